This is an optimization exercise on Yosys and OpenROAD, whose aim is small area, not a production implementation. Where RTL was checked, it was by simulation tests only, not by an equivalence proof against the original. Order is by start time. A run may have started before the one above it ended, and the first run may already hold edits. Not every run is shown, and edits may drop behaviour that the tests do not exercise. For runs 1 to 3, 6, 8 to 10 and 12, only the layout was checked, not whether the RTL still works.

==> flow/design.v <==
`timescale 1 ns / 1 ps
module axis_fraction_divider (
    input  wire        aclk,
    input  wire        aclken,
    input  wire        aresetn,
    input  wire        s_axis_divisor_tvalid,
    input  wire [31:0] s_axis_divisor_tdata,
    input  wire [0:0]  s_axis_divisor_tuser,
    input  wire        s_axis_dividend_tvalid,
    input  wire [31:0] s_axis_dividend_tdata,
    input  wire [0:0]  s_axis_dividend_tuser,
    output wire        m_axis_dout_tvalid,
    output wire [47:0] m_axis_dout_tdata,
    output wire [0:0]  m_axis_dout_tuser
);
wire [31:0] d_in = s_axis_divisor_tdata;
wire [31:0] a_in = s_axis_dividend_tdata;
wire v_in = s_axis_divisor_tvalid & s_axis_dividend_tvalid;
wire [0:0] t0 = a_in[31];
wire [1:0] x0 = {1'b0, t0} - {1'b0, d_in[0:0]};
wire g0 = ~x0[1] & ~|d_in[31:1];
wire [0:0] r0 = g0 ? x0[0:0] : t0[0:0];
wire [0:0] q0 = g0;
wire [1:0] t1 = {r0, a_in[30]};
wire [2:0] x1 = {1'b0, t1} - {1'b0, d_in[1:0]};
wire g1 = ~x1[2] & ~|d_in[31:2];
wire [1:0] r1 = g1 ? x1[1:0] : t1[1:0];
wire [1:0] q1 = {q0, g1};
wire [2:0] t2 = {r1, a_in[29]};
wire [3:0] x2 = {1'b0, t2} - {1'b0, d_in[2:0]};
wire g2 = ~x2[3] & ~|d_in[31:3];
wire [2:0] r2 = g2 ? x2[2:0] : t2[2:0];
wire [2:0] q2 = {q1, g2};
wire [3:0] t3 = {r2, a_in[28]};
wire [4:0] x3 = {1'b0, t3} - {1'b0, d_in[3:0]};
wire g3 = ~x3[4] & ~|d_in[31:4];
wire [3:0] r3 = g3 ? x3[3:0] : t3[3:0];
wire [3:0] q3 = {q2, g3};
wire [4:0] t4 = {r3, a_in[27]};
wire [5:0] x4 = {1'b0, t4} - {1'b0, d_in[4:0]};
wire g4 = ~x4[5] & ~|d_in[31:5];
wire [4:0] r4 = g4 ? x4[4:0] : t4[4:0];
wire [4:0] q4 = {q3, g4};
wire [5:0] t5 = {r4, a_in[26]};
wire [6:0] x5 = {1'b0, t5} - {1'b0, d_in[5:0]};
wire g5 = ~x5[6] & ~|d_in[31:6];
wire [5:0] r5 = g5 ? x5[5:0] : t5[5:0];
wire [5:0] q5 = {q4, g5};
reg [5:0] R_r5;
reg [31:0] R_d5;
reg [5:0] R_q5;
reg R_v5;
reg [25:0] R_a5;
always @(posedge aclk) begin
    if (~aresetn) R_v5 <= 1'b0;
    else if (aclken) R_v5 <= v_in;
end
always @(posedge aclk) begin
    if (aclken) begin
        R_r5 <= r5;
        R_d5 <= d_in;
        R_q5 <= q5;
        R_a5 <= a_in[25:0];
    end
end
wire [31:0] A5 = {6'b0, R_a5};
wire [6:0] t6 = {R_r5, A5[25]};
wire [7:0] x6 = {1'b0, t6} - {1'b0, R_d5[6:0]};
wire g6 = ~x6[7] & ~|R_d5[31:7];
wire [6:0] r6 = g6 ? x6[6:0] : t6[6:0];
wire [6:0] q6 = {R_q5, g6};
wire [7:0] t7 = {r6, A5[24]};
wire [8:0] x7 = {1'b0, t7} - {1'b0, R_d5[7:0]};
wire g7 = ~x7[8] & ~|R_d5[31:8];
wire [7:0] r7 = g7 ? x7[7:0] : t7[7:0];
wire [7:0] q7 = {q6, g7};
wire [8:0] t8 = {r7, A5[23]};
wire [9:0] x8 = {1'b0, t8} - {1'b0, R_d5[8:0]};
wire g8 = ~x8[9] & ~|R_d5[31:9];
wire [8:0] r8 = g8 ? x8[8:0] : t8[8:0];
wire [8:0] q8 = {q7, g8};
wire [9:0] t9 = {r8, A5[22]};
wire [10:0] x9 = {1'b0, t9} - {1'b0, R_d5[9:0]};
wire g9 = ~x9[10] & ~|R_d5[31:10];
wire [9:0] r9 = g9 ? x9[9:0] : t9[9:0];
wire [9:0] q9 = {q8, g9};
reg [9:0] R_r9;
reg [31:0] R_d9;
reg [9:0] R_q9;
reg R_v9;
reg [21:0] R_a9;
always @(posedge aclk) begin
    if (~aresetn) R_v9 <= 1'b0;
    else if (aclken) R_v9 <= R_v5;
end
always @(posedge aclk) begin
    if (aclken) begin
        R_r9 <= r9;
        R_d9 <= R_d5;
        R_q9 <= q9;
        R_a9 <= A5[21:0];
    end
end
wire [31:0] A9 = {10'b0, R_a9};
wire [10:0] t10 = {R_r9, A9[21]};
wire [11:0] x10 = {1'b0, t10} - {1'b0, R_d9[10:0]};
wire g10 = ~x10[11] & ~|R_d9[31:11];
wire [10:0] r10 = g10 ? x10[10:0] : t10[10:0];
wire [10:0] q10 = {R_q9, g10};
wire [11:0] t11 = {r10, A9[20]};
wire [12:0] x11 = {1'b0, t11} - {1'b0, R_d9[11:0]};
wire g11 = ~x11[12] & ~|R_d9[31:12];
wire [11:0] r11 = g11 ? x11[11:0] : t11[11:0];
wire [11:0] q11 = {q10, g11};
wire [12:0] t12 = {r11, A9[19]};
wire [13:0] x12 = {1'b0, t12} - {1'b0, R_d9[12:0]};
wire g12 = ~x12[13] & ~|R_d9[31:13];
wire [12:0] r12 = g12 ? x12[12:0] : t12[12:0];
wire [12:0] q12 = {q11, g12};
wire [13:0] t13 = {r12, A9[18]};
wire [14:0] x13 = {1'b0, t13} - {1'b0, R_d9[13:0]};
wire g13 = ~x13[14] & ~|R_d9[31:14];
wire [13:0] r13 = g13 ? x13[13:0] : t13[13:0];
wire [13:0] q13 = {q12, g13};
reg [13:0] R_r13;
reg [31:0] R_d13;
reg [13:0] R_q13;
reg R_v13;
reg [17:0] R_a13;
always @(posedge aclk) begin
    if (~aresetn) R_v13 <= 1'b0;
    else if (aclken) R_v13 <= R_v9;
end
always @(posedge aclk) begin
    if (aclken) begin
        R_r13 <= r13;
        R_d13 <= R_d9;
        R_q13 <= q13;
        R_a13 <= A9[17:0];
    end
end
wire [31:0] A13 = {14'b0, R_a13};
wire [14:0] t14 = {R_r13, A13[17]};
wire [15:0] x14 = {1'b0, t14} - {1'b0, R_d13[14:0]};
wire g14 = ~x14[15] & ~|R_d13[31:15];
wire [14:0] r14 = g14 ? x14[14:0] : t14[14:0];
wire [14:0] q14 = {R_q13, g14};
wire [15:0] t15 = {r14, A13[16]};
wire [16:0] x15 = {1'b0, t15} - {1'b0, R_d13[15:0]};
wire g15 = ~x15[16] & ~|R_d13[31:16];
wire [15:0] r15 = g15 ? x15[15:0] : t15[15:0];
wire [15:0] q15 = {q14, g15};
wire [16:0] t16 = {r15, A13[15]};
wire [17:0] x16 = {1'b0, t16} - {1'b0, R_d13[16:0]};
wire g16 = ~x16[17] & ~|R_d13[31:17];
wire [16:0] r16 = g16 ? x16[16:0] : t16[16:0];
wire [16:0] q16 = {q15, g16};
wire [17:0] t17 = {r16, A13[14]};
wire [18:0] x17 = {1'b0, t17} - {1'b0, R_d13[17:0]};
wire g17 = ~x17[18] & ~|R_d13[31:18];
wire [17:0] r17 = g17 ? x17[17:0] : t17[17:0];
wire [17:0] q17 = {q16, g17};
reg [17:0] R_r17;
reg [31:0] R_d17;
reg [17:0] R_q17;
reg R_v17;
reg [13:0] R_a17;
always @(posedge aclk) begin
    if (~aresetn) R_v17 <= 1'b0;
    else if (aclken) R_v17 <= R_v13;
end
always @(posedge aclk) begin
    if (aclken) begin
        R_r17 <= r17;
        R_d17 <= R_d13;
        R_q17 <= q17;
        R_a17 <= A13[13:0];
    end
end
wire [31:0] A17 = {18'b0, R_a17};
wire [18:0] t18 = {R_r17, A17[13]};
wire [19:0] x18 = {1'b0, t18} - {1'b0, R_d17[18:0]};
wire g18 = ~x18[19] & ~|R_d17[31:19];
wire [18:0] r18 = g18 ? x18[18:0] : t18[18:0];
wire [18:0] q18 = {R_q17, g18};
wire [19:0] t19 = {r18, A17[12]};
wire [20:0] x19 = {1'b0, t19} - {1'b0, R_d17[19:0]};
wire g19 = ~x19[20] & ~|R_d17[31:20];
wire [19:0] r19 = g19 ? x19[19:0] : t19[19:0];
wire [19:0] q19 = {q18, g19};
wire [20:0] t20 = {r19, A17[11]};
wire [21:0] x20 = {1'b0, t20} - {1'b0, R_d17[20:0]};
wire g20 = ~x20[21] & ~|R_d17[31:21];
wire [20:0] r20 = g20 ? x20[20:0] : t20[20:0];
wire [20:0] q20 = {q19, g20};
wire [21:0] t21 = {r20, A17[10]};
wire [22:0] x21 = {1'b0, t21} - {1'b0, R_d17[21:0]};
wire g21 = ~x21[22] & ~|R_d17[31:22];
wire [21:0] r21 = g21 ? x21[21:0] : t21[21:0];
wire [21:0] q21 = {q20, g21};
reg [21:0] R_r21;
reg [31:0] R_d21;
reg [21:0] R_q21;
reg R_v21;
reg [9:0] R_a21;
always @(posedge aclk) begin
    if (~aresetn) R_v21 <= 1'b0;
    else if (aclken) R_v21 <= R_v17;
end
always @(posedge aclk) begin
    if (aclken) begin
        R_r21 <= r21;
        R_d21 <= R_d17;
        R_q21 <= q21;
        R_a21 <= A17[9:0];
    end
end
wire [31:0] A21 = {22'b0, R_a21};
wire [22:0] t22 = {R_r21, A21[9]};
wire [23:0] x22 = {1'b0, t22} - {1'b0, R_d21[22:0]};
wire g22 = ~x22[23] & ~|R_d21[31:23];
wire [22:0] r22 = g22 ? x22[22:0] : t22[22:0];
wire [22:0] q22 = {R_q21, g22};
wire [23:0] t23 = {r22, A21[8]};
wire [24:0] x23 = {1'b0, t23} - {1'b0, R_d21[23:0]};
wire g23 = ~x23[24] & ~|R_d21[31:24];
wire [23:0] r23 = g23 ? x23[23:0] : t23[23:0];
wire [23:0] q23 = {q22, g23};
wire [24:0] t24 = {r23, A21[7]};
wire [25:0] x24 = {1'b0, t24} - {1'b0, R_d21[24:0]};
wire g24 = ~x24[25] & ~|R_d21[31:25];
wire [24:0] r24 = g24 ? x24[24:0] : t24[24:0];
wire [24:0] q24 = {q23, g24};
wire [25:0] t25 = {r24, A21[6]};
wire [26:0] x25 = {1'b0, t25} - {1'b0, R_d21[25:0]};
wire g25 = ~x25[26] & ~|R_d21[31:26];
wire [25:0] r25 = g25 ? x25[25:0] : t25[25:0];
wire [25:0] q25 = {q24, g25};
reg [25:0] R_r25;
reg [31:0] R_d25;
reg [25:0] R_q25;
reg R_v25;
reg [5:0] R_a25;
always @(posedge aclk) begin
    if (~aresetn) R_v25 <= 1'b0;
    else if (aclken) R_v25 <= R_v21;
end
always @(posedge aclk) begin
    if (aclken) begin
        R_r25 <= r25;
        R_d25 <= R_d21;
        R_q25 <= q25;
        R_a25 <= A21[5:0];
    end
end
wire [31:0] A25 = {26'b0, R_a25};
wire [26:0] t26 = {R_r25, A25[5]};
wire [27:0] x26 = {1'b0, t26} - {1'b0, R_d25[26:0]};
wire g26 = ~x26[27] & ~|R_d25[31:27];
wire [26:0] r26 = g26 ? x26[26:0] : t26[26:0];
wire [26:0] q26 = {R_q25, g26};
wire [27:0] t27 = {r26, A25[4]};
wire [28:0] x27 = {1'b0, t27} - {1'b0, R_d25[27:0]};
wire g27 = ~x27[28] & ~|R_d25[31:28];
wire [27:0] r27 = g27 ? x27[27:0] : t27[27:0];
wire [27:0] q27 = {q26, g27};
wire [28:0] t28 = {r27, A25[3]};
wire [29:0] x28 = {1'b0, t28} - {1'b0, R_d25[28:0]};
wire g28 = ~x28[29] & ~|R_d25[31:29];
wire [28:0] r28 = g28 ? x28[28:0] : t28[28:0];
wire [28:0] q28 = {q27, g28};
reg [28:0] R_r28;
reg [31:0] R_d28;
reg [28:0] R_q28;
reg R_v28;
reg [2:0] R_a28;
always @(posedge aclk) begin
    if (~aresetn) R_v28 <= 1'b0;
    else if (aclken) R_v28 <= R_v25;
end
always @(posedge aclk) begin
    if (aclken) begin
        R_r28 <= r28;
        R_d28 <= R_d25;
        R_q28 <= q28;
        R_a28 <= A25[2:0];
    end
end
wire [31:0] A28 = {29'b0, R_a28};
wire [29:0] t29 = {R_r28, A28[2]};
wire [30:0] x29 = {1'b0, t29} - {1'b0, R_d28[29:0]};
wire g29 = ~x29[30] & ~|R_d28[31:30];
wire [29:0] r29 = g29 ? x29[29:0] : t29[29:0];
wire [29:0] q29 = {R_q28, g29};
wire [30:0] t30 = {r29, A28[1]};
wire [31:0] x30 = {1'b0, t30} - {1'b0, R_d28[30:0]};
wire g30 = ~x30[31] & ~|R_d28[31:31];
wire [30:0] r30 = g30 ? x30[30:0] : t30[30:0];
wire [30:0] q30 = {q29, g30};
wire [31:0] t31 = {r30, A28[0]};
wire [32:0] x31 = {1'b0, t31} - {1'b0, R_d28[31:0]};
wire g31 = ~x31[32] & 1'b1;
wire [31:0] r31 = g31 ? x31[31:0] : t31[31:0];
wire [31:0] q31 = {q30, g31};
reg [31:0] R_r31;
reg [31:0] R_d31;
reg [31:0] R_q31;
reg R_v31;
always @(posedge aclk) begin
    if (~aresetn) R_v31 <= 1'b0;
    else if (aclken) R_v31 <= R_v28;
end
always @(posedge aclk) begin
    if (aclken) begin
        R_r31 <= r31;
        R_d31 <= R_d28;
        R_q31 <= q31;
    end
end
wire [32:0] t32 = {R_r31, 1'b0};
wire [33:0] x32 = {1'b0, t32} - {1'b0, {1'b0, R_d31}};
wire g32 = ~x32[33] & 1'b1;
wire [31:0] r32 = g32 ? x32[31:0] : t32[31:0];
wire [32:0] q32 = {R_q31, g32};
wire [32:0] t33 = {r32, 1'b0};
wire [33:0] x33 = {1'b0, t33} - {1'b0, {1'b0, R_d31}};
wire g33 = ~x33[33] & 1'b1;
wire [31:0] r33 = g33 ? x33[31:0] : t33[31:0];
wire [33:0] q33 = {q32, g33};
wire [32:0] t34 = {r33, 1'b0};
wire [33:0] x34 = {1'b0, t34} - {1'b0, {1'b0, R_d31}};
wire g34 = ~x34[33] & 1'b1;
wire [31:0] r34 = g34 ? x34[31:0] : t34[31:0];
wire [34:0] q34 = {q33, g34};
reg [31:0] R_r34;
reg [31:0] R_d34;
reg [34:0] R_q34;
reg R_v34;
always @(posedge aclk) begin
    if (~aresetn) R_v34 <= 1'b0;
    else if (aclken) R_v34 <= R_v31;
end
always @(posedge aclk) begin
    if (aclken) begin
        R_r34 <= r34;
        R_d34 <= R_d31;
        R_q34 <= q34;
    end
end
wire [32:0] t35 = {R_r34, 1'b0};
wire [33:0] x35 = {1'b0, t35} - {1'b0, {1'b0, R_d34}};
wire g35 = ~x35[33] & 1'b1;
wire [31:0] r35 = g35 ? x35[31:0] : t35[31:0];
wire [35:0] q35 = {R_q34, g35};
wire [32:0] t36 = {r35, 1'b0};
wire [33:0] x36 = {1'b0, t36} - {1'b0, {1'b0, R_d34}};
wire g36 = ~x36[33] & 1'b1;
wire [31:0] r36 = g36 ? x36[31:0] : t36[31:0];
wire [36:0] q36 = {q35, g36};
wire [32:0] t37 = {r36, 1'b0};
wire [33:0] x37 = {1'b0, t37} - {1'b0, {1'b0, R_d34}};
wire g37 = ~x37[33] & 1'b1;
wire [31:0] r37 = g37 ? x37[31:0] : t37[31:0];
wire [37:0] q37 = {q36, g37};
reg [31:0] R_r37;
reg [31:0] R_d37;
reg [37:0] R_q37;
reg R_v37;
always @(posedge aclk) begin
    if (~aresetn) R_v37 <= 1'b0;
    else if (aclken) R_v37 <= R_v34;
end
always @(posedge aclk) begin
    if (aclken) begin
        R_r37 <= r37;
        R_d37 <= R_d34;
        R_q37 <= q37;
    end
end
wire [32:0] t38 = {R_r37, 1'b0};
wire [33:0] x38 = {1'b0, t38} - {1'b0, {1'b0, R_d37}};
wire g38 = ~x38[33] & 1'b1;
wire [31:0] r38 = g38 ? x38[31:0] : t38[31:0];
wire [38:0] q38 = {R_q37, g38};
wire [32:0] t39 = {r38, 1'b0};
wire [33:0] x39 = {1'b0, t39} - {1'b0, {1'b0, R_d37}};
wire g39 = ~x39[33] & 1'b1;
wire [31:0] r39 = g39 ? x39[31:0] : t39[31:0];
wire [39:0] q39 = {q38, g39};
wire [32:0] t40 = {r39, 1'b0};
wire [33:0] x40 = {1'b0, t40} - {1'b0, {1'b0, R_d37}};
wire g40 = ~x40[33] & 1'b1;
wire [31:0] r40 = g40 ? x40[31:0] : t40[31:0];
wire [40:0] q40 = {q39, g40};
reg [31:0] R_r40;
reg [31:0] R_d40;
reg [40:0] R_q40;
reg R_v40;
always @(posedge aclk) begin
    if (~aresetn) R_v40 <= 1'b0;
    else if (aclken) R_v40 <= R_v37;
end
always @(posedge aclk) begin
    if (aclken) begin
        R_r40 <= r40;
        R_d40 <= R_d37;
        R_q40 <= q40;
    end
end
wire [32:0] t41 = {R_r40, 1'b0};
wire [33:0] x41 = {1'b0, t41} - {1'b0, {1'b0, R_d40}};
wire g41 = ~x41[33] & 1'b1;
wire [31:0] r41 = g41 ? x41[31:0] : t41[31:0];
wire [41:0] q41 = {R_q40, g41};
wire [32:0] t42 = {r41, 1'b0};
wire [33:0] x42 = {1'b0, t42} - {1'b0, {1'b0, R_d40}};
wire g42 = ~x42[33] & 1'b1;
wire [31:0] r42 = g42 ? x42[31:0] : t42[31:0];
wire [42:0] q42 = {q41, g42};
wire [32:0] t43 = {r42, 1'b0};
wire [33:0] x43 = {1'b0, t43} - {1'b0, {1'b0, R_d40}};
wire g43 = ~x43[33] & 1'b1;
wire [31:0] r43 = g43 ? x43[31:0] : t43[31:0];
wire [43:0] q43 = {q42, g43};
reg [31:0] R_r43;
reg [31:0] R_d43;
reg [43:0] R_q43;
reg R_v43;
always @(posedge aclk) begin
    if (~aresetn) R_v43 <= 1'b0;
    else if (aclken) R_v43 <= R_v40;
end
always @(posedge aclk) begin
    if (aclken) begin
        R_r43 <= r43;
        R_d43 <= R_d40;
        R_q43 <= q43;
    end
end
wire [32:0] t44 = {R_r43, 1'b0};
wire [33:0] x44 = {1'b0, t44} - {1'b0, {1'b0, R_d43}};
wire g44 = ~x44[33] & 1'b1;
wire [31:0] r44 = g44 ? x44[31:0] : t44[31:0];
wire [44:0] q44 = {R_q43, g44};
wire [32:0] t45 = {r44, 1'b0};
wire [33:0] x45 = {1'b0, t45} - {1'b0, {1'b0, R_d43}};
wire g45 = ~x45[33] & 1'b1;
wire [31:0] r45 = g45 ? x45[31:0] : t45[31:0];
wire [45:0] q45 = {q44, g45};
wire [32:0] t46 = {r45, 1'b0};
wire [33:0] x46 = {1'b0, t46} - {1'b0, {1'b0, R_d43}};
wire g46 = ~x46[33] & 1'b1;
wire [31:0] r46 = g46 ? x46[31:0] : t46[31:0];
wire [46:0] q46 = {q45, g46};
wire [32:0] t47 = {r46, 1'b0};
wire [33:0] x47 = {1'b0, t47} - {1'b0, {1'b0, R_d43}};
wire g47 = ~x47[33] & 1'b1;
wire [31:0] r47 = g47 ? x47[31:0] : t47[31:0];
wire [47:0] q47 = {q46, g47};
assign m_axis_dout_tvalid = R_v43;
assign m_axis_dout_tdata = q47;
assign m_axis_dout_tuser = ~|R_d43;
endmodule
==> flow/run.sh <==
#!/bin/bash
# synth_recipe.tcl (not shown) runs the flow's synth.tcl, then flattens the netlist and writes it again
# the make line also repeats each setting of config.mk as NAME=value (left out here)
make -C /OpenROAD-flow-scripts/flow DESIGN_CONFIG=/design/flow/config.mk WORK_HOME=/design/flow/orfs CLKGATE_MAP_FILE= SYNTH_SCRIPT=/design/flow/synth_recipe.tcl finish
==> flow/config.mk <==
export PLATFORM = sky130hd
export DESIGN_NAME = axis_fraction_divider
export DESIGN_NICKNAME = axis_fraction_divider
export VERILOG_FILES = /design/flow/design.v
export SDC_FILE = /design/flow/constraint.sdc
export NUM_CORES = 4
export LEC_CHECK = 0
export CAP_MARGIN = 20
export CORE_MARGIN = 2
export CORE_UTILIZATION = 45
export PLACE_DENSITY = 0.6
export SLEW_MARGIN = 20
==> flow/constraint.sdc <==
create_clock -name core_clock -period 7.5 [get_ports {aclk}]
set_input_delay 1.5000 -clock core_clock [delete_from_list [all_inputs] [get_ports {aclk}]]
set_output_delay 1.5000 -clock core_clock [all_outputs]
set_load 0.01 [all_outputs]
==> results of run 1 <==
-- synth_stat cells (275+ instances only) --
master,number
xnor2_1,509
mux2_2,395
nor2_1,690
nand2_1,745
xor2_1,275
o21ai_0,711
a21oi_1,855
a21o_1,350
edfxtp_1,1083
ha_1,1023
inv_1,608
-- layout by cell type, fill, tap and decap left out, types with 116 or more instances in the layout --
master	instances
nand3_1	124
a21oi_2	135
o21ai_0	507
ha_1	880
a21o_1	350
o21ai_2	116
clkbuf_16	154
nand2b_1	168
mux2_4	152
mux2_2	301
edfxtp_1	1083
o21a_1	169
buf_4	3931
xor2_1	274
ha_4	123
a21oi_1	701
xnor2_1	508
nand2_1	698
inv_1	540
nor2_1	655
-- area by class of cell --
class	instances	area [um2]
timing repair buffer	4217	33500
multi-input combinational	7627	61800
timing repair inverter	1	5.00
fill	15700	63800
inverter	620	2390
clock buffer	149	3370
clock inverter	92	1190
sequential	1095	32800
antenna	2	5.00
tap	2672	3340
-- final timing paths --
kind                   from              endpoint  slack [ps]  cells after the start
hold / removal      R_q5[0]               R_q9[4]         410                      0
setup / recovery   R_r43[1]  m_axis_dout_tdata[0]       -4370                     47
hold reg to reg     R_q5[0]               R_q9[4]         410                      0
setup reg to reg  R_d21[12]              R_r25[9]       -3310                     45
-- worst max-delay path, delay by kind of cell (launching register included) --
family / cells / cell delay [ps]
AO/OA/AOI/OAI: 24 / 4830
XOR/XNOR: 1 / 130
adder cells (fa/ha/maj): 4 / 1050
buffers and inverters: 7 / 1090
flip-flops: 1 / 440
multiplexers: 1 / 270
AND/OR/NAND/NOR: 10 / 1710
-- flip-flops by register name, indices dropped and copies added (netlist names), 35 cells and up --
| register | count |
|---|---|
| R_q34 | 35 |
| R_q43 | 44 |
| R_q37 | 38 |
| R_q40 | 41 |
-- what timing repair did --
action,CTS,global route
endpoints found under the setup margin,304,304
hold buffers,0,0
pin swaps,60,417
gates resized for setup,166,929
setup buffers,55,259
gates cloned,3,27
-- metal layers --
metal  GRT usage (%)  share of wire (%)  up-vias
met1            36.1                 46    41900
met4            7.41                2.9        0
met3            2.83                3.6      428
met5               0                  0        -
li1                -                  -    43700
met2            45.8                 48     1686
-- cell families after synthesis --
| kind of cell | after synthesis | share of synthesized area (%) |
|---|---|---|
| multiplexers | 519 | 6.46 |
| adder cells (fa/ha/maj) | 1059 | 14.8 |
| AND/OR/NAND/NOR | 2403 | 12.3 |
| AO/OA/AOI/OAI | 2861 | 19.7 |
| XOR/XNOR | 784 | 7.51 |
| flip-flops | 1095 | 35.8 |
| buffers and inverters | 792 | 3.41 |
-- through the flow --
step           instance area (um2)  utilization, %  hold slack [ps]  setup slack (ps)  cells
2_1_floorplan                94400               -              400             -2790   9513
3_3_place_gp                126000            62.5              401             -3980  15900
3_5_place_dp                126000            62.5              405             -4260  15900
4_1_cts                     132000            65.4              407             -4310  16200
5_1_grt                     138000            68.4              414             -4860  16500
6_report                    138000            68.4              408             -4370  16500
==> impl_metrics.yaml, run 1 <==
run_status:
  outcome: "failed layout checks"
  violations: "negative setup slack"
detailed_routing:
  num_vias: 87700
  drt_iter0_drc: 5399
  drc: 0
  routed_wl_mm: 296
  final_antenna_net_count: 0
  dr.pass1.iters: 9
  wl_per_cell_um: 18.0
  viasPerCell: 5.33
sta:
  setup_violations: 285
  drv_slew: 0
  finalClockSkew_ps: 56.5
  finalCriticalPeriod_ps: 11870
  tightest_slew_ps: 1070
  fin_crit_sh_pct: 158
  rsz0062_at_grt: "yes"
  finalWorstSetupSlack_ps: -4370
  slew_headroom_pct: 28.0
  tns_ps: -408500
  max_freq_mhz: 84.3
  hold_viol: 0
yosys:
  seq_area_frac_synth_pct: 35.8
  synthTopCellsByArea: "edfxtp_1 36%, ha_1 14%, xnor2_1 4.9%"
  synth_top_area_share_pct: 35.5
  yosysWarnings: 1
  synth_top_area_cell: "edfxtp_1"
  syn_inst: 9513
  avgSynthCellArea_um2: 9.62
  synth_area_mm2: 0.0915
  synth-edff-count: 1083
  synth-seq-cells: 1095
  ys.flop_type: "edfxtp_1"
  async_reset_ff_share_pct: 0
  synth_cell_types: 114
  syn_nets: 10600
setup_path:
  path_class: "reg -> out"
  critical-path-slowest-cell: "or4_4"
  max_stage_delay_ps: 450
  cp.arrival_ps: 10370
  critPathLaunchType: "register"
  required_ps: 6000
  critPathMaxFanout: 10
  cp-end-kind: "output pin"
floorplanning:
  die_y_um: 455
  fp.dieW_um: 455
  row_count: 165
  die-area_mm2: 0.207
  core_area_mm2: 0.202
  start_util_pct: 45.3
  ios: 121
final_layout:
  layout-drive-gt1-share_pct: 41.7
  syn_to_final_growth_pct: 51.2
  nets: 14800
clocking:
  cts_tree: "built"
  htreeDepth: 4
  cts_sinks: 1095
  clockBufferDepth: 3
  cts_root_buf: "clkbuf_16"
  cts_buffers: 132
  path_clk_slew_ps: 60
  clk_latency_ps: 830
global_route:
  track_usage_pct: 26.9
  grt_pass1_vias: 86100
  antenna_found_initial: 0
  grt_max_degree: 158
  grt_pass1_wl_mm: 450
  grt-ovfl-total: 0
min_path:
  hold_class: "reg -> reg"
placement:
  place_congestion: 0.953
  io_buffers: 118
  dpl.hpwl_mm: 233
job:
  maxCapViolations: 0
Power of run 1 is not shown: default switching activity piles up to over one toggle a cycle in this logic, so the estimate is an artifact.
--- run 2: outline of the changes from run 1 ---
flow/design.v: 463 -> 4080 lines; modules unchanged: 0
  axis_fraction_divider: edited, 462 -> 4079 lines, shown in part
==> module axis_fraction_divider, changes in run 2, first 47 of 4190 lines <==
@@ -14,3 +14,3 @@
 );
-wire [31:0] d_in = s_axis_divisor_tdata;
+wire [31:0] d_in = ~s_axis_divisor_tdata;
 wire [31:0] a_in = s_axis_dividend_tdata;
@@ -18,30 +18,80 @@
 wire [0:0] t0 = a_in[31];
-wire [1:0] x0 = {1'b0, t0} - {1'b0, d_in[0:0]};
-wire g0 = ~x0[1] & ~|d_in[31:1];
-wire [0:0] r0 = g0 ? x0[0:0] : t0[0:0];
+wire [0:0] e0 = d_in[0:0];
+wire [0:0] ci0 = {1'b1};
+wire g0 = (t0[0] | e0[0]) & &d_in[31:1];
+wire [0:0] u0 = {1{g0}} & (e0 ^ ci0);
+wire [0:0] r0 = t0[0:0] ^ u0[0:0];
 wire [0:0] q0 = g0;
 wire [1:0] t1 = {r0, a_in[30]};
-wire [2:0] x1 = {1'b0, t1} - {1'b0, d_in[1:0]};
-wire g1 = ~x1[2] & ~|d_in[31:2];
-wire [1:0] r1 = g1 ? x1[1:0] : t1[1:0];
+wire [1:0] e1 = d_in[1:0];
+wire c1_g0 = (t1[1] & e1[1]) | ((t1[1] | e1[1]) & (t1[0] | e1[0]));
+wire c1_p0 = (t1[1] | e1[1]) & 1'b0;
+wire [1:0] ci1 = {(t1[0] | e1[0]), 1'b1};
+wire g1 = c1_g0 & &d_in[31:2];
+wire [1:0] u1 = {2{g1}} & (e1 ^ ci1);
+wire [1:0] r1 = t1[1:0] ^ u1[1:0];
 wire [1:0] q1 = {q0, g1};
 wire [2:0] t2 = {r1, a_in[29]};
-wire [3:0] x2 = {1'b0, t2} - {1'b0, d_in[2:0]};
-wire g2 = ~x2[3] & ~|d_in[31:3];
-wire [2:0] r2 = g2 ? x2[2:0] : t2[2:0];
+wire [2:0] e2 = d_in[2:0];
+wire c2_g0 = (t2[1] & e2[1]) | ((t2[1] | e2[1]) & (t2[0] | e2[0]));
+wire c2_p0 = (t2[1] | e2[1]) & 1'b0;
+wire c2_g1 = (t2[2] & e2[2]) | ((t2[2] | e2[2]) & c2_g0);
+wire c2_p1 = (t2[2] | e2[2]) & c2_p0;
+wire [2:0] ci2 = {c2_g0, (t2[0] | e2[0]), 1'b1};
+wire g2 = c2_g1 & &d_in[31:3];
+wire [2:0] u2 = {3{g2}} & (e2 ^ ci2);
+wire [2:0] r2 = t2[2:0] ^ u2[2:0];
 wire [2:0] q2 = {q1, g2};
 wire [3:0] t3 = {r2, a_in[28]};
-wire [4:0] x3 = {1'b0, t3} - {1'b0, d_in[3:0]};
-wire g3 = ~x3[4] & ~|d_in[31:4];
-wire [3:0] r3 = g3 ? x3[3:0] : t3[3:0];
+wire [3:0] e3 = d_in[3:0];
--- a/flow/config.mk
+++ b/flow/config.mk
@@ -7,2 +7,3 @@
 export LEC_CHECK = 0
+export ABC_AREA = 1
 export CAP_MARGIN = 20
@@ -10,2 +11,3 @@
 export CORE_UTILIZATION = 45
+export GPL_TIMING_DRIVEN = 0
 export PLACE_DENSITY = 0.6
==> run 2 against run 1 <==
Effect of this change: still fails the layout checks on negative setup slack; utilization decreased by 11 points; synthesized cell count increased by 46%; non-clock buffer count decreased by 3090; sequential cell count decreased by 94; critical path depth decreased by 4; design area decreased by 19%; cell count increased by 6.4%; register-to-register slack improved by 3400 ps; largest cell class unchanged; clock skew increased by 36 ps; first-iteration DRC count increased by 6.1%; area after synthesis decreased by 2.1%; critical path type unchanged.
==> impl_metrics.yaml, run 2 <==
clocking:
  cts_root_buf: "clkbuf_16"
  htreeDepth: 3
  cts_sinks: 1001
  hold_buffers: 0
  clk_latency_ps: 840
  cts_tree: "built"
  path_clk_slew_ps: 60
  cts_buffers: 116
  clockBufferDepth: 3
setup_path:
  cp.arrival_ps: 6220
  critPathLaunchType: "register"
  required_ps: 6000
  critical-path-slowest-cell: "edfxtp_1"
  max_stage_delay_ps: 420
  cp-end-kind: "output pin"
  cpMostUsedCell: "buf_4"
  critPathMaxFanout: 3
  path_class: "reg -> out"
global_route:
  track_usage_pct: 26.5
  grt_max_degree: 147
  grt_pass1_wl_mm: 437
  grt-ovfl-total: 0
  antenna_found_initial: 2
  grt_pass1_vias: 86200
yosys:
  synth_area_mm2: 0.0895
  synth_cell_types: 79
  yosysWarnings: 1
  synth-seq-cells: 1001
  synthTopCellsByArea: "edfxtp_1 33%, nand2_1 22%, nand3_1 9.7%"
  syn_nets: 13900
  yosys-top-cells-count: "5,365 x nand2_1, 1,744 x nand3_1, 1,646 x inv_1"
  avgSynthCellArea_um2: 6.46
  synth.most_common_cell: "nand2_1"
  synth_top_area_cell: "edfxtp_1"
  ys.flop_type: "edfxtp_1"
  synth_top_area_share_pct: 33.2
  synth-edff-count: 990
  syn_inst: 13900
  seq_area_frac_synth_pct: 33.4
  async_reset_ff_share_pct: 0
final_layout:
  num-fill-cells: 18400
  layout_common_cells: "4,712 x nand2_1, 1,584 x inv_1, 1,517 x nand3_1"
  layout-drive-gt1-share_pct: 19.4
  nets: 14900
  reg_top3: "R_q45 x46, R_q41 x42, R_q37 x38"
  mostFrequentLayoutCell: "nand2_1"
  syn_to_final_growth_pct: 25.8
  design_area_mm2: 0.113
  regMostFlops: "R_q45"
  largest_reg_flops: 46
floorplanning:
  die_y_um: 450
  die-area_mm2: 0.203
  fp.dieW_um: 450
  start_util_pct: 45.3
  ios: 121
  core_area_mm2: 0.198
  row_count: 163
placement:
  dpl.hpwl_mm: 216
  place_congestion: 0.954
  io_buffers: 115
  dpl-instance-area_mm2: 0.0943
sta:
  slew_headroom_pct: 12.6
  finalCriticalPeriod_ps: 7720
  setup_violations: 1
  max_freq_mhz: 130
  rsz0062_at_grt: "yes"
  tightest_slew_ps: 1300
  drv_slew: 0
  finalClockSkew_ps: 92.8
  finalWorstSetupSlack_ps: -217
  hold_viol: 0
  fin_crit_sh_pct: 103
detailed_routing:
  drc: 0
  final_antenna_net_count: 0
  wl_per_cell_um: 16.7
  num_vias: 93000
  viasPerCell: 5.31
  dr.pass1.iters: 9
  routed_wl_mm: 292
  drt_iter0_drc: 5727
run_status:
  outcome: "failed layout checks"
  violations: "negative setup slack"
job:
  maxCapViolations: 0
min_path:
  hold_class: "reg -> reg"
## run 2: changes by cell type in the layout (fill, tap and decap cells not counted), moves of 301 or more
cell,change
inv_1,+1044
xnor2_1,-457
nand3_1,+1393
a21oi_1,-505
nand2_1,+4014
nand4_1,+368
buf_4,-3343
xor2_1,+360
ha_1,-875
mux2_2,-301
a21o_1,-348
nand2_2,+581
## run 2: metal layers
| layer | wire length (um) | up-vias | share of wire, % | GRT usage [%] |
|---|---|---|---|---|
| li1 | - | 46800 | - | - |
| met1 | 104000 | 43100 | 36 | 26.8 |
| met2 | 154000 | 2174 | 53 | 51.2 |
| met3 | 9600 | 887 | 3.3 | 2.49 |
| met4 | 24200 | 0 | 8.3 | 17.7 |
| met5 | 0 | - | 0 | 0 |
## run 2: kinds of logic after synthesis
group	count (synthesis)	share of synthesized area (%)
flops	1001	33.4
xor+xnor	736	7.23
buf+inv	2136	10.0
fa+ha+maj	8	0.103
compound gates	961	6.05
simple gates	9029	43.1
## run 2: final timing paths
check,start,end,slack (ps),cells past startpoint
setup / recovery,R_d45[1],m_axis_dout_tdata[0],-220,43
hold / removal,R_q33[28],R_q37[32],350,0
hold reg to reg,R_q33[28],R_q37[32],350,0
setup reg to reg,R_d37[17],R_r41[15],60,59
## run 2: area by class of cell
type	count	area (um2)	area share, %
tap	2640	3300	2.93
inverter	1794	6930	6.15
timing repair buffer	795	7830	6.95
buffer	332	3490	3.10
multi-input combinational	10700	57300	50.8
clock inverter	77	903	0.802
sequential	1001	29900	26.6
antenna	3	7.51	0.00666
clock buffer	139	3000	2.66
## run 2: stage by stage
stage          setup TNS, ps  std cells  hold WS [ps]  setup WS (ps)  util (%)
2_1_floorplan              0      13900           400            811         -
3_3_place_gp               -      16600           400         -29120      47.6
3_5_place_dp         -330920      16600           405          -2430      47.7
4_1_cts                 -127      17200           341           -127      52.5
5_1_grt               -17860      17500           359           -488      57.0
6_report                -217      17500           351           -217      57.0
## run 2: timing repair
| action | 4_1_cts | 5_1_grt |
|---|---|---|
| buffers inserted | 293 | 322 |
| pin swaps | 188 | 609 |
| setup endpoints to repair | 228 | 266 |
| gates cloned | 17 | 48 |
| hold endpoints to repair | 0 | 0 |
| gates resized for setup | 759 | 1650 |
## run 2: worst max-delay path: cells and delay by family (launching register included)
kind,cells,cell delay (ps)
xor gates and xnor gates,1,170
AOI/OAI and AO/OA,9,1130
DFF,1,420
and+or+nand+nor,8,720
buffers and inverters,25,3030
Power of run 2 is left out for the same reason.
==> run 3, diff against run 2 <==
--- a/flow/design.v
+++ b/flow/design.v
@@ -98,22 +98,4 @@
 wire [5:0] q5 = {q4, g5};
-reg [5:0] R_r5;
-reg [31:0] R_d5;
-reg [5:0] R_q5;
-reg R_v5;
-reg [25:0] R_a5;
-always @(posedge aclk) begin
-    if (~aresetn) R_v5 <= 1'b0;
-    else if (aclken) R_v5 <= v_in;
-end
-always @(posedge aclk) begin
-    if (aclken) begin
-        R_r5 <= r5;
-        R_d5 <= d_in;
-        R_q5 <= q5;
-        R_a5 <= a_in[25:0];
-    end
-end
-wire [31:0] A5 = {6'b0, R_a5};
-wire [6:0] t6 = {R_r5, A5[25]};
-wire [6:0] e6 = R_d5[6:0];
+wire [6:0] t6 = {r5, a_in[25]};
+wire [6:0] e6 = d_in[6:0];
 wire c6_g0 = (t6[1] & e6[1]) | ((t6[1] | e6[1]) & (t6[0] | e6[0]));
@@ -135,8 +117,26 @@
 wire [6:0] ci6 = {c6_g4, c6_g6, c6_g3, c6_g5, c6_g0, (t6[0] | e6[0]), 1'b1};
-wire g6 = c6_g7 & &R_d5[31:7];
+wire g6 = c6_g7 & &d_in[31:7];
 wire [6:0] u6 = {7{g6}} & (e6 ^ ci6);
 wire [6:0] r6 = t6[6:0] ^ u6[6:0];
-wire [6:0] q6 = {R_q5, g6};
-wire [7:0] t7 = {r6, A5[24]};
-wire [7:0] e7 = R_d5[7:0];
+wire [6:0] q6 = {q5, g6};
+reg [6:0] R_r6;
+reg [31:0] R_d6;
+reg [6:0] R_q6;
+reg R_v6;
+reg [24:0] R_a6;
+always @(posedge aclk) begin
+    if (~aresetn) R_v6 <= 1'b0;
+    else if (aclken) R_v6 <= v_in;
+end
+always @(posedge aclk) begin
+    if (aclken) begin
+        R_r6 <= r6;
+        R_d6 <= d_in;
+        R_q6 <= q6;
+        R_a6 <= a_in[24:0];
+    end
+end
+wire [31:0] A6 = {7'b0, R_a6};
+wire [7:0] t7 = {R_r6, A6[24]};
+wire [7:0] e7 = R_d6[7:0];
 wire c7_g0 = (t7[1] & e7[1]) | ((t7[1] | e7[1]) & (t7[0] | e7[0]));
@@ -164,8 +164,8 @@
 wire [7:0] ci7 = {c7_g10, c7_g7, c7_g9, c7_g4, c7_g8, c7_g0, (t7[0] | e7[0]), 1'b1};
-wire g7 = c7_g6 & &R_d5[31:8];
+wire g7 = c7_g6 & &R_d6[31:8];
 wire [7:0] u7 = {8{g7}} & (e7 ^ ci7);
 wire [7:0] r7 = t7[7:0] ^ u7[7:0];
-wire [7:0] q7 = {q6, g7};
-wire [8:0] t8 = {r7, A5[23]};
-wire [8:0] e8 = R_d5[8:0];
+wire [7:0] q7 = {R_q6, g7};
+wire [8:0] t8 = {r7, A6[23]};
+wire [8:0] e8 = R_d6[8:0];
 wire c8_g0 = (t8[1] & e8[1]) | ((t8[1] | e8[1]) & (t8[0] | e8[0]));
@@ -195,3 +195,3 @@
 wire [8:0] ci8 = {c8_g6, c8_g10, c8_g7, c8_g9, c8_g4, c8_g8, c8_g0, (t8[0] | e8[0]), 1'b1};
-wire g8 = c8_g11 & &R_d5[31:9];
+wire g8 = c8_g11 & &R_d6[31:9];
 wire [8:0] u8 = {9{g8}} & (e8 ^ ci8);
@@ -199,4 +199,4 @@
 wire [8:0] q8 = {q7, g8};
-wire [9:0] t9 = {r8, A5[22]};
-wire [9:0] e9 = R_d5[9:0];
+wire [9:0] t9 = {r8, A6[22]};
+wire [9:0] e9 = R_d6[9:0];
 wire c9_g0 = (t9[1] & e9[1]) | ((t9[1] | e9[1]) & (t9[0] | e9[0]));
@@ -230,3 +230,3 @@
 wire [9:0] ci9 = {c9_g13, c9_g7, c9_g12, c9_g8, c9_g11, c9_g5, c9_g10, c9_g0, (t9[0] | e9[0]), 1'b1};
-wire g9 = c9_g9 & &R_d5[31:10];
+wire g9 = c9_g9 & &R_d6[31:10];
 wire [9:0] u9 = {10{g9}} & (e9 ^ ci9);
@@ -234,22 +234,4 @@
 wire [9:0] q9 = {q8, g9};
-reg [9:0] R_r9;
-reg [31:0] R_d9;
-reg [9:0] R_q9;
-reg R_v9;
-reg [21:0] R_a9;
-always @(posedge aclk) begin
-    if (~aresetn) R_v9 <= 1'b0;
-    else if (aclken) R_v9 <= R_v5;
-end
-always @(posedge aclk) begin
-    if (aclken) begin
-        R_r9 <= r9;
-        R_d9 <= R_d5;
-        R_q9 <= q9;
-        R_a9 <= A5[21:0];
-    end
-end
-wire [31:0] A9 = {10'b0, R_a9};
-wire [10:0] t10 = {R_r9, A9[21]};
-wire [10:0] e10 = R_d9[10:0];
+wire [10:0] t10 = {r9, A6[21]};
+wire [10:0] e10 = R_d6[10:0];
 wire c10_g0 = (t10[1] & e10[1]) | ((t10[1] | e10[1]) & (t10[0] | e10[0]));
@@ -285,8 +267,8 @@
 wire [10:0] ci10 = {c10_g9, c10_g13, c10_g7, c10_g12, c10_g8, c10_g11, c10_g5, c10_g10, c10_g0, (t10[0] | e10[0]), 1'b1};
-wire g10 = c10_g14 & &R_d9[31:11];
+wire g10 = c10_g14 & &R_d6[31:11];
 wire [10:0] u10 = {11{g10}} & (e10 ^ ci10);
 wire [10:0] r10 = t10[10:0] ^ u10[10:0];
-wire [10:0] q10 = {R_q9, g10};
-wire [11:0] t11 = {r10, A9[20]};
-wire [11:0] e11 = R_d9[11:0];
+wire [10:0] q10 = {q9, g10};
+wire [11:0] t11 = {r10, A6[20]};
+wire [11:0] e11 = R_d6[11:0];
 wire c11_g0 = (t11[1] & e11[1]) | ((t11[1] | e11[1]) & (t11[0] | e11[0]));
@@ -328,3 +310,3 @@
 wire [11:0] ci11 = {c11_g17, c11_g12, c11_g16, c11_g9, c11_g15, c11_g11, c11_g14, c11_g6, c11_g13, c11_g0, (t11[0] | e11[0]), 1'b1};
-wire g11 = c11_g10 & &R_d9[31:12];
+wire g11 = c11_g10 & &R_d6[31:12];
 wire [11:0] u11 = {12{g11}} & (e11 ^ ci11);
@@ -332,4 +314,22 @@
 wire [11:0] q11 = {q10, g11};
-wire [12:0] t12 = {r11, A9[19]};
-wire [12:0] e12 = R_d9[12:0];
+reg [11:0] R_r11;
+reg [31:0] R_d11;
+reg [11:0] R_q11;
+reg R_v11;
+reg [19:0] R_a11;
+always @(posedge aclk) begin
+    if (~aresetn) R_v11 <= 1'b0;
+    else if (aclken) R_v11 <= R_v6;
+end
+always @(posedge aclk) begin
+    if (aclken) begin
+        R_r11 <= r11;
+        R_d11 <= R_d6;
+        R_q11 <= q11;
+        R_a11 <= A6[19:0];
+    end
+end
+wire [31:0] A11 = {12'b0, R_a11};
+wire [12:0] t12 = {R_r11, A11[19]};
+wire [12:0] e12 = R_d11[12:0];
 wire c12_g0 = (t12[1] & e12[1]) | ((t12[1] | e12[1]) & (t12[0] | e12[0]));
@@ -373,8 +373,8 @@
 wire [12:0] ci12 = {c12_g10, c12_g17, c12_g12, c12_g16, c12_g9, c12_g15, c12_g11, c12_g14, c12_g6, c12_g13, c12_g0, (t12[0] | e12[0]), 1'b1};
-wire g12 = c12_g18 & &R_d9[31:13];
+wire g12 = c12_g18 & &R_d11[31:13];
 wire [12:0] u12 = {13{g12}} & (e12 ^ ci12);
 wire [12:0] r12 = t12[12:0] ^ u12[12:0];
-wire [12:0] q12 = {q11, g12};
-wire [13:0] t13 = {r12, A9[18]};
-wire [13:0] e13 = R_d9[13:0];
+wire [12:0] q12 = {R_q11, g12};
+wire [13:0] t13 = {r12, A11[18]};
+wire [13:0] e13 = R_d11[13:0];
 wire c13_g0 = (t13[1] & e13[1]) | ((t13[1] | e13[1]) & (t13[0] | e13[0]));
@@ -422,3 +422,3 @@
 wire [13:0] ci13 = {c13_g20, c13_g11, c13_g19, c13_g13, c13_g18, c13_g10, c13_g17, c13_g12, c13_g16, c13_g7, c13_g15, c13_g0, (t13[0] | e13[0]), 1'b1};
-wire g13 = c13_g14 & &R_d9[31:14];
+wire g13 = c13_g14 & &R_d11[31:14];
 wire [13:0] u13 = {14{g13}} & (e13 ^ ci13);
@@ -426,22 +426,4 @@
 wire [13:0] q13 = {q12, g13};
-reg [13:0] R_r13;
-reg [31:0] R_d13;
-reg [13:0] R_q13;
-reg R_v13;
-reg [17:0] R_a13;
-always @(posedge aclk) begin
-    if (~aresetn) R_v13 <= 1'b0;
-    else if (aclken) R_v13 <= R_v9;
-end
-always @(posedge aclk) begin
-    if (aclken) begin
-        R_r13 <= r13;
-        R_d13 <= R_d9;
-        R_q13 <= q13;
-        R_a13 <= A9[17:0];
-    end
-end
-wire [31:0] A13 = {14'b0, R_a13};
-wire [14:0] t14 = {R_r13, A13[17]};
-wire [14:0] e14 = R_d13[14:0];
+wire [14:0] t14 = {r13, A11[17]};
+wire [14:0] e14 = R_d11[14:0];
 wire c14_g0 = (t14[1] & e14[1]) | ((t14[1] | e14[1]) & (t14[0] | e14[0]));
@@ -491,8 +473,8 @@
 wire [14:0] ci14 = {c14_g14, c14_g20, c14_g11, c14_g19, c14_g13, c14_g18, c14_g10, c14_g17, c14_g12, c14_g16, c14_g7, c14_g15, c14_g0, (t14[0] | e14[0]), 1'b1};
-wire g14 = c14_g21 & &R_d13[31:15];
+wire g14 = c14_g21 & &R_d11[31:15];
 wire [14:0] u14 = {15{g14}} & (e14 ^ ci14);
 wire [14:0] r14 = t14[14:0] ^ u14[14:0];
-wire [14:0] q14 = {R_q13, g14};
-wire [15:0] t15 = {r14, A13[16]};
-wire [15:0] e15 = R_d13[15:0];
+wire [14:0] q14 = {q13, g14};
+wire [15:0] t15 = {r14, A11[16]};
+wire [15:0] e15 = R_d11[15:0];
 wire c15_g0 = (t15[1] & e15[1]) | ((t15[1] | e15[1]) & (t15[0] | e15[0]));
@@ -550,3 +532,3 @@
 wire [15:0] ci15 = {c15_g25, c15_g18, c15_g24, c15_g15, c15_g23, c15_g17, c15_g22, c15_g12, c15_g21, c15_g16, c15_g20, c15_g8, c15_g19, c15_g0, (t15[0] | e15[0]), 1'b1};
-wire g15 = c15_g14 & &R_d13[31:16];
+wire g15 = c15_g14 & &R_d11[31:16];
 wire [15:0] u15 = {16{g15}} & (e15 ^ ci15);
@@ -554,4 +536,4 @@
 wire [15:0] q15 = {q14, g15};
-wire [16:0] t16 = {r15, A13[15]};
-wire [16:0] e16 = R_d13[16:0];
+wire [16:0] t16 = {r15, A11[15]};
+wire [16:0] e16 = R_d11[16:0];
 wire c16_g0 = (t16[1] & e16[1]) | ((t16[1] | e16[1]) & (t16[0] | e16[0]));
@@ -611,3 +593,3 @@
 wire [16:0] ci16 = {c16_g14, c16_g25, c16_g18, c16_g24, c16_g15, c16_g23, c16_g17, c16_g22, c16_g12, c16_g21, c16_g16, c16_g20, c16_g8, c16_g19, c16_g0, (t16[0] | e16[0]), 1'b1};
-wire g16 = c16_g26 & &R_d13[31:17];
+wire g16 = c16_g26 & &R_d11[31:17];
 wire [16:0] u16 = {17{g16}} & (e16 ^ ci16);
@@ -615,4 +597,22 @@
 wire [16:0] q16 = {q15, g16};
-wire [17:0] t17 = {r16, A13[14]};
-wire [17:0] e17 = R_d13[17:0];
+reg [16:0] R_r16;
+reg [31:0] R_d16;
+reg [16:0] R_q16;
+reg R_v16;
+reg [14:0] R_a16;
+always @(posedge aclk) begin
+    if (~aresetn) R_v16 <= 1'b0;
+    else if (aclken) R_v16 <= R_v11;
+end
+always @(posedge aclk) begin
+    if (aclken) begin
+        R_r16 <= r16;
+        R_d16 <= R_d11;
+        R_q16 <= q16;
+        R_a16 <= A11[14:0];
+    end
+end
+wire [31:0] A16 = {17'b0, R_a16};
+wire [17:0] t17 = {R_r16, A16[14]};
+wire [17:0] e17 = R_d16[17:0];
 wire c17_g0 = (t17[1] & e17[1]) | ((t17[1] | e17[1]) & (t17[0] | e17[0]));
@@ -676,26 +676,8 @@
 wire [17:0] ci17 = {c17_g28, c17_g15, c17_g27, c17_g19, c17_g26, c17_g16, c17_g25, c17_g18, c17_g24, c17_g13, c17_g23, c17_g17, c17_g22, c17_g9, c17_g21, c17_g0, (t17[0] | e17[0]), 1'b1};
-wire g17 = c17_g20 & &R_d13[31:18];
+wire g17 = c17_g20 & &R_d16[31:18];
 wire [17:0] u17 = {18{g17}} & (e17 ^ ci17);
 wire [17:0] r17 = t17[17:0] ^ u17[17:0];
-wire [17:0] q17 = {q16, g17};
-reg [17:0] R_r17;
-reg [31:0] R_d17;
-reg [17:0] R_q17;
-reg R_v17;
-reg [13:0] R_a17;
-always @(posedge aclk) begin
-    if (~aresetn) R_v17 <= 1'b0;
-    else if (aclken) R_v17 <= R_v13;
-end
-always @(posedge aclk) begin
-    if (aclken) begin
-        R_r17 <= r17;
-        R_d17 <= R_d13;
-        R_q17 <= q17;
-        R_a17 <= A13[13:0];
-    end
-end
-wire [31:0] A17 = {18'b0, R_a17};
-wire [18:0] t18 = {R_r17, A17[13]};
-wire [18:0] e18 = R_d17[18:0];
+wire [17:0] q17 = {R_q16, g17};
+wire [18:0] t18 = {r17, A16[13]};
+wire [18:0] e18 = R_d16[18:0];
 wire c18_g0 = (t18[1] & e18[1]) | ((t18[1] | e18[1]) & (t18[0] | e18[0]));
@@ -761,8 +743,8 @@
 wire [18:0] ci18 = {c18_g20, c18_g28, c18_g15, c18_g27, c18_g19, c18_g26, c18_g16, c18_g25, c18_g18, c18_g24, c18_g13, c18_g23, c18_g17, c18_g22, c18_g9, c18_g21, c18_g0, (t18[0] | e18[0]), 1'b1};
-wire g18 = c18_g29 & &R_d17[31:19];
+wire g18 = c18_g29 & &R_d16[31:19];
 wire [18:0] u18 = {19{g18}} & (e18 ^ ci18);
 wire [18:0] r18 = t18[18:0] ^ u18[18:0];
-wire [18:0] q18 = {R_q17, g18};
-wire [19:0] t19 = {r18, A17[12]};
-wire [19:0] e19 = R_d17[19:0];
+wire [18:0] q18 = {q17, g18};
+wire [19:0] t19 = {r18, A16[12]};
+wire [19:0] e19 = R_d16[19:0];
 wire c19_g0 = (t19[1] & e19[1]) | ((t19[1] | e19[1]) & (t19[0] | e19[0]));
@@ -834,3 +816,3 @@
 wire [19:0] ci19 = {c19_g32, c19_g23, c19_g31, c19_g17, c19_g30, c19_g22, c19_g29, c19_g18, c19_g28, c19_g21, c19_g27, c19_g15, c19_g26, c19_g20, c19_g25, c19_g10, c19_g24, c19_g0, (t19[0] | e19[0]), 1'b1};
-wire g19 = c19_g19 & &R_d17[31:20];
+wire g19 = c19_g19 & &R_d16[31:20];
 wire [19:0] u19 = {20{g19}} & (e19 ^ ci19);
@@ -838,4 +820,4 @@
 wire [19:0] q19 = {q18, g19};
-wire [20:0] t20 = {r19, A17[11]};
-wire [20:0] e20 = R_d17[20:0];
+wire [20:0] t20 = {r19, A16[11]};
+wire [20:0] e20 = R_d16[20:0];
 wire c20_g0 = (t20[1] & e20[1]) | ((t20[1] | e20[1]) & (t20[0] | e20[0]));
@@ -909,3 +891,3 @@
 wire [20:0] ci20 = {c20_g19, c20_g32, c20_g23, c20_g31, c20_g17, c20_g30, c20_g22, c20_g29, c20_g18, c20_g28, c20_g21, c20_g27, c20_g15, c20_g26, c20_g20, c20_g25, c20_g10, c20_g24, c20_g0, (t20[0] | e20[0]), 1'b1};
-wire g20 = c20_g33 & &R_d17[31:21];
+wire g20 = c20_g33 & &R_d16[31:21];
 wire [20:0] u20 = {21{g20}} & (e20 ^ ci20);
@@ -913,4 +895,4 @@
 wire [20:0] q20 = {q19, g20};
-wire [21:0] t21 = {r20, A17[10]};
-wire [21:0] e21 = R_d17[21:0];
+wire [21:0] t21 = {r20, A16[10]};
+wire [21:0] e21 = R_d16[21:0];
 wire c21_g0 = (t21[1] & e21[1]) | ((t21[1] | e21[1]) & (t21[0] | e21[0]));
@@ -988,3 +970,3 @@
 wire [21:0] ci21 = {c21_g35, c21_g20, c21_g34, c21_g24, c21_g33, c21_g18, c21_g32, c21_g23, c21_g31, c21_g19, c21_g30, c21_g22, c21_g29, c21_g16, c21_g28, c21_g21, c21_g27, c21_g11, c21_g26, c21_g0, (t21[0] | e21[0]), 1'b1};
-wire g21 = c21_g25 & &R_d17[31:22];
+wire g21 = c21_g25 & &R_d16[31:22];
 wire [21:0] u21 = {22{g21}} & (e21 ^ ci21);
@@ -999,3 +981,3 @@
     if (~aresetn) R_v21 <= 1'b0;
-    else if (aclken) R_v21 <= R_v17;
+    else if (aclken) R_v21 <= R_v16;
 end
@@ -1004,5 +986,5 @@
         R_r21 <= r21;
-        R_d21 <= R_d17;
+        R_d21 <= R_d16;
         R_q21 <= q21;
-        R_a21 <= A17[9:0];
+        R_a21 <= A16[9:0];
     end
@@ -1366,22 +1348,4 @@
 wire [25:0] q25 = {q24, g25};
-reg [25:0] R_r25;
-reg [31:0] R_d25;
-reg [25:0] R_q25;
-reg R_v25;
-reg [5:0] R_a25;
-always @(posedge aclk) begin
-    if (~aresetn) R_v25 <= 1'b0;
-    else if (aclken) R_v25 <= R_v21;
-end
-always @(posedge aclk) begin
-    if (aclken) begin
-        R_r25 <= r25;
-        R_d25 <= R_d21;
-        R_q25 <= q25;
-        R_a25 <= A21[5:0];
-    end
-end
-wire [31:0] A25 = {26'b0, R_a25};
-wire [26:0] t26 = {R_r25, A25[5]};
-wire [26:0] e26 = R_d25[26:0];
+wire [26:0] t26 = {r25, A21[5]};
+wire [26:0] e26 = R_d21[26:0];
 wire c26_g0 = (t26[1] & e26[1]) | ((t26[1] | e26[1]) & (t26[0] | e26[0]));
@@ -1477,8 +1441,26 @@
 wire [26:0] ci26 = {c26_g31, c26_g43, c26_g23, c26_g42, c26_g30, c26_g41, c26_g25, c26_g40, c26_g29, c26_g39, c26_g22, c26_g38, c26_g28, c26_g37, c26_g24, c26_g36, c26_g27, c26_g35, c26_g19, c26_g34, c26_g26, c26_g33, c26_g13, c26_g32, c26_g0, (t26[0] | e26[0]), 1'b1};
-wire g26 = c26_g44 & &R_d25[31:27];
+wire g26 = c26_g44 & &R_d21[31:27];
 wire [26:0] u26 = {27{g26}} & (e26 ^ ci26);
 wire [26:0] r26 = t26[26:0] ^ u26[26:0];
-wire [26:0] q26 = {R_q25, g26};
-wire [27:0] t27 = {r26, A25[4]};
-wire [27:0] e27 = R_d25[27:0];
+wire [26:0] q26 = {q25, g26};
+reg [26:0] R_r26;
+reg [31:0] R_d26;
+reg [26:0] R_q26;
+reg R_v26;
+reg [4:0] R_a26;
+always @(posedge aclk) begin
+    if (~aresetn) R_v26 <= 1'b0;
+    else if (aclken) R_v26 <= R_v21;
+end
+always @(posedge aclk) begin
+    if (aclken) begin
+        R_r26 <= r26;
+        R_d26 <= R_d21;
+        R_q26 <= q26;
+        R_a26 <= A21[4:0];
+    end
+end
+wire [31:0] A26 = {27'b0, R_a26};
+wire [27:0] t27 = {R_r26, A26[4]};
+wire [27:0] e27 = R_d26[27:0];
 wire c27_g0 = (t27[1] & e27[1]) | ((t27[1] | e27[1]) & (t27[0] | e27[0]));
@@ -1580,8 +1562,8 @@
 wire [27:0] ci27 = {c27_g47, c27_g34, c27_g46, c27_g25, c27_g45, c27_g33, c27_g44, c27_g27, c27_g43, c27_g32, c27_g42, c27_g24, c27_g41, c27_g31, c27_g40, c27_g26, c27_g39, c27_g30, c27_g38, c27_g21, c27_g37, c27_g29, c27_g36, c27_g14, c27_g35, c27_g0, (t27[0] | e27[0]), 1'b1};
-wire g27 = c27_g28 & &R_d25[31:28];
+wire g27 = c27_g28 & &R_d26[31:28];
 wire [27:0] u27 = {28{g27}} & (e27 ^ ci27);
 wire [27:0] r27 = t27[27:0] ^ u27[27:0];
-wire [27:0] q27 = {q26, g27};
-wire [28:0] t28 = {r27, A25[3]};
-wire [28:0] e28 = R_d25[28:0];
+wire [27:0] q27 = {R_q26, g27};
+wire [28:0] t28 = {r27, A26[3]};
+wire [28:0] e28 = R_d26[28:0];
 wire c28_g0 = (t28[1] & e28[1]) | ((t28[1] | e28[1]) & (t28[0] | e28[0]));
@@ -1685,3 +1667,3 @@
 wire [28:0] ci28 = {c28_g28, c28_g47, c28_g34, c28_g46, c28_g25, c28_g45, c28_g33, c28_g44, c28_g27, c28_g43, c28_g32, c28_g42, c28_g24, c28_g41, c28_g31, c28_g40, c28_g26, c28_g39, c28_g30, c28_g38, c28_g21, c28_g37, c28_g29, c28_g36, c28_g14, c28_g35, c28_g0, (t28[0] | e28[0]), 1'b1};
-wire g28 = c28_g48 & &R_d25[31:29];
+wire g28 = c28_g48 & &R_d26[31:29];
 wire [28:0] u28 = {29{g28}} & (e28 ^ ci28);
@@ -1689,4 +1671,4 @@
 wire [28:0] q28 = {q27, g28};
-wire [29:0] t29 = {r28, A25[2]};
-wire [29:0] e29 = R_d25[29:0];
+wire [29:0] t29 = {r28, A26[2]};
+wire [29:0] e29 = R_d26[29:0];
 wire c29_g0 = (t29[1] & e29[1]) | ((t29[1] | e29[1]) & (t29[0] | e29[0]));
@@ -1794,3 +1776,3 @@
 wire [29:0] ci29 = {c29_g50, c29_g29, c29_g49, c29_g35, c29_g48, c29_g26, c29_g47, c29_g34, c29_g46, c29_g28, c29_g45, c29_g33, c29_g44, c29_g25, c29_g43, c29_g32, c29_g42, c29_g27, c29_g41, c29_g31, c29_g40, c29_g22, c29_g39, c29_g30, c29_g38, c29_g15, c29_g37, c29_g0, (t29[0] | e29[0]), 1'b1};
-wire g29 = c29_g36 & &R_d25[31:30];
+wire g29 = c29_g36 & &R_d26[31:30];
 wire [29:0] u29 = {30{g29}} & (e29 ^ ci29);
@@ -1798,22 +1780,4 @@
 wire [29:0] q29 = {q28, g29};
-reg [29:0] R_r29;
-reg [31:0] R_d29;
-reg [29:0] R_q29;
-reg R_v29;
-reg [1:0] R_a29;
-always @(posedge aclk) begin
-    if (~aresetn) R_v29 <= 1'b0;
-    else if (aclken) R_v29 <= R_v25;
-end
-always @(posedge aclk) begin
-    if (aclken) begin
-        R_r29 <= r29;
-        R_d29 <= R_d25;
-        R_q29 <= q29;
-        R_a29 <= A25[1:0];
-    end
-end
-wire [31:0] A29 = {30'b0, R_a29};
-wire [30:0] t30 = {R_r29, A29[1]};
-wire [30:0] e30 = R_d29[30:0];
+wire [30:0] t30 = {r29, A26[1]};
+wire [30:0] e30 = R_d26[30:0];
 wire c30_g0 = (t30[1] & e30[1]) | ((t30[1] | e30[1]) & (t30[0] | e30[0]));
@@ -1923,8 +1887,26 @@
 wire [30:0] ci30 = {c30_g36, c30_g50, c30_g29, c30_g49, c30_g35, c30_g48, c30_g26, c30_g47, c30_g34, c30_g46, c30_g28, c30_g45, c30_g33, c30_g44, c30_g25, c30_g43, c30_g32, c30_g42, c30_g27, c30_g41, c30_g31, c30_g40, c30_g22, c30_g39, c30_g30, c30_g38, c30_g15, c30_g37, c30_g0, (t30[0] | e30[0]), 1'b1};
-wire g30 = c30_g51 & &R_d29[31:31];
+wire g30 = c30_g51 & &R_d26[31:31];
 wire [30:0] u30 = {31{g30}} & (e30 ^ ci30);
 wire [30:0] r30 = t30[30:0] ^ u30[30:0];
-wire [30:0] q30 = {R_q29, g30};
-wire [31:0] t31 = {r30, A29[0]};
-wire [31:0] e31 = R_d29[31:0];
+wire [30:0] q30 = {q29, g30};
+reg [30:0] R_r30;
+reg [31:0] R_d30;
+reg [30:0] R_q30;
+reg R_v30;
+reg [0:0] R_a30;
+always @(posedge aclk) begin
+    if (~aresetn) R_v30 <= 1'b0;
+    else if (aclken) R_v30 <= R_v26;
+end
+always @(posedge aclk) begin
+    if (aclken) begin
+        R_r30 <= r30;
+        R_d30 <= R_d26;
+        R_q30 <= q30;
+        R_a30 <= A26[0:0];
+    end
+end
+wire [31:0] A30 = {31'b0, R_a30};
+wire [31:0] t31 = {R_r30, A30[0]};
+wire [31:0] e31 = R_d30[31:0];
 wire c31_g0 = (t31[1] & e31[1]) | ((t31[1] | e31[1]) & (t31[0] | e31[0]));
@@ -2047,5 +2029,5 @@
 wire [31:0] r31 = t31[31:0] ^ u31[31:0];
-wire [31:0] q31 = {q30, g31};
+wire [31:0] q31 = {R_q30, g31};
 wire [32:0] t32 = {r31, 1'b0};
-wire [32:0] e32 = {1'b1, R_d29};
+wire [32:0] e32 = {1'b1, R_d30};
 wire c32_g0 = (t32[1] & e32[1]) | ((t32[1] | e32[1]) & (t32[0] | e32[0]));
@@ -2172,3 +2154,3 @@
 wire [32:0] t33 = {r32, 1'b0};
-wire [32:0] e33 = {1'b1, R_d29};
+wire [32:0] e33 = {1'b1, R_d30};
 wire c33_g0 = (t33[1] & e33[1]) | ((t33[1] | e33[1]) & (t33[0] | e33[0]));
@@ -2294,19 +2276,4 @@
 wire [33:0] q33 = {q32, g33};
-reg [31:0] R_r33;
-reg [31:0] R_d33;
-reg [33:0] R_q33;
-reg R_v33;
-always @(posedge aclk) begin
-    if (~aresetn) R_v33 <= 1'b0;
-    else if (aclken) R_v33 <= R_v29;
-end
-always @(posedge aclk) begin
-    if (aclken) begin
-        R_r33 <= r33;
-        R_d33 <= R_d29;
-        R_q33 <= q33;
-    end
-end
-wire [32:0] t34 = {R_r33, 1'b0};
-wire [32:0] e34 = {1'b1, R_d33};
+wire [32:0] t34 = {r33, 1'b0};
+wire [32:0] e34 = {1'b1, R_d30};
 wire c34_g0 = (t34[1] & e34[1]) | ((t34[1] | e34[1]) & (t34[0] | e34[0]));
@@ -2431,5 +2398,20 @@
 wire [31:0] r34 = t34[31:0] ^ u34[31:0];
-wire [34:0] q34 = {R_q33, g34};
-wire [32:0] t35 = {r34, 1'b0};
-wire [32:0] e35 = {1'b1, R_d33};
+wire [34:0] q34 = {q33, g34};
+reg [31:0] R_r34;
+reg [31:0] R_d34;
+reg [34:0] R_q34;
+reg R_v34;
+always @(posedge aclk) begin
+    if (~aresetn) R_v34 <= 1'b0;
+    else if (aclken) R_v34 <= R_v30;
+end
+always @(posedge aclk) begin
+    if (aclken) begin
+        R_r34 <= r34;
+        R_d34 <= R_d30;
+        R_q34 <= q34;
+    end
+end
+wire [32:0] t35 = {R_r34, 1'b0};
+wire [32:0] e35 = {1'b1, R_d34};
 wire c35_g0 = (t35[1] & e35[1]) | ((t35[1] | e35[1]) & (t35[0] | e35[0]));
@@ -2554,5 +2536,5 @@
 wire [31:0] r35 = t35[31:0] ^ u35[31:0];
-wire [35:0] q35 = {q34, g35};
+wire [35:0] q35 = {R_q34, g35};
 wire [32:0] t36 = {r35, 1'b0};
-wire [32:0] e36 = {1'b1, R_d33};
+wire [32:0] e36 = {1'b1, R_d34};
 wire c36_g0 = (t36[1] & e36[1]) | ((t36[1] | e36[1]) & (t36[0] | e36[0]));
@@ -2679,3 +2661,3 @@
 wire [32:0] t37 = {r36, 1'b0};
-wire [32:0] e37 = {1'b1, R_d33};
+wire [32:0] e37 = {1'b1, R_d34};
 wire c37_g0 = (t37[1] & e37[1]) | ((t37[1] | e37[1]) & (t37[0] | e37[0]));
@@ -2801,19 +2783,4 @@
 wire [37:0] q37 = {q36, g37};
-reg [31:0] R_r37;
-reg [31:0] R_d37;
-reg [37:0] R_q37;
-reg R_v37;
-always @(posedge aclk) begin
-    if (~aresetn) R_v37 <= 1'b0;
-    else if (aclken) R_v37 <= R_v33;
-end
-always @(posedge aclk) begin
-    if (aclken) begin
-        R_r37 <= r37;
-        R_d37 <= R_d33;
-        R_q37 <= q37;
-    end
-end
-wire [32:0] t38 = {R_r37, 1'b0};
-wire [32:0] e38 = {1'b1, R_d37};
+wire [32:0] t38 = {r37, 1'b0};
+wire [32:0] e38 = {1'b1, R_d34};
 wire c38_g0 = (t38[1] & e38[1]) | ((t38[1] | e38[1]) & (t38[0] | e38[0]));
@@ -2938,5 +2905,20 @@
 wire [31:0] r38 = t38[31:0] ^ u38[31:0];
-wire [38:0] q38 = {R_q37, g38};
-wire [32:0] t39 = {r38, 1'b0};
-wire [32:0] e39 = {1'b1, R_d37};
+wire [38:0] q38 = {q37, g38};
+reg [31:0] R_r38;
+reg [31:0] R_d38;
+reg [38:0] R_q38;
+reg R_v38;
+always @(posedge aclk) begin
+    if (~aresetn) R_v38 <= 1'b0;
+    else if (aclken) R_v38 <= R_v34;
+end
+always @(posedge aclk) begin
+    if (aclken) begin
+        R_r38 <= r38;
+        R_d38 <= R_d34;
+        R_q38 <= q38;
+    end
+end
+wire [32:0] t39 = {R_r38, 1'b0};
+wire [32:0] e39 = {1'b1, R_d38};
 wire c39_g0 = (t39[1] & e39[1]) | ((t39[1] | e39[1]) & (t39[0] | e39[0]));
@@ -3061,5 +3043,5 @@
 wire [31:0] r39 = t39[31:0] ^ u39[31:0];
-wire [39:0] q39 = {q38, g39};
+wire [39:0] q39 = {R_q38, g39};
 wire [32:0] t40 = {r39, 1'b0};
-wire [32:0] e40 = {1'b1, R_d37};
+wire [32:0] e40 = {1'b1, R_d38};
 wire c40_g0 = (t40[1] & e40[1]) | ((t40[1] | e40[1]) & (t40[0] | e40[0]));
@@ -3186,3 +3168,3 @@
 wire [32:0] t41 = {r40, 1'b0};
-wire [32:0] e41 = {1'b1, R_d37};
+wire [32:0] e41 = {1'b1, R_d38};
 wire c41_g0 = (t41[1] & e41[1]) | ((t41[1] | e41[1]) & (t41[0] | e41[0]));
@@ -3308,19 +3290,4 @@
 wire [41:0] q41 = {q40, g41};
-reg [31:0] R_r41;
-reg [31:0] R_d41;
-reg [41:0] R_q41;
-reg R_v41;
-always @(posedge aclk) begin
-    if (~aresetn) R_v41 <= 1'b0;
-    else if (aclken) R_v41 <= R_v37;
-end
-always @(posedge aclk) begin
-    if (aclken) begin
-        R_r41 <= r41;
-        R_d41 <= R_d37;
-        R_q41 <= q41;
-    end
-end
-wire [32:0] t42 = {R_r41, 1'b0};
-wire [32:0] e42 = {1'b1, R_d41};
+wire [32:0] t42 = {r41, 1'b0};
+wire [32:0] e42 = {1'b1, R_d38};
 wire c42_g0 = (t42[1] & e42[1]) | ((t42[1] | e42[1]) & (t42[0] | e42[0]));
@@ -3445,5 +3412,20 @@
 wire [31:0] r42 = t42[31:0] ^ u42[31:0];
-wire [42:0] q42 = {R_q41, g42};
-wire [32:0] t43 = {r42, 1'b0};
-wire [32:0] e43 = {1'b1, R_d41};
+wire [42:0] q42 = {q41, g42};
+reg [31:0] R_r42;
+reg [31:0] R_d42;
+reg [42:0] R_q42;
+reg R_v42;
+always @(posedge aclk) begin
+    if (~aresetn) R_v42 <= 1'b0;
+    else if (aclken) R_v42 <= R_v38;
+end
+always @(posedge aclk) begin
+    if (aclken) begin
+        R_r42 <= r42;
+        R_d42 <= R_d38;
+        R_q42 <= q42;
+    end
+end
+wire [32:0] t43 = {R_r42, 1'b0};
+wire [32:0] e43 = {1'b1, R_d42};
 wire c43_g0 = (t43[1] & e43[1]) | ((t43[1] | e43[1]) & (t43[0] | e43[0]));
@@ -3568,5 +3550,5 @@
 wire [31:0] r43 = t43[31:0] ^ u43[31:0];
-wire [43:0] q43 = {q42, g43};
+wire [43:0] q43 = {R_q42, g43};
 wire [32:0] t44 = {r43, 1'b0};
-wire [32:0] e44 = {1'b1, R_d41};
+wire [32:0] e44 = {1'b1, R_d42};
 wire c44_g0 = (t44[1] & e44[1]) | ((t44[1] | e44[1]) & (t44[0] | e44[0]));
@@ -3693,3 +3675,3 @@
 wire [32:0] t45 = {r44, 1'b0};
-wire [32:0] e45 = {1'b1, R_d41};
+wire [32:0] e45 = {1'b1, R_d42};
 wire c45_g0 = (t45[1] & e45[1]) | ((t45[1] | e45[1]) & (t45[0] | e45[0]));
@@ -3821,3 +3803,3 @@
     if (~aresetn) R_v45 <= 1'b0;
-    else if (aclken) R_v45 <= R_v41;
+    else if (aclken) R_v45 <= R_v42;
 end
@@ -3826,3 +3808,3 @@
         R_r45 <= r45;
-        R_d45 <= R_d41;
+        R_d45 <= R_d42;
         R_q45 <= q45;
==> run 3 against run 2 <==
Effect of this change: still fails the layout checks on negative setup slack; count of clock-buffer cells in the layout shrank 13; first-iteration DRC count grew 2.7%; routed wire length shrank 3.8%; synthesized cell count shrank 3.6%; worst setup slack lost 620 ps; area after synthesis shrank 4.4%; cell count shrank 2.1%; sequential cell count shrank 72; clock skew shrank 49 ps; register-to-register slack lost 890 ps; global-route usage grew 0.95 points; via count shrank 2.4%; largest cell class unchanged.
==> impl_metrics.yaml, run 3 <==
yosys:
  yosysWarnings: 1
  synthTopCellsByArea: "edfxtp_1 32%, nand2_1 22%, nand3_1 9.6%"
  yosys-top-cells-count: "5,074 x nand2_1, 1,634 x nand3_1, 1,549 x inv_1"
  synth_cell_types: 74
  synth-seq-cells: 929
  synth_top_area_cell: "edfxtp_1"
  syn_inst: 13400
  synth.most_common_cell: "nand2_1"
  synth_area_mm2: 0.0856
  ys.flop_type: "edfxtp_1"
  avgSynthCellArea_um2: 6.40
  async_reset_ff_share_pct: 0
  seq_area_frac_synth_pct: 32.5
  synth_top_area_share_pct: 32.3
  synth-edff-count: 919
  syn_nets: 13500
setup_path:
  critical-path-slowest-cell: "edfxtp_1"
  reg2reg_to: "R_r26[16]"
  cp.arrival_ps: 8830
  max_stage_delay_ps: 670
  required_ps: 7990
  cp-end-kind: "register"
  cpMostUsedCell: "nand2_4"
  reg2reg_depth: 60
  path_class: "reg -> reg"
  r2r_slack_ps: -830
  reg2reg_from: "R_d21[27]"
  critPathLaunchType: "register"
  critPathMaxFanout: 10
detailed_routing:
  drt_iter0_drc: 5883
  final_antenna_net_count: 0
  viasPerCell: 5.29
  drc: 0
  dr.pass1.iters: 7
  wl_per_cell_um: 16.4
  routed_wl_mm: 281
  num_vias: 90800
min_path:
  hold_class: "reg -> reg"
  hold_start: "R_q42[11]"
  min_to: "R_q45[14]"
  hold_depth: 0
sta:
  slew_headroom_pct: 30.3
  max_freq_mhz: 120
  setup_violations: 205
  finalClockSkew_ps: 43.9
  hold_viol: 0
  finalWorstSetupSlack_ps: -833
  drv_slew: 0
  rsz0062_at_grt: "yes"
  finalCriticalPeriod_ps: 8330
  tightest_slew_ps: 1030
  fin_crit_sh_pct: 111
clocking:
  cts_root_buf: "clkbuf_16"
  clockBufferDepth: 3
  cts_tree: "built"
  path_clk_slew_ps: 70
  clk_latency_ps: 780
  cts_sinks: 929
  hold_buffers: 0
  htreeDepth: 3
  cts_buffers: 108
final_layout:
  largest_reg_flops: 46
  mostFrequentLayoutCell: "nand2_1"
  reg_top3: "R_q45 x46, R_q42 x43, R_q38 x39"
  layout-drive-gt1-share_pct: 22.5
  nets: 14600
  regMostFlops: "R_q45"
  layout_common_cells: "4,308 x nand2_1, 1,485 x inv_1, 1,407 x nand3_1"
  final_util_pct: 58.9
  syn_to_final_growth_pct: 30.4
global_route:
  grt_max_degree: 160
  antenna_found_initial: 9
  grt_pass1_wl_mm: 430
  track_usage_pct: 27.5
  grt_pass1_vias: 83300
  grt-ovfl-total: 0
placement:
  dpl.hpwl_mm: 205
  io_buffers: 114
  post-place-ws_ps: -2360
  place_congestion: 0.921
job:
  maxCapViolations: 0
floorplanning:
  fp.dieW_um: 440
  die-area_mm2: 0.194
  ios: 121
  die_y_um: 440
  row_count: 160
  start_util_pct: 45.1
  core_area_mm2: 0.190
run_status:
  violations: "negative setup slack"
  outcome: "failed layout checks"
## run 3: worst max-delay path by stage
stage	start	end	slack (ps)	depth (start not counted)
2_1_floorplan	s_axis_divisor_tdata[16]	R_r6[3]	2	56
3_3_place_gp	aclken	R_v6	-34390	4
3_5_place_dp	R_d34[1]	R_r38[31]	-2360	56
4_1_cts	R_d45[0]	m_axis_dout_tdata[0]	-870	47
5_1_grt	R_d21[4]	R_r26[16]	-1220	74
6_report	R_d21[27]	R_r26[16]	-830	60
## run 3: stage by stage
stage          cells  TNS, ps  hold WS, ps  cell area, um2
6_report       17100   -61640          390          112000
3_5_place_dp   16000  -441120          405           90100
3_3_place_gp   16000        -          400           89800
4_1_cts        16900   -58910          386          106000
5_1_grt        17100  -193030          400          112000
2_1_floorplan  13400        0          400           85600
## run 3: layout make-up
| cell class | instances | area, um2 |
|---|---|---|
| Fill cell | 17300 | 78000 |
| Sequential cell | 929 | 27800 |
| Timing Repair Buffer | 1059 | 10200 |
| Inverter | 1672 | 6440 |
| Multi-Input combinational cell | 10400 | 57000 |
| Buffer | 370 | 3160 |
| Antenna cell | 2 | 5.00 |
| Tap cell | 2511 | 3140 |
| Clock buffer | 126 | 2820 |
| Clock inverter | 72 | 1000 |
## run 3: metal layers
metal / vias to the layer above / wire length, um / share of wire (%) / global-route usage, %
met3: 664 / 12300 / 4.4 / 2.77
met4: 2 / 15000 / 5.3 / 12.8
met1: 42200 / 115000 / 41 / 32.7
li1: 45500 / - / - / -
met2: 2366 / 139000 / 50 / 49.5
met5: - / 13 / 0.0046 / 0
## run 3: kinds of logic (layout without fill, tap and decap cells)
logic type | count (synthesis) | after routing | share of synthesized area, %
other | 0 | 2 | 0
XOR/XNOR | 779 | 779 | 7.98
buffers and inverters | 2045 | 3299 | 9.78
adder cells (fa/ha/maj) | 6 | 6 | 0.0848
flip-flops | 929 | 929 | 32.5
AND/OR/NAND/NOR | 8665 | 8671 | 43.4
AO/OA/AOI/OAI | 952 | 952 | 6.30
## run 3: what timing repair did
action / in CTS / in global routing
gates resized for setup: 1562 / 1054
cloned: 54 / 23
pin swaps: 546 / 491
endpoints found under the setup margin: 259 / 257
buffers inserted: 635 / 233
## run 3: critical path: cells and delay by family (launching register included)
kind	cells	cell delay [ps]
AO/OA/AOI/OAI	3	760
XOR/XNOR	1	200
buffers and inverters	14	2040
flip-flops	1	670
AND/OR/NAND/NOR	42	4370
Power of run 3 is not shown: the default activity estimate is doubtful for this run.
==> run 4, diff against run 3 <==
--- a/flow/design.v
+++ b/flow/design.v
@@ -98,4 +98,22 @@
 wire [5:0] q5 = {q4, g5};
-wire [6:0] t6 = {r5, a_in[25]};
-wire [6:0] e6 = d_in[6:0];
+reg [5:0] R_r5;
+reg [31:0] R_d5;
+reg [5:0] R_q5;
+reg R_v5;
+reg [25:0] R_a5;
+always @(posedge aclk) begin
+    if (~aresetn) R_v5 <= 1'b0;
+    else if (aclken) R_v5 <= v_in;
+end
+always @(posedge aclk) begin
+    if (aclken) begin
+        R_r5 <= r5;
+        R_d5 <= d_in;
+        R_q5 <= q5;
+        R_a5 <= a_in[25:0];
+    end
+end
+wire [31:0] A5 = {6'b0, R_a5};
+wire [6:0] t6 = {R_r5, A5[25]};
+wire [6:0] e6 = R_d5[6:0];
 wire c6_g0 = (t6[1] & e6[1]) | ((t6[1] | e6[1]) & (t6[0] | e6[0]));
@@ -117,26 +135,8 @@
 wire [6:0] ci6 = {c6_g4, c6_g6, c6_g3, c6_g5, c6_g0, (t6[0] | e6[0]), 1'b1};
-wire g6 = c6_g7 & &d_in[31:7];
+wire g6 = c6_g7 & &R_d5[31:7];
 wire [6:0] u6 = {7{g6}} & (e6 ^ ci6);
 wire [6:0] r6 = t6[6:0] ^ u6[6:0];
-wire [6:0] q6 = {q5, g6};
-reg [6:0] R_r6;
-reg [31:0] R_d6;
-reg [6:0] R_q6;
-reg R_v6;
-reg [24:0] R_a6;
-always @(posedge aclk) begin
-    if (~aresetn) R_v6 <= 1'b0;
-    else if (aclken) R_v6 <= v_in;
-end
-always @(posedge aclk) begin
-    if (aclken) begin
-        R_r6 <= r6;
-        R_d6 <= d_in;
-        R_q6 <= q6;
-        R_a6 <= a_in[24:0];
-    end
-end
-wire [31:0] A6 = {7'b0, R_a6};
-wire [7:0] t7 = {R_r6, A6[24]};
-wire [7:0] e7 = R_d6[7:0];
+wire [6:0] q6 = {R_q5, g6};
+wire [7:0] t7 = {r6, A5[24]};
+wire [7:0] e7 = R_d5[7:0];
 wire c7_g0 = (t7[1] & e7[1]) | ((t7[1] | e7[1]) & (t7[0] | e7[0]));
@@ -164,8 +164,8 @@
 wire [7:0] ci7 = {c7_g10, c7_g7, c7_g9, c7_g4, c7_g8, c7_g0, (t7[0] | e7[0]), 1'b1};
-wire g7 = c7_g6 & &R_d6[31:8];
+wire g7 = c7_g6 & &R_d5[31:8];
 wire [7:0] u7 = {8{g7}} & (e7 ^ ci7);
 wire [7:0] r7 = t7[7:0] ^ u7[7:0];
-wire [7:0] q7 = {R_q6, g7};
-wire [8:0] t8 = {r7, A6[23]};
-wire [8:0] e8 = R_d6[8:0];
+wire [7:0] q7 = {q6, g7};
+wire [8:0] t8 = {r7, A5[23]};
+wire [8:0] e8 = R_d5[8:0];
 wire c8_g0 = (t8[1] & e8[1]) | ((t8[1] | e8[1]) & (t8[0] | e8[0]));
@@ -195,3 +195,3 @@
 wire [8:0] ci8 = {c8_g6, c8_g10, c8_g7, c8_g9, c8_g4, c8_g8, c8_g0, (t8[0] | e8[0]), 1'b1};
-wire g8 = c8_g11 & &R_d6[31:9];
+wire g8 = c8_g11 & &R_d5[31:9];
 wire [8:0] u8 = {9{g8}} & (e8 ^ ci8);
@@ -199,4 +199,22 @@
 wire [8:0] q8 = {q7, g8};
-wire [9:0] t9 = {r8, A6[22]};
-wire [9:0] e9 = R_d6[9:0];
+reg [8:0] R_r8;
+reg [31:0] R_d8;
+reg [8:0] R_q8;
+reg R_v8;
+reg [22:0] R_a8;
+always @(posedge aclk) begin
+    if (~aresetn) R_v8 <= 1'b0;
+    else if (aclken) R_v8 <= R_v5;
+end
+always @(posedge aclk) begin
+    if (aclken) begin
+        R_r8 <= r8;
+        R_d8 <= R_d5;
+        R_q8 <= q8;
+        R_a8 <= A5[22:0];
+    end
+end
+wire [31:0] A8 = {9'b0, R_a8};
+wire [9:0] t9 = {R_r8, A8[22]};
+wire [9:0] e9 = R_d8[9:0];
 wire c9_g0 = (t9[1] & e9[1]) | ((t9[1] | e9[1]) & (t9[0] | e9[0]));
@@ -230,8 +248,8 @@
 wire [9:0] ci9 = {c9_g13, c9_g7, c9_g12, c9_g8, c9_g11, c9_g5, c9_g10, c9_g0, (t9[0] | e9[0]), 1'b1};
-wire g9 = c9_g9 & &R_d6[31:10];
+wire g9 = c9_g9 & &R_d8[31:10];
 wire [9:0] u9 = {10{g9}} & (e9 ^ ci9);
 wire [9:0] r9 = t9[9:0] ^ u9[9:0];
-wire [9:0] q9 = {q8, g9};
-wire [10:0] t10 = {r9, A6[21]};
-wire [10:0] e10 = R_d6[10:0];
+wire [9:0] q9 = {R_q8, g9};
+wire [10:0] t10 = {r9, A8[21]};
+wire [10:0] e10 = R_d8[10:0];
 wire c10_g0 = (t10[1] & e10[1]) | ((t10[1] | e10[1]) & (t10[0] | e10[0]));
@@ -267,3 +285,3 @@
 wire [10:0] ci10 = {c10_g9, c10_g13, c10_g7, c10_g12, c10_g8, c10_g11, c10_g5, c10_g10, c10_g0, (t10[0] | e10[0]), 1'b1};
-wire g10 = c10_g14 & &R_d6[31:11];
+wire g10 = c10_g14 & &R_d8[31:11];
 wire [10:0] u10 = {11{g10}} & (e10 ^ ci10);
@@ -271,4 +289,4 @@
 wire [10:0] q10 = {q9, g10};
-wire [11:0] t11 = {r10, A6[20]};
-wire [11:0] e11 = R_d6[11:0];
+wire [11:0] t11 = {r10, A8[20]};
+wire [11:0] e11 = R_d8[11:0];
 wire c11_g0 = (t11[1] & e11[1]) | ((t11[1] | e11[1]) & (t11[0] | e11[0]));
@@ -310,3 +328,3 @@
 wire [11:0] ci11 = {c11_g17, c11_g12, c11_g16, c11_g9, c11_g15, c11_g11, c11_g14, c11_g6, c11_g13, c11_g0, (t11[0] | e11[0]), 1'b1};
-wire g11 = c11_g10 & &R_d6[31:12];
+wire g11 = c11_g10 & &R_d8[31:12];
 wire [11:0] u11 = {12{g11}} & (e11 ^ ci11);
@@ -321,3 +339,3 @@
     if (~aresetn) R_v11 <= 1'b0;
-    else if (aclken) R_v11 <= R_v6;
+    else if (aclken) R_v11 <= R_v8;
 end
@@ -326,5 +344,5 @@
         R_r11 <= r11;
-        R_d11 <= R_d6;
+        R_d11 <= R_d8;
         R_q11 <= q11;
-        R_a11 <= A6[19:0];
+        R_a11 <= A8[19:0];
     end
@@ -477,4 +495,22 @@
 wire [14:0] q14 = {q13, g14};
-wire [15:0] t15 = {r14, A11[16]};
-wire [15:0] e15 = R_d11[15:0];
+reg [14:0] R_r14;
+reg [31:0] R_d14;
+reg [14:0] R_q14;
+reg R_v14;
+reg [16:0] R_a14;
+always @(posedge aclk) begin
+    if (~aresetn) R_v14 <= 1'b0;
+    else if (aclken) R_v14 <= R_v11;
+end
+always @(posedge aclk) begin
+    if (aclken) begin
+        R_r14 <= r14;
+        R_d14 <= R_d11;
+        R_q14 <= q14;
+        R_a14 <= A11[16:0];
+    end
+end
+wire [31:0] A14 = {15'b0, R_a14};
+wire [15:0] t15 = {R_r14, A14[16]};
+wire [15:0] e15 = R_d14[15:0];
 wire c15_g0 = (t15[1] & e15[1]) | ((t15[1] | e15[1]) & (t15[0] | e15[0]));
@@ -532,8 +568,8 @@
 wire [15:0] ci15 = {c15_g25, c15_g18, c15_g24, c15_g15, c15_g23, c15_g17, c15_g22, c15_g12, c15_g21, c15_g16, c15_g20, c15_g8, c15_g19, c15_g0, (t15[0] | e15[0]), 1'b1};
-wire g15 = c15_g14 & &R_d11[31:16];
+wire g15 = c15_g14 & &R_d14[31:16];
 wire [15:0] u15 = {16{g15}} & (e15 ^ ci15);
 wire [15:0] r15 = t15[15:0] ^ u15[15:0];
-wire [15:0] q15 = {q14, g15};
-wire [16:0] t16 = {r15, A11[15]};
-wire [16:0] e16 = R_d11[16:0];
+wire [15:0] q15 = {R_q14, g15};
+wire [16:0] t16 = {r15, A14[15]};
+wire [16:0] e16 = R_d14[16:0];
 wire c16_g0 = (t16[1] & e16[1]) | ((t16[1] | e16[1]) & (t16[0] | e16[0]));
@@ -593,3 +629,3 @@
 wire [16:0] ci16 = {c16_g14, c16_g25, c16_g18, c16_g24, c16_g15, c16_g23, c16_g17, c16_g22, c16_g12, c16_g21, c16_g16, c16_g20, c16_g8, c16_g19, c16_g0, (t16[0] | e16[0]), 1'b1};
-wire g16 = c16_g26 & &R_d11[31:17];
+wire g16 = c16_g26 & &R_d14[31:17];
 wire [16:0] u16 = {17{g16}} & (e16 ^ ci16);
@@ -597,22 +633,4 @@
 wire [16:0] q16 = {q15, g16};
-reg [16:0] R_r16;
-reg [31:0] R_d16;
-reg [16:0] R_q16;
-reg R_v16;
-reg [14:0] R_a16;
-always @(posedge aclk) begin
-    if (~aresetn) R_v16 <= 1'b0;
-    else if (aclken) R_v16 <= R_v11;
-end
-always @(posedge aclk) begin
-    if (aclken) begin
-        R_r16 <= r16;
-        R_d16 <= R_d11;
-        R_q16 <= q16;
-        R_a16 <= A11[14:0];
-    end
-end
-wire [31:0] A16 = {17'b0, R_a16};
-wire [17:0] t17 = {R_r16, A16[14]};
-wire [17:0] e17 = R_d16[17:0];
+wire [17:0] t17 = {r16, A14[14]};
+wire [17:0] e17 = R_d14[17:0];
 wire c17_g0 = (t17[1] & e17[1]) | ((t17[1] | e17[1]) & (t17[0] | e17[0]));
@@ -676,8 +694,26 @@
 wire [17:0] ci17 = {c17_g28, c17_g15, c17_g27, c17_g19, c17_g26, c17_g16, c17_g25, c17_g18, c17_g24, c17_g13, c17_g23, c17_g17, c17_g22, c17_g9, c17_g21, c17_g0, (t17[0] | e17[0]), 1'b1};
-wire g17 = c17_g20 & &R_d16[31:18];
+wire g17 = c17_g20 & &R_d14[31:18];
 wire [17:0] u17 = {18{g17}} & (e17 ^ ci17);
 wire [17:0] r17 = t17[17:0] ^ u17[17:0];
-wire [17:0] q17 = {R_q16, g17};
-wire [18:0] t18 = {r17, A16[13]};
-wire [18:0] e18 = R_d16[18:0];
+wire [17:0] q17 = {q16, g17};
+reg [17:0] R_r17;
+reg [31:0] R_d17;
+reg [17:0] R_q17;
+reg R_v17;
+reg [13:0] R_a17;
+always @(posedge aclk) begin
+    if (~aresetn) R_v17 <= 1'b0;
+    else if (aclken) R_v17 <= R_v14;
+end
+always @(posedge aclk) begin
+    if (aclken) begin
+        R_r17 <= r17;
+        R_d17 <= R_d14;
+        R_q17 <= q17;
+        R_a17 <= A14[13:0];
+    end
+end
+wire [31:0] A17 = {18'b0, R_a17};
+wire [18:0] t18 = {R_r17, A17[13]};
+wire [18:0] e18 = R_d17[18:0];
 wire c18_g0 = (t18[1] & e18[1]) | ((t18[1] | e18[1]) & (t18[0] | e18[0]));
@@ -743,8 +779,8 @@
 wire [18:0] ci18 = {c18_g20, c18_g28, c18_g15, c18_g27, c18_g19, c18_g26, c18_g16, c18_g25, c18_g18, c18_g24, c18_g13, c18_g23, c18_g17, c18_g22, c18_g9, c18_g21, c18_g0, (t18[0] | e18[0]), 1'b1};
-wire g18 = c18_g29 & &R_d16[31:19];
+wire g18 = c18_g29 & &R_d17[31:19];
 wire [18:0] u18 = {19{g18}} & (e18 ^ ci18);
 wire [18:0] r18 = t18[18:0] ^ u18[18:0];
-wire [18:0] q18 = {q17, g18};
-wire [19:0] t19 = {r18, A16[12]};
-wire [19:0] e19 = R_d16[19:0];
+wire [18:0] q18 = {R_q17, g18};
+wire [19:0] t19 = {r18, A17[12]};
+wire [19:0] e19 = R_d17[19:0];
 wire c19_g0 = (t19[1] & e19[1]) | ((t19[1] | e19[1]) & (t19[0] | e19[0]));
@@ -816,3 +852,3 @@
 wire [19:0] ci19 = {c19_g32, c19_g23, c19_g31, c19_g17, c19_g30, c19_g22, c19_g29, c19_g18, c19_g28, c19_g21, c19_g27, c19_g15, c19_g26, c19_g20, c19_g25, c19_g10, c19_g24, c19_g0, (t19[0] | e19[0]), 1'b1};
-wire g19 = c19_g19 & &R_d16[31:20];
+wire g19 = c19_g19 & &R_d17[31:20];
 wire [19:0] u19 = {20{g19}} & (e19 ^ ci19);
@@ -820,4 +856,4 @@
 wire [19:0] q19 = {q18, g19};
-wire [20:0] t20 = {r19, A16[11]};
-wire [20:0] e20 = R_d16[20:0];
+wire [20:0] t20 = {r19, A17[11]};
+wire [20:0] e20 = R_d17[20:0];
 wire c20_g0 = (t20[1] & e20[1]) | ((t20[1] | e20[1]) & (t20[0] | e20[0]));
@@ -891,3 +927,3 @@
 wire [20:0] ci20 = {c20_g19, c20_g32, c20_g23, c20_g31, c20_g17, c20_g30, c20_g22, c20_g29, c20_g18, c20_g28, c20_g21, c20_g27, c20_g15, c20_g26, c20_g20, c20_g25, c20_g10, c20_g24, c20_g0, (t20[0] | e20[0]), 1'b1};
-wire g20 = c20_g33 & &R_d16[31:21];
+wire g20 = c20_g33 & &R_d17[31:21];
 wire [20:0] u20 = {21{g20}} & (e20 ^ ci20);
@@ -895,4 +931,22 @@
 wire [20:0] q20 = {q19, g20};
-wire [21:0] t21 = {r20, A16[10]};
-wire [21:0] e21 = R_d16[21:0];
+reg [20:0] R_r20;
+reg [31:0] R_d20;
+reg [20:0] R_q20;
+reg R_v20;
+reg [10:0] R_a20;
+always @(posedge aclk) begin
+    if (~aresetn) R_v20 <= 1'b0;
+    else if (aclken) R_v20 <= R_v17;
+end
+always @(posedge aclk) begin
+    if (aclken) begin
+        R_r20 <= r20;
+        R_d20 <= R_d17;
+        R_q20 <= q20;
+        R_a20 <= A17[10:0];
+    end
+end
+wire [31:0] A20 = {21'b0, R_a20};
+wire [21:0] t21 = {R_r20, A20[10]};
+wire [21:0] e21 = R_d20[21:0];
 wire c21_g0 = (t21[1] & e21[1]) | ((t21[1] | e21[1]) & (t21[0] | e21[0]));
@@ -970,26 +1024,8 @@
 wire [21:0] ci21 = {c21_g35, c21_g20, c21_g34, c21_g24, c21_g33, c21_g18, c21_g32, c21_g23, c21_g31, c21_g19, c21_g30, c21_g22, c21_g29, c21_g16, c21_g28, c21_g21, c21_g27, c21_g11, c21_g26, c21_g0, (t21[0] | e21[0]), 1'b1};
-wire g21 = c21_g25 & &R_d16[31:22];
+wire g21 = c21_g25 & &R_d20[31:22];
 wire [21:0] u21 = {22{g21}} & (e21 ^ ci21);
 wire [21:0] r21 = t21[21:0] ^ u21[21:0];
-wire [21:0] q21 = {q20, g21};
-reg [21:0] R_r21;
-reg [31:0] R_d21;
-reg [21:0] R_q21;
-reg R_v21;
-reg [9:0] R_a21;
-always @(posedge aclk) begin
-    if (~aresetn) R_v21 <= 1'b0;
-    else if (aclken) R_v21 <= R_v16;
-end
-always @(posedge aclk) begin
-    if (aclken) begin
-        R_r21 <= r21;
-        R_d21 <= R_d16;
-        R_q21 <= q21;
-        R_a21 <= A16[9:0];
-    end
-end
-wire [31:0] A21 = {22'b0, R_a21};
-wire [22:0] t22 = {R_r21, A21[9]};
-wire [22:0] e22 = R_d21[22:0];
+wire [21:0] q21 = {R_q20, g21};
+wire [22:0] t22 = {r21, A20[9]};
+wire [22:0] e22 = R_d20[22:0];
 wire c22_g0 = (t22[1] & e22[1]) | ((t22[1] | e22[1]) & (t22[0] | e22[0]));
@@ -1069,8 +1105,8 @@
 wire [22:0] ci22 = {c22_g25, c22_g35, c22_g20, c22_g34, c22_g24, c22_g33, c22_g18, c22_g32, c22_g23, c22_g31, c22_g19, c22_g30, c22_g22, c22_g29, c22_g16, c22_g28, c22_g21, c22_g27, c22_g11, c22_g26, c22_g0, (t22[0] | e22[0]), 1'b1};
-wire g22 = c22_g36 & &R_d21[31:23];
+wire g22 = c22_g36 & &R_d20[31:23];
 wire [22:0] u22 = {23{g22}} & (e22 ^ ci22);
 wire [22:0] r22 = t22[22:0] ^ u22[22:0];
-wire [22:0] q22 = {R_q21, g22};
-wire [23:0] t23 = {r22, A21[8]};
-wire [23:0] e23 = R_d21[23:0];
+wire [22:0] q22 = {q21, g22};
+wire [23:0] t23 = {r22, A20[8]};
+wire [23:0] e23 = R_d20[23:0];
 wire c23_g0 = (t23[1] & e23[1]) | ((t23[1] | e23[1]) & (t23[0] | e23[0]));
@@ -1158,3 +1194,3 @@
 wire [23:0] ci23 = {c23_g40, c23_g29, c23_g39, c23_g24, c23_g38, c23_g28, c23_g37, c23_g21, c23_g36, c23_g27, c23_g35, c23_g23, c23_g34, c23_g26, c23_g33, c23_g18, c23_g32, c23_g25, c23_g31, c23_g12, c23_g30, c23_g0, (t23[0] | e23[0]), 1'b1};
-wire g23 = c23_g22 & &R_d21[31:24];
+wire g23 = c23_g22 & &R_d20[31:24];
 wire [23:0] u23 = {24{g23}} & (e23 ^ ci23);
@@ -1162,4 +1198,22 @@
 wire [23:0] q23 = {q22, g23};
-wire [24:0] t24 = {r23, A21[7]};
-wire [24:0] e24 = R_d21[24:0];
+reg [23:0] R_r23;
+reg [31:0] R_d23;
+reg [23:0] R_q23;
+reg R_v23;
+reg [7:0] R_a23;
+always @(posedge aclk) begin
+    if (~aresetn) R_v23 <= 1'b0;
+    else if (aclken) R_v23 <= R_v20;
+end
+always @(posedge aclk) begin
+    if (aclken) begin
+        R_r23 <= r23;
+        R_d23 <= R_d20;
+        R_q23 <= q23;
+        R_a23 <= A20[7:0];
+    end
+end
+wire [31:0] A23 = {24'b0, R_a23};
+wire [24:0] t24 = {R_r23, A23[7]};
+wire [24:0] e24 = R_d23[24:0];
 wire c24_g0 = (t24[1] & e24[1]) | ((t24[1] | e24[1]) & (t24[0] | e24[0]));
@@ -1249,8 +1303,8 @@
 wire [24:0] ci24 = {c24_g22, c24_g40, c24_g29, c24_g39, c24_g24, c24_g38, c24_g28, c24_g37, c24_g21, c24_g36, c24_g27, c24_g35, c24_g23, c24_g34, c24_g26, c24_g33, c24_g18, c24_g32, c24_g25, c24_g31, c24_g12, c24_g30, c24_g0, (t24[0] | e24[0]), 1'b1};
-wire g24 = c24_g41 & &R_d21[31:25];
+wire g24 = c24_g41 & &R_d23[31:25];
 wire [24:0] u24 = {25{g24}} & (e24 ^ ci24);
 wire [24:0] r24 = t24[24:0] ^ u24[24:0];
-wire [24:0] q24 = {q23, g24};
-wire [25:0] t25 = {r24, A21[6]};
-wire [25:0] e25 = R_d21[25:0];
+wire [24:0] q24 = {R_q23, g24};
+wire [25:0] t25 = {r24, A23[6]};
+wire [25:0] e25 = R_d23[25:0];
 wire c25_g0 = (t25[1] & e25[1]) | ((t25[1] | e25[1]) & (t25[0] | e25[0]));
@@ -1344,3 +1398,3 @@
 wire [25:0] ci25 = {c25_g43, c25_g23, c25_g42, c25_g30, c25_g41, c25_g25, c25_g40, c25_g29, c25_g39, c25_g22, c25_g38, c25_g28, c25_g37, c25_g24, c25_g36, c25_g27, c25_g35, c25_g19, c25_g34, c25_g26, c25_g33, c25_g13, c25_g32, c25_g0, (t25[0] | e25[0]), 1'b1};
-wire g25 = c25_g31 & &R_d21[31:26];
+wire g25 = c25_g31 & &R_d23[31:26];
 wire [25:0] u25 = {26{g25}} & (e25 ^ ci25);
@@ -1348,4 +1402,4 @@
 wire [25:0] q25 = {q24, g25};
-wire [26:0] t26 = {r25, A21[5]};
-wire [26:0] e26 = R_d21[26:0];
+wire [26:0] t26 = {r25, A23[5]};
+wire [26:0] e26 = R_d23[26:0];
 wire c26_g0 = (t26[1] & e26[1]) | ((t26[1] | e26[1]) & (t26[0] | e26[0]));
@@ -1441,3 +1495,3 @@
 wire [26:0] ci26 = {c26_g31, c26_g43, c26_g23, c26_g42, c26_g30, c26_g41, c26_g25, c26_g40, c26_g29, c26_g39, c26_g22, c26_g38, c26_g28, c26_g37, c26_g24, c26_g36, c26_g27, c26_g35, c26_g19, c26_g34, c26_g26, c26_g33, c26_g13, c26_g32, c26_g0, (t26[0] | e26[0]), 1'b1};
-wire g26 = c26_g44 & &R_d21[31:27];
+wire g26 = c26_g44 & &R_d23[31:27];
 wire [26:0] u26 = {27{g26}} & (e26 ^ ci26);
@@ -1452,3 +1506,3 @@
     if (~aresetn) R_v26 <= 1'b0;
-    else if (aclken) R_v26 <= R_v21;
+    else if (aclken) R_v26 <= R_v23;
 end
@@ -1457,5 +1511,5 @@
         R_r26 <= r26;
-        R_d26 <= R_d21;
+        R_d26 <= R_d23;
         R_q26 <= q26;
-        R_a26 <= A21[4:0];
+        R_a26 <= A23[4:0];
     end
@@ -1780,4 +1834,22 @@
 wire [29:0] q29 = {q28, g29};
-wire [30:0] t30 = {r29, A26[1]};
-wire [30:0] e30 = R_d26[30:0];
+reg [29:0] R_r29;
+reg [31:0] R_d29;
+reg [29:0] R_q29;
+reg R_v29;
+reg [1:0] R_a29;
+always @(posedge aclk) begin
+    if (~aresetn) R_v29 <= 1'b0;
+    else if (aclken) R_v29 <= R_v26;
+end
+always @(posedge aclk) begin
+    if (aclken) begin
+        R_r29 <= r29;
+        R_d29 <= R_d26;
+        R_q29 <= q29;
+        R_a29 <= A26[1:0];
+    end
+end
+wire [31:0] A29 = {30'b0, R_a29};
+wire [30:0] t30 = {R_r29, A29[1]};
+wire [30:0] e30 = R_d29[30:0];
 wire c30_g0 = (t30[1] & e30[1]) | ((t30[1] | e30[1]) & (t30[0] | e30[0]));
@@ -1887,26 +1959,8 @@
 wire [30:0] ci30 = {c30_g36, c30_g50, c30_g29, c30_g49, c30_g35, c30_g48, c30_g26, c30_g47, c30_g34, c30_g46, c30_g28, c30_g45, c30_g33, c30_g44, c30_g25, c30_g43, c30_g32, c30_g42, c30_g27, c30_g41, c30_g31, c30_g40, c30_g22, c30_g39, c30_g30, c30_g38, c30_g15, c30_g37, c30_g0, (t30[0] | e30[0]), 1'b1};
-wire g30 = c30_g51 & &R_d26[31:31];
+wire g30 = c30_g51 & &R_d29[31:31];
 wire [30:0] u30 = {31{g30}} & (e30 ^ ci30);
 wire [30:0] r30 = t30[30:0] ^ u30[30:0];
-wire [30:0] q30 = {q29, g30};
-reg [30:0] R_r30;
-reg [31:0] R_d30;
-reg [30:0] R_q30;
-reg R_v30;
-reg [0:0] R_a30;
-always @(posedge aclk) begin
-    if (~aresetn) R_v30 <= 1'b0;
-    else if (aclken) R_v30 <= R_v26;
-end
-always @(posedge aclk) begin
-    if (aclken) begin
-        R_r30 <= r30;
-        R_d30 <= R_d26;
-        R_q30 <= q30;
-        R_a30 <= A26[0:0];
-    end
-end
-wire [31:0] A30 = {31'b0, R_a30};
-wire [31:0] t31 = {R_r30, A30[0]};
-wire [31:0] e31 = R_d30[31:0];
+wire [30:0] q30 = {R_q29, g30};
+wire [31:0] t31 = {r30, A29[0]};
+wire [31:0] e31 = R_d29[31:0];
 wire c31_g0 = (t31[1] & e31[1]) | ((t31[1] | e31[1]) & (t31[0] | e31[0]));
@@ -2029,5 +2083,5 @@
 wire [31:0] r31 = t31[31:0] ^ u31[31:0];
-wire [31:0] q31 = {R_q30, g31};
+wire [31:0] q31 = {q30, g31};
 wire [32:0] t32 = {r31, 1'b0};
-wire [32:0] e32 = {1'b1, R_d30};
+wire [32:0] e32 = {1'b1, R_d29};
 wire c32_g0 = (t32[1] & e32[1]) | ((t32[1] | e32[1]) & (t32[0] | e32[0]));
@@ -2153,4 +2207,19 @@
 wire [32:0] q32 = {q31, g32};
-wire [32:0] t33 = {r32, 1'b0};
-wire [32:0] e33 = {1'b1, R_d30};
+reg [31:0] R_r32;
+reg [31:0] R_d32;
+reg [32:0] R_q32;
+reg R_v32;
+always @(posedge aclk) begin
+    if (~aresetn) R_v32 <= 1'b0;
+    else if (aclken) R_v32 <= R_v29;
+end
+always @(posedge aclk) begin
+    if (aclken) begin
+        R_r32 <= r32;
+        R_d32 <= R_d29;
+        R_q32 <= q32;
+    end
+end
+wire [32:0] t33 = {R_r32, 1'b0};
+wire [32:0] e33 = {1'b1, R_d32};
 wire c33_g0 = (t33[1] & e33[1]) | ((t33[1] | e33[1]) & (t33[0] | e33[0]));
@@ -2275,5 +2344,5 @@
 wire [31:0] r33 = t33[31:0] ^ u33[31:0];
-wire [33:0] q33 = {q32, g33};
+wire [33:0] q33 = {R_q32, g33};
 wire [32:0] t34 = {r33, 1'b0};
-wire [32:0] e34 = {1'b1, R_d30};
+wire [32:0] e34 = {1'b1, R_d32};
 wire c34_g0 = (t34[1] & e34[1]) | ((t34[1] | e34[1]) & (t34[0] | e34[0]));
@@ -2399,19 +2468,4 @@
 wire [34:0] q34 = {q33, g34};
-reg [31:0] R_r34;
-reg [31:0] R_d34;
-reg [34:0] R_q34;
-reg R_v34;
-always @(posedge aclk) begin
-    if (~aresetn) R_v34 <= 1'b0;
-    else if (aclken) R_v34 <= R_v30;
-end
-always @(posedge aclk) begin
-    if (aclken) begin
-        R_r34 <= r34;
-        R_d34 <= R_d30;
-        R_q34 <= q34;
-    end
-end
-wire [32:0] t35 = {R_r34, 1'b0};
-wire [32:0] e35 = {1'b1, R_d34};
+wire [32:0] t35 = {r34, 1'b0};
+wire [32:0] e35 = {1'b1, R_d32};
 wire c35_g0 = (t35[1] & e35[1]) | ((t35[1] | e35[1]) & (t35[0] | e35[0]));
@@ -2536,5 +2590,20 @@
 wire [31:0] r35 = t35[31:0] ^ u35[31:0];
-wire [35:0] q35 = {R_q34, g35};
-wire [32:0] t36 = {r35, 1'b0};
-wire [32:0] e36 = {1'b1, R_d34};
+wire [35:0] q35 = {q34, g35};
+reg [31:0] R_r35;
+reg [31:0] R_d35;
+reg [35:0] R_q35;
+reg R_v35;
+always @(posedge aclk) begin
+    if (~aresetn) R_v35 <= 1'b0;
+    else if (aclken) R_v35 <= R_v32;
+end
+always @(posedge aclk) begin
+    if (aclken) begin
+        R_r35 <= r35;
+        R_d35 <= R_d32;
+        R_q35 <= q35;
+    end
+end
+wire [32:0] t36 = {R_r35, 1'b0};
+wire [32:0] e36 = {1'b1, R_d35};
 wire c36_g0 = (t36[1] & e36[1]) | ((t36[1] | e36[1]) & (t36[0] | e36[0]));
@@ -2659,5 +2728,5 @@
 wire [31:0] r36 = t36[31:0] ^ u36[31:0];
-wire [36:0] q36 = {q35, g36};
+wire [36:0] q36 = {R_q35, g36};
 wire [32:0] t37 = {r36, 1'b0};
-wire [32:0] e37 = {1'b1, R_d34};
+wire [32:0] e37 = {1'b1, R_d35};
 wire c37_g0 = (t37[1] & e37[1]) | ((t37[1] | e37[1]) & (t37[0] | e37[0]));
@@ -2784,3 +2853,3 @@
 wire [32:0] t38 = {r37, 1'b0};
-wire [32:0] e38 = {1'b1, R_d34};
+wire [32:0] e38 = {1'b1, R_d35};
 wire c38_g0 = (t38[1] & e38[1]) | ((t38[1] | e38[1]) & (t38[0] | e38[0]));
@@ -2912,3 +2981,3 @@
     if (~aresetn) R_v38 <= 1'b0;
-    else if (aclken) R_v38 <= R_v34;
+    else if (aclken) R_v38 <= R_v35;
 end
@@ -2917,3 +2986,3 @@
         R_r38 <= r38;
-        R_d38 <= R_d34;
+        R_d38 <= R_d35;
         R_q38 <= q38;
@@ -3290,4 +3359,19 @@
 wire [41:0] q41 = {q40, g41};
-wire [32:0] t42 = {r41, 1'b0};
-wire [32:0] e42 = {1'b1, R_d38};
+reg [31:0] R_r41;
+reg [31:0] R_d41;
+reg [41:0] R_q41;
+reg R_v41;
+always @(posedge aclk) begin
+    if (~aresetn) R_v41 <= 1'b0;
+    else if (aclken) R_v41 <= R_v38;
+end
+always @(posedge aclk) begin
+    if (aclken) begin
+        R_r41 <= r41;
+        R_d41 <= R_d38;
+        R_q41 <= q41;
+    end
+end
+wire [32:0] t42 = {R_r41, 1'b0};
+wire [32:0] e42 = {1'b1, R_d41};
 wire c42_g0 = (t42[1] & e42[1]) | ((t42[1] | e42[1]) & (t42[0] | e42[0]));
@@ -3412,20 +3496,5 @@
 wire [31:0] r42 = t42[31:0] ^ u42[31:0];
-wire [42:0] q42 = {q41, g42};
-reg [31:0] R_r42;
-reg [31:0] R_d42;
-reg [42:0] R_q42;
-reg R_v42;
-always @(posedge aclk) begin
-    if (~aresetn) R_v42 <= 1'b0;
-    else if (aclken) R_v42 <= R_v38;
-end
-always @(posedge aclk) begin
-    if (aclken) begin
-        R_r42 <= r42;
-        R_d42 <= R_d38;
-        R_q42 <= q42;
-    end
-end
-wire [32:0] t43 = {R_r42, 1'b0};
-wire [32:0] e43 = {1'b1, R_d42};
+wire [42:0] q42 = {R_q41, g42};
+wire [32:0] t43 = {r42, 1'b0};
+wire [32:0] e43 = {1'b1, R_d41};
 wire c43_g0 = (t43[1] & e43[1]) | ((t43[1] | e43[1]) & (t43[0] | e43[0]));
@@ -3550,5 +3619,5 @@
 wire [31:0] r43 = t43[31:0] ^ u43[31:0];
-wire [43:0] q43 = {R_q42, g43};
+wire [43:0] q43 = {q42, g43};
 wire [32:0] t44 = {r43, 1'b0};
-wire [32:0] e44 = {1'b1, R_d42};
+wire [32:0] e44 = {1'b1, R_d41};
 wire c44_g0 = (t44[1] & e44[1]) | ((t44[1] | e44[1]) & (t44[0] | e44[0]));
@@ -3674,4 +3743,19 @@
 wire [44:0] q44 = {q43, g44};
-wire [32:0] t45 = {r44, 1'b0};
-wire [32:0] e45 = {1'b1, R_d42};
+reg [31:0] R_r44;
+reg [31:0] R_d44;
+reg [44:0] R_q44;
+reg R_v44;
+always @(posedge aclk) begin
+    if (~aresetn) R_v44 <= 1'b0;
+    else if (aclken) R_v44 <= R_v41;
+end
+always @(posedge aclk) begin
+    if (aclken) begin
+        R_r44 <= r44;
+        R_d44 <= R_d41;
+        R_q44 <= q44;
+    end
+end
+wire [32:0] t45 = {R_r44, 1'b0};
+wire [32:0] e45 = {1'b1, R_d44};
 wire c45_g0 = (t45[1] & e45[1]) | ((t45[1] | e45[1]) & (t45[0] | e45[0]));
@@ -3796,20 +3880,5 @@
 wire [31:0] r45 = t45[31:0] ^ u45[31:0];
-wire [45:0] q45 = {q44, g45};
-reg [31:0] R_r45;
-reg [31:0] R_d45;
-reg [45:0] R_q45;
-reg R_v45;
-always @(posedge aclk) begin
-    if (~aresetn) R_v45 <= 1'b0;
-    else if (aclken) R_v45 <= R_v42;
-end
-always @(posedge aclk) begin
-    if (aclken) begin
-        R_r45 <= r45;
-        R_d45 <= R_d42;
-        R_q45 <= q45;
-    end
-end
-wire [32:0] t46 = {R_r45, 1'b0};
-wire [32:0] e46 = {1'b1, R_d45};
+wire [45:0] q45 = {R_q44, g45};
+wire [32:0] t46 = {r45, 1'b0};
+wire [32:0] e46 = {1'b1, R_d44};
 wire c46_g0 = (t46[1] & e46[1]) | ((t46[1] | e46[1]) & (t46[0] | e46[0]));
@@ -3934,5 +4003,20 @@
 wire [31:0] r46 = t46[31:0] ^ u46[31:0];
-wire [46:0] q46 = {R_q45, g46};
-wire [32:0] t47 = {r46, 1'b0};
-wire [32:0] e47 = {1'b1, R_d45};
+wire [46:0] q46 = {q45, g46};
+reg [31:0] R_r46;
+reg [31:0] R_d46;
+reg [46:0] R_q46;
+reg R_v46;
+always @(posedge aclk) begin
+    if (~aresetn) R_v46 <= 1'b0;
+    else if (aclken) R_v46 <= R_v44;
+end
+always @(posedge aclk) begin
+    if (aclken) begin
+        R_r46 <= r46;
+        R_d46 <= R_d44;
+        R_q46 <= q46;
+    end
+end
+wire [32:0] t47 = {R_r46, 1'b0};
+wire [32:0] e47 = {1'b1, R_d46};
 wire c47_g0 = (t47[1] & e47[1]) | ((t47[1] | e47[1]) & (t47[0] | e47[0]));
@@ -4057,6 +4141,6 @@
 wire [31:0] r47 = t47[31:0] ^ u47[31:0];
-wire [47:0] q47 = {q46, g47};
-assign m_axis_dout_tvalid = R_v45;
+wire [47:0] q47 = {R_q46, g47};
+assign m_axis_dout_tvalid = R_v46;
 assign m_axis_dout_tdata = q47;
-assign m_axis_dout_tuser = &R_d45;
+assign m_axis_dout_tuser = &R_d46;
 endmodule
--- a/flow/config.mk
+++ b/flow/config.mk
@@ -10,5 +10,8 @@
 export CORE_MARGIN = 2
-export CORE_UTILIZATION = 45
+export CORE_UTILIZATION = 60
+export CTS_BUF_LIST = sky130_fd_sc_hd__clkbuf_16
+export CTS_CLUSTER_DIAMETER = 80
+export CTS_CLUSTER_SIZE = 25
 export GPL_TIMING_DRIVEN = 0
-export PLACE_DENSITY = 0.6
+export PLACE_DENSITY = 0.75
 export SLEW_MARGIN = 20
==> run 4 against run 3 <==
Effect of this change: now clean on timing, DRC and antenna; routed wire length hardly changed; largest cell class unchanged; utilization is 6.4 points higher; sequential cell count is 450 higher; global-route usage is 5.0 points higher; via count is 1.1% higher.
==> impl_metrics.yaml, run 4 <==
setup_path:
  required_ps: 8020
  critPathLaunchType: "register"
  cp-end-kind: "register"
  critPathMaxFanout: 10
  cp.arrival_ps: 7610
  critical-path-top-delay-family: "simple AND/OR/NAND/NOR gates"
  max_stage_delay_ps: 590
  cpMostUsedCell: "nand2_1"
  reg2reg_from: "R_d32[28]"
  critical-path-slowest-cell: "edfxtp_1"
  startpoint: "R_d32[28]"
  critical_path_buf_inv_count: 7
  path_class: "reg -> reg"
yosys:
  seq_area_frac_synth_pct: 41.3
  synth_cell_types: 87
  synth_area_mm2: 0.0999
  syn_inst: 13900
  async_reset_ff_share_pct: 0
  yosysWarnings: 1
  yosys-top-cells-count: "4,966 x nand2_1, 1,784 x inv_1, 1,564 x nand3_1"
  synthTopCellsByArea: "edfxtp_1 41%, nand2_1 19%, nand3_1 7.8%"
  synth_top_area_cell: "edfxtp_1"
  syn_nets: 14000
  synth_top_area_share_pct: 41.0
  ys.flop_type: "edfxtp_1"
  avgSynthCellArea_um2: 7.18
  synth-edff-count: 1364
  synth-seq-cells: 1379
  synth.most_common_cell: "nand2_1"
min_path:
  hold_class: "reg -> reg"
  hold_start: "R_a8[3]"
floorplanning:
  start_util_pct: 60.5
  die-area_mm2: 0.170
  die_y_um: 412
  ios: 121
  core_area_mm2: 0.165
  fp.dieW_um: 412
  row_count: 149
clocking:
  clk_latency_ps: 770
  htreeDepth: 3
  cts_root_buf: "clkbuf_16"
  cts_sinks: 1379
  cts_buffers: 95
  clockBufferDepth: 3
  hold_buffers: 0
  cts_tree: "built"
  path_clk_slew_ps: 90
final_layout:
  layout_common_cells: "4,966 x nand2_1, 1,786 x inv_1, 1,564 x nand3_1"
  largest_reg_flops: 47
  regMostFlops: "R_q46"
  reg_top3: "R_q46 x47, R_q44 x45, R_q41 x42"
  layout-drive-gt1-share_pct: 5.57
  fin_cells: 16400
  syn_to_final_growth_pct: 7.89
  nets: 14200
  mostFrequentLayoutCell: "nand2_1"
  num-fill-cells: 14100
  design_area_mm2: 0.108
global_route:
  grt_max_degree: 168
  antenna_found_initial: 13
  grt_pass1_vias: 83500
  grt-ovfl-total: 0
  grt_pass1_wl_mm: 437
  track_usage_pct: 32.5
detailed_routing:
  routed_wl_mm: 281
  drc: 0
  num_vias: 91800
  wl_per_cell_um: 17.2
  final_antenna_net_count: 0
  drt_iter0_drc: 8366
  viasPerCell: 5.60
  dr.pass1.iters: 9
sta:
  fin_crit_sh_pct: 94.6
  tns_ps: 0
  rsz0062_at_grt: "no"
  finalCriticalPeriod_ps: 7100
  hold_viol: 0
  drv_slew: 0
  max_freq_mhz: 141
  setup_violations: 0
  slew_headroom_pct: 27.1
  finalClockSkew_ps: 37.2
  tightest_slew_ps: 1090
placement:
  dp_cells: 16200
  dpl.hpwl_mm: 223
  place_congestion: 0.971
  dpl-instance-area_mm2: 0.104
  io_buffers: 117
job:
  maxCapViolations: 0
run_status:
  outcome: "complete, no violations"
-- run 4: what timing repair did --
item	CTS	global route
resized for setup	12	15
buffers inserted	0	8
endpoints found under the setup margin	12	31
-- run 4: cell type report --
| class | instances | area (um2) | area share [%] |
|---|---|---|---|
| diodes | 5 | 12.5 | 0.0116 |
| plain buffers | 260 | 1740 | 1.61 |
| clock buffers | 96 | 2400 | 2.23 |
| clock inverters | 63 | 1000 | 0.929 |
| inverters | 1879 | 7060 | 6.55 |
| multi-input cells | 10400 | 50000 | 46.4 |
| flip-flops and latches | 1379 | 41300 | 38.3 |
| well taps | 2189 | 2740 | 2.54 |
| repair buffers | 137 | 1520 | 1.41 |
-- run 4: stage by stage --
step	util [%]	setup slack, ps	hold slack, ps
2_1_floorplan	-	2020	400
3_3_place_gp	62.8	-42500	400
3_5_place_dp	63.0	-75.9	405
4_1_cts	65.1	3.62	413
5_1_grt	65.2	3.67	415
6_report	65.2	404	415
-- run 4: routing by layer --
metal | GRT usage, % | part of all wire (%) | up-vias
li1 | - | - | 45600
met1 | 41.0 | 41 | 42200
met2 | 53.6 | 46 | 3262
met3 | 4.39 | 6.7 | 705
met4 | 19.1 | 6.6 | 8
met5 | 0 | 0.017 | -
-- run 4: worst reg2reg max path: cells and delay by family (launching register included) --
kind,cells,cell delay (ps)
DFF,1,590
and+or+nand+nor,20,3020
AOI/OAI and AO/OA,4,750
buffers and inverters,7,2090
xor gates and xnor gates,1,400
-- run 4: final timing paths --
check              end  slack [ps]  cells after the start
min           R_a11[3]         410                      0
max reg2reg  R_r35[18]         400                     32
min reg2reg   R_a11[3]         410                      0
max          R_r35[18]         400                     32
-- run 4: cells by family after synthesis --
logic type | count (synthesis) | share of synthesized area [%]
AOI/OAI and AO/OA | 1033 | 5.92
adders and majority gates | 7 | 0.0827
DFF | 1379 | 41.3
and+or+nand+nor | 8517 | 36.6
xor gates and xnor gates | 823 | 7.25
buffers and inverters | 2139 | 8.80
Power of run 4 is not shown: the default activity estimate is doubtful for this run.
==> run 5, diff against run 4 <==
--- a/flow/design.v
+++ b/flow/design.v
@@ -199,22 +199,4 @@
 wire [8:0] q8 = {q7, g8};
-reg [8:0] R_r8;
-reg [31:0] R_d8;
-reg [8:0] R_q8;
-reg R_v8;
-reg [22:0] R_a8;
-always @(posedge aclk) begin
-    if (~aresetn) R_v8 <= 1'b0;
-    else if (aclken) R_v8 <= R_v5;
-end
-always @(posedge aclk) begin
-    if (aclken) begin
-        R_r8 <= r8;
-        R_d8 <= R_d5;
-        R_q8 <= q8;
-        R_a8 <= A5[22:0];
-    end
-end
-wire [31:0] A8 = {9'b0, R_a8};
-wire [9:0] t9 = {R_r8, A8[22]};
-wire [9:0] e9 = R_d8[9:0];
+wire [9:0] t9 = {r8, A5[22]};
+wire [9:0] e9 = R_d5[9:0];
 wire c9_g0 = (t9[1] & e9[1]) | ((t9[1] | e9[1]) & (t9[0] | e9[0]));
@@ -248,8 +230,26 @@
 wire [9:0] ci9 = {c9_g13, c9_g7, c9_g12, c9_g8, c9_g11, c9_g5, c9_g10, c9_g0, (t9[0] | e9[0]), 1'b1};
-wire g9 = c9_g9 & &R_d8[31:10];
+wire g9 = c9_g9 & &R_d5[31:10];
 wire [9:0] u9 = {10{g9}} & (e9 ^ ci9);
 wire [9:0] r9 = t9[9:0] ^ u9[9:0];
-wire [9:0] q9 = {R_q8, g9};
-wire [10:0] t10 = {r9, A8[21]};
-wire [10:0] e10 = R_d8[10:0];
+wire [9:0] q9 = {q8, g9};
+reg [9:0] R_r9;
+reg [31:0] R_d9;
+reg [9:0] R_q9;
+reg R_v9;
+reg [21:0] R_a9;
+always @(posedge aclk) begin
+    if (~aresetn) R_v9 <= 1'b0;
+    else if (aclken) R_v9 <= R_v5;
+end
+always @(posedge aclk) begin
+    if (aclken) begin
+        R_r9 <= r9;
+        R_d9 <= R_d5;
+        R_q9 <= q9;
+        R_a9 <= A5[21:0];
+    end
+end
+wire [31:0] A9 = {10'b0, R_a9};
+wire [10:0] t10 = {R_r9, A9[21]};
+wire [10:0] e10 = R_d9[10:0];
 wire c10_g0 = (t10[1] & e10[1]) | ((t10[1] | e10[1]) & (t10[0] | e10[0]));
@@ -285,8 +285,8 @@
 wire [10:0] ci10 = {c10_g9, c10_g13, c10_g7, c10_g12, c10_g8, c10_g11, c10_g5, c10_g10, c10_g0, (t10[0] | e10[0]), 1'b1};
-wire g10 = c10_g14 & &R_d8[31:11];
+wire g10 = c10_g14 & &R_d9[31:11];
 wire [10:0] u10 = {11{g10}} & (e10 ^ ci10);
 wire [10:0] r10 = t10[10:0] ^ u10[10:0];
-wire [10:0] q10 = {q9, g10};
-wire [11:0] t11 = {r10, A8[20]};
-wire [11:0] e11 = R_d8[11:0];
+wire [10:0] q10 = {R_q9, g10};
+wire [11:0] t11 = {r10, A9[20]};
+wire [11:0] e11 = R_d9[11:0];
 wire c11_g0 = (t11[1] & e11[1]) | ((t11[1] | e11[1]) & (t11[0] | e11[0]));
@@ -328,3 +328,3 @@
 wire [11:0] ci11 = {c11_g17, c11_g12, c11_g16, c11_g9, c11_g15, c11_g11, c11_g14, c11_g6, c11_g13, c11_g0, (t11[0] | e11[0]), 1'b1};
-wire g11 = c11_g10 & &R_d8[31:12];
+wire g11 = c11_g10 & &R_d9[31:12];
 wire [11:0] u11 = {12{g11}} & (e11 ^ ci11);
@@ -332,22 +332,4 @@
 wire [11:0] q11 = {q10, g11};
-reg [11:0] R_r11;
-reg [31:0] R_d11;
-reg [11:0] R_q11;
-reg R_v11;
-reg [19:0] R_a11;
-always @(posedge aclk) begin
-    if (~aresetn) R_v11 <= 1'b0;
-    else if (aclken) R_v11 <= R_v8;
-end
-always @(posedge aclk) begin
-    if (aclken) begin
-        R_r11 <= r11;
-        R_d11 <= R_d8;
-        R_q11 <= q11;
-        R_a11 <= A8[19:0];
-    end
-end
-wire [31:0] A11 = {12'b0, R_a11};
-wire [12:0] t12 = {R_r11, A11[19]};
-wire [12:0] e12 = R_d11[12:0];
+wire [12:0] t12 = {r11, A9[19]};
+wire [12:0] e12 = R_d9[12:0];
 wire c12_g0 = (t12[1] & e12[1]) | ((t12[1] | e12[1]) & (t12[0] | e12[0]));
@@ -391,8 +373,8 @@
 wire [12:0] ci12 = {c12_g10, c12_g17, c12_g12, c12_g16, c12_g9, c12_g15, c12_g11, c12_g14, c12_g6, c12_g13, c12_g0, (t12[0] | e12[0]), 1'b1};
-wire g12 = c12_g18 & &R_d11[31:13];
+wire g12 = c12_g18 & &R_d9[31:13];
 wire [12:0] u12 = {13{g12}} & (e12 ^ ci12);
 wire [12:0] r12 = t12[12:0] ^ u12[12:0];
-wire [12:0] q12 = {R_q11, g12};
-wire [13:0] t13 = {r12, A11[18]};
-wire [13:0] e13 = R_d11[13:0];
+wire [12:0] q12 = {q11, g12};
+wire [13:0] t13 = {r12, A9[18]};
+wire [13:0] e13 = R_d9[13:0];
 wire c13_g0 = (t13[1] & e13[1]) | ((t13[1] | e13[1]) & (t13[0] | e13[0]));
@@ -440,3 +422,3 @@
 wire [13:0] ci13 = {c13_g20, c13_g11, c13_g19, c13_g13, c13_g18, c13_g10, c13_g17, c13_g12, c13_g16, c13_g7, c13_g15, c13_g0, (t13[0] | e13[0]), 1'b1};
-wire g13 = c13_g14 & &R_d11[31:14];
+wire g13 = c13_g14 & &R_d9[31:14];
 wire [13:0] u13 = {14{g13}} & (e13 ^ ci13);
@@ -444,4 +426,22 @@
 wire [13:0] q13 = {q12, g13};
-wire [14:0] t14 = {r13, A11[17]};
-wire [14:0] e14 = R_d11[14:0];
+reg [13:0] R_r13;
+reg [31:0] R_d13;
+reg [13:0] R_q13;
+reg R_v13;
+reg [17:0] R_a13;
+always @(posedge aclk) begin
+    if (~aresetn) R_v13 <= 1'b0;
+    else if (aclken) R_v13 <= R_v9;
+end
+always @(posedge aclk) begin
+    if (aclken) begin
+        R_r13 <= r13;
+        R_d13 <= R_d9;
+        R_q13 <= q13;
+        R_a13 <= A9[17:0];
+    end
+end
+wire [31:0] A13 = {14'b0, R_a13};
+wire [14:0] t14 = {R_r13, A13[17]};
+wire [14:0] e14 = R_d13[14:0];
 wire c14_g0 = (t14[1] & e14[1]) | ((t14[1] | e14[1]) & (t14[0] | e14[0]));
@@ -491,26 +491,8 @@
 wire [14:0] ci14 = {c14_g14, c14_g20, c14_g11, c14_g19, c14_g13, c14_g18, c14_g10, c14_g17, c14_g12, c14_g16, c14_g7, c14_g15, c14_g0, (t14[0] | e14[0]), 1'b1};
-wire g14 = c14_g21 & &R_d11[31:15];
+wire g14 = c14_g21 & &R_d13[31:15];
 wire [14:0] u14 = {15{g14}} & (e14 ^ ci14);
 wire [14:0] r14 = t14[14:0] ^ u14[14:0];
-wire [14:0] q14 = {q13, g14};
-reg [14:0] R_r14;
-reg [31:0] R_d14;
-reg [14:0] R_q14;
-reg R_v14;
-reg [16:0] R_a14;
-always @(posedge aclk) begin
-    if (~aresetn) R_v14 <= 1'b0;
-    else if (aclken) R_v14 <= R_v11;
-end
-always @(posedge aclk) begin
-    if (aclken) begin
-        R_r14 <= r14;
-        R_d14 <= R_d11;
-        R_q14 <= q14;
-        R_a14 <= A11[16:0];
-    end
-end
-wire [31:0] A14 = {15'b0, R_a14};
-wire [15:0] t15 = {R_r14, A14[16]};
-wire [15:0] e15 = R_d14[15:0];
+wire [14:0] q14 = {R_q13, g14};
+wire [15:0] t15 = {r14, A13[16]};
+wire [15:0] e15 = R_d13[15:0];
 wire c15_g0 = (t15[1] & e15[1]) | ((t15[1] | e15[1]) & (t15[0] | e15[0]));
@@ -568,8 +550,8 @@
 wire [15:0] ci15 = {c15_g25, c15_g18, c15_g24, c15_g15, c15_g23, c15_g17, c15_g22, c15_g12, c15_g21, c15_g16, c15_g20, c15_g8, c15_g19, c15_g0, (t15[0] | e15[0]), 1'b1};
-wire g15 = c15_g14 & &R_d14[31:16];
+wire g15 = c15_g14 & &R_d13[31:16];
 wire [15:0] u15 = {16{g15}} & (e15 ^ ci15);
 wire [15:0] r15 = t15[15:0] ^ u15[15:0];
-wire [15:0] q15 = {R_q14, g15};
-wire [16:0] t16 = {r15, A14[15]};
-wire [16:0] e16 = R_d14[16:0];
+wire [15:0] q15 = {q14, g15};
+wire [16:0] t16 = {r15, A13[15]};
+wire [16:0] e16 = R_d13[16:0];
 wire c16_g0 = (t16[1] & e16[1]) | ((t16[1] | e16[1]) & (t16[0] | e16[0]));
@@ -629,3 +611,3 @@
 wire [16:0] ci16 = {c16_g14, c16_g25, c16_g18, c16_g24, c16_g15, c16_g23, c16_g17, c16_g22, c16_g12, c16_g21, c16_g16, c16_g20, c16_g8, c16_g19, c16_g0, (t16[0] | e16[0]), 1'b1};
-wire g16 = c16_g26 & &R_d14[31:17];
+wire g16 = c16_g26 & &R_d13[31:17];
 wire [16:0] u16 = {17{g16}} & (e16 ^ ci16);
@@ -633,4 +615,22 @@
 wire [16:0] q16 = {q15, g16};
-wire [17:0] t17 = {r16, A14[14]};
-wire [17:0] e17 = R_d14[17:0];
+reg [16:0] R_r16;
+reg [31:0] R_d16;
+reg [16:0] R_q16;
+reg R_v16;
+reg [14:0] R_a16;
+always @(posedge aclk) begin
+    if (~aresetn) R_v16 <= 1'b0;
+    else if (aclken) R_v16 <= R_v13;
+end
+always @(posedge aclk) begin
+    if (aclken) begin
+        R_r16 <= r16;
+        R_d16 <= R_d13;
+        R_q16 <= q16;
+        R_a16 <= A13[14:0];
+    end
+end
+wire [31:0] A16 = {17'b0, R_a16};
+wire [17:0] t17 = {R_r16, A16[14]};
+wire [17:0] e17 = R_d16[17:0];
 wire c17_g0 = (t17[1] & e17[1]) | ((t17[1] | e17[1]) & (t17[0] | e17[0]));
@@ -694,26 +694,8 @@
 wire [17:0] ci17 = {c17_g28, c17_g15, c17_g27, c17_g19, c17_g26, c17_g16, c17_g25, c17_g18, c17_g24, c17_g13, c17_g23, c17_g17, c17_g22, c17_g9, c17_g21, c17_g0, (t17[0] | e17[0]), 1'b1};
-wire g17 = c17_g20 & &R_d14[31:18];
+wire g17 = c17_g20 & &R_d16[31:18];
 wire [17:0] u17 = {18{g17}} & (e17 ^ ci17);
 wire [17:0] r17 = t17[17:0] ^ u17[17:0];
-wire [17:0] q17 = {q16, g17};
-reg [17:0] R_r17;
-reg [31:0] R_d17;
-reg [17:0] R_q17;
-reg R_v17;
-reg [13:0] R_a17;
-always @(posedge aclk) begin
-    if (~aresetn) R_v17 <= 1'b0;
-    else if (aclken) R_v17 <= R_v14;
-end
-always @(posedge aclk) begin
-    if (aclken) begin
-        R_r17 <= r17;
-        R_d17 <= R_d14;
-        R_q17 <= q17;
-        R_a17 <= A14[13:0];
-    end
-end
-wire [31:0] A17 = {18'b0, R_a17};
-wire [18:0] t18 = {R_r17, A17[13]};
-wire [18:0] e18 = R_d17[18:0];
+wire [17:0] q17 = {R_q16, g17};
+wire [18:0] t18 = {r17, A16[13]};
+wire [18:0] e18 = R_d16[18:0];
 wire c18_g0 = (t18[1] & e18[1]) | ((t18[1] | e18[1]) & (t18[0] | e18[0]));
@@ -779,8 +761,8 @@
 wire [18:0] ci18 = {c18_g20, c18_g28, c18_g15, c18_g27, c18_g19, c18_g26, c18_g16, c18_g25, c18_g18, c18_g24, c18_g13, c18_g23, c18_g17, c18_g22, c18_g9, c18_g21, c18_g0, (t18[0] | e18[0]), 1'b1};
-wire g18 = c18_g29 & &R_d17[31:19];
+wire g18 = c18_g29 & &R_d16[31:19];
 wire [18:0] u18 = {19{g18}} & (e18 ^ ci18);
 wire [18:0] r18 = t18[18:0] ^ u18[18:0];
-wire [18:0] q18 = {R_q17, g18};
-wire [19:0] t19 = {r18, A17[12]};
-wire [19:0] e19 = R_d17[19:0];
+wire [18:0] q18 = {q17, g18};
+wire [19:0] t19 = {r18, A16[12]};
+wire [19:0] e19 = R_d16[19:0];
 wire c19_g0 = (t19[1] & e19[1]) | ((t19[1] | e19[1]) & (t19[0] | e19[0]));
@@ -852,3 +834,3 @@
 wire [19:0] ci19 = {c19_g32, c19_g23, c19_g31, c19_g17, c19_g30, c19_g22, c19_g29, c19_g18, c19_g28, c19_g21, c19_g27, c19_g15, c19_g26, c19_g20, c19_g25, c19_g10, c19_g24, c19_g0, (t19[0] | e19[0]), 1'b1};
-wire g19 = c19_g19 & &R_d17[31:20];
+wire g19 = c19_g19 & &R_d16[31:20];
 wire [19:0] u19 = {20{g19}} & (e19 ^ ci19);
@@ -856,4 +838,22 @@
 wire [19:0] q19 = {q18, g19};
-wire [20:0] t20 = {r19, A17[11]};
-wire [20:0] e20 = R_d17[20:0];
+reg [19:0] R_r19;
+reg [31:0] R_d19;
+reg [19:0] R_q19;
+reg R_v19;
+reg [11:0] R_a19;
+always @(posedge aclk) begin
+    if (~aresetn) R_v19 <= 1'b0;
+    else if (aclken) R_v19 <= R_v16;
+end
+always @(posedge aclk) begin
+    if (aclken) begin
+        R_r19 <= r19;
+        R_d19 <= R_d16;
+        R_q19 <= q19;
+        R_a19 <= A16[11:0];
+    end
+end
+wire [31:0] A19 = {20'b0, R_a19};
+wire [20:0] t20 = {R_r19, A19[11]};
+wire [20:0] e20 = R_d19[20:0];
 wire c20_g0 = (t20[1] & e20[1]) | ((t20[1] | e20[1]) & (t20[0] | e20[0]));
@@ -927,26 +927,8 @@
 wire [20:0] ci20 = {c20_g19, c20_g32, c20_g23, c20_g31, c20_g17, c20_g30, c20_g22, c20_g29, c20_g18, c20_g28, c20_g21, c20_g27, c20_g15, c20_g26, c20_g20, c20_g25, c20_g10, c20_g24, c20_g0, (t20[0] | e20[0]), 1'b1};
-wire g20 = c20_g33 & &R_d17[31:21];
+wire g20 = c20_g33 & &R_d19[31:21];
 wire [20:0] u20 = {21{g20}} & (e20 ^ ci20);
 wire [20:0] r20 = t20[20:0] ^ u20[20:0];
-wire [20:0] q20 = {q19, g20};
-reg [20:0] R_r20;
-reg [31:0] R_d20;
-reg [20:0] R_q20;
-reg R_v20;
-reg [10:0] R_a20;
-always @(posedge aclk) begin
-    if (~aresetn) R_v20 <= 1'b0;
-    else if (aclken) R_v20 <= R_v17;
-end
-always @(posedge aclk) begin
-    if (aclken) begin
-        R_r20 <= r20;
-        R_d20 <= R_d17;
-        R_q20 <= q20;
-        R_a20 <= A17[10:0];
-    end
-end
-wire [31:0] A20 = {21'b0, R_a20};
-wire [21:0] t21 = {R_r20, A20[10]};
-wire [21:0] e21 = R_d20[21:0];
+wire [20:0] q20 = {R_q19, g20};
+wire [21:0] t21 = {r20, A19[10]};
+wire [21:0] e21 = R_d19[21:0];
 wire c21_g0 = (t21[1] & e21[1]) | ((t21[1] | e21[1]) & (t21[0] | e21[0]));
@@ -1024,8 +1006,8 @@
 wire [21:0] ci21 = {c21_g35, c21_g20, c21_g34, c21_g24, c21_g33, c21_g18, c21_g32, c21_g23, c21_g31, c21_g19, c21_g30, c21_g22, c21_g29, c21_g16, c21_g28, c21_g21, c21_g27, c21_g11, c21_g26, c21_g0, (t21[0] | e21[0]), 1'b1};
-wire g21 = c21_g25 & &R_d20[31:22];
+wire g21 = c21_g25 & &R_d19[31:22];
 wire [21:0] u21 = {22{g21}} & (e21 ^ ci21);
 wire [21:0] r21 = t21[21:0] ^ u21[21:0];
-wire [21:0] q21 = {R_q20, g21};
-wire [22:0] t22 = {r21, A20[9]};
-wire [22:0] e22 = R_d20[22:0];
+wire [21:0] q21 = {q20, g21};
+wire [22:0] t22 = {r21, A19[9]};
+wire [22:0] e22 = R_d19[22:0];
 wire c22_g0 = (t22[1] & e22[1]) | ((t22[1] | e22[1]) & (t22[0] | e22[0]));
@@ -1105,3 +1087,3 @@
 wire [22:0] ci22 = {c22_g25, c22_g35, c22_g20, c22_g34, c22_g24, c22_g33, c22_g18, c22_g32, c22_g23, c22_g31, c22_g19, c22_g30, c22_g22, c22_g29, c22_g16, c22_g28, c22_g21, c22_g27, c22_g11, c22_g26, c22_g0, (t22[0] | e22[0]), 1'b1};
-wire g22 = c22_g36 & &R_d20[31:23];
+wire g22 = c22_g36 & &R_d19[31:23];
 wire [22:0] u22 = {23{g22}} & (e22 ^ ci22);
@@ -1109,4 +1091,22 @@
 wire [22:0] q22 = {q21, g22};
-wire [23:0] t23 = {r22, A20[8]};
-wire [23:0] e23 = R_d20[23:0];
+reg [22:0] R_r22;
+reg [31:0] R_d22;
+reg [22:0] R_q22;
+reg R_v22;
+reg [8:0] R_a22;
+always @(posedge aclk) begin
+    if (~aresetn) R_v22 <= 1'b0;
+    else if (aclken) R_v22 <= R_v19;
+end
+always @(posedge aclk) begin
+    if (aclken) begin
+        R_r22 <= r22;
+        R_d22 <= R_d19;
+        R_q22 <= q22;
+        R_a22 <= A19[8:0];
+    end
+end
+wire [31:0] A22 = {23'b0, R_a22};
+wire [23:0] t23 = {R_r22, A22[8]};
+wire [23:0] e23 = R_d22[23:0];
 wire c23_g0 = (t23[1] & e23[1]) | ((t23[1] | e23[1]) & (t23[0] | e23[0]));
@@ -1194,26 +1194,8 @@
 wire [23:0] ci23 = {c23_g40, c23_g29, c23_g39, c23_g24, c23_g38, c23_g28, c23_g37, c23_g21, c23_g36, c23_g27, c23_g35, c23_g23, c23_g34, c23_g26, c23_g33, c23_g18, c23_g32, c23_g25, c23_g31, c23_g12, c23_g30, c23_g0, (t23[0] | e23[0]), 1'b1};
-wire g23 = c23_g22 & &R_d20[31:24];
+wire g23 = c23_g22 & &R_d22[31:24];
 wire [23:0] u23 = {24{g23}} & (e23 ^ ci23);
 wire [23:0] r23 = t23[23:0] ^ u23[23:0];
-wire [23:0] q23 = {q22, g23};
-reg [23:0] R_r23;
-reg [31:0] R_d23;
-reg [23:0] R_q23;
-reg R_v23;
-reg [7:0] R_a23;
-always @(posedge aclk) begin
-    if (~aresetn) R_v23 <= 1'b0;
-    else if (aclken) R_v23 <= R_v20;
-end
-always @(posedge aclk) begin
-    if (aclken) begin
-        R_r23 <= r23;
-        R_d23 <= R_d20;
-        R_q23 <= q23;
-        R_a23 <= A20[7:0];
-    end
-end
-wire [31:0] A23 = {24'b0, R_a23};
-wire [24:0] t24 = {R_r23, A23[7]};
-wire [24:0] e24 = R_d23[24:0];
+wire [23:0] q23 = {R_q22, g23};
+wire [24:0] t24 = {r23, A22[7]};
+wire [24:0] e24 = R_d22[24:0];
 wire c24_g0 = (t24[1] & e24[1]) | ((t24[1] | e24[1]) & (t24[0] | e24[0]));
@@ -1303,8 +1285,8 @@
 wire [24:0] ci24 = {c24_g22, c24_g40, c24_g29, c24_g39, c24_g24, c24_g38, c24_g28, c24_g37, c24_g21, c24_g36, c24_g27, c24_g35, c24_g23, c24_g34, c24_g26, c24_g33, c24_g18, c24_g32, c24_g25, c24_g31, c24_g12, c24_g30, c24_g0, (t24[0] | e24[0]), 1'b1};
-wire g24 = c24_g41 & &R_d23[31:25];
+wire g24 = c24_g41 & &R_d22[31:25];
 wire [24:0] u24 = {25{g24}} & (e24 ^ ci24);
 wire [24:0] r24 = t24[24:0] ^ u24[24:0];
-wire [24:0] q24 = {R_q23, g24};
-wire [25:0] t25 = {r24, A23[6]};
-wire [25:0] e25 = R_d23[25:0];
+wire [24:0] q24 = {q23, g24};
+wire [25:0] t25 = {r24, A22[6]};
+wire [25:0] e25 = R_d22[25:0];
 wire c25_g0 = (t25[1] & e25[1]) | ((t25[1] | e25[1]) & (t25[0] | e25[0]));
@@ -1398,3 +1380,3 @@
 wire [25:0] ci25 = {c25_g43, c25_g23, c25_g42, c25_g30, c25_g41, c25_g25, c25_g40, c25_g29, c25_g39, c25_g22, c25_g38, c25_g28, c25_g37, c25_g24, c25_g36, c25_g27, c25_g35, c25_g19, c25_g34, c25_g26, c25_g33, c25_g13, c25_g32, c25_g0, (t25[0] | e25[0]), 1'b1};
-wire g25 = c25_g31 & &R_d23[31:26];
+wire g25 = c25_g31 & &R_d22[31:26];
 wire [25:0] u25 = {26{g25}} & (e25 ^ ci25);
@@ -1402,4 +1384,22 @@
 wire [25:0] q25 = {q24, g25};
-wire [26:0] t26 = {r25, A23[5]};
-wire [26:0] e26 = R_d23[26:0];
+reg [25:0] R_r25;
+reg [31:0] R_d25;
+reg [25:0] R_q25;
+reg R_v25;
+reg [5:0] R_a25;
+always @(posedge aclk) begin
+    if (~aresetn) R_v25 <= 1'b0;
+    else if (aclken) R_v25 <= R_v22;
+end
+always @(posedge aclk) begin
+    if (aclken) begin
+        R_r25 <= r25;
+        R_d25 <= R_d22;
+        R_q25 <= q25;
+        R_a25 <= A22[5:0];
+    end
+end
+wire [31:0] A25 = {26'b0, R_a25};
+wire [26:0] t26 = {R_r25, A25[5]};
+wire [26:0] e26 = R_d25[26:0];
 wire c26_g0 = (t26[1] & e26[1]) | ((t26[1] | e26[1]) & (t26[0] | e26[0]));
@@ -1495,26 +1495,8 @@
 wire [26:0] ci26 = {c26_g31, c26_g43, c26_g23, c26_g42, c26_g30, c26_g41, c26_g25, c26_g40, c26_g29, c26_g39, c26_g22, c26_g38, c26_g28, c26_g37, c26_g24, c26_g36, c26_g27, c26_g35, c26_g19, c26_g34, c26_g26, c26_g33, c26_g13, c26_g32, c26_g0, (t26[0] | e26[0]), 1'b1};
-wire g26 = c26_g44 & &R_d23[31:27];
+wire g26 = c26_g44 & &R_d25[31:27];
 wire [26:0] u26 = {27{g26}} & (e26 ^ ci26);
 wire [26:0] r26 = t26[26:0] ^ u26[26:0];
-wire [26:0] q26 = {q25, g26};
-reg [26:0] R_r26;
-reg [31:0] R_d26;
-reg [26:0] R_q26;
-reg R_v26;
-reg [4:0] R_a26;
-always @(posedge aclk) begin
-    if (~aresetn) R_v26 <= 1'b0;
-    else if (aclken) R_v26 <= R_v23;
-end
-always @(posedge aclk) begin
-    if (aclken) begin
-        R_r26 <= r26;
-        R_d26 <= R_d23;
-        R_q26 <= q26;
-        R_a26 <= A23[4:0];
-    end
-end
-wire [31:0] A26 = {27'b0, R_a26};
-wire [27:0] t27 = {R_r26, A26[4]};
-wire [27:0] e27 = R_d26[27:0];
+wire [26:0] q26 = {R_q25, g26};
+wire [27:0] t27 = {r26, A25[4]};
+wire [27:0] e27 = R_d25[27:0];
 wire c27_g0 = (t27[1] & e27[1]) | ((t27[1] | e27[1]) & (t27[0] | e27[0]));
@@ -1616,8 +1598,8 @@
 wire [27:0] ci27 = {c27_g47, c27_g34, c27_g46, c27_g25, c27_g45, c27_g33, c27_g44, c27_g27, c27_g43, c27_g32, c27_g42, c27_g24, c27_g41, c27_g31, c27_g40, c27_g26, c27_g39, c27_g30, c27_g38, c27_g21, c27_g37, c27_g29, c27_g36, c27_g14, c27_g35, c27_g0, (t27[0] | e27[0]), 1'b1};
-wire g27 = c27_g28 & &R_d26[31:28];
+wire g27 = c27_g28 & &R_d25[31:28];
 wire [27:0] u27 = {28{g27}} & (e27 ^ ci27);
 wire [27:0] r27 = t27[27:0] ^ u27[27:0];
-wire [27:0] q27 = {R_q26, g27};
-wire [28:0] t28 = {r27, A26[3]};
-wire [28:0] e28 = R_d26[28:0];
+wire [27:0] q27 = {q26, g27};
+wire [28:0] t28 = {r27, A25[3]};
+wire [28:0] e28 = R_d25[28:0];
 wire c28_g0 = (t28[1] & e28[1]) | ((t28[1] | e28[1]) & (t28[0] | e28[0]));
@@ -1721,3 +1703,3 @@
 wire [28:0] ci28 = {c28_g28, c28_g47, c28_g34, c28_g46, c28_g25, c28_g45, c28_g33, c28_g44, c28_g27, c28_g43, c28_g32, c28_g42, c28_g24, c28_g41, c28_g31, c28_g40, c28_g26, c28_g39, c28_g30, c28_g38, c28_g21, c28_g37, c28_g29, c28_g36, c28_g14, c28_g35, c28_g0, (t28[0] | e28[0]), 1'b1};
-wire g28 = c28_g48 & &R_d26[31:29];
+wire g28 = c28_g48 & &R_d25[31:29];
 wire [28:0] u28 = {29{g28}} & (e28 ^ ci28);
@@ -1725,4 +1707,22 @@
 wire [28:0] q28 = {q27, g28};
-wire [29:0] t29 = {r28, A26[2]};
-wire [29:0] e29 = R_d26[29:0];
+reg [28:0] R_r28;
+reg [31:0] R_d28;
+reg [28:0] R_q28;
+reg R_v28;
+reg [2:0] R_a28;
+always @(posedge aclk) begin
+    if (~aresetn) R_v28 <= 1'b0;
+    else if (aclken) R_v28 <= R_v25;
+end
+always @(posedge aclk) begin
+    if (aclken) begin
+        R_r28 <= r28;
+        R_d28 <= R_d25;
+        R_q28 <= q28;
+        R_a28 <= A25[2:0];
+    end
+end
+wire [31:0] A28 = {29'b0, R_a28};
+wire [29:0] t29 = {R_r28, A28[2]};
+wire [29:0] e29 = R_d28[29:0];
 wire c29_g0 = (t29[1] & e29[1]) | ((t29[1] | e29[1]) & (t29[0] | e29[0]));
@@ -1830,26 +1830,8 @@
 wire [29:0] ci29 = {c29_g50, c29_g29, c29_g49, c29_g35, c29_g48, c29_g26, c29_g47, c29_g34, c29_g46, c29_g28, c29_g45, c29_g33, c29_g44, c29_g25, c29_g43, c29_g32, c29_g42, c29_g27, c29_g41, c29_g31, c29_g40, c29_g22, c29_g39, c29_g30, c29_g38, c29_g15, c29_g37, c29_g0, (t29[0] | e29[0]), 1'b1};
-wire g29 = c29_g36 & &R_d26[31:30];
+wire g29 = c29_g36 & &R_d28[31:30];
 wire [29:0] u29 = {30{g29}} & (e29 ^ ci29);
 wire [29:0] r29 = t29[29:0] ^ u29[29:0];
-wire [29:0] q29 = {q28, g29};
-reg [29:0] R_r29;
-reg [31:0] R_d29;
-reg [29:0] R_q29;
-reg R_v29;
-reg [1:0] R_a29;
-always @(posedge aclk) begin
-    if (~aresetn) R_v29 <= 1'b0;
-    else if (aclken) R_v29 <= R_v26;
-end
-always @(posedge aclk) begin
-    if (aclken) begin
-        R_r29 <= r29;
-        R_d29 <= R_d26;
-        R_q29 <= q29;
-        R_a29 <= A26[1:0];
-    end
-end
-wire [31:0] A29 = {30'b0, R_a29};
-wire [30:0] t30 = {R_r29, A29[1]};
-wire [30:0] e30 = R_d29[30:0];
+wire [29:0] q29 = {R_q28, g29};
+wire [30:0] t30 = {r29, A28[1]};
+wire [30:0] e30 = R_d28[30:0];
 wire c30_g0 = (t30[1] & e30[1]) | ((t30[1] | e30[1]) & (t30[0] | e30[0]));
@@ -1959,8 +1941,8 @@
 wire [30:0] ci30 = {c30_g36, c30_g50, c30_g29, c30_g49, c30_g35, c30_g48, c30_g26, c30_g47, c30_g34, c30_g46, c30_g28, c30_g45, c30_g33, c30_g44, c30_g25, c30_g43, c30_g32, c30_g42, c30_g27, c30_g41, c30_g31, c30_g40, c30_g22, c30_g39, c30_g30, c30_g38, c30_g15, c30_g37, c30_g0, (t30[0] | e30[0]), 1'b1};
-wire g30 = c30_g51 & &R_d29[31:31];
+wire g30 = c30_g51 & &R_d28[31:31];
 wire [30:0] u30 = {31{g30}} & (e30 ^ ci30);
 wire [30:0] r30 = t30[30:0] ^ u30[30:0];
-wire [30:0] q30 = {R_q29, g30};
-wire [31:0] t31 = {r30, A29[0]};
-wire [31:0] e31 = R_d29[31:0];
+wire [30:0] q30 = {q29, g30};
+wire [31:0] t31 = {r30, A28[0]};
+wire [31:0] e31 = R_d28[31:0];
 wire c31_g0 = (t31[1] & e31[1]) | ((t31[1] | e31[1]) & (t31[0] | e31[0]));
@@ -2084,4 +2066,19 @@
 wire [31:0] q31 = {q30, g31};
-wire [32:0] t32 = {r31, 1'b0};
-wire [32:0] e32 = {1'b1, R_d29};
+reg [31:0] R_r31;
+reg [31:0] R_d31;
+reg [31:0] R_q31;
+reg R_v31;
+always @(posedge aclk) begin
+    if (~aresetn) R_v31 <= 1'b0;
+    else if (aclken) R_v31 <= R_v28;
+end
+always @(posedge aclk) begin
+    if (aclken) begin
+        R_r31 <= r31;
+        R_d31 <= R_d28;
+        R_q31 <= q31;
+    end
+end
+wire [32:0] t32 = {R_r31, 1'b0};
+wire [32:0] e32 = {1'b1, R_d31};
 wire c32_g0 = (t32[1] & e32[1]) | ((t32[1] | e32[1]) & (t32[0] | e32[0]));
@@ -2206,20 +2203,5 @@
 wire [31:0] r32 = t32[31:0] ^ u32[31:0];
-wire [32:0] q32 = {q31, g32};
-reg [31:0] R_r32;
-reg [31:0] R_d32;
-reg [32:0] R_q32;
-reg R_v32;
-always @(posedge aclk) begin
-    if (~aresetn) R_v32 <= 1'b0;
-    else if (aclken) R_v32 <= R_v29;
-end
-always @(posedge aclk) begin
-    if (aclken) begin
-        R_r32 <= r32;
-        R_d32 <= R_d29;
-        R_q32 <= q32;
-    end
-end
-wire [32:0] t33 = {R_r32, 1'b0};
-wire [32:0] e33 = {1'b1, R_d32};
+wire [32:0] q32 = {R_q31, g32};
+wire [32:0] t33 = {r32, 1'b0};
+wire [32:0] e33 = {1'b1, R_d31};
 wire c33_g0 = (t33[1] & e33[1]) | ((t33[1] | e33[1]) & (t33[0] | e33[0]));
@@ -2344,5 +2326,5 @@
 wire [31:0] r33 = t33[31:0] ^ u33[31:0];
-wire [33:0] q33 = {R_q32, g33};
+wire [33:0] q33 = {q32, g33};
 wire [32:0] t34 = {r33, 1'b0};
-wire [32:0] e34 = {1'b1, R_d32};
+wire [32:0] e34 = {1'b1, R_d31};
 wire c34_g0 = (t34[1] & e34[1]) | ((t34[1] | e34[1]) & (t34[0] | e34[0]));
@@ -2468,4 +2450,19 @@
 wire [34:0] q34 = {q33, g34};
-wire [32:0] t35 = {r34, 1'b0};
-wire [32:0] e35 = {1'b1, R_d32};
+reg [31:0] R_r34;
+reg [31:0] R_d34;
+reg [34:0] R_q34;
+reg R_v34;
+always @(posedge aclk) begin
+    if (~aresetn) R_v34 <= 1'b0;
+    else if (aclken) R_v34 <= R_v31;
+end
+always @(posedge aclk) begin
+    if (aclken) begin
+        R_r34 <= r34;
+        R_d34 <= R_d31;
+        R_q34 <= q34;
+    end
+end
+wire [32:0] t35 = {R_r34, 1'b0};
+wire [32:0] e35 = {1'b1, R_d34};
 wire c35_g0 = (t35[1] & e35[1]) | ((t35[1] | e35[1]) & (t35[0] | e35[0]));
@@ -2590,20 +2587,5 @@
 wire [31:0] r35 = t35[31:0] ^ u35[31:0];
-wire [35:0] q35 = {q34, g35};
-reg [31:0] R_r35;
-reg [31:0] R_d35;
-reg [35:0] R_q35;
-reg R_v35;
-always @(posedge aclk) begin
-    if (~aresetn) R_v35 <= 1'b0;
-    else if (aclken) R_v35 <= R_v32;
-end
-always @(posedge aclk) begin
-    if (aclken) begin
-        R_r35 <= r35;
-        R_d35 <= R_d32;
-        R_q35 <= q35;
-    end
-end
-wire [32:0] t36 = {R_r35, 1'b0};
-wire [32:0] e36 = {1'b1, R_d35};
+wire [35:0] q35 = {R_q34, g35};
+wire [32:0] t36 = {r35, 1'b0};
+wire [32:0] e36 = {1'b1, R_d34};
 wire c36_g0 = (t36[1] & e36[1]) | ((t36[1] | e36[1]) & (t36[0] | e36[0]));
@@ -2728,5 +2710,5 @@
 wire [31:0] r36 = t36[31:0] ^ u36[31:0];
-wire [36:0] q36 = {R_q35, g36};
+wire [36:0] q36 = {q35, g36};
 wire [32:0] t37 = {r36, 1'b0};
-wire [32:0] e37 = {1'b1, R_d35};
+wire [32:0] e37 = {1'b1, R_d34};
 wire c37_g0 = (t37[1] & e37[1]) | ((t37[1] | e37[1]) & (t37[0] | e37[0]));
@@ -2852,4 +2834,19 @@
 wire [37:0] q37 = {q36, g37};
-wire [32:0] t38 = {r37, 1'b0};
-wire [32:0] e38 = {1'b1, R_d35};
+reg [31:0] R_r37;
+reg [31:0] R_d37;
+reg [37:0] R_q37;
+reg R_v37;
+always @(posedge aclk) begin
+    if (~aresetn) R_v37 <= 1'b0;
+    else if (aclken) R_v37 <= R_v34;
+end
+always @(posedge aclk) begin
+    if (aclken) begin
+        R_r37 <= r37;
+        R_d37 <= R_d34;
+        R_q37 <= q37;
+    end
+end
+wire [32:0] t38 = {R_r37, 1'b0};
+wire [32:0] e38 = {1'b1, R_d37};
 wire c38_g0 = (t38[1] & e38[1]) | ((t38[1] | e38[1]) & (t38[0] | e38[0]));
@@ -2974,20 +2971,5 @@
 wire [31:0] r38 = t38[31:0] ^ u38[31:0];
-wire [38:0] q38 = {q37, g38};
-reg [31:0] R_r38;
-reg [31:0] R_d38;
-reg [38:0] R_q38;
-reg R_v38;
-always @(posedge aclk) begin
-    if (~aresetn) R_v38 <= 1'b0;
-    else if (aclken) R_v38 <= R_v35;
-end
-always @(posedge aclk) begin
-    if (aclken) begin
-        R_r38 <= r38;
-        R_d38 <= R_d35;
-        R_q38 <= q38;
-    end
-end
-wire [32:0] t39 = {R_r38, 1'b0};
-wire [32:0] e39 = {1'b1, R_d38};
+wire [38:0] q38 = {R_q37, g38};
+wire [32:0] t39 = {r38, 1'b0};
+wire [32:0] e39 = {1'b1, R_d37};
 wire c39_g0 = (t39[1] & e39[1]) | ((t39[1] | e39[1]) & (t39[0] | e39[0]));
@@ -3112,5 +3094,5 @@
 wire [31:0] r39 = t39[31:0] ^ u39[31:0];
-wire [39:0] q39 = {R_q38, g39};
+wire [39:0] q39 = {q38, g39};
 wire [32:0] t40 = {r39, 1'b0};
-wire [32:0] e40 = {1'b1, R_d38};
+wire [32:0] e40 = {1'b1, R_d37};
 wire c40_g0 = (t40[1] & e40[1]) | ((t40[1] | e40[1]) & (t40[0] | e40[0]));
@@ -3236,4 +3218,19 @@
 wire [40:0] q40 = {q39, g40};
-wire [32:0] t41 = {r40, 1'b0};
-wire [32:0] e41 = {1'b1, R_d38};
+reg [31:0] R_r40;
+reg [31:0] R_d40;
+reg [40:0] R_q40;
+reg R_v40;
+always @(posedge aclk) begin
+    if (~aresetn) R_v40 <= 1'b0;
+    else if (aclken) R_v40 <= R_v37;
+end
+always @(posedge aclk) begin
+    if (aclken) begin
+        R_r40 <= r40;
+        R_d40 <= R_d37;
+        R_q40 <= q40;
+    end
+end
+wire [32:0] t41 = {R_r40, 1'b0};
+wire [32:0] e41 = {1'b1, R_d40};
 wire c41_g0 = (t41[1] & e41[1]) | ((t41[1] | e41[1]) & (t41[0] | e41[0]));
@@ -3358,20 +3355,5 @@
 wire [31:0] r41 = t41[31:0] ^ u41[31:0];
-wire [41:0] q41 = {q40, g41};
-reg [31:0] R_r41;
-reg [31:0] R_d41;
-reg [41:0] R_q41;
-reg R_v41;
-always @(posedge aclk) begin
-    if (~aresetn) R_v41 <= 1'b0;
-    else if (aclken) R_v41 <= R_v38;
-end
-always @(posedge aclk) begin
-    if (aclken) begin
-        R_r41 <= r41;
-        R_d41 <= R_d38;
-        R_q41 <= q41;
-    end
-end
-wire [32:0] t42 = {R_r41, 1'b0};
-wire [32:0] e42 = {1'b1, R_d41};
+wire [41:0] q41 = {R_q40, g41};
+wire [32:0] t42 = {r41, 1'b0};
+wire [32:0] e42 = {1'b1, R_d40};
 wire c42_g0 = (t42[1] & e42[1]) | ((t42[1] | e42[1]) & (t42[0] | e42[0]));
@@ -3496,5 +3478,5 @@
 wire [31:0] r42 = t42[31:0] ^ u42[31:0];
-wire [42:0] q42 = {R_q41, g42};
+wire [42:0] q42 = {q41, g42};
 wire [32:0] t43 = {r42, 1'b0};
-wire [32:0] e43 = {1'b1, R_d41};
+wire [32:0] e43 = {1'b1, R_d40};
 wire c43_g0 = (t43[1] & e43[1]) | ((t43[1] | e43[1]) & (t43[0] | e43[0]));
@@ -3620,4 +3602,19 @@
 wire [43:0] q43 = {q42, g43};
-wire [32:0] t44 = {r43, 1'b0};
-wire [32:0] e44 = {1'b1, R_d41};
+reg [31:0] R_r43;
+reg [31:0] R_d43;
+reg [43:0] R_q43;
+reg R_v43;
+always @(posedge aclk) begin
+    if (~aresetn) R_v43 <= 1'b0;
+    else if (aclken) R_v43 <= R_v40;
+end
+always @(posedge aclk) begin
+    if (aclken) begin
+        R_r43 <= r43;
+        R_d43 <= R_d40;
+        R_q43 <= q43;
+    end
+end
+wire [32:0] t44 = {R_r43, 1'b0};
+wire [32:0] e44 = {1'b1, R_d43};
 wire c44_g0 = (t44[1] & e44[1]) | ((t44[1] | e44[1]) & (t44[0] | e44[0]));
@@ -3742,20 +3739,5 @@
 wire [31:0] r44 = t44[31:0] ^ u44[31:0];
-wire [44:0] q44 = {q43, g44};
-reg [31:0] R_r44;
-reg [31:0] R_d44;
-reg [44:0] R_q44;
-reg R_v44;
-always @(posedge aclk) begin
-    if (~aresetn) R_v44 <= 1'b0;
-    else if (aclken) R_v44 <= R_v41;
-end
-always @(posedge aclk) begin
-    if (aclken) begin
-        R_r44 <= r44;
-        R_d44 <= R_d41;
-        R_q44 <= q44;
-    end
-end
-wire [32:0] t45 = {R_r44, 1'b0};
-wire [32:0] e45 = {1'b1, R_d44};
+wire [44:0] q44 = {R_q43, g44};
+wire [32:0] t45 = {r44, 1'b0};
+wire [32:0] e45 = {1'b1, R_d43};
 wire c45_g0 = (t45[1] & e45[1]) | ((t45[1] | e45[1]) & (t45[0] | e45[0]));
@@ -3880,5 +3862,20 @@
 wire [31:0] r45 = t45[31:0] ^ u45[31:0];
-wire [45:0] q45 = {R_q44, g45};
-wire [32:0] t46 = {r45, 1'b0};
-wire [32:0] e46 = {1'b1, R_d44};
+wire [45:0] q45 = {q44, g45};
+reg [31:0] R_r45;
+reg [31:0] R_d45;
+reg [45:0] R_q45;
+reg R_v45;
+always @(posedge aclk) begin
+    if (~aresetn) R_v45 <= 1'b0;
+    else if (aclken) R_v45 <= R_v43;
+end
+always @(posedge aclk) begin
+    if (aclken) begin
+        R_r45 <= r45;
+        R_d45 <= R_d43;
+        R_q45 <= q45;
+    end
+end
+wire [32:0] t46 = {R_r45, 1'b0};
+wire [32:0] e46 = {1'b1, R_d45};
 wire c46_g0 = (t46[1] & e46[1]) | ((t46[1] | e46[1]) & (t46[0] | e46[0]));
@@ -4003,20 +4000,5 @@
 wire [31:0] r46 = t46[31:0] ^ u46[31:0];
-wire [46:0] q46 = {q45, g46};
-reg [31:0] R_r46;
-reg [31:0] R_d46;
-reg [46:0] R_q46;
-reg R_v46;
-always @(posedge aclk) begin
-    if (~aresetn) R_v46 <= 1'b0;
-    else if (aclken) R_v46 <= R_v44;
-end
-always @(posedge aclk) begin
-    if (aclken) begin
-        R_r46 <= r46;
-        R_d46 <= R_d44;
-        R_q46 <= q46;
-    end
-end
-wire [32:0] t47 = {R_r46, 1'b0};
-wire [32:0] e47 = {1'b1, R_d46};
+wire [46:0] q46 = {R_q45, g46};
+wire [32:0] t47 = {r46, 1'b0};
+wire [32:0] e47 = {1'b1, R_d45};
 wire c47_g0 = (t47[1] & e47[1]) | ((t47[1] | e47[1]) & (t47[0] | e47[0]));
@@ -4141,6 +4123,6 @@
 wire [31:0] r47 = t47[31:0] ^ u47[31:0];
-wire [47:0] q47 = {R_q46, g47};
-assign m_axis_dout_tvalid = R_v46;
+wire [47:0] q47 = {q46, g47};
+assign m_axis_dout_tvalid = R_v45;
 assign m_axis_dout_tdata = q47;
-assign m_axis_dout_tuser = &R_d46;
+assign m_axis_dout_tuser = &R_d45;
 endmodule
--- a/flow/config.mk
+++ b/flow/config.mk
@@ -10,3 +10,3 @@
 export CORE_MARGIN = 2
-export CORE_UTILIZATION = 60
+export CORE_UTILIZATION = 70
 export CTS_BUF_LIST = sky130_fd_sc_hd__clkbuf_16
@@ -15,3 +15,3 @@
 export GPL_TIMING_DRIVEN = 0
-export PLACE_DENSITY = 0.75
+export PLACE_DENSITY = 0.85
 export SLEW_MARGIN = 20
==> run 5 against run 4 <==
Effect of this change: design area decreased by 3.9%; maximum frequency decreased by 2.4%; via count increased by 1.4%; global-route usage increased by 6.2 points; first-iteration DRC count increased by 11%; utilization increased by 10 points; non-clock buffer count increased by 27; die area decreased by 17%; worst hold slack got worse by 7.4 ps.
==> impl_metrics.yaml, run 5 <==
yosys:
  synth-seq-cells: 1291
  seq_area_frac_synth_pct: 39.9
  synth_area_mm2: 0.0967
  synth_top_area_cell: "edfxtp_1"
  syn_nets: 13600
  synthTopCellsByArea: "edfxtp_1 40%, nand2_1 18%, nand3_1 7.8%"
  ys.flop_type: "edfxtp_1"
  syn_inst: 13500
  synth_cell_types: 85
  synth.most_common_cell: "nand2_1"
  async_reset_ff_share_pct: 0
  synth_top_area_share_pct: 39.7
  yosysWarnings: 1
  yosys-top-cells-count: "4,765 x nand2_1, 1,634 x inv_1, 1,511 x nand3_1"
  synth-edff-count: 1277
  avgSynthCellArea_um2: 7.16
final_layout:
  final_util_pct: 75.4
  largest_reg_flops: 46
  mostFrequentLayoutCell: "nand2_1"
  regMostFlops: "R_q45"
  syn_to_final_growth_pct: 7.13
  nets: 13800
  reg_top3: "R_q45 x46, R_q43 x44, R_q40 x41"
  layout-drive-gt1-share_pct: 6.15
  layout_common_cells: "4,761 x nand2_1, 1,636 x inv_1, 1,509 x nand3_1"
  num-fill-cells: 10000
setup_path:
  cp.arrival_ps: 5770
  path_class: "reg -> out"
  critPathMaxFanout: 7
  critical-path-slowest-cell: "edfxtp_1"
  cp-end-kind: "output pin"
  max_stage_delay_ps: 460
  required_ps: 6000
  cpMostUsedCell: "nand2_1"
  critical_path_buf_inv_count: 8
  critical-path-top-delay-family: "compound AO/OA/AOI/OAI gates"
  critPathLaunchType: "register"
run_status:
  outcome: "complete, no violations"
floorplanning:
  die_y_um: 376
  core_area_mm2: 0.137
  fp.dieW_um: 376
  die-area_mm2: 0.141
  ios: 121
  start_util_pct: 70.4
  row_count: 136
placement:
  dpl.hpwl_mm: 217
  place_congestion: 0.991
  io_buffers: 116
  post-place-ws_ps: -696
detailed_routing:
  drc: 0
  viasPerCell: 5.97
  drt_iter0_drc: 9284
  dr.pass1.iters: 10
  routed_wl_mm: 279
  final_antenna_net_count: 0
  wl_per_cell_um: 17.9
  num_vias: 93100
sta:
  slew_headroom_pct: 32.8
  tns_ps: 0
  finalWorstSetupSlack_ps: 227
  fin_crit_sh_pct: 97.0
  max_freq_mhz: 137
  finalClockSkew_ps: 50.0
  tightest_slew_ps: 1010
  finalCriticalPeriod_ps: 7270
  hold_viol: 0
  drv_slew: 0
  whs_ps: 407
  setup_violations: 0
global_route:
  grt_max_degree: 159
  grt-ovfl-total: 0
  grt_pass1_wl_mm: 439
  track_usage_pct: 38.7
  grt_pass1_vias: 88500
  antenna_found_initial: 7
clocking:
  cts_tree: "built"
  clockBufferDepth: 3
  clk_latency_ps: 790
  htreeDepth: 3
  path_clk_slew_ps: 90
  cts_buffers: 81
  cts_root_buf: "clkbuf_16"
  cts_sinks: 1291
job:
  maxCapViolations: 0
min_path:
  hold_class: "reg -> reg"
-- run 5: cell types whose count changed after synthesis, sizes merged, moves of 19 or more --
cell    delta
nand3     -53
nand2    -175
clkbuf    +24
nor2      +19
inv      -163
xnor2     +28
edfxtp    -87
a21oi     -60
o21ai     +59
-- run 5: kinds of logic after synthesis --
group	after synthesis	synth area share (%)
AND/OR/NAND/NOR	8308	37.3
buffers and inverters	1992	8.48
XOR/XNOR	857	7.91
AO/OA/AOI/OAI	1053	6.27
flip-flops	1291	39.9
adder cells (fa/ha/maj)	6	0.0776
-- run 5: routing by layer --
metal	share of wire (%)	up-vias	wire, um	global-route usage (%)
met5	0.0097	-	27	0
met4	10	4	29100	35.0
met3	6.7	1464	18700	5.32
met2	49	4793	137000	68.8
met1	34	42400	94000	39.7
li1	-	44400	-	-
-- run 5: final timing paths --
| kind | end | depth (start not counted) | slack, ps | from |
|---|---|---|---|---|
| setup / recovery | m_axis_dout_tdata[0] | 36 | 230 | R_d45[1] |
| hold reg to reg | R_q28[11] | 0 | 410 | R_q25[8] |
| hold / removal | R_q28[11] | 0 | 410 | R_q25[8] |
| setup reg to reg | R_r34[13] | 38 | 240 | R_d31[2] |
-- run 5: area by class of cell --
type	count	area (um2)	share of cell area (%)
antenna	7	17.5	0.0169
buffer	280	1790	1.73
clock buffer	81	2030	1.96
clock inverter	53	826	0.797
inverter	1712	6440	6.22
multi-input combinational	10200	50000	48.3
sequential	1291	38600	37.3
tap	1794	2240	2.17
timing repair buffer	144	1580	1.53
-- run 5: what timing repair did --
action	CTS	global route
cloned	1	0
setup endpoints to repair	2	66
setup buffers	1	14
resized for setup	20	30
hold buffers	0	0
pin swaps	2	11
-- run 5: through the flow --
step	area, um2	std cells
CTS	103000	15600
finish	104000	15600
floorplan	96700	13500
global route	104000	15600
detailed placement	100000	15400
global placement	100000	15400
Power of run 5 is not shown: the default activity estimate is doubtful for this run.
==> run 6, diff against run 5 <==
--- a/flow/design.v
+++ b/flow/design.v
@@ -98,22 +98,4 @@
 wire [5:0] q5 = {q4, g5};
-reg [5:0] R_r5;
-reg [31:0] R_d5;
-reg [5:0] R_q5;
-reg R_v5;
-reg [25:0] R_a5;
-always @(posedge aclk) begin
-    if (~aresetn) R_v5 <= 1'b0;
-    else if (aclken) R_v5 <= v_in;
-end
-always @(posedge aclk) begin
-    if (aclken) begin
-        R_r5 <= r5;
-        R_d5 <= d_in;
-        R_q5 <= q5;
-        R_a5 <= a_in[25:0];
-    end
-end
-wire [31:0] A5 = {6'b0, R_a5};
-wire [6:0] t6 = {R_r5, A5[25]};
-wire [6:0] e6 = R_d5[6:0];
+wire [6:0] t6 = {r5, a_in[25]};
+wire [6:0] e6 = d_in[6:0];
 wire c6_g0 = (t6[1] & e6[1]) | ((t6[1] | e6[1]) & (t6[0] | e6[0]));
@@ -135,8 +117,26 @@
 wire [6:0] ci6 = {c6_g4, c6_g6, c6_g3, c6_g5, c6_g0, (t6[0] | e6[0]), 1'b1};
-wire g6 = c6_g7 & &R_d5[31:7];
+wire g6 = c6_g7 & &d_in[31:7];
 wire [6:0] u6 = {7{g6}} & (e6 ^ ci6);
 wire [6:0] r6 = t6[6:0] ^ u6[6:0];
-wire [6:0] q6 = {R_q5, g6};
-wire [7:0] t7 = {r6, A5[24]};
-wire [7:0] e7 = R_d5[7:0];
+wire [6:0] q6 = {q5, g6};
+reg [6:0] R_r6;
+reg [31:0] R_d6;
+reg [6:0] R_q6;
+reg R_v6;
+reg [24:0] R_a6;
+always @(posedge aclk) begin
+    if (~aresetn) R_v6 <= 1'b0;
+    else if (aclken) R_v6 <= v_in;
+end
+always @(posedge aclk) begin
+    if (aclken) begin
+        R_r6 <= r6;
+        R_d6 <= d_in;
+        R_q6 <= q6;
+        R_a6 <= a_in[24:0];
+    end
+end
+wire [31:0] A6 = {7'b0, R_a6};
+wire [7:0] t7 = {R_r6, A6[24]};
+wire [7:0] e7 = R_d6[7:0];
 wire c7_g0 = (t7[1] & e7[1]) | ((t7[1] | e7[1]) & (t7[0] | e7[0]));
@@ -164,8 +164,8 @@
 wire [7:0] ci7 = {c7_g10, c7_g7, c7_g9, c7_g4, c7_g8, c7_g0, (t7[0] | e7[0]), 1'b1};
-wire g7 = c7_g6 & &R_d5[31:8];
+wire g7 = c7_g6 & &R_d6[31:8];
 wire [7:0] u7 = {8{g7}} & (e7 ^ ci7);
 wire [7:0] r7 = t7[7:0] ^ u7[7:0];
-wire [7:0] q7 = {q6, g7};
-wire [8:0] t8 = {r7, A5[23]};
-wire [8:0] e8 = R_d5[8:0];
+wire [7:0] q7 = {R_q6, g7};
+wire [8:0] t8 = {r7, A6[23]};
+wire [8:0] e8 = R_d6[8:0];
 wire c8_g0 = (t8[1] & e8[1]) | ((t8[1] | e8[1]) & (t8[0] | e8[0]));
@@ -195,3 +195,3 @@
 wire [8:0] ci8 = {c8_g6, c8_g10, c8_g7, c8_g9, c8_g4, c8_g8, c8_g0, (t8[0] | e8[0]), 1'b1};
-wire g8 = c8_g11 & &R_d5[31:9];
+wire g8 = c8_g11 & &R_d6[31:9];
 wire [8:0] u8 = {9{g8}} & (e8 ^ ci8);
@@ -199,4 +199,4 @@
 wire [8:0] q8 = {q7, g8};
-wire [9:0] t9 = {r8, A5[22]};
-wire [9:0] e9 = R_d5[9:0];
+wire [9:0] t9 = {r8, A6[22]};
+wire [9:0] e9 = R_d6[9:0];
 wire c9_g0 = (t9[1] & e9[1]) | ((t9[1] | e9[1]) & (t9[0] | e9[0]));
@@ -230,3 +230,3 @@
 wire [9:0] ci9 = {c9_g13, c9_g7, c9_g12, c9_g8, c9_g11, c9_g5, c9_g10, c9_g0, (t9[0] | e9[0]), 1'b1};
-wire g9 = c9_g9 & &R_d5[31:10];
+wire g9 = c9_g9 & &R_d6[31:10];
 wire [9:0] u9 = {10{g9}} & (e9 ^ ci9);
@@ -234,22 +234,4 @@
 wire [9:0] q9 = {q8, g9};
-reg [9:0] R_r9;
-reg [31:0] R_d9;
-reg [9:0] R_q9;
-reg R_v9;
-reg [21:0] R_a9;
-always @(posedge aclk) begin
-    if (~aresetn) R_v9 <= 1'b0;
-    else if (aclken) R_v9 <= R_v5;
-end
-always @(posedge aclk) begin
-    if (aclken) begin
-        R_r9 <= r9;
-        R_d9 <= R_d5;
-        R_q9 <= q9;
-        R_a9 <= A5[21:0];
-    end
-end
-wire [31:0] A9 = {10'b0, R_a9};
-wire [10:0] t10 = {R_r9, A9[21]};
-wire [10:0] e10 = R_d9[10:0];
+wire [10:0] t10 = {r9, A6[21]};
+wire [10:0] e10 = R_d6[10:0];
 wire c10_g0 = (t10[1] & e10[1]) | ((t10[1] | e10[1]) & (t10[0] | e10[0]));
@@ -285,8 +267,8 @@
 wire [10:0] ci10 = {c10_g9, c10_g13, c10_g7, c10_g12, c10_g8, c10_g11, c10_g5, c10_g10, c10_g0, (t10[0] | e10[0]), 1'b1};
-wire g10 = c10_g14 & &R_d9[31:11];
+wire g10 = c10_g14 & &R_d6[31:11];
 wire [10:0] u10 = {11{g10}} & (e10 ^ ci10);
 wire [10:0] r10 = t10[10:0] ^ u10[10:0];
-wire [10:0] q10 = {R_q9, g10};
-wire [11:0] t11 = {r10, A9[20]};
-wire [11:0] e11 = R_d9[11:0];
+wire [10:0] q10 = {q9, g10};
+wire [11:0] t11 = {r10, A6[20]};
+wire [11:0] e11 = R_d6[11:0];
 wire c11_g0 = (t11[1] & e11[1]) | ((t11[1] | e11[1]) & (t11[0] | e11[0]));
@@ -328,3 +310,3 @@
 wire [11:0] ci11 = {c11_g17, c11_g12, c11_g16, c11_g9, c11_g15, c11_g11, c11_g14, c11_g6, c11_g13, c11_g0, (t11[0] | e11[0]), 1'b1};
-wire g11 = c11_g10 & &R_d9[31:12];
+wire g11 = c11_g10 & &R_d6[31:12];
 wire [11:0] u11 = {12{g11}} & (e11 ^ ci11);
@@ -332,4 +314,22 @@
 wire [11:0] q11 = {q10, g11};
-wire [12:0] t12 = {r11, A9[19]};
-wire [12:0] e12 = R_d9[12:0];
+reg [11:0] R_r11;
+reg [31:0] R_d11;
+reg [11:0] R_q11;
+reg R_v11;
+reg [19:0] R_a11;
+always @(posedge aclk) begin
+    if (~aresetn) R_v11 <= 1'b0;
+    else if (aclken) R_v11 <= R_v6;
+end
+always @(posedge aclk) begin
+    if (aclken) begin
+        R_r11 <= r11;
+        R_d11 <= R_d6;
+        R_q11 <= q11;
+        R_a11 <= A6[19:0];
+    end
+end
+wire [31:0] A11 = {12'b0, R_a11};
+wire [12:0] t12 = {R_r11, A11[19]};
+wire [12:0] e12 = R_d11[12:0];
 wire c12_g0 = (t12[1] & e12[1]) | ((t12[1] | e12[1]) & (t12[0] | e12[0]));
@@ -373,8 +373,8 @@
 wire [12:0] ci12 = {c12_g10, c12_g17, c12_g12, c12_g16, c12_g9, c12_g15, c12_g11, c12_g14, c12_g6, c12_g13, c12_g0, (t12[0] | e12[0]), 1'b1};
-wire g12 = c12_g18 & &R_d9[31:13];
+wire g12 = c12_g18 & &R_d11[31:13];
 wire [12:0] u12 = {13{g12}} & (e12 ^ ci12);
 wire [12:0] r12 = t12[12:0] ^ u12[12:0];
-wire [12:0] q12 = {q11, g12};
-wire [13:0] t13 = {r12, A9[18]};
-wire [13:0] e13 = R_d9[13:0];
+wire [12:0] q12 = {R_q11, g12};
+wire [13:0] t13 = {r12, A11[18]};
+wire [13:0] e13 = R_d11[13:0];
 wire c13_g0 = (t13[1] & e13[1]) | ((t13[1] | e13[1]) & (t13[0] | e13[0]));
@@ -422,3 +422,3 @@
 wire [13:0] ci13 = {c13_g20, c13_g11, c13_g19, c13_g13, c13_g18, c13_g10, c13_g17, c13_g12, c13_g16, c13_g7, c13_g15, c13_g0, (t13[0] | e13[0]), 1'b1};
-wire g13 = c13_g14 & &R_d9[31:14];
+wire g13 = c13_g14 & &R_d11[31:14];
 wire [13:0] u13 = {14{g13}} & (e13 ^ ci13);
@@ -426,22 +426,4 @@
 wire [13:0] q13 = {q12, g13};
-reg [13:0] R_r13;
-reg [31:0] R_d13;
-reg [13:0] R_q13;
-reg R_v13;
-reg [17:0] R_a13;
-always @(posedge aclk) begin
-    if (~aresetn) R_v13 <= 1'b0;
-    else if (aclken) R_v13 <= R_v9;
-end
-always @(posedge aclk) begin
-    if (aclken) begin
-        R_r13 <= r13;
-        R_d13 <= R_d9;
-        R_q13 <= q13;
-        R_a13 <= A9[17:0];
-    end
-end
-wire [31:0] A13 = {14'b0, R_a13};
-wire [14:0] t14 = {R_r13, A13[17]};
-wire [14:0] e14 = R_d13[14:0];
+wire [14:0] t14 = {r13, A11[17]};
+wire [14:0] e14 = R_d11[14:0];
 wire c14_g0 = (t14[1] & e14[1]) | ((t14[1] | e14[1]) & (t14[0] | e14[0]));
@@ -491,8 +473,8 @@
 wire [14:0] ci14 = {c14_g14, c14_g20, c14_g11, c14_g19, c14_g13, c14_g18, c14_g10, c14_g17, c14_g12, c14_g16, c14_g7, c14_g15, c14_g0, (t14[0] | e14[0]), 1'b1};
-wire g14 = c14_g21 & &R_d13[31:15];
+wire g14 = c14_g21 & &R_d11[31:15];
 wire [14:0] u14 = {15{g14}} & (e14 ^ ci14);
 wire [14:0] r14 = t14[14:0] ^ u14[14:0];
-wire [14:0] q14 = {R_q13, g14};
-wire [15:0] t15 = {r14, A13[16]};
-wire [15:0] e15 = R_d13[15:0];
+wire [14:0] q14 = {q13, g14};
+wire [15:0] t15 = {r14, A11[16]};
+wire [15:0] e15 = R_d11[15:0];
 wire c15_g0 = (t15[1] & e15[1]) | ((t15[1] | e15[1]) & (t15[0] | e15[0]));
@@ -550,3 +532,3 @@
 wire [15:0] ci15 = {c15_g25, c15_g18, c15_g24, c15_g15, c15_g23, c15_g17, c15_g22, c15_g12, c15_g21, c15_g16, c15_g20, c15_g8, c15_g19, c15_g0, (t15[0] | e15[0]), 1'b1};
-wire g15 = c15_g14 & &R_d13[31:16];
+wire g15 = c15_g14 & &R_d11[31:16];
 wire [15:0] u15 = {16{g15}} & (e15 ^ ci15);
@@ -554,4 +536,22 @@
 wire [15:0] q15 = {q14, g15};
-wire [16:0] t16 = {r15, A13[15]};
-wire [16:0] e16 = R_d13[16:0];
+reg [15:0] R_r15;
+reg [31:0] R_d15;
+reg [15:0] R_q15;
+reg R_v15;
+reg [15:0] R_a15;
+always @(posedge aclk) begin
+    if (~aresetn) R_v15 <= 1'b0;
+    else if (aclken) R_v15 <= R_v11;
+end
+always @(posedge aclk) begin
+    if (aclken) begin
+        R_r15 <= r15;
+        R_d15 <= R_d11;
+        R_q15 <= q15;
+        R_a15 <= A11[15:0];
+    end
+end
+wire [31:0] A15 = {16'b0, R_a15};
+wire [16:0] t16 = {R_r15, A15[15]};
+wire [16:0] e16 = R_d15[16:0];
 wire c16_g0 = (t16[1] & e16[1]) | ((t16[1] | e16[1]) & (t16[0] | e16[0]));
@@ -611,26 +611,8 @@
 wire [16:0] ci16 = {c16_g14, c16_g25, c16_g18, c16_g24, c16_g15, c16_g23, c16_g17, c16_g22, c16_g12, c16_g21, c16_g16, c16_g20, c16_g8, c16_g19, c16_g0, (t16[0] | e16[0]), 1'b1};
-wire g16 = c16_g26 & &R_d13[31:17];
+wire g16 = c16_g26 & &R_d15[31:17];
 wire [16:0] u16 = {17{g16}} & (e16 ^ ci16);
 wire [16:0] r16 = t16[16:0] ^ u16[16:0];
-wire [16:0] q16 = {q15, g16};
-reg [16:0] R_r16;
-reg [31:0] R_d16;
-reg [16:0] R_q16;
-reg R_v16;
-reg [14:0] R_a16;
-always @(posedge aclk) begin
-    if (~aresetn) R_v16 <= 1'b0;
-    else if (aclken) R_v16 <= R_v13;
-end
-always @(posedge aclk) begin
-    if (aclken) begin
-        R_r16 <= r16;
-        R_d16 <= R_d13;
-        R_q16 <= q16;
-        R_a16 <= A13[14:0];
-    end
-end
-wire [31:0] A16 = {17'b0, R_a16};
-wire [17:0] t17 = {R_r16, A16[14]};
-wire [17:0] e17 = R_d16[17:0];
+wire [16:0] q16 = {R_q15, g16};
+wire [17:0] t17 = {r16, A15[14]};
+wire [17:0] e17 = R_d15[17:0];
 wire c17_g0 = (t17[1] & e17[1]) | ((t17[1] | e17[1]) & (t17[0] | e17[0]));
@@ -694,8 +676,8 @@
 wire [17:0] ci17 = {c17_g28, c17_g15, c17_g27, c17_g19, c17_g26, c17_g16, c17_g25, c17_g18, c17_g24, c17_g13, c17_g23, c17_g17, c17_g22, c17_g9, c17_g21, c17_g0, (t17[0] | e17[0]), 1'b1};
-wire g17 = c17_g20 & &R_d16[31:18];
+wire g17 = c17_g20 & &R_d15[31:18];
 wire [17:0] u17 = {18{g17}} & (e17 ^ ci17);
 wire [17:0] r17 = t17[17:0] ^ u17[17:0];
-wire [17:0] q17 = {R_q16, g17};
-wire [18:0] t18 = {r17, A16[13]};
-wire [18:0] e18 = R_d16[18:0];
+wire [17:0] q17 = {q16, g17};
+wire [18:0] t18 = {r17, A15[13]};
+wire [18:0] e18 = R_d15[18:0];
 wire c18_g0 = (t18[1] & e18[1]) | ((t18[1] | e18[1]) & (t18[0] | e18[0]));
@@ -761,3 +743,3 @@
 wire [18:0] ci18 = {c18_g20, c18_g28, c18_g15, c18_g27, c18_g19, c18_g26, c18_g16, c18_g25, c18_g18, c18_g24, c18_g13, c18_g23, c18_g17, c18_g22, c18_g9, c18_g21, c18_g0, (t18[0] | e18[0]), 1'b1};
-wire g18 = c18_g29 & &R_d16[31:19];
+wire g18 = c18_g29 & &R_d15[31:19];
 wire [18:0] u18 = {19{g18}} & (e18 ^ ci18);
@@ -765,4 +747,4 @@
 wire [18:0] q18 = {q17, g18};
-wire [19:0] t19 = {r18, A16[12]};
-wire [19:0] e19 = R_d16[19:0];
+wire [19:0] t19 = {r18, A15[12]};
+wire [19:0] e19 = R_d15[19:0];
 wire c19_g0 = (t19[1] & e19[1]) | ((t19[1] | e19[1]) & (t19[0] | e19[0]));
@@ -834,3 +816,3 @@
 wire [19:0] ci19 = {c19_g32, c19_g23, c19_g31, c19_g17, c19_g30, c19_g22, c19_g29, c19_g18, c19_g28, c19_g21, c19_g27, c19_g15, c19_g26, c19_g20, c19_g25, c19_g10, c19_g24, c19_g0, (t19[0] | e19[0]), 1'b1};
-wire g19 = c19_g19 & &R_d16[31:20];
+wire g19 = c19_g19 & &R_d15[31:20];
 wire [19:0] u19 = {20{g19}} & (e19 ^ ci19);
@@ -845,3 +827,3 @@
     if (~aresetn) R_v19 <= 1'b0;
-    else if (aclken) R_v19 <= R_v16;
+    else if (aclken) R_v19 <= R_v15;
 end
@@ -850,5 +832,5 @@
         R_r19 <= r19;
-        R_d19 <= R_d16;
+        R_d19 <= R_d15;
         R_q19 <= q19;
-        R_a19 <= A16[11:0];
+        R_a19 <= A15[11:0];
     end
@@ -1091,22 +1073,4 @@
 wire [22:0] q22 = {q21, g22};
-reg [22:0] R_r22;
-reg [31:0] R_d22;
-reg [22:0] R_q22;
-reg R_v22;
-reg [8:0] R_a22;
-always @(posedge aclk) begin
-    if (~aresetn) R_v22 <= 1'b0;
-    else if (aclken) R_v22 <= R_v19;
-end
-always @(posedge aclk) begin
-    if (aclken) begin
-        R_r22 <= r22;
-        R_d22 <= R_d19;
-        R_q22 <= q22;
-        R_a22 <= A19[8:0];
-    end
-end
-wire [31:0] A22 = {23'b0, R_a22};
-wire [23:0] t23 = {R_r22, A22[8]};
-wire [23:0] e23 = R_d22[23:0];
+wire [23:0] t23 = {r22, A19[8]};
+wire [23:0] e23 = R_d19[23:0];
 wire c23_g0 = (t23[1] & e23[1]) | ((t23[1] | e23[1]) & (t23[0] | e23[0]));
@@ -1194,8 +1158,26 @@
 wire [23:0] ci23 = {c23_g40, c23_g29, c23_g39, c23_g24, c23_g38, c23_g28, c23_g37, c23_g21, c23_g36, c23_g27, c23_g35, c23_g23, c23_g34, c23_g26, c23_g33, c23_g18, c23_g32, c23_g25, c23_g31, c23_g12, c23_g30, c23_g0, (t23[0] | e23[0]), 1'b1};
-wire g23 = c23_g22 & &R_d22[31:24];
+wire g23 = c23_g22 & &R_d19[31:24];
 wire [23:0] u23 = {24{g23}} & (e23 ^ ci23);
 wire [23:0] r23 = t23[23:0] ^ u23[23:0];
-wire [23:0] q23 = {R_q22, g23};
-wire [24:0] t24 = {r23, A22[7]};
-wire [24:0] e24 = R_d22[24:0];
+wire [23:0] q23 = {q22, g23};
+reg [23:0] R_r23;
+reg [31:0] R_d23;
+reg [23:0] R_q23;
+reg R_v23;
+reg [7:0] R_a23;
+always @(posedge aclk) begin
+    if (~aresetn) R_v23 <= 1'b0;
+    else if (aclken) R_v23 <= R_v19;
+end
+always @(posedge aclk) begin
+    if (aclken) begin
+        R_r23 <= r23;
+        R_d23 <= R_d19;
+        R_q23 <= q23;
+        R_a23 <= A19[7:0];
+    end
+end
+wire [31:0] A23 = {24'b0, R_a23};
+wire [24:0] t24 = {R_r23, A23[7]};
+wire [24:0] e24 = R_d23[24:0];
 wire c24_g0 = (t24[1] & e24[1]) | ((t24[1] | e24[1]) & (t24[0] | e24[0]));
@@ -1285,8 +1267,8 @@
 wire [24:0] ci24 = {c24_g22, c24_g40, c24_g29, c24_g39, c24_g24, c24_g38, c24_g28, c24_g37, c24_g21, c24_g36, c24_g27, c24_g35, c24_g23, c24_g34, c24_g26, c24_g33, c24_g18, c24_g32, c24_g25, c24_g31, c24_g12, c24_g30, c24_g0, (t24[0] | e24[0]), 1'b1};
-wire g24 = c24_g41 & &R_d22[31:25];
+wire g24 = c24_g41 & &R_d23[31:25];
 wire [24:0] u24 = {25{g24}} & (e24 ^ ci24);
 wire [24:0] r24 = t24[24:0] ^ u24[24:0];
-wire [24:0] q24 = {q23, g24};
-wire [25:0] t25 = {r24, A22[6]};
-wire [25:0] e25 = R_d22[25:0];
+wire [24:0] q24 = {R_q23, g24};
+wire [25:0] t25 = {r24, A23[6]};
+wire [25:0] e25 = R_d23[25:0];
 wire c25_g0 = (t25[1] & e25[1]) | ((t25[1] | e25[1]) & (t25[0] | e25[0]));
@@ -1380,3 +1362,3 @@
 wire [25:0] ci25 = {c25_g43, c25_g23, c25_g42, c25_g30, c25_g41, c25_g25, c25_g40, c25_g29, c25_g39, c25_g22, c25_g38, c25_g28, c25_g37, c25_g24, c25_g36, c25_g27, c25_g35, c25_g19, c25_g34, c25_g26, c25_g33, c25_g13, c25_g32, c25_g0, (t25[0] | e25[0]), 1'b1};
-wire g25 = c25_g31 & &R_d22[31:26];
+wire g25 = c25_g31 & &R_d23[31:26];
 wire [25:0] u25 = {26{g25}} & (e25 ^ ci25);
@@ -1384,22 +1366,4 @@
 wire [25:0] q25 = {q24, g25};
-reg [25:0] R_r25;
-reg [31:0] R_d25;
-reg [25:0] R_q25;
-reg R_v25;
-reg [5:0] R_a25;
-always @(posedge aclk) begin
-    if (~aresetn) R_v25 <= 1'b0;
-    else if (aclken) R_v25 <= R_v22;
-end
-always @(posedge aclk) begin
-    if (aclken) begin
-        R_r25 <= r25;
-        R_d25 <= R_d22;
-        R_q25 <= q25;
-        R_a25 <= A22[5:0];
-    end
-end
-wire [31:0] A25 = {26'b0, R_a25};
-wire [26:0] t26 = {R_r25, A25[5]};
-wire [26:0] e26 = R_d25[26:0];
+wire [26:0] t26 = {r25, A23[5]};
+wire [26:0] e26 = R_d23[26:0];
 wire c26_g0 = (t26[1] & e26[1]) | ((t26[1] | e26[1]) & (t26[0] | e26[0]));
@@ -1495,8 +1459,8 @@
 wire [26:0] ci26 = {c26_g31, c26_g43, c26_g23, c26_g42, c26_g30, c26_g41, c26_g25, c26_g40, c26_g29, c26_g39, c26_g22, c26_g38, c26_g28, c26_g37, c26_g24, c26_g36, c26_g27, c26_g35, c26_g19, c26_g34, c26_g26, c26_g33, c26_g13, c26_g32, c26_g0, (t26[0] | e26[0]), 1'b1};
-wire g26 = c26_g44 & &R_d25[31:27];
+wire g26 = c26_g44 & &R_d23[31:27];
 wire [26:0] u26 = {27{g26}} & (e26 ^ ci26);
 wire [26:0] r26 = t26[26:0] ^ u26[26:0];
-wire [26:0] q26 = {R_q25, g26};
-wire [27:0] t27 = {r26, A25[4]};
-wire [27:0] e27 = R_d25[27:0];
+wire [26:0] q26 = {q25, g26};
+wire [27:0] t27 = {r26, A23[4]};
+wire [27:0] e27 = R_d23[27:0];
 wire c27_g0 = (t27[1] & e27[1]) | ((t27[1] | e27[1]) & (t27[0] | e27[0]));
@@ -1598,3 +1562,3 @@
 wire [27:0] ci27 = {c27_g47, c27_g34, c27_g46, c27_g25, c27_g45, c27_g33, c27_g44, c27_g27, c27_g43, c27_g32, c27_g42, c27_g24, c27_g41, c27_g31, c27_g40, c27_g26, c27_g39, c27_g30, c27_g38, c27_g21, c27_g37, c27_g29, c27_g36, c27_g14, c27_g35, c27_g0, (t27[0] | e27[0]), 1'b1};
-wire g27 = c27_g28 & &R_d25[31:28];
+wire g27 = c27_g28 & &R_d23[31:28];
 wire [27:0] u27 = {28{g27}} & (e27 ^ ci27);
@@ -1602,4 +1566,22 @@
 wire [27:0] q27 = {q26, g27};
-wire [28:0] t28 = {r27, A25[3]};
-wire [28:0] e28 = R_d25[28:0];
+reg [27:0] R_r27;
+reg [31:0] R_d27;
+reg [27:0] R_q27;
+reg R_v27;
+reg [3:0] R_a27;
+always @(posedge aclk) begin
+    if (~aresetn) R_v27 <= 1'b0;
+    else if (aclken) R_v27 <= R_v23;
+end
+always @(posedge aclk) begin
+    if (aclken) begin
+        R_r27 <= r27;
+        R_d27 <= R_d23;
+        R_q27 <= q27;
+        R_a27 <= A23[3:0];
+    end
+end
+wire [31:0] A27 = {28'b0, R_a27};
+wire [28:0] t28 = {R_r27, A27[3]};
+wire [28:0] e28 = R_d27[28:0];
 wire c28_g0 = (t28[1] & e28[1]) | ((t28[1] | e28[1]) & (t28[0] | e28[0]));
@@ -1703,26 +1685,8 @@
 wire [28:0] ci28 = {c28_g28, c28_g47, c28_g34, c28_g46, c28_g25, c28_g45, c28_g33, c28_g44, c28_g27, c28_g43, c28_g32, c28_g42, c28_g24, c28_g41, c28_g31, c28_g40, c28_g26, c28_g39, c28_g30, c28_g38, c28_g21, c28_g37, c28_g29, c28_g36, c28_g14, c28_g35, c28_g0, (t28[0] | e28[0]), 1'b1};
-wire g28 = c28_g48 & &R_d25[31:29];
+wire g28 = c28_g48 & &R_d27[31:29];
 wire [28:0] u28 = {29{g28}} & (e28 ^ ci28);
 wire [28:0] r28 = t28[28:0] ^ u28[28:0];
-wire [28:0] q28 = {q27, g28};
-reg [28:0] R_r28;
-reg [31:0] R_d28;
-reg [28:0] R_q28;
-reg R_v28;
-reg [2:0] R_a28;
-always @(posedge aclk) begin
-    if (~aresetn) R_v28 <= 1'b0;
-    else if (aclken) R_v28 <= R_v25;
-end
-always @(posedge aclk) begin
-    if (aclken) begin
-        R_r28 <= r28;
-        R_d28 <= R_d25;
-        R_q28 <= q28;
-        R_a28 <= A25[2:0];
-    end
-end
-wire [31:0] A28 = {29'b0, R_a28};
-wire [29:0] t29 = {R_r28, A28[2]};
-wire [29:0] e29 = R_d28[29:0];
+wire [28:0] q28 = {R_q27, g28};
+wire [29:0] t29 = {r28, A27[2]};
+wire [29:0] e29 = R_d27[29:0];
 wire c29_g0 = (t29[1] & e29[1]) | ((t29[1] | e29[1]) & (t29[0] | e29[0]));
@@ -1830,8 +1794,8 @@
 wire [29:0] ci29 = {c29_g50, c29_g29, c29_g49, c29_g35, c29_g48, c29_g26, c29_g47, c29_g34, c29_g46, c29_g28, c29_g45, c29_g33, c29_g44, c29_g25, c29_g43, c29_g32, c29_g42, c29_g27, c29_g41, c29_g31, c29_g40, c29_g22, c29_g39, c29_g30, c29_g38, c29_g15, c29_g37, c29_g0, (t29[0] | e29[0]), 1'b1};
-wire g29 = c29_g36 & &R_d28[31:30];
+wire g29 = c29_g36 & &R_d27[31:30];
 wire [29:0] u29 = {30{g29}} & (e29 ^ ci29);
 wire [29:0] r29 = t29[29:0] ^ u29[29:0];
-wire [29:0] q29 = {R_q28, g29};
-wire [30:0] t30 = {r29, A28[1]};
-wire [30:0] e30 = R_d28[30:0];
+wire [29:0] q29 = {q28, g29};
+wire [30:0] t30 = {r29, A27[1]};
+wire [30:0] e30 = R_d27[30:0];
 wire c30_g0 = (t30[1] & e30[1]) | ((t30[1] | e30[1]) & (t30[0] | e30[0]));
@@ -1941,3 +1905,3 @@
 wire [30:0] ci30 = {c30_g36, c30_g50, c30_g29, c30_g49, c30_g35, c30_g48, c30_g26, c30_g47, c30_g34, c30_g46, c30_g28, c30_g45, c30_g33, c30_g44, c30_g25, c30_g43, c30_g32, c30_g42, c30_g27, c30_g41, c30_g31, c30_g40, c30_g22, c30_g39, c30_g30, c30_g38, c30_g15, c30_g37, c30_g0, (t30[0] | e30[0]), 1'b1};
-wire g30 = c30_g51 & &R_d28[31:31];
+wire g30 = c30_g51 & &R_d27[31:31];
 wire [30:0] u30 = {31{g30}} & (e30 ^ ci30);
@@ -1945,4 +1909,22 @@
 wire [30:0] q30 = {q29, g30};
-wire [31:0] t31 = {r30, A28[0]};
-wire [31:0] e31 = R_d28[31:0];
+reg [30:0] R_r30;
+reg [31:0] R_d30;
+reg [30:0] R_q30;
+reg R_v30;
+reg [0:0] R_a30;
+always @(posedge aclk) begin
+    if (~aresetn) R_v30 <= 1'b0;
+    else if (aclken) R_v30 <= R_v27;
+end
+always @(posedge aclk) begin
+    if (aclken) begin
+        R_r30 <= r30;
+        R_d30 <= R_d27;
+        R_q30 <= q30;
+        R_a30 <= A27[0:0];
+    end
+end
+wire [31:0] A30 = {31'b0, R_a30};
+wire [31:0] t31 = {R_r30, A30[0]};
+wire [31:0] e31 = R_d30[31:0];
 wire c31_g0 = (t31[1] & e31[1]) | ((t31[1] | e31[1]) & (t31[0] | e31[0]));
@@ -2065,20 +2047,5 @@
 wire [31:0] r31 = t31[31:0] ^ u31[31:0];
-wire [31:0] q31 = {q30, g31};
-reg [31:0] R_r31;
-reg [31:0] R_d31;
-reg [31:0] R_q31;
-reg R_v31;
-always @(posedge aclk) begin
-    if (~aresetn) R_v31 <= 1'b0;
-    else if (aclken) R_v31 <= R_v28;
-end
-always @(posedge aclk) begin
-    if (aclken) begin
-        R_r31 <= r31;
-        R_d31 <= R_d28;
-        R_q31 <= q31;
-    end
-end
-wire [32:0] t32 = {R_r31, 1'b0};
-wire [32:0] e32 = {1'b1, R_d31};
+wire [31:0] q31 = {R_q30, g31};
+wire [32:0] t32 = {r31, 1'b0};
+wire [32:0] e32 = {1'b1, R_d30};
 wire c32_g0 = (t32[1] & e32[1]) | ((t32[1] | e32[1]) & (t32[0] | e32[0]));
@@ -2203,5 +2170,5 @@
 wire [31:0] r32 = t32[31:0] ^ u32[31:0];
-wire [32:0] q32 = {R_q31, g32};
+wire [32:0] q32 = {q31, g32};
 wire [32:0] t33 = {r32, 1'b0};
-wire [32:0] e33 = {1'b1, R_d31};
+wire [32:0] e33 = {1'b1, R_d30};
 wire c33_g0 = (t33[1] & e33[1]) | ((t33[1] | e33[1]) & (t33[0] | e33[0]));
@@ -2327,4 +2294,19 @@
 wire [33:0] q33 = {q32, g33};
-wire [32:0] t34 = {r33, 1'b0};
-wire [32:0] e34 = {1'b1, R_d31};
+reg [31:0] R_r33;
+reg [31:0] R_d33;
+reg [33:0] R_q33;
+reg R_v33;
+always @(posedge aclk) begin
+    if (~aresetn) R_v33 <= 1'b0;
+    else if (aclken) R_v33 <= R_v30;
+end
+always @(posedge aclk) begin
+    if (aclken) begin
+        R_r33 <= r33;
+        R_d33 <= R_d30;
+        R_q33 <= q33;
+    end
+end
+wire [32:0] t34 = {R_r33, 1'b0};
+wire [32:0] e34 = {1'b1, R_d33};
 wire c34_g0 = (t34[1] & e34[1]) | ((t34[1] | e34[1]) & (t34[0] | e34[0]));
@@ -2449,20 +2431,5 @@
 wire [31:0] r34 = t34[31:0] ^ u34[31:0];
-wire [34:0] q34 = {q33, g34};
-reg [31:0] R_r34;
-reg [31:0] R_d34;
-reg [34:0] R_q34;
-reg R_v34;
-always @(posedge aclk) begin
-    if (~aresetn) R_v34 <= 1'b0;
-    else if (aclken) R_v34 <= R_v31;
-end
-always @(posedge aclk) begin
-    if (aclken) begin
-        R_r34 <= r34;
-        R_d34 <= R_d31;
-        R_q34 <= q34;
-    end
-end
-wire [32:0] t35 = {R_r34, 1'b0};
-wire [32:0] e35 = {1'b1, R_d34};
+wire [34:0] q34 = {R_q33, g34};
+wire [32:0] t35 = {r34, 1'b0};
+wire [32:0] e35 = {1'b1, R_d33};
 wire c35_g0 = (t35[1] & e35[1]) | ((t35[1] | e35[1]) & (t35[0] | e35[0]));
@@ -2587,5 +2554,5 @@
 wire [31:0] r35 = t35[31:0] ^ u35[31:0];
-wire [35:0] q35 = {R_q34, g35};
+wire [35:0] q35 = {q34, g35};
 wire [32:0] t36 = {r35, 1'b0};
-wire [32:0] e36 = {1'b1, R_d34};
+wire [32:0] e36 = {1'b1, R_d33};
 wire c36_g0 = (t36[1] & e36[1]) | ((t36[1] | e36[1]) & (t36[0] | e36[0]));
@@ -2711,4 +2678,19 @@
 wire [36:0] q36 = {q35, g36};
-wire [32:0] t37 = {r36, 1'b0};
-wire [32:0] e37 = {1'b1, R_d34};
+reg [31:0] R_r36;
+reg [31:0] R_d36;
+reg [36:0] R_q36;
+reg R_v36;
+always @(posedge aclk) begin
+    if (~aresetn) R_v36 <= 1'b0;
+    else if (aclken) R_v36 <= R_v33;
+end
+always @(posedge aclk) begin
+    if (aclken) begin
+        R_r36 <= r36;
+        R_d36 <= R_d33;
+        R_q36 <= q36;
+    end
+end
+wire [32:0] t37 = {R_r36, 1'b0};
+wire [32:0] e37 = {1'b1, R_d36};
 wire c37_g0 = (t37[1] & e37[1]) | ((t37[1] | e37[1]) & (t37[0] | e37[0]));
@@ -2833,20 +2815,5 @@
 wire [31:0] r37 = t37[31:0] ^ u37[31:0];
-wire [37:0] q37 = {q36, g37};
-reg [31:0] R_r37;
-reg [31:0] R_d37;
-reg [37:0] R_q37;
-reg R_v37;
-always @(posedge aclk) begin
-    if (~aresetn) R_v37 <= 1'b0;
-    else if (aclken) R_v37 <= R_v34;
-end
-always @(posedge aclk) begin
-    if (aclken) begin
-        R_r37 <= r37;
-        R_d37 <= R_d34;
-        R_q37 <= q37;
-    end
-end
-wire [32:0] t38 = {R_r37, 1'b0};
-wire [32:0] e38 = {1'b1, R_d37};
+wire [37:0] q37 = {R_q36, g37};
+wire [32:0] t38 = {r37, 1'b0};
+wire [32:0] e38 = {1'b1, R_d36};
 wire c38_g0 = (t38[1] & e38[1]) | ((t38[1] | e38[1]) & (t38[0] | e38[0]));
@@ -2971,5 +2938,5 @@
 wire [31:0] r38 = t38[31:0] ^ u38[31:0];
-wire [38:0] q38 = {R_q37, g38};
+wire [38:0] q38 = {q37, g38};
 wire [32:0] t39 = {r38, 1'b0};
-wire [32:0] e39 = {1'b1, R_d37};
+wire [32:0] e39 = {1'b1, R_d36};
 wire c39_g0 = (t39[1] & e39[1]) | ((t39[1] | e39[1]) & (t39[0] | e39[0]));
@@ -3095,4 +3062,19 @@
 wire [39:0] q39 = {q38, g39};
-wire [32:0] t40 = {r39, 1'b0};
-wire [32:0] e40 = {1'b1, R_d37};
+reg [31:0] R_r39;
+reg [31:0] R_d39;
+reg [39:0] R_q39;
+reg R_v39;
+always @(posedge aclk) begin
+    if (~aresetn) R_v39 <= 1'b0;
+    else if (aclken) R_v39 <= R_v36;
+end
+always @(posedge aclk) begin
+    if (aclken) begin
+        R_r39 <= r39;
+        R_d39 <= R_d36;
+        R_q39 <= q39;
+    end
+end
+wire [32:0] t40 = {R_r39, 1'b0};
+wire [32:0] e40 = {1'b1, R_d39};
 wire c40_g0 = (t40[1] & e40[1]) | ((t40[1] | e40[1]) & (t40[0] | e40[0]));
@@ -3217,20 +3199,5 @@
 wire [31:0] r40 = t40[31:0] ^ u40[31:0];
-wire [40:0] q40 = {q39, g40};
-reg [31:0] R_r40;
-reg [31:0] R_d40;
-reg [40:0] R_q40;
-reg R_v40;
-always @(posedge aclk) begin
-    if (~aresetn) R_v40 <= 1'b0;
-    else if (aclken) R_v40 <= R_v37;
-end
-always @(posedge aclk) begin
-    if (aclken) begin
-        R_r40 <= r40;
-        R_d40 <= R_d37;
-        R_q40 <= q40;
-    end
-end
-wire [32:0] t41 = {R_r40, 1'b0};
-wire [32:0] e41 = {1'b1, R_d40};
+wire [40:0] q40 = {R_q39, g40};
+wire [32:0] t41 = {r40, 1'b0};
+wire [32:0] e41 = {1'b1, R_d39};
 wire c41_g0 = (t41[1] & e41[1]) | ((t41[1] | e41[1]) & (t41[0] | e41[0]));
@@ -3355,5 +3322,5 @@
 wire [31:0] r41 = t41[31:0] ^ u41[31:0];
-wire [41:0] q41 = {R_q40, g41};
+wire [41:0] q41 = {q40, g41};
 wire [32:0] t42 = {r41, 1'b0};
-wire [32:0] e42 = {1'b1, R_d40};
+wire [32:0] e42 = {1'b1, R_d39};
 wire c42_g0 = (t42[1] & e42[1]) | ((t42[1] | e42[1]) & (t42[0] | e42[0]));
@@ -3479,4 +3446,19 @@
 wire [42:0] q42 = {q41, g42};
-wire [32:0] t43 = {r42, 1'b0};
-wire [32:0] e43 = {1'b1, R_d40};
+reg [31:0] R_r42;
+reg [31:0] R_d42;
+reg [42:0] R_q42;
+reg R_v42;
+always @(posedge aclk) begin
+    if (~aresetn) R_v42 <= 1'b0;
+    else if (aclken) R_v42 <= R_v39;
+end
+always @(posedge aclk) begin
+    if (aclken) begin
+        R_r42 <= r42;
+        R_d42 <= R_d39;
+        R_q42 <= q42;
+    end
+end
+wire [32:0] t43 = {R_r42, 1'b0};
+wire [32:0] e43 = {1'b1, R_d42};
 wire c43_g0 = (t43[1] & e43[1]) | ((t43[1] | e43[1]) & (t43[0] | e43[0]));
@@ -3601,20 +3583,5 @@
 wire [31:0] r43 = t43[31:0] ^ u43[31:0];
-wire [43:0] q43 = {q42, g43};
-reg [31:0] R_r43;
-reg [31:0] R_d43;
-reg [43:0] R_q43;
-reg R_v43;
-always @(posedge aclk) begin
-    if (~aresetn) R_v43 <= 1'b0;
-    else if (aclken) R_v43 <= R_v40;
-end
-always @(posedge aclk) begin
-    if (aclken) begin
-        R_r43 <= r43;
-        R_d43 <= R_d40;
-        R_q43 <= q43;
-    end
-end
-wire [32:0] t44 = {R_r43, 1'b0};
-wire [32:0] e44 = {1'b1, R_d43};
+wire [43:0] q43 = {R_q42, g43};
+wire [32:0] t44 = {r43, 1'b0};
+wire [32:0] e44 = {1'b1, R_d42};
 wire c44_g0 = (t44[1] & e44[1]) | ((t44[1] | e44[1]) & (t44[0] | e44[0]));
@@ -3739,5 +3706,5 @@
 wire [31:0] r44 = t44[31:0] ^ u44[31:0];
-wire [44:0] q44 = {R_q43, g44};
+wire [44:0] q44 = {q43, g44};
 wire [32:0] t45 = {r44, 1'b0};
-wire [32:0] e45 = {1'b1, R_d43};
+wire [32:0] e45 = {1'b1, R_d42};
 wire c45_g0 = (t45[1] & e45[1]) | ((t45[1] | e45[1]) & (t45[0] | e45[0]));
@@ -3869,3 +3836,3 @@
     if (~aresetn) R_v45 <= 1'b0;
-    else if (aclken) R_v45 <= R_v43;
+    else if (aclken) R_v45 <= R_v42;
 end
@@ -3874,3 +3841,3 @@
         R_r45 <= r45;
-        R_d45 <= R_d43;
+        R_d45 <= R_d42;
         R_q45 <= q45;
==> run 6 against run 5 <==
Effect of this change: now fails the layout checks on negative setup slack; worst hold slack improved by 2.8 ps; non-clock buffer count rose by 223; routed wire length fell by 6.8%; critical path depth rose by 10; sequential cell count fell by 173; clock skew fell by 9.9 ps; maximum frequency fell by 5.1%; worst setup slack got worse by 390 ps; die area fell by 6.5%; critical path type unchanged; critical endpoint unchanged.
==> impl_metrics.yaml, run 6 <==
yosys:
  synth-edff-count: 1106
  synth.most_common_cell: "nand2_1"
  async_reset_ff_share_pct: 0
  synthTopCellsByArea: "edfxtp_1 37%, nand2_1 20%, nand3_1 8.4%"
  synth_area_mm2: 0.0904
  avgSynthCellArea_um2: 6.79
  ys.flop_type: "edfxtp_1"
  yosys-top-cells-count: "4,874 x nand2_1, 1,578 x inv_1, 1,516 x nand3_1"
  synth_top_area_cell: "edfxtp_1"
  synth_cell_types: 77
  syn_nets: 13400
  yosysWarnings: 1
  synth_top_area_share_pct: 36.7
  seq_area_frac_synth_pct: 37.0
  synth-seq-cells: 1118
  syn_inst: 13300
global_route:
  grt_pass1_vias: 81800
  antenna_found_initial: 15
  met1_usage_pct: 45.4
  grt_util_met2_pct: 62.8
  globalRouteMet3Util_pct: 5.03
  grt-ovfl-total: 0
  grt_pass1_wl_mm: 396
  track_usage_pct: 36.8
  grt_busiest_layer: "met2"
  grt_max_degree: 171
sta:
  setup_violations: 3
  drv_slew: 0
  rsz0062_at_grt: "yes"
  finalCriticalPeriod_ps: 7660
  finalWorstSetupSlack_ps: -163
  fin_crit_sh_pct: 102
  slew_headroom_pct: 30.9
  tightest_slew_ps: 1030
  tns_ps: -168
  hold_viol: 0
  max_freq_mhz: 130
  finalClockSkew_ps: 40.2
final_layout:
  syn_to_final_growth_pct: 11.1
  layout_common_cells: "4,768 x nand2_1, 1,575 x inv_1, 1,489 x nand3_1"
  nets: 13800
  reg_top3: "R_q45 x46, R_q42 x43, R_q39 x40"
  design_area_mm2: 0.100
  mostFrequentLayoutCell: "nand2_1"
  regMostFlops: "R_q45"
  largest_reg_flops: 46
  layout-drive-gt1-share_pct: 8.38
run_status:
  outcome: "failed layout checks"
  violations: "negative setup slack"
detailed_routing:
  wl_per_cell_um: 16.8
  drt_iter0_drc: 10500
  drc: 0
  num_vias: 91200
  final_antenna_net_count: 0
  dr.pass1.iters: 10
  routed_wl_mm: 260
  viasPerCell: 5.90
setup_path:
  critical-path-top-delay-family: "compound AO/OA/AOI/OAI gates"
  critical_path_buf_inv_count: 7
  reg2reg_to: "R_r27[9]"
  critPathLaunchType: "register"
  cpMostUsedCell: "nand2_1"
  max_stage_delay_ps: 480
  r2r_slack_ps: 0
  reg2reg_depth: 49
  path_class: "reg -> out"
  required_ps: 6000
  reg2reg_from: "R_d23[26]"
  critical-path-slowest-cell: "edfxtp_1"
  cp-end-kind: "output pin"
  cp.arrival_ps: 6160
  critPathMaxFanout: 3
  cp.depth: 46
clocking:
  clockBufferDepth: 3
  clk_latency_ps: 740
  cts_buffers: 74
  hold_buffers: 0
  htreeDepth: 3
  cts_root_buf: "clkbuf_16"
  cts_tree: "built"
  cts_sinks: 1118
  path_clk_slew_ps: 100
min_path:
  min_to: "R_q45[22]"
  hold_start: "R_q42[19]"
  hold_class: "reg -> reg"
  hold_depth: 0
floorplanning:
  core_area_mm2: 0.128
  start_util_pct: 70.7
  ios: 121
  fp.dieW_um: 363
  die_y_um: 363
  row_count: 131
  die-area_mm2: 0.132
placement:
  io_buffers: 116
  dpl.hpwl_mm: 193
  place_congestion: 0.962
  post-place-ws_ps: -1630
  dpl-instance-area_mm2: 0.0939
job:
  maxCapViolations: 0
run 6: layer usage:
layer  share of wire, %  up-vias
met1                 38    41500
met3                8.7      951
met2                 48     4642
li1                   -    44100
met5              0.017        -
met4                5.4        8
run 6: timing repair:
item                                    4_1_cts  5_1_grt
pin swaps                                    29      108
gates cloned                                  0       11
gates resized for setup                      95      515
endpoints found under the setup margin      227      311
setup buffers                                52      166
run 6: worst reg2reg max path, delay by kind of cell, from the launching register on:
family | cells | cell delay (ps)
compound gates | 4 | 790
xor+xnor | 1 | 180
buf+inv | 9 | 1730
flops | 1 | 750
simple gates | 35 | 3770
run 6: stage by stage:
| stage | cells | hold WS [ps] | util [%] |
|---|---|---|---|
| 2_1_floorplan | 13300 | 400 | - |
| 3_3_place_gp | 15100 | 400 | 73.2 |
| 3_5_place_dp | 15100 | 405 | 73.4 |
| 4_1_cts | 15300 | 415 | 76.0 |
| 5_1_grt | 15500 | 419 | 78.5 |
| 6_report | 15500 | 410 | 78.5 |
run 6: final cells by class:
| class | count | area [um2] |
|---|---|---|
| Inverter | 1683 | 6390 |
| Timing Repair Buffer | 349 | 3210 |
| Buffer | 298 | 1870 |
| Fill cell | 9149 | 27500 |
| Clock inverter | 49 | 662 |
| Antenna cell | 7 | 17.5 |
| Multi-Input combinational cell | 10200 | 50800 |
| Clock buffer | 75 | 1880 |
| Sequential cell | 1118 | 33500 |
| Tap cell | 1662 | 2080 |
run 6: worst max path at each step:
stage                         from              endpoint
final                     R_d45[1]  m_axis_dout_tdata[0]
after global routing      R_d45[0]  m_axis_dout_tdata[0]
after CTS                 R_d45[1]  m_axis_dout_tdata[0]
after detailed placement  R_d45[0]  m_axis_dout_tdata[0]
after global placement      aclken                 R_v39
after floorplan           R_d45[1]  m_axis_dout_tdata[0]
run 6: cell families (layout without fill, tap and decap cells):
family,after synthesis,after routing,share of synthesized area [%]
AOI/OAI and AO/OA,1012,1012,6.35
xor gates and xnor gates,845,845,8.21
adders and majority gates,9,9,0.118
buffers and inverters,1985,2454,8.72
DFF,1118,1118,37.0
other,0,7,0
and+or+nand+nor,8341,8346,39.6
Power of run 6 is not shown: the default activity estimate is doubtful for this run.
==> run 7, diff against run 6 <==
--- a/flow/design.v
+++ b/flow/design.v
@@ -271,4 +271,22 @@
 wire [10:0] q10 = {q9, g10};
-wire [11:0] t11 = {r10, A6[20]};
-wire [11:0] e11 = R_d6[11:0];
+reg [10:0] R_r10;
+reg [31:0] R_d10;
+reg [10:0] R_q10;
+reg R_v10;
+reg [20:0] R_a10;
+always @(posedge aclk) begin
+    if (~aresetn) R_v10 <= 1'b0;
+    else if (aclken) R_v10 <= R_v6;
+end
+always @(posedge aclk) begin
+    if (aclken) begin
+        R_r10 <= r10;
+        R_d10 <= R_d6;
+        R_q10 <= q10;
+        R_a10 <= A6[20:0];
+    end
+end
+wire [31:0] A10 = {11'b0, R_a10};
+wire [11:0] t11 = {R_r10, A10[20]};
+wire [11:0] e11 = R_d10[11:0];
 wire c11_g0 = (t11[1] & e11[1]) | ((t11[1] | e11[1]) & (t11[0] | e11[0]));
@@ -310,26 +328,8 @@
 wire [11:0] ci11 = {c11_g17, c11_g12, c11_g16, c11_g9, c11_g15, c11_g11, c11_g14, c11_g6, c11_g13, c11_g0, (t11[0] | e11[0]), 1'b1};
-wire g11 = c11_g10 & &R_d6[31:12];
+wire g11 = c11_g10 & &R_d10[31:12];
 wire [11:0] u11 = {12{g11}} & (e11 ^ ci11);
 wire [11:0] r11 = t11[11:0] ^ u11[11:0];
-wire [11:0] q11 = {q10, g11};
-reg [11:0] R_r11;
-reg [31:0] R_d11;
-reg [11:0] R_q11;
-reg R_v11;
-reg [19:0] R_a11;
-always @(posedge aclk) begin
-    if (~aresetn) R_v11 <= 1'b0;
-    else if (aclken) R_v11 <= R_v6;
-end
-always @(posedge aclk) begin
-    if (aclken) begin
-        R_r11 <= r11;
-        R_d11 <= R_d6;
-        R_q11 <= q11;
-        R_a11 <= A6[19:0];
-    end
-end
-wire [31:0] A11 = {12'b0, R_a11};
-wire [12:0] t12 = {R_r11, A11[19]};
-wire [12:0] e12 = R_d11[12:0];
+wire [11:0] q11 = {R_q10, g11};
+wire [12:0] t12 = {r11, A10[19]};
+wire [12:0] e12 = R_d10[12:0];
 wire c12_g0 = (t12[1] & e12[1]) | ((t12[1] | e12[1]) & (t12[0] | e12[0]));
@@ -373,8 +373,8 @@
 wire [12:0] ci12 = {c12_g10, c12_g17, c12_g12, c12_g16, c12_g9, c12_g15, c12_g11, c12_g14, c12_g6, c12_g13, c12_g0, (t12[0] | e12[0]), 1'b1};
-wire g12 = c12_g18 & &R_d11[31:13];
+wire g12 = c12_g18 & &R_d10[31:13];
 wire [12:0] u12 = {13{g12}} & (e12 ^ ci12);
 wire [12:0] r12 = t12[12:0] ^ u12[12:0];
-wire [12:0] q12 = {R_q11, g12};
-wire [13:0] t13 = {r12, A11[18]};
-wire [13:0] e13 = R_d11[13:0];
+wire [12:0] q12 = {q11, g12};
+wire [13:0] t13 = {r12, A10[18]};
+wire [13:0] e13 = R_d10[13:0];
 wire c13_g0 = (t13[1] & e13[1]) | ((t13[1] | e13[1]) & (t13[0] | e13[0]));
@@ -422,3 +422,3 @@
 wire [13:0] ci13 = {c13_g20, c13_g11, c13_g19, c13_g13, c13_g18, c13_g10, c13_g17, c13_g12, c13_g16, c13_g7, c13_g15, c13_g0, (t13[0] | e13[0]), 1'b1};
-wire g13 = c13_g14 & &R_d11[31:14];
+wire g13 = c13_g14 & &R_d10[31:14];
 wire [13:0] u13 = {14{g13}} & (e13 ^ ci13);
@@ -426,4 +426,4 @@
 wire [13:0] q13 = {q12, g13};
-wire [14:0] t14 = {r13, A11[17]};
-wire [14:0] e14 = R_d11[14:0];
+wire [14:0] t14 = {r13, A10[17]};
+wire [14:0] e14 = R_d10[14:0];
 wire c14_g0 = (t14[1] & e14[1]) | ((t14[1] | e14[1]) & (t14[0] | e14[0]));
@@ -473,3 +473,3 @@
 wire [14:0] ci14 = {c14_g14, c14_g20, c14_g11, c14_g19, c14_g13, c14_g18, c14_g10, c14_g17, c14_g12, c14_g16, c14_g7, c14_g15, c14_g0, (t14[0] | e14[0]), 1'b1};
-wire g14 = c14_g21 & &R_d11[31:15];
+wire g14 = c14_g21 & &R_d10[31:15];
 wire [14:0] u14 = {15{g14}} & (e14 ^ ci14);
@@ -477,4 +477,22 @@
 wire [14:0] q14 = {q13, g14};
-wire [15:0] t15 = {r14, A11[16]};
-wire [15:0] e15 = R_d11[15:0];
+reg [14:0] R_r14;
+reg [31:0] R_d14;
+reg [14:0] R_q14;
+reg R_v14;
+reg [16:0] R_a14;
+always @(posedge aclk) begin
+    if (~aresetn) R_v14 <= 1'b0;
+    else if (aclken) R_v14 <= R_v10;
+end
+always @(posedge aclk) begin
+    if (aclken) begin
+        R_r14 <= r14;
+        R_d14 <= R_d10;
+        R_q14 <= q14;
+        R_a14 <= A10[16:0];
+    end
+end
+wire [31:0] A14 = {15'b0, R_a14};
+wire [15:0] t15 = {R_r14, A14[16]};
+wire [15:0] e15 = R_d14[15:0];
 wire c15_g0 = (t15[1] & e15[1]) | ((t15[1] | e15[1]) & (t15[0] | e15[0]));
@@ -532,26 +550,8 @@
 wire [15:0] ci15 = {c15_g25, c15_g18, c15_g24, c15_g15, c15_g23, c15_g17, c15_g22, c15_g12, c15_g21, c15_g16, c15_g20, c15_g8, c15_g19, c15_g0, (t15[0] | e15[0]), 1'b1};
-wire g15 = c15_g14 & &R_d11[31:16];
+wire g15 = c15_g14 & &R_d14[31:16];
 wire [15:0] u15 = {16{g15}} & (e15 ^ ci15);
 wire [15:0] r15 = t15[15:0] ^ u15[15:0];
-wire [15:0] q15 = {q14, g15};
-reg [15:0] R_r15;
-reg [31:0] R_d15;
-reg [15:0] R_q15;
-reg R_v15;
-reg [15:0] R_a15;
-always @(posedge aclk) begin
-    if (~aresetn) R_v15 <= 1'b0;
-    else if (aclken) R_v15 <= R_v11;
-end
-always @(posedge aclk) begin
-    if (aclken) begin
-        R_r15 <= r15;
-        R_d15 <= R_d11;
-        R_q15 <= q15;
-        R_a15 <= A11[15:0];
-    end
-end
-wire [31:0] A15 = {16'b0, R_a15};
-wire [16:0] t16 = {R_r15, A15[15]};
-wire [16:0] e16 = R_d15[16:0];
+wire [15:0] q15 = {R_q14, g15};
+wire [16:0] t16 = {r15, A14[15]};
+wire [16:0] e16 = R_d14[16:0];
 wire c16_g0 = (t16[1] & e16[1]) | ((t16[1] | e16[1]) & (t16[0] | e16[0]));
@@ -611,8 +611,8 @@
 wire [16:0] ci16 = {c16_g14, c16_g25, c16_g18, c16_g24, c16_g15, c16_g23, c16_g17, c16_g22, c16_g12, c16_g21, c16_g16, c16_g20, c16_g8, c16_g19, c16_g0, (t16[0] | e16[0]), 1'b1};
-wire g16 = c16_g26 & &R_d15[31:17];
+wire g16 = c16_g26 & &R_d14[31:17];
 wire [16:0] u16 = {17{g16}} & (e16 ^ ci16);
 wire [16:0] r16 = t16[16:0] ^ u16[16:0];
-wire [16:0] q16 = {R_q15, g16};
-wire [17:0] t17 = {r16, A15[14]};
-wire [17:0] e17 = R_d15[17:0];
+wire [16:0] q16 = {q15, g16};
+wire [17:0] t17 = {r16, A14[14]};
+wire [17:0] e17 = R_d14[17:0];
 wire c17_g0 = (t17[1] & e17[1]) | ((t17[1] | e17[1]) & (t17[0] | e17[0]));
@@ -676,3 +676,3 @@
 wire [17:0] ci17 = {c17_g28, c17_g15, c17_g27, c17_g19, c17_g26, c17_g16, c17_g25, c17_g18, c17_g24, c17_g13, c17_g23, c17_g17, c17_g22, c17_g9, c17_g21, c17_g0, (t17[0] | e17[0]), 1'b1};
-wire g17 = c17_g20 & &R_d15[31:18];
+wire g17 = c17_g20 & &R_d14[31:18];
 wire [17:0] u17 = {18{g17}} & (e17 ^ ci17);
@@ -680,4 +680,4 @@
 wire [17:0] q17 = {q16, g17};
-wire [18:0] t18 = {r17, A15[13]};
-wire [18:0] e18 = R_d15[18:0];
+wire [18:0] t18 = {r17, A14[13]};
+wire [18:0] e18 = R_d14[18:0];
 wire c18_g0 = (t18[1] & e18[1]) | ((t18[1] | e18[1]) & (t18[0] | e18[0]));
@@ -743,3 +743,3 @@
 wire [18:0] ci18 = {c18_g20, c18_g28, c18_g15, c18_g27, c18_g19, c18_g26, c18_g16, c18_g25, c18_g18, c18_g24, c18_g13, c18_g23, c18_g17, c18_g22, c18_g9, c18_g21, c18_g0, (t18[0] | e18[0]), 1'b1};
-wire g18 = c18_g29 & &R_d15[31:19];
+wire g18 = c18_g29 & &R_d14[31:19];
 wire [18:0] u18 = {19{g18}} & (e18 ^ ci18);
@@ -747,4 +747,22 @@
 wire [18:0] q18 = {q17, g18};
-wire [19:0] t19 = {r18, A15[12]};
-wire [19:0] e19 = R_d15[19:0];
+reg [18:0] R_r18;
+reg [31:0] R_d18;
+reg [18:0] R_q18;
+reg R_v18;
+reg [12:0] R_a18;
+always @(posedge aclk) begin
+    if (~aresetn) R_v18 <= 1'b0;
+    else if (aclken) R_v18 <= R_v14;
+end
+always @(posedge aclk) begin
+    if (aclken) begin
+        R_r18 <= r18;
+        R_d18 <= R_d14;
+        R_q18 <= q18;
+        R_a18 <= A14[12:0];
+    end
+end
+wire [31:0] A18 = {19'b0, R_a18};
+wire [19:0] t19 = {R_r18, A18[12]};
+wire [19:0] e19 = R_d18[19:0];
 wire c19_g0 = (t19[1] & e19[1]) | ((t19[1] | e19[1]) & (t19[0] | e19[0]));
@@ -816,26 +834,8 @@
 wire [19:0] ci19 = {c19_g32, c19_g23, c19_g31, c19_g17, c19_g30, c19_g22, c19_g29, c19_g18, c19_g28, c19_g21, c19_g27, c19_g15, c19_g26, c19_g20, c19_g25, c19_g10, c19_g24, c19_g0, (t19[0] | e19[0]), 1'b1};
-wire g19 = c19_g19 & &R_d15[31:20];
+wire g19 = c19_g19 & &R_d18[31:20];
 wire [19:0] u19 = {20{g19}} & (e19 ^ ci19);
 wire [19:0] r19 = t19[19:0] ^ u19[19:0];
-wire [19:0] q19 = {q18, g19};
-reg [19:0] R_r19;
-reg [31:0] R_d19;
-reg [19:0] R_q19;
-reg R_v19;
-reg [11:0] R_a19;
-always @(posedge aclk) begin
-    if (~aresetn) R_v19 <= 1'b0;
-    else if (aclken) R_v19 <= R_v15;
-end
-always @(posedge aclk) begin
-    if (aclken) begin
-        R_r19 <= r19;
-        R_d19 <= R_d15;
-        R_q19 <= q19;
-        R_a19 <= A15[11:0];
-    end
-end
-wire [31:0] A19 = {20'b0, R_a19};
-wire [20:0] t20 = {R_r19, A19[11]};
-wire [20:0] e20 = R_d19[20:0];
+wire [19:0] q19 = {R_q18, g19};
+wire [20:0] t20 = {r19, A18[11]};
+wire [20:0] e20 = R_d18[20:0];
 wire c20_g0 = (t20[1] & e20[1]) | ((t20[1] | e20[1]) & (t20[0] | e20[0]));
@@ -909,8 +909,8 @@
 wire [20:0] ci20 = {c20_g19, c20_g32, c20_g23, c20_g31, c20_g17, c20_g30, c20_g22, c20_g29, c20_g18, c20_g28, c20_g21, c20_g27, c20_g15, c20_g26, c20_g20, c20_g25, c20_g10, c20_g24, c20_g0, (t20[0] | e20[0]), 1'b1};
-wire g20 = c20_g33 & &R_d19[31:21];
+wire g20 = c20_g33 & &R_d18[31:21];
 wire [20:0] u20 = {21{g20}} & (e20 ^ ci20);
 wire [20:0] r20 = t20[20:0] ^ u20[20:0];
-wire [20:0] q20 = {R_q19, g20};
-wire [21:0] t21 = {r20, A19[10]};
-wire [21:0] e21 = R_d19[21:0];
+wire [20:0] q20 = {q19, g20};
+wire [21:0] t21 = {r20, A18[10]};
+wire [21:0] e21 = R_d18[21:0];
 wire c21_g0 = (t21[1] & e21[1]) | ((t21[1] | e21[1]) & (t21[0] | e21[0]));
@@ -988,3 +988,3 @@
 wire [21:0] ci21 = {c21_g35, c21_g20, c21_g34, c21_g24, c21_g33, c21_g18, c21_g32, c21_g23, c21_g31, c21_g19, c21_g30, c21_g22, c21_g29, c21_g16, c21_g28, c21_g21, c21_g27, c21_g11, c21_g26, c21_g0, (t21[0] | e21[0]), 1'b1};
-wire g21 = c21_g25 & &R_d19[31:22];
+wire g21 = c21_g25 & &R_d18[31:22];
 wire [21:0] u21 = {22{g21}} & (e21 ^ ci21);
@@ -992,4 +992,22 @@
 wire [21:0] q21 = {q20, g21};
-wire [22:0] t22 = {r21, A19[9]};
-wire [22:0] e22 = R_d19[22:0];
+reg [21:0] R_r21;
+reg [31:0] R_d21;
+reg [21:0] R_q21;
+reg R_v21;
+reg [9:0] R_a21;
+always @(posedge aclk) begin
+    if (~aresetn) R_v21 <= 1'b0;
+    else if (aclken) R_v21 <= R_v18;
+end
+always @(posedge aclk) begin
+    if (aclken) begin
+        R_r21 <= r21;
+        R_d21 <= R_d18;
+        R_q21 <= q21;
+        R_a21 <= A18[9:0];
+    end
+end
+wire [31:0] A21 = {22'b0, R_a21};
+wire [22:0] t22 = {R_r21, A21[9]};
+wire [22:0] e22 = R_d21[22:0];
 wire c22_g0 = (t22[1] & e22[1]) | ((t22[1] | e22[1]) & (t22[0] | e22[0]));
@@ -1069,8 +1087,8 @@
 wire [22:0] ci22 = {c22_g25, c22_g35, c22_g20, c22_g34, c22_g24, c22_g33, c22_g18, c22_g32, c22_g23, c22_g31, c22_g19, c22_g30, c22_g22, c22_g29, c22_g16, c22_g28, c22_g21, c22_g27, c22_g11, c22_g26, c22_g0, (t22[0] | e22[0]), 1'b1};
-wire g22 = c22_g36 & &R_d19[31:23];
+wire g22 = c22_g36 & &R_d21[31:23];
 wire [22:0] u22 = {23{g22}} & (e22 ^ ci22);
 wire [22:0] r22 = t22[22:0] ^ u22[22:0];
-wire [22:0] q22 = {q21, g22};
-wire [23:0] t23 = {r22, A19[8]};
-wire [23:0] e23 = R_d19[23:0];
+wire [22:0] q22 = {R_q21, g22};
+wire [23:0] t23 = {r22, A21[8]};
+wire [23:0] e23 = R_d21[23:0];
 wire c23_g0 = (t23[1] & e23[1]) | ((t23[1] | e23[1]) & (t23[0] | e23[0]));
@@ -1158,3 +1176,3 @@
 wire [23:0] ci23 = {c23_g40, c23_g29, c23_g39, c23_g24, c23_g38, c23_g28, c23_g37, c23_g21, c23_g36, c23_g27, c23_g35, c23_g23, c23_g34, c23_g26, c23_g33, c23_g18, c23_g32, c23_g25, c23_g31, c23_g12, c23_g30, c23_g0, (t23[0] | e23[0]), 1'b1};
-wire g23 = c23_g22 & &R_d19[31:24];
+wire g23 = c23_g22 & &R_d21[31:24];
 wire [23:0] u23 = {24{g23}} & (e23 ^ ci23);
@@ -1162,22 +1180,4 @@
 wire [23:0] q23 = {q22, g23};
-reg [23:0] R_r23;
-reg [31:0] R_d23;
-reg [23:0] R_q23;
-reg R_v23;
-reg [7:0] R_a23;
-always @(posedge aclk) begin
-    if (~aresetn) R_v23 <= 1'b0;
-    else if (aclken) R_v23 <= R_v19;
-end
-always @(posedge aclk) begin
-    if (aclken) begin
-        R_r23 <= r23;
-        R_d23 <= R_d19;
-        R_q23 <= q23;
-        R_a23 <= A19[7:0];
-    end
-end
-wire [31:0] A23 = {24'b0, R_a23};
-wire [24:0] t24 = {R_r23, A23[7]};
-wire [24:0] e24 = R_d23[24:0];
+wire [24:0] t24 = {r23, A21[7]};
+wire [24:0] e24 = R_d21[24:0];
 wire c24_g0 = (t24[1] & e24[1]) | ((t24[1] | e24[1]) & (t24[0] | e24[0]));
@@ -1267,8 +1267,26 @@
 wire [24:0] ci24 = {c24_g22, c24_g40, c24_g29, c24_g39, c24_g24, c24_g38, c24_g28, c24_g37, c24_g21, c24_g36, c24_g27, c24_g35, c24_g23, c24_g34, c24_g26, c24_g33, c24_g18, c24_g32, c24_g25, c24_g31, c24_g12, c24_g30, c24_g0, (t24[0] | e24[0]), 1'b1};
-wire g24 = c24_g41 & &R_d23[31:25];
+wire g24 = c24_g41 & &R_d21[31:25];
 wire [24:0] u24 = {25{g24}} & (e24 ^ ci24);
 wire [24:0] r24 = t24[24:0] ^ u24[24:0];
-wire [24:0] q24 = {R_q23, g24};
-wire [25:0] t25 = {r24, A23[6]};
-wire [25:0] e25 = R_d23[25:0];
+wire [24:0] q24 = {q23, g24};
+reg [24:0] R_r24;
+reg [31:0] R_d24;
+reg [24:0] R_q24;
+reg R_v24;
+reg [6:0] R_a24;
+always @(posedge aclk) begin
+    if (~aresetn) R_v24 <= 1'b0;
+    else if (aclken) R_v24 <= R_v21;
+end
+always @(posedge aclk) begin
+    if (aclken) begin
+        R_r24 <= r24;
+        R_d24 <= R_d21;
+        R_q24 <= q24;
+        R_a24 <= A21[6:0];
+    end
+end
+wire [31:0] A24 = {25'b0, R_a24};
+wire [25:0] t25 = {R_r24, A24[6]};
+wire [25:0] e25 = R_d24[25:0];
 wire c25_g0 = (t25[1] & e25[1]) | ((t25[1] | e25[1]) & (t25[0] | e25[0]));
@@ -1362,8 +1380,8 @@
 wire [25:0] ci25 = {c25_g43, c25_g23, c25_g42, c25_g30, c25_g41, c25_g25, c25_g40, c25_g29, c25_g39, c25_g22, c25_g38, c25_g28, c25_g37, c25_g24, c25_g36, c25_g27, c25_g35, c25_g19, c25_g34, c25_g26, c25_g33, c25_g13, c25_g32, c25_g0, (t25[0] | e25[0]), 1'b1};
-wire g25 = c25_g31 & &R_d23[31:26];
+wire g25 = c25_g31 & &R_d24[31:26];
 wire [25:0] u25 = {26{g25}} & (e25 ^ ci25);
 wire [25:0] r25 = t25[25:0] ^ u25[25:0];
-wire [25:0] q25 = {q24, g25};
-wire [26:0] t26 = {r25, A23[5]};
-wire [26:0] e26 = R_d23[26:0];
+wire [25:0] q25 = {R_q24, g25};
+wire [26:0] t26 = {r25, A24[5]};
+wire [26:0] e26 = R_d24[26:0];
 wire c26_g0 = (t26[1] & e26[1]) | ((t26[1] | e26[1]) & (t26[0] | e26[0]));
@@ -1459,3 +1477,3 @@
 wire [26:0] ci26 = {c26_g31, c26_g43, c26_g23, c26_g42, c26_g30, c26_g41, c26_g25, c26_g40, c26_g29, c26_g39, c26_g22, c26_g38, c26_g28, c26_g37, c26_g24, c26_g36, c26_g27, c26_g35, c26_g19, c26_g34, c26_g26, c26_g33, c26_g13, c26_g32, c26_g0, (t26[0] | e26[0]), 1'b1};
-wire g26 = c26_g44 & &R_d23[31:27];
+wire g26 = c26_g44 & &R_d24[31:27];
 wire [26:0] u26 = {27{g26}} & (e26 ^ ci26);
@@ -1463,4 +1481,4 @@
 wire [26:0] q26 = {q25, g26};
-wire [27:0] t27 = {r26, A23[4]};
-wire [27:0] e27 = R_d23[27:0];
+wire [27:0] t27 = {r26, A24[4]};
+wire [27:0] e27 = R_d24[27:0];
 wire c27_g0 = (t27[1] & e27[1]) | ((t27[1] | e27[1]) & (t27[0] | e27[0]));
@@ -1562,3 +1580,3 @@
 wire [27:0] ci27 = {c27_g47, c27_g34, c27_g46, c27_g25, c27_g45, c27_g33, c27_g44, c27_g27, c27_g43, c27_g32, c27_g42, c27_g24, c27_g41, c27_g31, c27_g40, c27_g26, c27_g39, c27_g30, c27_g38, c27_g21, c27_g37, c27_g29, c27_g36, c27_g14, c27_g35, c27_g0, (t27[0] | e27[0]), 1'b1};
-wire g27 = c27_g28 & &R_d23[31:28];
+wire g27 = c27_g28 & &R_d24[31:28];
 wire [27:0] u27 = {28{g27}} & (e27 ^ ci27);
@@ -1573,3 +1591,3 @@
     if (~aresetn) R_v27 <= 1'b0;
-    else if (aclken) R_v27 <= R_v23;
+    else if (aclken) R_v27 <= R_v24;
 end
@@ -1578,5 +1596,5 @@
         R_r27 <= r27;
-        R_d27 <= R_d23;
+        R_d27 <= R_d24;
         R_q27 <= q27;
-        R_a27 <= A23[3:0];
+        R_a27 <= A24[3:0];
     end
==> run 7 against run 6 <==
Effect of this change: clock skew fell by 2.5 ps; maximum frequency grew 6.8%; critical path type is now reg -> reg; routed wire length grew 7.0%; design area grew 1.1%; via count increased by 2.6%; the run now finishes clean; largest cell class unchanged; global-route usage up 2.4 points; first-iteration DRC count down 1.4%.
==> impl_metrics.yaml, run 7 <==
global_route:
  grt_busiest_layer: "met2"
  antenna_found_initial: 8
  met1_usage_pct: 44.8
  grt_util_met2_pct: 66.5
  grt_max_degree: 175
  grt_pass1_wl_mm: 433
  globalRouteMet3Util_pct: 6.38
  track_usage_pct: 39.2
  grt-ovfl-total: 0
  grt_pass1_vias: 87000
floorplanning:
  fp.dieW_um: 372
  die_y_um: 372
  start_util_pct: 70.8
  row_count: 134
  core_area_mm2: 0.134
  die-area_mm2: 0.138
  ios: 121
setup_path:
  path_class: "reg -> reg"
  reg2reg_from: "R_d24[2]"
  cp.arrival_ps: 7690
  required_ps: 8010
  critical-path-slowest-cell: "edfxtp_1"
  startpoint: "R_d24[2]"
  cp-end-kind: "register"
  max_stage_delay_ps: 630
  reg2reg_depth: 40
  critPathLaunchType: "register"
  cpMostUsedCell: "nand2_4"
  critPathMaxFanout: 10
final_layout:
  nets: 14000
  mostFrequentLayoutCell: "nand2_1"
  design_area_mm2: 0.101
  syn_to_final_growth_pct: 7.18
  regMostFlops: "R_q45"
  reg_top3: "R_q45 x46, R_q42 x43, R_q39 x40"
  layout_common_cells: "4,956 x nand2_1, 1,662 x inv_1, 1,487 x nand3_1"
  num-fill-cells: 10000
  largest_reg_flops: 46
  layout-drive-gt1-share_pct: 5.97
sta:
  finalWorstSetupSlack_ps: 326
  max_freq_mhz: 139
  setup_violations: 0
  finalClockSkew_ps: 37.7
  fin_crit_sh_pct: 95.7
  slew_headroom_pct: 29.2
  hold_viol: 0
  tns_ps: 0
  finalCriticalPeriod_ps: 7170
  tightest_slew_ps: 1050
  whs_ps: 408
  drv_slew: 0
run_status:
  outcome: "complete, no violations"
job:
  maxCapViolations: 0
detailed_routing:
  final_antenna_net_count: 0
  wl_per_cell_um: 17.7
  num_vias: 93500
  drc: 0
  routed_wl_mm: 278
  dr.pass1.iters: 10
  viasPerCell: 5.95
  drt_iter0_drc: 10400
min_path:
  hold_depth: 0
  hold_class: "reg -> reg"
  hold_start: "R_q36[1]"
clocking:
  clk_latency_ps: 770
  htreeDepth: 3
  cts_buffers: 76
  cts_sinks: 1203
  path_clk_slew_ps: 100
  hold_buffers: 0
  clockBufferDepth: 3
  cts_root_buf: "clkbuf_16"
  cts_tree: "built"
placement:
  dpl.hpwl_mm: 215
  post-place-ws_ps: -813
  dpl-instance-area_mm2: 0.0983
  io_buffers: 117
  place_congestion: 1.01
yosys:
  yosysWarnings: 1
  synth_top_area_share_pct: 37.7
  synth_cell_types: 82
  synth_top_area_cell: "edfxtp_1"
  synth.most_common_cell: "nand2_1"
  syn_nets: 13800
  async_reset_ff_share_pct: 0
  seq_area_frac_synth_pct: 38.0
  synth_area_mm2: 0.0947
  syn_inst: 13700
  synth-edff-count: 1190
  yosys-top-cells-count: "4,968 x nand2_1, 1,661 x inv_1, 1,489 x nand3_1"
  synth-seq-cells: 1203
  avgSynthCellArea_um2: 6.92
  synthTopCellsByArea: "edfxtp_1 38%, nand2_1 20%, nand3_1 7.9%"
  ys.flop_type: "edfxtp_1"
run 7: cell count changes after synthesis, sizes merged, moves of 21 or more:
| cell | before | now |
|---|---|---|
| clkbuf | 135 | 112 |
| edfxtp | 1106 | 1190 |
| inv | 1639 | 1710 |
| nand2 | 4967 | 5120 |
| nand3b | 90 | 68 |
| nand4 | 404 | 379 |
| nor2 | 1110 | 1260 |
| nor4 | 16 | 37 |
| xor2 | 768 | 744 |
run 7: path summary, 6_finish.rpt:
| kind | to | slack [ps] |
|---|---|---|
| max reg2reg | R_r27[20] | 330 |
| min | R_q39[4] | 410 |
| min reg2reg | R_q39[4] | 410 |
| max | R_r27[20] | 330 |
run 7: kinds of logic (layout without fill, tap and decap cells):
logic type,Yosys count,in the layout,synth area share (%)
fa+ha+maj,8,8,0.100
buf+inv,2039,2305,8.88
flops,1203,1203,38.0
other cells,0,1,0
xor+xnor,820,820,7.64
simple gates,8595,8595,39.2
compound gates,1015,1015,6.21
run 7: area by class of cell:
cell class	count	area (um2)	area share, %
Antenna cell	1	2.50	0.00247
Sequential cell	1203	36000	35.5
Inverter	1740	6540	6.45
Clock inverter	49	763	0.752
Multi-Input combinational cell	10400	50600	49.9
Tap cell	1768	2210	2.18
Buffer	298	1930	1.90
Clock buffer	76	1900	1.87
Timing Repair Buffer	142	1520	1.50
run 7: stage by stage:
step	cells	utilization (%)
2_1_floorplan	13700	-
3_3_place_gp	15600	73.3
3_5_place_dp	15600	73.5
4_1_cts	15700	75.6
5_1_grt	15700	75.8
6_report	15700	75.8
run 7: worst max-delay path: cells and delay by family, from the launching register on:
kind,cells,cell delay [ps]
AND/OR/NAND/NOR,27,3000
buffers and inverters,5,1180
AO/OA/AOI/OAI,5,1140
XOR/XNOR,3,960
flip-flops,1,630
run 7: timing repair:
item,4_1_cts,5_1_grt
buffers inserted,7,8
endpoints found under the setup margin,8,173
pin swaps,5,13
resized for setup,30,69
run 7: metal layers:
layer | up-vias | wire length, um
met4 | 8 | 22900
met3 | 1251 | 23600
met5 | - | 52
li1 | 44700 | -
met1 | 42700 | 101000
met2 | 4817 | 131000
Power of run 7 is not shown: the default activity estimate is doubtful for this run.
==> run 8, diff against run 7 <==
--- a/flow/design.v
+++ b/flow/design.v
@@ -98,4 +98,22 @@
 wire [5:0] q5 = {q4, g5};
-wire [6:0] t6 = {r5, a_in[25]};
-wire [6:0] e6 = d_in[6:0];
+reg [5:0] R_r5;
+reg [31:0] R_d5;
+reg [5:0] R_q5;
+reg R_v5;
+reg [25:0] R_a5;
+always @(posedge aclk) begin
+    if (~aresetn) R_v5 <= 1'b0;
+    else if (aclken) R_v5 <= v_in;
+end
+always @(posedge aclk) begin
+    if (aclken) begin
+        R_r5 <= r5;
+        R_d5 <= d_in;
+        R_q5 <= q5;
+        R_a5 <= a_in[25:0];
+    end
+end
+wire [31:0] A5 = {6'b0, R_a5};
+wire [6:0] t6 = {R_r5, A5[25]};
+wire [6:0] e6 = R_d5[6:0];
 wire c6_g0 = (t6[1] & e6[1]) | ((t6[1] | e6[1]) & (t6[0] | e6[0]));
@@ -117,26 +135,8 @@
 wire [6:0] ci6 = {c6_g4, c6_g6, c6_g3, c6_g5, c6_g0, (t6[0] | e6[0]), 1'b1};
-wire g6 = c6_g7 & &d_in[31:7];
+wire g6 = c6_g7 & &R_d5[31:7];
 wire [6:0] u6 = {7{g6}} & (e6 ^ ci6);
 wire [6:0] r6 = t6[6:0] ^ u6[6:0];
-wire [6:0] q6 = {q5, g6};
-reg [6:0] R_r6;
-reg [31:0] R_d6;
-reg [6:0] R_q6;
-reg R_v6;
-reg [24:0] R_a6;
-always @(posedge aclk) begin
-    if (~aresetn) R_v6 <= 1'b0;
-    else if (aclken) R_v6 <= v_in;
-end
-always @(posedge aclk) begin
-    if (aclken) begin
-        R_r6 <= r6;
-        R_d6 <= d_in;
-        R_q6 <= q6;
-        R_a6 <= a_in[24:0];
-    end
-end
-wire [31:0] A6 = {7'b0, R_a6};
-wire [7:0] t7 = {R_r6, A6[24]};
-wire [7:0] e7 = R_d6[7:0];
+wire [6:0] q6 = {R_q5, g6};
+wire [7:0] t7 = {r6, A5[24]};
+wire [7:0] e7 = R_d5[7:0];
 wire c7_g0 = (t7[1] & e7[1]) | ((t7[1] | e7[1]) & (t7[0] | e7[0]));
@@ -164,8 +164,8 @@
 wire [7:0] ci7 = {c7_g10, c7_g7, c7_g9, c7_g4, c7_g8, c7_g0, (t7[0] | e7[0]), 1'b1};
-wire g7 = c7_g6 & &R_d6[31:8];
+wire g7 = c7_g6 & &R_d5[31:8];
 wire [7:0] u7 = {8{g7}} & (e7 ^ ci7);
 wire [7:0] r7 = t7[7:0] ^ u7[7:0];
-wire [7:0] q7 = {R_q6, g7};
-wire [8:0] t8 = {r7, A6[23]};
-wire [8:0] e8 = R_d6[8:0];
+wire [7:0] q7 = {q6, g7};
+wire [8:0] t8 = {r7, A5[23]};
+wire [8:0] e8 = R_d5[8:0];
 wire c8_g0 = (t8[1] & e8[1]) | ((t8[1] | e8[1]) & (t8[0] | e8[0]));
@@ -195,3 +195,3 @@
 wire [8:0] ci8 = {c8_g6, c8_g10, c8_g7, c8_g9, c8_g4, c8_g8, c8_g0, (t8[0] | e8[0]), 1'b1};
-wire g8 = c8_g11 & &R_d6[31:9];
+wire g8 = c8_g11 & &R_d5[31:9];
 wire [8:0] u8 = {9{g8}} & (e8 ^ ci8);
@@ -199,4 +199,4 @@
 wire [8:0] q8 = {q7, g8};
-wire [9:0] t9 = {r8, A6[22]};
-wire [9:0] e9 = R_d6[9:0];
+wire [9:0] t9 = {r8, A5[22]};
+wire [9:0] e9 = R_d5[9:0];
 wire c9_g0 = (t9[1] & e9[1]) | ((t9[1] | e9[1]) & (t9[0] | e9[0]));
@@ -230,3 +230,3 @@
 wire [9:0] ci9 = {c9_g13, c9_g7, c9_g12, c9_g8, c9_g11, c9_g5, c9_g10, c9_g0, (t9[0] | e9[0]), 1'b1};
-wire g9 = c9_g9 & &R_d6[31:10];
+wire g9 = c9_g9 & &R_d5[31:10];
 wire [9:0] u9 = {10{g9}} & (e9 ^ ci9);
@@ -234,4 +234,4 @@
 wire [9:0] q9 = {q8, g9};
-wire [10:0] t10 = {r9, A6[21]};
-wire [10:0] e10 = R_d6[10:0];
+wire [10:0] t10 = {r9, A5[21]};
+wire [10:0] e10 = R_d5[10:0];
 wire c10_g0 = (t10[1] & e10[1]) | ((t10[1] | e10[1]) & (t10[0] | e10[0]));
@@ -267,3 +267,3 @@
 wire [10:0] ci10 = {c10_g9, c10_g13, c10_g7, c10_g12, c10_g8, c10_g11, c10_g5, c10_g10, c10_g0, (t10[0] | e10[0]), 1'b1};
-wire g10 = c10_g14 & &R_d6[31:11];
+wire g10 = c10_g14 & &R_d5[31:11];
 wire [10:0] u10 = {11{g10}} & (e10 ^ ci10);
@@ -271,22 +271,4 @@
 wire [10:0] q10 = {q9, g10};
-reg [10:0] R_r10;
-reg [31:0] R_d10;
-reg [10:0] R_q10;
-reg R_v10;
-reg [20:0] R_a10;
-always @(posedge aclk) begin
-    if (~aresetn) R_v10 <= 1'b0;
-    else if (aclken) R_v10 <= R_v6;
-end
-always @(posedge aclk) begin
-    if (aclken) begin
-        R_r10 <= r10;
-        R_d10 <= R_d6;
-        R_q10 <= q10;
-        R_a10 <= A6[20:0];
-    end
-end
-wire [31:0] A10 = {11'b0, R_a10};
-wire [11:0] t11 = {R_r10, A10[20]};
-wire [11:0] e11 = R_d10[11:0];
+wire [11:0] t11 = {r10, A5[20]};
+wire [11:0] e11 = R_d5[11:0];
 wire c11_g0 = (t11[1] & e11[1]) | ((t11[1] | e11[1]) & (t11[0] | e11[0]));
@@ -328,8 +310,26 @@
 wire [11:0] ci11 = {c11_g17, c11_g12, c11_g16, c11_g9, c11_g15, c11_g11, c11_g14, c11_g6, c11_g13, c11_g0, (t11[0] | e11[0]), 1'b1};
-wire g11 = c11_g10 & &R_d10[31:12];
+wire g11 = c11_g10 & &R_d5[31:12];
 wire [11:0] u11 = {12{g11}} & (e11 ^ ci11);
 wire [11:0] r11 = t11[11:0] ^ u11[11:0];
-wire [11:0] q11 = {R_q10, g11};
-wire [12:0] t12 = {r11, A10[19]};
-wire [12:0] e12 = R_d10[12:0];
+wire [11:0] q11 = {q10, g11};
+reg [11:0] R_r11;
+reg [31:0] R_d11;
+reg [11:0] R_q11;
+reg R_v11;
+reg [19:0] R_a11;
+always @(posedge aclk) begin
+    if (~aresetn) R_v11 <= 1'b0;
+    else if (aclken) R_v11 <= R_v5;
+end
+always @(posedge aclk) begin
+    if (aclken) begin
+        R_r11 <= r11;
+        R_d11 <= R_d5;
+        R_q11 <= q11;
+        R_a11 <= A5[19:0];
+    end
+end
+wire [31:0] A11 = {12'b0, R_a11};
+wire [12:0] t12 = {R_r11, A11[19]};
+wire [12:0] e12 = R_d11[12:0];
 wire c12_g0 = (t12[1] & e12[1]) | ((t12[1] | e12[1]) & (t12[0] | e12[0]));
@@ -373,8 +373,8 @@
 wire [12:0] ci12 = {c12_g10, c12_g17, c12_g12, c12_g16, c12_g9, c12_g15, c12_g11, c12_g14, c12_g6, c12_g13, c12_g0, (t12[0] | e12[0]), 1'b1};
-wire g12 = c12_g18 & &R_d10[31:13];
+wire g12 = c12_g18 & &R_d11[31:13];
 wire [12:0] u12 = {13{g12}} & (e12 ^ ci12);
 wire [12:0] r12 = t12[12:0] ^ u12[12:0];
-wire [12:0] q12 = {q11, g12};
-wire [13:0] t13 = {r12, A10[18]};
-wire [13:0] e13 = R_d10[13:0];
+wire [12:0] q12 = {R_q11, g12};
+wire [13:0] t13 = {r12, A11[18]};
+wire [13:0] e13 = R_d11[13:0];
 wire c13_g0 = (t13[1] & e13[1]) | ((t13[1] | e13[1]) & (t13[0] | e13[0]));
@@ -422,3 +422,3 @@
 wire [13:0] ci13 = {c13_g20, c13_g11, c13_g19, c13_g13, c13_g18, c13_g10, c13_g17, c13_g12, c13_g16, c13_g7, c13_g15, c13_g0, (t13[0] | e13[0]), 1'b1};
-wire g13 = c13_g14 & &R_d10[31:14];
+wire g13 = c13_g14 & &R_d11[31:14];
 wire [13:0] u13 = {14{g13}} & (e13 ^ ci13);
@@ -426,4 +426,4 @@
 wire [13:0] q13 = {q12, g13};
-wire [14:0] t14 = {r13, A10[17]};
-wire [14:0] e14 = R_d10[14:0];
+wire [14:0] t14 = {r13, A11[17]};
+wire [14:0] e14 = R_d11[14:0];
 wire c14_g0 = (t14[1] & e14[1]) | ((t14[1] | e14[1]) & (t14[0] | e14[0]));
@@ -473,3 +473,3 @@
 wire [14:0] ci14 = {c14_g14, c14_g20, c14_g11, c14_g19, c14_g13, c14_g18, c14_g10, c14_g17, c14_g12, c14_g16, c14_g7, c14_g15, c14_g0, (t14[0] | e14[0]), 1'b1};
-wire g14 = c14_g21 & &R_d10[31:15];
+wire g14 = c14_g21 & &R_d11[31:15];
 wire [14:0] u14 = {15{g14}} & (e14 ^ ci14);
@@ -477,22 +477,4 @@
 wire [14:0] q14 = {q13, g14};
-reg [14:0] R_r14;
-reg [31:0] R_d14;
-reg [14:0] R_q14;
-reg R_v14;
-reg [16:0] R_a14;
-always @(posedge aclk) begin
-    if (~aresetn) R_v14 <= 1'b0;
-    else if (aclken) R_v14 <= R_v10;
-end
-always @(posedge aclk) begin
-    if (aclken) begin
-        R_r14 <= r14;
-        R_d14 <= R_d10;
-        R_q14 <= q14;
-        R_a14 <= A10[16:0];
-    end
-end
-wire [31:0] A14 = {15'b0, R_a14};
-wire [15:0] t15 = {R_r14, A14[16]};
-wire [15:0] e15 = R_d14[15:0];
+wire [15:0] t15 = {r14, A11[16]};
+wire [15:0] e15 = R_d11[15:0];
 wire c15_g0 = (t15[1] & e15[1]) | ((t15[1] | e15[1]) & (t15[0] | e15[0]));
@@ -550,8 +532,26 @@
 wire [15:0] ci15 = {c15_g25, c15_g18, c15_g24, c15_g15, c15_g23, c15_g17, c15_g22, c15_g12, c15_g21, c15_g16, c15_g20, c15_g8, c15_g19, c15_g0, (t15[0] | e15[0]), 1'b1};
-wire g15 = c15_g14 & &R_d14[31:16];
+wire g15 = c15_g14 & &R_d11[31:16];
 wire [15:0] u15 = {16{g15}} & (e15 ^ ci15);
 wire [15:0] r15 = t15[15:0] ^ u15[15:0];
-wire [15:0] q15 = {R_q14, g15};
-wire [16:0] t16 = {r15, A14[15]};
-wire [16:0] e16 = R_d14[16:0];
+wire [15:0] q15 = {q14, g15};
+reg [15:0] R_r15;
+reg [31:0] R_d15;
+reg [15:0] R_q15;
+reg R_v15;
+reg [15:0] R_a15;
+always @(posedge aclk) begin
+    if (~aresetn) R_v15 <= 1'b0;
+    else if (aclken) R_v15 <= R_v11;
+end
+always @(posedge aclk) begin
+    if (aclken) begin
+        R_r15 <= r15;
+        R_d15 <= R_d11;
+        R_q15 <= q15;
+        R_a15 <= A11[15:0];
+    end
+end
+wire [31:0] A15 = {16'b0, R_a15};
+wire [16:0] t16 = {R_r15, A15[15]};
+wire [16:0] e16 = R_d15[16:0];
 wire c16_g0 = (t16[1] & e16[1]) | ((t16[1] | e16[1]) & (t16[0] | e16[0]));
@@ -611,8 +611,8 @@
 wire [16:0] ci16 = {c16_g14, c16_g25, c16_g18, c16_g24, c16_g15, c16_g23, c16_g17, c16_g22, c16_g12, c16_g21, c16_g16, c16_g20, c16_g8, c16_g19, c16_g0, (t16[0] | e16[0]), 1'b1};
-wire g16 = c16_g26 & &R_d14[31:17];
+wire g16 = c16_g26 & &R_d15[31:17];
 wire [16:0] u16 = {17{g16}} & (e16 ^ ci16);
 wire [16:0] r16 = t16[16:0] ^ u16[16:0];
-wire [16:0] q16 = {q15, g16};
-wire [17:0] t17 = {r16, A14[14]};
-wire [17:0] e17 = R_d14[17:0];
+wire [16:0] q16 = {R_q15, g16};
+wire [17:0] t17 = {r16, A15[14]};
+wire [17:0] e17 = R_d15[17:0];
 wire c17_g0 = (t17[1] & e17[1]) | ((t17[1] | e17[1]) & (t17[0] | e17[0]));
@@ -676,3 +676,3 @@
 wire [17:0] ci17 = {c17_g28, c17_g15, c17_g27, c17_g19, c17_g26, c17_g16, c17_g25, c17_g18, c17_g24, c17_g13, c17_g23, c17_g17, c17_g22, c17_g9, c17_g21, c17_g0, (t17[0] | e17[0]), 1'b1};
-wire g17 = c17_g20 & &R_d14[31:18];
+wire g17 = c17_g20 & &R_d15[31:18];
 wire [17:0] u17 = {18{g17}} & (e17 ^ ci17);
@@ -680,4 +680,4 @@
 wire [17:0] q17 = {q16, g17};
-wire [18:0] t18 = {r17, A14[13]};
-wire [18:0] e18 = R_d14[18:0];
+wire [18:0] t18 = {r17, A15[13]};
+wire [18:0] e18 = R_d15[18:0];
 wire c18_g0 = (t18[1] & e18[1]) | ((t18[1] | e18[1]) & (t18[0] | e18[0]));
@@ -743,3 +743,3 @@
 wire [18:0] ci18 = {c18_g20, c18_g28, c18_g15, c18_g27, c18_g19, c18_g26, c18_g16, c18_g25, c18_g18, c18_g24, c18_g13, c18_g23, c18_g17, c18_g22, c18_g9, c18_g21, c18_g0, (t18[0] | e18[0]), 1'b1};
-wire g18 = c18_g29 & &R_d14[31:19];
+wire g18 = c18_g29 & &R_d15[31:19];
 wire [18:0] u18 = {19{g18}} & (e18 ^ ci18);
@@ -747,22 +747,4 @@
 wire [18:0] q18 = {q17, g18};
-reg [18:0] R_r18;
-reg [31:0] R_d18;
-reg [18:0] R_q18;
-reg R_v18;
-reg [12:0] R_a18;
-always @(posedge aclk) begin
-    if (~aresetn) R_v18 <= 1'b0;
-    else if (aclken) R_v18 <= R_v14;
-end
-always @(posedge aclk) begin
-    if (aclken) begin
-        R_r18 <= r18;
-        R_d18 <= R_d14;
-        R_q18 <= q18;
-        R_a18 <= A14[12:0];
-    end
-end
-wire [31:0] A18 = {19'b0, R_a18};
-wire [19:0] t19 = {R_r18, A18[12]};
-wire [19:0] e19 = R_d18[19:0];
+wire [19:0] t19 = {r18, A15[12]};
+wire [19:0] e19 = R_d15[19:0];
 wire c19_g0 = (t19[1] & e19[1]) | ((t19[1] | e19[1]) & (t19[0] | e19[0]));
@@ -834,8 +816,26 @@
 wire [19:0] ci19 = {c19_g32, c19_g23, c19_g31, c19_g17, c19_g30, c19_g22, c19_g29, c19_g18, c19_g28, c19_g21, c19_g27, c19_g15, c19_g26, c19_g20, c19_g25, c19_g10, c19_g24, c19_g0, (t19[0] | e19[0]), 1'b1};
-wire g19 = c19_g19 & &R_d18[31:20];
+wire g19 = c19_g19 & &R_d15[31:20];
 wire [19:0] u19 = {20{g19}} & (e19 ^ ci19);
 wire [19:0] r19 = t19[19:0] ^ u19[19:0];
-wire [19:0] q19 = {R_q18, g19};
-wire [20:0] t20 = {r19, A18[11]};
-wire [20:0] e20 = R_d18[20:0];
+wire [19:0] q19 = {q18, g19};
+reg [19:0] R_r19;
+reg [31:0] R_d19;
+reg [19:0] R_q19;
+reg R_v19;
+reg [11:0] R_a19;
+always @(posedge aclk) begin
+    if (~aresetn) R_v19 <= 1'b0;
+    else if (aclken) R_v19 <= R_v15;
+end
+always @(posedge aclk) begin
+    if (aclken) begin
+        R_r19 <= r19;
+        R_d19 <= R_d15;
+        R_q19 <= q19;
+        R_a19 <= A15[11:0];
+    end
+end
+wire [31:0] A19 = {20'b0, R_a19};
+wire [20:0] t20 = {R_r19, A19[11]};
+wire [20:0] e20 = R_d19[20:0];
 wire c20_g0 = (t20[1] & e20[1]) | ((t20[1] | e20[1]) & (t20[0] | e20[0]));
@@ -909,8 +909,8 @@
 wire [20:0] ci20 = {c20_g19, c20_g32, c20_g23, c20_g31, c20_g17, c20_g30, c20_g22, c20_g29, c20_g18, c20_g28, c20_g21, c20_g27, c20_g15, c20_g26, c20_g20, c20_g25, c20_g10, c20_g24, c20_g0, (t20[0] | e20[0]), 1'b1};
-wire g20 = c20_g33 & &R_d18[31:21];
+wire g20 = c20_g33 & &R_d19[31:21];
 wire [20:0] u20 = {21{g20}} & (e20 ^ ci20);
 wire [20:0] r20 = t20[20:0] ^ u20[20:0];
-wire [20:0] q20 = {q19, g20};
-wire [21:0] t21 = {r20, A18[10]};
-wire [21:0] e21 = R_d18[21:0];
+wire [20:0] q20 = {R_q19, g20};
+wire [21:0] t21 = {r20, A19[10]};
+wire [21:0] e21 = R_d19[21:0];
 wire c21_g0 = (t21[1] & e21[1]) | ((t21[1] | e21[1]) & (t21[0] | e21[0]));
@@ -988,3 +988,3 @@
 wire [21:0] ci21 = {c21_g35, c21_g20, c21_g34, c21_g24, c21_g33, c21_g18, c21_g32, c21_g23, c21_g31, c21_g19, c21_g30, c21_g22, c21_g29, c21_g16, c21_g28, c21_g21, c21_g27, c21_g11, c21_g26, c21_g0, (t21[0] | e21[0]), 1'b1};
-wire g21 = c21_g25 & &R_d18[31:22];
+wire g21 = c21_g25 & &R_d19[31:22];
 wire [21:0] u21 = {22{g21}} & (e21 ^ ci21);
@@ -992,22 +992,4 @@
 wire [21:0] q21 = {q20, g21};
-reg [21:0] R_r21;
-reg [31:0] R_d21;
-reg [21:0] R_q21;
-reg R_v21;
-reg [9:0] R_a21;
-always @(posedge aclk) begin
-    if (~aresetn) R_v21 <= 1'b0;
-    else if (aclken) R_v21 <= R_v18;
-end
-always @(posedge aclk) begin
-    if (aclken) begin
-        R_r21 <= r21;
-        R_d21 <= R_d18;
-        R_q21 <= q21;
-        R_a21 <= A18[9:0];
-    end
-end
-wire [31:0] A21 = {22'b0, R_a21};
-wire [22:0] t22 = {R_r21, A21[9]};
-wire [22:0] e22 = R_d21[22:0];
+wire [22:0] t22 = {r21, A19[9]};
+wire [22:0] e22 = R_d19[22:0];
 wire c22_g0 = (t22[1] & e22[1]) | ((t22[1] | e22[1]) & (t22[0] | e22[0]));
@@ -1087,8 +1069,8 @@
 wire [22:0] ci22 = {c22_g25, c22_g35, c22_g20, c22_g34, c22_g24, c22_g33, c22_g18, c22_g32, c22_g23, c22_g31, c22_g19, c22_g30, c22_g22, c22_g29, c22_g16, c22_g28, c22_g21, c22_g27, c22_g11, c22_g26, c22_g0, (t22[0] | e22[0]), 1'b1};
-wire g22 = c22_g36 & &R_d21[31:23];
+wire g22 = c22_g36 & &R_d19[31:23];
 wire [22:0] u22 = {23{g22}} & (e22 ^ ci22);
 wire [22:0] r22 = t22[22:0] ^ u22[22:0];
-wire [22:0] q22 = {R_q21, g22};
-wire [23:0] t23 = {r22, A21[8]};
-wire [23:0] e23 = R_d21[23:0];
+wire [22:0] q22 = {q21, g22};
+wire [23:0] t23 = {r22, A19[8]};
+wire [23:0] e23 = R_d19[23:0];
 wire c23_g0 = (t23[1] & e23[1]) | ((t23[1] | e23[1]) & (t23[0] | e23[0]));
@@ -1176,3 +1158,3 @@
 wire [23:0] ci23 = {c23_g40, c23_g29, c23_g39, c23_g24, c23_g38, c23_g28, c23_g37, c23_g21, c23_g36, c23_g27, c23_g35, c23_g23, c23_g34, c23_g26, c23_g33, c23_g18, c23_g32, c23_g25, c23_g31, c23_g12, c23_g30, c23_g0, (t23[0] | e23[0]), 1'b1};
-wire g23 = c23_g22 & &R_d21[31:24];
+wire g23 = c23_g22 & &R_d19[31:24];
 wire [23:0] u23 = {24{g23}} & (e23 ^ ci23);
@@ -1180,4 +1162,22 @@
 wire [23:0] q23 = {q22, g23};
-wire [24:0] t24 = {r23, A21[7]};
-wire [24:0] e24 = R_d21[24:0];
+reg [23:0] R_r23;
+reg [31:0] R_d23;
+reg [23:0] R_q23;
+reg R_v23;
+reg [7:0] R_a23;
+always @(posedge aclk) begin
+    if (~aresetn) R_v23 <= 1'b0;
+    else if (aclken) R_v23 <= R_v19;
+end
+always @(posedge aclk) begin
+    if (aclken) begin
+        R_r23 <= r23;
+        R_d23 <= R_d19;
+        R_q23 <= q23;
+        R_a23 <= A19[7:0];
+    end
+end
+wire [31:0] A23 = {24'b0, R_a23};
+wire [24:0] t24 = {R_r23, A23[7]};
+wire [24:0] e24 = R_d23[24:0];
 wire c24_g0 = (t24[1] & e24[1]) | ((t24[1] | e24[1]) & (t24[0] | e24[0]));
@@ -1267,26 +1267,8 @@
 wire [24:0] ci24 = {c24_g22, c24_g40, c24_g29, c24_g39, c24_g24, c24_g38, c24_g28, c24_g37, c24_g21, c24_g36, c24_g27, c24_g35, c24_g23, c24_g34, c24_g26, c24_g33, c24_g18, c24_g32, c24_g25, c24_g31, c24_g12, c24_g30, c24_g0, (t24[0] | e24[0]), 1'b1};
-wire g24 = c24_g41 & &R_d21[31:25];
+wire g24 = c24_g41 & &R_d23[31:25];
 wire [24:0] u24 = {25{g24}} & (e24 ^ ci24);
 wire [24:0] r24 = t24[24:0] ^ u24[24:0];
-wire [24:0] q24 = {q23, g24};
-reg [24:0] R_r24;
-reg [31:0] R_d24;
-reg [24:0] R_q24;
-reg R_v24;
-reg [6:0] R_a24;
-always @(posedge aclk) begin
-    if (~aresetn) R_v24 <= 1'b0;
-    else if (aclken) R_v24 <= R_v21;
-end
-always @(posedge aclk) begin
-    if (aclken) begin
-        R_r24 <= r24;
-        R_d24 <= R_d21;
-        R_q24 <= q24;
-        R_a24 <= A21[6:0];
-    end
-end
-wire [31:0] A24 = {25'b0, R_a24};
-wire [25:0] t25 = {R_r24, A24[6]};
-wire [25:0] e25 = R_d24[25:0];
+wire [24:0] q24 = {R_q23, g24};
+wire [25:0] t25 = {r24, A23[6]};
+wire [25:0] e25 = R_d23[25:0];
 wire c25_g0 = (t25[1] & e25[1]) | ((t25[1] | e25[1]) & (t25[0] | e25[0]));
@@ -1380,8 +1362,8 @@
 wire [25:0] ci25 = {c25_g43, c25_g23, c25_g42, c25_g30, c25_g41, c25_g25, c25_g40, c25_g29, c25_g39, c25_g22, c25_g38, c25_g28, c25_g37, c25_g24, c25_g36, c25_g27, c25_g35, c25_g19, c25_g34, c25_g26, c25_g33, c25_g13, c25_g32, c25_g0, (t25[0] | e25[0]), 1'b1};
-wire g25 = c25_g31 & &R_d24[31:26];
+wire g25 = c25_g31 & &R_d23[31:26];
 wire [25:0] u25 = {26{g25}} & (e25 ^ ci25);
 wire [25:0] r25 = t25[25:0] ^ u25[25:0];
-wire [25:0] q25 = {R_q24, g25};
-wire [26:0] t26 = {r25, A24[5]};
-wire [26:0] e26 = R_d24[26:0];
+wire [25:0] q25 = {q24, g25};
+wire [26:0] t26 = {r25, A23[5]};
+wire [26:0] e26 = R_d23[26:0];
 wire c26_g0 = (t26[1] & e26[1]) | ((t26[1] | e26[1]) & (t26[0] | e26[0]));
@@ -1477,3 +1459,3 @@
 wire [26:0] ci26 = {c26_g31, c26_g43, c26_g23, c26_g42, c26_g30, c26_g41, c26_g25, c26_g40, c26_g29, c26_g39, c26_g22, c26_g38, c26_g28, c26_g37, c26_g24, c26_g36, c26_g27, c26_g35, c26_g19, c26_g34, c26_g26, c26_g33, c26_g13, c26_g32, c26_g0, (t26[0] | e26[0]), 1'b1};
-wire g26 = c26_g44 & &R_d24[31:27];
+wire g26 = c26_g44 & &R_d23[31:27];
 wire [26:0] u26 = {27{g26}} & (e26 ^ ci26);
@@ -1481,4 +1463,4 @@
 wire [26:0] q26 = {q25, g26};
-wire [27:0] t27 = {r26, A24[4]};
-wire [27:0] e27 = R_d24[27:0];
+wire [27:0] t27 = {r26, A23[4]};
+wire [27:0] e27 = R_d23[27:0];
 wire c27_g0 = (t27[1] & e27[1]) | ((t27[1] | e27[1]) & (t27[0] | e27[0]));
@@ -1580,3 +1562,3 @@
 wire [27:0] ci27 = {c27_g47, c27_g34, c27_g46, c27_g25, c27_g45, c27_g33, c27_g44, c27_g27, c27_g43, c27_g32, c27_g42, c27_g24, c27_g41, c27_g31, c27_g40, c27_g26, c27_g39, c27_g30, c27_g38, c27_g21, c27_g37, c27_g29, c27_g36, c27_g14, c27_g35, c27_g0, (t27[0] | e27[0]), 1'b1};
-wire g27 = c27_g28 & &R_d24[31:28];
+wire g27 = c27_g28 & &R_d23[31:28];
 wire [27:0] u27 = {28{g27}} & (e27 ^ ci27);
@@ -1591,3 +1573,3 @@
     if (~aresetn) R_v27 <= 1'b0;
-    else if (aclken) R_v27 <= R_v24;
+    else if (aclken) R_v27 <= R_v23;
 end
@@ -1596,5 +1578,5 @@
         R_r27 <= r27;
-        R_d27 <= R_d24;
+        R_d27 <= R_d23;
         R_q27 <= q27;
-        R_a27 <= A24[3:0];
+        R_a27 <= A23[3:0];
     end
==> run 8 against run 7 <==
Effect of this change: the layout now fails its checks (negative setup slack); design area rose by 3.4%; global-route usage fell by 1.2 points; routed wire length rose by 5.4%; register-to-register slack got worse by 1500 ps; sequential cell count fell by 86; maximum frequency fell by 18%; worst hold slack barely moved; area after synthesis fell by 5.0%; synthesized cell count fell by 5.3%; sequential share of layout area fell by 3.6 points; die area fell by 4.9%; critical path depth rose by 4; largest cell class unchanged.
==> impl_metrics.yaml, run 8 <==
run_status:
  outcome: "failed layout checks"
  violations: "negative setup slack"
yosys:
  seq_area_frac_synth_pct: 37.2
  synthTopCellsByArea: "edfxtp_1 37%, nand2_1 19%, xor2_1 8.0%"
  synth_area_mm2: 0.0900
  syn_nets: 13000
  synth-edff-count: 1105
  yosysWarnings: 1
  synth-seq-cells: 1117
  syn_inst: 13000
  synth_top_area_cell: "edfxtp_1"
  synth_cell_types: 84
  yosys-top-cells-count: "4,555 x nand2_1, 1,501 x inv_1, 1,365 x nand3_1"
  ys.flop_type: "edfxtp_1"
  avgSynthCellArea_um2: 6.94
  async_reset_ff_share_pct: 0
  synth_top_area_share_pct: 36.9
  synth.most_common_cell: "nand2_1"
detailed_routing:
  final_antenna_net_count: 0
  wl_per_cell_um: 19.1
  viasPerCell: 6.14
  drt_iter0_drc: 12400
  num_vias: 94100
  routed_wl_mm: 293
  dr.pass1.iters: 22
  drc: 0
floorplanning:
  core_area_mm2: 0.128
  die_y_um: 362
  fp.dieW_um: 362
  start_util_pct: 70.5
  ios: 121
  row_count: 131
  die-area_mm2: 0.131
clocking:
  cts_root_buf: "clkbuf_16"
  path_clk_slew_ps: 120
  htreeDepth: 3
  clk_latency_ps: 770
  cts_tree: "built"
  cts_sinks: 1117
  clockBufferDepth: 3
  cts_buffers: 72
setup_path:
  cp.arrival_ps: 9170
  critical_path_buf_inv_count: 8
  reg2reg_from: "R_d30[2]"
  startpoint: "R_d30[2]"
  critical-path-top-delay-family: "simple AND/OR/NAND/NOR gates"
  critical-path-slowest-cell: "edfxtp_1"
  cpMostUsedCell: "nand2_1"
  cp-end-kind: "register"
  critPathMaxFanout: 10
  cp.depth: 44
  critPathLaunchType: "register"
  required_ps: 7940
  max_stage_delay_ps: 750
  path_class: "reg -> reg"
  reg2reg_depth: 44
  r2r_slack_ps: -1220
sta:
  finalClockSkew_ps: 55.3
  finalCriticalPeriod_ps: 8720
  hold_viol: 0
  fin_crit_sh_pct: 116
  drv_slew: 0
  tightest_slew_ps: 1360
  finalWorstSetupSlack_ps: -1220
  slew_headroom_pct: 8.38
  setup_violations: 144
  rsz0062_at_grt: "yes"
  whs_ps: 408
  max_freq_mhz: 115
final_layout:
  regMostFlops: "R_q45"
  mostFrequentLayoutCell: "nand2_1"
  layout_common_cells: "4,298 x nand2_1, 1,477 x inv_1, 1,287 x nand3_1"
  nets: 13700
  design_area_mm2: 0.105
  largest_reg_flops: 46
  syn_to_final_growth_pct: 16.7
  fin_cells: 15300
  reg_top3: "R_q45 x46, R_q42 x43, R_q39 x40"
  layout-drive-gt1-share_pct: 14.2
placement:
  dpl.hpwl_mm: 193
  place_congestion: 0.963
  io_buffers: 117
  dp_cells: 14700
  dpl-instance-area_mm2: 0.0935
min_path:
  hold_class: "reg -> reg"
  hold_depth: 0
  hold_start: "R_q33[12]"
global_route:
  grt_pass1_wl_mm: 406
  antenna_found_initial: 19
  grt_max_degree: 169
  track_usage_pct: 38.0
  grt_pass1_vias: 83300
  grt-ovfl-total: 0
job:
  maxCapViolations: 0
-- run 8: changes by cell type after synthesis, sizes merged, moves of 85 or more --
| cell | previous run | this run |
|---|---|---|
| inv | 1710 | 1551 |
| nand3 | 1538 | 1397 |
| edfxtp | 1190 | 1105 |
| xor2 | 744 | 830 |
| nor2 | 1260 | 1151 |
| nand2 | 5120 | 4689 |
-- run 8: worst reg2reg max path, delay by kind of cell (launching register included) --
kind	cells	cell delay (ps)
xor+xnor	1	670
fa+ha+maj	1	280
flops	1	750
simple gates	23	3050
buf+inv	8	1710
compound gates	11	1940
-- run 8: cell families (layout without fill, tap and decap cells) --
| logic type | after synthesis | count (layout) | synth area share, % |
|---|---|---|---|
| AND/OR/NAND/NOR | 7872 | 7875 | 37.6 |
| AO/OA/AOI/OAI | 1115 | 1115 | 7.06 |
| adder cells (fa/ha/maj) | 11 | 11 | 0.140 |
| buffers and inverters | 1911 | 2591 | 8.95 |
| other | 0 | 9 | 0 |
| XOR/XNOR | 929 | 929 | 9.12 |
| flip-flops | 1117 | 1117 | 37.2 |
-- run 8: repair_timing --
action                                  4_1_cts  5_1_grt
gates cloned                                  2       36
gates resized for setup                     332      978
hold buffers                                  0        0
pin swaps                                    64      323
setup buffers                                87      313
endpoints found under the setup margin      302      311
-- run 8: metal layers --
layer | routed length, um | global-route usage, % | vias to the layer above | share of wire (%)
li1 | - | - | 43300 | -
met1 | 96700 | 40.6 | 42400 | 33
met4 | 30800 | 28.3 | 16 | 11
met5 | 138 | 0 | - | 0.047
met3 | 28000 | 5.69 | 2199 | 9.6
met2 | 137000 | 67.8 | 6161 | 47
-- run 8: area by class of cell --
cell class / count / area [um2]
Clock buffer: 73 / 1830
Fill cell: 7853 / 22600
Antenna cell: 9 / 22.5
Sequential cell: 1117 / 33400
Clock inverter: 48 / 742
Inverter: 1595 / 6070
Multi-Input combinational cell: 9930 / 52500
Timing Repair Buffer: 561 / 5390
Tap cell: 1662 / 2080
Buffer: 314 / 2880
-- run 8: per-stage QoR --
step	utilization (%)	setup TNS (ps)	worst slack, ps
after CTS	76.9	-197	-197
after global placement	73.1	-	-31590
final	82.3	-54600	-1220
after global routing	82.3	-107730	-1260
after detailed placement	73.3	-246380	-2010
after floorplan	-	0	625
-- run 8: worst paths after layout --
| path | endpoint |
|---|---|
| max | R_r33[7] |
| min | R_q36[15] |
| max reg2reg | R_r33[7] |
| min reg2reg | R_q36[15] |
Power of run 8 is not shown: the default activity estimate is doubtful for this run.
==> run 9, diff against run 8 <==
==> flow/design.v: back to that of run 6 <==
==> flow/flow/run.sh (new file) <==
#!/bin/bash
set -euo pipefail
bash standard.sh 'BUFFER_PORTS_ARGS=-buffer_cell sky130_fd_sc_hd__buf_2' finish > run_make.log 2>&1
==> flow/standard.sh (new file) <==
#!/bin/bash
# synth_recipe.tcl (not shown) runs the flow's synth.tcl, then flattens the netlist and writes it again
# the make line also repeats each setting of config.mk as NAME=value (left out here)
make -C /OpenROAD-flow-scripts/flow DESIGN_CONFIG=/design/flow/config.mk WORK_HOME=/design/flow/orfs CLKGATE_MAP_FILE= SYNTH_SCRIPT=/design/flow/synth_recipe.tcl "${@:-finish}"
removed: flow/run.sh
==> run 9 against run 8 <==
Effect of this change: still fails the layout checks on negative setup slack; die area grew 0.47%; critical path depth grew 3; routed wire length shrank 12%; first-iteration DRC count shrank 23%; global-route usage shrank 1.4 points; critical endpoint is now m_axis_dout_tdata[0].
==> impl_metrics.yaml, run 9 <==
global_route:
  antenna_found_initial: 10
  grt_pass1_wl_mm: 395
  grt-ovfl-total: 0
  grt_pass1_vias: 82600
  track_usage_pct: 36.5
  grt_max_degree: 161
setup_path:
  path_class: "reg -> out"
  reg2reg_from: "R_d23[31]"
  cp-end-kind: "output pin"
  critical-path-slowest-cell: "edfxtp_1"
  critPathLaunchType: "register"
  required_ps: 6000
  reg2reg_to: "R_r27[6]"
  cpMostUsedCell: "nand2_1"
  reg2reg_depth: 52
  max_stage_delay_ps: 470
  r2r_slack_ps: 230
  critical-path-top-delay-family: "simple AND/OR/NAND/NOR gates"
  cp.arrival_ps: 6130
  critPathMaxFanout: 6
  critical_path_buf_inv_count: 6
run_status:
  violations: "negative setup slack"
  outcome: "failed layout checks"
placement:
  dpl.hpwl_mm: 195
  place_congestion: 0.961
  io_buffers: 116
min_path:
  hold_start: "R_q6[1]"
  hold_class: "reg -> reg"
  min_to: "R_q11[6]"
  hold_depth: 0
final_layout:
  layout_common_cells: "4,774 x nand2_1, 1,573 x inv_1, 1,494 x nand3_1"
  reg_top3: "R_q45 x46, R_q42 x43, R_q39 x40"
  layout-drive-gt1-share_pct: 8.93
  largest_reg_flops: 46
  nets: 13800
  regMostFlops: "R_q45"
  final_util_pct: 77.8
  mostFrequentLayoutCell: "nand2_1"
  syn_to_final_growth_pct: 10.0
detailed_routing:
  wl_per_cell_um: 16.7
  wl_met3_mm: 21.7
  drt_iter0_drc: 9618
  dr.pass1.iters: 7
  highest_layer: "met5"
  drc: 0
  final_antenna_net_count: 0
  wl_met1_mm: 98.8
  route.met2.wl_mm: 122
  routed_wl_mm: 257
  viasPerCell: 5.88
  num_vias: 90600
floorplanning:
  fp.dieW_um: 363
  start_util_pct: 70.7
  die_y_um: 363
  row_count: 131
  die-area_mm2: 0.132
  core_area_mm2: 0.128
  ios: 121
job:
  maxCapViolations: 0
clocking:
  clk_latency_ps: 720
  cts_sinks: 1118
  cts_tree: "built"
  cts_buffers: 71
  clockBufferDepth: 3
  path_clk_slew_ps: 100
  htreeDepth: 3
  cts_root_buf: "clkbuf_16"
sta:
  drv_slew: 0
  finalWorstSetupSlack_ps: -126
  max_freq_mhz: 131
  tightest_slew_ps: 1150
  slew_headroom_pct: 23.6
  fin_crit_sh_pct: 102
  finalCriticalPeriod_ps: 7630
  rsz0062_at_grt: "yes"
  setup_violations: 1
  hold_viol: 0
  finalClockSkew_ps: 45.0
yosys:
  synth.most_common_cell: "nand2_1"
  synth_cell_types: 77
  synth_top_area_cell: "edfxtp_1"
  syn_nets: 13400
  synthTopCellsByArea: "edfxtp_1 37%, nand2_1 20%, nand3_1 8.4%"
  synth-seq-cells: 1118
  synth_area_mm2: 0.0904
  async_reset_ff_share_pct: 0
  synth-edff-count: 1106
  yosys-top-cells-count: "4,874 x nand2_1, 1,578 x inv_1, 1,516 x nand3_1"
  synth_top_area_share_pct: 36.7
  yosysWarnings: 1
  ys.flop_type: "edfxtp_1"
  seq_area_frac_synth_pct: 37.0
  avgSynthCellArea_um2: 6.79
  syn_inst: 13300
-- run 9: kinds of logic after synthesis --
| logic type | share of synthesized area, % |
|---|---|
| buffers and inverters | 8.72 |
| XOR/XNOR | 8.21 |
| adder cells (fa/ha/maj) | 0.118 |
| AO/OA/AOI/OAI | 6.35 |
| AND/OR/NAND/NOR | 39.6 |
| flip-flops | 37.0 |
-- run 9: worst max path at each step --
stage	startpoint	to	slack (ps)	cells after the start
floorplan	R_d45[1]	m_axis_dout_tdata[0]	990	44
global placement	aclken	R_v39	-12330	5
detailed placement	s_axis_divisor_tdata[11]	R_r6[2]	-1290	53
CTS	R_d45[0]	m_axis_dout_tdata[0]	-170	49
global route	R_d45[1]	m_axis_dout_tdata[0]	-360	47
finish	R_d45[0]	m_axis_dout_tdata[0]	-130	47
-- run 9: final cells by class --
| cell class | count | area (um2) |
|---|---|---|
| Timing Repair Buffer | 321 | 2390 |
| Multi-Input combinational cell | 10200 | 50800 |
| Inverter | 1683 | 6390 |
| Clock buffer | 72 | 1800 |
| Fill cell | 9354 | 28400 |
| Clock inverter | 48 | 661 |
| Antenna cell | 6 | 15.0 |
| Sequential cell | 1118 | 33500 |
| Tap cell | 1662 | 2080 |
| Buffer | 298 | 1880 |
-- run 9: timing repair --
action	CTS	global route
gates resized for setup	101	511
cloned	1	7
pin swaps	14	111
buffers inserted	23	166
setup endpoints to repair	252	311
hold buffers	0	0
-- run 9: through the flow --
step | area [um2] | setup slack, ps | cells | TNS (ps) | hold WS [ps]
after floorplan | 90400 | 986 | 13300 | 0 | 400
after global placement | 93000 | -12330 | 15100 | - | 400
after detailed placement | 93300 | -1290 | 15100 | -68190 | 405
after CTS | 96300 | -171 | 15200 | -171 | 411
after global routing | 99400 | -363 | 15400 | -8130 | 429
final | 99400 | -126 | 15400 | -126 | 405
-- run 9: layer usage --
metal / vias up / GRT usage [%]
met5: - / 0
met4: 6 / 18.9
met3: 874 / 4.70
met2: 4320 / 62.7
met1: 41400 / 45.2
li1: 44000 / -
Power of run 9 is not shown: the default activity estimate is doubtful for this run.
==> run 10: too many edits to list; what changed since run 9 <==
flow/design.v: 4095 -> 3431 lines; modules unchanged: 0
  axis_fraction_divider: edited, 4094 -> 3430 lines, shown in part
==> module axis_fraction_divider, changes in run 10, first 39 of 6535 lines <==
@@ -48,9 +48,7 @@
 wire c3_p0 = (t3[1] | e3[1]) & 1'b0;
-wire c3_g1 = (t3[3] & e3[3]) | ((t3[3] | e3[3]) & (t3[2] & e3[2]));
-wire c3_p1 = (t3[3] | e3[3]) & (t3[2] | e3[2]);
-wire c3_g2 = c3_g1 | (c3_p1 & c3_g0);
-wire c3_p2 = c3_p1 & c3_p0;
-wire c3_g3 = (t3[2] & e3[2]) | ((t3[2] | e3[2]) & c3_g0);
-wire c3_p3 = (t3[2] | e3[2]) & c3_p0;
-wire [3:0] ci3 = {c3_g3, c3_g0, (t3[0] | e3[0]), 1'b1};
+wire c3_g1 = (t3[2] & e3[2]) | ((t3[2] | e3[2]) & c3_g0);
+wire c3_p1 = (t3[2] | e3[2]) & c3_p0;
+wire c3_g2 = (t3[3] & e3[3]) | ((t3[3] | e3[3]) & c3_g1);
+wire c3_p2 = (t3[3] | e3[3]) & c3_p1;
+wire [3:0] ci3 = {c3_g1, c3_g0, (t3[0] | e3[0]), 1'b1};
 wire g3 = c3_g2 & &d_in[31:4];
@@ -63,12 +61,10 @@
 wire c4_p0 = (t4[1] | e4[1]) & 1'b0;
-wire c4_g1 = (t4[3] & e4[3]) | ((t4[3] | e4[3]) & (t4[2] & e4[2]));
-wire c4_p1 = (t4[3] | e4[3]) & (t4[2] | e4[2]);
-wire c4_g2 = c4_g1 | (c4_p1 & c4_g0);
-wire c4_p2 = c4_p1 & c4_p0;
-wire c4_g3 = (t4[2] & e4[2]) | ((t4[2] | e4[2]) & c4_g0);
-wire c4_p3 = (t4[2] | e4[2]) & c4_p0;
-wire c4_g4 = (t4[4] & e4[4]) | ((t4[4] | e4[4]) & c4_g2);
-wire c4_p4 = (t4[4] | e4[4]) & c4_p2;
-wire [4:0] ci4 = {c4_g2, c4_g3, c4_g0, (t4[0] | e4[0]), 1'b1};
-wire g4 = c4_g4 & &d_in[31:5];
+wire c4_g1 = (t4[2] & e4[2]) | ((t4[2] | e4[2]) & c4_g0);
+wire c4_p1 = (t4[2] | e4[2]) & c4_p0;
+wire c4_g2 = (t4[3] & e4[3]) | ((t4[3] | e4[3]) & c4_g1);
+wire c4_p2 = (t4[3] | e4[3]) & c4_p1;
+wire c4_g3 = (t4[4] & e4[4]) | ((t4[4] | e4[4]) & c4_g2);
+wire c4_p3 = (t4[4] | e4[4]) & c4_p2;
+wire [4:0] ci4 = {c4_g2, c4_g1, c4_g0, (t4[0] | e4[0]), 1'b1};
+wire g4 = c4_g3 & &d_in[31:5];
 wire [4:0] u4 = {5{g4}} & (e4 ^ ci4);
@@ -80,15 +76,12 @@
 wire c5_p0 = (t5[1] | e5[1]) & 1'b0;
-wire c5_g1 = (t5[3] & e5[3]) | ((t5[3] | e5[3]) & (t5[2] & e5[2]));
removed: flow/flow/run.sh
removed: flow/standard.sh
==> flow/run.sh (new file) <==
#!/bin/bash
# synth_recipe.tcl (not shown) runs the flow's synth.tcl, then flattens the netlist and writes it again
# the make line also repeats each setting of config.mk as NAME=value (left out here)
make -C /OpenROAD-flow-scripts/flow DESIGN_CONFIG=/design/flow/config.mk WORK_HOME=/design/flow/orfs CLKGATE_MAP_FILE= SYNTH_SCRIPT=/design/flow/synth_recipe.tcl finish
--- a/flow/config.mk
+++ b/flow/config.mk
@@ -14,3 +14,3 @@
 export CTS_CLUSTER_SIZE = 25
-export GPL_TIMING_DRIVEN = 0
+export GPL_TIMING_DRIVEN = 1
 export PLACE_DENSITY = 0.85
==> run 10 against run 9 <==
Effect of this change: still fails the layout checks on negative setup slack; design area increased by 1.1%; clock skew increased by 10 ps; sequential share of layout area is 2.2 points higher; worst hold slack got worse by 2.9 ps; global-route usage down 2.2 points; worst setup slack better by 110 ps; via count fell by 1.3%; sequential cell count increased by 85; critical path depth increased by 2; maximum frequency up 1.5%; register-to-register slack better by 230 ps; count of clock-buffer cells in the layout up 4; critical endpoint unchanged; largest cell class unchanged.
==> impl_metrics.yaml, run 10 <==
run_status:
  outcome: "failed layout checks"
  violations: "negative setup slack"
placement:
  dpl-instance-area_mm2: 0.0968
  dpl.hpwl_mm: 183
  post-place-ws_ps: -24.9
  io_buffers: 118
  place_congestion: 0.965
clocking:
  cts_sinks: 1203
  cts_tree: "built"
  hold_buffers: 0
  clk_latency_ps: 750
  cts_buffers: 76
  cts_root_buf: "clkbuf_16"
  path_clk_slew_ps: 110
  clockBufferDepth: 3
  htreeDepth: 3
floorplanning:
  die-area_mm2: 0.137
  fp.dieW_um: 370
  ios: 121
  die_y_um: 370
  core_area_mm2: 0.133
  start_util_pct: 70.4
  row_count: 134
detailed_routing:
  num_vias: 89400
  drc: 0
  routed_wl_mm: 243
  drt_iter0_drc: 7165
  viasPerCell: 5.79
  dr.pass1.iters: 10
  final_antenna_net_count: 0
  wl_per_cell_um: 15.7
yosys:
  synthSimpleGateAreaFrac_pct: 38.4
  synthTopCellsByArea: "edfxtp_1 38%, nand2_1 20%, nand3_1 8.2%"
  synth-edff-count: 1190
  synth_area_mm2: 0.0937
  seq_area_frac_synth_pct: 38.4
  synth_top_area_cell: "edfxtp_1"
  synth_fa_ha_area_share_pct: 0.155
  synth-xor-area-share_pct: 7.40
  synth_top_area_share_pct: 38.1
  syn_inst: 13500
  synth_top_family_by_area: "simple AND/OR/NAND/NOR gates"
  synth_compound_area_share_pct: 6.81
  synth.most_common_cell: "nand2_1"
  async_reset_ff_share_pct: 0
  syn_nets: 13600
  yosys-top-cells-count: "5,110 x nand2_1, 1,636 x inv_1, 1,531 x nand3_1"
  synthMuxAreaShare_pct: 0
  ys.flop_type: "edfxtp_1"
  yosysWarnings: 1
  avgSynthCellArea_um2: 6.95
  synth_cell_types: 88
  synth-seq-cells: 1203
job:
  maxCapViolations: 0
sta:
  finalClockSkew_ps: 55.1
  tightest_slew_ps: 1080
  hold_viol: 0
  whs_ps: 402
  rsz0062_at_grt: "yes"
  fin_crit_sh_pct: 100
  finalCriticalPeriod_ps: 7510
  max_freq_mhz: 133
  setup_violations: 1
  finalWorstSetupSlack_ps: -14.6
  slew_headroom_pct: 28.0
  drv_slew: 0
setup_path:
  max_stage_delay_ps: 440
  cp-end-kind: "output pin"
  critPathLaunchType: "register"
  required_ps: 6000
  critPathMaxFanout: 5
  path_class: "reg -> out"
  critical-path-slowest-cell: "edfxtp_1"
  cp.arrival_ps: 6010
global_route:
  grt_max_degree: 179
  grt_pass1_vias: 85300
  grt-ovfl-total: 0
  antenna_found_initial: 2
  grt_pass1_wl_mm: 390
  track_usage_pct: 34.4
final_layout:
  reg_top3: "R_q45 x46, R_q42 x43, R_q39 x40"
  layout_common_cells: "5,092 x nand2_1, 1,634 x inv_1, 1,524 x nand3_1"
  syn_to_final_growth_pct: 7.34
  layout-drive-gt1-share_pct: 6.51
  mostFrequentLayoutCell: "nand2_1"
  largest_reg_flops: 46
  final_util_pct: 75.5
  regMostFlops: "R_q45"
  design_area_mm2: 0.101
  nets: 13700
min_path:
  hold_class: "reg -> reg"
-- run 10: cell types whose count changed after synthesis, moves of 38 or more --
cell,previous run,this run
and2_1,73,25
buf_2,101,63
edfxtp_1,1106,1190
inv_1,1578,1636
nand2_1,4874,5110
nand2_2,74,117
nand3b_1,88,48
nand4_1,401,347
nor2_1,1081,898
o21ai_0,402,355
xor2_1,766,713
-- run 10: path summary, 6_finish.rpt --
kind / startpoint / to / slack (ps) / depth (start not counted)
worst min register to register: R_q14[13] / R_q18[17] / 400 / 0
worst min-delay path: R_q14[13] / R_q18[17] / 400 / 0
worst max-delay path: R_d45[1] / m_axis_dout_tdata[0] / -10 / 49
worst max register to register: R_d30[17] / R_r33[21] / 460 / 38
-- run 10: layer usage --
layer	up-vias	share of wire (%)	GRT usage (%)
met3	989	5.1	3.90
met4	2	7.5	24.0
li1	44000	-	-
met2	3397	52	65.6
met5	-	0.0062	0
met1	41000	35	34.6
-- run 10: layout make-up --
type	count	area (um2)
multi-input cells	10300	49800
flip-flops and latches	1203	36000
fillers	9941	32600
inverters	1708	6460
repair buffers	368	3450
well taps	1768	2210
clock buffers	76	1900
clock inverters	52	761
diodes	1	2.50
-- run 10: what timing repair did --
item	in CTS	in global routing
setup buffers	65	27
cloned	1	3
endpoints found under the setup margin	1	146
resized for setup	21	85
pin swaps	23	44
-- run 10: through the flow --
stage	cells	setup TNS, ps
6_report	15400	-14.6
3_3_place_gp	15200	0
3_5_place_dp	15200	-46.4
2_1_floorplan	13500	0
5_1_grt	15400	-577
4_1_cts	15400	0
-- run 10: critical path, delay by kind of cell (launching register included) --
kind / cells / cell delay (ps)
AND/OR/NAND/NOR: 29 / 2440
AO/OA/AOI/OAI: 10 / 1230
buffers and inverters: 9 / 930
flip-flops: 1 / 440
XOR/XNOR: 1 / 220
-- run 10: cells by family after synthesis --
group	after synthesis
xor+xnor	791
buf+inv	2015
flops	1203
compound gates	1075
simple gates	8378
fa+ha+maj	13
Power of run 10 is not shown: the default activity estimate is doubtful for this run.
==> run 11, diff against run 10 <==
==> flow/design.v: back to that of run 7 <==
==> run 11 against run 10 <==
Effect of this change: area after synthesis rose by 1.1%; synthesized cell count is 1.5% higher; clock skew shrank 22 ps; cell count is 0.63% higher; worst setup slack gained 280 ps; the run now finishes clean; global-route usage decreased by 0.53 points; non-clock buffer count decreased by 107; first-iteration DRC count up 5.6%; design area decreased by 0.34%.
==> impl_metrics.yaml, run 11 <==
final_layout:
  regMostFlops: "R_q45"
  num-fill-cells: 10000
  fin_cells: 15500
  layout_common_cells: "4,962 x nand2_1, 1,664 x inv_1, 1,488 x nand3_1"
  layout-drive-gt1-share_pct: 5.26
  largest_reg_flops: 46
  mostFrequentLayoutCell: "nand2_1"
  syn_to_final_growth_pct: 5.86
  nets: 13800
  reg_top3: "R_q45 x46, R_q42 x43, R_q39 x40"
floorplanning:
  die_y_um: 372
  ios: 121
  core_area_mm2: 0.134
  start_util_pct: 70.8
  fp.dieW_um: 372
  die-area_mm2: 0.138
  row_count: 134
min_path:
  hold_class: "reg -> reg"
  hold_depth: 0
  min_to: "R_q39[10]"
  hold_start: "R_q36[7]"
detailed_routing:
  wl_per_cell_um: 15.5
  drc: 0
  routed_wl_mm: 240
  drt_iter0_drc: 7566
  viasPerCell: 5.78
  final_antenna_net_count: 0
  num_vias: 89800
  dr.pass1.iters: 9
setup_path:
  max_stage_delay_ps: 430
  cp.arrival_ps: 5740
  critPathMaxFanout: 19
  critical_path_buf_inv_count: 6
  cp.depth: 39
  critical-path-slowest-cell: "edfxtp_1"
  r2r_slack_ps: 470
  reg2reg_depth: 41
  critical-path-top-delay-family: "compound AO/OA/AOI/OAI gates"
  required_ps: 6000
  cpMostUsedCell: "nand2_1"
  cp-end-kind: "output pin"
  path_class: "reg -> out"
  reg2reg_to: "R_r27[19]"
  critPathLaunchType: "register"
  reg2reg_from: "R_d24[10]"
yosys:
  synth.most_common_cell: "nand2_1"
  avgSynthCellArea_um2: 6.92
  synth_cell_types: 82
  synth_area_mm2: 0.0947
  synth-seq-cells: 1203
  synth_top_area_share_pct: 37.7
  seq_area_frac_synth_pct: 38.0
  synth-edff-count: 1190
  yosys-top-cells-count: "4,968 x nand2_1, 1,661 x inv_1, 1,489 x nand3_1"
  synthTopCellsByArea: "edfxtp_1 38%, nand2_1 20%, nand3_1 7.9%"
  synth_top_area_cell: "edfxtp_1"
  syn_inst: 13700
  async_reset_ff_share_pct: 0
  ys.flop_type: "edfxtp_1"
  yosysWarnings: 1
  syn_nets: 13800
global_route:
  grt-ovfl-total: 0
  track_usage_pct: 33.9
  grt_pass1_vias: 84900
  grt_util_met2_pct: 63.4
  antenna_found_initial: 2
  grt_pass1_wl_mm: 387
  grt_busiest_layer: "met2"
  grt_max_degree: 176
  met1_usage_pct: 35.8
  globalRouteMet3Util_pct: 3.71
clocking:
  hold_buffers: 0
  htreeDepth: 3
  cts_sinks: 1203
  clk_latency_ps: 710
  cts_buffers: 72
  cts_root_buf: "clkbuf_16"
  cts_tree: "built"
  clockBufferDepth: 3
  path_clk_slew_ps: 90
sta:
  finalClockSkew_ps: 32.7
  drv_slew: 0
  tightest_slew_ps: 1180
  slew_headroom_pct: 20.9
  finalCriticalPeriod_ps: 7240
  setup_violations: 0
  fin_crit_sh_pct: 96.5
  hold_viol: 0
  max_freq_mhz: 138
placement:
  dpl.hpwl_mm: 182
  io_buffers: 118
  place_congestion: 0.929
  dp_cells: 15400
job:
  maxCapViolations: 0
run_status:
  outcome: "complete, no violations"
-- run 11: cell count changes after synthesis, moves of 27 or more --
cell / before / now
o21ai_0: 355 / 399
and2_1: 25 / 64
clkbuf_1: 136 / 106
xor2_1: 713 / 740
nor2_1: 898 / 1214
nand2_1: 5110 / 4968
a21oi_1: 323 / 295
nand3_1: 1531 / 1489
-- run 11: layer usage --
layer  share of wire, %  vias to the layer above
li1                   -                    44300
met1                 37                    41100
met4                7.0                        0
met5                  0                        -
met3                5.4                      966
met2                 51                     3409
-- run 11: kinds of logic after synthesis --
logic type	synth area share, %
DFF	38.0
and+or+nand+nor	39.2
AOI/OAI and AO/OA	6.21
adders and majority gates	0.100
xor gates and xnor gates	7.64
buffers and inverters	8.88
-- run 11: area by class of cell --
| class | count | area [um2] | share of cell area, % |
|---|---|---|---|
| Inverter | 1740 | 6540 | 6.52 |
| Clock inverter | 41 | 488 | 0.487 |
| Sequential cell | 1203 | 36000 | 35.9 |
| Multi-Input combinational cell | 10400 | 50500 | 50.4 |
| Timing Repair Buffer | 261 | 2580 | 2.57 |
| Antenna cell | 1 | 2.50 | 0.00250 |
| Tap cell | 1768 | 2210 | 2.21 |
| Clock buffer | 77 | 1930 | 1.92 |
-- run 11: timing repair --
item / 4_1_cts / 5_1_grt
endpoints found under the setup margin: 1 / 109
resized for setup: 13 / 35
pin swaps: 4 / 7
setup buffers: 5 / 3
gates cloned: 1 / 2
-- run 11: worst max path at each step --
stage	from	to	slack, ps
4_1_cts	R_d45[0]	m_axis_dout_tdata[0]	20
3_3_place_gp	s_axis_divisor_tdata[5]	R_r6[4]	190
6_report	R_d45[0]	m_axis_dout_tdata[0]	260
2_1_floorplan	R_d45[1]	m_axis_dout_tdata[0]	1360
5_1_grt	R_d45[0]	m_axis_dout_tdata[0]	-110
3_5_place_dp	s_axis_divisor_tdata[5]	R_r6[4]	-6
-- run 11: per-stage QoR --
stage / cell area, um2 / hold WS, ps / util [%] / TNS (ps) / setup WS (ps)
global route: 100000 / 424 / 74.9 / -110 / -110
detailed placement: 97500 / 405 / 72.9 / -6.23 / -6.23
floorplan: 94700 / 400 / - / 0 / 1360
global placement: 97500 / 400 / 72.9 / 0 / 189
CTS: 100000 / 417 / 74.7 / 0 / 19.0
finish: 100000 / 416 / 74.9 / 0 / 263
Power of run 11 is not shown: the default activity estimate is doubtful for this run.
--- run 12: outline of the changes from run 11 ---
flow/design.v: 4113 -> 4221 lines; modules unchanged: 0
  axis_fraction_divider: edited, 4112 -> 4220 lines, shown in part
==> module axis_fraction_divider, changes in run 12, first 57 of 1383 lines <==
@@ -270,22 +270,4 @@
 wire [10:0] q10 = {q9, g10};
-reg [10:0] R_r10;
-reg [31:0] R_d10;
-reg [10:0] R_q10;
-reg R_v10;
-reg [20:0] R_a10;
-always @(posedge aclk) begin
-    if (~aresetn) R_v10 <= 1'b0;
-    else if (aclken) R_v10 <= R_v6;
-end
-always @(posedge aclk) begin
-    if (aclken) begin
-        R_r10 <= r10;
-        R_d10 <= R_d6;
-        R_q10 <= q10;
-        R_a10 <= A6[20:0];
-    end
-end
-wire [31:0] A10 = {11'b0, R_a10};
-wire [11:0] t11 = {R_r10, A10[20]};
-wire [11:0] e11 = R_d10[11:0];
+wire [11:0] t11 = {r10, A6[20]};
+wire [11:0] e11 = R_d6[11:0];
 wire c11_g0 = (t11[1] & e11[1]) | ((t11[1] | e11[1]) & (t11[0] | e11[0]));
@@ -327,8 +309,26 @@
 wire [11:0] ci11 = {c11_g17, c11_g12, c11_g16, c11_g9, c11_g15, c11_g11, c11_g14, c11_g6, c11_g13, c11_g0, (t11[0] | e11[0]), 1'b1};
-wire g11 = c11_g10 & &R_d10[31:12];
+wire g11 = c11_g10 & &R_d6[31:12];
 wire [11:0] u11 = {12{g11}} & (e11 ^ ci11);
 wire [11:0] r11 = t11[11:0] ^ u11[11:0];
-wire [11:0] q11 = {R_q10, g11};
-wire [12:0] t12 = {r11, A10[19]};
-wire [12:0] e12 = R_d10[12:0];
+wire [11:0] q11 = {q10, g11};
+reg [11:0] R_r11;
+reg [31:0] R_d11;
+reg [11:0] R_q11;
+reg R_v11;
+reg [19:0] R_a11;
+always @(posedge aclk) begin
+    if (~aresetn) R_v11 <= 1'b0;
+    else if (aclken) R_v11 <= R_v6;
+end
+always @(posedge aclk) begin
+    if (aclken) begin
+        R_r11 <= r11;
+        R_d11 <= R_d6;
+        R_q11 <= q11;
+        R_a11 <= A6[19:0];
+    end
+end
+wire [31:0] A11 = {12'b0, R_a11};
+wire [12:0] t12 = {R_r11, A11[19]};
+wire [12:0] e12 = R_d11[12:0];
 wire c12_g0 = (t12[1] & e12[1]) | ((t12[1] | e12[1]) & (t12[0] | e12[0]));
@@ -372,8 +372,8 @@
==> run 12 against run 11 <==
Effect of this change: the layout now fails its checks (negative setup slack); via count up 2.4%; die area shrank 3.2%; register-to-register slack worse by 480 ps; count of clock-buffer cells in the layout is 6 lower; clock skew rose by 21 ps; worst setup slack got worse by 1400 ps; area after synthesis fell by 3.3%; maximum frequency shrank 16%; design area up 1.7%; first-iteration DRC count rose by 20%; routed wire length up 6.4%; synthesized cell count down 2.3%; critical path type unchanged.
==> impl_metrics.yaml, run 12 <==
placement:
  dpl-instance-area_mm2: 0.0977
  place_congestion: 0.952
  post-place-ws_ps: -1240
  dp_cells: 15500
  dpl.hpwl_mm: 186
  io_buffers: 118
clocking:
  clockBufferDepth: 3
  path_clk_slew_ps: 110
  htreeDepth: 3
  cts_root_buf: "clkbuf_16"
  cts_sinks: 1111
  cts_buffers: 70
  clk_latency_ps: 740
  cts_tree: "built"
  hold_buffers: 0
yosys:
  synth_area_mm2: 0.0916
  synth_top_area_share_pct: 36.0
  synth.most_common_cell: "nand2_1"
  syn_nets: 13500
  synth-edff-count: 1099
  ys.flop_type: "edfxtp_1"
  synth_cell_types: 78
  synthTopCellsByArea: "edfxtp_1 36%, nand2_1 19%, nand3_1 8.1%"
  synth-seq-cells: 1111
  yosys-top-cells-count: "4,729 x nand2_1, 1,703 x inv_1, 1,481 x nand3_1"
  async_reset_ff_share_pct: 0
  synth_top_area_cell: "edfxtp_1"
  yosysWarnings: 1
  avgSynthCellArea_um2: 6.85
  syn_inst: 13400
  seq_area_frac_synth_pct: 36.3
sta:
  fin_crit_sh_pct: 115
  setup_violations: 11
  finalCriticalPeriod_ps: 8640
  tightest_slew_ps: 1080
  max_freq_mhz: 116
  slew_headroom_pct: 27.8
  finalWorstSetupSlack_ps: -1140
  rsz0062_at_grt: "yes"
  finalClockSkew_ps: 54.2
  hold_viol: 0
  drv_slew: 0
floorplanning:
  row_count: 132
  core_area_mm2: 0.130
  die-area_mm2: 0.134
  ios: 121
  start_util_pct: 70.6
  fp.dieW_um: 366
  die_y_um: 366
final_layout:
  largest_reg_flops: 45
  nets: 14100
  syn_to_final_growth_pct: 11.3
  num-fill-cells: 9095
  reg_top3: "R_q44 x45, R_q41 x42, R_q38 x39"
  fin_cells: 15700
  mostFrequentLayoutCell: "nand2_1"
  design_area_mm2: 0.102
  regMostFlops: "R_q44"
  layout-drive-gt1-share_pct: 9.16
  multiInputGateArea_mm2: 0.0506
  final-seq-area_mm2: 0.0332
  layout_common_cells: "4,692 x nand2_1, 1,698 x inv_1, 1,471 x nand3_1"
detailed_routing:
  drc: 0
  highest_layer: "met5"
  wl_per_cell_um: 16.3
  routed_wl_mm: 256
  drt_iter0_drc: 9095
  viasPerCell: 5.85
  wl_met1_mm: 93.3
  wl_met3_mm: 18.7
  final_antenna_net_count: 0
  num_vias: 92000
  route.met2.wl_mm: 126
  dr.pass1.iters: 10
global_route:
  antenna_found_initial: 9
  grt_pass1_wl_mm: 397
  grt_max_degree: 203
  grt_pass1_vias: 85300
  track_usage_pct: 35.9
  grt-ovfl-total: 0
setup_path:
  cp-end-kind: "output pin"
  max_stage_delay_ps: 520
  critical-path-slowest-cell: "fa_1"
  cpMostUsedCell: "buf_4"
  path_class: "reg -> out"
  required_ps: 6000
  critPathMaxFanout: 2
  cp.arrival_ps: 7140
  critPathLaunchType: "register"
run_status:
  outcome: "failed layout checks"
  violations: "negative setup slack"
min_path:
  hold_class: "reg -> reg"
job:
  maxCapViolations: 0
## run 12: critical path: cells and delay by family (launching register included)
kind | cells | cell delay [ps]
buffers and inverters | 27 | 2960
AND/OR/NAND/NOR | 5 | 420
flip-flops | 1 | 380
XOR/XNOR | 1 | 190
AO/OA/AOI/OAI | 13 | 1940
adder cells (fa/ha/maj) | 1 | 520
## run 12: cells by family after synthesis
| family | after synthesis | share of synthesized area, % |
|---|---|---|
| AO/OA/AOI/OAI | 1012 | 6.30 |
| XOR/XNOR | 815 | 7.84 |
| adder cells (fa/ha/maj) | 100 | 1.61 |
| buffers and inverters | 2098 | 9.38 |
| flip-flops | 1111 | 36.3 |
| AND/OR/NAND/NOR | 8226 | 38.6 |
## run 12: per-stage QoR
stage	TNS, ps	hold slack [ps]	util (%)
global route	-15060	425	78.6
detailed placement	-6180	405	75.4
finish	-5970	410	78.6
floorplan	-157	400	-
global placement	-1740	401	75.4
CTS	-1900	414	77.7
## run 12: path summary, 6_finish.rpt
| path | to | startpoint | cells past startpoint | slack (ps) |
|---|---|---|---|---|
| max | m_axis_dout_tdata[0] | R_d44[1] | 47 | -1140 |
| min | R_q38[9] | R_q35[6] | 0 | 410 |
| max reg2reg | R_r29[1] | R_d26[0] | 49 | -10 |
| min reg2reg | R_q38[9] | R_q35[6] | 0 | 410 |
## run 12: area by class of cell
cell class,instances,area share (%)
Antenna cell,6,0.0147
Clock buffer,71,1.74
Clock inverter,50,0.763
Inverter,1789,6.61
Multi-Input combinational cell,10200,49.6
Sequential cell,1111,32.6
Tap cell,1742,2.14
Timing Repair Buffer,782,6.53
## run 12: routing by layer
layer	global-route usage, %	up-vias
li1	-	44300
met1	40.0	41700
met2	65.2	4613
met3	4.39	1323
met4	21.9	8
met5	0	-
## run 12: timing repair
| action | CTS | global route |
|---|---|---|
| pin swaps | 24 | 62 |
| setup endpoints to repair | 41 | 298 |
| hold endpoints to repair | 0 | 0 |
| resized for setup | 30 | 172 |
| buffers inserted | 45 | 63 |
| gates cloned | 0 | 6 |
Power of run 12 is not shown: the default activity estimate is doubtful for this run.
==> run 13, diff against run 12 <==
==> flow/design.v: back to that of run 7 <==
==> flow/flow/run.sh (new file) <==
#!/bin/bash
set -euo pipefail
bash standard.sh 'BUFFER_PORTS_ARGS=-buffer_cell sky130_fd_sc_hd__buf_2' finish > run_make.log 2>&1
==> flow/standard.sh (new file) <==
#!/bin/bash
# synth_recipe.tcl (not shown) runs the flow's synth.tcl, then flattens the netlist and writes it again
# the make line also repeats each setting of config.mk as NAME=value (left out here)
make -C /OpenROAD-flow-scripts/flow DESIGN_CONFIG=/design/flow/config.mk WORK_HOME=/design/flow/orfs CLKGATE_MAP_FILE= SYNTH_SCRIPT=/design/flow/synth_recipe.tcl "${@:-finish}"
removed: flow/run.sh
==> run 13 against run 12 <==
Effect of this change: register-to-register slack better by 290 ps; critical endpoint is now R_r27[21]; synthesized cell count up 2.4%; maximum frequency up 20%; highest routed layer unchanged; first-iteration DRC count is 18% lower; clock skew is essentially flat; the run now finishes clean; routed wire length is 4.6% lower; sequential cell count grew 92; cell count is 1.1% lower.
==> impl_metrics.yaml, run 13 <==
min_path:
  hold_depth: 0
  hold_class: "reg -> reg"
  min_to: "R_a14[3]"
  hold_start: "R_a10[3]"
yosys:
  synthMuxAreaShare_pct: 0
  async_reset_ff_share_pct: 0
  ys.flop_type: "edfxtp_1"
  synthTopCellsByArea: "edfxtp_1 38%, nand2_1 20%, nand3_1 7.9%"
  yosys-top-cells-count: "4,968 x nand2_1, 1,661 x inv_1, 1,489 x nand3_1"
  synth_compound_area_share_pct: 6.21
  yosysWarnings: 1
  avgSynthCellArea_um2: 6.92
  synth_area_mm2: 0.0947
  syn_nets: 13800
  synth-edff-count: 1190
  synth_top_area_cell: "edfxtp_1"
  synth_fa_ha_area_share_pct: 0.100
  syn_inst: 13700
  synth_top_family_by_area: "simple AND/OR/NAND/NOR gates"
  seq_area_frac_synth_pct: 38.0
  synthSimpleGateAreaFrac_pct: 39.2
  synth_cell_types: 82
  synth-seq-cells: 1203
  synth-xor-area-share_pct: 7.64
  synth.most_common_cell: "nand2_1"
  synth_top_area_share_pct: 37.7
clocking:
  cts_root_buf: "clkbuf_16"
  clockBufferDepth: 3
  htreeDepth: 3
  cts_tree: "built"
  cts_sinks: 1203
  cts_buffers: 74
  clk_latency_ps: 750
  path_clk_slew_ps: 100
sta:
  setup_violations: 0
  finalCriticalPeriod_ps: 7220
  tightest_slew_ps: 1150
  slew_headroom_pct: 23.4
  fin_crit_sh_pct: 96.3
  max_freq_mhz: 138
  finalClockSkew_ps: 54.6
  hold_viol: 0
  drv_slew: 0
setup_path:
  critPathMaxFanout: 28
  max_stage_delay_ps: 760
  required_ps: 8060
  cpMostUsedCell: "nand2_2"
  r2r_slack_ps: 280
  reg2reg_to: "R_r27[21]"
  path_class: "reg -> reg"
  critical_path_buf_inv_count: 4
  critPathLaunchType: "register"
  critical-path-slowest-cell: "edfxtp_1"
  cp.arrival_ps: 7780
  reg2reg_depth: 45
  reg2reg_from: "R_d24[2]"
  cp-end-kind: "register"
  critical-path-top-delay-family: "simple AND/OR/NAND/NOR gates"
final_layout:
  syn_to_final_growth_pct: 5.42
  mostFrequentLayoutCell: "nand2_1"
  design_area_mm2: 0.0998
  multiInputGateArea_mm2: 0.0505
  final_util_pct: 74.6
  layout-drive-gt1-share_pct: 6.23
  final-seq-area_mm2: 0.0360
  reg_top3: "R_q45 x46, R_q42 x43, R_q39 x40"
  largest_reg_flops: 46
  regMostFlops: "R_q45"
  num-fill-cells: 10100
  nets: 13800
  layout_common_cells: "4,963 x nand2_1, 1,664 x inv_1, 1,486 x nand3_1"
  fin_cells: 15500
detailed_routing:
  dr.pass1.iters: 9
  num_vias: 89900
  viasPerCell: 5.79
  drc: 0
  wl_per_cell_um: 15.7
  routed_wl_mm: 244
  final_antenna_net_count: 0
  drt_iter0_drc: 7448
floorplanning:
  start_util_pct: 70.8
  fp.dieW_um: 372
  core_area_mm2: 0.134
  die_y_um: 372
  die-area_mm2: 0.138
  ios: 121
  row_count: 134
global_route:
  antenna_found_initial: 7
  grt_max_degree: 216
  grt_pass1_wl_mm: 390
  grt-ovfl-total: 0
  track_usage_pct: 34.2
  grt_pass1_vias: 84900
placement:
  io_buffers: 118
  dpl-instance-area_mm2: 0.0968
  place_congestion: 0.937
  dpl.hpwl_mm: 183
  dp_cells: 15400
run_status:
  outcome: "complete, no violations"
job:
  maxCapViolations: 0
## run 13: layer usage
layer / part of all wire (%) / wire [um] / GRT usage, %
met2: 51 / 125000 / 64.5
met4: 7.1 / 17400 / 21.8
met3: 5.7 / 13900 / 3.69
met1: 36 / 87300 / 36.1
met5: 0.0078 / 19 / 0
## run 13: metrics by stage
| stage | hold WS (ps) | setup slack (ps) | setup TNS, ps |
|---|---|---|---|
| after floorplan | 400 | 1360 | 0 |
| after detailed placement | 405 | 116 | 0 |
| after global routing | 422 | -122 | -139 |
| after global placement | 400 | 319 | 0 |
| after CTS | 415 | 31.8 | 0 |
| final | 417 | 280 | 0 |
## run 13: logic make-up (layout without fill, tap and decap cells)
| kind of cell | count (synthesis) | in the layout |
|---|---|---|
| buffers and inverters | 2039 | 2122 |
| AO/OA/AOI/OAI | 1015 | 1015 |
| AND/OR/NAND/NOR | 8595 | 8598 |
| other | 0 | 4 |
| adder cells (fa/ha/maj) | 8 | 8 |
| flip-flops | 1203 | 1203 |
| XOR/XNOR | 820 | 820 |
## run 13: worst max path at each step
| stage | start | endpoint | slack (ps) | cells after the start |
|---|---|---|---|---|
| 6_report | R_d24[2] | R_r27[21] | 280 | 45 |
| 5_1_grt | R_d45[1] | m_axis_dout_tdata[0] | -120 | 36 |
| 4_1_cts | R_d45[0] | m_axis_dout_tdata[0] | 30 | 35 |
| 3_5_place_dp | R_d45[0] | m_axis_dout_tdata[0] | 120 | 36 |
| 3_3_place_gp | R_d45[1] | m_axis_dout_tdata[0] | 320 | 36 |
| 2_1_floorplan | R_d45[1] | m_axis_dout_tdata[0] | 1360 | 36 |
## run 13: timing repair
item	CTS	global route
hold buffers	0	0
pin swaps	1	9
gates cloned	0	7
buffers inserted	1	13
setup endpoints to repair	1	150
gates resized for setup	10	51
## run 13: area by class of cell
type,count,area share (%)
Multi-Input combinational cell,10400,50.6
Clock inverter,47,0.671
Tap cell,1768,2.22
Sequential cell,1203,36.1
Antenna cell,4,0.0100
Inverter,1740,6.56
Timing Repair Buffer,261,1.98
Clock buffer,74,1.86
Power of run 13 is not shown: the default activity estimate is doubtful for this run.
==> run 14, diff against run 13 <==
--- a/flow/config.mk
+++ b/flow/config.mk
@@ -12,4 +12,4 @@
 export CTS_BUF_LIST = sky130_fd_sc_hd__clkbuf_16
-export CTS_CLUSTER_DIAMETER = 80
-export CTS_CLUSTER_SIZE = 25
+export CTS_CLUSTER_DIAMETER = 100
+export CTS_CLUSTER_SIZE = 30
 export GPL_TIMING_DRIVEN = 1
==> run 14 against run 13 <==
Effect of this change: first-iteration DRC count increased by 4.5%; sequential share of layout area increased by 0.26 points; register-to-register slack got worse by 120 ps; worst hold slack got worse by 23 ps; maximum frequency shrank 1.6%; non-clock buffer count decreased by 2; routed wire length down 1.2%; design area is 0.72% lower; critical path depth decreased by 1; count of clock-buffer cells in the layout is 19 lower; via count is 0.25% lower; critical path type unchanged.
==> impl_metrics.yaml, run 14 <==
detailed_routing:
  drc: 0
  wl_per_cell_um: 15.6
  num_vias: 89700
  routed_wl_mm: 241
  final_antenna_net_count: 0
  drt_iter0_drc: 7785
  dr.pass1.iters: 10
  viasPerCell: 5.78
floorplanning:
  core_area_mm2: 0.134
  start_util_pct: 70.8
  ios: 121
  row_count: 134
  die_y_um: 372
  die-area_mm2: 0.138
  fp.dieW_um: 372
setup_path:
  reg2reg_depth: 44
  critical_path_buf_inv_count: 2
  cpMostUsedCell: "nand2_2"
  cp-end-kind: "register"
  critical-path-top-delay-family: "simple AND/OR/NAND/NOR gates"
  path_class: "reg -> reg"
  critPathMaxFanout: 17
  critPathLaunchType: "register"
  max_stage_delay_ps: 780
  cp.arrival_ps: 7880
  required_ps: 8040
  critical-path-slowest-cell: "edfxtp_1"
  cp.depth: 44
clocking:
  htreeDepth: 2
  cts_root_buf: "clkbuf_16"
  hold_buffers: 0
  cts_sinks: 1203
  clockBufferDepth: 3
  clk_latency_ps: 750
  cts_tree: "built"
  cts_buffers: 54
  path_clk_slew_ps: 110
min_path:
  hold_class: "reg -> reg"
  hold_depth: 0
sta:
  slew_headroom_pct: 28.1
  fin_crit_sh_pct: 97.8
  drv_slew: 0
  max_freq_mhz: 136
  tightest_slew_ps: 1080
  hold_viol: 0
  finalClockSkew_ps: 49.3
  finalCriticalPeriod_ps: 7340
  rsz0062_at_grt: "yes"
  setup_violations: 0
yosys:
  synth_top_area_share_pct: 37.7
  synth-xor-area-share_pct: 7.64
  seq_area_frac_synth_pct: 38.0
  async_reset_ff_share_pct: 0
  syn_inst: 13700
  synth_top_family_by_area: "simple AND/OR/NAND/NOR gates"
  synth_top_area_cell: "edfxtp_1"
  syn_nets: 13800
  synthTopCellsByArea: "edfxtp_1 38%, nand2_1 20%, nand3_1 7.9%"
  synth_compound_area_share_pct: 6.21
  synth_fa_ha_area_share_pct: 0.100
  synthSimpleGateAreaFrac_pct: 39.2
  yosys-top-cells-count: "4,968 x nand2_1, 1,661 x inv_1, 1,489 x nand3_1"
  synth_cell_types: 82
  ys.flop_type: "edfxtp_1"
  synth_area_mm2: 0.0947
  synth.most_common_cell: "nand2_1"
  synth-edff-count: 1190
  synthMuxAreaShare_pct: 0
  synth-seq-cells: 1203
  yosysWarnings: 1
  avgSynthCellArea_um2: 6.92
final_layout:
  num-fill-cells: 10200
  final_util_pct: 74.1
  layout-drive-gt1-share_pct: 5.97
  regMostFlops: "R_q45"
  reg_top3: "R_q45 x46, R_q42 x43, R_q39 x40"
  largest_reg_flops: 46
  final-seq-area_mm2: 0.0360
  nets: 13800
  fin_cells: 15500
  syn_to_final_growth_pct: 4.66
  layout_common_cells: "4,964 x nand2_1, 1,663 x inv_1, 1,487 x nand3_1"
  multiInputGateArea_mm2: 0.0505
  mostFrequentLayoutCell: "nand2_1"
run_status:
  outcome: "complete, no violations"
job:
  maxCapViolations: 0
global_route:
  antenna_found_initial: 5
  track_usage_pct: 33.9
  grt_pass1_vias: 84600
  grt_pass1_wl_mm: 388
  grt-ovfl-total: 0
  grt_max_degree: 216
placement:
  io_buffers: 118
  place_congestion: 0.937
  dp_cells: 15400
  dpl.hpwl_mm: 183
[run 14: cell counts after synthesis]
No cell type changed its count.
[run 14: area by class of cell]
cell class,count,share of cell area [%]
flip-flops and latches,1203,36.3
multi-input cells,10400,51.0
clock inverters,31,0.458
well taps,1768,2.23
diodes,7,0.0177
clock buffers,55,1.39
inverters,1740,6.61
repair buffers,259,1.99
[run 14: cells by family after synthesis]
family,Yosys count
AOI/OAI and AO/OA,1015
xor gates and xnor gates,820
adders and majority gates,8
buffers and inverters,2039
DFF,1203
and+or+nand+nor,8595
[run 14: final timing paths]
| path | from | endpoint | slack [ps] |
|---|---|---|---|
| min | R_q42[23] | R_q45[26] | 390 |
| max reg2reg | R_d24[2] | R_r27[21] | 160 |
| max | R_d24[2] | R_r27[21] | 160 |
| min reg2reg | R_q42[23] | R_q45[26] | 390 |
[run 14: stage by stage]
stage	hold WS (ps)	area [um2]	worst slack (ps)	setup TNS [ps]
CTS	393	98700	13.1	0
global route	413	99100	-199	-217
detailed placement	405	96800	116	0
global placement	400	96800	319	0
finish	394	99100	163	0
floorplan	400	94700	1360	0
[run 14: layer usage]
layer  wire [um]  up-vias  track usage (%)  part of all wire [%]
li1            -    44300                -                     -
met1       87200    41100             35.8                    36
met2      124000     3311             63.9                    51
met3       13000      934             3.52                   5.4
met4       16900        0             21.2                   7.0
met5           0        -                0                     0
[run 14: worst register-to-register path: cells and delay by family, from the launching register on]
family	cells	cell delay (ps)
buffers and inverters	2	610
AND/OR/NAND/NOR	38	4850
AO/OA/AOI/OAI	3	690
flip-flops	1	780
XOR/XNOR	1	240
[run 14: what timing repair did]
action / in CTS / in global routing
setup buffers: 1 / 12
pin swaps: 1 / 7
gates cloned: 0 / 5
gates resized for setup: 10 / 46
setup endpoints to repair: 1 / 147
Power of run 14 is not shown: the default activity estimate is doubtful for this run.

## afterwards: timing with drivers on the ports
The flow's constraints put no driver on any port. The routed layouts listed below were extracted and timed again, unchanged, in two steps.
Step 1 sets driving cells, clkbuf_16 on the clock port and buf_2 on the other inputs (assumed; they add their load-dependent delay and slew).
Step 2 adds t to the input delays and takes it off the output delays; t is the mean of the earliest and latest rising clock arrival at the registers after step 1. Input paths then give back, and output paths get back, about the clock's delay inside the block.
a / b / c = ideal / step 1 / step 2; a / b = the first two.
| run | shift t [ns] | setup WS [ns] | worst setup path after step 2 | slew at the worst register clock pin (ns) | pins driven straight from the clock port |
|---|---|---|---|---|---|
| run 1 | 0.895 | -4.365 / -4.464 / -3.570 | register to output | 0.07 / 0.07 | 1 |
| run 2 | 0.881 | -0.217 / -0.304 / -0.284 | input to register | 0.07 / 0.07 | 1 |
| run 3 | 0.851 | -0.833 / -0.833 / -1.061 | input to register | 0.07 / 0.07 | 1 |
| run 4 | 0.845 | 0.404 / 0.404 / -0.267 | input to register | 0.10 / 0.10 | 1 |
| run 5 | 0.846 | 0.227 / 0.141 / 0.135 | input to register | 0.11 / 0.11 | 1 |
| run 6 | 0.806 | -0.163 / -0.250 / -0.279 | input to register | 0.11 / 0.11 | 1 |
| run 7 | 0.839 | 0.326 / 0.283 / -0.333 | input to register | 0.10 / 0.10 | 1 |
| run 8 | 0.835 | -1.224 / -1.224 / -1.224 | register to register | 0.12 / 0.12 | 1 |
| run 9 | 0.790 | -0.126 / -0.211 / -0.183 | input to register | 0.11 / 0.11 | 1 |
| run 10 | 0.814 | -0.015 / -0.102 / 0.003 | input to register | 0.11 / 0.11 | 1 |
| run 11 | 0.778 | 0.263 / 0.182 / 0.098 | input to register | 0.11 / 0.11 | 1 |
| run 12 | 0.820 | -1.140 / -1.231 / -1.373 | input to register | 0.11 / 0.11 | 1 |
| run 13 | 0.799 | 0.280 / 0.211 / 0.022 | input to register | 0.10 / 0.10 | 1 |
| run 14 | 0.808 | 0.163 / 0.129 / 0.014 | input to register | 0.12 / 0.12 | 1 |
Met with ideal ports but missed after step 2: setup timing in run 4 and run 7. The setup slack of run 4, which loses most, moves by 0.000 ns with the drivers and by -0.671 ns with both steps.
